Source: an optimization exercise on an open RTL-to-GDS flow (aim: small area and a short achievable clock period). Production flows keep margins and buffers that such runs may drop. At most, simulation tests tie the RTL to the original design; equivalence was not proved. Order is by start time. A run may have started before the one above it ended, and the first run may already hold edits. Not every run is shown, and edits may drop behaviour that the tests do not exercise. For runs 2 to 15, 28, 29 and 31 to 33, only the layout was checked, not whether the RTL still works. Power figures rest on the tool's default switching activity, not on a simulated workload.

--- config.mk ---
export PLATFORM = sky130hd
export DESIGN_NAME = fir13_filter
export DESIGN_NICKNAME = fir13_filter
export VERILOG_FILES = /design/flow/design.v
export SDC_FILE = /design/flow/constraint.sdc
export NUM_CORES = 4
export LEC_CHECK = 0
export CAP_MARGIN = 20
export CORE_MARGIN = 2
export CORE_UTILIZATION = 40
export SLEW_MARGIN = 20
--- constraint.sdc ---
create_clock -name core_clock -period 7.5 [get_ports {clk}]
set_input_delay 1.5000 -clock core_clock [delete_from_list [all_inputs] [get_ports {clk}]]
set_output_delay 1.5000 -clock core_clock [all_outputs]
set_load 0.01 [all_outputs]
--- design.v ---
`timescale 1ns / 1ps
module fir13_filter(
    input wire clk,
    input wire n_rst,
    input wire signed [7:0] x_in,
    output reg signed [7:0] y_out
);
    wire signed [7:0] h0 = -8'sd24;
    wire signed [7:0] h1 = -8'sd21;
    wire signed [7:0] h2 = 8'sd0;
    wire signed [7:0] h3 = 8'sd37;
    wire signed [7:0] h4 = 8'sd80;
    wire signed [7:0] h5 = 8'sd114;
    wire signed [7:0] h6 = 8'sd127;
    reg signed [7:0] x0, x1, x2, x3, x4, x5, x6, x7, x8, x9, x10, x11, x12;
    always @(posedge clk or negedge n_rst) begin
        if (!n_rst) begin
            x0 <= 0;  x1 <= 0;  x2 <= 0;  x3 <= 0;  x4 <= 0;
            x5 <= 0;  x6 <= 0;  x7 <= 0;  x8 <= 0;  x9 <= 0;
            x10 <= 0; x11 <= 0; x12 <= 0;
        end else begin
            x12 <= x11; x11 <= x10; x10 <= x9; x9 <= x8;
            x8  <= x7;  x7  <= x6;  x6  <= x5; x5 <= x4;
            x4  <= x3;  x3  <= x2;  x2  <= x1; x1 <= x0;
            x0  <= x_in;
        end
    end
    wire signed [8:0] sum0 = x0 + x12;
    wire signed [8:0] sum1 = x1 + x11;
    wire signed [8:0] sum2 = x2 + x10;
    wire signed [8:0] sum3 = x3 + x9;
    wire signed [8:0] sum4 = x4 + x8;
    wire signed [8:0] sum5 = x5 + x7;
    wire signed [16:0] p0 = h0 * sum0;
    wire signed [16:0] p1 = h1 * sum1;
    wire signed [16:0] p2 = h2 * sum2;
    wire signed [16:0] p3 = h3 * sum3;
    wire signed [16:0] p4 = h4 * sum4;
    wire signed [16:0] p5 = h5 * sum5;
    wire signed [16:0] p6 = h6 * x6;
    wire signed [17:0] s1_0 = p0 + p1;
    wire signed [17:0] s1_1 = p2 + p3;
    wire signed [17:0] s1_2 = p4 + p5;
    reg signed [18:0] s2_0, s2_1;
        always @(posedge clk or negedge n_rst) begin
        if (!n_rst) begin
            s2_0 <= 0;
            s2_1 <= 0;
        end else begin
            s2_0 <= s1_0 + s1_1;
            s2_1 <= s1_2 + p6;
        end
    end
    reg signed [19:0] acc ;
    always @(posedge clk or negedge n_rst) begin
        if (!n_rst) begin
            acc <= 0;
        end else begin
            acc <= s2_0 + s2_1;
        end
    end
    wire sign = acc[19];
    wire signed [2:0] acc_top3 = $signed(acc[18:16]);
    wire signed [6:0] acc_mid7 = $signed(acc[15:9]);
    wire signed [7:0] clip_val = $signed({sign, acc_mid7});
    wire signed [7:0] clip;
    assign clip = (sign == 1'b0 && acc_top3 != 3'sb000) ? 8'sd127 :
                (sign == 1'b1 && acc_top3 != 3'sb111) ? -8'sd128 :
                $signed(clip_val);
    always @(posedge clk or negedge n_rst) begin
        if (!n_rst)
            y_out <= 8'd0;
        else
            y_out <= clip;
    end
endmodule
--- run.sh ---
#!/bin/bash
# synth_recipe.tcl (not shown) runs the flow's synth.tcl, then flattens the netlist and writes it again
# the make line also repeats each setting of config.mk as NAME=value (left out here)
make -C /OpenROAD-flow-scripts/flow DESIGN_CONFIG=/design/flow/config.mk WORK_HOME=/design/flow/orfs CLKGATE_MAP_FILE= SYNTH_SCRIPT=/design/flow/synth_recipe.tcl finish
==> results of run 1 <==
[layout by cell type (no fill, tap or decap), types with 7 or more instances in the layout]
cell and instances:
inv_1 292, ha_1 263, dfrtp_1 158, fa_1 123, xnor2_1 65, nor2_1 59
a21oi_1 57, nand2_1 31, xor2_1 29, a21o_1 26, o21ai_0 25, clkbuf_16 17
clkdlybuf4s50_1 16, nor2b_1 12, o21bai_1 11, nor3_1 11, o21a_1 11, nand3_1 10
a21oi_2 8, nand2b_1 7
[area by class of cell]
class	instances	area share
multi-input combinational	824	0.576
sequential	158	0.261
inverter	293	0.0726
tap	448	0.0370
clock buffer	19	0.0299
timing repair buffer	21	0.0135
clock inverter	13	0.00967
[worst min-delay path by stage]
stage	endpoint	cells past startpoint	slack, ps	startpoint
after floorplan	x11[0]$_DFF_PN0_	0	330	x10[0]$_DFF_PN0_
after global placement	x11[5]$_DFF_PN0_	0	330	x10[5]$_DFF_PN0_
after detailed placement	x11[4]$_DFF_PN0_	0	330	x10[4]$_DFF_PN0_
after CTS	x11[4]$_DFF_PN0_	0	350	x10[4]$_DFF_PN0_
after global routing	x3[2]$_DFF_PN0_	0	350	x2[2]$_DFF_PN0_
final	x11[5]$_DFF_PN0_	0	340	x10[5]$_DFF_PN0_
[per-layer routing]
metal,GRT usage,wire (um),vias to the layer above,share of wire
met1,0.207,12600,3902,0.52
met2,0.231,10600,78,0.44
met3,0.0237,547,28,0.023
met4,0.0418,495,0,0.020
met5,0,0,-,0
li1,-,-,4154,-
[through the flow]
stage               cell area, um2  utilization  hold slack, ps  worst slack, ps  TNS (ps)
CTS                          15000        0.447             350             1.48         0
detailed placement           14400        0.429             335             22.4         0
global route                 15100        0.451             352            -64.4     -96.0
floorplan                    13700            -             331              508         0
global placement             14400        0.429             332              174         0
finish                       15100        0.451             344              309         0
[worst reg2reg max path: cells and delay by family, from the launching register on]
| kind | cells | cell delay [ps] |
|---|---|---|
| mux | 1 | 190 |
| fa+ha+maj | 11 | 4110 |
| buf+inv | 3 | 170 |
| simple gates | 2 | 190 |
| flops | 1 | 380 |
| xor+xnor | 3 | 590 |
| compound gates | 10 | 1450 |
[sequential cells by signal, indices dropped and copies added (netlist names)]
name	flops
x7	8
x12	8
x11	8
x6	8
s2_1	18
x2	8
x0	8
x1	8
x5	8
x9	8
acc	11
x4	8
x10	8
y_out	8
s2_0	17
x8	8
x3	8
[what timing repair did]
action	in CTS	in global routing
buffers inserted	0	1
setup endpoints to repair	0	9
gates resized for setup	0	26
[kinds of logic after synthesis]
logic type	share of synthesized area
muxes	0.00192
AOI/OAI and AO/OA	0.0868
and+or+nand+nor	0.0498
adders and majority gates	0.427
DFF	0.289
buffers and inverters	0.0815
xor gates and xnor gates	0.0634
==> metrics.cfg, run 1 <==
[outcome]
status = complete, no violations

[final_layout]
diodes = 0
multiInputGateArea_mm2 = 0.00873
area_growth_pct = 10.8
n_fill_cell = 3069
finalNonFillerCells = 1776
regArea_mm2 = 0.00395
nets = 1717
drive_gt1_frac = 0.0557

[global_routing]
grt_usage = 0.146
grt_pass1_wl_um = 41200
grt_pass1_vias = 8503
antenna_found_initial = 0
grt_max_degree = 86
overflow = 0

[worst_setup_path]
crit_fanout = 5
critPathCaptureType = flip-flop
required_ps = 7850
slowest_stage = fa_1
crit_start = x0[0]$_DFF_PN0_
critPathTopFamily = adder cells
r2r-start = x0[0]$_DFF_PN0_
path_depth = 30
rrSetupSlack_ps = 310
crit_top_cell = fa_1
max_stage_delay_ps = 520
crit_path_start_kind = flip-flop
reg2reg_depth = 30
r2r-end = s2_0[16]$_DFF_PN0_
crit_buf_inv = 3
crit_end = s2_0[16]$_DFF_PN0_
critPathArrivalTime_ps = 7540
worstSetupPathType = flip-flop to flip-flop

[sta]
fmax_ghz = 0.139
period_minus_slack_ps = 7190
rsz0062_at_grt = true
setup_violations = 0
maxSlewViolCount = 0
slew_headroom = 0.512
worst_pin_slew_ps = 732
fin_worst_skew_ps = 9.89
period_share = 0.959
hold_viol = 0

[yosys]
synth_cell_types = 55
synth_top_cell_area_share = 0.289
synth_ff_type = dfrtp_1
netlist_instances = 1279
synth_top_area_cell = dfrtp_1
yosysSeqAreaShare = 0.289
synth_edf_count = 0
avgSynthCellArea_um2 = 10.7
netlist_area_mm2 = 0.0137
synth.area.top_cells = dfrtp_1 29%, ha_1 24%, fa_1 18%
ys_ff_latch = 158
async_flop_share = 1.00
synth_common_cells = 293 x inv_1, 267 x ha_1, 158 x dfrtp_1
synth.most_common_cell = inv_1
syn-num-nets = 1681
yosysWarnings = 1

[clock_network]
cts_buffers = 17
cts-root-buf = clkbuf_16
postCtsHoldBufs = 0
clock_latency_ps = 430
clkTransAtPathRegs_ps = 70
tritoncts = done
htree_levels = 4
cts_buffer_depth = 2
cts_sinks = 158

[die]
start_util = 0.407
die-area_mm2 = 0.0357
fp.dieW_um = 189
pin_count = 18
chipHeight_um = 189
num_rows = 67
design.core.area_mm2 = 0.0336

[drt]
first_pass_iters = 4
drt_iter0_drc = 388
wl_per_cell_um = 13.6
drcViolationCount = 0
postRouteAntennaNets = 0
viasPerCell = 4.60
routed_wl_um = 24200
num_vias = 8162

[place]
port_buffers = 17
dp_hpwl_um = 20500
place_inst = 1743
gp_congestion = 0.821

[worst_hold_path]
hp-class = flip-flop to flip-flop

[job]
max-cap-violations = 0

Power of run 1 is left out: the tool's default activity adds up to more than one toggle a clock period on the data nets, which glitch-free logic cannot reach.
==> run 2, diff against run 1 <==
==> design.v (replaced) <==
`timescale 1ns / 1ps
module fir13_filter(
    input wire clk,
    input wire n_rst,
    input wire signed [7:0] x_in,
    output reg signed [7:0] y_out
);
    reg signed [7:0] xr0, xr1, xr2, xr3, xr4, xr5, xr6, xr7, xr8, xr9, xr10, xr11, xr12, xr13;
    always @(posedge clk or negedge n_rst) begin
        if (!n_rst) begin
            xr0 <= 0; xr1 <= 0; xr2 <= 0; xr3 <= 0; xr4 <= 0; xr5 <= 0; xr6 <= 0;
            xr7 <= 0; xr8 <= 0; xr9 <= 0; xr10 <= 0; xr11 <= 0; xr12 <= 0; xr13 <= 0;
        end else begin
            xr0 <= x_in; xr1 <= xr0; xr2 <= xr1; xr3 <= xr2; xr4 <= xr3; xr5 <= xr4; xr6 <= xr5;
            xr7 <= xr6; xr8 <= xr7; xr9 <= xr8; xr10 <= xr9; xr11 <= xr10; xr12 <= xr11; xr13 <= xr12;
        end
    end
    wire signed [8:0] s0 = xr1 + xr13;
    wire signed [8:0] s1 = xr2 + xr12;
    wire signed [8:0] s3 = xr4 + xr10;
    wire signed [8:0] s4 = xr5 + xr9;
    wire signed [8:0] s5 = xr6 + xr8;
    wire signed [7:0] x6 = xr7;
    wire signed [9:0] d = s3 - s1;
    wire t1 = ~x6[0] ^ 1'b1 ^ d[0];
    wire t2 = (~x6[0] & 1'b1) | (~x6[0] & d[0]) | (1'b1 & d[0]);
    wire t3 = ~x6[1] ^ s5[0] ^ d[1];
    wire t4 = (~x6[1] & s5[0]) | (~x6[1] & d[1]) | (s5[0] & d[1]);
    wire t5 = ~x6[2] ^ s5[1] ^ d[0];
    wire t6 = (~x6[2] & s5[1]) | (~x6[2] & d[0]) | (s5[1] & d[0]);
    wire t7 = d[2] ^ t4 ^ t5;
    wire t8 = (d[2] & t4) | (d[2] & t5) | (t4 & t5);
    wire t9 = ~x6[3] ^ 1'b1 ^ ~s0[0];
    wire t10 = (~x6[3] & 1'b1) | (~x6[3] & ~s0[0]) | (1'b1 & ~s0[0]);
    wire t11 = s5[2] ^ d[1] ^ d[3];
    wire t12 = (s5[2] & d[1]) | (s5[2] & d[3]) | (d[1] & d[3]);
    wire t13 = t9 ^ t6 ^ t11;
    wire t14 = (t9 & t6) | (t9 & t11) | (t6 & t11);
    wire t15 = ~x6[4] ^ 1'b1 ^ ~s0[0];
    wire t16 = (~x6[4] & 1'b1) | (~x6[4] & ~s0[0]) | (1'b1 & ~s0[0]);
    wire t17 = ~s0[1] ^ ~s1[0] ^ s4[0];
    wire t18 = (~s0[1] & ~s1[0]) | (~s0[1] & s4[0]) | (~s1[0] & s4[0]);
    wire t19 = ~s5[0] ^ s5[3] ^ t10;
    wire t20 = (~s5[0] & s5[3]) | (~s5[0] & t10) | (s5[3] & t10);
    wire t21 = d[2] ^ d[4] ^ t15;
    wire t22 = (d[2] & d[4]) | (d[2] & t15) | (d[4] & t15);
    wire t23 = t17 ^ t12 ^ t19;
    wire t24 = (t17 & t12) | (t17 & t19) | (t12 & t19);
    wire t25 = t21 ^ t14 ^ t23;
    wire t26 = (t21 & t14) | (t21 & t23) | (t14 & t23);
    wire t27 = ~x6[5] ^ 1'b1 ^ ~s0[1];
    wire t28 = (~x6[5] & 1'b1) | (~x6[5] & ~s0[1]) | (1'b1 & ~s0[1]);
    wire t29 = ~s0[2] ^ s3[0] ^ ~s1[1];
    wire t30 = (~s0[2] & s3[0]) | (~s0[2] & ~s1[1]) | (s3[0] & ~s1[1]);
    wire t31 = s4[1] ^ ~s5[1] ^ s5[4];
    wire t32 = (s4[1] & ~s5[1]) | (s4[1] & s5[4]) | (~s5[1] & s5[4]);
    wire t33 = t16 ^ t18 ^ d[3];
    wire t34 = (t16 & t18) | (t16 & d[3]) | (t18 & d[3]);
    wire t35 = d[5] ^ t27 ^ t29;
    wire t36 = (d[5] & t27) | (d[5] & t29) | (t27 & t29);
    wire t37 = t31 ^ t20 ^ t22;
    wire t38 = (t31 & t20) | (t31 & t22) | (t20 & t22);
    wire t39 = t33 ^ t35 ^ t24;
    wire t40 = (t33 & t35) | (t33 & t24) | (t35 & t24);
    wire t41 = t37 ^ t26 ^ t39;
    wire t42 = (t37 & t26) | (t37 & t39) | (t26 & t39);
    wire t43 = ~x6[6] ^ ~s0[2] ^ ~s0[3];
    wire t44 = (~x6[6] & ~s0[2]) | (~x6[6] & ~s0[3]) | (~s0[2] & ~s0[3]);
    wire t45 = s3[1] ^ ~s1[2] ^ s4[0];
    wire t46 = (s3[1] & ~s1[2]) | (s3[1] & s4[0]) | (~s1[2] & s4[0]);
    wire t47 = s4[2] ^ ~s5[2] ^ s5[5];
    wire t48 = (s4[2] & ~s5[2]) | (s4[2] & s5[5]) | (~s5[2] & s5[5]);
    wire t49 = t28 ^ t30 ^ t32;
    wire t50 = (t28 & t30) | (t28 & t32) | (t30 & t32);
    wire t51 = d[4] ^ d[6] ^ t43;
    wire t52 = (d[4] & d[6]) | (d[4] & t43) | (d[6] & t43);
    wire t53 = t45 ^ t47 ^ t34;
    wire t54 = (t45 & t47) | (t45 & t34) | (t47 & t34);
    wire t55 = t36 ^ t49 ^ t51;
    wire t56 = (t36 & t49) | (t36 & t51) | (t49 & t51);
    wire t57 = t38 ^ t53 ^ t55;
    wire t58 = (t38 & t53) | (t38 & t55) | (t53 & t55);
    wire t59 = t40 ^ t57 ^ t42;
    wire t60 = (t40 & t57) | (t40 & t42) | (t57 & t42);
    wire t61 = x6[0] ^ x6[7] ^ 1'b1;
    wire t62 = (x6[0] & x6[7]) | (x6[0] & 1'b1) | (x6[7] & 1'b1);
    wire t63 = t61 ^ ~s0[3] ^ ~s0[4];
    wire t64 = (t61 & ~s0[3]) | (t61 & ~s0[4]) | (~s0[3] & ~s0[4]);
    wire t65 = s3[2] ^ ~s1[3] ^ s4[1];
    wire t66 = (s3[2] & ~s1[3]) | (s3[2] & s4[1]) | (~s1[3] & s4[1]);
    wire t67 = s4[3] ^ s5[0] ^ ~s5[3];
    wire t68 = (s4[3] & s5[0]) | (s4[3] & ~s5[3]) | (s5[0] & ~s5[3]);
    wire t69 = s5[6] ^ t44 ^ t46;
    wire t70 = (s5[6] & t44) | (s5[6] & t46) | (t44 & t46);
    wire t71 = t48 ^ d[5] ^ d[7];
    wire t72 = (t48 & d[5]) | (t48 & d[7]) | (d[5] & d[7]);
    wire t73 = t63 ^ t65 ^ t67;
    wire t74 = (t63 & t65) | (t63 & t67) | (t65 & t67);
    wire t75 = t50 ^ t52 ^ t69;
    wire t76 = (t50 & t52) | (t50 & t69) | (t52 & t69);
    wire t77 = t71 ^ t73 ^ t54;
    wire t78 = (t71 & t73) | (t71 & t54) | (t73 & t54);
    wire t79 = t56 ^ t75 ^ t77;
    wire t80 = (t56 & t75) | (t56 & t77) | (t75 & t77);
    wire t81 = t58 ^ t79 ^ t60;
    wire t82 = (t58 & t79) | (t58 & t60) | (t79 & t60);
    wire t83 = x6[1] ^ 1'b1 ^ t62;
    wire t84 = (x6[1] & 1'b1) | (x6[1] & t62) | (1'b1 & t62);
    wire t85 = ~s0[4] ^ ~s0[5] ^ s3[3];
    wire t86 = (~s0[4] & ~s0[5]) | (~s0[4] & s3[3]) | (~s0[5] & s3[3]);
    wire t87 = ~s1[4] ^ s4[2] ^ s4[4];
    wire t88 = (~s1[4] & s4[2]) | (~s1[4] & s4[4]) | (s4[2] & s4[4]);
    wire t89 = s5[1] ^ ~s5[4] ^ s5[7];
    wire t90 = (s5[1] & ~s5[4]) | (s5[1] & s5[7]) | (~s5[4] & s5[7]);
    wire t91 = t83 ^ t64 ^ t66;
    wire t92 = (t83 & t64) | (t83 & t66) | (t64 & t66);
    wire t93 = t68 ^ d[6] ^ d[8];
    wire t94 = (t68 & d[6]) | (t68 & d[8]) | (d[6] & d[8]);
    wire t95 = t85 ^ t87 ^ t89;
    wire t96 = (t85 & t87) | (t85 & t89) | (t87 & t89);
    wire t97 = t70 ^ t72 ^ t74;
    wire t98 = (t70 & t72) | (t70 & t74) | (t72 & t74);
    wire t99 = t91 ^ t93 ^ t95;
    wire t100 = (t91 & t93) | (t91 & t95) | (t93 & t95);
    wire t101 = t76 ^ t97 ^ t99;
    wire t102 = (t76 & t97) | (t76 & t99) | (t97 & t99);
    wire t103 = t78 ^ t101 ^ t80;
    wire t104 = (t78 & t101) | (t78 & t80) | (t101 & t80);
    wire t105 = x6[2] ^ 1'b1 ^ ~s0[5];
    wire t106 = (x6[2] & 1'b1) | (x6[2] & ~s0[5]) | (1'b1 & ~s0[5]);
    wire t107 = ~s0[6] ^ s3[4] ^ ~s1[5];
    wire t108 = (~s0[6] & s3[4]) | (~s0[6] & ~s1[5]) | (s3[4] & ~s1[5]);
    wire t109 = s4[3] ^ s4[5] ^ s5[2];
    wire t110 = (s4[3] & s4[5]) | (s4[3] & s5[2]) | (s4[5] & s5[2]);
    wire t111 = ~s5[5] ^ ~s5[8] ^ t84;
    wire t112 = (~s5[5] & ~s5[8]) | (~s5[5] & t84) | (~s5[8] & t84);
    wire t113 = t86 ^ t88 ^ t90;
    wire t114 = (t86 & t88) | (t86 & t90) | (t88 & t90);
    wire t115 = d[7] ^ ~d[9] ^ t105;
    wire t116 = (d[7] & ~d[9]) | (d[7] & t105) | (~d[9] & t105);
    wire t117 = t107 ^ t109 ^ t111;
    wire t118 = (t107 & t109) | (t107 & t111) | (t109 & t111);
    wire t119 = t92 ^ t94 ^ t96;
    wire t120 = (t92 & t94) | (t92 & t96) | (t94 & t96);
    wire t121 = t113 ^ t115 ^ t117;
    wire t122 = (t113 & t115) | (t113 & t117) | (t115 & t117);
    wire t123 = t98 ^ t100 ^ t119;
    wire t124 = (t98 & t100) | (t98 & t119) | (t100 & t119);
    wire t125 = t121 ^ t102 ^ t123;
    wire t126 = (t121 & t102) | (t121 & t123) | (t102 & t123);
    wire t127 = x6[3] ^ ~s0[6] ^ ~s0[7];
    wire t128 = (x6[3] & ~s0[6]) | (x6[3] & ~s0[7]) | (~s0[6] & ~s0[7]);
    wire t129 = s3[5] ^ ~s1[6] ^ s4[4];
    wire t130 = (s3[5] & ~s1[6]) | (s3[5] & s4[4]) | (~s1[6] & s4[4]);
    wire t131 = s4[6] ^ s5[3] ^ ~s5[6];
    wire t132 = (s4[6] & s5[3]) | (s4[6] & ~s5[6]) | (s5[3] & ~s5[6]);
    wire t133 = t106 ^ t108 ^ t110;
    wire t134 = (t106 & t108) | (t106 & t110) | (t108 & t110);
    wire t135 = d[8] ^ t112 ^ t127;
    wire t136 = (d[8] & t112) | (d[8] & t127) | (t112 & t127);
    wire t137 = t129 ^ t131 ^ t114;
    wire t138 = (t129 & t131) | (t129 & t114) | (t131 & t114);
    wire t139 = t116 ^ t133 ^ t118;
    wire t140 = (t116 & t133) | (t116 & t118) | (t133 & t118);
    wire t141 = t135 ^ t120 ^ t137;
    wire t142 = (t135 & t120) | (t135 & t137) | (t120 & t137);
    wire t143 = t122 ^ t139 ^ t124;
    wire t144 = (t122 & t139) | (t122 & t124) | (t139 & t124);
    wire t145 = t141 ^ t126 ^ t143;
    wire t146 = (t141 & t126) | (t141 & t143) | (t126 & t143);
    wire t147 = x6[4] ^ 1'b1 ^ ~s0[7];
    wire t148 = (x6[4] & 1'b1) | (x6[4] & ~s0[7]) | (1'b1 & ~s0[7]);
    wire t149 = s0[8] ^ s3[6] ^ ~s1[7];
    wire t150 = (s0[8] & s3[6]) | (s0[8] & ~s1[7]) | (s3[6] & ~s1[7]);
    wire t151 = s4[5] ^ s4[7] ^ s5[4];
    wire t152 = (s4[5] & s4[7]) | (s4[5] & s5[4]) | (s4[7] & s5[4]);
    wire t153 = ~s5[7] ^ t128 ^ t130;
    wire t154 = (~s5[7] & t128) | (~s5[7] & t130) | (t128 & t130);
    wire t155 = t132 ^ ~d[9] ^ t147;
    wire t156 = (t132 & ~d[9]) | (t132 & t147) | (~d[9] & t147);
    wire t157 = t149 ^ t151 ^ t134;
    wire t158 = (t149 & t151) | (t149 & t134) | (t151 & t134);
    wire t159 = t136 ^ t153 ^ t155;
    wire t160 = (t136 & t153) | (t136 & t155) | (t153 & t155);
    wire t161 = t138 ^ t157 ^ t140;
    wire t162 = (t138 & t157) | (t138 & t140) | (t157 & t140);
    wire t163 = t159 ^ t142 ^ t161;
    wire t164 = (t159 & t142) | (t159 & t161) | (t142 & t161);
    wire t165 = t144 ^ t163 ^ t146;
    wire t166 = (t144 & t163) | (t144 & t146) | (t163 & t146);
    wire t167 = x6[5] ^ s0[8] ^ s3[7];
    wire t168 = (x6[5] & s0[8]) | (x6[5] & s3[7]) | (s0[8] & s3[7]);
    wire t169 = s1[8] ^ s4[6] ^ ~s4[8];
    wire t170 = (s1[8] & s4[6]) | (s1[8] & ~s4[8]) | (s4[6] & ~s4[8]);
    wire t171 = s5[5] ^ s5[8] ^ t148;
    wire t172 = (s5[5] & s5[8]) | (s5[5] & t148) | (s5[8] & t148);
    wire t173 = t150 ^ t152 ^ t167;
    wire t174 = (t150 & t152) | (t150 & t167) | (t152 & t167);
    wire t175 = t169 ^ t154 ^ t156;
    wire t176 = (t169 & t154) | (t169 & t156) | (t154 & t156);
    wire t177 = t171 ^ t173 ^ t158;
    wire t178 = (t171 & t173) | (t171 & t158) | (t173 & t158);
    wire t179 = t160 ^ t175 ^ t177;
    wire t180 = (t160 & t175) | (t160 & t177) | (t175 & t177);
    wire t181 = t162 ^ t179 ^ t164;
    wire t182 = (t162 & t179) | (t162 & t164) | (t179 & t164);
    wire t183 = x6[6] ^ ~s3[8] ^ s4[7];
    wire t184 = (x6[6] & ~s3[8]) | (x6[6] & s4[7]) | (~s3[8] & s4[7]);
    wire t185 = s5[6] ^ t168 ^ t170;
    wire t186 = (s5[6] & t168) | (s5[6] & t170) | (t168 & t170);
    wire t187 = t183 ^ t172 ^ t174;
    wire t188 = (t183 & t172) | (t183 & t174) | (t172 & t174);
    wire t189 = t185 ^ t176 ^ t187;
    wire t190 = (t185 & t176) | (t185 & t187) | (t176 & t187);
    wire t191 = t178 ^ t189 ^ t180;
    wire t192 = (t178 & t189) | (t178 & t180) | (t189 & t180);
    wire t193 = ~x6[7] ^ ~s4[8] ^ s5[7];
    wire t194 = (~x6[7] & ~s4[8]) | (~x6[7] & s5[7]) | (~s4[8] & s5[7]);
    wire t195 = t184 ^ t193 ^ t186;
    wire t196 = (t184 & t193) | (t184 & t186) | (t193 & t186);
    wire t197 = t188 ^ t195 ^ t190;
    wire t198 = (t188 & t195) | (t188 & t190) | (t195 & t190);
    wire t199 = 1'b1 ^ ~s5[8] ^ t194;
    wire t200 = (1'b1 & ~s5[8]) | (1'b1 & t194) | (~s5[8] & t194);
    wire t201 = t199 ^ t196 ^ t198;
    wire t202 = (t199 & t196) | (t199 & t198) | (t196 & t198);
    wire [8:0] lo_a = {t82, t81, t59, t41, t25, t8, t7, t2, t1};
    wire [8:0] lo_b = {t103, 1'b0, 1'b0, 1'b0, 1'b0, t13, 1'b0, t3, 1'b0};
    wire [9:0] lo_sum = {1'b0, lo_a} + {1'b0, lo_b};
    wire lo_c = lo_sum[9];
    wire [8:0] hi_0 = {1'b1, t200, t201, t192, t182, t166, t165, t145, t104};
    wire [8:0] hi_1 = {1'b0, t202, 1'b0, t197, t191, t181, 1'b0, 1'b0, t125};
    reg [8:0] z0;
    reg [8:0] z1;
    reg zc;
    always @(posedge clk or negedge n_rst) begin
        if (!n_rst) begin
            z0 <= 0;
            z1 <= 0;
            zc <= 0;
        end else begin
            z0 <= hi_0;
            z1 <= hi_1;
            zc <= lo_c;
        end
    end
    wire [8:0] acc_hi = z0 + z1 + {8'd0, zc};
    wire sgn = acc_hi[8];
    wire ovf = acc_hi[8] ^ acc_hi[7];
    wire [7:0] clip = ovf ? {sgn, {7{~sgn}}} : acc_hi[7:0];
    always @(posedge clk or negedge n_rst) begin
        if (!n_rst)
            y_out <= 8'd0;
        else
            y_out <= clip;
    end
endmodule
==> metrics.cfg, run 2 <==
[global_routing]
grtUsageMet1 = 0.206
grt_max_degree = 73
busiest_layer = met2
antenna_found_initial = 0
overflow = 0
grtUsageMet3 = 0.0306
use_met2 = 0.255
grt_pass1_wl_um = 25000
grt_pass1_vias = 4871
grt_usage = 0.154

[clock_network]
cts-root-buf = clkbuf_16
postCtsHoldBufs = 0
cts_buffers = 17
htree_levels = 4
cts_resized = 0
clkTransAtPathRegs_ps = 60
postCtsSetupBuffers = 0
cts_buffer_depth = 2
tritoncts = done
clock_latency_ps = 420
cts_sinks = 135

[drt]
routed_wl_um = 15100
postRouteAntennaNets = 0
drcViolationCount = 0
num_vias = 4465
first_pass_iters = 4
wl_per_cell_um = 15.7
drt_iter0_drc = 154
viasPerCell = 4.63

[yosys]
synth_ff_type = dfrtp_1
synth_top_area_cell = dfrtp_1
avgSynthCellArea_um2 = 12.6
netlist_instances = 645
synth.most_common_cell = inv_1
yosysSeqAreaShare = 0.416
ys_ff_latch = 135
synth.area.top_cells = dfrtp_1 42%, fa_1 22%, ha_1 10%
yosysWarnings = 1
synth_cell_types = 47
synth_edf_count = 0
synth_common_cells = 138 x inv_1, 135 x dfrtp_1, 89 x fa_1
netlist_area_mm2 = 0.00812
async_flop_share = 1.00
syn-num-nets = 811
synth_top_cell_area_share = 0.416

[die]
start_util = 0.404
die-area_mm2 = 0.0215
chipHeight_um = 146
num_rows = 52
fp.dieW_um = 146
pin_count = 18
design.core.area_mm2 = 0.0201

[sta]
hold_viol = 0
slew_headroom = 0.477
fmax_ghz = 0.171
fin_worst_skew_ps = 9.67
period_minus_slack_ps = 5860
setup_violations = 0
period_share = 0.781
tns_ps = 0
maxSlewViolCount = 0
worst_pin_slew_ps = 784
rsz0062_at_grt = false

[final_layout]
drive_gt1_frac = 0.0691
final_cell_mix = 138 x inv_1, 135 x dfrtp_1, 89 x fa_1, 67 x ha_1, 34 x xnor2_1
largest_reg_flops = 9
layout_commonest_cell = inv_1
registers.top_by_ff_count = z0
nets = 848
diodes = 0
area_growth_pct = 13.6

[worst_setup_path]
worstSetupPathType = flip-flop to flip-flop
crit_path_start_kind = flip-flop
crit_fanout = 4
rrSetupSlack_ps = 1640
critPathArrivalTime_ps = 6150
required_ps = 7790
critPathCaptureType = flip-flop

[place]
dp_hpwl_um = 12200
gp_congestion = 0.896
port_buffers = 17

[worst_hold_path]
hp-class = flip-flop to flip-flop

[outcome]
status = complete, no violations

[job]
max-cap-violations = 0

## run 2: changes by cell type after synthesis, moves of 16 or more
cell / change
ha_1: -200
inv_1: -155
nor2_1: -50
fa_1: -36
a21oi_1: -35
xnor2_1: -33
dfrtp_1: -23
nand2_1: -18
a21o_1: -17
o21ai_0: -16
## run 2: routing by layer
layer  routed length, um  part of all wire
met5                   0                 0
met4                 233             0.015
met3                 389             0.026
met2                7470              0.49
met1                7030              0.46
## run 2: final cells by class
type	count	area [um2]
clock buffer	21	470
clock inverter	11	114
fill	1800	10900
inverter	138	518
multi-input combinational	372	4220
sequential	135	3380
tap	270	338
timing repair buffer	18	179
## run 2: final timing paths
check / startpoint / endpoint / cells past startpoint
max in group asynchronous: n_rst / xr8[4]$_DFF_PN0_ / 2
max reg2reg: xr2[0]$_DFF_PN0_ / z0[2]$_DFF_PN0_ / 20
min: xr11[1]$_DFF_PN0_ / xr12[1]$_DFF_PN0_ / 0
min in group asynchronous: n_rst / xr6[0]$_DFF_PN0_ / 1
min reg2reg: xr11[1]$_DFF_PN0_ / xr12[1]$_DFF_PN0_ / 0
max: xr2[0]$_DFF_PN0_ / z0[2]$_DFF_PN0_ / 20
## run 2: logic make-up (layout without fill, tap and decap cells)
family                   count (synthesis)  in the layout  share of synthesized area
AO/OA/AOI/OAI                           95             95                     0.0851
XOR/XNOR                                59             59                     0.0653
adder cells (fa/ha/maj)                168            168                      0.338
buffers and inverters                  138            188                     0.0638
flip-flops                             135            135                      0.416
multiplexers                             2              2                    0.00262
other                                    1              1                   0.000462
AND/OR/NAND/NOR                         47             47                     0.0290
## run 2: metrics by stage
stage	instances	instance area (um2)	hold WS [ps]	utilization	setup slack (ps)
2_1_floorplan	645	8120	331	-	2120
3_3_place_gp	933	8640	332	0.430	1730
3_5_place_dp	933	8640	335	0.430	1660
4_1_cts	965	9220	349	0.459	1620
5_1_grt	965	9220	354	0.459	1340
6_report	965	9220	348	0.459	1640
## run 2: critical path: stages (launching register included)
cell,delay [ps]
dfrtp_1,380
ha_1,230
inv_1,70
fa_1,230
nor2b_1,60
o21ai_0,230
nand2_1,100
xnor2_1,390
ha_1,290
inv_1,70
o21ba_2,260
o21ai_1,330
xor2_1,320
ha_1,300
xor2_1,180
fa_1,520
inv_1,50
fa_1,400
fa_1,430
fa_1,430
fa_1,440
Power of run 2 is not shown: the default activity estimate is doubtful for this run.
==> run 3, diff against run 2 <==
--- a/config.mk
+++ b/config.mk
@@ -5,7 +5,9 @@
 export SDC_FILE = /design/flow/constraint.sdc
 export NUM_CORES = 4
 export LEC_CHECK = 0
+export ABC_CLOCK_PERIOD_IN_PS = 2500
 export CAP_MARGIN = 20
 export CORE_MARGIN = 2
 export CORE_UTILIZATION = 40
+export SETUP_SLACK_MARGIN = 4.8
 export SLEW_MARGIN = 20
==> metrics.cfg, run 3 <==
[place]
port_buffers = 17
gp_congestion = 0.860
dp_hpwl_um = 12500

[die]
fp.dieW_um = 146
chipHeight_um = 146
die-area_mm2 = 0.0215
design.core.area_mm2 = 0.0201
pin_count = 18
start_util = 0.404
num_rows = 52

[yosys]
yosysSeqAreaShare = 0.416
yosysWarnings = 1
synth_top_cell_area_share = 0.416
netlist_instances = 645
synth.most_common_cell = inv_1
synth.area.top_cells = dfrtp_1 42%, fa_1 22%, ha_1 10%
synth_cell_types = 47
synth_ff_type = dfrtp_1
synth_top_area_cell = dfrtp_1
synth_edf_count = 0
async_flop_share = 1.00
netlist_area_mm2 = 0.00812
avgSynthCellArea_um2 = 12.6
ys_ff_latch = 135
synth_common_cells = 138 x inv_1, 135 x dfrtp_1, 89 x fa_1
syn-num-nets = 811

[final_layout]
n_fill_cell = 1698
final_cell_mix = 135 x dfrtp_1, 122 x inv_1, 62 x fa_1, 58 x ha_1, 44 x buf_4
area_growth_pct = 23.8
largest_reg_flops = 9
layout_commonest_cell = dfrtp_1
registers.top_by_ff_count = z0
diodes = 0
drive_gt1_frac = 0.267
nets = 892

[clock_network]
clock_latency_ps = 430
cts_buffer_depth = 2
cts-root-buf = clkbuf_16
cts_sinks = 135
postCtsHoldBufs = 0
tritoncts = done
htree_levels = 4
clkTransAtPathRegs_ps = 60
cts_buffers = 17

[worst_setup_path]
required_ps = 7860
max_stage_delay_ps = 520
worstSetupPathType = flip-flop to flip-flop
crit_fanout = 3
cp_cell_sequence = ha_4, a211o_4, a211oi_4, o21bai_1, a21oi_1, xor2_1, ha_1, a21o_2, a21oi_2, o21a_1, o311ai_4, o31ai_4, fa_1, fa_2, fa_2, fa_2, fa_2
slowest_stage = fa_2
crit_buf_inv = 0
crit_path_start_kind = flip-flop
critPathCaptureType = flip-flop
critPathTopFamily = adder cells
critPathArrivalTime_ps = 5600
crit_top_cell = fa_2

[job]
max-cap-violations = 0

[global_routing]
grt_max_degree = 85
grt_pass1_vias = 5330
overflow = 0
antenna_found_initial = 0
grt_usage = 0.166
grt_pass1_wl_um = 27000

[drt]
postRouteAntennaNets = 0
first_pass_iters = 4
drt_iter0_drc = 187
wl_per_cell_um = 16.3
routed_wl_um = 16400
num_vias = 4735
viasPerCell = 4.69
drcViolationCount = 0

[sta]
maxSlewViolCount = 0
worst_pin_slew_ps = 737
period_minus_slack_ps = 5240
fmax_ghz = 0.191
hold_viol = 0
tns_ps = 0
rsz0062_at_grt = true
fin_worst_skew_ps = 9.87
period_share = 0.699
setup_violations = 0
slew_headroom = 0.509

[worst_hold_path]
hp-class = flip-flop to flip-flop

[outcome]
status = complete, no violations

==> run 3: cell counts after synthesis <==
Identical to the previous run, type by type.
==> run 3: logic make-up after synthesis <==
family                   after synthesis  share of synthesized area
AND/OR/NAND/NOR                       47                     0.0290
buffers and inverters                138                     0.0638
XOR/XNOR                              59                     0.0653
AO/OA/AOI/OAI                         95                     0.0851
flip-flops                           135                      0.416
other                                  1                   0.000462
adder cells (fa/ha/maj)              168                      0.338
multiplexers                           2                    0.00262
==> run 3: area by class of cell <==
class / instances / area [um2] / share of cell area
Multi-Input combinational cell: 372 / 4720 / 0.470
Timing Repair Buffer: 62 / 503 / 0.0501
Clock buffer: 19 / 453 / 0.0451
Sequential cell: 135 / 3380 / 0.336
Clock inverter: 13 / 135 / 0.0134
Tap cell: 270 / 338 / 0.0336
Inverter: 138 / 518 / 0.0516
==> run 3: path summary, 6_finish.rpt <==
check                      slack [ps]           endpoint  cells past startpoint              start
min                               340   xr4[7]$_DFF_PN0_                      0   xr3[7]$_DFF_PN0_
max reg2reg                      2260    z0[2]$_DFF_PN0_                     17  xr12[1]$_DFF_PN0_
min in group asynchronous        1020   xr6[0]$_DFF_PN0_                      1              n_rst
max in group asynchronous        5390  xr13[7]$_DFF_PN0_                      2              n_rst
min reg2reg                       340   xr4[7]$_DFF_PN0_                      0   xr3[7]$_DFF_PN0_
max                              2260    z0[2]$_DFF_PN0_                     17  xr12[1]$_DFF_PN0_
==> run 3: metrics by stage <==
step	utilization	hold slack, ps	worst slack, ps	cell area [um2]	cells
4_1_cts	0.489	346	2200	9820	1000
2_1_floorplan	-	331	2370	8250	645
3_3_place_gp	0.436	332	1920	8770	933
5_1_grt	0.500	355	2050	10000	1009
3_5_place_dp	0.436	335	1890	8770	933
6_report	0.500	342	2260	10000	1009
==> run 3: per-layer routing <==
layer	wire [um]	share of wire	up-vias	global-route usage
met2	8220	0.50	79	0.285
met3	544	0.033	24	0.0400
li1	-	-	2199	-
met5	0	0	-	0
met4	307	0.019	0	0.0466
met1	7340	0.45	2433	0.210
==> run 3: timing repair <==
item,in CTS,in global routing
pin swaps,47,21
gates resized for setup,53,28
buffers inserted,35,9
setup endpoints to repair,22,22
Power of run 3 is not shown: the default activity estimate is doubtful for this run.
==> run 4, diff against run 3 <==
==> design.v (replaced) <==
`timescale 1ns / 1ps
module fir13_filter(
    input wire clk,
    input wire n_rst,
    input wire signed [7:0] x_in,
    output reg signed [7:0] y_out
);
    reg signed [7:0] xr0, xr1, xr2, xr3, xr4, xr5, xr6, xr7, xr8, xr9, xr10, xr11, xr12;
    always @(posedge clk or negedge n_rst) begin
        if (!n_rst) begin
            xr0 <= 0; xr1 <= 0; xr2 <= 0; xr3 <= 0; xr4 <= 0; xr5 <= 0; xr6 <= 0;
            xr7 <= 0; xr8 <= 0; xr9 <= 0; xr10 <= 0; xr11 <= 0; xr12 <= 0;
        end else begin
            xr0 <= x_in; xr1 <= xr0; xr2 <= xr1; xr3 <= xr2; xr4 <= xr3; xr5 <= xr4; xr6 <= xr5;
            xr7 <= xr6; xr8 <= xr7; xr9 <= xr8; xr10 <= xr9; xr11 <= xr10; xr12 <= xr11;
        end
    end
    reg signed [8:0] s0, s1, s3, s4, s5;
    always @(posedge clk or negedge n_rst) begin
        if (!n_rst) begin
            s0 <= 0; s1 <= 0; s3 <= 0; s4 <= 0; s5 <= 0;
        end else begin
            s0 <= xr0 + xr12;
            s1 <= xr1 + xr11;
            s3 <= xr3 + xr9;
            s4 <= xr4 + xr8;
            s5 <= xr5 + xr7;
        end
    end
    wire signed [7:0] x6 = xr7;    
    wire t1 = ~s1[0] ^ s3[0] ^ ~x6[0];
    wire t2 = (~s1[0] & s3[0]) | (~s1[0] & ~x6[0]) | (s3[0] & ~x6[0]);
    wire t3 = ~s1[1] ^ s3[1] ^ s5[0];
    wire t4 = (~s1[1] & s3[1]) | (~s1[1] & s5[0]) | (s3[1] & s5[0]);
    wire t5 = ~x6[1] ^ 1'b1 ^ t2;
    wire t6 = (~x6[1] & 1'b1) | (~x6[1] & t2) | (1'b1 & t2);
    wire t7 = ~s1[0] ^ ~s1[2] ^ s3[0];
    wire t8 = (~s1[0] & ~s1[2]) | (~s1[0] & s3[0]) | (~s1[2] & s3[0]);
    wire t9 = s3[2] ^ s5[1] ^ ~x6[2];
    wire t10 = (s3[2] & s5[1]) | (s3[2] & ~x6[2]) | (s5[1] & ~x6[2]);
    wire t11 = 1'b1 ^ t4 ^ t7;
    wire t12 = (1'b1 & t4) | (1'b1 & t7) | (t4 & t7);
    wire t13 = t9 ^ t6 ^ t11;
    wire t14 = (t9 & t6) | (t9 & t11) | (t6 & t11);
    wire t15 = ~s0[0] ^ ~s1[1] ^ ~s1[3];
    wire t16 = (~s0[0] & ~s1[1]) | (~s0[0] & ~s1[3]) | (~s1[1] & ~s1[3]);
    wire t17 = s3[1] ^ s3[3] ^ s5[2];
    wire t18 = (s3[1] & s3[3]) | (s3[1] & s5[2]) | (s3[3] & s5[2]);
    wire t19 = ~x6[3] ^ 1'b1 ^ t8;
    wire t20 = (~x6[3] & 1'b1) | (~x6[3] & t8) | (1'b1 & t8);
    wire t21 = t10 ^ t15 ^ t17;
    wire t22 = (t10 & t15) | (t10 & t17) | (t15 & t17);
    wire t23 = t12 ^ t19 ^ t21;
    wire t24 = (t12 & t19) | (t12 & t21) | (t19 & t21);
    wire t25 = ~s0[0] ^ ~s0[1] ^ ~s1[0];
    wire t26 = (~s0[0] & ~s0[1]) | (~s0[0] & ~s1[0]) | (~s0[1] & ~s1[0]);
    wire t27 = ~s1[2] ^ ~s1[4] ^ s3[2];
    wire t28 = (~s1[2] & ~s1[4]) | (~s1[2] & s3[2]) | (~s1[4] & s3[2]);
    wire t29 = s3[4] ^ s4[0] ^ ~s5[0];
    wire t30 = (s3[4] & s4[0]) | (s3[4] & ~s5[0]) | (s4[0] & ~s5[0]);
    wire t31 = s5[3] ^ ~x6[4] ^ 1'b1;
    wire t32 = (s5[3] & ~x6[4]) | (s5[3] & 1'b1) | (~x6[4] & 1'b1);
    wire t33 = t16 ^ t18 ^ t25;
    wire t34 = (t16 & t18) | (t16 & t25) | (t18 & t25);
    wire t35 = t27 ^ t29 ^ t31;
    wire t36 = (t27 & t29) | (t27 & t31) | (t29 & t31);
    wire t37 = t20 ^ t22 ^ t33;
    wire t38 = (t20 & t22) | (t20 & t33) | (t22 & t33);
    wire t39 = t35 ^ t24 ^ t37;
    wire t40 = (t35 & t24) | (t35 & t37) | (t24 & t37);
    wire t41 = ~s0[1] ^ ~s0[2] ^ ~s1[1];
    wire t42 = (~s0[1] & ~s0[2]) | (~s0[1] & ~s1[1]) | (~s0[2] & ~s1[1]);
    wire t43 = ~s1[3] ^ ~s1[5] ^ s3[0];
    wire t44 = (~s1[3] & ~s1[5]) | (~s1[3] & s3[0]) | (~s1[5] & s3[0]);
    wire t45 = s3[3] ^ s3[5] ^ s4[1];
    wire t46 = (s3[3] & s3[5]) | (s3[3] & s4[1]) | (s3[5] & s4[1]);
    wire t47 = ~s5[1] ^ s5[4] ^ ~x6[5];
    wire t48 = (~s5[1] & s5[4]) | (~s5[1] & ~x6[5]) | (s5[4] & ~x6[5]);
    wire t49 = 1'b1 ^ t26 ^ t28;
    wire t50 = (1'b1 & t26) | (1'b1 & t28) | (t26 & t28);
    wire t51 = t30 ^ t32 ^ t41;
    wire t52 = (t30 & t32) | (t30 & t41) | (t32 & t41);
    wire t53 = t43 ^ t45 ^ t47;
    wire t54 = (t43 & t45) | (t43 & t47) | (t45 & t47);
    wire t55 = t34 ^ t36 ^ t49;
    wire t56 = (t34 & t36) | (t34 & t49) | (t36 & t49);
    wire t57 = t51 ^ t53 ^ t38;
    wire t58 = (t51 & t53) | (t51 & t38) | (t53 & t38);
    wire t59 = t55 ^ t40 ^ t57;
    wire t60 = (t55 & t40) | (t55 & t57) | (t40 & t57);
    wire t61 = ~s0[2] ^ ~s0[3] ^ ~s1[2];
    wire t62 = (~s0[2] & ~s0[3]) | (~s0[2] & ~s1[2]) | (~s0[3] & ~s1[2]);
    wire t63 = ~s1[4] ^ ~s1[6] ^ s3[1];
    wire t64 = (~s1[4] & ~s1[6]) | (~s1[4] & s3[1]) | (~s1[6] & s3[1]);
    wire t65 = s3[4] ^ s3[6] ^ s4[0];
    wire t66 = (s3[4] & s3[6]) | (s3[4] & s4[0]) | (s3[6] & s4[0]);
    wire t67 = s4[2] ^ ~s5[2] ^ s5[5];
    wire t68 = (s4[2] & ~s5[2]) | (s4[2] & s5[5]) | (~s5[2] & s5[5]);
    wire t69 = ~x6[6] ^ t42 ^ t44;
    wire t70 = (~x6[6] & t42) | (~x6[6] & t44) | (t42 & t44);
    wire t71 = t46 ^ t48 ^ t61;
    wire t72 = (t46 & t48) | (t46 & t61) | (t48 & t61);
    wire t73 = t63 ^ t65 ^ t67;
    wire t74 = (t63 & t65) | (t63 & t67) | (t65 & t67);
    wire t75 = t50 ^ t52 ^ t54;
    wire t76 = (t50 & t52) | (t50 & t54) | (t52 & t54);
    wire t77 = t69 ^ t71 ^ t73;
    wire t78 = (t69 & t71) | (t69 & t73) | (t71 & t73);
    wire t79 = t56 ^ t75 ^ t77;
    wire t80 = (t56 & t75) | (t56 & t77) | (t75 & t77);
    wire t81 = t58 ^ t79 ^ t60;
    wire t82 = (t58 & t79) | (t58 & t60) | (t79 & t60);
    wire t83 = ~s0[3] ^ ~s0[4] ^ ~s1[3];
    wire t84 = (~s0[3] & ~s0[4]) | (~s0[3] & ~s1[3]) | (~s0[4] & ~s1[3]);
    wire t85 = ~s1[5] ^ ~s1[7] ^ s3[2];
    wire t86 = (~s1[5] & ~s1[7]) | (~s1[5] & s3[2]) | (~s1[7] & s3[2]);
    wire t87 = s3[5] ^ s3[7] ^ s4[1];
    wire t88 = (s3[5] & s3[7]) | (s3[5] & s4[1]) | (s3[7] & s4[1]);
    wire t89 = s4[3] ^ s5[0] ^ ~s5[3];
    wire t90 = (s4[3] & s5[0]) | (s4[3] & ~s5[3]) | (s5[0] & ~s5[3]);
    wire t91 = s5[6] ^ x6[0] ^ x6[7];
    wire t92 = (s5[6] & x6[0]) | (s5[6] & x6[7]) | (x6[0] & x6[7]);
    wire t93 = 1'b1 ^ t62 ^ t64;
    wire t94 = (1'b1 & t62) | (1'b1 & t64) | (t62 & t64);
    wire t95 = t66 ^ t68 ^ t83;
    wire t96 = (t66 & t68) | (t66 & t83) | (t68 & t83);
    wire t97 = t85 ^ t87 ^ t89;
    wire t98 = (t85 & t87) | (t85 & t89) | (t87 & t89);
    wire t99 = t91 ^ t70 ^ t72;
    wire t100 = (t91 & t70) | (t91 & t72) | (t70 & t72);
    wire t101 = t74 ^ t93 ^ t95;
    wire t102 = (t74 & t93) | (t74 & t95) | (t93 & t95);
    wire t103 = t97 ^ t76 ^ t78;
    wire t104 = (t97 & t76) | (t97 & t78) | (t76 & t78);
    wire t105 = t99 ^ t101 ^ t80;
    wire t106 = (t99 & t101) | (t99 & t80) | (t101 & t80);
    wire t107 = t103 ^ t105 ^ t82;
    wire t108 = (t103 & t105) | (t103 & t82) | (t105 & t82);
    wire t109 = ~s0[4] ^ ~s0[5] ^ ~s1[4];
    wire t110 = (~s0[4] & ~s0[5]) | (~s0[4] & ~s1[4]) | (~s0[5] & ~s1[4]);
    wire t111 = ~s1[6] ^ s1[8] ^ s3[3];
    wire t112 = (~s1[6] & s1[8]) | (~s1[6] & s3[3]) | (s1[8] & s3[3]);
    wire t113 = s3[6] ^ ~s3[8] ^ s4[2];
    wire t114 = (s3[6] & ~s3[8]) | (s3[6] & s4[2]) | (~s3[8] & s4[2]);
    wire t115 = s4[4] ^ s5[1] ^ ~s5[4];
    wire t116 = (s4[4] & s5[1]) | (s4[4] & ~s5[4]) | (s5[1] & ~s5[4]);
    wire t117 = s5[7] ^ x6[1] ^ 1'b1;
    wire t118 = (s5[7] & x6[1]) | (s5[7] & 1'b1) | (x6[1] & 1'b1);
    wire t119 = t84 ^ t86 ^ t88;
    wire t120 = (t84 & t86) | (t84 & t88) | (t86 & t88);
    wire t121 = t90 ^ t92 ^ t109;
    wire t122 = (t90 & t92) | (t90 & t109) | (t92 & t109);
    wire t123 = t111 ^ t113 ^ t115;
    wire t124 = (t111 & t113) | (t111 & t115) | (t113 & t115);
    wire t125 = t117 ^ t94 ^ t96;
    wire t126 = (t117 & t94) | (t117 & t96) | (t94 & t96);
    wire t127 = t98 ^ t119 ^ t121;
    wire t128 = (t98 & t119) | (t98 & t121) | (t119 & t121);
    wire t129 = t123 ^ t100 ^ t102;
    wire t130 = (t123 & t100) | (t123 & t102) | (t100 & t102);
    wire t131 = t125 ^ t127 ^ t104;
    wire t132 = (t125 & t127) | (t125 & t104) | (t127 & t104);
    wire t133 = t129 ^ t106 ^ t131;
    wire t134 = (t129 & t106) | (t129 & t131) | (t106 & t131);
    wire t135 = ~s0[5] ^ ~s0[6] ^ ~s1[5];
    wire t136 = (~s0[5] & ~s0[6]) | (~s0[5] & ~s1[5]) | (~s0[6] & ~s1[5]);
    wire t137 = ~s1[7] ^ s3[4] ^ s3[7];
    wire t138 = (~s1[7] & s3[4]) | (~s1[7] & s3[7]) | (s3[4] & s3[7]);
    wire t139 = s4[3] ^ s4[5] ^ s5[2];
    wire t140 = (s4[3] & s4[5]) | (s4[3] & s5[2]) | (s4[5] & s5[2]);
    wire t141 = ~s5[5] ^ ~s5[8] ^ x6[2];
    wire t142 = (~s5[5] & ~s5[8]) | (~s5[5] & x6[2]) | (~s5[8] & x6[2]);
    wire t143 = 1'b1 ^ t110 ^ t112;
    wire t144 = (1'b1 & t110) | (1'b1 & t112) | (t110 & t112);
    wire t145 = t114 ^ t116 ^ t118;
    wire t146 = (t114 & t116) | (t114 & t118) | (t116 & t118);
    wire t147 = t135 ^ t137 ^ t139;
    wire t148 = (t135 & t137) | (t135 & t139) | (t137 & t139);
    wire t149 = t141 ^ t120 ^ t122;
    wire t150 = (t141 & t120) | (t141 & t122) | (t120 & t122);
    wire t151 = t124 ^ t143 ^ t145;
    wire t152 = (t124 & t143) | (t124 & t145) | (t143 & t145);
    wire t153 = t147 ^ t126 ^ t128;
    wire t154 = (t147 & t126) | (t147 & t128) | (t126 & t128);
    wire t155 = t149 ^ t151 ^ t130;
    wire t156 = (t149 & t151) | (t149 & t130) | (t151 & t130);
    wire t157 = t153 ^ t132 ^ t155;
    wire t158 = (t153 & t132) | (t153 & t155) | (t132 & t155);
    wire t159 = ~s0[6] ^ ~s0[7] ^ ~s1[6];
    wire t160 = (~s0[6] & ~s0[7]) | (~s0[6] & ~s1[6]) | (~s0[7] & ~s1[6]);
    wire t161 = s1[8] ^ s3[5] ^ ~s3[8];
    wire t162 = (s1[8] & s3[5]) | (s1[8] & ~s3[8]) | (s3[5] & ~s3[8]);
    wire t163 = s4[4] ^ s4[6] ^ s5[3];
    wire t164 = (s4[4] & s4[6]) | (s4[4] & s5[3]) | (s4[6] & s5[3]);
    wire t165 = ~s5[6] ^ x6[3] ^ t136;
    wire t166 = (~s5[6] & x6[3]) | (~s5[6] & t136) | (x6[3] & t136);
    wire t167 = t138 ^ t140 ^ t142;
    wire t168 = (t138 & t140) | (t138 & t142) | (t140 & t142);
    wire t169 = t159 ^ t161 ^ t163;
    wire t170 = (t159 & t161) | (t159 & t163) | (t161 & t163);
    wire t171 = t144 ^ t146 ^ t148;
    wire t172 = (t144 & t146) | (t144 & t148) | (t146 & t148);
    wire t173 = t165 ^ t167 ^ t169;
    wire t174 = (t165 & t167) | (t165 & t169) | (t167 & t169);
    wire t175 = t150 ^ t152 ^ t171;
    wire t176 = (t150 & t152) | (t150 & t171) | (t152 & t171);
    wire t177 = t173 ^ t154 ^ t175;
    wire t178 = (t173 & t154) | (t173 & t175) | (t154 & t175);
    wire t179 = t156 ^ t177 ^ t158;
    wire t180 = (t156 & t177) | (t156 & t158) | (t177 & t158);
    wire t181 = ~s0[7] ^ s0[8] ^ ~s1[7];
    wire t182 = (~s0[7] & s0[8]) | (~s0[7] & ~s1[7]) | (s0[8] & ~s1[7]);
    wire t183 = s3[6] ^ s4[5] ^ s4[7];
    wire t184 = (s3[6] & s4[5]) | (s3[6] & s4[7]) | (s4[5] & s4[7]);
    wire t185 = s5[4] ^ ~s5[7] ^ x6[4];
    wire t186 = (s5[4] & ~s5[7]) | (s5[4] & x6[4]) | (~s5[7] & x6[4]);
    wire t187 = 1'b1 ^ t160 ^ t162;
    wire t188 = (1'b1 & t160) | (1'b1 & t162) | (t160 & t162);
    wire t189 = t164 ^ t181 ^ t183;
    wire t190 = (t164 & t181) | (t164 & t183) | (t181 & t183);
    wire t191 = t185 ^ t166 ^ t168;
    wire t192 = (t185 & t166) | (t185 & t168) | (t166 & t168);
    wire t193 = t170 ^ t187 ^ t189;
    wire t194 = (t170 & t187) | (t170 & t189) | (t187 & t189);
    wire t195 = t172 ^ t191 ^ t174;
    wire t196 = (t172 & t191) | (t172 & t174) | (t191 & t174);
    wire t197 = t193 ^ t176 ^ t195;
    wire t198 = (t193 & t176) | (t193 & t195) | (t176 & t195);
    wire t199 = t178 ^ t197 ^ t180;
    wire t200 = (t178 & t197) | (t178 & t180) | (t197 & t180);
    wire t201 = s0[8] ^ s1[8] ^ s3[7];
    wire t202 = (s0[8] & s1[8]) | (s0[8] & s3[7]) | (s1[8] & s3[7]);
    wire t203 = s4[6] ^ ~s4[8] ^ s5[5];
    wire t204 = (s4[6] & ~s4[8]) | (s4[6] & s5[5]) | (~s4[8] & s5[5]);
    wire t205 = s5[8] ^ x6[5] ^ t182;
    wire t206 = (s5[8] & x6[5]) | (s5[8] & t182) | (x6[5] & t182);
    wire t207 = t184 ^ t186 ^ t201;
    wire t208 = (t184 & t186) | (t184 & t201) | (t186 & t201);
    wire t209 = t203 ^ t188 ^ t190;
    wire t210 = (t203 & t188) | (t203 & t190) | (t188 & t190);
    wire t211 = t205 ^ t207 ^ t192;
    wire t212 = (t205 & t207) | (t205 & t192) | (t207 & t192);
    wire t213 = t194 ^ t209 ^ t211;
    wire t214 = (t194 & t209) | (t194 & t211) | (t209 & t211);
    wire t215 = t196 ^ t213 ^ t198;
    wire t216 = (t196 & t213) | (t196 & t198) | (t213 & t198);
    wire t217 = ~s3[8] ^ s4[7] ^ s5[6];
    wire t218 = (~s3[8] & s4[7]) | (~s3[8] & s5[6]) | (s4[7] & s5[6]);
    wire t219 = x6[6] ^ t202 ^ t204;
    wire t220 = (x6[6] & t202) | (x6[6] & t204) | (t202 & t204);
    wire t221 = t217 ^ t206 ^ t208;
    wire t222 = (t217 & t206) | (t217 & t208) | (t206 & t208);
    wire t223 = t219 ^ t210 ^ t221;
    wire t224 = (t219 & t210) | (t219 & t221) | (t210 & t221);
    wire t225 = t212 ^ t223 ^ t214;
    wire t226 = (t212 & t223) | (t212 & t214) | (t223 & t214);
    wire t227 = ~s4[8] ^ s5[7] ^ ~x6[7];
    wire t228 = (~s4[8] & s5[7]) | (~s4[8] & ~x6[7]) | (s5[7] & ~x6[7]);
    wire t229 = t218 ^ t227 ^ t220;
    wire t230 = (t218 & t227) | (t218 & t220) | (t227 & t220);
    wire t231 = t222 ^ t229 ^ t224;
    wire t232 = (t222 & t229) | (t222 & t224) | (t229 & t224);
    wire t233 = ~s5[8] ^ 1'b1 ^ t228;
    wire t234 = (~s5[8] & 1'b1) | (~s5[8] & t228) | (1'b1 & t228);
    wire t235 = t233 ^ t230 ^ t232;
    wire t236 = (t233 & t230) | (t233 & t232) | (t230 & t232);
    wire [8:0] lo_a = {t108, t107, t81, t59, t39, t14, t13, t3, t1};
    wire [8:0] lo_b = {t133, 1'b0, 1'b0, 1'b0, 1'b0, t23, 1'b0, t5, 1'b0};
    wire [9:0] lo_sum = {1'b0, lo_a} + {1'b0, lo_b};
    wire lo_c = lo_sum[9];
    wire [8:0] hi_0 = {1'b1, t234, t235, t226, t216, t200, t199, t179, t134};
    wire [8:0] hi_1 = {1'b0, t236, 1'b0, t231, t225, t215, 1'b0, 1'b0, t157};
    reg [8:0] z0;
    reg [8:0] z1;
    reg zc;
    always @(posedge clk or negedge n_rst) begin
        if (!n_rst) begin
            z0 <= 0;
            z1 <= 0;
            zc <= 0;
        end else begin
            z0 <= hi_0;
            z1 <= hi_1;
            zc <= lo_c;
        end
    end
    wire [8:0] acc_hi = z0 + z1 + {8'd0, zc};
    wire sgn = acc_hi[8];
    wire ovf = acc_hi[8] ^ acc_hi[7];
    wire [7:0] clip = ovf ? {sgn, {7{~sgn}}} : acc_hi[7:0];
    always @(posedge clk or negedge n_rst) begin
        if (!n_rst)
            y_out <= 8'd0;
        else
            y_out <= clip;
    end
endmodule
--- a/config.mk
+++ b/config.mk
@@ -9,5 +9,5 @@
 export CAP_MARGIN = 20
 export CORE_MARGIN = 2
 export CORE_UTILIZATION = 40
-export SETUP_SLACK_MARGIN = 4.8
+export SETUP_SLACK_MARGIN = 5.0
 export SLEW_MARGIN = 20
==> metrics.cfg, run 4 <==
[worst_setup_path]
path_depth = 15
crit_path_start_kind = flip-flop
crit_fanout = 2
rrSetupSlack_ps = 3490
required_ps = 7820
crit_end = zc$_DFF_PN0_
reg2reg_depth = 15
critPathArrivalTime_ps = 4330
cp_cell_sequence = inv_1, fa_1, inv_1, fa_1, inv_1, fa_1, fa_2, fa_2, fa_2, inv_2, fa_2, inv_1, ha_1, nand2_1, o41ai_2
worstSetupPathType = flip-flop to flip-flop
crit_buf_inv = 5
r2r-start = s1[0]$_DFF_PN0_
slowest_stage = fa_1
max_stage_delay_ps = 530
crit_start = s1[0]$_DFF_PN0_
critPathCaptureType = flip-flop
critPathTopFamily = adder cells
r2r-end = zc$_DFF_PN0_

[global_routing]
antenna_found_initial = 0
overflow = 0
grt_pass1_vias = 5140
grt_usage = 0.147
grt_pass1_wl_um = 26400
grt_max_degree = 89

[sta]
fmax_ghz = 0.250
setup_violations = 0
setup_ws_ps = 3490
maxSlewViolCount = 0
rsz0062_at_grt = true
tns_ps = 0
period_share = 0.534
worst_pin_slew_ps = 780
slew_headroom = 0.480
hold_viol = 0
period_minus_slack_ps = 4010
fin_worst_skew_ps = 12.5

[final_layout]
drive_gt1_frac = 0.153
diodes = 0
layout_commonest_cell = inv_1
final_cell_mix = 183 x inv_1, 162 x dfrtp_1, 82 x fa_1, 57 x ha_1, 31 x fa_2
n_fill_cell = 2042
area_growth_pct = 13.9
nets = 927

[clock_network]
tritoncts = done
htree_levels = 4
cts_buffers = 17
cts_sinks = 172
clock_latency_ps = 430
cts_buffer_depth = 2
cts-root-buf = clkbuf_16
clkTransAtPathRegs_ps = 70
postCtsHoldBufs = 0

[yosys]
synth_top_area_cell = dfrtp_1
muxShareOfSynthArea = 0
synth_top_family_by_area = adder cells
synth_top_cell_area_share = 0.476
synthAdderAreaFrac = 0.330
netlist_instances = 701
async_flop_share = 1.00
synth_compound_area_frac = 0.0494
synth.most_common_cell = inv_1
synth.area.top_cells = dfrtp_1 48%, fa_1 25%, inv_1 8.2%
synthXorXnorAreaFrac = 0.0328
yosysWarnings = 1
ys_ff_latch = 172
synth_common_cells = 198 x inv_1, 172 x dfrtp_1, 113 x fa_1
synth_ff_type = dfrtp_1
avgSynthCellArea_um2 = 12.9
synth_edf_count = 0
netlist_area_mm2 = 0.00904
yosys.area_share.simple = 0.0292
syn-num-nets = 881
synth_cell_types = 32
yosysSeqAreaShare = 0.476

[drt]
num_vias = 4599
first_pass_iters = 6
postRouteAntennaNets = 0
routed_wl_um = 15800
viasPerCell = 4.40
wl_per_cell_um = 15.1
drcViolationCount = 0
drt_iter0_drc = 150

[worst_hold_path]
hp-class = flip-flop to flip-flop

[die]
die-area_mm2 = 0.0238
fp.dieW_um = 154
num_rows = 55
chipHeight_um = 154
start_util = 0.403
pin_count = 18
design.core.area_mm2 = 0.0224

[outcome]
status = complete, no violations

[job]
max-cap-violations = 0

[place]
port_buffers = 17
dp_hpwl_um = 12300
place_ws_ps = 3370
gp_congestion = 0.868

[run 4: through the flow]
step,utilization,hold WS [ps],cells,instance area [um2]
floorplan,-,331,701,9120
global placement,0.430,331,1004,9650
CTS,0.458,342,1043,10300
finish,0.459,343,1045,10300
global route,0.459,355,1045,10300
detailed placement,0.430,335,1004,9650
[run 4: worst min path at each step]
stage | startpoint | cells past startpoint | slack, ps | endpoint
after global placement | xr10[6]$_DFF_PN0_ | 0 | 330 | xr11[6]$_DFF_PN0_
after global routing | xr2[3]$_DFF_PN0_ | 0 | 360 | xr3[3]$_DFF_PN0_
after floorplan | xr10[0]$_DFF_PN0_ | 0 | 330 | xr11[0]$_DFF_PN0_
after detailed placement | xr6[3]$_DFF_PN0_ | 0 | 330 | xr7[3]$_DFF_PN0_
after CTS | xr6[7]$_DFF_PN0_ | 0 | 340 | xr7[7]$_DFF_PN0_
final | xr6[7]$_DFF_PN0_ | 0 | 340 | xr7[7]$_DFF_PN0_
[run 4: area by class of cell]
class	count	area, um2	area share
clock buffer	18	429	0.0417
clock inverter	14	153	0.0148
inverter	198	743	0.0721
multi-input combinational	331	4080	0.396
sequential	172	4320	0.419
tap	285	357	0.0346
timing repair buffer	27	223	0.0216
[run 4: routing by layer]
layer | GRT usage | share of wire
met2 | 0.240 | 0.48
met1 | 0.202 | 0.48
met4 | 0.0445 | 0.015
met3 | 0.0277 | 0.019
met5 | 0 | 0
[run 4: cells by family after synthesis]
kind of cell	after synthesis
AND/OR/NAND/NOR	60
other	1
flip-flops	172
AO/OA/AOI/OAI	66
adder cells (fa/ha/maj)	171
buffers and inverters	198
XOR/XNOR	33
[run 4: repair_timing]
item	CTS	global route
endpoints found under the setup margin	109	21
pin swaps	1	2
setup buffers	7	2
gates resized for setup	47	6
Power of run 4 is not shown: the default activity estimate is doubtful for this run.
==> run 5, diff against run 4 <==
--- a/design.v
+++ b/design.v
@@ -206,85 +206,77 @@
     wire t176 = (t150 & t152) | (t150 & t171) | (t152 & t171);
     wire t177 = t173 ^ t154 ^ t175;
     wire t178 = (t173 & t154) | (t173 & t175) | (t154 & t175);
-    wire t179 = t156 ^ t177 ^ t158;
-    wire t180 = (t156 & t177) | (t156 & t158) | (t177 & t158);
-    wire t181 = ~s0[7] ^ s0[8] ^ ~s1[7];
-    wire t182 = (~s0[7] & s0[8]) | (~s0[7] & ~s1[7]) | (s0[8] & ~s1[7]);
-    wire t183 = s3[6] ^ s4[5] ^ s4[7];
-    wire t184 = (s3[6] & s4[5]) | (s3[6] & s4[7]) | (s4[5] & s4[7]);
-    wire t185 = s5[4] ^ ~s5[7] ^ x6[4];
-    wire t186 = (s5[4] & ~s5[7]) | (s5[4] & x6[4]) | (~s5[7] & x6[4]);
-    wire t187 = 1'b1 ^ t160 ^ t162;
-    wire t188 = (1'b1 & t160) | (1'b1 & t162) | (t160 & t162);
-    wire t189 = t164 ^ t181 ^ t183;
-    wire t190 = (t164 & t181) | (t164 & t183) | (t181 & t183);
-    wire t191 = t185 ^ t166 ^ t168;
-    wire t192 = (t185 & t166) | (t185 & t168) | (t166 & t168);
-    wire t193 = t170 ^ t187 ^ t189;
-    wire t194 = (t170 & t187) | (t170 & t189) | (t187 & t189);
-    wire t195 = t172 ^ t191 ^ t174;
-    wire t196 = (t172 & t191) | (t172 & t174) | (t191 & t174);
-    wire t197 = t193 ^ t176 ^ t195;
-    wire t198 = (t193 & t176) | (t193 & t195) | (t176 & t195);
-    wire t199 = t178 ^ t197 ^ t180;
-    wire t200 = (t178 & t197) | (t178 & t180) | (t197 & t180);
-    wire t201 = s0[8] ^ s1[8] ^ s3[7];
-    wire t202 = (s0[8] & s1[8]) | (s0[8] & s3[7]) | (s1[8] & s3[7]);
-    wire t203 = s4[6] ^ ~s4[8] ^ s5[5];
-    wire t204 = (s4[6] & ~s4[8]) | (s4[6] & s5[5]) | (~s4[8] & s5[5]);
-    wire t205 = s5[8] ^ x6[5] ^ t182;
-    wire t206 = (s5[8] & x6[5]) | (s5[8] & t182) | (x6[5] & t182);
-    wire t207 = t184 ^ t186 ^ t201;
-    wire t208 = (t184 & t186) | (t184 & t201) | (t186 & t201);
-    wire t209 = t203 ^ t188 ^ t190;
-    wire t210 = (t203 & t188) | (t203 & t190) | (t188 & t190);
-    wire t211 = t205 ^ t207 ^ t192;
-    wire t212 = (t205 & t207) | (t205 & t192) | (t207 & t192);
-    wire t213 = t194 ^ t209 ^ t211;
-    wire t214 = (t194 & t209) | (t194 & t211) | (t209 & t211);
-    wire t215 = t196 ^ t213 ^ t198;
-    wire t216 = (t196 & t213) | (t196 & t198) | (t213 & t198);
-    wire t217 = ~s3[8] ^ s4[7] ^ s5[6];
-    wire t218 = (~s3[8] & s4[7]) | (~s3[8] & s5[6]) | (s4[7] & s5[6]);
-    wire t219 = x6[6] ^ t202 ^ t204;
-    wire t220 = (x6[6] & t202) | (x6[6] & t204) | (t202 & t204);
-    wire t221 = t217 ^ t206 ^ t208;
-    wire t222 = (t217 & t206) | (t217 & t208) | (t206 & t208);
-    wire t223 = t219 ^ t210 ^ t221;
-    wire t224 = (t219 & t210) | (t219 & t221) | (t210 & t221);
-    wire t225 = t212 ^ t223 ^ t214;
-    wire t226 = (t212 & t223) | (t212 & t214) | (t223 & t214);
-    wire t227 = ~s4[8] ^ s5[7] ^ ~x6[7];
-    wire t228 = (~s4[8] & s5[7]) | (~s4[8] & ~x6[7]) | (s5[7] & ~x6[7]);
-    wire t229 = t218 ^ t227 ^ t220;
-    wire t230 = (t218 & t227) | (t218 & t220) | (t227 & t220);
-    wire t231 = t222 ^ t229 ^ t224;
-    wire t232 = (t222 & t229) | (t222 & t224) | (t229 & t224);
-    wire t233 = ~s5[8] ^ 1'b1 ^ t228;
-    wire t234 = (~s5[8] & 1'b1) | (~s5[8] & t228) | (1'b1 & t228);
-    wire t235 = t233 ^ t230 ^ t232;
-    wire t236 = (t233 & t230) | (t233 & t232) | (t230 & t232);
+    wire t179 = ~s0[7] ^ s0[8] ^ ~s1[7];
+    wire t180 = (~s0[7] & s0[8]) | (~s0[7] & ~s1[7]) | (s0[8] & ~s1[7]);
+    wire t181 = s3[6] ^ s4[5] ^ s4[7];
+    wire t182 = (s3[6] & s4[5]) | (s3[6] & s4[7]) | (s4[5] & s4[7]);
+    wire t183 = s5[4] ^ ~s5[7] ^ x6[4];
+    wire t184 = (s5[4] & ~s5[7]) | (s5[4] & x6[4]) | (~s5[7] & x6[4]);
+    wire t185 = 1'b1 ^ t160 ^ t162;
+    wire t186 = (1'b1 & t160) | (1'b1 & t162) | (t160 & t162);
+    wire t187 = t164 ^ t179 ^ t181;
+    wire t188 = (t164 & t179) | (t164 & t181) | (t179 & t181);
+    wire t189 = t183 ^ t166 ^ t168;
+    wire t190 = (t183 & t166) | (t183 & t168) | (t166 & t168);
+    wire t191 = t170 ^ t185 ^ t187;
+    wire t192 = (t170 & t185) | (t170 & t187) | (t185 & t187);
+    wire t193 = t172 ^ t189 ^ t174;
+    wire t194 = (t172 & t189) | (t172 & t174) | (t189 & t174);
+    wire t195 = t191 ^ t176 ^ t193;
+    wire t196 = (t191 & t176) | (t191 & t193) | (t176 & t193);
+    wire t197 = s0[8] ^ s1[8] ^ s3[7];
+    wire t198 = (s0[8] & s1[8]) | (s0[8] & s3[7]) | (s1[8] & s3[7]);
+    wire t199 = s4[6] ^ ~s4[8] ^ s5[5];
+    wire t200 = (s4[6] & ~s4[8]) | (s4[6] & s5[5]) | (~s4[8] & s5[5]);
+    wire t201 = s5[8] ^ x6[5] ^ t180;
+    wire t202 = (s5[8] & x6[5]) | (s5[8] & t180) | (x6[5] & t180);
+    wire t203 = t182 ^ t184 ^ t197;
+    wire t204 = (t182 & t184) | (t182 & t197) | (t184 & t197);
+    wire t205 = t199 ^ t186 ^ t188;
+    wire t206 = (t199 & t186) | (t199 & t188) | (t186 & t188);
+    wire t207 = t201 ^ t203 ^ t190;
+    wire t208 = (t201 & t203) | (t201 & t190) | (t203 & t190);
+    wire t209 = t192 ^ t205 ^ t207;
+    wire t210 = (t192 & t205) | (t192 & t207) | (t205 & t207);
+    wire t211 = ~s3[8] ^ s4[7] ^ s5[6];
+    wire t212 = (~s3[8] & s4[7]) | (~s3[8] & s5[6]) | (s4[7] & s5[6]);
+    wire t213 = x6[6] ^ t198 ^ t200;
+    wire t214 = (x6[6] & t198) | (x6[6] & t200) | (t198 & t200);
+    wire t215 = t211 ^ t202 ^ t204;
+    wire t216 = (t211 & t202) | (t211 & t204) | (t202 & t204);
+    wire t217 = t213 ^ t206 ^ t215;
+    wire t218 = (t213 & t206) | (t213 & t215) | (t206 & t215);
+    wire t219 = ~s4[8] ^ s5[7] ^ ~x6[7];
+    wire t220 = (~s4[8] & s5[7]) | (~s4[8] & ~x6[7]) | (s5[7] & ~x6[7]);
+    wire t221 = t212 ^ t219 ^ t214;
+    wire t222 = (t212 & t219) | (t212 & t214) | (t219 & t214);
+    wire t223 = ~s5[8] ^ 1'b1 ^ t220;
+    wire t224 = (~s5[8] & 1'b1) | (~s5[8] & t220) | (1'b1 & t220);
     wire [8:0] lo_a = {t108, t107, t81, t59, t39, t14, t13, t3, t1};
     wire [8:0] lo_b = {t133, 1'b0, 1'b0, 1'b0, 1'b0, t23, 1'b0, t5, 1'b0};
     wire [9:0] lo_sum = {1'b0, lo_a} + {1'b0, lo_b};
     wire lo_c = lo_sum[9];
-    wire [8:0] hi_0 = {1'b1, t234, t235, t226, t216, t200, t199, t179, t134};
-    wire [8:0] hi_1 = {1'b0, t236, 1'b0, t231, t225, t215, 1'b0, 1'b0, t157};
+    wire [8:0] hi_0 = {1'b1, t224, t222, t216, t208, t194, t178, t156, t134};
+    wire [8:0] hi_1 = {1'b0, 1'b0, t223, t218, t210, t196, t195, t158, t157};
+    wire [8:0] hi_2 = {1'b0, 1'b0, 1'b0, t221, t217, t209, 1'b0, t177, 1'b0};
     reg [8:0] z0;
     reg [8:0] z1;
+    reg [8:0] z2;
     reg zc;
     always @(posedge clk or negedge n_rst) begin
         if (!n_rst) begin
             z0 <= 0;
             z1 <= 0;
+            z2 <= 0;
             zc <= 0;
         end else begin
             z0 <= hi_0;
             z1 <= hi_1;
+            z2 <= hi_2;
             zc <= lo_c;
         end
     end
-    wire [8:0] acc_hi = z0 + z1 + {8'd0, zc};
+    wire [8:0] acc_hi = z0 + z1 + z2 + {8'd0, zc};
     wire sgn = acc_hi[8];
     wire ovf = acc_hi[8] ^ acc_hi[7];
     wire [7:0] clip = ovf ? {sgn, {7{~sgn}}} : acc_hi[7:0];
==> metrics.cfg, run 5 <==
[clock_network]
cts_buffer_depth = 2
cts-root-buf = clkbuf_16
tritoncts = done
clock_latency_ps = 440
clkTransAtPathRegs_ps = 80
postCtsHoldBufs = 0
cts_buffers = 17
cts_sinks = 178
htree_levels = 4

[die]
num_rows = 55
fp.dieW_um = 156
pin_count = 18
design.core.area_mm2 = 0.0226
die-area_mm2 = 0.0243
chipHeight_um = 156
start_util = 0.407

[final_layout]
multiInputGateArea_mm2 = 0.00424
area_growth_pct = 15.3
final_cell_mix = 168 x dfrtp_1, 160 x inv_1, 81 x fa_1, 58 x ha_1, 31 x fa_2
diodes = 0
drive_gt1_frac = 0.175
layout_commonest_cell = dfrtp_1
nets = 943
final_util = 0.469
regArea_mm2 = 0.00447
n_fill_cell = 1991
finalNonFillerCells = 1058

[yosys]
synth_cell_types = 36
netlist_area_mm2 = 0.00922
synth_ff_type = dfrtp_1
synth_common_cells = 179 x inv_1, 178 x dfrtp_1, 112 x fa_1
netlist_instances = 707
synth.most_common_cell = inv_1
avgSynthCellArea_um2 = 13.0
yosysSeqAreaShare = 0.483
yosysWarnings = 1
async_flop_share = 1.00
synth_top_area_cell = dfrtp_1
syn-num-nets = 890
ys_ff_latch = 178
synth_top_cell_area_share = 0.483
synth_edf_count = 0
synth.area.top_cells = dfrtp_1 48%, fa_1 24%, ha_1 8.3%

[sta]
tns_ps = 0
period_share = 0.517
worst_pin_slew_ps = 860
slew_headroom = 0.427
fmax_ghz = 0.258
setup_ws_ps = 3620
hold_viol = 0
fin_worst_skew_ps = 13.0
maxSlewViolCount = 0
setup_violations = 0
rsz0062_at_grt = true
period_minus_slack_ps = 3880

[drt]
num_vias = 4757
first_pass_iters = 4
drt_iter0_drc = 224
routed_wl_um = 16200
viasPerCell = 4.50
wl_per_cell_um = 15.4
drcViolationCount = 0
postRouteAntennaNets = 0

[global_routing]
grt_max_degree = 110
grt_pass1_wl_um = 27300
grt_usage = 0.151
antenna_found_initial = 0
grt_pass1_vias = 5286
overflow = 0

[worst_setup_path]
critPathCaptureType = flip-flop
rrSetupSlack_ps = 3620
worstSetupPathType = flip-flop to flip-flop
slowest_stage = fa_1
crit_fanout = 2
crit_path_start_kind = flip-flop
critPathArrivalTime_ps = 4250
cp_cell_sequence = fa_1, fa_1, inv_1, fa_1, fa_2, fa_2, fa_2, inv_2, fa_2, nor2_1, o2111ai_1, nand2b_1
max_stage_delay_ps = 490
required_ps = 7870
crit_top_cell = fa_2

[place]
place_inst = 1010
gp_congestion = 0.879
port_buffers = 17
dp_hpwl_um = 12700
place_ws_ps = 3560

[worst_hold_path]
hp-class = flip-flop to flip-flop

[job]
max-cap-violations = 0

[outcome]
status = complete, no violations

## run 5: changes by cell type after synthesis, sizes merged, moves of 2 or more
cell    before  now
nand2b       5    8
a211oi       0    3
a21o         9    7
a21oi       10   15
a31oi        7    3
inv        198  179
ha          57   61
nor2b        5    7
nor3         3    8
o22ai        0    2
dfrtp      172  178
xnor2       25   22
## run 5: through the flow
step	cell area, um2	hold WS (ps)
global route	10600	343
global placement	9830	331
CTS	10500	343
detailed placement	9830	335
floorplan	9300	331
finish	10600	343
## run 5: worst paths after layout
check / endpoint / cells past startpoint / startpoint
worst max-delay path: zc$_DFF_PN0_ / 12 / s0[0]$_DFF_PN0_
worst min-delay path: xr11[6]$_DFF_PN0_ / 0 / xr10[6]$_DFF_PN0_
worst max register to register: zc$_DFF_PN0_ / 12 / s0[0]$_DFF_PN0_
worst min register to register: xr11[6]$_DFF_PN0_ / 0 / xr10[6]$_DFF_PN0_
max in group asynchronous: s0[4]$_DFF_PN0_ / 2 / n_rst
min in group asynchronous: zc$_DFF_PN0_ / 1 / n_rst
## run 5: repair_timing
| item | in CTS | in global routing |
|---|---|---|
| setup endpoints to repair | 96 | 89 |
| pin swaps | 11 | 4 |
| buffers inserted | 9 | 7 |
| gates resized for setup | 58 | 19 |
## run 5: logic make-up (layout without fill, tap and decap cells)
logic type / count (synthesis) / in the layout / synth area share
AOI/OAI and AO/OA: 71 / 71 / 0.0478
xor gates and xnor gates: 30 / 30 / 0.0293
adders and majority gates: 174 / 174 / 0.327
buffers and inverters: 179 / 245 / 0.0729
DFF: 178 / 178 / 0.483
muxes: 1 / 1 / 0.00109
other: 1 / 1 / 0.000407
and+or+nand+nor: 73 / 73 / 0.0380
## run 5: metal layers
metal | track usage | part of all wire | up-vias
met3 | 0.0292 | 0.023 | 17
met4 | 0.0437 | 0.012 | 0
met2 | 0.243 | 0.49 | 55
met5 | 0 | 0 | -
li1 | - | - | 2252
met1 | 0.211 | 0.48 | 2433
## run 5: worst max-delay path, delay by kind of cell (launching register included)
family	cells	cell delay, ps
buffers and inverters	2	130
DFF	1	420
and+or+nand+nor	2	190
AOI/OAI and AO/OA	1	130
adders and majority gates	7	2940
## run 5: final cells by class
type / instances / share of cell area
clock buffer: 17 / 0.0400
multi-input combinational: 350 / 0.399
sequential: 178 / 0.420
clock inverter: 15 / 0.0173
tap: 285 / 0.0336
timing repair buffer: 34 / 0.0261
inverter: 179 / 0.0632
Power of run 5 is not shown: the default activity estimate is doubtful for this run.
==> run 6, diff against run 5 <==
==> design.v (replaced) <==
`timescale 1ns / 1ps
module fir13_filter(
    input wire clk,
    input wire n_rst,
    input wire signed [7:0] x_in,
    output reg signed [7:0] y_out
);
    reg signed [7:0] xr0, xr1, xr2, xr3, xr4, xr5, xr6, xr7, xr8, xr9, xr10, xr11, xr12, xr13;
    always @(posedge clk or negedge n_rst) begin
        if (!n_rst) begin
            xr0 <= 0; xr1 <= 0; xr2 <= 0; xr3 <= 0; xr4 <= 0; xr5 <= 0; xr6 <= 0;
            xr7 <= 0; xr8 <= 0; xr9 <= 0; xr10 <= 0; xr11 <= 0; xr12 <= 0; xr13 <= 0;
        end else begin
            xr0 <= x_in; xr1 <= xr0; xr2 <= xr1; xr3 <= xr2; xr4 <= xr3; xr5 <= xr4; xr6 <= xr5;
            xr7 <= xr6; xr8 <= xr7; xr9 <= xr8; xr10 <= xr9; xr11 <= xr10; xr12 <= xr11; xr13 <= xr12;
        end
    end
    wire signed [8:0] s0 = xr1 + xr13;
    wire signed [8:0] s1 = xr2 + xr12;
    wire signed [8:0] s3 = xr4 + xr10;
    wire signed [8:0] s4 = xr5 + xr9;
    wire signed [8:0] s5 = xr6 + xr8;
    wire signed [7:0] x6 = xr7;
    wire t1 = ~x6[0] ^ ~s1[0] ^ s3[0];
    wire t2 = (~x6[0] & ~s1[0]) | (~x6[0] & s3[0]) | (~s1[0] & s3[0]);
    wire t3 = ~x6[1] ^ 1'b1 ^ ~s1[1];
    wire t4 = (~x6[1] & 1'b1) | (~x6[1] & ~s1[1]) | (1'b1 & ~s1[1]);
    wire t5 = s3[1] ^ s5[0] ^ t2;
    wire t6 = (s3[1] & s5[0]) | (s3[1] & t2) | (s5[0] & t2);
    wire t7 = ~x6[2] ^ 1'b1 ^ ~s1[0];
    wire t8 = (~x6[2] & 1'b1) | (~x6[2] & ~s1[0]) | (1'b1 & ~s1[0]);
    wire t9 = ~s1[2] ^ s3[0] ^ s3[2];
    wire t10 = (~s1[2] & s3[0]) | (~s1[2] & s3[2]) | (s3[0] & s3[2]);
    wire t11 = s5[1] ^ t4 ^ t7;
    wire t12 = (s5[1] & t4) | (s5[1] & t7) | (t4 & t7);
    wire t13 = t9 ^ t6 ^ t11;
    wire t14 = (t9 & t6) | (t9 & t11) | (t6 & t11);
    wire t15 = ~x6[3] ^ 1'b1 ^ ~s0[0];
    wire t16 = (~x6[3] & 1'b1) | (~x6[3] & ~s0[0]) | (1'b1 & ~s0[0]);
    wire t17 = ~s1[1] ^ ~s1[3] ^ s3[1];
    wire t18 = (~s1[1] & ~s1[3]) | (~s1[1] & s3[1]) | (~s1[3] & s3[1]);
    wire t19 = s3[3] ^ s5[2] ^ t8;
    wire t20 = (s3[3] & s5[2]) | (s3[3] & t8) | (s5[2] & t8);
    wire t21 = t10 ^ t15 ^ t17;
    wire t22 = (t10 & t15) | (t10 & t17) | (t15 & t17);
    wire t23 = t12 ^ t19 ^ t21;
    wire t24 = (t12 & t19) | (t12 & t21) | (t19 & t21);
    wire t25 = ~x6[4] ^ 1'b1 ^ ~s0[0];
    wire t26 = (~x6[4] & 1'b1) | (~x6[4] & ~s0[0]) | (1'b1 & ~s0[0]);
    wire t27 = ~s0[1] ^ ~s1[0] ^ ~s1[2];
    wire t28 = (~s0[1] & ~s1[0]) | (~s0[1] & ~s1[2]) | (~s1[0] & ~s1[2]);
    wire t29 = ~s1[4] ^ s3[2] ^ s3[4];
    wire t30 = (~s1[4] & s3[2]) | (~s1[4] & s3[4]) | (s3[2] & s3[4]);
    wire t31 = s4[0] ^ ~s5[0] ^ s5[3];
    wire t32 = (s4[0] & ~s5[0]) | (s4[0] & s5[3]) | (~s5[0] & s5[3]);
    wire t33 = t16 ^ t18 ^ t25;
    wire t34 = (t16 & t18) | (t16 & t25) | (t18 & t25);
    wire t35 = t27 ^ t29 ^ t31;
    wire t36 = (t27 & t29) | (t27 & t31) | (t29 & t31);
    wire t37 = t20 ^ t22 ^ t33;
    wire t38 = (t20 & t22) | (t20 & t33) | (t22 & t33);
    wire t39 = t35 ^ t24 ^ t37;
    wire t40 = (t35 & t24) | (t35 & t37) | (t24 & t37);
    wire t41 = ~x6[5] ^ 1'b1 ^ ~s0[1];
    wire t42 = (~x6[5] & 1'b1) | (~x6[5] & ~s0[1]) | (1'b1 & ~s0[1]);
    wire t43 = ~s0[2] ^ ~s1[1] ^ ~s1[3];
    wire t44 = (~s0[2] & ~s1[1]) | (~s0[2] & ~s1[3]) | (~s1[1] & ~s1[3]);
    wire t45 = ~s1[5] ^ s3[0] ^ s3[3];
    wire t46 = (~s1[5] & s3[0]) | (~s1[5] & s3[3]) | (s3[0] & s3[3]);
    wire t47 = s3[5] ^ s4[1] ^ ~s5[1];
    wire t48 = (s3[5] & s4[1]) | (s3[5] & ~s5[1]) | (s4[1] & ~s5[1]);
    wire t49 = s5[4] ^ t26 ^ t28;
    wire t50 = (s5[4] & t26) | (s5[4] & t28) | (t26 & t28);
    wire t51 = t30 ^ t32 ^ t41;
    wire t52 = (t30 & t32) | (t30 & t41) | (t32 & t41);
    wire t53 = t43 ^ t45 ^ t47;
    wire t54 = (t43 & t45) | (t43 & t47) | (t45 & t47);
    wire t55 = t34 ^ t36 ^ t49;
    wire t56 = (t34 & t36) | (t34 & t49) | (t36 & t49);
    wire t57 = t51 ^ t53 ^ t38;
    wire t58 = (t51 & t53) | (t51 & t38) | (t53 & t38);
    wire t59 = t55 ^ t40 ^ t57;
    wire t60 = (t55 & t40) | (t55 & t57) | (t40 & t57);
    wire t61 = ~x6[6] ^ ~s0[2] ^ ~s0[3];
    wire t62 = (~x6[6] & ~s0[2]) | (~x6[6] & ~s0[3]) | (~s0[2] & ~s0[3]);
    wire t63 = ~s1[2] ^ ~s1[4] ^ ~s1[6];
    wire t64 = (~s1[2] & ~s1[4]) | (~s1[2] & ~s1[6]) | (~s1[4] & ~s1[6]);
    wire t65 = s3[1] ^ s3[4] ^ s3[6];
    wire t66 = (s3[1] & s3[4]) | (s3[1] & s3[6]) | (s3[4] & s3[6]);
    wire t67 = s4[0] ^ s4[2] ^ ~s5[2];
    wire t68 = (s4[0] & s4[2]) | (s4[0] & ~s5[2]) | (s4[2] & ~s5[2]);
    wire t69 = s5[5] ^ t42 ^ t44;
    wire t70 = (s5[5] & t42) | (s5[5] & t44) | (t42 & t44);
    wire t71 = t46 ^ t48 ^ t61;
    wire t72 = (t46 & t48) | (t46 & t61) | (t48 & t61);
    wire t73 = t63 ^ t65 ^ t67;
    wire t74 = (t63 & t65) | (t63 & t67) | (t65 & t67);
    wire t75 = t50 ^ t52 ^ t54;
    wire t76 = (t50 & t52) | (t50 & t54) | (t52 & t54);
    wire t77 = t69 ^ t71 ^ t73;
    wire t78 = (t69 & t71) | (t69 & t73) | (t71 & t73);
    wire t79 = t56 ^ t75 ^ t77;
    wire t80 = (t56 & t75) | (t56 & t77) | (t75 & t77);
    wire t81 = t58 ^ t79 ^ t60;
    wire t82 = (t58 & t79) | (t58 & t60) | (t79 & t60);
    wire t83 = x6[0] ^ x6[7] ^ 1'b1;
    wire t84 = (x6[0] & x6[7]) | (x6[0] & 1'b1) | (x6[7] & 1'b1);
    wire t85 = t83 ^ ~s0[3] ^ ~s0[4];
    wire t86 = (t83 & ~s0[3]) | (t83 & ~s0[4]) | (~s0[3] & ~s0[4]);
    wire t87 = ~s1[3] ^ ~s1[5] ^ ~s1[7];
    wire t88 = (~s1[3] & ~s1[5]) | (~s1[3] & ~s1[7]) | (~s1[5] & ~s1[7]);
    wire t89 = s3[2] ^ s3[5] ^ s3[7];
    wire t90 = (s3[2] & s3[5]) | (s3[2] & s3[7]) | (s3[5] & s3[7]);
    wire t91 = s4[1] ^ s4[3] ^ s5[0];
    wire t92 = (s4[1] & s4[3]) | (s4[1] & s5[0]) | (s4[3] & s5[0]);
    wire t93 = ~s5[3] ^ s5[6] ^ t62;
    wire t94 = (~s5[3] & s5[6]) | (~s5[3] & t62) | (s5[6] & t62);
    wire t95 = t64 ^ t66 ^ t68;
    wire t96 = (t64 & t66) | (t64 & t68) | (t66 & t68);
    wire t97 = t85 ^ t87 ^ t89;
    wire t98 = (t85 & t87) | (t85 & t89) | (t87 & t89);
    wire t99 = t91 ^ t70 ^ t72;
    wire t100 = (t91 & t70) | (t91 & t72) | (t70 & t72);
    wire t101 = t74 ^ t93 ^ t95;
    wire t102 = (t74 & t93) | (t74 & t95) | (t93 & t95);
    wire t103 = t97 ^ t76 ^ t78;
    wire t104 = (t97 & t76) | (t97 & t78) | (t76 & t78);
    wire t105 = t99 ^ t101 ^ t80;
    wire t106 = (t99 & t101) | (t99 & t80) | (t101 & t80);
    wire t107 = t103 ^ t105 ^ t82;
    wire t108 = (t103 & t105) | (t103 & t82) | (t105 & t82);
    wire t109 = x6[1] ^ 1'b1 ^ t84;
    wire t110 = (x6[1] & 1'b1) | (x6[1] & t84) | (1'b1 & t84);
    wire t111 = ~s0[4] ^ ~s0[5] ^ ~s1[4];
    wire t112 = (~s0[4] & ~s0[5]) | (~s0[4] & ~s1[4]) | (~s0[5] & ~s1[4]);
    wire t113 = ~s1[6] ^ s1[8] ^ s3[3];
    wire t114 = (~s1[6] & s1[8]) | (~s1[6] & s3[3]) | (s1[8] & s3[3]);
    wire t115 = s3[6] ^ ~s3[8] ^ s4[2];
    wire t116 = (s3[6] & ~s3[8]) | (s3[6] & s4[2]) | (~s3[8] & s4[2]);
    wire t117 = s4[4] ^ s5[1] ^ ~s5[4];
    wire t118 = (s4[4] & s5[1]) | (s4[4] & ~s5[4]) | (s5[1] & ~s5[4]);
    wire t119 = s5[7] ^ t109 ^ t86;
    wire t120 = (s5[7] & t109) | (s5[7] & t86) | (t109 & t86);
    wire t121 = t88 ^ t90 ^ t92;
    wire t122 = (t88 & t90) | (t88 & t92) | (t90 & t92);
    wire t123 = t111 ^ t113 ^ t115;
    wire t124 = (t111 & t113) | (t111 & t115) | (t113 & t115);
    wire t125 = t117 ^ t94 ^ t96;
    wire t126 = (t117 & t94) | (t117 & t96) | (t94 & t96);
    wire t127 = t98 ^ t119 ^ t121;
    wire t128 = (t98 & t119) | (t98 & t121) | (t119 & t121);
    wire t129 = t123 ^ t100 ^ t102;
    wire t130 = (t123 & t100) | (t123 & t102) | (t100 & t102);
    wire t131 = t125 ^ t127 ^ t104;
    wire t132 = (t125 & t127) | (t125 & t104) | (t127 & t104);
    wire t133 = t129 ^ t106 ^ t131;
    wire t134 = (t129 & t106) | (t129 & t131) | (t106 & t131);
    wire t135 = x6[2] ^ 1'b1 ^ ~s0[5];
    wire t136 = (x6[2] & 1'b1) | (x6[2] & ~s0[5]) | (1'b1 & ~s0[5]);
    wire t137 = ~s0[6] ^ ~s1[5] ^ ~s1[7];
    wire t138 = (~s0[6] & ~s1[5]) | (~s0[6] & ~s1[7]) | (~s1[5] & ~s1[7]);
    wire t139 = s3[4] ^ s3[7] ^ s4[3];
    wire t140 = (s3[4] & s3[7]) | (s3[4] & s4[3]) | (s3[7] & s4[3]);
    wire t141 = s4[5] ^ s5[2] ^ ~s5[5];
    wire t142 = (s4[5] & s5[2]) | (s4[5] & ~s5[5]) | (s5[2] & ~s5[5]);
    wire t143 = ~s5[8] ^ t110 ^ t112;
    wire t144 = (~s5[8] & t110) | (~s5[8] & t112) | (t110 & t112);
    wire t145 = t114 ^ t116 ^ t118;
    wire t146 = (t114 & t116) | (t114 & t118) | (t116 & t118);
    wire t147 = t135 ^ t137 ^ t139;
    wire t148 = (t135 & t137) | (t135 & t139) | (t137 & t139);
    wire t149 = t141 ^ t120 ^ t122;
    wire t150 = (t141 & t120) | (t141 & t122) | (t120 & t122);
    wire t151 = t124 ^ t143 ^ t145;
    wire t152 = (t124 & t143) | (t124 & t145) | (t143 & t145);
    wire t153 = t147 ^ t126 ^ t128;
    wire t154 = (t147 & t126) | (t147 & t128) | (t126 & t128);
    wire t155 = t149 ^ t151 ^ t130;
    wire t156 = (t149 & t151) | (t149 & t130) | (t151 & t130);
    wire t157 = t153 ^ t132 ^ t155;
    wire t158 = (t153 & t132) | (t153 & t155) | (t132 & t155);
    wire t159 = x6[3] ^ ~s0[6] ^ ~s0[7];
    wire t160 = (x6[3] & ~s0[6]) | (x6[3] & ~s0[7]) | (~s0[6] & ~s0[7]);
    wire t161 = ~s1[6] ^ s1[8] ^ s3[5];
    wire t162 = (~s1[6] & s1[8]) | (~s1[6] & s3[5]) | (s1[8] & s3[5]);
    wire t163 = ~s3[8] ^ s4[4] ^ s4[6];
    wire t164 = (~s3[8] & s4[4]) | (~s3[8] & s4[6]) | (s4[4] & s4[6]);
    wire t165 = s5[3] ^ ~s5[6] ^ t136;
    wire t166 = (s5[3] & ~s5[6]) | (s5[3] & t136) | (~s5[6] & t136);
    wire t167 = t138 ^ t140 ^ t142;
    wire t168 = (t138 & t140) | (t138 & t142) | (t140 & t142);
    wire t169 = t159 ^ t161 ^ t163;
    wire t170 = (t159 & t161) | (t159 & t163) | (t161 & t163);
    wire t171 = t144 ^ t146 ^ t148;
    wire t172 = (t144 & t146) | (t144 & t148) | (t146 & t148);
    wire t173 = t165 ^ t167 ^ t169;
    wire t174 = (t165 & t167) | (t165 & t169) | (t167 & t169);
    wire t175 = t150 ^ t152 ^ t171;
    wire t176 = (t150 & t152) | (t150 & t171) | (t152 & t171);
    wire t177 = t173 ^ t154 ^ t175;
    wire t178 = (t173 & t154) | (t173 & t175) | (t154 & t175);
    wire t179 = t156 ^ t177 ^ t158;
    wire t180 = (t156 & t177) | (t156 & t158) | (t177 & t158);
    wire t181 = x6[4] ^ 1'b1 ^ ~s0[7];
    wire t182 = (x6[4] & 1'b1) | (x6[4] & ~s0[7]) | (1'b1 & ~s0[7]);
    wire t183 = s0[8] ^ ~s1[7] ^ s3[6];
    wire t184 = (s0[8] & ~s1[7]) | (s0[8] & s3[6]) | (~s1[7] & s3[6]);
    wire t185 = s4[5] ^ s4[7] ^ s5[4];
    wire t186 = (s4[5] & s4[7]) | (s4[5] & s5[4]) | (s4[7] & s5[4]);
    wire t187 = ~s5[7] ^ t160 ^ t162;
    wire t188 = (~s5[7] & t160) | (~s5[7] & t162) | (t160 & t162);
    wire t189 = t164 ^ t181 ^ t183;
    wire t190 = (t164 & t181) | (t164 & t183) | (t181 & t183);
    wire t191 = t185 ^ t166 ^ t168;
    wire t192 = (t185 & t166) | (t185 & t168) | (t166 & t168);
    wire t193 = t170 ^ t187 ^ t189;
    wire t194 = (t170 & t187) | (t170 & t189) | (t187 & t189);
    wire t195 = t172 ^ t191 ^ t174;
    wire t196 = (t172 & t191) | (t172 & t174) | (t191 & t174);
    wire t197 = t193 ^ t176 ^ t195;
    wire t198 = (t193 & t176) | (t193 & t195) | (t176 & t195);
    wire t199 = t178 ^ t197 ^ t180;
    wire t200 = (t178 & t197) | (t178 & t180) | (t197 & t180);
    wire t201 = x6[5] ^ s0[8] ^ s1[8];
    wire t202 = (x6[5] & s0[8]) | (x6[5] & s1[8]) | (s0[8] & s1[8]);
    wire t203 = s3[7] ^ s4[6] ^ ~s4[8];
    wire t204 = (s3[7] & s4[6]) | (s3[7] & ~s4[8]) | (s4[6] & ~s4[8]);
    wire t205 = s5[5] ^ s5[8] ^ t182;
    wire t206 = (s5[5] & s5[8]) | (s5[5] & t182) | (s5[8] & t182);
    wire t207 = t184 ^ t186 ^ t201;
    wire t208 = (t184 & t186) | (t184 & t201) | (t186 & t201);
    wire t209 = t203 ^ t188 ^ t190;
    wire t210 = (t203 & t188) | (t203 & t190) | (t188 & t190);
    wire t211 = t205 ^ t207 ^ t192;
    wire t212 = (t205 & t207) | (t205 & t192) | (t207 & t192);
    wire t213 = t194 ^ t209 ^ t211;
    wire t214 = (t194 & t209) | (t194 & t211) | (t209 & t211);
    wire t215 = t196 ^ t213 ^ t198;
    wire t216 = (t196 & t213) | (t196 & t198) | (t213 & t198);
    wire t217 = x6[6] ^ ~s3[8] ^ s4[7];
    wire t218 = (x6[6] & ~s3[8]) | (x6[6] & s4[7]) | (~s3[8] & s4[7]);
    wire t219 = s5[6] ^ t202 ^ t204;
    wire t220 = (s5[6] & t202) | (s5[6] & t204) | (t202 & t204);
    wire t221 = t217 ^ t206 ^ t208;
    wire t222 = (t217 & t206) | (t217 & t208) | (t206 & t208);
    wire t223 = t219 ^ t210 ^ t221;
    wire t224 = (t219 & t210) | (t219 & t221) | (t210 & t221);
    wire t225 = t212 ^ t223 ^ t214;
    wire t226 = (t212 & t223) | (t212 & t214) | (t223 & t214);
    wire t227 = ~x6[7] ^ ~s4[8] ^ s5[7];
    wire t228 = (~x6[7] & ~s4[8]) | (~x6[7] & s5[7]) | (~s4[8] & s5[7]);
    wire t229 = t218 ^ t227 ^ t220;
    wire t230 = (t218 & t227) | (t218 & t220) | (t227 & t220);
    wire t231 = t222 ^ t229 ^ t224;
    wire t232 = (t222 & t229) | (t222 & t224) | (t229 & t224);
    wire t233 = 1'b1 ^ ~s5[8] ^ t228;
    wire t234 = (1'b1 & ~s5[8]) | (1'b1 & t228) | (~s5[8] & t228);
    wire t235 = t233 ^ t230 ^ t232;
    wire t236 = (t233 & t230) | (t233 & t232) | (t230 & t232);
    wire [8:0] lo_a = {t108, t107, t81, t59, t39, t14, t13, t3, t1};
    wire [8:0] lo_b = {t133, 1'b0, 1'b0, 1'b0, 1'b0, t23, 1'b0, t5, 1'b0};
    wire [9:0] lo_sum = {1'b0, lo_a} + {1'b0, lo_b};
    wire lo_c = lo_sum[9];
    wire [8:0] hi_0 = {1'b1, t234, t235, t226, t216, t200, t199, t179, t134};
    wire [8:0] hi_1 = {1'b0, t236, 1'b0, t231, t225, t215, 1'b0, 1'b0, t157};
    reg [8:0] z0;
    reg [8:0] z1;
    reg zc;
    always @(posedge clk or negedge n_rst) begin
        if (!n_rst) begin
            z0 <= 0;
            z1 <= 0;
            zc <= 0;
        end else begin
            z0 <= hi_0;
            z1 <= hi_1;
            zc <= lo_c;
        end
    end
    wire [8:0] acc_hi = z0 + z1 + {8'd0, zc};
    wire sgn = acc_hi[8];
    wire ovf = acc_hi[8] ^ acc_hi[7];
    wire [7:0] clip = ovf ? {sgn, {7{~sgn}}} : acc_hi[7:0];
    always @(posedge clk or negedge n_rst) begin
        if (!n_rst)
            y_out <= 8'd0;
        else
            y_out <= clip;
    end
endmodule
==> metrics.cfg, run 6 <==
[outcome]
status = complete, no violations

[final_layout]
n_fill_cell = 1732
final_util = 0.509
nets = 921
finalNonFillerCells = 1027
area_growth_pct = 24.4
final_cell_mix = 135 x dfrtp_1, 121 x inv_1, 68 x fa_1, 58 x ha_1, 34 x buf_4
largest_reg_flops = 9
registers.top_by_ff_count = z0
multiInputGateArea_mm2 = 0.00497
diodes = 0
regArea_mm2 = 0.00338
layout_commonest_cell = dfrtp_1
drive_gt1_frac = 0.281

[sta]
hold_viol = 0
rsz0062_at_grt = true
fmax_ghz = 0.195
worst_pin_slew_ps = 715
period_share = 0.685
fin_worst_skew_ps = 20.3
slew_headroom = 0.520
tns_ps = 0
maxSlewViolCount = 0
period_minus_slack_ps = 5130
setup_violations = 0

[yosys]
synth_top_area_cell = dfrtp_1
netlist_instances = 669
ys_ff_latch = 135
async_flop_share = 1.00
avgSynthCellArea_um2 = 12.4
yosysSeqAreaShare = 0.406
syn-num-nets = 846
synth.most_common_cell = inv_1
synth.area.top_cells = dfrtp_1 41%, fa_1 24%, ha_1 9.9%
synth_ff_type = dfrtp_1
netlist_area_mm2 = 0.00831
synth_edf_count = 0
synth_cell_types = 59
yosysWarnings = 1
synth_common_cells = 146 x inv_1, 135 x dfrtp_1, 101 x fa_1
synth_top_cell_area_share = 0.406

[drt]
drt_iter0_drc = 260
wl_per_cell_um = 17.6
num_vias = 4867
first_pass_iters = 4
viasPerCell = 4.74
drcViolationCount = 0
routed_wl_um = 18000
postRouteAntennaNets = 0

[worst_setup_path]
slowest_stage = fa_1
r2r-start = xr4[0]$_DFF_PN0_
critPathTopFamily = adder cells
crit_start = xr4[0]$_DFF_PN0_
critPathArrivalTime_ps = 5430
required_ps = 7800
rrSetupSlack_ps = 2370
worstSetupPathType = flip-flop to flip-flop
crit_fanout = 2
crit_path_start_kind = flip-flop
max_stage_delay_ps = 490
crit_top_cell = fa_2
critPathCaptureType = flip-flop
crit_buf_inv = 2
cp_cell_sequence = ha_2, fa_2, a21o_1, a21oi_4, o21bai_1, a21oi_2, nand2b_4, a31oi_4, fa_2, fa_2, fa_2, fa_1, inv_1, fa_1, fa_2, inv_2, fa_1

[clock_network]
cts-root-buf = clkbuf_16
clkTransAtPathRegs_ps = 60
htree_levels = 4
clock_latency_ps = 430
cts_buffer_depth = 2
tritoncts = done
cts_sinks = 135
cts_buffers = 17

[die]
num_rows = 52
start_util = 0.409
design.core.area_mm2 = 0.0203
fp.dieW_um = 148
chipHeight_um = 148
pin_count = 18
die-area_mm2 = 0.0219

[global_routing]
antenna_found_initial = 0
grt_max_degree = 79
grt_pass1_vias = 5461
grt_usage = 0.180
grt_pass1_wl_um = 29500
overflow = 0

[job]
max-cap-violations = 0

[place]
place_inst = 954
port_buffers = 17
dp_hpwl_um = 13900
gp_congestion = 0.854

[worst_hold_path]
hp-class = flip-flop to flip-flop
min_from = xr11[6]$_DFF_PN0_

-- run 6: cell types whose count changed after synthesis, sizes merged, moves of 4 or more --
cell,before,now
o21a,1,7
or2,0,4
fa,112,101
a21o,7,11
a21oi,15,28
o21ai,25,14
xor2,8,20
dfrtp,178,135
xnor2,22,31
ha,61,66
inv,179,147
nand2,20,9
-- run 6: cells by family after synthesis --
family                   Yosys count  share of synthesized area
adder cells (fa/ha/maj)          168                      0.344
buffers and inverters            150                     0.0688
flip-flops                       135                      0.406
AO/OA/AOI/OAI                     91                     0.0762
AND/OR/NAND/NOR                   71                     0.0432
XOR/XNOR                          52                     0.0598
other                              1                   0.000451
multiplexers                       1                    0.00135
-- run 6: worst reg2reg max path, cell delays in order (launching register included) --
cell      delay, ps
dfrtp_1         390
ha_2            200
fa_2            350
a21o_1          200
a21oi_4         160
o21bai_1        110
a21oi_2         260
nand2b_4        190
a31oi_4         110
fa_2            470
fa_2            360
fa_2            400
fa_1            480
inv_1            50
fa_1            490
fa_2            350
inv_2            60
fa_1            390
-- run 6: layout make-up --
cell class | count | share of cell area
Clock buffer | 19 | 0.0419
Tap cell | 270 | 0.0327
Inverter | 147 | 0.0536
Clock inverter | 13 | 0.0166
Sequential cell | 135 | 0.327
Multi-Input combinational cell | 384 | 0.481
Timing Repair Buffer | 59 | 0.0478
-- run 6: path summary, 6_finish.rpt --
check	cells after the start	end
hold / removal	0	xr12[6]$_DFF_PN0_
min in group asynchronous	1	xr0[3]$_DFF_PN0_
setup / recovery	17	z0[2]$_DFF_PN0_
hold reg to reg	0	xr12[6]$_DFF_PN0_
setup reg to reg	17	z0[2]$_DFF_PN0_
max in group asynchronous	2	y_out[0]$_DFF_PN0_
-- run 6: timing repair --
action                     CTS  global route
pin swaps                   42            38
setup buffers               25            16
hold buffers                 0             0
resized for setup           85            53
setup endpoints to repair   22            99
-- run 6: per-stage QoR --
step                instance area, um2  worst slack (ps)  hold WS, ps
detailed placement                8960              2150          335
CTS                              10000              2320          346
global placement                  8960              2150          332
floorplan                         8460              2540          331
finish                           10300              2370          343
global route                     10300              2240          350
-- run 6: routing by layer --
metal,vias up,track usage,routed length [um]
li1,2241,-,-
met5,-,0,0
met3,24,0.0347,598
met4,0,0.0600,422
met1,2523,0.241,8190
met2,79,0.298,8840
Power of run 6 is not shown: the default activity estimate is doubtful for this run.
==> run 7, diff against run 6 <==
==> design.v (replaced) <==
`timescale 1ns / 1ps
module fir13_filter(
    input wire clk,
    input wire n_rst,
    input wire signed [7:0] x_in,
    output reg signed [7:0] y_out
);
    reg signed [7:0] xr0, xr1, xr2, xr3, xr4, xr5, xr6, xr7, xr8, xr9, xr10, xr11, xr12;
    always @(posedge clk or negedge n_rst) begin
        if (!n_rst) begin
            xr0 <= 0; xr1 <= 0; xr2 <= 0; xr3 <= 0; xr4 <= 0; xr5 <= 0; xr6 <= 0;
            xr7 <= 0; xr8 <= 0; xr9 <= 0; xr10 <= 0; xr11 <= 0; xr12 <= 0;
        end else begin
            xr0 <= x_in; xr1 <= xr0; xr2 <= xr1; xr3 <= xr2; xr4 <= xr3; xr5 <= xr4; xr6 <= xr5;
            xr7 <= xr6; xr8 <= xr7; xr9 <= xr8; xr10 <= xr9; xr11 <= xr10; xr12 <= xr11;
        end
    end
    reg signed [8:0] s0, s1, s3, s4, s5;
    always @(posedge clk or negedge n_rst) begin
        if (!n_rst) begin
            s0 <= 0; s1 <= 0; s3 <= 0; s4 <= 0; s5 <= 0;
        end else begin
            s0 <= xr0 + xr12;
            s1 <= xr1 + xr11;
            s3 <= xr3 + xr9;
            s4 <= xr4 + xr8;
            s5 <= xr5 + xr7;
        end
    end
    wire signed [7:0] x6 = xr7;    
    wire t1 = ~s0[3] ^ ~s0[4] ^ ~s1[3];
    wire t2 = (~s0[3] & ~s0[4]) | (~s0[3] & ~s1[3]) | (~s0[4] & ~s1[3]);
    wire t3 = ~s1[5] ^ ~s1[7];
    wire t4 = ~s1[5] & ~s1[7];
    wire t5 = ~s0[4] ^ ~s0[5] ^ ~s1[4];
    wire t6 = (~s0[4] & ~s0[5]) | (~s0[4] & ~s1[4]) | (~s0[5] & ~s1[4]);
    wire t7 = ~s1[6] ^ s1[8] ^ s3[3];
    wire t8 = (~s1[6] & s1[8]) | (~s1[6] & s3[3]) | (s1[8] & s3[3]);
    wire t9 = ~s0[5] ^ ~s0[6] ^ ~s1[5];
    wire t10 = (~s0[5] & ~s0[6]) | (~s0[5] & ~s1[5]) | (~s0[6] & ~s1[5]);
    wire t11 = ~s0[0] ^ ~s0[1] ^ ~s1[0];
    wire t12 = (~s0[0] & ~s0[1]) | (~s0[0] & ~s1[0]) | (~s0[1] & ~s1[0]);
    wire t13 = ~s1[2] ^ ~s1[4];
    wire t14 = ~s1[2] & ~s1[4];
    wire t15 = ~s0[1] ^ ~s0[2] ^ ~s1[1];
    wire t16 = (~s0[1] & ~s0[2]) | (~s0[1] & ~s1[1]) | (~s0[2] & ~s1[1]);
    wire t17 = ~s1[3] ^ ~s1[5] ^ s3[0];
    wire t18 = (~s1[3] & ~s1[5]) | (~s1[3] & s3[0]) | (~s1[5] & s3[0]);
    wire t19 = s3[3] ^ s3[5] ^ s4[1];
    wire t20 = (s3[3] & s3[5]) | (s3[3] & s4[1]) | (s3[5] & s4[1]);
    wire t21 = ~s0[2] ^ ~s0[3] ^ ~s1[2];
    wire t22 = (~s0[2] & ~s0[3]) | (~s0[2] & ~s1[2]) | (~s0[3] & ~s1[2]);
    wire t23 = ~s1[4] ^ ~s1[6] ^ s3[1];
    wire t24 = (~s1[4] & ~s1[6]) | (~s1[4] & s3[1]) | (~s1[6] & s3[1]);
    wire t25 = s3[4] ^ s3[6] ^ s4[0];
    wire t26 = (s3[4] & s3[6]) | (s3[4] & s4[0]) | (s3[6] & s4[0]);
    wire t27 = s4[2] ^ ~s5[2];
    wire t28 = s4[2] & ~s5[2];
    wire t29 = s3[2] ^ s3[5] ^ s3[7];
    wire t30 = (s3[2] & s3[5]) | (s3[2] & s3[7]) | (s3[5] & s3[7]);
    wire t31 = s4[1] ^ s4[3] ^ s5[0];
    wire t32 = (s4[1] & s4[3]) | (s4[1] & s5[0]) | (s4[3] & s5[0]);
    wire t33 = ~s5[3] ^ s5[6] ^ x6[0];
    wire t34 = (~s5[3] & s5[6]) | (~s5[3] & x6[0]) | (s5[6] & x6[0]);
    wire t35 = x6[7] ^ 1'b1 ^ t3;
    wire t36 = (x6[7] & 1'b1) | (x6[7] & t3) | (1'b1 & t3);
    wire t37 = s3[6] ^ ~s3[8] ^ s4[2];
    wire t38 = (s3[6] & ~s3[8]) | (s3[6] & s4[2]) | (~s3[8] & s4[2]);
    wire t39 = s4[4] ^ s5[1] ^ ~s5[4];
    wire t40 = (s4[4] & s5[1]) | (s4[4] & ~s5[4]) | (s5[1] & ~s5[4]);
    wire t41 = s5[7] ^ x6[1] ^ 1'b1;
    wire t42 = (s5[7] & x6[1]) | (s5[7] & 1'b1) | (x6[1] & 1'b1);
    wire t43 = t4 ^ t2 ^ t5;
    wire t44 = (t4 & t2) | (t4 & t5) | (t2 & t5);
    wire t45 = ~s1[7] ^ s3[4] ^ s3[7];
    wire t46 = (~s1[7] & s3[4]) | (~s1[7] & s3[7]) | (s3[4] & s3[7]);
    wire t47 = s4[3] ^ s4[5] ^ s5[2];
    wire t48 = (s4[3] & s4[5]) | (s4[3] & s5[2]) | (s4[5] & s5[2]);
    wire t49 = ~s5[5] ^ ~s5[8] ^ x6[2];
    wire t50 = (~s5[5] & ~s5[8]) | (~s5[5] & x6[2]) | (~s5[8] & x6[2]);
    wire t51 = 1'b1 ^ t6 ^ t8;
    wire t52 = (1'b1 & t6) | (1'b1 & t8) | (t6 & t8);
    wire t53 = ~s0[6] ^ ~s0[7] ^ ~s1[6];
    wire t54 = (~s0[6] & ~s0[7]) | (~s0[6] & ~s1[6]) | (~s0[7] & ~s1[6]);
    wire t55 = s1[8] ^ s3[5] ^ ~s3[8];
    wire t56 = (s1[8] & s3[5]) | (s1[8] & ~s3[8]) | (s3[5] & ~s3[8]);
    wire t57 = s4[4] ^ s4[6] ^ s5[3];
    wire t58 = (s4[4] & s4[6]) | (s4[4] & s5[3]) | (s4[6] & s5[3]);
    wire t59 = ~s5[6] ^ x6[3];
    wire t60 = ~s5[6] & x6[3];
    wire t61 = ~s0[7] ^ s0[8] ^ ~s1[7];
    wire t62 = (~s0[7] & s0[8]) | (~s0[7] & ~s1[7]) | (s0[8] & ~s1[7]);
    wire t63 = s3[6] ^ s4[5] ^ s4[7];
    wire t64 = (s3[6] & s4[5]) | (s3[6] & s4[7]) | (s4[5] & s4[7]);
    wire t65 = s5[4] ^ ~s5[7];
    wire t66 = s5[4] & ~s5[7];
    wire t67 = s0[8] ^ s1[8] ^ s3[7];
    wire t68 = (s0[8] & s1[8]) | (s0[8] & s3[7]) | (s1[8] & s3[7]);
    wire t69 = ~s1[0] ^ ~s1[2];
    wire t70 = ~s1[0] & ~s1[2];
    wire t71 = ~s0[0] ^ ~s1[1] ^ ~s1[3];
    wire t72 = (~s0[0] & ~s1[1]) | (~s0[0] & ~s1[3]) | (~s1[1] & ~s1[3]);
    wire t73 = s3[1] ^ s3[3];
    wire t74 = s3[1] & s3[3];
    wire t75 = s3[2] ^ s3[4] ^ s4[0];
    wire t76 = (s3[2] & s3[4]) | (s3[2] & s4[0]) | (s3[4] & s4[0]);
    wire t77 = ~s5[0] ^ s5[3] ^ ~x6[4];
    wire t78 = (~s5[0] & s5[3]) | (~s5[0] & ~x6[4]) | (s5[3] & ~x6[4]);
    wire t79 = 1'b1 ^ t13;
    wire t80 = 1'b1 & t13;
    wire t81 = ~s5[1] ^ s5[4] ^ ~x6[5];
    wire t82 = (~s5[1] & s5[4]) | (~s5[1] & ~x6[5]) | (s5[4] & ~x6[5]);
    wire t83 = 1'b1 ^ t14 ^ t12;
    wire t84 = (1'b1 & t14) | (1'b1 & t12) | (t14 & t12);
    wire t85 = t15 ^ t17 ^ t19;
    wire t86 = (t15 & t17) | (t15 & t19) | (t17 & t19);
    wire t87 = s5[5] ^ ~x6[6] ^ t27;
    wire t88 = (s5[5] & ~x6[6]) | (s5[5] & t27) | (~x6[6] & t27);
    wire t89 = t16 ^ t18 ^ t20;
    wire t90 = (t16 & t18) | (t16 & t20) | (t18 & t20);
    wire t91 = t21 ^ t23 ^ t25;
    wire t92 = (t21 & t23) | (t21 & t25) | (t23 & t25);
    wire t93 = t28 ^ t22 ^ t24;
    wire t94 = (t28 & t22) | (t28 & t24) | (t22 & t24);
    wire t95 = t26 ^ t29 ^ t31;
    wire t96 = (t26 & t29) | (t26 & t31) | (t29 & t31);
    wire t97 = t33 ^ t1 ^ t35;
    wire t98 = (t33 & t1) | (t33 & t35) | (t1 & t35);
    wire t99 = t30 ^ t32 ^ t34;
    wire t100 = (t30 & t32) | (t30 & t34) | (t32 & t34);
    wire t101 = t37 ^ t39 ^ t41;
    wire t102 = (t37 & t39) | (t37 & t41) | (t39 & t41);
    wire t103 = t7 ^ t36 ^ t43;
    wire t104 = (t7 & t36) | (t7 & t43) | (t36 & t43);
    wire t105 = t38 ^ t40 ^ t42;
    wire t106 = (t38 & t40) | (t38 & t42) | (t40 & t42);
    wire t107 = t45 ^ t47 ^ t49;
    wire t108 = (t45 & t47) | (t45 & t49) | (t47 & t49);
    wire t109 = t9 ^ t44 ^ t51;
    wire t110 = (t9 & t44) | (t9 & t51) | (t44 & t51);
    wire t111 = t59 ^ t46 ^ t48;
    wire t112 = (t59 & t46) | (t59 & t48) | (t46 & t48);
    wire t113 = t50 ^ t10 ^ t53;
    wire t114 = (t50 & t10) | (t50 & t53) | (t10 & t53);
    wire t115 = t55 ^ t57 ^ t52;
    wire t116 = (t55 & t57) | (t55 & t52) | (t57 & t52);
    wire t117 = x6[4] ^ 1'b1 ^ t60;
    wire t118 = (x6[4] & 1'b1) | (x6[4] & t60) | (1'b1 & t60);
    wire t119 = t65 ^ t54 ^ t56;
    wire t120 = (t65 & t54) | (t65 & t56) | (t54 & t56);
    wire t121 = t58 ^ t61 ^ t63;
    wire t122 = (t58 & t61) | (t58 & t63) | (t61 & t63);
    wire t123 = s4[6] ^ ~s4[8] ^ s5[5];
    wire t124 = (s4[6] & ~s4[8]) | (s4[6] & s5[5]) | (~s4[8] & s5[5]);
    wire t125 = s5[8] ^ x6[5] ^ t66;
    wire t126 = (s5[8] & x6[5]) | (s5[8] & t66) | (x6[5] & t66);
    wire t127 = t62 ^ t64 ^ t67;
    wire t128 = (t62 & t64) | (t62 & t67) | (t64 & t67);
    wire t129 = ~s3[8] ^ s4[7] ^ s5[6];
    wire t130 = (~s3[8] & s4[7]) | (~s3[8] & s5[6]) | (s4[7] & s5[6]);
    wire t131 = ~s1[1] ^ s3[1];
    wire t132 = ~s1[1] & s3[1];
    wire t133 = s3[0] ^ s3[2] ^ s5[1];
    wire t134 = (s3[0] & s3[2]) | (s3[0] & s5[1]) | (s3[2] & s5[1]);
    wire t135 = ~x6[2] ^ 1'b1;
    wire t136 = ~x6[2] & 1'b1;
    wire t137 = s5[2] ^ ~x6[3] ^ 1'b1;
    wire t138 = (s5[2] & ~x6[3]) | (s5[2] & 1'b1) | (~x6[3] & 1'b1);
    wire t139 = t70 ^ t73 ^ t71;
    wire t140 = (t70 & t73) | (t70 & t71) | (t73 & t71);
    wire t141 = t74 ^ t72 ^ t75;
    wire t142 = (t74 & t72) | (t74 & t75) | (t72 & t75);
    wire t143 = t77 ^ t11 ^ t79;
    wire t144 = (t77 & t11) | (t77 & t79) | (t11 & t79);
    wire t145 = t76 ^ t78 ^ t81;
    wire t146 = (t76 & t78) | (t76 & t81) | (t78 & t81);
    wire t147 = t80 ^ t83 ^ t85;
    wire t148 = (t80 & t83) | (t80 & t85) | (t83 & t85);
    wire t149 = t82 ^ t84 ^ t87;
    wire t150 = (t82 & t84) | (t82 & t87) | (t84 & t87);
    wire t151 = t86 ^ t89 ^ t91;
    wire t152 = (t86 & t89) | (t86 & t91) | (t89 & t91);
    wire t153 = t88 ^ t90 ^ t92;
    wire t154 = (t88 & t90) | (t88 & t92) | (t90 & t92);
    wire t155 = t93 ^ t95 ^ t97;
    wire t156 = (t93 & t95) | (t93 & t97) | (t95 & t97);
    wire t157 = t94 ^ t96 ^ t99;
    wire t158 = (t94 & t96) | (t94 & t99) | (t96 & t99);
    wire t159 = t101 ^ t98 ^ t103;
    wire t160 = (t101 & t98) | (t101 & t103) | (t98 & t103);
    wire t161 = t100 ^ t102 ^ t105;
    wire t162 = (t100 & t102) | (t100 & t105) | (t102 & t105);
    wire t163 = t107 ^ t104 ^ t109;
    wire t164 = (t107 & t104) | (t107 & t109) | (t104 & t109);
    wire t165 = t106 ^ t108 ^ t111;
    wire t166 = (t106 & t108) | (t106 & t111) | (t108 & t111);
    wire t167 = t113 ^ t110 ^ t115;
    wire t168 = (t113 & t110) | (t113 & t115) | (t110 & t115);
    wire t169 = t117 ^ t112 ^ t114;
    wire t170 = (t117 & t112) | (t117 & t114) | (t112 & t114);
    wire t171 = t119 ^ t121 ^ t116;
    wire t172 = (t119 & t121) | (t119 & t116) | (t121 & t116);
    wire t173 = t123 ^ t118 ^ t125;
    wire t174 = (t123 & t118) | (t123 & t125) | (t118 & t125);
    wire t175 = t120 ^ t122 ^ t127;
    wire t176 = (t120 & t122) | (t120 & t127) | (t122 & t127);
    wire t177 = x6[6] ^ t124 ^ t68;
    wire t178 = (x6[6] & t124) | (x6[6] & t68) | (t124 & t68);
    wire t179 = t129 ^ t126 ^ t128;
    wire t180 = (t129 & t126) | (t129 & t128) | (t126 & t128);
    wire t181 = ~s4[8] ^ s5[7] ^ ~x6[7];
    wire t182 = (~s4[8] & s5[7]) | (~s4[8] & ~x6[7]) | (s5[7] & ~x6[7]);
    wire t183 = s5[0] ^ ~x6[1];
    wire t184 = s5[0] & ~x6[1];
    wire t185 = t132 ^ t135 ^ t69;
    wire t186 = (t132 & t135) | (t132 & t69) | (t135 & t69);
    wire t187 = t136 ^ t134 ^ t137;
    wire t188 = (t136 & t134) | (t136 & t137) | (t134 & t137);
    wire t189 = t138 ^ t140 ^ t141;
    wire t190 = (t138 & t140) | (t138 & t141) | (t140 & t141);
    wire t191 = t142 ^ t145 ^ t144;
    wire t192 = (t142 & t145) | (t142 & t144) | (t145 & t144);
    wire t193 = t146 ^ t149 ^ t148;
    wire t194 = (t146 & t149) | (t146 & t148) | (t149 & t148);
    wire t195 = t150 ^ t152 ^ t153;
    wire t196 = (t150 & t152) | (t150 & t153) | (t152 & t153);
    wire t197 = t154 ^ t157 ^ t156;
    wire t198 = (t154 & t157) | (t154 & t156) | (t157 & t156);
    wire t199 = t158 ^ t161 ^ t163;
    wire t200 = (t158 & t161) | (t158 & t163) | (t161 & t163);
    wire t201 = t162 ^ t165 ^ t167;
    wire t202 = (t162 & t165) | (t162 & t167) | (t165 & t167);
    wire t203 = t166 ^ t169 ^ t171;
    wire t204 = (t166 & t169) | (t166 & t171) | (t169 & t171);
    wire t205 = t173 ^ t170 ^ t175;
    wire t206 = (t173 & t170) | (t173 & t175) | (t170 & t175);
    wire t207 = t177 ^ t174 ^ t176;
    wire t208 = (t177 & t174) | (t177 & t176) | (t174 & t176);
    wire t209 = t130 ^ t181 ^ t178;
    wire t210 = (t130 & t181) | (t130 & t178) | (t181 & t178);
    wire t211 = ~s5[8] ^ 1'b1;
    wire t212 = ~s5[8] & 1'b1;
    wire t213 = ~s1[0] ^ s3[0];
    wire t214 = ~s1[0] & s3[0];
    wire t215 = 1'b1 ^ t183 ^ t131;
    wire t216 = (1'b1 & t183) | (1'b1 & t131) | (t183 & t131);
    wire t217 = t184 ^ t133 ^ t185;
    wire t218 = (t184 & t133) | (t184 & t185) | (t133 & t185);
    wire t219 = t186 ^ t187 ^ t139;
    wire t220 = (t186 & t187) | (t186 & t139) | (t187 & t139);
    wire t221 = t188 ^ t143 ^ t189;
    wire t222 = (t188 & t143) | (t188 & t189) | (t143 & t189);
    wire t223 = t190 ^ t147 ^ t191;
    wire t224 = (t190 & t147) | (t190 & t191) | (t147 & t191);
    wire t225 = t192 ^ t151 ^ t193;
    wire t226 = (t192 & t151) | (t192 & t193) | (t151 & t193);
    wire t227 = t194 ^ t155 ^ t195;
    wire t228 = (t194 & t155) | (t194 & t195) | (t155 & t195);
    wire t229 = t196 ^ t159 ^ t197;
    wire t230 = (t196 & t159) | (t196 & t197) | (t159 & t197);
    wire t231 = t160 ^ t198;
    wire t232 = t160 & t198;
    wire t233 = t164 ^ t200;
    wire t234 = t164 & t200;
    wire t235 = t168 ^ t202;
    wire t236 = t168 & t202;
    wire t237 = t172 ^ t205;
    wire t238 = t172 & t205;
    wire t239 = t179 ^ t207;
    wire t240 = t179 & t207;
    wire t241 = t209 ^ t180;
    wire t242 = t209 & t180;
    wire t243 = t211 ^ t182;
    wire t244 = t211 & t182;
    wire [8:0] lo_a = {t228, t226, t224, t222, t220, t218, t216, t214, t213};
    wire [8:0] lo_b = {t229, t227, t225, t223, t221, t219, t217, t215, ~x6[0]};
    wire [9:0] lo_sum = {1'b0, lo_a} + {1'b0, lo_b};
    wire lo_c = lo_sum[9];
    wire [8:0] hi_0 = {1'b1, t244, t242, t240, t238, t236, t234, t232, t230};
    wire [8:0] hi_1 = {1'b0, t212, t243, t241, t239, t237, t235, t233, t231};
    wire [8:0] hi_2 = {1'b0, 1'b0, t210, t208, t206, t204, t203, t201, t199};
    reg [8:0] z0;
    reg [8:0] z1;
    reg [8:0] z2;
    reg zc;
    always @(posedge clk or negedge n_rst) begin
        if (!n_rst) begin
            z0 <= 0;
            z1 <= 0;
            z2 <= 0;
            zc <= 0;
        end else begin
            z0 <= hi_0;
            z1 <= hi_1;
            z2 <= hi_2;
            zc <= lo_c;
        end
    end
    wire [8:0] acc_hi = z0 + z1 + z2 + {8'd0, zc};
    wire sgn = acc_hi[8];
    wire ovf = acc_hi[8] ^ acc_hi[7];
    wire [7:0] clip = ovf ? {sgn, {7{~sgn}}} : acc_hi[7:0];
    always @(posedge clk or negedge n_rst) begin
        if (!n_rst)
            y_out <= 8'd0;
        else
            y_out <= clip;
    end
endmodule
==> metrics.cfg, run 7 <==
[die]
fp.dieW_um = 158
num_rows = 56
pin_count = 18
die-area_mm2 = 0.0250
chipHeight_um = 158
start_util = 0.406
design.core.area_mm2 = 0.0234

[outcome]
status = complete, no violations

[sta]
setup_violations = 0
worst_pin_slew_ps = 504
hold_viol = 0
fin_worst_skew_ps = 21.8
fmax_ghz = 0.273
period_minus_slack_ps = 3660
period_share = 0.488
slew_headroom = 0.664
rsz0062_at_grt = true
maxSlewViolCount = 0
tns_ps = 0

[final_layout]
layout_commonest_cell = dfrtp_1
area_growth_pct = 14.7
n_fill_cell = 2099
final_cell_mix = 176 x dfrtp_1, 161 x inv_1, 93 x fa_1, 73 x ha_1, 27 x nor2_1
diodes = 0
nets = 968
drive_gt1_frac = 0.143

[yosys]
synth_common_cells = 182 x dfrtp_1, 173 x inv_1, 108 x fa_1
async_flop_share = 1.00
synth_top_area_cell = dfrtp_1
yosysSeqAreaShare = 0.479
netlist_instances = 719
avgSynthCellArea_um2 = 13.2
synth_cell_types = 32
yosysWarnings = 1
ys_ff_latch = 182
netlist_area_mm2 = 0.00951
synth.area.top_cells = dfrtp_1 48%, fa_1 23%, ha_1 11%
synth_edf_count = 0
synth_ff_type = dfrtp_1
synth_top_cell_area_share = 0.479
syn-num-nets = 918
synth.most_common_cell = dfrtp_1

[global_routing]
grt_usage = 0.149
grt_pass1_wl_um = 27700
antenna_found_initial = 0
grt_pass1_vias = 5426
overflow = 0
grt_max_degree = 126

[worst_setup_path]
crit_start = s0[4]$_DFF_PN0_
worstSetupPathType = flip-flop to flip-flop
path_depth = 13
crit_path_start_kind = flip-flop
crit_end = zc$_DFF_PN0_
critPathTopFamily = adder cells
max_stage_delay_ps = 540
crit_fanout = 2
crit_buf_inv = 5
cp_cell_sequence = fa_1, inv_1, fa_1, inv_1, fa_1, inv_1, fa_1, inv_1, fa_1, inv_2, ha_4, a21oi_2, o21ai_1
reg2reg_depth = 13
r2r-start = s0[4]$_DFF_PN0_
required_ps = 7810
rrSetupSlack_ps = 3840
slowest_stage = fa_1
critPathArrivalTime_ps = 3970
crit_top_cell = fa_1
r2r-end = zc$_DFF_PN0_
critPathCaptureType = flip-flop

[job]
max-cap-violations = 0

[drt]
drcViolationCount = 0
wl_per_cell_um = 14.8
num_vias = 4877
postRouteAntennaNets = 0
viasPerCell = 4.43
routed_wl_um = 16300
first_pass_iters = 5
drt_iter0_drc = 139

[clock_network]
postCtsHoldBufs = 0
clkTransAtPathRegs_ps = 70
cts_buffer_depth = 2
cts_buffers = 17
htree_levels = 4
cts_sinks = 182
cts-root-buf = clkbuf_16
tritoncts = done
clock_latency_ps = 440

[place]
gp_congestion = 0.892
dp_hpwl_um = 12900
port_buffers = 17

[worst_hold_path]
hp-class = flip-flop to flip-flop
hold_depth = 0

## run 7: changes by cell type after synthesis, sizes merged, moves of 12 or more
cell   change
a21oi     -13
o21ai     +12
dfrtp     +47
xor2      -15
ha        +15
inv       +26
## run 7: worst reg2reg max path: stages (launching register included)
cell and delay (ps):
dfrtp_2 450, fa_1 540, inv_1 50, fa_1 470
inv_1 50, fa_1 480, inv_1 50, fa_1 470
inv_1 50, fa_1 490, inv_2 50, ha_4 210
a21oi_2 110, o21ai_1 70
## run 7: worst min-delay path by stage
stage / start / endpoint / slack [ps]
after floorplan: xr10[0]$_DFF_PN0_ / xr11[0]$_DFF_PN0_ / 330
after global placement: xr6[7]$_DFF_PN0_ / xr7[7]$_DFF_PN0_ / 330
after detailed placement: xr2[2]$_DFF_PN0_ / xr3[2]$_DFF_PN0_ / 330
after CTS: xr6[4]$_DFF_PN0_ / xr7[4]$_DFF_PN0_ / 350
after global routing: xr6[0]$_DFF_PN0_ / xr7[0]$_DFF_PN0_ / 360
final: xr6[4]$_DFF_PN0_ / xr7[4]$_DFF_PN0_ / 350
## run 7: kinds of logic (layout without fill, tap and decap cells)
kind of cell | count (synthesis) | count (layout) | synth area share
adders and majority gates | 196 | 196 | 0.342
DFF | 182 | 182 | 0.479
buffers and inverters | 173 | 235 | 0.0683
AOI/OAI and AO/OA | 71 | 71 | 0.0484
and+or+nand+nor | 63 | 63 | 0.0287
xor gates and xnor gates | 33 | 33 | 0.0332
other | 1 | 1 | 0.000394
## run 7: area by class of cell
type / count / area, um2 / area share
clock buffers: 18 / 439 / 0.0403
flip-flops and latches: 182 / 4560 / 0.418
multi-input cells: 364 / 4420 / 0.406
clock inverters: 13 / 165 / 0.0151
well taps: 319 / 399 / 0.0366
inverters: 173 / 649 / 0.0596
repair buffers: 31 / 267 / 0.0244
## run 7: what timing repair did
item                       CTS  global route
pin swaps                   18             2
buffers inserted            10             2
gates resized for setup     55             5
setup endpoints to repair   91            25
## run 7: per-layer routing
metal,up-vias,track usage,wire length (um)
met5,-,0,0
met4,0,0.0446,257
met3,14,0.0266,339
met2,50,0.255,8210
met1,2515,0.195,7480
li1,2298,-,-
## run 7: stage by stage
stage                     cells  setup slack, ps  utilization  instance area [um2]  hold WS (ps)
final                      1100             3840        0.466                10900           349
after global placement     1056             3820        0.433                10100           332
after CTS                  1097             3850        0.464                10800           350
after floorplan             719             3930            -                 9560           331
after global routing       1100             3720        0.466                10900           357
after detailed placement   1056             3740        0.433                10100           335
Power of run 7 is not shown: the default activity estimate is doubtful for this run.
==> run 8, diff against run 7 <==
--- a/design.v
+++ b/design.v
@@ -258,45 +258,41 @@
     wire t228 = (t194 & t155) | (t194 & t195) | (t155 & t195);
     wire t229 = t196 ^ t159 ^ t197;
     wire t230 = (t196 & t159) | (t196 & t197) | (t159 & t197);
-    wire t231 = t160 ^ t198;
-    wire t232 = t160 & t198;
-    wire t233 = t164 ^ t200;
-    wire t234 = t164 & t200;
-    wire t235 = t168 ^ t202;
-    wire t236 = t168 & t202;
-    wire t237 = t172 ^ t205;
-    wire t238 = t172 & t205;
-    wire t239 = t179 ^ t207;
-    wire t240 = t179 & t207;
-    wire t241 = t209 ^ t180;
-    wire t242 = t209 & t180;
-    wire t243 = t211 ^ t182;
-    wire t244 = t211 & t182;
+    wire t231 = t160 ^ t198 ^ t199;
+    wire t232 = (t160 & t198) | (t160 & t199) | (t198 & t199);
+    wire t233 = t164 ^ t200 ^ t201;
+    wire t234 = (t164 & t200) | (t164 & t201) | (t200 & t201);
+    wire t235 = t168 ^ t202 ^ t203;
+    wire t236 = (t168 & t202) | (t168 & t203) | (t202 & t203);
+    wire t237 = t172 ^ t205 ^ t204;
+    wire t238 = (t172 & t205) | (t172 & t204) | (t205 & t204);
+    wire t239 = t179 ^ t207 ^ t206;
+    wire t240 = (t179 & t207) | (t179 & t206) | (t207 & t206);
+    wire t241 = t209 ^ t180 ^ t208;
+    wire t242 = (t209 & t180) | (t209 & t208) | (t180 & t208);
+    wire t243 = t211 ^ t182 ^ t210;
+    wire t244 = (t211 & t182) | (t211 & t210) | (t182 & t210);
     wire [8:0] lo_a = {t228, t226, t224, t222, t220, t218, t216, t214, t213};
     wire [8:0] lo_b = {t229, t227, t225, t223, t221, t219, t217, t215, ~x6[0]};
     wire [9:0] lo_sum = {1'b0, lo_a} + {1'b0, lo_b};
     wire lo_c = lo_sum[9];
     wire [8:0] hi_0 = {1'b1, t244, t242, t240, t238, t236, t234, t232, t230};
     wire [8:0] hi_1 = {1'b0, t212, t243, t241, t239, t237, t235, t233, t231};
-    wire [8:0] hi_2 = {1'b0, 1'b0, t210, t208, t206, t204, t203, t201, t199};
     reg [8:0] z0;
     reg [8:0] z1;
-    reg [8:0] z2;
     reg zc;
     always @(posedge clk or negedge n_rst) begin
         if (!n_rst) begin
             z0 <= 0;
             z1 <= 0;
-            z2 <= 0;
             zc <= 0;
         end else begin
             z0 <= hi_0;
             z1 <= hi_1;
-            z2 <= hi_2;
             zc <= lo_c;
         end
     end
-    wire [8:0] acc_hi = z0 + z1 + z2 + {8'd0, zc};
+    wire [8:0] acc_hi = z0 + z1 + {8'd0, zc};
     wire sgn = acc_hi[8];
     wire ovf = acc_hi[8] ^ acc_hi[7];
     wire [7:0] clip = ovf ? {sgn, {7{~sgn}}} : acc_hi[7:0];
==> metrics.cfg, run 8 <==
[yosys]
muxShareOfSynthArea = 0.00108
async_flop_share = 1.00
yosys.area_share.simple = 0.0351
synth_top_area_cell = dfrtp_1
synth_cell_types = 35
yosysSeqAreaShare = 0.472
synth_ff_type = dfrtp_1
synth_common_cells = 186 x inv_1, 175 x dfrtp_1, 109 x fa_1
synthAdderAreaFrac = 0.334
synth.most_common_cell = inv_1
avgSynthCellArea_um2 = 12.8
yosysWarnings = 1
synth_top_family_by_area = adder cells
synth_top_cell_area_share = 0.472
ys_ff_latch = 175
netlist_area_mm2 = 0.00928
syn-num-nets = 916
synth_compound_area_frac = 0.0525
netlist_instances = 725
synth_edf_count = 0
synthXorXnorAreaFrac = 0.0293
synth.area.top_cells = dfrtp_1 47%, fa_1 24%, ha_1 9.7%

[clock_network]
cts_buffers = 17
clkTransAtPathRegs_ps = 70
cts-root-buf = clkbuf_16
cts_buffer_depth = 2
clock_latency_ps = 430
tritoncts = done
htree_levels = 4
cts_sinks = 175

[sta]
rsz0062_at_grt = true
period_share = 0.481
worst_pin_slew_ps = 651
fin_worst_skew_ps = 11.7
fmax_ghz = 0.277
setup_violations = 0
hold_viol = 0
period_minus_slack_ps = 3610
maxSlewViolCount = 0
slew_headroom = 0.566
tns_ps = 0

[outcome]
status = complete, no violations

[place]
dp_hpwl_um = 13000
gp_congestion = 0.850
port_buffers = 17

[drt]
wl_per_cell_um = 15.3
num_vias = 4870
viasPerCell = 4.52
first_pass_iters = 4
drcViolationCount = 0
postRouteAntennaNets = 0
drt_iter0_drc = 193
routed_wl_um = 16500

[worst_setup_path]
r2r-start = s0[5]$_DFF_PN0_
worstSetupPathType = flip-flop to flip-flop
crit_fanout = 2
crit_path_start_kind = flip-flop
critPathCaptureType = flip-flop
required_ps = 7810
critPathArrivalTime_ps = 3920
crit_start = s0[5]$_DFF_PN0_

[die]
fp.dieW_um = 156
die-area_mm2 = 0.0244
chipHeight_um = 156
pin_count = 18
start_util = 0.409
num_rows = 55
design.core.area_mm2 = 0.0227

[global_routing]
grt_max_degree = 69
antenna_found_initial = 0
grt_pass1_wl_um = 27300
overflow = 0
grt_usage = 0.151
grt_pass1_vias = 5338

[final_layout]
drive_gt1_frac = 0.160
n_fill_cell = 2017
multiInputGateArea_mm2 = 0.00434
regArea_mm2 = 0.00438
area_growth_pct = 15.2
diodes = 0
layout_commonest_cell = dfrtp_1
nets = 971
final_cell_mix = 173 x dfrtp_1, 161 x inv_1, 84 x fa_1, 69 x ha_1

[worst_hold_path]
min_from = xr10[2]$_DFF_PN0_
hp-class = flip-flop to flip-flop

[job]
max-cap-violations = 0

## run 8: cell count changes after synthesis, sizes merged, moves of 2 or more
cell / change
xnor2: -3
nor2: -4
nor3: +3
nand2: +4
maj3: -5
nor2b: +2
dfrtp: -7
a21o: -2
a21oi: +7
ha: -9
inv: +13
## run 8: cells by family (layout without fill, tap and decap cells)
logic type                 Yosys count  count (layout)
AOI/OAI and AO/OA                   77              77
adders and majority gates          183             183
xor gates and xnor gates            31              31
muxes                                1               1
DFF                                175             175
and+or+nand+nor                     71              71
other                                1               1
buffers and inverters              186             253
## run 8: cell type report
cell class                      instances  area share
Clock buffer                           18      0.0411
Clock inverter                         13      0.0164
Inverter                              186      0.0653
Tap cell                              285      0.0334
Sequential cell                       175       0.410
Timing Repair Buffer                   36      0.0277
Multi-Input combinational cell        364       0.406
## run 8: through the flow
step / hold slack [ps] / worst slack (ps) / cells / util / instance area (um2)
finish: 349 / 3890 / 1077 / 0.471 / 10700
global route: 347 / 3730 / 1077 / 0.471 / 10700
global placement: 332 / 3840 / 1029 / 0.434 / 9860
CTS: 350 / 3880 / 1071 / 0.466 / 10600
floorplan: 331 / 3930 / 725 / - / 9320
detailed placement: 335 / 3780 / 1029 / 0.434 / 9860
## run 8: path summary, 6_finish.rpt
path | depth (start not counted) | endpoint | slack, ps
max in group asynchronous | 2 | s3[6]$_DFF_PN0_ | 5270
max reg2reg | 11 | zc$_DFF_PN0_ | 3890
min reg2reg | 0 | xr11[2]$_DFF_PN0_ | 350
min | 0 | xr11[2]$_DFF_PN0_ | 350
min in group asynchronous | 1 | z1[0]$_DFF_PN0_ | 1080
max | 11 | zc$_DFF_PN0_ | 3890
## run 8: timing repair
| action | CTS | global route |
|---|---|---|
| resized for setup | 60 | 21 |
| hold buffers | 0 | 0 |
| endpoints found under the hold margin | 0 | 0 |
| cloned | 0 | 0 |
| setup endpoints to repair | 30 | 22 |
| buffers inserted | 11 | 6 |
| pin swaps | 24 | 15 |
## run 8: layer usage
layer | vias to the layer above | track usage | routed length [um]
met5 | - | 0 | 0
met4 | 0 | 0.0533 | 273
met3 | 21 | 0.0269 | 275
met2 | 38 | 0.248 | 7970
met1 | 2493 | 0.202 | 7950
li1 | 2318 | - | -
## run 8: worst max-delay path, stage by stage, from the launching register on
cell	delay (ps)
dfrtp_1	400
fa_1	560
inv_2	40
fa_2	520
inv_2	40
fa_2	520
fa_1	420
fa_2	530
inv_1	60
ha_4	210
a21oi_1	130
o21ai_1	70
Power of run 8 is not shown: the default activity estimate is doubtful for this run.
## Run 9: large edit since run 8, in outline
design.v: 305 -> 316 lines; modules unchanged: 0
  fir13_filter: edited, 304 -> 315 lines, shown in part
==> module fir13_filter, changes in run 9, first 43 of 557 lines <==
@@ -14,281 +14,292 @@
             xr7 <= xr6; xr8 <= xr7; xr9 <= xr8; xr10 <= xr9; xr11 <= xr10; xr12 <= xr11;
         end
     end
-    reg signed [8:0] s0, s1, s3, s4, s5;
+    reg signed [8:0] pa3, pa4, pa5, pb0, pb1;
     always @(posedge clk or negedge n_rst) begin
         if (!n_rst) begin
-            s0 <= 0; s1 <= 0; s3 <= 0; s4 <= 0; s5 <= 0;
+            pa3 <= 0; pa4 <= 0; pa5 <= 0; pb0 <= 0; pb1 <= 0;
         end else begin
-            s0 <= xr0 + xr12;
-            s1 <= xr1 + xr11;
-            s3 <= xr3 + xr9;
-            s4 <= xr4 + xr8;
-            s5 <= xr5 + xr7;
+            pa3 <= xr2 + xr8;    
+            pa4 <= xr3 + xr7;    
+            pa5 <= xr4 + xr6;    
+            pb0 <= xr0 + xr12;
+            pb1 <= xr1 + xr11;
         end
     end
     wire signed [7:0] x6 = xr7;    
-    wire t1 = ~s0[3] ^ ~s0[4] ^ ~s1[3];
-    wire t2 = (~s0[3] & ~s0[4]) | (~s0[3] & ~s1[3]) | (~s0[4] & ~s1[3]);
-    wire t3 = ~s1[5] ^ ~s1[7];
-    wire t4 = ~s1[5] & ~s1[7];
-    wire t5 = ~s0[4] ^ ~s0[5] ^ ~s1[4];
-    wire t6 = (~s0[4] & ~s0[5]) | (~s0[4] & ~s1[4]) | (~s0[5] & ~s1[4]);
-    wire t7 = ~s1[6] ^ s1[8] ^ s3[3];
-    wire t8 = (~s1[6] & s1[8]) | (~s1[6] & s3[3]) | (s1[8] & s3[3]);
-    wire t9 = ~s0[5] ^ ~s0[6] ^ ~s1[5];
-    wire t10 = (~s0[5] & ~s0[6]) | (~s0[5] & ~s1[5]) | (~s0[6] & ~s1[5]);
-    wire t11 = ~s0[0] ^ ~s0[1] ^ ~s1[0];
-    wire t12 = (~s0[0] & ~s0[1]) | (~s0[0] & ~s1[0]) | (~s0[1] & ~s1[0]);
-    wire t13 = ~s1[2] ^ ~s1[4];
-    wire t14 = ~s1[2] & ~s1[4];
-    wire t15 = ~s0[1] ^ ~s0[2] ^ ~s1[1];
-    wire t16 = (~s0[1] & ~s0[2]) | (~s0[1] & ~s1[1]) | (~s0[2] & ~s1[1]);
-    wire t17 = ~s1[3] ^ ~s1[5] ^ s3[0];
-    wire t18 = (~s1[3] & ~s1[5]) | (~s1[3] & s3[0]) | (~s1[5] & s3[0]);
-    wire t19 = s3[3] ^ s3[5] ^ s4[1];
==> metrics.cfg, run 9 <==
[yosys]
synth_top_family_by_area = adder cells
synth_edf_count = 0
yosysWarnings = 1
synthXorXnorAreaFrac = 0.0276
ys_ff_latch = 206
netlist_area_mm2 = 0.0102
synth_ff_type = dfrtp_1
netlist_instances = 769
synth_cell_types = 37
synthAdderAreaFrac = 0.311
synth_common_cells = 199 x inv_1, 194 x dfrtp_1, 108 x fa_1
avgSynthCellArea_um2 = 13.2
synth_compound_area_frac = 0.0477
synth.most_common_cell = inv_1
yosys.area_share.simple = 0.0310
synth_top_cell_area_share = 0.477
syn-num-nets = 965
synth.area.top_cells = dfrtp_1 48%, fa_1 21%, ha_1 9.6%
synth_top_area_cell = dfrtp_1
muxShareOfSynthArea = 0.000984
yosysSeqAreaShare = 0.508
async_flop_share = 1.00

[final_layout]
area_growth_pct = 15.3
finalNonFillerCells = 1177
nets = 1028
n_fill_cell = 2204
drive_gt1_frac = 0.161
layout_commonest_cell = inv_1
final_cell_mix = 183 x inv_1, 182 x dfrtp_1, 94 x fa_1, 77 x ha_1, 27 x xnor2_1
diodes = 0
largest_reg_flops = 31
registers.top_by_ff_count = qa
multiInputGateArea_mm2 = 0.00433
regArea_mm2 = 0.00518

[pwr]
p_per_area_mw_per_mm2 = 430
p_leak_uw = 0.00571
ir_worst_vdd_v = 0.000238
finalPower_uw = 5050

[global_routing]
grt_pass1_vias = 5892
grt_pass1_wl_um = 29800
antenna_found_initial = 0
overflow = 0
grt_usage = 0.146
grt_max_degree = 95

[worst_hold_path]
hp-class = flip-flop to flip-flop

[clock_network]
cts_buffer_depth = 3
cts_buffers = 22
cts-root-buf = clkbuf_16
tritoncts = done
cts_sinks = 206
postCtsHoldBufs = 0
htree_levels = 1
clock_latency_ps = 510
clkTransAtPathRegs_ps = 60

[drt]
routed_wl_um = 17700
wl_per_cell_um = 15.0
dr.max_layer_used = met4
drcViolationCount = 0
wl_met3_um = 609
wl_met1_um = 8180
postRouteAntennaNets = 0
first_pass_iters = 6
viasPerCell = 4.44
drt_iter0_drc = 287
num_vias = 5231
wl_met2_um = 8390

[die]
design.core.area_mm2 = 0.0250
start_util = 0.406
fp.dieW_um = 163
pin_count = 18
die-area_mm2 = 0.0267
num_rows = 58
chipHeight_um = 163

[place]
place_inst = 1118
port_buffers = 17
gp_congestion = 0.825
dp_hpwl_um = 13600

[worst_setup_path]
crit_fanout = 2
max_stage_delay_ps = 550
cp_cell_sequence = inv_2, fa_1, inv_2, fa_2, fa_1, fa_1, inv_2, ha_4, a21oi_2, a21oi_1, a211o_1
slowest_stage = fa_1
required_ps = 7890
crit_path_start_kind = flip-flop
critPathArrivalTime_ps = 3510
critPathCaptureType = flip-flop
worstSetupPathType = flip-flop to flip-flop

[sta]
fin_worst_skew_ps = 19.6
worst_hold_slack_ps = 343
period_share = 0.416
tns_ps = 0
setup_violations = 0
maxSlewViolCount = 0
period_minus_slack_ps = 3120
hold_viol = 0
worst_pin_slew_ps = 743
rsz0062_at_grt = true
slew_headroom = 0.505
fmax_ghz = 0.321

[job]
max-cap-violations = 0

[outcome]
status = complete, no violations

[run 9: changes by cell type in the layout (fill, tap and decap cells not counted), sizes merged, moves of 3 or more]
cell	before	now
xnor2	25	28
dfstp	0	12
clkbuf	18	31
inv	190	200
o21ai	27	24
ha	72	78
clkinv	8	4
dfrtp	175	194
buf	28	31
[run 9: cells by family after synthesis]
logic type               after synthesis
flip-flops                           206
buffers and inverters                199
adder cells (fa/ha/maj)              188
AO/OA/AOI/OAI                         73
AND/OR/NAND/NOR                       69
XOR/XNOR                              32
other                                  1
multiplexers                           1
[run 9: final cells by class]
cell class,instances,area share
tap,330,0.0352
clock inverter,8,0.00917
timing repair buffer,39,0.0261
sequential,206,0.442
clock buffer,31,0.0549
inverter,199,0.0637
multi-input combinational,364,0.369
[run 9: repair_timing]
| action | CTS | global route |
|---|---|---|
| setup endpoints to repair | 22 | 23 |
| resized for setup | 56 | 23 |
| pin swaps | 14 | 12 |
| buffers inserted | 10 | 10 |
[run 9: final timing paths]
kind,from,end,slack [ps],cells after the start
min in group asynchronous,n_rst,qa[4]$_DFF_PN0_,990,1
setup reg to reg,pb1[1]$_DFF_PN0_,zc$_DFF_PN0_,4380,11
max in group asynchronous,n_rst,pb0[2]$_DFF_PN0_,5320,2
setup / recovery,pb1[1]$_DFF_PN0_,zc$_DFF_PN0_,4380,11
hold reg to reg,xr5[6]$_DFF_PN0_,xr6[6]$_DFF_PN0_,340,0
hold / removal,xr5[6]$_DFF_PN0_,xr6[6]$_DFF_PN0_,340,0
[run 9: critical path: cells and delay by family, from the launching register on]
family                   cells  cell delay [ps]
adder cells (fa/ha/maj)      5             2110
AO/OA/AOI/OAI                3              410
flip-flops                   1              350
buffers and inverters        3              140
[run 9: power breakdown]
part | total [uW] | switching [uW] | internal, uW
logic | 2420 | 1310 | 1110
clock network | 1100 | 432 | 670
registers | 1530 | 117 | 1410
[run 9: per-stage QoR]
step / area (um2) / setup WS (ps) / utilization
after detailed placement: 10800 / 4250 / 0.430
final: 11700 / 4380 / 0.468
after CTS: 11600 / 4350 / 0.463
after global routing: 11700 / 4270 / 0.468
after global placement: 10800 / 4320 / 0.430
after floorplan: 10200 / 4400 / -
[run 9: routing by layer]
| metal | GRT usage | up-vias |
|---|---|---|
| met5 | 0 | - |
| met3 | 0.0251 | 30 |
| met4 | 0.0435 | 0 |
| met1 | 0.198 | 2674 |
| li1 | - | 2455 |
| met2 | 0.241 | 72 |
==> run 10, diff against run 9 <==
==> design.v (replaced) <==
`timescale 1ns / 1ps
module fir13_filter(
    input wire clk,
    input wire n_rst,
    input wire signed [7:0] x_in,
    output reg signed [7:0] y_out
);
    reg signed [7:0] xr0, xr1, xr2, xr3, xr4, xr5, xr6, xr7, xr8, xr9, xr10, xr11, xr12;
    always @(posedge clk or negedge n_rst) begin
        if (!n_rst) begin
            xr0 <= 0; xr1 <= 0; xr2 <= 0; xr3 <= 0; xr4 <= 0; xr5 <= 0; xr6 <= 0;
            xr7 <= 0; xr8 <= 0; xr9 <= 0; xr10 <= 0; xr11 <= 0; xr12 <= 0;
        end else begin
            xr0 <= x_in; xr1 <= xr0; xr2 <= xr1; xr3 <= xr2; xr4 <= xr3; xr5 <= xr4; xr6 <= xr5;
            xr7 <= xr6; xr8 <= xr7; xr9 <= xr8; xr10 <= xr9; xr11 <= xr10; xr12 <= xr11;
        end
    end
    reg [8:0] pa3, pa4, pa5, pb0, pb1;
    always @(posedge clk or negedge n_rst) begin
        if (!n_rst) begin
            pa3 <= 9'h000;
            pa4 <= 9'h000;
            pa5 <= 9'h000;
            pb0 <= 9'h1ff;
            pb1 <= 9'h1ff;
        end else begin
            pa3 <= $signed(xr2) + $signed(xr8);    
            pa4 <= $signed(xr3) + $signed(xr7);    
            pa5 <= $signed(xr4) + $signed(xr6);    
            pb0 <= ~($signed(xr0) + $signed(xr12));
            pb1 <= ~($signed(xr1) + $signed(xr11));
        end
    end
    wire [7:0] x6 = xr7;    
    wire t1 = pa3[0] ^ pa3[3];
    wire t2 = pa3[0] & pa3[3];
    wire t3 = pa3[1] ^ pa3[4] ^ pa3[6];
    wire t4 = (pa3[1] & pa3[4]) | (pa3[1] & pa3[6]) | (pa3[4] & pa3[6]);
    wire t5 = pa3[2] ^ pa3[5] ^ pa3[7];
    wire t6 = (pa3[2] & pa3[5]) | (pa3[2] & pa3[7]) | (pa3[5] & pa3[7]);
    wire t7 = pa4[1] ^ pa4[3] ^ pa5[0];
    wire t8 = (pa4[1] & pa4[3]) | (pa4[1] & pa5[0]) | (pa4[3] & pa5[0]);
    wire t9 = pa3[3] ^ pa3[6] ^ pa4[2];
    wire t10 = (pa3[3] & pa3[6]) | (pa3[3] & pa4[2]) | (pa3[6] & pa4[2]);
    wire t11 = pa4[4] ^ pa5[1] ^ pa5[7];
    wire t12 = (pa4[4] & pa5[1]) | (pa4[4] & pa5[7]) | (pa5[1] & pa5[7]);
    wire t13 = pa3[8] ^ pa5[4];
    wire t14 = pa3[8] | pa5[4];
    wire t15 = pa3[4] ^ pa3[7] ^ pa4[3];
    wire t16 = (pa3[4] & pa3[7]) | (pa3[4] & pa4[3]) | (pa3[7] & pa4[3]);
    wire t17 = pa4[5] ^ pa5[2] ^ 1'b1;
    wire t18 = (pa4[5] & pa5[2]) | (pa4[5] & 1'b1) | (pa5[2] & 1'b1);
    wire t19 = pa5[5] ^ pa5[8];
    wire t20 = pa5[5] | pa5[8];
    wire t21 = pa3[5] ^ pa4[4] ^ pa4[6];
    wire t22 = (pa3[5] & pa4[4]) | (pa3[5] & pa4[6]) | (pa4[4] & pa4[6]);
    wire t23 = pa3[8] ^ pa5[3];
    wire t24 = ~pa3[8] & pa5[3];
    wire t25 = pa3[6] ^ pa4[5] ^ pa4[7];
    wire t26 = (pa3[6] & pa4[5]) | (pa3[6] & pa4[7]) | (pa4[5] & pa4[7]);
    wire t27 = pa3[2] ^ pa3[4] ^ pa4[0];
    wire t28 = (pa3[2] & pa3[4]) | (pa3[2] & pa4[0]) | (pa3[4] & pa4[0]);
    wire t29 = pa3[5] ^ pa4[1] ^ pa5[4];
    wire t30 = (pa3[5] & pa4[1]) | (pa3[5] & pa5[4]) | (pa4[1] & pa5[4]);
    wire t31 = pa5[1] ^ 1'b0;
    wire t32 = pa5[1] | 1'b0;
    wire t33 = pa4[0] ^ pa4[2] ^ pa5[5];
    wire t34 = (pa4[0] & pa4[2]) | (pa4[0] & pa5[5]) | (pa4[2] & pa5[5]);
    wire t35 = ~pa5[2] ^ t2 ^ t3;
    wire t36 = (~pa5[2] & t2) | (~pa5[2] & t3) | (t2 & t3);
    wire t37 = pa5[3] ^ ~pa5[6] ^ 1'b0;
    wire t38 = (pa5[3] & ~pa5[6]) | (pa5[3] & 1'b0) | (~pa5[6] & 1'b0);
    wire t39 = t4 ^ t5 ^ t7;
    wire t40 = (t4 & t5) | (t4 & t7) | (t5 & t7);
    wire t41 = 1'b1 ^ t13 ^ t6;
    wire t42 = (1'b1 & t13) | (1'b1 & t6) | (t13 & t6);
    wire t43 = t8 ^ t9 ^ t11;
    wire t44 = (t8 & t9) | (t8 & t11) | (t9 & t11);
    wire t45 = t19 ^ t10 ^ t12;
    wire t46 = (t19 & t10) | (t19 & t12) | (t10 & t12);
    wire t47 = ~t14 ^ t15 ^ t17;
    wire t48 = (~t14 & t15) | (~t14 & t17) | (t15 & t17);
    wire t49 = pa5[6] ^ t20 ^ t23;
    wire t50 = (pa5[6] & t20) | (pa5[6] & t23) | (t20 & t23);
    wire t51 = t16 ^ t18 ^ t21;
    wire t52 = (t16 & t18) | (t16 & t21) | (t18 & t21);
    wire t53 = ~pa5[4] ^ pa5[7] ^ 1'b0;
    wire t54 = (~pa5[4] & pa5[7]) | (~pa5[4] & 1'b0) | (pa5[7] & 1'b0);
    wire t55 = t24 ^ t22 ^ t25;
    wire t56 = (t24 & t22) | (t24 & t25) | (t22 & t25);
    wire t57 = pa3[7] ^ pa4[6] ^ pa5[5];
    wire t58 = (pa3[7] & pa4[6]) | (pa3[7] & pa5[5]) | (pa4[6] & pa5[5]);
    wire t59 = ~pa4[8] ^ pa5[8] ^ t26;
    wire t60 = (~pa4[8] & pa5[8]) | (~pa4[8] & t26) | (pa5[8] & t26);
    wire t61 = pa3[8] ^ pa4[7];
    wire t62 = ~pa3[8] & pa4[7];
    wire t63 = pa3[0] ^ pa3[2];
    wire t64 = pa3[0] & pa3[2];
    wire t65 = pa3[1] ^ pa3[3] ^ pa5[2];
    wire t66 = (pa3[1] & pa3[3]) | (pa3[1] & pa5[2]) | (pa3[3] & pa5[2]);
    wire t67 = pa5[0] ^ ~pa5[3] ^ 1'b0;
    wire t68 = (pa5[0] & ~pa5[3]) | (pa5[0] & 1'b0) | (~pa5[3] & 1'b0);
    wire t69 = t31 ^ t1 ^ t28;
    wire t70 = (t31 & t1) | (t31 & t28) | (t1 & t28);
    wire t71 = ~t32 ^ t30 ^ t33;
    wire t72 = (~t32 & t30) | (~t32 & t33) | (t30 & t33);
    wire t73 = t34 ^ ~t37 ^ t36;
    wire t74 = (t34 & ~t37) | (t34 & t36) | (~t37 & t36);
    wire t75 = ~t38 ^ t40 ^ t41;
    wire t76 = (~t38 & t40) | (~t38 & t41) | (t40 & t41);
    wire t77 = t42 ^ t44 ^ t45;
    wire t78 = (t42 & t44) | (t42 & t45) | (t44 & t45);
    wire t79 = t46 ^ ~t49 ^ t48;
    wire t80 = (t46 & ~t49) | (t46 & t48) | (~t49 & t48);
    wire t81 = t53 ^ t50 ^ ~t52;
    wire t82 = (t53 & t50) | (t53 & ~t52) | (t50 & ~t52);
    wire t83 = t57 ^ t56 ^ t59;
    wire t84 = (t57 & t56) | (t57 & t59) | (t56 & t59);
    wire t85 = pa5[6] ^ ~t61 ^ t58;
    wire t86 = (pa5[6] & ~t61) | (pa5[6] & t58) | (~t61 & t58);
    wire t87 = pa4[8] ^ pa5[7];
    wire t88 = ~pa4[8] & pa5[7];
    wire t89 = pa3[1] ^ pa5[0];
    wire t90 = pa3[1] & pa5[0];
    wire t91 = pa5[1] ^ 1'b1 ^ t63;
    wire t92 = (pa5[1] & 1'b1) | (pa5[1] & t63) | (1'b1 & t63);
    wire t93 = 1'b1 ^ t64 ^ t65;
    wire t94 = (1'b1 & t64) | (1'b1 & t65) | (t64 & t65);
    wire t95 = t66 ^ t27 ^ ~t67;
    wire t96 = (t66 & t27) | (t66 & ~t67) | (t27 & ~t67);
    wire t97 = ~t68 ^ t29 ^ t69;
    wire t98 = (~t68 & t29) | (~t68 & t69) | (t29 & t69);
    wire t99 = t70 ^ t71 ^ t35;
    wire t100 = (t70 & t71) | (t70 & t35) | (t71 & t35);
    wire t101 = t72 ^ t39 ^ t73;
    wire t102 = (t72 & t39) | (t72 & t73) | (t39 & t73);
    wire t103 = t43 ^ t74 ^ t75;
    wire t104 = (t43 & t74) | (t43 & t75) | (t74 & t75);
    wire t105 = t47 ^ t76 ^ t77;
    wire t106 = (t47 & t76) | (t47 & t77) | (t76 & t77);
    wire t107 = t51 ^ t78 ^ t79;
    wire t108 = (t51 & t78) | (t51 & t79) | (t78 & t79);
    wire t109 = t55 ^ t80 ^ ~t81;
    wire t110 = (t55 & t80) | (t55 & ~t81) | (t80 & ~t81);
    wire t111 = t54 ^ t82 ^ ~t83;
    wire t112 = (t54 & t82) | (t54 & ~t83) | (t82 & ~t83);
    wire t113 = t60 ^ t85 ^ t84;
    wire t114 = (t60 & t85) | (t60 & t84) | (t85 & t84);
    wire t115 = t62 ^ ~t87 ^ t86;
    wire t116 = (t62 & ~t87) | (t62 & t86) | (~t87 & t86);
    wire t117 = pa5[8] ^ 1'b0 ^ ~t88;
    wire t118 = (pa5[8] & 1'b0) | (pa5[8] & ~t88) | (1'b0 & ~t88);
    reg [30:0] qa;
    always @(posedge clk or negedge n_rst) begin
        if (!n_rst)
            qa <= 31'b0101010110000100001001000101000;    
        else
            qa <= {t118, t117, t116, t115, t114, t113, t112, t111, t110, t109, t108, t107, t106, t105, t104, t103, t102, t101, t100, t99, t98, t97, t96, t95, t94, t93, t92, t91, t90, t89, pa3[0]};
    end
    wire t119 = pb0[0] ^ pb0[1] ^ pb1[0];
    wire t120 = (pb0[0] & pb0[1]) | (pb0[0] & pb1[0]) | (pb0[1] & pb1[0]);
    wire t121 = pb0[1] ^ pb0[2] ^ pb1[1];
    wire t122 = (pb0[1] & pb0[2]) | (pb0[1] & pb1[1]) | (pb0[2] & pb1[1]);
    wire t123 = pb1[3] ^ pb1[5];
    wire t124 = pb1[3] & pb1[5];
    wire t125 = pb0[2] ^ pb0[3] ^ pb1[2];
    wire t126 = (pb0[2] & pb0[3]) | (pb0[2] & pb1[2]) | (pb0[3] & pb1[2]);
    wire t127 = pb1[4] ^ pb1[6] ^ qa[10];
    wire t128 = (pb1[4] & pb1[6]) | (pb1[4] & qa[10]) | (pb1[6] & qa[10]);
    wire t129 = pb0[3] ^ pb0[4] ^ pb1[3];
    wire t130 = (pb0[3] & pb0[4]) | (pb0[3] & pb1[3]) | (pb0[4] & pb1[3]);
    wire t131 = pb1[5] ^ pb1[7] ^ x6[0];
    wire t132 = (pb1[5] & pb1[7]) | (pb1[5] & x6[0]) | (pb1[7] & x6[0]);
    wire t133 = x6[7] ^ qa[12];
    wire t134 = x6[7] & qa[12];
    wire t135 = pb0[4] ^ pb0[5] ^ pb1[4];
    wire t136 = (pb0[4] & pb0[5]) | (pb0[4] & pb1[4]) | (pb0[5] & pb1[4]);
    wire t137 = pb1[6] ^ x6[1] ^ qa[14];
    wire t138 = (pb1[6] & x6[1]) | (pb1[6] & qa[14]) | (x6[1] & qa[14]);
    wire t139 = pb1[8] ^ qa[15];
    wire t140 = ~pb1[8] & qa[15];
    wire t141 = pb0[5] ^ pb0[6] ^ pb1[5];
    wire t142 = (pb0[5] & pb0[6]) | (pb0[5] & pb1[5]) | (pb0[6] & pb1[5]);
    wire t143 = pb1[7] ^ x6[2] ^ qa[16];
    wire t144 = (pb1[7] & x6[2]) | (pb1[7] & qa[16]) | (x6[2] & qa[16]);
    wire t145 = pb0[6] ^ pb0[7] ^ pb1[6];
    wire t146 = (pb0[6] & pb0[7]) | (pb0[6] & pb1[6]) | (pb0[7] & pb1[6]);
    wire t147 = pb1[8] ^ x6[3];
    wire t148 = ~pb1[8] & x6[3];
    wire t149 = pb0[7] ^ pb1[7] ^ x6[4];
    wire t150 = (pb0[7] & pb1[7]) | (pb0[7] & x6[4]) | (pb1[7] & x6[4]);
    wire t151 = pb1[0] ^ pb1[2];
    wire t152 = pb1[0] & pb1[2];
    wire t153 = pb0[0] ^ pb1[1] ^ pb1[3];
    wire t154 = (pb0[0] & pb1[1]) | (pb0[0] & pb1[3]) | (pb1[1] & pb1[3]);
    wire t155 = x6[3] ^ qa[4];
    wire t156 = ~x6[3] & qa[4];
    wire t157 = pb1[2] ^ pb1[4] ^ qa[6];
    wire t158 = (pb1[2] & pb1[4]) | (pb1[2] & qa[6]) | (pb1[4] & qa[6]);
    wire t159 = ~x6[4] ^ qa[7] ^ t119;
    wire t160 = (~x6[4] & qa[7]) | (~x6[4] & t119) | (qa[7] & t119);
    wire t161 = ~x6[5] ^ qa[8] ^ qa[9];
    wire t162 = (~x6[5] & qa[8]) | (~x6[5] & qa[9]) | (qa[8] & qa[9]);
    wire t163 = t123 ^ t120 ^ t121;
    wire t164 = (t123 & t120) | (t123 & t121) | (t120 & t121);
    wire t165 = ~x6[6] ^ qa[11] ^ t124;
    wire t166 = (~x6[6] & qa[11]) | (~x6[6] & t124) | (qa[11] & t124);
    wire t167 = t122 ^ t125 ^ t127;
    wire t168 = (t122 & t125) | (t122 & t127) | (t125 & t127);
    wire t169 = qa[13] ^ t133 ^ t126;
    wire t170 = (qa[13] & t133) | (qa[13] & t126) | (t133 & t126);
    wire t171 = t128 ^ t129 ^ t131;
    wire t172 = (t128 & t129) | (t128 & t131) | (t129 & t131);
    wire t173 = t134 ^ t130 ^ t132;
    wire t174 = (t134 & t130) | (t134 & t132) | (t130 & t132);
    wire t175 = ~t139 ^ t135 ^ t137;
    wire t176 = (~t139 & t135) | (~t139 & t137) | (t135 & t137);
    wire t177 = qa[17] ^ t140 ^ t136;
    wire t178 = (qa[17] & t140) | (qa[17] & t136) | (t140 & t136);
    wire t179 = t138 ^ t141 ^ t143;
    wire t180 = (t138 & t141) | (t138 & t143) | (t141 & t143);
    wire t181 = qa[18] ^ qa[19] ^ ~t147;
    wire t182 = (qa[18] & qa[19]) | (qa[18] & ~t147) | (qa[19] & ~t147);
    wire t183 = t142 ^ t144 ^ t145;
    wire t184 = (t142 & t144) | (t142 & t145) | (t144 & t145);
    wire t185 = ~pb0[8] ^ qa[20] ^ qa[21];
    wire t186 = (~pb0[8] & qa[20]) | (~pb0[8] & qa[21]) | (qa[20] & qa[21]);
    wire t187 = t148 ^ t146 ^ t149;
    wire t188 = (t148 & t146) | (t148 & t149) | (t146 & t149);
    wire t189 = pb0[8] ^ pb1[8] ^ qa[23];
    wire t190 = (pb0[8] & pb1[8]) | (pb0[8] & qa[23]) | (pb1[8] & qa[23]);
    wire t191 = x6[5] ^ qa[22] ^ t150;
    wire t192 = (x6[5] & qa[22]) | (x6[5] & t150) | (qa[22] & t150);
    wire t193 = x6[6] ^ qa[24];
    wire t194 = x6[6] & ~qa[24];
    wire t195 = pb1[1] ^ x6[1];
    wire t196 = pb1[1] & ~x6[1];
    wire t197 = ~x6[2] ^ qa[2] ^ qa[3];
    wire t198 = (~x6[2] & qa[2]) | (~x6[2] & qa[3]) | (qa[2] & qa[3]);
    wire t199 = qa[5] ^ t152 ^ ~t155;
    wire t200 = (qa[5] & t152) | (qa[5] & ~t155) | (t152 & ~t155);
    wire t201 = t156 ^ t154 ^ t157;
    wire t202 = (t156 & t154) | (t156 & t157) | (t154 & t157);
    wire t203 = t158 ^ t161 ^ t160;
    wire t204 = (t158 & t161) | (t158 & t160) | (t161 & t160);
    wire t205 = t162 ^ t165 ^ t164;
    wire t206 = (t162 & t165) | (t162 & t164) | (t165 & t164);
    wire t207 = t166 ^ t168 ^ t169;
    wire t208 = (t166 & t168) | (t166 & t169) | (t168 & t169);
    wire t209 = t170 ^ t172 ^ t173;
    wire t210 = (t170 & t172) | (t170 & t173) | (t172 & t173);
    wire t211 = t174 ^ t176 ^ t177;
    wire t212 = (t174 & t176) | (t174 & t177) | (t176 & t177);
    wire t213 = t178 ^ t181 ^ t180;
    wire t214 = (t178 & t181) | (t178 & t180) | (t181 & t180);
    wire t215 = t185 ^ t182 ^ t184;
    wire t216 = (t185 & t182) | (t185 & t184) | (t182 & t184);
    wire t217 = t186 ^ t188 ^ t191;
    wire t218 = (t186 & t188) | (t186 & t191) | (t188 & t191);
    wire t219 = ~qa[25] ^ t193 ^ t190;
    wire t220 = (~qa[25] & t193) | (~qa[25] & t190) | (t193 & t190);
    wire t221 = ~x6[7] ^ qa[26] ^ qa[27];
    wire t222 = (~x6[7] & qa[26]) | (~x6[7] & qa[27]) | (qa[26] & qa[27]);
    wire t223 = pb1[0] ^ x6[0];
    wire t224 = pb1[0] & ~x6[0];
    wire t225 = 1'b0 ^ ~qa[1] ^ t195;
    wire t226 = (1'b0 & ~qa[1]) | (1'b0 & t195) | (~qa[1] & t195);
    wire t227 = t196 ^ t151 ^ t197;
    wire t228 = (t196 & t151) | (t196 & t197) | (t151 & t197);
    wire t229 = t198 ^ t153 ^ t199;
    wire t230 = (t198 & t153) | (t198 & t199) | (t153 & t199);
    wire t231 = t200 ^ t201 ^ t159;
    wire t232 = (t200 & t201) | (t200 & t159) | (t201 & t159);
    wire t233 = t202 ^ t163 ^ t203;
    wire t234 = (t202 & t163) | (t202 & t203) | (t163 & t203);
    wire t235 = t167 ^ t204 ^ t205;
    wire t236 = (t167 & t204) | (t167 & t205) | (t204 & t205);
    wire t237 = t171 ^ t206 ^ t207;
    wire t238 = (t171 & t206) | (t171 & t207) | (t206 & t207);
    wire t239 = t175 ^ t208 ^ t209;
    wire t240 = (t175 & t208) | (t175 & t209) | (t208 & t209);
    wire t241 = t179 ^ t210 ^ t211;
    wire t242 = (t179 & t210) | (t179 & t211) | (t210 & t211);
    wire t243 = t183 ^ t212 ^ t213;
    wire t244 = (t183 & t212) | (t183 & t213) | (t212 & t213);
    wire t245 = t187 ^ t214 ^ t215;
    wire t246 = (t187 & t214) | (t187 & t215) | (t214 & t215);
    wire t247 = ~t189 ^ t216 ^ t217;
    wire t248 = (~t189 & t216) | (~t189 & t217) | (t216 & t217);
    wire t249 = t192 ^ ~t219 ^ t218;
    wire t250 = (t192 & ~t219) | (t192 & t218) | (~t219 & t218);
    wire t251 = t194 ^ t221 ^ ~t220;
    wire t252 = (t194 & t221) | (t194 & ~t220) | (t221 & ~t220);
    wire t253 = qa[28] ^ ~qa[29] ^ t222;
    wire t254 = (qa[28] & ~qa[29]) | (qa[28] & t222) | (~qa[29] & t222);
    wire [8:0] lo_a = {t238, t236, t234, t232, t230, t228, ~t226, t224, ~t223};
    wire [8:0] lo_b = {t239, t237, t235, t233, t231, t229, t227, ~t225, qa[0]};
    wire [9:0] lo_sum = {1'b0, lo_a} + {1'b0, lo_b};
    reg [8:0] z0, z1;
    reg zc;
    always @(posedge clk or negedge n_rst) begin
        if (!n_rst) begin
            z0 <= 0; z1 <= 0; zc <= 0;
        end else begin
            z0 <= {1'b1, t254, t252, t250, t248, t246, t244, t242, t240};
            z1 <= {1'b0, ~qa[30], t253, t251, t249, t247, t245, t243, t241};
            zc <= lo_sum[9];
        end
    end
    wire [8:0] acc_hi = z0 + z1 + {8'd0, zc};
    wire sgn = acc_hi[8];
    wire ovf = acc_hi[8] ^ acc_hi[7];
    wire [7:0] clip = ovf ? {sgn, {7{~sgn}}} : acc_hi[7:0];
    always @(posedge clk or negedge n_rst) begin
        if (!n_rst)
            y_out <= 8'd0;
        else
            y_out <= clip;
    end
endmodule
==> metrics.cfg, run 10 <==
[final_layout]
n_fill_cell = 2306
registers.top_by_ff_count = qa
diodes = 0
layout_commonest_cell = inv_1
largest_reg_flops = 31
final_cell_mix = 176 x inv_1, 169 x dfrtp_1, 84 x fa_1, 78 x ha_1, 28 x dfstp_2
drive_gt1_frac = 0.203
area_growth_pct = 16.2
nets = 1033

[clock_network]
htree_levels = 1
clock_latency_ps = 530
cts_buffer_depth = 3
cts_buffers = 23
cts_sinks = 206
tritoncts = done
postCtsHoldBufs = 0
cts-root-buf = clkbuf_16
clkTransAtPathRegs_ps = 60

[yosys]
ys_ff_latch = 206
synth_edf_count = 0
avgSynthCellArea_um2 = 13.2
syn-num-nets = 971
async_flop_share = 1.00
synth.most_common_cell = inv_1
synth_common_cells = 202 x inv_1, 178 x dfrtp_1, 107 x fa_1
synth.area.top_cells = dfrtp_1 44%, fa_1 21%, ha_1 9.9%
yosysWarnings = 1
synth_cell_types = 39
yosysSeqAreaShare = 0.508
synth_top_area_cell = dfrtp_1
netlist_area_mm2 = 0.0102
netlist_instances = 773
synth_ff_type = dfrtp_1
synth_top_cell_area_share = 0.436

[place]
gp_congestion = 0.793
port_buffers = 17
dp_hpwl_um = 13300

[drt]
first_pass_iters = 4
postRouteAntennaNets = 0
viasPerCell = 4.41
drcViolationCount = 0
routed_wl_um = 17800
wl_per_cell_um = 15.1
drt_iter0_drc = 218
num_vias = 5210

[global_routing]
antenna_found_initial = 0
grt_pass1_wl_um = 29400
overflow = 0
grt_max_degree = 122
grt_pass1_vias = 5773
grt_usage = 0.143

[die]
design.core.area_mm2 = 0.0251
num_rows = 58
start_util = 0.407
chipHeight_um = 164
die-area_mm2 = 0.0269
fp.dieW_um = 164
pin_count = 18

[worst_setup_path]
worstSetupPathType = flip-flop to flip-flop
crit_fanout = 2
required_ps = 7890
critPathCaptureType = flip-flop
critPathArrivalTime_ps = 3610
crit_path_start_kind = flip-flop

[sta]
hold_viol = 0
tns_ps = 0
slew_headroom = 0.475
rsz0062_at_grt = true
maxSlewViolCount = 0
setup_violations = 0
worst_hold_slack_ps = 345
period_minus_slack_ps = 3220
worst_pin_slew_ps = 783
fmax_ghz = 0.311
fin_worst_skew_ps = 19.8
period_share = 0.429

[worst_hold_path]
hp-class = flip-flop to flip-flop

[job]
max-cap-violations = 0

[outcome]
status = complete, no violations

-- run 10: area by class of cell --
cell class / instances / area [um2] / share of cell area
clock inverters: 13 / 166 / 0.0140
clock buffers: 28 / 604 / 0.0509
multi-input cells: 365 / 4420 / 0.372
repair buffers: 37 / 307 / 0.0258
flip-flops and latches: 206 / 5200 / 0.438
well taps: 330 / 413 / 0.0348
inverters: 202 / 761 / 0.0641
-- run 10: through the flow --
step	cell area [um2]	cells	setup slack, ps	util
floorplan	10200	773	4320	-
global placement	10800	1121	4100	0.431
detailed placement	10800	1121	4070	0.431
CTS	11700	1172	4260	0.467
global route	11900	1181	4150	0.473
finish	11900	1181	4280	0.473
-- run 10: worst max-delay path, cell delays in order (launching register included) --
cell	delay, ps
dfstp_2	540
inv_2	60
fa_1	530
inv_1	60
fa_2	380
fa_1	500
fa_1	410
ha_1	280
nand2_1	70
a21oi_1	40
a211o_1	230
-- run 10: kinds of logic (layout without fill, tap and decap cells) --
logic type	Yosys count	after routing	synth area share
other cells	1	1	0.000367
simple gates	64	64	0.0293
compound gates	76	76	0.0486
xor+xnor	33	33	0.0283
fa+ha+maj	190	190	0.311
flops	206	206	0.508
buf+inv	202	280	0.0742
mux	1	1	0.000979
-- run 10: timing repair --
item / 4_1_cts / 5_1_grt
pin swaps: 19 / 27
resized for setup: 63 / 43
endpoints found under the setup margin: 118 / 31
gates cloned: 0 / 0
setup buffers: 10 / 9
-- run 10: metal layers --
metal / up-vias / routed length (um) / GRT usage
met3: 31 / 489 / 0.0215
met2: 55 / 8460 / 0.238
li1: 2471 / - / -
met4: 0 / 376 / 0.0355
met1: 2653 / 8520 / 0.200
met5: - / 0 / 0
-- run 10: worst paths after layout --
path / startpoint / to / slack, ps / cells past startpoint
min reg2reg: xr9[6]$_DFF_PN0_ / xr10[6]$_DFF_PN0_ / 340 / 0
max reg2reg: pb1[4]$_DFF_PN1_ / zc$_DFF_PN0_ / 4280 / 10
min: xr9[6]$_DFF_PN0_ / xr10[6]$_DFF_PN0_ / 340 / 0
min in group asynchronous: n_rst / xr10[7]$_DFF_PN0_ / 960 / 1
max in group asynchronous: n_rst / xr7[4]$_DFF_PN0_ / 5300 / 2
max: pb1[4]$_DFF_PN1_ / zc$_DFF_PN0_ / 4280 / 10
Power of run 10 is not shown: the default activity estimate is doubtful for this run.
==> run 11, diff against run 10 <==
--- a/design.v
+++ b/design.v
@@ -293,24 +293,24 @@
     wire t252 = (t194 & t221) | (t194 & ~t220) | (t221 & ~t220);
     wire t253 = qa[28] ^ ~qa[29] ^ t222;
     wire t254 = (qa[28] & ~qa[29]) | (qa[28] & t222) | (~qa[29] & t222);
-    wire [8:0] lo_a = {t238, t236, t234, t232, t230, t228, ~t226, t224, ~t223};
-    wire [8:0] lo_b = {t239, t237, t235, t233, t231, t229, t227, ~t225, qa[0]};
-    wire [9:0] lo_sum = {1'b0, lo_a} + {1'b0, lo_b};
-    reg [8:0] z0, z1;
+    wire [5:0] lo_a = {t232, t230, t228, ~t226, t224, ~t223};
+    wire [5:0] lo_b = {t233, t231, t229, t227, ~t225, qa[0]};
+    wire [6:0] lo_sum = {1'b0, lo_a} + {1'b0, lo_b};
+    reg [11:0] z0, z1;
     reg zc;
     always @(posedge clk or negedge n_rst) begin
         if (!n_rst) begin
             z0 <= 0; z1 <= 0; zc <= 0;
         end else begin
-            z0 <= {1'b1, t254, t252, t250, t248, t246, t244, t242, t240};
-            z1 <= {1'b0, ~qa[30], t253, t251, t249, t247, t245, t243, t241};
-            zc <= lo_sum[9];
+            z0 <= {1'b1, t254, t252, t250, t248, t246, t244, t242, t240, t238, t236, t234};
+            z1 <= {1'b0, ~qa[30], t253, t251, t249, t247, t245, t243, t241, t239, t237, t235};
+            zc <= lo_sum[6];
         end
     end
-    wire [8:0] acc_hi = z0 + z1 + {8'd0, zc};
-    wire sgn = acc_hi[8];
-    wire ovf = acc_hi[8] ^ acc_hi[7];
-    wire [7:0] clip = ovf ? {sgn, {7{~sgn}}} : acc_hi[7:0];
+    wire [11:0] acc_hi = z0 + z1 + {11'd0, zc};
+    wire sgn = acc_hi[11];
+    wire ovf = acc_hi[11] ^ acc_hi[10];
+    wire [7:0] clip = ovf ? {sgn, {7{~sgn}}} : acc_hi[10:3];
     always @(posedge clk or negedge n_rst) begin
         if (!n_rst)
             y_out <= 8'd0;
==> metrics.cfg, run 11 <==
[outcome]
status = complete, no violations

[die]
start_util = 0.405
fp.dieW_um = 166
die-area_mm2 = 0.0275
num_rows = 59
pin_count = 18
chipHeight_um = 166
design.core.area_mm2 = 0.0258

[yosys]
synth_top_area_cell = dfrtp_1
synth_common_cells = 217 x inv_1, 184 x dfrtp_1, 105 x fa_1
yosysSeqAreaShare = 0.510
synth_top_family_by_area = adder cells
synth_top_cell_area_share = 0.440
synthAdderAreaFrac = 0.299
yosysWarnings = 1
yosys.area_share.simple = 0.0346
synth.area.top_cells = dfrtp_1 44%, fa_1 20%, ha_1 9.8%
synth_ff_type = dfrtp_1
syn-num-nets = 993
muxShareOfSynthArea = 0.00287
netlist_instances = 796
avgSynthCellArea_um2 = 13.1
synthXorXnorAreaFrac = 0.0276
ys_ff_latch = 212
synth_compound_area_frac = 0.0472
synth_cell_types = 39
synth.most_common_cell = inv_1
async_flop_share = 1.00
synth_edf_count = 0
netlist_area_mm2 = 0.0105

[sta]
fin_worst_skew_ps = 18.0
slew_headroom = 0.364
maxSlewViolCount = 0
setup_violations = 0
fmax_ghz = 0.341
rsz0062_at_grt = true
period_minus_slack_ps = 2930
worst_pin_slew_ps = 954
tns_ps = 0
hold_viol = 0
period_share = 0.391

[worst_setup_path]
required_ps = 7900
crit_fanout = 2
crit_path_start_kind = flip-flop
worstSetupPathType = flip-flop to flip-flop
critPathArrivalTime_ps = 3330
critPathCaptureType = flip-flop

[place]
port_buffers = 17
place_area_mm2 = 0.0111
gp_congestion = 0.815
dp_hpwl_um = 13500

[final_layout]
area_growth_pct = 16.7
multiInputGateArea_mm2 = 0.00441
layout_commonest_cell = inv_1
diodes = 0
design_area_mm2 = 0.0122
nets = 1056
largest_reg_flops = 31
registers.top_by_ff_count = qa
largestRegisters = qa: 31 flops, z0: 12 flops, z1: 11 flops
regArea_mm2 = 0.00534
final_cell_mix = 186 x inv_1, 182 x dfrtp_1, 80 x ha_1, 75 x fa_1, 31 x inv_2
n_fill_cell = 2320
drive_gt1_frac = 0.201

[clock_network]
cts-root-buf = clkbuf_16
clock_latency_ps = 520
htree_levels = 1
cts_buffer_depth = 3
cts_buffers = 23
tritoncts = done
clkTransAtPathRegs_ps = 60
cts_sinks = 212
postCtsHoldBufs = 0

[global_routing]
grt_usage = 0.139
grt_pass1_wl_um = 30400
overflow = 0
antenna_found_initial = 0
grt_max_degree = 122
grt_pass1_vias = 6053

[drt]
drt_iter0_drc = 177
first_pass_iters = 4
viasPerCell = 4.36
postRouteAntennaNets = 0
num_vias = 5279
routed_wl_um = 17600
drcViolationCount = 0
wl_per_cell_um = 14.5

[pwr]
ir_worst_vdd_v = 0.000193
p_leak_uw = 0.00591
p_per_area_mw_per_mm2 = 415

[worst_hold_path]
hp-class = flip-flop to flip-flop

[job]
max-cap-violations = 0

-- run 11: what timing repair did --
action	CTS	global route
pin swaps	17	19
gates resized for setup	62	35
endpoints found under the setup margin	28	44
setup buffers	14	5
-- run 11: per-stage QoR --
step | setup slack (ps) | util | power, uW | std cells | hold slack (ps)
2_1_floorplan | 4620 | - | 3170 | 796 | 331
3_3_place_gp | 4560 | 0.429 | 3630 | 1150 | 332
3_5_place_dp | 4520 | 0.429 | 3720 | 1150 | 335
4_1_cts | 4570 | 0.469 | 5090 | 1206 | 348
5_1_grt | 4470 | 0.473 | 5610 | 1211 | 355
6_report | 4570 | 0.473 | 5060 | 1211 | 347
-- run 11: report_power, final --
group,leakage (uW),switching [uW],internal (uW)
clock,0.000437,470,852
sequential,0.00244,116,1470
combinational,0.00304,1190,970
-- run 11: per-layer routing --
metal,up-vias,GRT usage,share of wire
met1,2650,0.188,0.45
met4,0,0.0378,0.025
met5,-,0,0
met2,64,0.233,0.49
li1,2530,-,-
met3,35,0.0234,0.031
-- run 11: worst max-delay path: stages, from the launching register on --
cell      delay, ps
dfstp_2         520
inv_2            50
fa_1            510
fa_2            360
fa_1            460
fa_1            490
inv_1            40
ha_1            260
o21ai_1          70
nand2b_1         60
-- run 11: final cells by class --
cell class,instances,share of cell area
sequential,212,0.438
multi-input combinational,367,0.361
inverter,217,0.0667
clock buffer,28,0.0520
tap,335,0.0343
timing repair buffer,38,0.0258
clock inverter,14,0.0227
-- run 11: cells by family after synthesis --
kind of cell               after synthesis
buffers and inverters                  217
muxes                                    2
and+or+nand+nor                         71
other                                    1
adders and majority gates              187
DFF                                    212
AOI/OAI and AO/OA                       73
xor gates and xnor gates                33
-- run 11: final timing paths --
| check | slack [ps] | startpoint | end | cells past startpoint |
|---|---|---|---|---|
| hold reg to reg | 350 | xr5[5]$_DFF_PN0_ | xr6[5]$_DFF_PN0_ | 0 |
| setup / recovery | 4570 | pb0[0]$_DFF_PN1_ | zc$_DFF_PN0_ | 9 |
| setup reg to reg | 4570 | pb0[0]$_DFF_PN1_ | zc$_DFF_PN0_ | 9 |
| max in group asynchronous | 5310 | n_rst | xr7[4]$_DFF_PN0_ | 2 |
| min in group asynchronous | 1000 | n_rst | zc$_DFF_PN0_ | 1 |
| hold / removal | 350 | xr5[5]$_DFF_PN0_ | xr6[5]$_DFF_PN0_ | 0 |
==> run 12, diff against run 11 <==
==> design.v (replaced) <==
`timescale 1ns / 1ps
module fir13_filter(
    input wire clk,
    input wire n_rst,
    input wire signed [7:0] x_in,
    output reg signed [7:0] y_out
);
    reg signed [7:0] xr0, xr1, xr2, xr3, xr4, xr5, xr6, xr7, xr8, xr9, xr10, xr11, xr12;
    always @(posedge clk or negedge n_rst) begin
        if (!n_rst) begin
            xr0 <= 0; xr1 <= 0; xr2 <= 0; xr3 <= 0; xr4 <= 0; xr5 <= 0; xr6 <= 0;
            xr7 <= 0; xr8 <= 0; xr9 <= 0; xr10 <= 0; xr11 <= 0; xr12 <= 0;
        end else begin
            xr0 <= x_in; xr1 <= xr0; xr2 <= xr1; xr3 <= xr2; xr4 <= xr3; xr5 <= xr4; xr6 <= xr5;
            xr7 <= xr6; xr8 <= xr7; xr9 <= xr8; xr10 <= xr9; xr11 <= xr10; xr12 <= xr11;
        end
    end
    reg [8:0] pa3, pa4, pa5, pb0, pb1;
    always @(posedge clk or negedge n_rst) begin
        if (!n_rst) begin
            pa3 <= 9'h000;
            pa4 <= 9'h000;
            pa5 <= 9'h000;
            pb0 <= 9'h1ff;
            pb1 <= 9'h1ff;
        end else begin
            pa3 <= $signed(xr2) + $signed(xr8);    
            pa4 <= $signed(xr3) + $signed(xr7);    
            pa5 <= $signed(xr4) + $signed(xr6);    
            pb0 <= ~($signed(xr0) + $signed(xr12));
            pb1 <= ~($signed(xr1) + $signed(xr11));
        end
    end
    wire [7:0] x6 = xr7;    
    wire t1, t2;
    fir13_ha u_t1 (.a(pa3[0]), .b(pa3[3]), .s(t1), .co(t2));
    wire t3, t4;
    fir13_fa u_t3 (.a(pa3[1]), .b(pa3[4]), .c(pa3[6]), .s(t3), .co(t4));
    wire t5, t6;
    fir13_fa u_t5 (.a(pa3[2]), .b(pa3[5]), .c(pa3[7]), .s(t5), .co(t6));
    wire t7, t8;
    fir13_fa u_t7 (.a(pa4[1]), .b(pa4[3]), .c(pa5[0]), .s(t7), .co(t8));
    wire t9, t10;
    fir13_fa u_t9 (.a(pa3[3]), .b(pa3[6]), .c(pa4[2]), .s(t9), .co(t10));
    wire t11, t12;
    fir13_fa u_t11 (.a(pa4[4]), .b(pa5[1]), .c(pa5[7]), .s(t11), .co(t12));
    wire t13 = pa3[8] ^ pa5[4];
    wire t14 = pa3[8] | pa5[4];
    wire t15, t16;
    fir13_fa u_t15 (.a(pa3[4]), .b(pa3[7]), .c(pa4[3]), .s(t15), .co(t16));
    wire t17 = pa4[5] ^ pa5[2] ^ 1'b1;
    wire t18 = (pa4[5] & pa5[2]) | (pa4[5] & 1'b1) | (pa5[2] & 1'b1);
    wire t19 = pa5[5] ^ pa5[8];
    wire t20 = pa5[5] | pa5[8];
    wire t21, t22;
    fir13_fa u_t21 (.a(pa3[5]), .b(pa4[4]), .c(pa4[6]), .s(t21), .co(t22));
    wire t23 = pa3[8] ^ pa5[3];
    wire t24 = ~pa3[8] & pa5[3];
    wire t25, t26;
    fir13_fa u_t25 (.a(pa3[6]), .b(pa4[5]), .c(pa4[7]), .s(t25), .co(t26));
    wire t27, t28;
    fir13_fa u_t27 (.a(pa3[2]), .b(pa3[4]), .c(pa4[0]), .s(t27), .co(t28));
    wire t29, t30;
    fir13_fa u_t29 (.a(pa3[5]), .b(pa4[1]), .c(pa5[4]), .s(t29), .co(t30));
    wire t31 = pa5[1] ^ 1'b0;
    wire t32 = pa5[1] | 1'b0;
    wire t33, t34;
    fir13_fa u_t33 (.a(pa4[0]), .b(pa4[2]), .c(pa5[5]), .s(t33), .co(t34));
    wire t35, t36;
    fir13_fa u_t35 (.a(~pa5[2]), .b(t2), .c(t3), .s(t35), .co(t36));
    wire t37 = pa5[3] ^ ~pa5[6] ^ 1'b0;
    wire t38 = (pa5[3] & ~pa5[6]) | (pa5[3] & 1'b0) | (~pa5[6] & 1'b0);
    wire t39, t40;
    fir13_fa u_t39 (.a(t4), .b(t5), .c(t7), .s(t39), .co(t40));
    wire t41 = 1'b1 ^ t13 ^ t6;
    wire t42 = (1'b1 & t13) | (1'b1 & t6) | (t13 & t6);
    wire t43, t44;
    fir13_fa u_t43 (.a(t8), .b(t9), .c(t11), .s(t43), .co(t44));
    wire t45, t46;
    fir13_fa u_t45 (.a(t19), .b(t10), .c(t12), .s(t45), .co(t46));
    wire t47, t48;
    fir13_fa u_t47 (.a(~t14), .b(t15), .c(t17), .s(t47), .co(t48));
    wire t49, t50;
    fir13_fa u_t49 (.a(pa5[6]), .b(t20), .c(t23), .s(t49), .co(t50));
    wire t51, t52;
    fir13_fa u_t51 (.a(t16), .b(t18), .c(t21), .s(t51), .co(t52));
    wire t53 = ~pa5[4] ^ pa5[7] ^ 1'b0;
    wire t54 = (~pa5[4] & pa5[7]) | (~pa5[4] & 1'b0) | (pa5[7] & 1'b0);
    wire t55, t56;
    fir13_fa u_t55 (.a(t24), .b(t22), .c(t25), .s(t55), .co(t56));
    wire t57, t58;
    fir13_fa u_t57 (.a(pa3[7]), .b(pa4[6]), .c(pa5[5]), .s(t57), .co(t58));
    wire t59, t60;
    fir13_fa u_t59 (.a(~pa4[8]), .b(pa5[8]), .c(t26), .s(t59), .co(t60));
    wire t61 = pa3[8] ^ pa4[7];
    wire t62 = ~pa3[8] & pa4[7];
    wire t63, t64;
    fir13_ha u_t63 (.a(pa3[0]), .b(pa3[2]), .s(t63), .co(t64));
    wire t65, t66;
    fir13_fa u_t65 (.a(pa3[1]), .b(pa3[3]), .c(pa5[2]), .s(t65), .co(t66));
    wire t67 = pa5[0] ^ ~pa5[3] ^ 1'b0;
    wire t68 = (pa5[0] & ~pa5[3]) | (pa5[0] & 1'b0) | (~pa5[3] & 1'b0);
    wire t69, t70;
    fir13_fa u_t69 (.a(t31), .b(t1), .c(t28), .s(t69), .co(t70));
    wire t71, t72;
    fir13_fa u_t71 (.a(~t32), .b(t30), .c(t33), .s(t71), .co(t72));
    wire t73, t74;
    fir13_fa u_t73 (.a(t34), .b(~t37), .c(t36), .s(t73), .co(t74));
    wire t75, t76;
    fir13_fa u_t75 (.a(~t38), .b(t40), .c(t41), .s(t75), .co(t76));
    wire t77, t78;
    fir13_fa u_t77 (.a(t42), .b(t44), .c(t45), .s(t77), .co(t78));
    wire t79, t80;
    fir13_fa u_t79 (.a(t46), .b(~t49), .c(t48), .s(t79), .co(t80));
    wire t81, t82;
    fir13_fa u_t81 (.a(t53), .b(t50), .c(~t52), .s(t81), .co(t82));
    wire t83, t84;
    fir13_fa u_t83 (.a(t57), .b(t56), .c(t59), .s(t83), .co(t84));
    wire t85, t86;
    fir13_fa u_t85 (.a(pa5[6]), .b(~t61), .c(t58), .s(t85), .co(t86));
    wire t87 = pa4[8] ^ pa5[7];
    wire t88 = ~pa4[8] & pa5[7];
    wire t89, t90;
    fir13_ha u_t89 (.a(pa3[1]), .b(pa5[0]), .s(t89), .co(t90));
    wire t91 = pa5[1] ^ 1'b1 ^ t63;
    wire t92 = (pa5[1] & 1'b1) | (pa5[1] & t63) | (1'b1 & t63);
    wire t93 = 1'b1 ^ t64 ^ t65;
    wire t94 = (1'b1 & t64) | (1'b1 & t65) | (t64 & t65);
    wire t95, t96;
    fir13_fa u_t95 (.a(t66), .b(t27), .c(~t67), .s(t95), .co(t96));
    wire t97, t98;
    fir13_fa u_t97 (.a(~t68), .b(t29), .c(t69), .s(t97), .co(t98));
    wire t99, t100;
    fir13_fa u_t99 (.a(t70), .b(t71), .c(t35), .s(t99), .co(t100));
    wire t101, t102;
    fir13_fa u_t101 (.a(t72), .b(t39), .c(t73), .s(t101), .co(t102));
    wire t103, t104;
    fir13_fa u_t103 (.a(t43), .b(t74), .c(t75), .s(t103), .co(t104));
    wire t105, t106;
    fir13_fa u_t105 (.a(t47), .b(t76), .c(t77), .s(t105), .co(t106));
    wire t107, t108;
    fir13_fa u_t107 (.a(t51), .b(t78), .c(t79), .s(t107), .co(t108));
    wire t109, t110;
    fir13_fa u_t109 (.a(t55), .b(t80), .c(~t81), .s(t109), .co(t110));
    wire t111, t112;
    fir13_fa u_t111 (.a(t54), .b(t82), .c(~t83), .s(t111), .co(t112));
    wire t113, t114;
    fir13_fa u_t113 (.a(t60), .b(t85), .c(t84), .s(t113), .co(t114));
    wire t115, t116;
    fir13_fa u_t115 (.a(t62), .b(~t87), .c(t86), .s(t115), .co(t116));
    wire t117 = pa5[8] ^ 1'b0 ^ ~t88;
    wire t118 = (pa5[8] & 1'b0) | (pa5[8] & ~t88) | (1'b0 & ~t88);
    reg [30:0] qa;
    always @(posedge clk or negedge n_rst) begin
        if (!n_rst)
            qa <= 31'b0101010110000100001001000101000;    
        else
            qa <= {t118, t117, t116, t115, t114, t113, t112, t111, t110, t109, t108, t107, t106, t105, t104, t103, t102, t101, t100, t99, t98, t97, t96, t95, t94, t93, t92, t91, t90, t89, pa3[0]};
    end
    wire t119, t120;
    fir13_fa u_t119 (.a(pb0[0]), .b(pb0[1]), .c(pb1[0]), .s(t119), .co(t120));
    wire t121, t122;
    fir13_fa u_t121 (.a(pb0[1]), .b(pb0[2]), .c(pb1[1]), .s(t121), .co(t122));
    wire t123, t124;
    fir13_ha u_t123 (.a(pb1[3]), .b(pb1[5]), .s(t123), .co(t124));
    wire t125, t126;
    fir13_fa u_t125 (.a(pb0[2]), .b(pb0[3]), .c(pb1[2]), .s(t125), .co(t126));
    wire t127, t128;
    fir13_fa u_t127 (.a(pb1[4]), .b(pb1[6]), .c(qa[10]), .s(t127), .co(t128));
    wire t129, t130;
    fir13_fa u_t129 (.a(pb0[3]), .b(pb0[4]), .c(pb1[3]), .s(t129), .co(t130));
    wire t131, t132;
    fir13_fa u_t131 (.a(pb1[5]), .b(pb1[7]), .c(x6[0]), .s(t131), .co(t132));
    wire t133, t134;
    fir13_ha u_t133 (.a(x6[7]), .b(qa[12]), .s(t133), .co(t134));
    wire t135, t136;
    fir13_fa u_t135 (.a(pb0[4]), .b(pb0[5]), .c(pb1[4]), .s(t135), .co(t136));
    wire t137, t138;
    fir13_fa u_t137 (.a(pb1[6]), .b(x6[1]), .c(qa[14]), .s(t137), .co(t138));
    wire t139 = pb1[8] ^ qa[15];
    wire t140 = ~pb1[8] & qa[15];
    wire t141, t142;
    fir13_fa u_t141 (.a(pb0[5]), .b(pb0[6]), .c(pb1[5]), .s(t141), .co(t142));
    wire t143, t144;
    fir13_fa u_t143 (.a(pb1[7]), .b(x6[2]), .c(qa[16]), .s(t143), .co(t144));
    wire t145, t146;
    fir13_fa u_t145 (.a(pb0[6]), .b(pb0[7]), .c(pb1[6]), .s(t145), .co(t146));
    wire t147 = pb1[8] ^ x6[3];
    wire t148 = ~pb1[8] & x6[3];
    wire t149, t150;
    fir13_fa u_t149 (.a(pb0[7]), .b(pb1[7]), .c(x6[4]), .s(t149), .co(t150));
    wire t151, t152;
    fir13_ha u_t151 (.a(pb1[0]), .b(pb1[2]), .s(t151), .co(t152));
    wire t153, t154;
    fir13_fa u_t153 (.a(pb0[0]), .b(pb1[1]), .c(pb1[3]), .s(t153), .co(t154));
    wire t155 = x6[3] ^ qa[4];
    wire t156 = ~x6[3] & qa[4];
    wire t157, t158;
    fir13_fa u_t157 (.a(pb1[2]), .b(pb1[4]), .c(qa[6]), .s(t157), .co(t158));
    wire t159, t160;
    fir13_fa u_t159 (.a(~x6[4]), .b(qa[7]), .c(t119), .s(t159), .co(t160));
    wire t161, t162;
    fir13_fa u_t161 (.a(~x6[5]), .b(qa[8]), .c(qa[9]), .s(t161), .co(t162));
    wire t163, t164;
    fir13_fa u_t163 (.a(t123), .b(t120), .c(t121), .s(t163), .co(t164));
    wire t165, t166;
    fir13_fa u_t165 (.a(~x6[6]), .b(qa[11]), .c(t124), .s(t165), .co(t166));
    wire t167, t168;
    fir13_fa u_t167 (.a(t122), .b(t125), .c(t127), .s(t167), .co(t168));
    wire t169, t170;
    fir13_fa u_t169 (.a(qa[13]), .b(t133), .c(t126), .s(t169), .co(t170));
    wire t171, t172;
    fir13_fa u_t171 (.a(t128), .b(t129), .c(t131), .s(t171), .co(t172));
    wire t173, t174;
    fir13_fa u_t173 (.a(t134), .b(t130), .c(t132), .s(t173), .co(t174));
    wire t175, t176;
    fir13_fa u_t175 (.a(~t139), .b(t135), .c(t137), .s(t175), .co(t176));
    wire t177, t178;
    fir13_fa u_t177 (.a(qa[17]), .b(t140), .c(t136), .s(t177), .co(t178));
    wire t179, t180;
    fir13_fa u_t179 (.a(t138), .b(t141), .c(t143), .s(t179), .co(t180));
    wire t181, t182;
    fir13_fa u_t181 (.a(qa[18]), .b(qa[19]), .c(~t147), .s(t181), .co(t182));
    wire t183, t184;
    fir13_fa u_t183 (.a(t142), .b(t144), .c(t145), .s(t183), .co(t184));
    wire t185, t186;
    fir13_fa u_t185 (.a(~pb0[8]), .b(qa[20]), .c(qa[21]), .s(t185), .co(t186));
    wire t187, t188;
    fir13_fa u_t187 (.a(t148), .b(t146), .c(t149), .s(t187), .co(t188));
    wire t189, t190;
    fir13_fa u_t189 (.a(pb0[8]), .b(pb1[8]), .c(qa[23]), .s(t189), .co(t190));
    wire t191, t192;
    fir13_fa u_t191 (.a(x6[5]), .b(qa[22]), .c(t150), .s(t191), .co(t192));
    wire t193 = x6[6] ^ qa[24];
    wire t194 = x6[6] & ~qa[24];
    wire t195 = pb1[1] ^ x6[1];
    wire t196 = pb1[1] & ~x6[1];
    wire t197, t198;
    fir13_fa u_t197 (.a(~x6[2]), .b(qa[2]), .c(qa[3]), .s(t197), .co(t198));
    wire t199, t200;
    fir13_fa u_t199 (.a(qa[5]), .b(t152), .c(~t155), .s(t199), .co(t200));
    wire t201, t202;
    fir13_fa u_t201 (.a(t156), .b(t154), .c(t157), .s(t201), .co(t202));
    wire t203, t204;
    fir13_fa u_t203 (.a(t158), .b(t161), .c(t160), .s(t203), .co(t204));
    wire t205, t206;
    fir13_fa u_t205 (.a(t162), .b(t165), .c(t164), .s(t205), .co(t206));
    wire t207, t208;
    fir13_fa u_t207 (.a(t166), .b(t168), .c(t169), .s(t207), .co(t208));
    wire t209, t210;
    fir13_fa u_t209 (.a(t170), .b(t172), .c(t173), .s(t209), .co(t210));
    wire t211, t212;
    fir13_fa u_t211 (.a(t174), .b(t176), .c(t177), .s(t211), .co(t212));
    wire t213, t214;
    fir13_fa u_t213 (.a(t178), .b(t181), .c(t180), .s(t213), .co(t214));
    wire t215, t216;
    fir13_fa u_t215 (.a(t185), .b(t182), .c(t184), .s(t215), .co(t216));
    wire t217, t218;
    fir13_fa u_t217 (.a(t186), .b(t188), .c(t191), .s(t217), .co(t218));
    wire t219, t220;
    fir13_fa u_t219 (.a(~qa[25]), .b(t193), .c(t190), .s(t219), .co(t220));
    wire t221, t222;
    fir13_fa u_t221 (.a(~x6[7]), .b(qa[26]), .c(qa[27]), .s(t221), .co(t222));
    wire t223 = pb1[0] ^ x6[0];
    wire t224 = pb1[0] & ~x6[0];
    wire t225 = 1'b0 ^ ~qa[1] ^ t195;
    wire t226 = (1'b0 & ~qa[1]) | (1'b0 & t195) | (~qa[1] & t195);
    wire t227, t228;
    fir13_fa u_t227 (.a(t196), .b(t151), .c(t197), .s(t227), .co(t228));
    wire t229, t230;
    fir13_fa u_t229 (.a(t198), .b(t153), .c(t199), .s(t229), .co(t230));
    wire t231, t232;
    fir13_fa u_t231 (.a(t200), .b(t201), .c(t159), .s(t231), .co(t232));
    wire t233, t234;
    fir13_fa u_t233 (.a(t202), .b(t163), .c(t203), .s(t233), .co(t234));
    wire t235, t236;
    fir13_fa u_t235 (.a(t167), .b(t204), .c(t205), .s(t235), .co(t236));
    wire t237, t238;
    fir13_fa u_t237 (.a(t171), .b(t206), .c(t207), .s(t237), .co(t238));
    wire t239, t240;
    fir13_fa u_t239 (.a(t175), .b(t208), .c(t209), .s(t239), .co(t240));
    wire t241, t242;
    fir13_fa u_t241 (.a(t179), .b(t210), .c(t211), .s(t241), .co(t242));
    wire t243, t244;
    fir13_fa u_t243 (.a(t183), .b(t212), .c(t213), .s(t243), .co(t244));
    wire t245, t246;
    fir13_fa u_t245 (.a(t187), .b(t214), .c(t215), .s(t245), .co(t246));
    wire t247, t248;
    fir13_fa u_t247 (.a(~t189), .b(t216), .c(t217), .s(t247), .co(t248));
    wire t249, t250;
    fir13_fa u_t249 (.a(t192), .b(~t219), .c(t218), .s(t249), .co(t250));
    wire t251, t252;
    fir13_fa u_t251 (.a(t194), .b(t221), .c(~t220), .s(t251), .co(t252));
    wire t253, t254;
    fir13_fa u_t253 (.a(qa[28]), .b(~qa[29]), .c(t222), .s(t253), .co(t254));
    wire [5:0] lo_a = {t232, t230, t228, ~t226, t224, ~t223};
    wire [5:0] lo_b = {t233, t231, t229, t227, ~t225, qa[0]};
    wire [6:0] lo_sum = {1'b0, lo_a} + {1'b0, lo_b};
    reg [11:0] z0, z1;
    reg zc;
    always @(posedge clk or negedge n_rst) begin
        if (!n_rst) begin
            z0 <= 0; z1 <= 0; zc <= 0;
        end else begin
            z0 <= {1'b1, t254, t252, t250, t248, t246, t244, t242, t240, t238, t236, t234};
            z1 <= {1'b0, ~qa[30], t253, t251, t249, t247, t245, t243, t241, t239, t237, t235};
            zc <= lo_sum[6];
        end
    end
    wire [11:0] acc_hi = z0 + z1 + {11'd0, zc};
    wire sgn = acc_hi[11];
    wire ovf = acc_hi[11] ^ acc_hi[10];
    wire [7:0] clip = ovf ? {sgn, {7{~sgn}}} : acc_hi[10:3];
    always @(posedge clk or negedge n_rst) begin
        if (!n_rst)
            y_out <= 8'd0;
        else
            y_out <= clip;
    end
endmodule
module fir13_fa(input wire a, input wire b, input wire c, output wire s, output wire co);
    assign s = a ^ b ^ c;
    assign co = (a & b) | (a & c) | (b & c);
endmodule
module fir13_ha(input wire a, input wire b, output wire s, output wire co);
    assign s = a ^ b;
    assign co = a & b;
endmodule
--- a/config.mk
+++ b/config.mk
@@ -11,3 +11,5 @@
 export CORE_UTILIZATION = 40
 export SETUP_SLACK_MARGIN = 5.0
 export SLEW_MARGIN = 20
+export SYNTH_HIERARCHICAL = 1
+export SYNTH_MINIMUM_KEEP_SIZE = 0
==> metrics.cfg, run 12 <==
[drt]
postRouteAntennaNets = 0
viasPerCell = 4.63
num_vias = 4865
first_pass_iters = 4
routed_wl_um = 17400
drt_iter0_drc = 192
wl_per_cell_um = 16.6
drcViolationCount = 0

[sta]
tns_ps = 0
hold_viol = 0
setup_ws_ps = 4700
period_minus_slack_ps = 2800
fin_worst_skew_ps = 29.4
worst_pin_slew_ps = 837
rsz0062_at_grt = true
fmax_ghz = 0.357
slew_headroom = 0.442
maxSlewViolCount = 0
setup_violations = 0
period_share = 0.374

[clock_network]
clkTransAtPathRegs_ps = 60
tritoncts = done
postCtsHoldBufs = 0
cts_buffers = 24
cts_buffer_depth = 3
cts_sinks = 212
cts-root-buf = clkbuf_16
htree_levels = 1
clock_latency_ps = 530

[final_layout]
nets = 907
largestRegisters = qa: 31 flops, z0: 12 flops, z1: 11 flops
largest_reg_flops = 31
drive_gt1_frac = 0.184
n_fill_cell = 2068
layout_commonest_cell = dfrtp_1
final_cell_mix = 176 x dfrtp_1, 89 x inv_1, 83 x fa_1, 79 x ha_1, 29 x a21oi_1
area_growth_pct = 16.3
diodes = 0
finalNonFillerCells = 1051
registers.top_by_ff_count = qa
design_area_mm2 = 0.0115

[worst_setup_path]
cp_cell_sequence = fa_1, fa_2, fa_1, fa_1, ha_1, o21ai_1, nand2b_1
slowest_stage = dfstp_2
critPathArrivalTime_ps = 3200
max_stage_delay_ps = 540
crit_path_start_kind = flip-flop
critPathCaptureType = flip-flop
crit_top_cell = fa_1
crit_fanout = 2
worstSetupPathType = flip-flop to flip-flop
required_ps = 7890

[outcome]
status = complete, no violations

[global_routing]
grt_max_degree = 107
antenna_found_initial = 0
grt_usage = 0.143
grt_pass1_wl_um = 28800
grt_pass1_vias = 5619
overflow = 0

[yosys]
async_flop_share = 1.00
syn-num-nets = 857
yosysWarnings = 7
netlist_instances = 660
synth_cell_types = 37
synth.most_common_cell = dfrtp_1
synth.area.top_cells = dfrtp_1 46%, fa_1 21%, ha_1 10%
synth_edf_count = 0
synth_top_cell_area_share = 0.464
synth_ff_type = dfrtp_1
synth_top_area_cell = dfrtp_1
avgSynthCellArea_um2 = 15.0
synth_common_cells = 184 x dfrtp_1, 105 x fa_1, 89 x inv_1
yosysSeqAreaShare = 0.538
netlist_area_mm2 = 0.00993
ys_ff_latch = 212

[worst_hold_path]
hp-class = flip-flop to flip-flop

[place]
dp_hpwl_um = 13100
port_buffers = 17
gp_congestion = 0.812
place_ws_ps = 4590
place_area_mm2 = 0.0105
place_inst = 1002

[job]
max-cap-violations = 0

[die]
design.core.area_mm2 = 0.0243
fp.dieW_um = 162
chipHeight_um = 162
start_util = 0.408
pin_count = 18
num_rows = 57
die-area_mm2 = 0.0261

[pwr]
p_per_area_mw_per_mm2 = 438
p_leak_uw = 0.00521
ir_worst_vdd_v = 0.000203

-- run 12: cell count changes in the layout (fill, tap and decap cells not counted), moves of 6 or more --
cell	previous run	this run
o21ai_0	12	20
buf_4	15	6
nor2_1	27	13
a21oi_1	16	29
dfrtp_1	182	176
fa_1	75	83
inv_2	31	0
inv_1	186	89
dfrtp_2	2	8
fa_2	30	22
maj3_2	0	7
-- run 12: critical path, delay by kind of cell (launching register included) --
kind,cells,cell delay [ps]
adder cells (fa/ha/maj),5,2010
flip-flops,1,540
AO/OA/AOI/OAI,1,70
AND/OR/NAND/NOR,1,60
-- run 12: Yosys stat by module (local to each module, per instance) --
module,cells inside,flip-flops and latches,times used
fir13_ha,1,0,6
fir13_fa,1,0,100
fir13_filter,554,212,1
-- run 12: path summary, 6_finish.rpt --
check | endpoint | slack [ps] | depth (start not counted) | startpoint
worst max-delay path | zc$_DFF_PN0_ | 4700 | 7 | pb0[1]$_DFF_PN1_
worst min-delay path | xr6[2]$_DFF_PN0_ | 340 | 0 | xr5[2]$_DFF_PN0_
worst max register to register | zc$_DFF_PN0_ | 4700 | 7 | pb0[1]$_DFF_PN1_
worst min register to register | xr6[2]$_DFF_PN0_ | 340 | 0 | xr5[2]$_DFF_PN0_
max in group asynchronous | pb0[8]$_DFF_PN1_ | 5460 | 2 | n_rst
min in group asynchronous | xr0[0]$_DFF_PN0_ | 1070 | 1 | n_rst
-- run 12: logic make-up (layout without fill, tap and decap cells) --
logic type,count (synthesis),after routing,share of synthesized area
buffers and inverters,90,157,0.0340
adder cells (fa/ha/maj),194,194,0.323
flip-flops,212,212,0.538
AND/OR/NAND/NOR,43,43,0.0202
AO/OA/AOI/OAI,84,84,0.0522
other,1,1,0.000378
XOR/XNOR,36,36,0.0325
-- run 12: layout make-up --
class                           instances  area (um2)  share of cell area
Inverter                               89         334              0.0289
Clock inverter                         13         226              0.0196
Clock buffer                           30         653              0.0566
Timing Repair Buffer                   25         201              0.0174
Sequential cell                       212        5350               0.463
Multi-Input combinational cell        358        4380               0.379
Tap cell                              324         405              0.0351
-- run 12: repair_timing --
action,in CTS,in global routing
resized for setup,46,26
setup endpoints to repair,26,127
pin swaps,9,9
endpoints found under the hold margin,0,0
setup buffers,4,2
-- run 12: metal layers --
layer	vias up	wire length, um	global-route usage
met3	42	450	0.0211
met1	2534	8030	0.191
met5	-	0	0
met2	68	8350	0.239
met4	0	587	0.0528
li1	2221	-	-
-- run 12: report_power, final --
part / internal [uW] / switching (uW)
Sequential: 1480 / 157
Clock: 795 / 463
Combinational: 1060 / 1100
Total: 3330 / 1720
-- run 12: metrics by stage --
stage	hold WS (ps)	utilization	total power (uW)
2_1_floorplan	331	-	3170
3_3_place_gp	332	0.433	3660
3_5_place_dp	336	0.433	3740
4_1_cts	349	0.471	5040
5_1_grt	356	0.475	5530
6_report	343	0.475	5060
==> run 13, diff against run 12 <==
--- a/design.v
+++ b/design.v
@@ -293,24 +293,24 @@
     fir13_fa u_t251 (.a(t194), .b(t221), .c(~t220), .s(t251), .co(t252));
     wire t253, t254;
     fir13_fa u_t253 (.a(qa[28]), .b(~qa[29]), .c(t222), .s(t253), .co(t254));
-    wire [5:0] lo_a = {t232, t230, t228, ~t226, t224, ~t223};
-    wire [5:0] lo_b = {t233, t231, t229, t227, ~t225, qa[0]};
-    wire [6:0] lo_sum = {1'b0, lo_a} + {1'b0, lo_b};
-    reg [11:0] z0, z1;
+    wire [8:0] lo_a = {t238, t236, t234, t232, t230, t228, ~t226, t224, ~t223};
+    wire [8:0] lo_b = {t239, t237, t235, t233, t231, t229, t227, ~t225, qa[0]};
+    wire [9:0] lo_sum = {1'b0, lo_a} + {1'b0, lo_b};
+    reg [8:0] z0, z1;
     reg zc;
     always @(posedge clk or negedge n_rst) begin
         if (!n_rst) begin
             z0 <= 0; z1 <= 0; zc <= 0;
         end else begin
-            z0 <= {1'b1, t254, t252, t250, t248, t246, t244, t242, t240, t238, t236, t234};
-            z1 <= {1'b0, ~qa[30], t253, t251, t249, t247, t245, t243, t241, t239, t237, t235};
-            zc <= lo_sum[6];
+            z0 <= {1'b1, t254, t252, t250, t248, t246, t244, t242, t240};
+            z1 <= {1'b0, ~qa[30], t253, t251, t249, t247, t245, t243, t241};
+            zc <= lo_sum[9];
         end
     end
-    wire [11:0] acc_hi = z0 + z1 + {11'd0, zc};
-    wire sgn = acc_hi[11];
-    wire ovf = acc_hi[11] ^ acc_hi[10];
-    wire [7:0] clip = ovf ? {sgn, {7{~sgn}}} : acc_hi[10:3];
+    wire [8:0] acc_hi = z0 + z1 + {8'd0, zc};
+    wire sgn = acc_hi[8];
+    wire ovf = acc_hi[8] ^ acc_hi[7];
+    wire [7:0] clip = ovf ? {sgn, {7{~sgn}}} : acc_hi[7:0];
     always @(posedge clk or negedge n_rst) begin
         if (!n_rst)
             y_out <= 8'd0;
==> metrics.cfg, run 13 <==
[die]
die-area_mm2 = 0.0258
chipHeight_um = 161
pin_count = 18
start_util = 0.406
design.core.area_mm2 = 0.0242
num_rows = 57
fp.dieW_um = 161

[yosys]
synth_cell_types = 38
netlist_instances = 655
syn-num-nets = 853
ys_ff_latch = 206
avgSynthCellArea_um2 = 15.0
synth.area.top_cells = dfrtp_1 45%, fa_1 22%, ha_1 10%
synth_top_area_cell = dfrtp_1
synth_top_cell_area_share = 0.454
synth_common_cells = 178 x dfrtp_1, 107 x fa_1, 83 x inv_1
yosysSeqAreaShare = 0.529
synth_edf_count = 0
yosysWarnings = 7
async_flop_share = 1.00
synth_ff_type = dfrtp_1
netlist_area_mm2 = 0.00981
synth.most_common_cell = dfrtp_1

[worst_hold_path]
hold_depth = 0
min_from = xr5[6]$_DFF_PN0_
holdPathEnd = xr6[6]$_DFF_PN0_
hp-class = flip-flop to flip-flop

[place]
port_buffers = 17
dp_hpwl_um = 13700
place_ws_ps = 4250
gp_congestion = 0.871

[sta]
slew_headroom = 0.541
fin_worst_skew_ps = 21.7
worst_pin_slew_ps = 688
tns_ps = 0
period_minus_slack_ps = 3080
setup_ws_ps = 4420
rsz0062_at_grt = true
maxSlewViolCount = 0
period_share = 0.411
hold_viol = 0
setup_violations = 0
fmax_ghz = 0.324

[drt]
drt_iter0_drc = 323
wl_per_cell_um = 17.4
first_pass_iters = 4
num_vias = 4908
routed_wl_um = 18300
drcViolationCount = 0
postRouteAntennaNets = 0
viasPerCell = 4.67

[worst_setup_path]
max_stage_delay_ps = 540
slowest_stage = dfstp_2
crit_path_start_kind = flip-flop
r2r-end = zc$_DFF_PN0_
path_depth = 9
reg2reg_depth = 9
cp_cell_sequence = fa_1, fa_2, fa_1, fa_1, ha_4, nand3_1, o21ai_1, a21oi_1, o21ai_1
worstSetupPathType = flip-flop to flip-flop
crit_top_cell = fa_1
critPathArrivalTime_ps = 3520
required_ps = 7940
critPathTopFamily = adder cells
r2r-start = pb1[0]$_DFF_PN1_
crit_buf_inv = 0
crit_fanout = 2
critPathCaptureType = flip-flop
rrSetupSlack_ps = 4420

[clock_network]
htree_levels = 1
cts-root-buf = clkbuf_16
cts_buffer_depth = 3
clock_latency_ps = 510
clkTransAtPathRegs_ps = 60
cts_sinks = 206
tritoncts = done
cts_buffers = 22

[final_layout]
multiInputGateArea_mm2 = 0.00439
regArea_mm2 = 0.00520
area_growth_pct = 15.1
registers.top_by_ff_count = qa
n_fill_cell = 2017
layout_commonest_cell = dfrtp_1
largest_reg_flops = 31
drive_gt1_frac = 0.171
diodes = 0
nets = 908
final_cell_mix = 169 x dfrtp_1, 92 x fa_1, 82 x inv_1, 79 x ha_1, 28 x dfstp_2

[global_routing]
overflow = 0
grtUsageMet1 = 0.199
antenna_found_initial = 0
busiest_layer = met2
use_met2 = 0.264
grt_pass1_wl_um = 30400
grt_usage = 0.152
grtUsageMet3 = 0.0263
grt_pass1_vias = 5649
grt_max_degree = 144

[pwr]
finalPower_uw = 4860
p_leak_uw = 0.00512
ir_worst_vdd_v = 0.000314
p_per_area_mw_per_mm2 = 430

[outcome]
status = complete, no violations

[job]
max-cap-violations = 0

[run 13: logic make-up after synthesis]
group / synth area share
AND/OR/NAND/NOR: 0.0236
multiplexers: 0.00102
other: 0.000382
AO/OA/AOI/OAI: 0.0663
flip-flops: 0.529
XOR/XNOR: 0.0259
adder cells (fa/ha/maj): 0.322
buffers and inverters: 0.0318
[run 13: metal layers]
metal | vias up | routed length [um]
li1 | 2247 | -
met5 | - | 0
met2 | 65 | 9200
met4 | 0 | 352
met1 | 2566 | 8130
met3 | 30 | 633
[run 13: stage by stage]
stage	cells	hold slack (ps)	util	area, um2
after detailed placement	997	335	0.430	10400
after global placement	997	332	0.430	10400
after global routing	1050	359	0.467	11300
after floorplan	655	331	-	9810
after CTS	1043	346	0.462	11200
final	1050	343	0.467	11300
[run 13: worst max-delay path by stage]
stage | slack [ps] | from | endpoint
3_5_place_dp | 4250 | n_rst | xr11[2]$_DFF_PN0_
6_report | 4420 | pb1[0]$_DFF_PN1_ | zc$_DFF_PN0_
4_1_cts | 4410 | pb1[0]$_DFF_PN1_ | zc$_DFF_PN0_
3_3_place_gp | 4290 | n_rst | pa3[1]$_DFF_PN0_
5_1_grt | 4300 | pb1[0]$_DFF_PN1_ | zc$_DFF_PN0_
2_1_floorplan | 4480 | pb1[0]$_DFF_PN1_ | zc$_DFF_PN0_
[run 13: modules after synthesis (local to each module, per instance)]
| module | area [um2] | cells | copies in the design | flip-flops and latches |
|---|---|---|---|---|
| fir13_ha | 12.5 | 1 | 6 | 0 |
| fir13_fa | 20.0 | 1 | 100 | 0 |
| fir13_filter | 7730 | 549 | 1 | 206 |
[run 13: cell type report]
cell class | count | share of cell area
Clock buffer | 29 | 0.0529
Clock inverter | 11 | 0.0112
Inverter | 83 | 0.0276
Multi-Input combinational cell | 366 | 0.389
Sequential cell | 206 | 0.461
Tap cell | 324 | 0.0359
Timing Repair Buffer | 31 | 0.0228
[run 13: power breakdown]
part | internal, uW | switching [uW]
Clock | 635 | 441
Sequential | 1410 | 146
Combinational | 1060 | 1160
Total | 3110 | 1740
[run 13: what timing repair did]
| action | 4_1_cts | 5_1_grt |
|---|---|---|
| hold buffers | 0 | 0 |
| resized for setup | 48 | 18 |
| pin swaps | 5 | 5 |
| buffers inserted | 6 | 7 |
| endpoints found under the setup margin | 87 | 78 |
==> run 14, diff against run 13 <==
--- a/design.v
+++ b/design.v
@@ -16,20 +16,12 @@
         end
     end
     reg [8:0] pa3, pa4, pa5, pb0, pb1;
-    always @(posedge clk or negedge n_rst) begin
-        if (!n_rst) begin
-            pa3 <= 9'h000;
-            pa4 <= 9'h000;
-            pa5 <= 9'h000;
-            pb0 <= 9'h1ff;
-            pb1 <= 9'h1ff;
-        end else begin
+    always @(posedge clk) begin
             pa3 <= $signed(xr2) + $signed(xr8);    
             pa4 <= $signed(xr3) + $signed(xr7);    
             pa5 <= $signed(xr4) + $signed(xr6);    
             pb0 <= ~($signed(xr0) + $signed(xr12));
             pb1 <= ~($signed(xr1) + $signed(xr11));
-        end
     end
     wire [7:0] x6 = xr7;    
     wire t1, t2;
@@ -151,12 +143,8 @@
     wire t117 = pa5[8] ^ 1'b0 ^ ~t88;
     wire t118 = (pa5[8] & 1'b0) | (pa5[8] & ~t88) | (1'b0 & ~t88);
     reg [30:0] qa;
-    always @(posedge clk or negedge n_rst) begin
-        if (!n_rst)
-            qa <= 31'b0101010110000100001001000101000;    
-        else
-            qa <= {t118, t117, t116, t115, t114, t113, t112, t111, t110, t109, t108, t107, t106, t105, t104, t103, t102, t101, t100, t99, t98, t97, t96, t95, t94, t93, t92, t91, t90, t89, pa3[0]};
-    end
+    always @(posedge clk)
+        qa <= {t118, t117, t116, t115, t114, t113, t112, t111, t110, t109, t108, t107, t106, t105, t104, t103, t102, t101, t100, t99, t98, t97, t96, t95, t94, t93, t92, t91, t90, t89, pa3[0]};
     wire t119, t120;
     fir13_fa u_t119 (.a(pb0[0]), .b(pb0[1]), .c(pb1[0]), .s(t119), .co(t120));
     wire t121, t122;
@@ -293,29 +281,32 @@
     fir13_fa u_t251 (.a(t194), .b(t221), .c(~t220), .s(t251), .co(t252));
     wire t253, t254;
     fir13_fa u_t253 (.a(qa[28]), .b(~qa[29]), .c(t222), .s(t253), .co(t254));
-    wire [8:0] lo_a = {t238, t236, t234, t232, t230, t228, ~t226, t224, ~t223};
-    wire [8:0] lo_b = {t239, t237, t235, t233, t231, t229, t227, ~t225, qa[0]};
-    wire [9:0] lo_sum = {1'b0, lo_a} + {1'b0, lo_b};
-    reg [8:0] z0, z1;
+    wire [5:0] lo_a = {t232, t230, t228, ~t226, t224, ~t223};
+    wire [5:0] lo_b = {t233, t231, t229, t227, ~t225, qa[0]};
+    wire [6:0] lo_sum = {1'b0, lo_a} + {1'b0, lo_b};
+    reg [11:0] z0, z1;
     reg zc;
+    always @(posedge clk) begin
+            z0 <= {1'b1, t254, t252, t250, t248, t246, t244, t242, t240, t238, t236, t234};
+            z1 <= {1'b0, ~qa[30], t253, t251, t249, t247, t245, t243, t241, t239, t237, t235};
+            zc <= lo_sum[6];
+    end
+    reg [2:0] vld;
     always @(posedge clk or negedge n_rst) begin
-        if (!n_rst) begin
-            z0 <= 0; z1 <= 0; zc <= 0;
-        end else begin
-            z0 <= {1'b1, t254, t252, t250, t248, t246, t244, t242, t240};
-            z1 <= {1'b0, ~qa[30], t253, t251, t249, t247, t245, t243, t241};
-            zc <= lo_sum[9];
-        end
+        if (!n_rst)
+            vld <= 3'b000;
+        else
+            vld <= {vld[1:0], 1'b1};
     end
-    wire [8:0] acc_hi = z0 + z1 + {8'd0, zc};
-    wire sgn = acc_hi[8];
-    wire ovf = acc_hi[8] ^ acc_hi[7];
-    wire [7:0] clip = ovf ? {sgn, {7{~sgn}}} : acc_hi[7:0];
+    wire [11:0] acc_hi = z0 + z1 + {11'd0, zc};
+    wire sgn = acc_hi[11];
+    wire ovf = acc_hi[11] ^ acc_hi[10];
+    wire [7:0] clip = ovf ? {sgn, {7{~sgn}}} : acc_hi[10:3];
     always @(posedge clk or negedge n_rst) begin
         if (!n_rst)
             y_out <= 8'd0;
         else
-            y_out <= clip;
+            y_out <= vld[2] ? clip : 8'd0;
     end
 endmodule
 module fir13_fa(input wire a, input wire b, input wire c, output wire s, output wire co);
==> metrics.cfg, run 14 <==
[clock_network]
cts_sinks = 214
tritoncts = done
clkTransAtPathRegs_ps = 60
cts_buffers = 24
postCtsHoldBufs = 0
clock_latency_ps = 510
cts-root-buf = clkbuf_16
htree_levels = 1
cts_buffer_depth = 3

[yosys]
synth.area.top_cells = dfrtp_1 30%, fa_1 22%, dfxtp_1 21%
synth_ff_type = dfrtp_1
synth_edf_count = 0
synth_top_cell_area_share = 0.305
synth_common_cells = 115 x dfrtp_1, 105 x fa_1, 99 x dfxtp_1
synth.most_common_cell = dfrtp_1
async_flop_share = 0.537
avgSynthCellArea_um2 = 14.2
synth_top_area_cell = dfrtp_1
yosysWarnings = 7
netlist_instances = 664
ys_ff_latch = 214
yosysSeqAreaShare = 0.515
synth_cell_types = 44
netlist_area_mm2 = 0.00944
syn-num-nets = 861

[place]
place_area_mm2 = 0.0100
dp_hpwl_um = 12900
gp_congestion = 0.812
port_buffers = 17

[sta]
fin_worst_skew_ps = 12.5
maxSlewViolCount = 0
rsz0062_at_grt = true
period_share = 0.357
fmax_ghz = 0.373
tns_ps = 0
slew_headroom = 0.575
worst_hold_slack_ps = 346
period_minus_slack_ps = 2680
hold_viol = 0
setup_violations = 0
worst_pin_slew_ps = 638

[global_routing]
grt_max_degree = 70
grt_pass1_vias = 5311
grt_usage = 0.146
grt_pass1_wl_um = 27700
overflow = 0
antenna_found_initial = 1

[pwr]
p_clk_frac = 0.239
swShare = 0.347
p_per_area_mw_per_mm2 = 430
p_leak_uw = 0.00487
switchingPower_uw = 1610
comb_power_share = 0.417
seq_power_share = 0.344
ir_worst_vdd_v = 0.000172
intPower_uw = 3030

[final_layout]
final_cell_mix = 110 x dfrtp_1, 104 x fa_1, 89 x dfxtp_1, 81 x ha_1, 72 x inv_1
nets = 906
largest_reg_flops = 31
area_growth_pct = 14.5
layout_commonest_cell = dfrtp_1
design_area_mm2 = 0.0108
drive_gt1_frac = 0.110
diodes = 0
final_util = 0.463
largestRegisters = qa: 31 flops, z0: 11 flops, z1: 11 flops
registers.top_by_ff_count = qa

[worst_hold_path]
hold_depth = 0
hp-class = flip-flop to flip-flop
holdPathEnd = xr11[4]$_DFF_PN0_
min_from = xr10[4]$_DFF_PN0_

[worst_setup_path]
rrSetupSlack_ps = 4820
cp_cell_sequence = fa_1, fa_2, fa_1, fa_1, ha_4, a21oi_2, o21ai_1
critPathArrivalTime_ps = 3070
crit_buf_inv = 0
crit_fanout = 2
r2r-start = pb1[0]$_DFF_P_
crit_path_start_kind = flip-flop
r2r-end = zc$_DFF_P_
required_ps = 7890
slowest_stage = fa_1
critPathTopFamily = adder cells
worstSetupPathType = flip-flop to flip-flop
max_stage_delay_ps = 540
crit_top_cell = fa_1
reg2reg_depth = 7
critPathCaptureType = flip-flop

[drt]
postRouteAntennaNets = 0
first_pass_iters = 4
viasPerCell = 4.53
drcViolationCount = 0
routed_wl_um = 16700
drt_iter0_drc = 207
wl_per_cell_um = 16.0
num_vias = 4742

[job]
max-cap-violations = 0

[die]
num_rows = 56
pin_count = 18
start_util = 0.405
chipHeight_um = 158
die-area_mm2 = 0.0248
design.core.area_mm2 = 0.0233
fp.dieW_um = 158

[outcome]
status = complete, no violations

run 14: changes by cell type after synthesis, sizes merged, moves of 6 or more:
cell	before	now
dfxtp	0	99
o21ai	20	27
dfstp	28	0
nor4	6	0
dfrtp	178	115
nand2	5	22
a211oi	7	1
inv	83	72
run 14: kinds of logic (layout without fill, tap and decap cells):
group                    Yosys count  in the layout  share of synthesized area
flip-flops                       214            214                      0.515
adder cells (fa/ha/maj)          187            187                      0.331
AO/OA/AOI/OAI                     88             88                     0.0601
buffers and inverters             73            136                     0.0290
AND/OR/NAND/NOR                   69             69                     0.0346
XOR/XNOR                          32             32                     0.0297
other                              1              1                   0.000397
run 14: power by group through the flow:
stage / Combinational [uW] / Sequential [uW] / Clock, uW
final: 1940 / 1600 / 1110
after floorplan: 1430 / 1580 / 0
after global placement: 1850 / 1620 / 0
after CTS: 1930 / 1600 / 1140
after global routing: 2330 / 1620 / 1190
after detailed placement: 1930 / 1620 / 0
run 14: how the worst max path moves through the flow:
stage	startpoint	endpoint	slack (ps)	depth (start not counted)
floorplan	pb1[0]$_DFF_P_	zc$_DFF_P_	4860	7
global placement	n_rst	xr7[6]$_DFF_PN0_	4640	2
detailed placement	n_rst	xr5[6]$_DFF_PN0_	4560	2
CTS	pb1[0]$_DFF_P_	zc$_DFF_P_	4740	7
global route	pb1[0]$_DFF_P_	zc$_DFF_P_	4730	7
finish	pb1[0]$_DFF_P_	zc$_DFF_P_	4820	7
run 14: routing by layer:
layer  share of wire  GRT usage  up-vias
li1                -          -     2263
met1            0.45      0.190     2381
met2            0.49      0.252       70
met3           0.036     0.0298       28
met4           0.022     0.0368        0
met5               0          0        -
run 14: repair_timing:
item / in CTS / in global routing
buffers inserted: 1 / 1
pin swaps: 0 / 0
gates cloned: 0 / 0
resized for setup: 35 / 17
endpoints found under the setup margin: 11 / 87
run 14: per-module statistics from Yosys, one instance, submodules excluded:
module	flops+latches	area, um2	cells
fir13_filter	214	7360	558
fir13_fa	0	20.0	1
fir13_ha	0	12.5	1
run 14: through the flow:
step                      total power (uW)  setup slack (ps)  instances
after CTS                             4670              4740       1045
after floorplan                       3010              4860        664
after global routing                  5150              4730       1046
after detailed placement              3550              4560       1000
final                                 4640              4820       1046
after global placement                3470              4640       1000
run 14: layout make-up:
| class | instances | area (um2) |
|---|---|---|
| Fill cell | 2047 | 12500 |
| Sequential cell | 214 | 4880 |
| Multi-Input combinational cell | 377 | 4320 |
| Clock buffer | 32 | 671 |
| Tap cell | 319 | 399 |
| Inverter | 72 | 270 |
| Timing Repair Buffer | 20 | 160 |
| Clock inverter | 12 | 101 |
==> run 15, diff against run 14 <==
--- a/design.v
+++ b/design.v
@@ -281,15 +281,15 @@
     fir13_fa u_t251 (.a(t194), .b(t221), .c(~t220), .s(t251), .co(t252));
     wire t253, t254;
     fir13_fa u_t253 (.a(qa[28]), .b(~qa[29]), .c(t222), .s(t253), .co(t254));
-    wire [5:0] lo_a = {t232, t230, t228, ~t226, t224, ~t223};
-    wire [5:0] lo_b = {t233, t231, t229, t227, ~t225, qa[0]};
-    wire [6:0] lo_sum = {1'b0, lo_a} + {1'b0, lo_b};
-    reg [11:0] z0, z1;
+    wire [8:0] lo_a = {t238, t236, t234, t232, t230, t228, ~t226, t224, ~t223};
+    wire [8:0] lo_b = {t239, t237, t235, t233, t231, t229, t227, ~t225, qa[0]};
+    wire [9:0] lo_sum = {1'b0, lo_a} + {1'b0, lo_b};
+    reg [8:0] z0, z1;
     reg zc;
     always @(posedge clk) begin
-            z0 <= {1'b1, t254, t252, t250, t248, t246, t244, t242, t240, t238, t236, t234};
-            z1 <= {1'b0, ~qa[30], t253, t251, t249, t247, t245, t243, t241, t239, t237, t235};
-            zc <= lo_sum[6];
+            z0 <= {1'b1, t254, t252, t250, t248, t246, t244, t242, t240};
+            z1 <= {1'b0, ~qa[30], t253, t251, t249, t247, t245, t243, t241};
+            zc <= lo_sum[9];
     end
     reg [2:0] vld;
     always @(posedge clk or negedge n_rst) begin
@@ -298,10 +298,10 @@
         else
             vld <= {vld[1:0], 1'b1};
     end
-    wire [11:0] acc_hi = z0 + z1 + {11'd0, zc};
-    wire sgn = acc_hi[11];
-    wire ovf = acc_hi[11] ^ acc_hi[10];
-    wire [7:0] clip = ovf ? {sgn, {7{~sgn}}} : acc_hi[10:3];
+    wire [8:0] acc_hi = z0 + z1 + {8'd0, zc};
+    wire sgn = acc_hi[8];
+    wire ovf = acc_hi[8] ^ acc_hi[7];
+    wire [7:0] clip = ovf ? {sgn, {7{~sgn}}} : acc_hi[7:0];
     always @(posedge clk or negedge n_rst) begin
         if (!n_rst)
             y_out <= 8'd0;
==> metrics.cfg, run 15 <==
[yosys]
yosysWarnings = 7
synth_top_cell_area_share = 0.305
async_flop_share = 0.553
synth_edf_count = 0
synth.area.top_cells = dfrtp_1 30%, fa_1 23%, dfxtp_1 20%
synth_ff_type = dfrtp_1
synth_cell_types = 43
ys_ff_latch = 208
synth.most_common_cell = dfrtp_1
synth_top_area_cell = dfrtp_1
synth_common_cells = 115 x dfrtp_1, 107 x fa_1, 93 x dfxtp_1
avgSynthCellArea_um2 = 14.1
syn-num-nets = 869
netlist_instances = 671
yosysSeqAreaShare = 0.502
netlist_area_mm2 = 0.00944

[pwr]
swShare = 0.357
seq_power_share = 0.309
switchingPower_uw = 1770
comb_power_share = 0.468
p_per_area_mw_per_mm2 = 459
intPower_uw = 3200
ir_worst_vdd_v = 0.000376
p_leak_uw = 0.00486
p_clk_frac = 0.223

[place]
dp_hpwl_um = 13400
place_inst = 1004
place_area_mm2 = 0.0100
gp_congestion = 0.820
port_buffers = 17
place_ws_ps = 4500

[global_routing]
grt_pass1_wl_um = 28200
grt_max_degree = 85
grt_usage = 0.148
antenna_found_initial = 0
overflow = 0
grt_pass1_vias = 5498

[clock_network]
clock_latency_ps = 500
clkTransAtPathRegs_ps = 60
cts-root-buf = clkbuf_16
htree_levels = 1
cts_buffer_depth = 3
tritoncts = done
cts_buffers = 23
cts_sinks = 208

[worst_setup_path]
slowest_stage = fa_1
crit_fanout = 2
critPathCaptureType = flip-flop
critPathTopFamily = adder cells
max_stage_delay_ps = 530
cp_cell_sequence = fa_1, fa_2, fa_1, fa_1, ha_1, or2_4, a21oi_2, a21oi_1
crit_path_start_kind = flip-flop
critPathArrivalTime_ps = 3310
crit_buf_inv = 0
worstSetupPathType = flip-flop to flip-flop
required_ps = 7890
crit_top_cell = fa_1

[drt]
drt_iter0_drc = 154
num_vias = 4853
first_pass_iters = 4
postRouteAntennaNets = 0
routed_wl_um = 17000
drcViolationCount = 0
wl_per_cell_um = 16.2
viasPerCell = 4.62

[die]
die-area_mm2 = 0.0248
chipHeight_um = 158
num_rows = 56
start_util = 0.404
design.core.area_mm2 = 0.0233
fp.dieW_um = 158
pin_count = 18

[final_layout]
diodes = 0
registers.top_by_ff_count = qa
nets = 913
design_area_mm2 = 0.0108
area_growth_pct = 14.6
final_cell_mix = 111 x dfrtp_1, 101 x fa_1, 81 x ha_1, 81 x dfxtp_1, 75 x inv_1
drive_gt1_frac = 0.114
layout_commonest_cell = dfrtp_1
finalNonFillerCells = 1050
largest_reg_flops = 31

[worst_hold_path]
hp-class = flip-flop to flip-flop

[sta]
period_share = 0.389
slew_headroom = 0.514
period_minus_slack_ps = 2920
setup_violations = 0
worst_pin_slew_ps = 729
fmax_ghz = 0.343
rsz0062_at_grt = true
tns_ps = 0
fin_worst_skew_ps = 5.53
maxSlewViolCount = 0
setup_ws_ps = 4580
hold_viol = 0

[job]
max-cap-violations = 0

[outcome]
status = complete, no violations

[run 15: changes by cell type in the layout (fill, tap and decap cells not counted), moves of 4 or more]
cell | before | now
dfxtp_1 | 89 | 81
fa_2 | 1 | 6
nand2_1 | 21 | 13
clkinv_2 | 7 | 3
nand3_1 | 7 | 2
[run 15: path summary, 6_finish.rpt]
path / start / slack (ps) / depth (start not counted) / end
setup / recovery: pb1[6]$_DFF_P_ / 4580 / 8 / zc$_DFF_P_
hold / removal: xr10[3]$_DFF_PN0_ / 350 / 0 / xr11[3]$_DFF_PN0_
setup reg to reg: pb1[6]$_DFF_P_ / 4580 / 8 / zc$_DFF_P_
hold reg to reg: xr10[3]$_DFF_PN0_ / 350 / 0 / xr11[3]$_DFF_PN0_
max in group asynchronous: n_rst / 5440 / 2 / xr7[5]$_DFF_PN0_
min in group asynchronous: n_rst / 940 / 1 / xr2[0]$_DFF_PN0_
[run 15: cell families after synthesis]
family / count (synthesis) / share of synthesized area
compound gates: 99 / 0.0671
xor+xnor: 32 / 0.0297
fa+ha+maj: 191 / 0.338
buf+inv: 79 / 0.0324
flops: 208 / 0.502
other cells: 1 / 0.000397
simple gates: 61 / 0.0306
[run 15: per-layer routing]
layer | share of wire | wire, um | track usage | vias up
li1 | - | - | - | 2293
met2 | 0.50 | 8480 | 0.265 | 81
met3 | 0.045 | 764 | 0.0263 | 22
met1 | 0.44 | 7530 | 0.190 | 2457
met4 | 0.016 | 272 | 0.0329 | 0
met5 | 0 | 0 | 0 | -
[run 15: per-stage QoR]
| step | total power (uW) | util | hold WS (ps) |
|---|---|---|---|
| detailed placement | 3890 | 0.429 | 335 |
| CTS | 5020 | 0.461 | 348 |
| global placement | 3840 | 0.429 | 332 |
| finish | 4970 | 0.463 | 346 |
| global route | 5470 | 0.463 | 358 |
| floorplan | 3320 | - | 331 |
[run 15: modules after synthesis (local to each module, per instance)]
| module | cells | cell area [um2] | copies in the design | flip-flops and latches |
|---|---|---|---|---|
| fir13_fa | 1 | 20.0 | 100 | 0 |
| fir13_ha | 1 | 12.5 | 6 | 0 |
| fir13_filter | 565 | 7360 | 1 | 208 |
[run 15: what timing repair did]
item                                    4_1_cts  5_1_grt
hold endpoints to repair                      0        0
resized for setup                            44       10
setup buffers                                 2        3
endpoints found under the setup margin       13       18
pin swaps                                     7        3
hold buffers                                  0        0
[run 15: power groups by stage]
stage	combinational (uW)	sequential, uW	clock, uW
2_1_floorplan	1800	1520	0
3_3_place_gp	2280	1560	0
3_5_place_dp	2330	1560	0
4_1_cts	2340	1540	1140
5_1_grt	2720	1560	1180
6_report	2320	1540	1110
[run 15: layout make-up]
class / count / area [um2]
clock buffers: 29 / 648
clock inverters: 12 / 119
fillers: 2025 / 12500
inverters: 75 / 282
multi-input cells: 384 / 4420
flip-flops and latches: 208 / 4760
well taps: 319 / 399
repair buffers: 23 / 183
==> run 16, diff against run 15 <==
--- a/design.v
+++ b/design.v
@@ -281,15 +281,15 @@
     fir13_fa u_t251 (.a(t194), .b(t221), .c(~t220), .s(t251), .co(t252));
     wire t253, t254;
     fir13_fa u_t253 (.a(qa[28]), .b(~qa[29]), .c(t222), .s(t253), .co(t254));
-    wire [8:0] lo_a = {t238, t236, t234, t232, t230, t228, ~t226, t224, ~t223};
-    wire [8:0] lo_b = {t239, t237, t235, t233, t231, t229, t227, ~t225, qa[0]};
-    wire [9:0] lo_sum = {1'b0, lo_a} + {1'b0, lo_b};
-    reg [8:0] z0, z1;
+    wire [4:0] lo_a = {t230, t228, ~t226, t224, ~t223};
+    wire [4:0] lo_b = {t231, t229, t227, ~t225, qa[0]};
+    wire [5:0] lo_sum = {1'b0, lo_a} + {1'b0, lo_b};
+    reg [12:0] z0, z1;
     reg zc;
     always @(posedge clk) begin
-            z0 <= {1'b1, t254, t252, t250, t248, t246, t244, t242, t240};
-            z1 <= {1'b0, ~qa[30], t253, t251, t249, t247, t245, t243, t241};
-            zc <= lo_sum[9];
+            z0 <= {1'b1, t254, t252, t250, t248, t246, t244, t242, t240, t238, t236, t234, t232};
+            z1 <= {1'b0, ~qa[30], t253, t251, t249, t247, t245, t243, t241, t239, t237, t235, t233};
+            zc <= lo_sum[5];
     end
     reg [2:0] vld;
     always @(posedge clk or negedge n_rst) begin
@@ -298,10 +298,10 @@
         else
             vld <= {vld[1:0], 1'b1};
     end
-    wire [8:0] acc_hi = z0 + z1 + {8'd0, zc};
-    wire sgn = acc_hi[8];
-    wire ovf = acc_hi[8] ^ acc_hi[7];
-    wire [7:0] clip = ovf ? {sgn, {7{~sgn}}} : acc_hi[7:0];
+    wire [12:0] acc_hi = z0 + z1 + {12'd0, zc};
+    wire sgn = acc_hi[12];
+    wire ovf = acc_hi[12] ^ acc_hi[11];
+    wire [7:0] clip = ovf ? {sgn, {7{~sgn}}} : acc_hi[11:4];
     always @(posedge clk or negedge n_rst) begin
         if (!n_rst)
             y_out <= 8'd0;
==> metrics.cfg, run 16 <==
[outcome]
status = complete, no violations

[clock_network]
cts_sinks = 216
cts-root-buf = clkbuf_16
clkTransAtPathRegs_ps = 60
cts_buffers = 23
tritoncts = done
postCtsHoldBufs = 0
htree_levels = 1
clock_latency_ps = 520
cts_buffer_depth = 3

[global_routing]
grt_max_degree = 72
grt_usage = 0.142
grt_pass1_vias = 5340
grt_pass1_wl_um = 27200
antenna_found_initial = 0
overflow = 0

[final_layout]
drive_gt1_frac = 0.100
final_cell_mix = 111 x dfrtp_1, 105 x fa_1, 97 x dfxtp_1, 82 x ha_1, 70 x inv_1
registers.top_by_ff_count = qa
diodes = 0
layout_commonest_cell = dfrtp_1
largestRegisters = qa: 31 flops, z0: 12 flops, z1: 12 flops
nets = 890
area_growth_pct = 14.1
finalNonFillerCells = 1029
largest_reg_flops = 31

[sta]
rsz0062_at_grt = true
worst_pin_slew_ps = 603
fin_worst_skew_ps = 26.0
maxSlewViolCount = 0
slew_headroom = 0.598
period_minus_slack_ps = 2490
tns_ps = 0
fmax_ghz = 0.401
hold_viol = 0
setup_violations = 0
period_share = 0.333

[worst_setup_path]
cp_cell_sequence = buf_6
critPathArrivalTime_ps = 990
reg2reg_depth = 4
crit_buf_inv = 1
required_ps = 6000
worstSetupPathType = flip-flop to output port
critPathTopFamily = flip-flops
crit_fanout = 1
slowest_stage = dfrtp_1
max_stage_delay_ps = 380
critPathCaptureType = output port
crit_path_start_kind = flip-flop
path_depth = 1

[pwr]
p_clk_frac = 0.246
comb_power_share = 0.398
swShare = 0.340
ir_worst_vdd_v = 0.000254
finalPower_uw = 4520
seq_power_share = 0.356
intPower_uw = 2980
p_per_area_mw_per_mm2 = 419
p_leak_uw = 0.00487
switchingPower_uw = 1540

[die]
chipHeight_um = 158
pin_count = 18
design.core.area_mm2 = 0.0233
fp.dieW_um = 158
die-area_mm2 = 0.0249
start_util = 0.405
num_rows = 56

[yosys]
yosysWarnings = 7
netlist_instances = 648
synth_ff_type = dfrtp_1
netlist_area_mm2 = 0.00945
synth_top_cell_area_share = 0.305
synth_cell_types = 41
ys_ff_latch = 216
synth.most_common_cell = dfrtp_1
synth_top_area_cell = dfrtp_1
yosysSeqAreaShare = 0.519
synth_edf_count = 0
synth.area.top_cells = dfrtp_1 30%, fa_1 22%, dfxtp_1 21%
syn-num-nets = 845
synth_common_cells = 115 x dfrtp_1, 105 x fa_1, 101 x dfxtp_1
async_flop_share = 0.532
avgSynthCellArea_um2 = 14.6

[place]
port_buffers = 17
dp_hpwl_um = 12600
gp_congestion = 0.862
place_inst = 985

[drt]
num_vias = 4634
drt_iter0_drc = 114
viasPerCell = 4.50
wl_per_cell_um = 15.7
drcViolationCount = 0
postRouteAntennaNets = 0
routed_wl_um = 16100
first_pass_iters = 4

[worst_hold_path]
hold_depth = 0
hp-class = flip-flop to flip-flop

[job]
max-cap-violations = 0

## run 16: cell types whose count changed after synthesis, sizes merged, moves of 5 or more
cell / before / now
inv: 75 / 70
dfxtp: 93 / 101
xor2: 13 / 20
nor2: 21 / 15
a21oi: 24 / 19
## run 16: timing repair
action | in CTS | in global routing
endpoints found under the setup margin | 10 | 87
gates resized for setup | 34 | 10
setup buffers | 0 | 2
pin swaps | 0 | 0
## run 16: path summary, 6_finish.rpt
kind,from,to,slack [ps]
max,y_out[7]$_DFF_PN0_,y_out[7],5010
min,xr10[2]$_DFF_PN0_,xr11[2]$_DFF_PN0_,350
max reg2reg,xr7[1]$_DFF_PN0_,z1[4]$_DFF_P_,5060
min reg2reg,xr10[2]$_DFF_PN0_,xr11[2]$_DFF_PN0_,350
max in group asynchronous,n_rst,xr1[3]$_DFF_PN0_,5500
min in group asynchronous,n_rst,xr5[1]$_DFF_PN0_,990
## run 16: routing by layer
metal	GRT usage	routed length, um	vias up
met5	0	0	-
met4	0.0359	368	0
met3	0.0219	527	27
met2	0.244	7810	60
met1	0.190	7450	2345
li1	-	-	2202
## run 16: per-stage QoR
stage / instance area [um2] / util / hold slack, ps / setup WS [ps]
after floorplan: 9450 / - / 331 / 5170
after global placement: 10000 / 0.429 / 332 / 4630
after detailed placement: 10000 / 0.429 / 336 / 4570
after CTS: 10700 / 0.460 / 350 / 4970
after global routing: 10800 / 0.462 / 357 / 4960
final: 10800 / 0.462 / 346 / 5010
## run 16: power by group through the flow
stage / combinational (uW) / sequential [uW] / clock (uW)
6_report: 1800 / 1610 / 1110
3_5_place_dp: 1840 / 1640 / 0
3_3_place_gp: 1790 / 1630 / 0
4_1_cts: 1830 / 1610 / 1150
5_1_grt: 2140 / 1640 / 1200
2_1_floorplan: 1380 / 1600 / 0
## run 16: cell families after synthesis
logic type,count (synthesis),synth area share
flip-flops,216,0.519
adder cells (fa/ha/maj),187,0.331
AO/OA/AOI/OAI,77,0.0544
buffers and inverters,70,0.0278
AND/OR/NAND/NOR,60,0.0325
XOR/XNOR,36,0.0334
other,1,0.000397
multiplexers,1,0.00159
## run 16: cell type report
cell class,instances,area (um2)
well taps,319,399
clock buffers,27,611
flip-flops and latches,216,4910
repair buffers,20,166
clock inverters,15,148
inverters,70,263
fillers,2051,12600
multi-input cells,362,4280
## run 16: modules after synthesis, one instance, submodules excluded
module        cell area, um2  copies in the design  flip-flops and latches
fir13_filter            7370                     1                     216
fir13_ha                12.5                     6                       0
fir13_fa                20.0                   100                       0
==> run 17, diff against run 16 <==
--- a/config.mk
+++ b/config.mk
@@ -9,6 +9,9 @@
 export CAP_MARGIN = 20
 export CORE_MARGIN = 2
 export CORE_UTILIZATION = 40
+export CTS_BUF_LIST = sky130_fd_sc_hd__clkbuf_8
+export CTS_CLUSTER_DIAMETER = 50
+export CTS_CLUSTER_SIZE = 18
 export SETUP_SLACK_MARGIN = 5.0
 export SLEW_MARGIN = 20
 export SYNTH_HIERARCHICAL = 1
==> metrics.cfg, run 17 <==
[outcome]
status = complete, no violations

[final_layout]
largest_reg_flops = 31
final_cell_mix = 110 x dfrtp_1, 105 x fa_1, 96 x dfxtp_1, 82 x ha_1, 72 x inv_1
area_growth_pct = 11.4
drive_gt1_frac = 0.0977
largestRegisters = qa: 31 flops, z0: 12 flops, z1: 12 flops
design_area_mm2 = 0.0105
layout_commonest_cell = dfrtp_1
registers.top_by_ff_count = qa
nets = 888

[sta]
maxSlewViolCount = 0
worst_pin_slew_ps = 609
rsz0062_at_grt = true
slew_headroom = 0.594
hold_viol = 0
fmax_ghz = 0.396
setup_violations = 0
tns_ps = 0
period_share = 0.336
fin_worst_skew_ps = 32.6
period_minus_slack_ps = 2520

[global_routing]
grt_pass1_wl_um = 26800
grt_max_degree = 72
overflow = 0
antenna_found_initial = 1
grt_usage = 0.141
grt_pass1_vias = 5270

[place]
place_area_mm2 = 0.0100
port_buffers = 17
gp_congestion = 0.862
dp_hpwl_um = 12600

[die]
die-area_mm2 = 0.0249
chipHeight_um = 158
fp.dieW_um = 158
pin_count = 18
num_rows = 56
design.core.area_mm2 = 0.0233
start_util = 0.405

[yosys]
synth_top_family_by_area = adder cells
netlist_area_mm2 = 0.00945
synth_ff_type = dfrtp_1
synth_edf_count = 0
synth_top_cell_area_share = 0.305
async_flop_share = 0.532
yosys.area_share.simple = 0.0325
yosysWarnings = 7
synthAdderAreaFrac = 0.331
synth.area.top_cells = dfrtp_1 30%, fa_1 22%, dfxtp_1 21%
synth_compound_area_frac = 0.0544
synthXorXnorAreaFrac = 0.0334
syn-num-nets = 845
synth_cell_types = 41
synth_common_cells = 115 x dfrtp_1, 105 x fa_1, 101 x dfxtp_1
avgSynthCellArea_um2 = 14.6
muxShareOfSynthArea = 0.00159
netlist_instances = 648
synth.most_common_cell = dfrtp_1
ys_ff_latch = 216
synth_top_area_cell = dfrtp_1
yosysSeqAreaShare = 0.519

[drt]
drcViolationCount = 0
first_pass_iters = 4
num_vias = 4599
routed_wl_um = 16000
drt_iter0_drc = 105
postRouteAntennaNets = 0
wl_per_cell_um = 15.6
viasPerCell = 4.48

[pwr]
p_per_area_mw_per_mm2 = 400
p_leak_uw = 0.00475
ir_worst_vdd_v = 0.000181

[worst_setup_path]
crit_buf_inv = 1
slowest_stage = dfrtp_1
crit_fanout = 1
cp_cell_sequence = buf_6
worstSetupPathType = flip-flop to output port
critPathTopFamily = flip-flops
critPathCaptureType = output port
max_stage_delay_ps = 390
path_depth = 1
required_ps = 6000
crit_path_start_kind = flip-flop
critPathArrivalTime_ps = 1020
reg2reg_depth = 4

[worst_hold_path]
hp-class = flip-flop to flip-flop
hold_depth = 0

[clock_network]
cts-root-buf = clkbuf_8
clock_latency_ps = 540
clkTransAtPathRegs_ps = 90
tritoncts = done
cts_buffer_depth = 3
htree_levels = 1
cts_buffers = 21
cts_sinks = 216

[job]
max-cap-violations = 0

run 17: changes by cell type in the layout (fill, tap and decap cells not counted), sizes merged:
cell / before / now
bufinv: 2 / 3
clkbuf: 27 / 21
clkinvlp: 3 / 2
diode: 0 / 1
inv: 71 / 76
clkinv: 9 / 6
run 17: cell type report:
cell class | count | area (um2)
Antenna cell | 1 | 2.50
Clock buffer | 21 | 289
Clock inverter | 17 | 211
Fill cell | 2073 | 12800
Inverter | 70 | 263
Multi-Input combinational cell | 362 | 4280
Sequential cell | 216 | 4910
Tap cell | 319 | 399
Timing Repair Buffer | 20 | 166
run 17: where the power goes:
group	internal [uW]	switching (uW)	total (uW)
clock	390	426	817
sequential	1460	148	1610
combinational	859	932	1790
run 17: final timing paths:
kind,to,start,slack (ps)
worst max-delay path,y_out[7],y_out[7]$_DFF_PN0_,4980
worst min-delay path,xr11[1]$_DFF_PN0_,xr10[1]$_DFF_PN0_,350
worst max register to register,z1[4]$_DFF_P_,xr7[1]$_DFF_PN0_,5060
worst min register to register,xr11[1]$_DFF_PN0_,xr10[1]$_DFF_PN0_,350
max in group asynchronous,xr9[1]$_DFF_PN0_,n_rst,5510
min in group asynchronous,xr7[2]$_DFF_PN0_,n_rst,960
run 17: timing repair:
| item | CTS | global route |
|---|---|---|
| pin swaps | 0 | 0 |
| hold buffers | 0 | 0 |
| gates resized for setup | 35 | 11 |
| endpoints found under the setup margin | 11 | 65 |
| setup buffers | 0 | 2 |
run 17: logic make-up after synthesis:
logic type	count (synthesis)
flip-flops	216
AO/OA/AOI/OAI	77
XOR/XNOR	36
multiplexers	1
AND/OR/NAND/NOR	60
buffers and inverters	70
other	1
adder cells (fa/ha/maj)	187
run 17: stage by stage:
stage | setup slack (ps) | hold WS, ps | cells | util | power [uW]
floorplan | 5170 | 331 | 648 | - | 2980
global placement | 4630 | 332 | 985 | 0.429 | 3420
detailed placement | 4570 | 336 | 985 | 0.429 | 3480
CTS | 4930 | 357 | 1023 | 0.449 | 4280
global route | 4930 | 363 | 1025 | 0.451 | 4660
finish | 4980 | 354 | 1026 | 0.451 | 4220
run 17: per-module statistics from Yosys (local to each module, per instance):
module        copies in the design  flip-flops and latches
fir13_filter                     1                     216
fir13_ha                         6                       0
fir13_fa                       100                       0
run 17: per-layer routing:
metal / track usage / wire (um)
met1: 0.186 / 7400
met2: 0.242 / 7730
met3: 0.0249 / 580
met4: 0.0316 / 290
met5: 0 / 0
==> run 18, diff against run 17 <==
--- a/config.mk
+++ b/config.mk
@@ -9,9 +9,9 @@
 export CAP_MARGIN = 20
 export CORE_MARGIN = 2
 export CORE_UTILIZATION = 40
-export CTS_BUF_LIST = sky130_fd_sc_hd__clkbuf_8
-export CTS_CLUSTER_DIAMETER = 50
-export CTS_CLUSTER_SIZE = 18
+export CTS_BUF_LIST = sky130_fd_sc_hd__clkbuf_16
+export CTS_CLUSTER_DIAMETER = 80
+export CTS_CLUSTER_SIZE = 30
 export SETUP_SLACK_MARGIN = 5.0
 export SLEW_MARGIN = 20
 export SYNTH_HIERARCHICAL = 1
==> metrics.cfg, run 18 <==
[yosys]
synth_cell_types = 41
yosysSeqAreaShare = 0.519
synth_top_cell_area_share = 0.305
syn-num-nets = 845
yosysWarnings = 7
synth_ff_type = dfrtp_1
netlist_area_mm2 = 0.00945
async_flop_share = 0.532
avgSynthCellArea_um2 = 14.6
netlist_instances = 648
synth.area.top_cells = dfrtp_1 30%, fa_1 22%, dfxtp_1 21%
ys_ff_latch = 216
synth_edf_count = 0
synth_top_area_cell = dfrtp_1
synth_common_cells = 115 x dfrtp_1, 105 x fa_1, 101 x dfxtp_1
synth.most_common_cell = dfrtp_1

[drt]
viasPerCell = 4.54
first_pass_iters = 4
num_vias = 4578
postRouteAntennaNets = 0
drcViolationCount = 0
wl_per_cell_um = 15.8
drt_iter0_drc = 147
routed_wl_um = 15900

[worst_setup_path]
crit_buf_inv = 1
max_stage_delay_ps = 370
critPathCaptureType = output port
critPathArrivalTime_ps = 960
crit_fanout = 1
cp_cell_sequence = buf_2
slowest_stage = dfrtp_1
rrSetupSlack_ps = 5060
required_ps = 6000
critPathTopFamily = flip-flops
worstSetupPathType = flip-flop to output port
crit_path_start_kind = flip-flop

[final_layout]
nets = 880
layout_commonest_cell = dfrtp_1
n_fill_cell = 2074
regArea_mm2 = 0.00492
registers.top_by_ff_count = qa
multiInputGateArea_mm2 = 0.00428
drive_gt1_frac = 0.0826
largest_reg_flops = 31
final_cell_mix = 109 x dfrtp_1, 105 x fa_1, 93 x dfxtp_1, 82 x ha_1, 71 x inv_1
design_area_mm2 = 0.0105
diodes = 0
largestRegisters = qa: 31 flops, z0: 12 flops, z1: 12 flops
area_growth_pct = 10.7

[clock_network]
cts_buffer_depth = 3
htree_levels = 1
cts-root-buf = clkbuf_16
cts_buffers = 13
clkTransAtPathRegs_ps = 90
tritoncts = done
cts_sinks = 216
clock_latency_ps = 490

[global_routing]
grt_usage = 0.141
antenna_found_initial = 0
grt_pass1_wl_um = 26800
grt_max_degree = 72
overflow = 0
grt_pass1_vias = 5261

[die]
design.core.area_mm2 = 0.0233
num_rows = 56
chipHeight_um = 158
start_util = 0.405
pin_count = 18
die-area_mm2 = 0.0249
fp.dieW_um = 158

[pwr]
swShare = 0.355
seq_power_share = 0.385
p_leak_uw = 0.00471
intPower_uw = 2690
p_clk_frac = 0.186
switchingPower_uw = 1480
finalPower_uw = 4170
comb_power_share = 0.429
ir_worst_vdd_v = 0.000167
p_per_area_mw_per_mm2 = 399

[place]
port_buffers = 17
place_ws_ps = 4570
place_area_mm2 = 0.0100
gp_congestion = 0.862
dp_hpwl_um = 12600

[sta]
worst_pin_slew_ps = 603
tns_ps = 0
fin_worst_skew_ps = 44.0
fmax_ghz = 0.407
period_share = 0.328
setup_ws_ps = 5040
rsz0062_at_grt = true
worst_hold_slack_ps = 356
period_minus_slack_ps = 2460
maxSlewViolCount = 0
slew_headroom = 0.598
setup_violations = 0
hold_viol = 0

[worst_hold_path]
hp-class = flip-flop to flip-flop

[job]
max-cap-violations = 0

[outcome]
status = complete, no violations

run 18: cell counts after synthesis:
Identical to the previous run, type by type.
run 18: modules after synthesis (local to each module, per instance):
| module | flip-flops and latches | copies in the design | area (um2) |
|---|---|---|---|
| fir13_ha | 0 | 6 | 12.5 |
| fir13_filter | 216 | 1 | 7370 |
| fir13_fa | 0 | 100 | 20.0 |
run 18: cell type report:
| type | instances | area share |
|---|---|---|
| inverter | 70 | 0.0251 |
| sequential | 216 | 0.470 |
| clock inverter | 9 | 0.0114 |
| tap | 319 | 0.0382 |
| clock buffer | 13 | 0.0311 |
| multi-input combinational | 362 | 0.409 |
| timing repair buffer | 20 | 0.0147 |
run 18: routing by layer:
layer / part of all wire / track usage / vias to the layer above
li1: - / - / 2174
met5: 0 / 0 / -
met1: 0.47 / 0.191 / 2334
met2: 0.48 / 0.237 / 51
met4: 0.022 / 0.0381 / 0
met3: 0.029 / 0.0197 / 19
run 18: path summary, 6_finish.rpt:
path | start | to | depth (start not counted)
max | y_out[7]$_DFF_PN0_ | y_out[7] | 1
min | xr10[1]$_DFF_PN0_ | xr11[1]$_DFF_PN0_ | 0
max reg2reg | xr7[1]$_DFF_PN0_ | z1[4]$_DFF_P_ | 4
min reg2reg | xr10[1]$_DFF_PN0_ | xr11[1]$_DFF_PN0_ | 0
max in group asynchronous | n_rst | xr2[3]$_DFF_PN0_ | 2
min in group asynchronous | n_rst | xr5[1]$_DFF_PN0_ | 1
run 18: metrics by stage:
stage,instances,util
detailed placement,985,0.429
CTS,1007,0.447
floorplan,648,-
finish,1009,0.448
global placement,985,0.429
global route,1009,0.448
run 18: kinds of logic after synthesis:
kind of cell	share of synthesized area
flops	0.519
fa+ha+maj	0.331
compound gates	0.0544
buf+inv	0.0278
simple gates	0.0325
xor+xnor	0.0334
other cells	0.000397
mux	0.00159
run 18: what timing repair did:
| action | 4_1_cts | 5_1_grt |
|---|---|---|
| endpoints found under the setup margin | 12 | 84 |
| gates resized for setup | 35 | 13 |
| buffers inserted | 0 | 2 |
| hold buffers | 0 | 0 |
| cloned | 0 | 0 |
run 18: power by group through the flow:
stage | clock, uW | sequential (uW) | combinational (uW)
final | 775 | 1610 | 1790
after global routing | 849 | 1640 | 2130
after CTS | 804 | 1610 | 1830
after detailed placement | 0 | 1640 | 1840
after global placement | 0 | 1630 | 1790
after floorplan | 0 | 1600 | 1380
==> run 19, diff against run 18 <==
--- a/config.mk
+++ b/config.mk
@@ -8,7 +8,7 @@
 export ABC_CLOCK_PERIOD_IN_PS = 2500
 export CAP_MARGIN = 20
 export CORE_MARGIN = 2
-export CORE_UTILIZATION = 40
+export CORE_UTILIZATION = 75
 export CTS_BUF_LIST = sky130_fd_sc_hd__clkbuf_16
 export CTS_CLUSTER_DIAMETER = 80
 export CTS_CLUSTER_SIZE = 30
==> metrics.cfg, run 19 <==
[final_layout]
registers.top_by_ff_count = qa
nets = 878
drive_gt1_frac = 0.0686
final_cell_mix = 111 x dfrtp_1, 105 x fa_1, 94 x dfxtp_1, 82 x ha_1, 74 x inv_1
n_fill_cell = 649
layout_commonest_cell = dfrtp_1
final_util = 0.834
largest_reg_flops = 31
area_growth_pct = 7.44
diodes = 0
largestRegisters = qa: 31 flops, z0: 12 flops, z1: 12 flops

[yosys]
synth.most_common_cell = dfrtp_1
avgSynthCellArea_um2 = 14.6
synth_top_area_cell = dfrtp_1
async_flop_share = 0.532
synth_common_cells = 115 x dfrtp_1, 105 x fa_1, 101 x dfxtp_1
netlist_instances = 648
synth_ff_type = dfrtp_1
netlist_area_mm2 = 0.00945
synth.area.top_cells = dfrtp_1 30%, fa_1 22%, dfxtp_1 21%
synth_cell_types = 41
synth_top_cell_area_share = 0.305
ys_ff_latch = 216
synth_edf_count = 0
yosysWarnings = 7
yosysSeqAreaShare = 0.519
syn-num-nets = 845

[sta]
rsz0062_at_grt = true
worst_pin_slew_ps = 661
setup_violations = 0
slew_headroom = 0.560
maxSlewViolCount = 0
hold_viol = 0
fin_worst_skew_ps = 15.7
period_share = 0.331
tns_ps = 0
fmax_ghz = 0.403
period_minus_slack_ps = 2480

[clock_network]
postCtsHoldBufs = 0
cts_buffers = 11
cts-root-buf = clkbuf_16
htree_levels = 1
cts_buffer_depth = 3
tritoncts = done
cts_sinks = 216
clock_latency_ps = 460
clkTransAtPathRegs_ps = 110

[die]
fp.dieW_um = 116
num_rows = 40
chipHeight_um = 116
pin_count = 18
die-area_mm2 = 0.0135
design.core.area_mm2 = 0.0122
start_util = 0.777

[worst_hold_path]
min_from = xr9[0]$_DFF_PN0_
hp-class = flip-flop to flip-flop
hold_depth = 0
holdPathEnd = xr10[0]$_DFF_PN0_

[job]
max-cap-violations = 0

[drt]
wl_per_cell_um = 20.3
postRouteAntennaNets = 0
drt_iter0_drc = 202
routed_wl_um = 17400
viasPerCell = 5.65
first_pass_iters = 4
num_vias = 4823
drcViolationCount = 0

[global_routing]
grt_pass1_vias = 5535
overflow = 0
grt_usage = 0.284
antenna_found_initial = 0
grt_max_degree = 69
grt_pass1_wl_um = 27900

[pwr]
finalPower_uw = 4140
ir_worst_vdd_v = 0.000270
p_leak_uw = 0.00467
p_per_area_mw_per_mm2 = 408

[worst_setup_path]
worstSetupPathType = flip-flop to flip-flop
crit_top_cell = fa_1
r2r-end = z1[6]$_DFF_P_
crit_path_start_kind = flip-flop
critPathArrivalTime_ps = 2830
r2r-start = xr7[2]$_DFF_PN0_
reg2reg_depth = 4
cp_cell_sequence = fa_1, fa_1, fa_1, fa_1
crit_fanout = 4
critPathCaptureType = flip-flop
required_ps = 7850
slowest_stage = fa_1
rrSetupSlack_ps = 5020
max_stage_delay_ps = 530

[place]
gp_congestion = 0.949
port_buffers = 17
dp_hpwl_um = 13500

[outcome]
status = complete, no violations

-- run 19: power breakdown --
| part | leakage (uW) | total [uW] | internal, uW | switching, uW |
|---|---|---|---|---|
| Clock | 0.000171 | 632 | 278 | 354 |
| Sequential | 0.00220 | 1620 | 1460 | 158 |
| Combinational | 0.00230 | 1890 | 893 | 998 |
-- run 19: critical path: cells and delay by family (launching register included) --
| family | cells | cell delay (ps) |
|---|---|---|
| adders and majority gates | 4 | 1860 |
| DFF | 1 | 510 |
-- run 19: kinds of logic (layout without fill, tap and decap cells) --
group,Yosys count,after routing,share of synthesized area
and+or+nand+nor,60,60,0.0325
AOI/OAI and AO/OA,77,77,0.0544
adders and majority gates,187,187,0.331
DFF,216,216,0.519
xor gates and xnor gates,36,36,0.0334
muxes,1,1,0.00159
other,1,1,0.000397
buffers and inverters,70,107,0.0278
-- run 19: through the flow --
stage               area (um2)  cells  hold WS, ps  setup WS [ps]
floorplan                 9450    648          331           5170
global placement          9830    834          332           4700
detailed placement        9830    834          336           4620
CTS                      10100    851          360           4930
global route             10100    853          364           4990
finish                   10100    853          359           5020
-- run 19: timing repair --
item,in CTS,in global routing
gates resized for setup,34,12
buffers inserted,0,2
setup endpoints to repair,11,81
-- run 19: final cells by class --
| type | instances | area [um2] | share of cell area |
|---|---|---|---|
| Clock buffer | 11 | 275 | 0.0271 |
| Clock inverter | 6 | 43.8 | 0.00432 |
| Inverter | 70 | 263 | 0.0259 |
| Multi-Input combinational cell | 362 | 4280 | 0.422 |
| Sequential cell | 216 | 4910 | 0.484 |
| Tap cell | 168 | 210 | 0.0207 |
| Timing Repair Buffer | 20 | 160 | 0.0158 |
-- run 19: how the worst max path moves through the flow --
stage	startpoint	endpoint
6_report	xr7[2]$_DFF_PN0_	z1[6]$_DFF_P_
4_1_cts	y_out[2]$_DFF_PN0_	y_out[2]
3_5_place_dp	n_rst	xr12[3]$_DFF_PN0_
5_1_grt	y_out[6]$_DFF_PN0_	y_out[6]
2_1_floorplan	xr7[1]$_DFF_PN0_	z1[4]$_DFF_P_
3_3_place_gp	n_rst	xr8[3]$_DFF_PN0_
-- run 19: routing by layer --
layer,vias to the layer above,track usage,wire (um)
met5,-,0,0
met2,100,0.516,9050
met3,47,0.0457,690
met1,2511,0.355,7050
met4,0,0.0849,563
li1,2165,-,-
-- run 19: modules after synthesis, one instance, submodules excluded --
module | cell area (um2) | copies in the design
fir13_fa | 20.0 | 100
fir13_filter | 7370 | 1
fir13_ha | 12.5 | 6
==> run 20, diff against run 19 <==
--- a/config.mk
+++ b/config.mk
@@ -8,11 +8,11 @@
 export ABC_CLOCK_PERIOD_IN_PS = 2500
 export CAP_MARGIN = 20
 export CORE_MARGIN = 2
-export CORE_UTILIZATION = 75
+export CORE_UTILIZATION = 60
 export CTS_BUF_LIST = sky130_fd_sc_hd__clkbuf_16
 export CTS_CLUSTER_DIAMETER = 80
 export CTS_CLUSTER_SIZE = 30
-export SETUP_SLACK_MARGIN = 5.0
+export SETUP_SLACK_MARGIN = 4.8
 export SLEW_MARGIN = 20
 export SYNTH_HIERARCHICAL = 1
 export SYNTH_MINIMUM_KEEP_SIZE = 0
==> metrics.cfg, run 20 <==
[outcome]
status = complete, no violations

[drt]
first_pass_iters = 4
num_vias = 4541
drcViolationCount = 0
viasPerCell = 5.08
routed_wl_um = 15400
drt_iter0_drc = 126
postRouteAntennaNets = 0
wl_per_cell_um = 17.2

[yosys]
netlist_instances = 648
netlist_area_mm2 = 0.00945
synth_edf_count = 0
syn-num-nets = 845
synth_top_cell_area_share = 0.305
synth.most_common_cell = dfrtp_1
synth_top_area_cell = dfrtp_1
synth_common_cells = 115 x dfrtp_1, 105 x fa_1, 101 x dfxtp_1
synth_ff_type = dfrtp_1
yosysWarnings = 7
synth.area.top_cells = dfrtp_1 30%, fa_1 22%, dfxtp_1 21%
ys_ff_latch = 216
avgSynthCellArea_um2 = 14.6
synth_cell_types = 41
yosysSeqAreaShare = 0.519
async_flop_share = 0.532

[final_layout]
drive_gt1_frac = 0.0410
nets = 876
final_cell_mix = 115 x dfrtp_1, 105 x fa_1, 101 x dfxtp_1, 82 x ha_1, 72 x inv_1
layout_commonest_cell = dfrtp_1
area_growth_pct = 8.37
registers.top_by_ff_count = qa
n_fill_cell = 1105
diodes = 0
largestRegisters = qa: 31 flops, z0: 12 flops, z1: 12 flops
design_area_mm2 = 0.0102
finalNonFillerCells = 894
largest_reg_flops = 31

[sta]
fin_worst_skew_ps = 11.3
period_minus_slack_ps = 2600
period_share = 0.347
fmax_ghz = 0.384
tns_ps = 0
setup_violations = 0
maxSlewViolCount = 0
worst_pin_slew_ps = 734
setup_ws_ps = 4900
hold_viol = 0
rsz0062_at_grt = false
slew_headroom = 0.510
worst_hold_slack_ps = 357

[place]
gp_congestion = 0.870
place_ws_ps = 4590
port_buffers = 17
place_inst = 877
dp_hpwl_um = 12500
place_area_mm2 = 0.00988

[global_routing]
grtUsageMet1 = 0.263
grt_pass1_wl_um = 25100
use_met2 = 0.355
antenna_found_initial = 0
overflow = 0
grtUsageMet3 = 0.0277
grt_pass1_vias = 5071
grt_usage = 0.199
grt_max_degree = 89
busiest_layer = met2

[clock_network]
cts_buffer_depth = 3
cts_buffers = 11
htree_levels = 1
tritoncts = done
clock_latency_ps = 450
cts-root-buf = clkbuf_16
postCtsHoldBufs = 0
cts_sinks = 216
clkTransAtPathRegs_ps = 100

[worst_setup_path]
crit_start = y_out[5]$_DFF_PN0_
crit_path_start_kind = flip-flop
critPathArrivalTime_ps = 1100
path_depth = 1
r2r-start = xr7[3]$_DFF_PN0_
crit_end = y_out[5]
crit_fanout = 1
required_ps = 6000
r2r-end = zc$_DFF_P_
slowest_stage = dfrtp_1
crit_buf_inv = 1
reg2reg_depth = 8
critPathTopFamily = flip-flops
worstSetupPathType = flip-flop to output port
max_stage_delay_ps = 370
rrSetupSlack_ps = 4970
critPathCaptureType = output port
cp_cell_sequence = dlygate4sd2_1

[die]
pin_count = 18
die-area_mm2 = 0.0168
chipHeight_um = 129
design.core.area_mm2 = 0.0153
fp.dieW_um = 129
num_rows = 45
start_util = 0.617

[pwr]
ir_worst_vdd_v = 0.000228
seq_power_share = 0.395
swShare = 0.351
switchingPower_uw = 1430
p_leak_uw = 0.00469
p_clk_frac = 0.164
intPower_uw = 2640
comb_power_share = 0.441
p_per_area_mw_per_mm2 = 398

[job]
max-cap-violations = 0

[worst_hold_path]
hp-class = flip-flop to flip-flop

==> run 20: cell count changes in the layout (fill, tap and decap cells not counted), moves of 2 or more <==
cell,delta
buf_2,-7
buf_4,-2
dfrtp_1,+4
dfrtp_2,-4
dfxtp_1,+7
dfxtp_2,-7
dlygate4sd2_1,+8
inv_1,-2
==> run 20: metal layers <==
layer,part of all wire,wire length [um],vias to the layer above
li1,-,-,2164
met3,0.030,464,23
met4,0.022,333,0
met5,0,0,-
met2,0.50,7710,62
met1,0.45,6900,2292
==> run 20: cell type report <==
type,count,area (um2),area share
Clock inverter,5,57.6,0.00562
Clock buffer,12,300,0.0293
Multi-Input combinational cell,362,4280,0.418
Inverter,70,263,0.0257
Sequential cell,216,4900,0.479
Tap cell,211,264,0.0258
Timing Repair Buffer,18,169,0.0165
==> run 20: repair_timing <==
item	CTS	global route
gates resized for setup	8	0
endpoints found under the hold margin	0	0
buffers inserted	0	0
setup endpoints to repair	8	0
==> run 20: worst min-delay path by stage <==
stage                           start                end  slack, ps  cells past startpoint
floorplan            vld[0]$_DFF_PN0_   vld[1]$_DFF_PN0_        330                      0
global placement     xr9[0]$_DFF_PN0_  xr10[0]$_DFF_PN0_        330                      0
detailed placement  xr10[0]$_DFF_PN0_  xr11[0]$_DFF_PN0_        330                      0
CTS                  xr5[6]$_DFF_PN0_   xr6[6]$_DFF_PN0_        360                      0
global route         xr5[6]$_DFF_PN0_   xr6[6]$_DFF_PN0_        370                      0
finish               xr5[6]$_DFF_PN0_   xr6[6]$_DFF_PN0_        360                      0
==> run 20: per-module statistics from Yosys (local to each module, per instance) <==
module | cells inside | copies in the design
fir13_filter | 542 | 1
fir13_ha | 1 | 6
fir13_fa | 1 | 100
==> run 20: through the flow <==
step	power (uW)	util
6_report	4070	0.668
5_1_grt	4490	0.668
4_1_cts	4140	0.668
3_5_place_dp	3470	0.645
3_3_place_gp	3400	0.645
2_1_floorplan	2980	-
==> run 20: cell families (layout without fill, tap and decap cells) <==
group | Yosys count | in the layout | share of synthesized area
other | 1 | 1 | 0.000397
AND/OR/NAND/NOR | 60 | 60 | 0.0325
XOR/XNOR | 36 | 36 | 0.0334
multiplexers | 1 | 1 | 0.00159
flip-flops | 216 | 216 | 0.519
adder cells (fa/ha/maj) | 187 | 187 | 0.331
buffers and inverters | 70 | 105 | 0.0278
AO/OA/AOI/OAI | 77 | 77 | 0.0544
==> run 20: power by group through the flow <==
stage,clock network [uW],logic (uW),registers [uW]
after floorplan,0,1380,1600
after global placement,0,1760,1630
after detailed placement,0,1840,1640
after CTS,694,1830,1610
after global routing,734,2120,1640
final,669,1790,1610
==> run 21, diff against run 20 <==
--- a/config.mk
+++ b/config.mk
@@ -12,7 +12,7 @@
 export CTS_BUF_LIST = sky130_fd_sc_hd__clkbuf_16
 export CTS_CLUSTER_DIAMETER = 80
 export CTS_CLUSTER_SIZE = 30
-export SETUP_SLACK_MARGIN = 4.8
+export SETUP_SLACK_MARGIN = 5.0
 export SLEW_MARGIN = 20
 export SYNTH_HIERARCHICAL = 1
 export SYNTH_MINIMUM_KEEP_SIZE = 0
==> metrics.cfg, run 21 <==
[final_layout]
layout_commonest_cell = dfrtp_1
registers.top_by_ff_count = qa
nets = 879
finalNonFillerCells = 897
final_util = 0.669
area_growth_pct = 8.45
largest_reg_flops = 31
largestRegisters = qa: 31 flops, z0: 12 flops, z1: 12 flops
drive_gt1_frac = 0.0743
final_cell_mix = 110 x dfrtp_1, 105 x fa_1, 94 x dfxtp_1, 82 x ha_1, 72 x inv_1
diodes = 0

[clock_network]
tritoncts = done
htree_levels = 1
cts-root-buf = clkbuf_16
cts_sinks = 216
clkTransAtPathRegs_ps = 100
cts_buffers = 11
clock_latency_ps = 450
postCtsHoldBufs = 0
cts_buffer_depth = 3

[sta]
setup_violations = 0
period_share = 0.328
worst_pin_slew_ps = 729
tns_ps = 0
maxSlewViolCount = 0
fmax_ghz = 0.406
period_minus_slack_ps = 2460
slew_headroom = 0.514
rsz0062_at_grt = true
hold_viol = 0
fin_worst_skew_ps = 11.0
worst_hold_slack_ps = 357

[outcome]
status = complete, no violations

[yosys]
avgSynthCellArea_um2 = 14.6
async_flop_share = 0.532
yosysWarnings = 7
synth_edf_count = 0
synth.most_common_cell = dfrtp_1
synth_top_cell_area_share = 0.305
synth.area.top_cells = dfrtp_1 30%, fa_1 22%, dfxtp_1 21%
synth_ff_type = dfrtp_1
netlist_area_mm2 = 0.00945
syn-num-nets = 845
synth_cell_types = 41
synth_top_area_cell = dfrtp_1
yosysSeqAreaShare = 0.519
ys_ff_latch = 216
synth_common_cells = 115 x dfrtp_1, 105 x fa_1, 101 x dfxtp_1
netlist_instances = 648

[job]
max-cap-violations = 0

[worst_setup_path]
required_ps = 6000
r2r-end = z1[3]$_DFF_P_
r2r-start = xr7[0]$_DFF_PN0_
critPathCaptureType = output port
crit_buf_inv = 1
max_stage_delay_ps = 380
critPathArrivalTime_ps = 960
slowest_stage = dfrtp_1
crit_fanout = 1
path_depth = 1
cp_cell_sequence = buf_2
critPathTopFamily = flip-flops
reg2reg_depth = 4
rrSetupSlack_ps = 5070
crit_path_start_kind = flip-flop
worstSetupPathType = flip-flop to output port

[pwr]
finalPower_uw = 4070
p_leak_uw = 0.00468
p_per_area_mw_per_mm2 = 398
ir_worst_vdd_v = 0.000229

[place]
dp_hpwl_um = 12500
place_inst = 877
port_buffers = 17
gp_congestion = 0.870

[drt]
viasPerCell = 5.09
wl_per_cell_um = 17.2
num_vias = 4570
drcViolationCount = 0
first_pass_iters = 4
routed_wl_um = 15500
drt_iter0_drc = 132
postRouteAntennaNets = 0

[global_routing]
grt_pass1_vias = 5073
antenna_found_initial = 0
grt_usage = 0.199
grt_max_degree = 89
overflow = 0
grt_pass1_wl_um = 25200

[die]
start_util = 0.617
chipHeight_um = 129
num_rows = 45
die-area_mm2 = 0.0168
pin_count = 18
design.core.area_mm2 = 0.0153
fp.dieW_um = 129

[worst_hold_path]
min_from = xr5[6]$_DFF_PN0_
hp-class = flip-flop to flip-flop
hold_depth = 0
holdPathEnd = xr6[6]$_DFF_PN0_

==> run 21: cell counts after synthesis <==
Identical to the previous run, type by type.
==> run 21: power by group <==
group          internal, uW  switching [uW]
sequential             1460             150
clock                   330             338
combinational           855             940
total                  2640            1430
==> run 21: logic make-up (layout without fill, tap and decap cells) <==
group           after synthesis  count (layout)  share of synthesized area
fa+ha+maj                   187             187                      0.331
flops                       216             216                      0.519
buf+inv                      70             108                     0.0278
mux                           1               1                    0.00159
simple gates                 60              60                     0.0325
other cells                   1               1                   0.000397
xor+xnor                     36              36                     0.0334
compound gates               77              77                     0.0544
==> run 21: modules after synthesis (local to each module, per instance) <==
module	cell area [um2]	cells	flip-flops and latches
fir13_fa	20.0	1	0
fir13_filter	7370	542	216
fir13_ha	12.5	1	0
==> run 21: worst max path at each step <==
stage	to	startpoint	slack (ps)
after global placement	xr5[7]$_DFF_PN0_	n_rst	4640
after detailed placement	xr10[7]$_DFF_PN0_	n_rst	4590
final	y_out[2]	y_out[2]$_DFF_PN0_	5040
after CTS	z1[7]$_DFF_P_	xr7[4]$_DFF_PN0_	5020
after global routing	zc$_DFF_P_	pb1[4]$_DFF_P_	4990
after floorplan	z1[4]$_DFF_P_	xr7[1]$_DFF_PN0_	5170
==> run 21: final cells by class <==
class	count	area, um2
fill	1108	5070
sequential	216	4910
clock buffer	12	300
inverter	70	263
multi-input combinational	362	4280
timing repair buffer	21	161
tap	211	264
clock inverter	5	57.6
==> run 21: metal layers <==
metal,vias to the layer above,wire [um],GRT usage
li1,2172,-,-
met1,2309,6840,0.264
met2,66,7770,0.355
met3,23,513,0.0277
met4,0,333,0.0468
met5,-,0,0
==> run 21: repair_timing <==
item | in CTS | in global routing
endpoints found under the hold margin | 0 | 0
buffers inserted | 0 | 3
setup endpoints to repair | 10 | 11
resized for setup | 34 | 11
==> run 21: metrics by stage <==
step	setup WS, ps	cell area [um2]
after floorplan	5170	9450
after global placement	4640	9880
after detailed placement	4590	9880
after CTS	5020	10200
after global routing	4990	10200
final	5040	10200
==> run 22, diff against run 21 <==
--- a/config.mk
+++ b/config.mk
@@ -9,9 +9,9 @@
 export CAP_MARGIN = 20
 export CORE_MARGIN = 2
 export CORE_UTILIZATION = 60
-export CTS_BUF_LIST = sky130_fd_sc_hd__clkbuf_16
-export CTS_CLUSTER_DIAMETER = 80
-export CTS_CLUSTER_SIZE = 30
+export CTS_BUF_LIST = sky130_fd_sc_hd__clkbuf_4 sky130_fd_sc_hd__clkbuf_8
+export CTS_CLUSTER_DIAMETER = 40
+export CTS_CLUSTER_SIZE = 12
 export SETUP_SLACK_MARGIN = 5.0
 export SLEW_MARGIN = 20
 export SYNTH_HIERARCHICAL = 1
==> metrics.cfg, run 22 <==
[final_layout]
design_area_mm2 = 0.0105
largest_reg_flops = 31
largestRegisters = qa: 31 flops, z0: 12 flops, z1: 12 flops
diodes = 0
multiInputGateArea_mm2 = 0.00428
regArea_mm2 = 0.00492
area_growth_pct = 11.6
final_cell_mix = 110 x dfrtp_1, 105 x fa_1, 92 x dfxtp_1, 82 x ha_1, 70 x inv_1
layout_commonest_cell = dfrtp_1
nets = 898
registers.top_by_ff_count = qa
final_util = 0.688
drive_gt1_frac = 0.126
n_fill_cell = 1106

[sta]
fin_worst_skew_ps = 32.5
tns_ps = 0
period_share = 0.339
setup_violations = 0
fmax_ghz = 0.394
slew_headroom = 0.502
maxSlewViolCount = 0
hold_viol = 0
period_minus_slack_ps = 2540
rsz0062_at_grt = true
worst_pin_slew_ps = 748

[worst_setup_path]
crit_buf_inv = 1
critPathTopFamily = flip-flops
crit_path_start_kind = flip-flop
required_ps = 6000
max_stage_delay_ps = 360
critPathArrivalTime_ps = 1040
cp_cell_sequence = buf_2
worstSetupPathType = flip-flop to output port
slowest_stage = dfrtp_1
crit_fanout = 1
critPathCaptureType = output port

[drt]
postRouteAntennaNets = 0
wl_per_cell_um = 17.0
first_pass_iters = 4
drt_iter0_drc = 134
routed_wl_um = 15900
drcViolationCount = 0
num_vias = 4730
viasPerCell = 5.07

[pwr]
p_per_area_mw_per_mm2 = 413
comb_power_share = 0.413
ir_worst_vdd_v = 0.000166
p_leak_uw = 0.00483
switchingPower_uw = 1530
intPower_uw = 2820
p_clk_frac = 0.217
swShare = 0.351
seq_power_share = 0.370

[worst_hold_path]
hp-class = flip-flop to flip-flop

[global_routing]
antenna_found_initial = 0
grt_pass1_wl_um = 25800
grt_pass1_vias = 5235
grt_max_degree = 89
overflow = 0
grt_usage = 0.206

[clock_network]
cts_buffers = 28
clock_latency_ps = 560
htree_levels = 1
tritoncts = done
clkTransAtPathRegs_ps = 80
cts_sinks = 216
cts-root-buf = clkbuf_8
cts_buffer_depth = 3

[place]
port_buffers = 17
place_area_mm2 = 0.00988
dp_hpwl_um = 12500
gp_congestion = 0.870

[yosys]
yosysSeqAreaShare = 0.519
synth.area.top_cells = dfrtp_1 30%, fa_1 22%, dfxtp_1 21%
synth_cell_types = 41
synth.most_common_cell = dfrtp_1
synth_top_area_cell = dfrtp_1
ys_ff_latch = 216
synth_edf_count = 0
netlist_area_mm2 = 0.00945
synth_compound_area_frac = 0.0544
netlist_instances = 648
synth_common_cells = 115 x dfrtp_1, 105 x fa_1, 101 x dfxtp_1
yosys.area_share.simple = 0.0325
async_flop_share = 0.532
synthXorXnorAreaFrac = 0.0334
muxShareOfSynthArea = 0.00159
synth_top_cell_area_share = 0.305
syn-num-nets = 845
synth_top_family_by_area = adder cells
yosysWarnings = 7
synth_ff_type = dfrtp_1
avgSynthCellArea_um2 = 14.6
synthAdderAreaFrac = 0.331

[die]
design.core.area_mm2 = 0.0153
fp.dieW_um = 129
pin_count = 18
start_util = 0.617
chipHeight_um = 129
num_rows = 45
die-area_mm2 = 0.0168

[job]
max-cap-violations = 0

[outcome]
status = complete, no violations

[run 22: cell count changes in the layout (fill, tap and decap cells not counted), sizes merged]
cell	change
bufinv	+2
inv	+1
clkbuf	+22
buf	+2
clkinvlp	+3
clkinv	+6
[run 22: metal layers]
metal,wire length [um],GRT usage,vias up
met2,7890,0.357,94
met1,6910,0.268,2379
met5,0,0,-
met4,472,0.0734,0
met3,629,0.0334,36
li1,-,-,2221
[run 22: kinds of logic after synthesis]
| logic type | count (synthesis) |
|---|---|
| muxes | 1 |
| xor gates and xnor gates | 36 |
| and+or+nand+nor | 60 |
| adders and majority gates | 187 |
| buffers and inverters | 70 |
| DFF | 216 |
| other | 1 |
| AOI/OAI and AO/OA | 77 |
[run 22: path summary, 6_finish.rpt]
path	start	end	slack, ps	cells past startpoint
min in group asynchronous	n_rst	xr5[0]$_DFF_PN0_	860	1
max	y_out[5]$_DFF_PN0_	y_out[5]	4960	1
max reg2reg	xr7[3]$_DFF_PN0_	zc$_DFF_P_	5060	8
min reg2reg	xr10[5]$_DFF_PN0_	xr11[5]$_DFF_PN0_	340	0
min	xr10[5]$_DFF_PN0_	xr11[5]$_DFF_PN0_	340	0
max in group asynchronous	n_rst	xr7[4]$_DFF_PN0_	5560	2
[run 22: Yosys stat by module, one instance, submodules excluded]
module        times used  flops+latches  cells inside
fir13_ha               6              0             1
fir13_fa             100              0             1
fir13_filter           1            216           542
[run 22: final cells by class]
class | instances | share of cell area
flip-flops and latches | 216 | 0.467
multi-input cells | 362 | 0.406
clock buffers | 34 | 0.0414
well taps | 211 | 0.0251
inverters | 70 | 0.0249
clock inverters | 17 | 0.0186
repair buffers | 23 | 0.0167
[run 22: power groups by stage]
stage / Sequential [uW] / Combinational (uW) / Clock [uW]
6_report: 1610 / 1790 / 942
5_1_grt: 1640 / 2120 / 1020
4_1_cts: 1610 / 1830 / 970
3_5_place_dp: 1640 / 1840 / 0
3_3_place_gp: 1630 / 1760 / 0
2_1_floorplan: 1600 / 1380 / 0
[run 22: repair_timing]
action	in CTS	in global routing
setup buffers	0	5
endpoints found under the setup margin	10	19
hold buffers	0	0
gates resized for setup	34	12
[run 22: metrics by stage]
step	power [uW]	setup WS, ps	std cells	hold slack [ps]
2_1_floorplan	2980	5170	648	331
3_3_place_gp	3400	4640	877	332
3_5_place_dp	3470	4590	877	335
4_1_cts	4410	4920	928	343
5_1_grt	4780	4910	933	334
6_report	4350	4960	933	344
==> run 23, diff against run 22 <==
--- a/config.mk
+++ b/config.mk
@@ -9,9 +9,9 @@
 export CAP_MARGIN = 20
 export CORE_MARGIN = 2
 export CORE_UTILIZATION = 60
-export CTS_BUF_LIST = sky130_fd_sc_hd__clkbuf_4 sky130_fd_sc_hd__clkbuf_8
-export CTS_CLUSTER_DIAMETER = 40
-export CTS_CLUSTER_SIZE = 12
+export CTS_BUF_LIST = sky130_fd_sc_hd__clkbuf_16
+export CTS_CLUSTER_DIAMETER = 150
+export CTS_CLUSTER_SIZE = 35
 export SETUP_SLACK_MARGIN = 5.0
 export SLEW_MARGIN = 20
 export SYNTH_HIERARCHICAL = 1
==> metrics.cfg, run 23 <==
[worst_setup_path]
crit_buf_inv = 1
rrSetupSlack_ps = 5070
path_depth = 1
required_ps = 6000
critPathArrivalTime_ps = 980
reg2reg_depth = 4
max_stage_delay_ps = 380
r2r-start = xr7[0]$_DFF_PN0_
slowest_stage = dfrtp_1
worstSetupPathType = flip-flop to output port
crit_path_start_kind = flip-flop
r2r-end = z1[3]$_DFF_P_
crit_fanout = 1
critPathCaptureType = output port
cp_cell_sequence = buf_2
crit_start = y_out[5]$_DFF_PN0_
critPathTopFamily = flip-flops

[worst_hold_path]
hp-class = flip-flop to flip-flop
hold_depth = 0
min_from = xr5[6]$_DFF_PN0_
holdPathEnd = xr6[6]$_DFF_PN0_

[final_layout]
nets = 878
largest_reg_flops = 31
largestRegisters = qa: 31 flops, z0: 12 flops, z1: 12 flops
registers.top_by_ff_count = qa
diodes = 0
layout_commonest_cell = dfrtp_1
area_growth_pct = 8.03
finalNonFillerCells = 896
drive_gt1_frac = 0.0672
final_cell_mix = 110 x dfrtp_1, 105 x fa_1, 96 x dfxtp_1, 82 x ha_1, 74 x inv_1
n_fill_cell = 1122

[drt]
wl_per_cell_um = 17.2
drcViolationCount = 0
routed_wl_um = 15400
first_pass_iters = 4
postRouteAntennaNets = 0
viasPerCell = 5.09
drt_iter0_drc = 132
num_vias = 4557

[global_routing]
grt_pass1_vias = 5059
grt_usage = 0.199
grt_pass1_wl_um = 25100
antenna_found_initial = 0
grt_max_degree = 89
overflow = 0

[clock_network]
cts_buffers = 10
tritoncts = done
clock_latency_ps = 470
cts_sinks = 216
cts_buffer_depth = 3
htree_levels = 1
cts-root-buf = clkbuf_16
clkTransAtPathRegs_ps = 120

[pwr]
p_leak_uw = 0.00467
finalPower_uw = 4020
ir_worst_vdd_v = 0.000190
p_per_area_mw_per_mm2 = 394

[yosys]
ys_ff_latch = 216
synth_ff_type = dfrtp_1
synth_top_cell_area_share = 0.305
syn-num-nets = 845
netlist_area_mm2 = 0.00945
yosysWarnings = 7
netlist_instances = 648
synth_edf_count = 0
async_flop_share = 0.532
avgSynthCellArea_um2 = 14.6
yosysSeqAreaShare = 0.519
synth.area.top_cells = dfrtp_1 30%, fa_1 22%, dfxtp_1 21%
synth_common_cells = 115 x dfrtp_1, 105 x fa_1, 101 x dfxtp_1
synth.most_common_cell = dfrtp_1
synth_top_area_cell = dfrtp_1
synth_cell_types = 41

[die]
pin_count = 18
die-area_mm2 = 0.0168
design.core.area_mm2 = 0.0153
fp.dieW_um = 129
start_util = 0.617
chipHeight_um = 129
num_rows = 45

[sta]
period_share = 0.331
hold_viol = 0
tns_ps = 0
fin_worst_skew_ps = 42.6
rsz0062_at_grt = true
setup_ws_ps = 5020
slew_headroom = 0.508
worst_hold_slack_ps = 360
fmax_ghz = 0.403
maxSlewViolCount = 0
worst_pin_slew_ps = 738
setup_violations = 0
period_minus_slack_ps = 2480

[place]
dp_hpwl_um = 12500
gp_congestion = 0.870
place_ws_ps = 4590
port_buffers = 17
place_inst = 877

[job]
max-cap-violations = 0

[outcome]
status = complete, no violations

run 23: cell count changes in the layout (fill, tap and decap cells not counted), moves of 2 or more:
| cell | previous run | this run |
|---|---|---|
| dfxtp_1 | 92 | 96 |
| clkbuf_8 | 29 | 0 |
| dfxtp_2 | 9 | 5 |
| clkinvlp_4 | 3 | 0 |
| clkbuf_4 | 5 | 0 |
| clkinv_2 | 4 | 0 |
| inv_1 | 70 | 74 |
| clkbuf_16 | 0 | 11 |
| bufinv_16 | 3 | 0 |
| inv_6 | 3 | 0 |
| clkinv_4 | 3 | 0 |
| buf_4 | 6 | 4 |
run 23: worst max-delay path by stage:
stage / end / slack (ps)
5_1_grt: y_out[6] / 4970
6_report: y_out[5] / 5020
4_1_cts: y_out[2] / 5000
3_3_place_gp: xr5[7]$_DFF_PN0_ / 4640
2_1_floorplan: z1[4]$_DFF_P_ / 5170
3_5_place_dp: xr10[7]$_DFF_PN0_ / 4590
run 23: cells by family (layout without fill, tap and decap cells):
group                    count (synthesis)  count (layout)  share of synthesized area
AO/OA/AOI/OAI                           77              77                     0.0544
adder cells (fa/ha/maj)                187             187                      0.331
multiplexers                             1               1                    0.00159
flip-flops                             216             216                      0.519
buffers and inverters                   70             107                     0.0278
other                                    1               1                   0.000397
XOR/XNOR                                36              36                     0.0334
AND/OR/NAND/NOR                         60              60                     0.0325
run 23: metrics by stage:
step,cell area (um2),util
2_1_floorplan,9450,-
3_3_place_gp,9880,0.645
3_5_place_dp,9880,0.645
4_1_cts,10200,0.664
5_1_grt,10200,0.666
6_report,10200,0.666
run 23: report_power, final:
group	total, uW	switching, uW	internal (uW)
logic	1800	940	856
registers	1610	150	1460
clock network	614	339	275
run 23: layout make-up:
type,count,area (um2),share of cell area
clock buffer,11,275,0.0270
sequential,216,4910,0.481
clock inverter,5,45.0,0.00441
timing repair buffer,21,161,0.0158
multi-input combinational,362,4280,0.420
inverter,70,263,0.0258
tap,211,264,0.0259
run 23: what timing repair did:
| action | CTS | global route |
|---|---|---|
| buffers inserted | 0 | 3 |
| hold endpoints to repair | 0 | 0 |
| setup endpoints to repair | 10 | 15 |
| hold buffers | 0 | 0 |
| resized for setup | 34 | 9 |
run 23: modules after synthesis (local to each module, per instance):
module / cell area, um2 / flip-flops and latches / copies in the design / cells
fir13_fa: 20.0 / 0 / 100 / 1
fir13_ha: 12.5 / 0 / 6 / 1
fir13_filter: 7370 / 216 / 1 / 542
run 23: routing by layer:
layer	GRT usage	share of wire	vias to the layer above
li1	-	-	2168
met1	0.266	0.45	2302
met2	0.352	0.50	63
met3	0.0264	0.029	24
met4	0.0468	0.022	0
met5	0	0	-
==> run 24, diff against run 23 <==
==> flow/run.sh (new file) <==
#!/bin/bash
bash standard.sh SETUP_SLACK_MARGIN=5.3 finish > standard.log 2>&1
==> standard.sh (new file) <==
#!/bin/bash
# synth_recipe.tcl (not shown) runs the flow's synth.tcl, then flattens the netlist and writes it again
# the make line also repeats each setting of config.mk as NAME=value (left out here)
make -C /OpenROAD-flow-scripts/flow DESIGN_CONFIG=/design/flow/config.mk WORK_HOME=/design/flow/orfs CLKGATE_MAP_FILE= SYNTH_SCRIPT=/design/flow/synth_recipe.tcl "${@:-finish}"
--- a/config.mk
+++ b/config.mk
@@ -10,8 +10,8 @@
 export CORE_MARGIN = 2
 export CORE_UTILIZATION = 60
 export CTS_BUF_LIST = sky130_fd_sc_hd__clkbuf_16
-export CTS_CLUSTER_DIAMETER = 150
-export CTS_CLUSTER_SIZE = 35
+export CTS_CLUSTER_DIAMETER = 80
+export CTS_CLUSTER_SIZE = 30
 export SETUP_SLACK_MARGIN = 5.0
 export SLEW_MARGIN = 20
 export SYNTH_HIERARCHICAL = 1
removed: run.sh
==> metrics.cfg, run 24 <==
[global_routing]
busiest_layer = met2
grt_pass1_vias = 5232
grt_usage = 0.219
grt_max_degree = 68
overflow = 0
grtUsageMet3 = 0.0244
grt_pass1_wl_um = 27300
use_met2 = 0.392
grtUsageMet1 = 0.296
antenna_found_initial = 0

[drt]
postRouteAntennaNets = 0
drcViolationCount = 0
routed_wl_um = 16800
first_pass_iters = 4
num_vias = 4680
drt_iter0_drc = 149
wl_per_cell_um = 18.4
viasPerCell = 5.11

[clock_network]
cts_buffers = 11
cts_sinks = 216
htree_levels = 1
clock_latency_ps = 460
clkTransAtPathRegs_ps = 110
cts-root-buf = clkbuf_16
postCtsHoldBufs = 0
cts_buffer_depth = 3
tritoncts = done

[worst_setup_path]
crit_path_start_kind = flip-flop
max_stage_delay_ps = 390
rrSetupSlack_ps = 5050
critPathArrivalTime_ps = 960
cp_cell_sequence = buf_6
crit_buf_inv = 1
slowest_stage = dfrtp_1
required_ps = 6000
critPathCaptureType = output port
critPathTopFamily = flip-flops
worstSetupPathType = flip-flop to output port
crit_fanout = 1

[die]
design.core.area_mm2 = 0.0153
die-area_mm2 = 0.0168
pin_count = 18
start_util = 0.617
fp.dieW_um = 129
num_rows = 45
chipHeight_um = 129

[pwr]
p_per_area_mw_per_mm2 = 400
ir_worst_vdd_v = 0.000180
p_leak_uw = 0.00472
finalPower_uw = 4280

[sta]
fin_worst_skew_ps = 13.5
maxSlewViolCount = 0
rsz0062_at_grt = true
slew_headroom = 0.537
period_minus_slack_ps = 2460
worst_pin_slew_ps = 694
tns_ps = 0
fmax_ghz = 0.406
hold_viol = 0
setup_violations = 0
period_share = 0.328
setup_ws_ps = 5040

[job]
max-cap-violations = 0

[place]
gp_congestion = 0.827
dp_hpwl_um = 13000
place_inst = 877
port_buffers = 17
place_ws_ps = 4570

[yosys]
synth_edf_count = 0
async_flop_share = 0.532
ys_ff_latch = 216
synth_top_cell_area_share = 0.305
synth_ff_type = dfrtp_1
synth_top_area_cell = dfrtp_1
netlist_area_mm2 = 0.00945
avgSynthCellArea_um2 = 14.6
yosysWarnings = 7
synth_common_cells = 115 x dfrtp_1, 105 x fa_1, 101 x dfxtp_1
yosysSeqAreaShare = 0.519
synth_cell_types = 41
syn-num-nets = 845
synth.area.top_cells = dfrtp_1 30%, fa_1 22%, dfxtp_1 21%
netlist_instances = 648
synth.most_common_cell = dfrtp_1

[final_layout]
drive_gt1_frac = 0.244
finalNonFillerCells = 915
n_fill_cell = 1076
diodes = 0
largestRegisters = qa: 31 flops, z0: 12 flops, z1: 12 flops
area_growth_pct = 13.4
largest_reg_flops = 31
registers.top_by_ff_count = qa
nets = 897
layout_commonest_cell = dfrtp_1
final_cell_mix = 107 x dfrtp_1, 75 x ha_1, 70 x inv_1, 61 x dfxtp_1, 55 x fa_1

[worst_hold_path]
hp-class = flip-flop to flip-flop

[outcome]
status = complete, no violations

-- run 24: cell counts after synthesis --
Identical to the previous run, type by type.
-- run 24: report_power, final --
part,switching [uW],total (uW),internal [uW]
clock,352,628,277
combinational,1010,2020,1010
sequential,163,1640,1470
-- run 24: timing repair --
action | in CTS | in global routing
gates resized for setup | 96 | 38
endpoints found under the setup margin | 113 | 120
setup buffers | 16 | 5
pin swaps | 17 | 15
-- run 24: per-stage QoR --
stage	area (um2)	hold slack [ps]	utilization
detailed placement	9980	336	0.651
floorplan	9540	331	-
global placement	9980	332	0.651
CTS	10600	359	0.689
global route	10700	355	0.700
finish	10700	357	0.700
-- run 24: path summary, 6_finish.rpt --
| check | from | endpoint | cells after the start |
|---|---|---|---|
| worst max-delay path | y_out[3]$_DFF_PN0_ | y_out[3] | 1 |
| worst min-delay path | xr5[1]$_DFF_PN0_ | xr6[1]$_DFF_PN0_ | 0 |
| worst max register to register | xr7[2]$_DFF_PN0_ | z1[5]$_DFF_P_ | 5 |
| worst min register to register | xr5[1]$_DFF_PN0_ | xr6[1]$_DFF_PN0_ | 0 |
| max in group asynchronous | n_rst | xr7[0]$_DFF_PN0_ | 2 |
| min in group asynchronous | n_rst | y_out[1]$_DFF_PN0_ | 1 |
-- run 24: Yosys stat by module, one instance, submodules excluded --
module / area, um2 / flops+latches / cells
fir13_filter: 7370 / 216 / 542
fir13_ha: 12.5 / 0 / 1
fir13_fa: 20.0 / 0 / 1
-- run 24: cells by family (layout without fill, tap and decap cells) --
family | Yosys count | after routing | synth area share
other | 1 | 1 | 0.000397
AOI/OAI and AO/OA | 77 | 77 | 0.0544
buffers and inverters | 70 | 126 | 0.0278
adders and majority gates | 187 | 187 | 0.331
DFF | 216 | 216 | 0.519
muxes | 1 | 1 | 0.00159
and+or+nand+nor | 60 | 60 | 0.0325
xor gates and xnor gates | 36 | 36 | 0.0334
-- run 24: routing by layer --
layer | wire length, um | share of wire | vias up
met5 | 0 | 0 | -
met3 | 447 | 0.027 | 19
met1 | 7420 | 0.44 | 2386
met4 | 238 | 0.014 | 0
met2 | 8690 | 0.52 | 69
li1 | - | - | 2206
-- run 24: final cells by class --
class	instances	area, um2	area share
timing repair buffer	39	324	0.0302
clock inverter	6	43.8	0.00409
clock buffer	11	275	0.0257
inverter	70	263	0.0245
tap	211	264	0.0246
sequential	216	5010	0.467
multi-input combinational	362	4540	0.424
==> run 25, diff against run 24 <==
==> flow/run.sh (replaced) <==
#!/bin/bash
bash standard.sh SETUP_SLACK_MARGIN=5.6 finish > standard.log 2>&1
==> metrics.cfg, run 25 <==
[outcome]
status = complete, no violations

[final_layout]
n_fill_cell = 989
largestRegisters = qa: 31 flops, z0: 12 flops, z1: 12 flops
final_cell_mix = 106 x dfrtp_1, 68 x ha_1, 67 x fa_2, 65 x inv_1, 60 x dfxtp_1
diodes = 0
finalNonFillerCells = 943
area_growth_pct = 19.2
drive_gt1_frac = 0.362
layout_commonest_cell = dfrtp_1
nets = 925
largest_reg_flops = 31
registers.top_by_ff_count = qa

[yosys]
yosysSeqAreaShare = 0.519
avgSynthCellArea_um2 = 14.6
async_flop_share = 0.532
synth_edf_count = 0
synth_cell_types = 41
synth_ff_type = dfrtp_1
yosysWarnings = 7
synth_top_area_cell = dfrtp_1
synth.most_common_cell = dfrtp_1
netlist_area_mm2 = 0.00945
ys_ff_latch = 216
synth.area.top_cells = dfrtp_1 30%, fa_1 22%, dfxtp_1 21%
synth_top_cell_area_share = 0.305
syn-num-nets = 845
synth_common_cells = 115 x dfrtp_1, 105 x fa_1, 101 x dfxtp_1
netlist_instances = 648

[drt]
first_pass_iters = 4
viasPerCell = 5.15
drt_iter0_drc = 223
routed_wl_um = 17600
postRouteAntennaNets = 0
num_vias = 4857
drcViolationCount = 0
wl_per_cell_um = 18.7

[clock_network]
clock_latency_ps = 470
cts_sinks = 216
tritoncts = done
cts_buffers = 11
clkTransAtPathRegs_ps = 110
cts_buffer_depth = 3
cts-root-buf = clkbuf_16
htree_levels = 1

[pwr]
ir_worst_vdd_v = 0.000239
finalPower_uw = 4510
p_leak_uw = 0.00491
p_per_area_mw_per_mm2 = 400

[sta]
setup_ws_ps = 5040
period_minus_slack_ps = 2460
slew_headroom = 0.666
hold_viol = 0
fmax_ghz = 0.406
fin_worst_skew_ps = 18.1
setup_violations = 0
worst_pin_slew_ps = 502
period_share = 0.328
tns_ps = 0
maxSlewViolCount = 0
rsz0062_at_grt = true

[place]
dp_hpwl_um = 12800
gp_congestion = 0.839
place_ws_ps = 4590
place_inst = 877
port_buffers = 17

[worst_setup_path]
crit_path_start_kind = flip-flop
critPathArrivalTime_ps = 960
max_stage_delay_ps = 380
crit_buf_inv = 1
worstSetupPathType = flip-flop to output port
critPathCaptureType = output port
critPathTopFamily = flip-flops
required_ps = 6000
cp_cell_sequence = buf_2
crit_fanout = 1
slowest_stage = dfrtp_1

[die]
start_util = 0.617
fp.dieW_um = 129
pin_count = 18
die-area_mm2 = 0.0168
design.core.area_mm2 = 0.0153
chipHeight_um = 129
num_rows = 45

[global_routing]
antenna_found_initial = 0
grt_max_degree = 67
grt_pass1_vias = 5531
grt_usage = 0.226
grt_pass1_wl_um = 28200
overflow = 0

[worst_hold_path]
hp-class = flip-flop to flip-flop

[job]
max-cap-violations = 0

==> run 25: cell counts after synthesis <==
Identical to the previous run, type by type.
==> run 25: kinds of logic after synthesis <==
kind of cell    count (synthesis)  synth area share
flops                         216             0.519
fa+ha+maj                     187             0.331
compound gates                 77            0.0544
buf+inv                        70            0.0278
simple gates                   60            0.0325
xor+xnor                       36            0.0334
other cells                     1          0.000397
mux                             1           0.00159
==> run 25: cell type report <==
type | instances | area (um2) | share of cell area
sequential | 216 | 5010 | 0.445
timing repair buffer | 67 | 557 | 0.0495
multi-input combinational | 362 | 4820 | 0.428
tap | 211 | 264 | 0.0234
clock inverter | 6 | 63.8 | 0.00567
inverter | 70 | 263 | 0.0233
clock buffer | 11 | 275 | 0.0244
==> run 25: final timing paths <==
check	slack, ps	from	cells past startpoint	end
hold / removal	360	xr9[5]$_DFF_PN0_	0	xr10[5]$_DFF_PN0_
setup / recovery	5040	y_out[0]$_DFF_PN0_	1	y_out[0]
min in group asynchronous	980	n_rst	1	xr1[0]$_DFF_PN0_
setup reg to reg	5090	pb1[4]$_DFF_P_	5	z1[4]$_DFF_P_
max in group asynchronous	5780	n_rst	2	xr7[1]$_DFF_PN0_
hold reg to reg	360	xr9[5]$_DFF_PN0_	0	xr10[5]$_DFF_PN0_
==> run 25: repair_timing <==
item / CTS / global route
gates resized for setup: 140 / 47
setup endpoints to repair: 130 / 138
hold buffers: 0 / 0
cloned: 0 / 0
buffers inserted: 37 / 12
pin swaps: 51 / 52
==> run 25: routing by layer <==
layer | GRT usage | part of all wire
met2 | 0.397 | 0.51
met5 | 0 | 0
met4 | 0.0683 | 0.022
met1 | 0.300 | 0.43
met3 | 0.0264 | 0.028
==> run 25: metrics by stage <==
stage | util | cell area [um2] | hold slack [ps]
floorplan | - | 9630 | 331
global placement | 0.657 | 10100 | 332
detailed placement | 0.657 | 10100 | 336
CTS | 0.717 | 11000 | 362
global route | 0.735 | 11300 | 369
finish | 0.735 | 11300 | 359
==> run 25: report_power, final <==
part | switching (uW) | total [uW] | internal, uW
Clock | 353 | 663 | 310
Sequential | 164 | 1640 | 1470
Combinational | 1100 | 2210 | 1110
Total | 1610 | 4510 | 2890
==> run 25: Yosys stat by module (local to each module, per instance) <==
module | times used | cell area, um2 | flops+latches | cells
fir13_fa | 100 | 20.0 | 0 | 1
fir13_filter | 1 | 7370 | 216 | 542
fir13_ha | 6 | 12.5 | 0 | 1
==> run 26, diff against run 25 <==
==> run.sh (new file) <==
#!/bin/bash
# synth_recipe.tcl (not shown) runs the flow's synth.tcl, then flattens the netlist and writes it again
# the make line also repeats each setting of config.mk as NAME=value (left out here)
make -C /OpenROAD-flow-scripts/flow DESIGN_CONFIG=/design/flow/config.mk WORK_HOME=/design/flow/orfs CLKGATE_MAP_FILE= SYNTH_SCRIPT=/design/flow/synth_recipe.tcl finish
--- a/config.mk
+++ b/config.mk
@@ -12,6 +12,8 @@
 export CTS_BUF_LIST = sky130_fd_sc_hd__clkbuf_16
 export CTS_CLUSTER_DIAMETER = 80
 export CTS_CLUSTER_SIZE = 30
+export GPL_ROUTABILITY_DRIVEN = 0
+export GPL_TIMING_DRIVEN = 0
 export SETUP_SLACK_MARGIN = 5.0
 export SLEW_MARGIN = 20
 export SYNTH_HIERARCHICAL = 1
removed: flow/run.sh
removed: standard.sh
==> metrics.cfg, run 26 <==
[yosys]
yosys.area_share.simple = 0.0325
synthXorXnorAreaFrac = 0.0334
async_flop_share = 0.532
synth.most_common_cell = dfrtp_1
netlist_instances = 648
synthAdderAreaFrac = 0.331
yosysSeqAreaShare = 0.519
ys_ff_latch = 216
muxShareOfSynthArea = 0.00159
synth_compound_area_frac = 0.0544
synth_top_area_cell = dfrtp_1
yosysWarnings = 7
synth.area.top_cells = dfrtp_1 30%, fa_1 22%, dfxtp_1 21%
avgSynthCellArea_um2 = 14.6
syn-num-nets = 845
synth_ff_type = dfrtp_1
synth_top_cell_area_share = 0.305
synth_cell_types = 41
synth_edf_count = 0
synth_common_cells = 115 x dfrtp_1, 105 x fa_1, 101 x dfxtp_1
synth_top_family_by_area = adder cells
netlist_area_mm2 = 0.00945

[final_layout]
area_growth_pct = 8.35
largest_reg_flops = 31
nets = 880
final_cell_mix = 110 x dfrtp_1, 105 x fa_1, 90 x dfxtp_1, 82 x ha_1, 73 x inv_1
drive_gt1_frac = 0.0801
diodes = 0
registers.top_by_ff_count = qa
layout_commonest_cell = dfrtp_1
largestRegisters = qa: 31 flops, z0: 12 flops, z1: 12 flops

[sta]
tns_ps = 0
period_share = 0.327
slew_headroom = 0.664
hold_viol = 0
setup_violations = 0
period_minus_slack_ps = 2450
worst_pin_slew_ps = 504
fmax_ghz = 0.408
maxSlewViolCount = 0
worst_hold_slack_ps = 350
rsz0062_at_grt = false
fin_worst_skew_ps = 14.7

[global_routing]
antenna_found_initial = 0
grt_pass1_wl_um = 25700
overflow = 0
grt_max_degree = 68
grt_usage = 0.204
grt_pass1_vias = 5203

[worst_setup_path]
crit_path_start_kind = flip-flop
slowest_stage = dfrtp_1
worstSetupPathType = flip-flop to output port
crit_buf_inv = 1
cp_cell_sequence = buf_2
max_stage_delay_ps = 370
crit_fanout = 1
critPathTopFamily = flip-flops
critPathCaptureType = output port
critPathArrivalTime_ps = 950
required_ps = 6000

[clock_network]
cts_buffer_depth = 3
tritoncts = done
htree_levels = 1
clock_latency_ps = 460
postCtsHoldBufs = 0
cts-root-buf = clkbuf_16
cts_sinks = 216
cts_buffers = 11
clkTransAtPathRegs_ps = 110

[die]
num_rows = 45
fp.dieW_um = 129
design.core.area_mm2 = 0.0153
start_util = 0.617
chipHeight_um = 129
die-area_mm2 = 0.0168
pin_count = 18

[place]
port_buffers = 17
dp_hpwl_um = 12600

[pwr]
swShare = 0.356
p_per_area_mw_per_mm2 = 394
finalPower_uw = 4030
intPower_uw = 2590
p_leak_uw = 0.00468
switchingPower_uw = 1430
p_clk_frac = 0.156
comb_power_share = 0.444
seq_power_share = 0.401
ir_worst_vdd_v = 0.000207

[drt]
num_vias = 4566
wl_per_cell_um = 17.4
drt_iter0_drc = 176
routed_wl_um = 15600
drcViolationCount = 0
first_pass_iters = 4
postRouteAntennaNets = 0
viasPerCell = 5.08

[outcome]
status = complete, no violations

[worst_hold_path]
hp-class = flip-flop to flip-flop

[job]
max-cap-violations = 0

==> run 26: cell counts after synthesis <==
Identical to the previous run, type by type.
==> run 26: power by group through the flow <==
stage / logic, uW / registers [uW] / clock network [uW]
finish: 1790 / 1610 / 626
global route: 2130 / 1640 / 687
CTS: 1830 / 1620 / 649
detailed placement: 1840 / 1640 / 0
global placement: 1750 / 1640 / 0
floorplan: 1380 / 1600 / 0
==> run 26: worst paths after layout <==
kind                                     from  cells past startpoint                 to  slack [ps]
min reg2reg                 xr10[4]$_DFF_PN0_                      0  xr11[4]$_DFF_PN0_         350
min in group asynchronous               n_rst                      1  xr11[0]$_DFF_PN0_         990
max                        y_out[5]$_DFF_PN0_                      1           y_out[5]        5050
min                         xr10[4]$_DFF_PN0_                      0  xr11[4]$_DFF_PN0_         350
max in group asynchronous               n_rst                      2   xr7[4]$_DFF_PN0_        5820
max reg2reg                  xr7[4]$_DFF_PN0_                      4      z1[7]$_DFF_P_        5060
==> run 26: layer usage <==
layer,share of wire,track usage
met4,0.015,0.0342
met2,0.51,0.369
met3,0.019,0.0223
met5,0,0
met1,0.46,0.274
==> run 26: layout make-up <==
class,instances,area [um2]
fillers,1129,5080
flip-flops and latches,216,4920
multi-input cells,362,4280
clock buffers,11,275
well taps,211,264
inverters,70,263
repair buffers,22,189
clock inverters,6,40.0
==> run 26: logic make-up after synthesis <==
kind of cell | count (synthesis)
AO/OA/AOI/OAI | 77
XOR/XNOR | 36
adder cells (fa/ha/maj) | 187
buffers and inverters | 70
flip-flops | 216
multiplexers | 1
other | 1
AND/OR/NAND/NOR | 60
==> run 26: what timing repair did <==
action,in CTS,in global routing
endpoints found under the hold margin,0,0
setup endpoints to repair,15,10
gates resized for setup,35,12
setup buffers,0,4
==> run 26: per-module statistics from Yosys (local to each module, per instance) <==
module / cells / flip-flops and latches / area (um2) / copies in the design
fir13_filter: 542 / 216 / 7370 / 1
fir13_ha: 1 / 0 / 12.5 / 6
fir13_fa: 1 / 0 / 20.0 / 100
==> run 26: metrics by stage <==
step	cell area, um2	utilization	instances	worst slack, ps
4_1_cts	10200	0.666	894	4930
3_5_place_dp	9910	0.647	877	4940
2_1_floorplan	9450	-	648	5170
5_1_grt	10200	0.668	898	5000
3_3_place_gp	9880	0.645	876	648
6_report	10200	0.668	898	5050
==> run 27, diff against run 26 <==
--- a/config.mk
+++ b/config.mk
@@ -10,10 +10,8 @@
 export CORE_MARGIN = 2
 export CORE_UTILIZATION = 60
 export CTS_BUF_LIST = sky130_fd_sc_hd__clkbuf_16
-export CTS_CLUSTER_DIAMETER = 80
-export CTS_CLUSTER_SIZE = 30
-export GPL_ROUTABILITY_DRIVEN = 0
-export GPL_TIMING_DRIVEN = 0
+export CTS_CLUSTER_DIAMETER = 100
+export CTS_CLUSTER_SIZE = 32
 export SETUP_SLACK_MARGIN = 5.0
 export SLEW_MARGIN = 20
 export SYNTH_HIERARCHICAL = 1
==> metrics.cfg, run 27 <==
[outcome]
status = complete, no violations

[worst_setup_path]
reg2reg_depth = 4
crit_buf_inv = 1
r2r-end = qa[15]$_DFF_P_
crit_path_start_kind = flip-flop
crit_fanout = 1
critPathCaptureType = output port
required_ps = 6000
slowest_stage = dfrtp_1
critPathTopFamily = flip-flops
cp_cell_sequence = buf_2
critPathArrivalTime_ps = 970
worstSetupPathType = flip-flop to output port
r2r-start = pa3[7]$_DFF_P_
max_stage_delay_ps = 380
rrSetupSlack_ps = 5060

[final_layout]
nets = 878
layout_commonest_cell = dfrtp_1
area_growth_pct = 7.76
multiInputGateArea_mm2 = 0.00428
diodes = 0
regArea_mm2 = 0.00491
n_fill_cell = 1126
final_cell_mix = 110 x dfrtp_1, 105 x fa_1, 96 x dfxtp_1, 82 x ha_1, 72 x inv_1
largestRegisters = qa: 31 flops, z0: 12 flops, z1: 12 flops
drive_gt1_frac = 0.0687
registers.top_by_ff_count = qa
largest_reg_flops = 31

[drt]
wl_met2_um = 7740
dr.max_layer_used = met4
viasPerCell = 5.09
wl_met1_um = 6890
drt_iter0_drc = 130
postRouteAntennaNets = 0
wl_met3_um = 494
routed_wl_um = 15500
wl_per_cell_um = 17.3
first_pass_iters = 4
num_vias = 4560
drcViolationCount = 0

[sta]
period_share = 0.330
setup_violations = 0
rsz0062_at_grt = true
slew_headroom = 0.505
period_minus_slack_ps = 2470
fin_worst_skew_ps = 19.0
hold_viol = 0
maxSlewViolCount = 0
worst_hold_slack_ps = 358
worst_pin_slew_ps = 742
tns_ps = 0
fmax_ghz = 0.405

[pwr]
finalPower_uw = 4010
p_leak_uw = 0.00465
p_per_area_mw_per_mm2 = 394
ir_worst_vdd_v = 0.000201

[yosys]
async_flop_share = 0.532
synth_top_cell_area_share = 0.305
synth_common_cells = 115 x dfrtp_1, 105 x fa_1, 101 x dfxtp_1
ys_ff_latch = 216
netlist_area_mm2 = 0.00945
synth.area.top_cells = dfrtp_1 30%, fa_1 22%, dfxtp_1 21%
synth_ff_type = dfrtp_1
synth_top_area_cell = dfrtp_1
synth.most_common_cell = dfrtp_1
yosysWarnings = 7
syn-num-nets = 845
avgSynthCellArea_um2 = 14.6
yosysSeqAreaShare = 0.519
synth_edf_count = 0
synth_cell_types = 41
netlist_instances = 648

[worst_hold_path]
holdPathEnd = xr6[6]$_DFF_PN0_
hold_depth = 0
min_from = xr5[6]$_DFF_PN0_
hp-class = flip-flop to flip-flop

[die]
chipHeight_um = 129
pin_count = 18
fp.dieW_um = 129
num_rows = 45
die-area_mm2 = 0.0168
start_util = 0.617
design.core.area_mm2 = 0.0153

[clock_network]
cts_sinks = 216
cts-root-buf = clkbuf_16
cts_buffer_depth = 3
clock_latency_ps = 460
clkTransAtPathRegs_ps = 110
tritoncts = done
cts_buffers = 10
htree_levels = 1

[global_routing]
grt_max_degree = 89
grt_pass1_wl_um = 25000
overflow = 0
grt_usage = 0.199
antenna_found_initial = 0
grt_pass1_vias = 5031

[place]
dp_hpwl_um = 12500
gp_congestion = 0.870
port_buffers = 17

[job]
max-cap-violations = 0

run 27: cells by family (layout without fill, tap and decap cells):
group / after synthesis / in the layout / share of synthesized area
compound gates: 77 / 77 / 0.0544
xor+xnor: 36 / 36 / 0.0334
fa+ha+maj: 187 / 187 / 0.331
buf+inv: 70 / 106 / 0.0278
flops: 216 / 216 / 0.519
mux: 1 / 1 / 0.00159
other cells: 1 / 1 / 0.000397
simple gates: 60 / 60 / 0.0325
run 27: where the power goes:
group	switching, uW	internal (uW)
clock	330	268
combinational	943	857
sequential	149	1460
total	1420	2580
run 27: how the worst max path moves through the flow:
stage,from,end,cells after the start
finish,y_out[5]$_DFF_PN0_,y_out[5],1
detailed placement,n_rst,xr10[7]$_DFF_PN0_,2
global placement,n_rst,xr5[7]$_DFF_PN0_,2
floorplan,xr7[1]$_DFF_PN0_,z1[4]$_DFF_P_,4
CTS,y_out[2]$_DFF_PN0_,y_out[2],1
global route,y_out[6]$_DFF_PN0_,y_out[6],1
run 27: metrics by stage:
stage | instances | util | setup slack [ps] | cell area (um2)
floorplan | 648 | - | 5170 | 9450
global placement | 877 | 0.645 | 4640 | 9880
detailed placement | 877 | 0.645 | 4590 | 9880
CTS | 892 | 0.662 | 5010 | 10100
global route | 895 | 0.665 | 4980 | 10200
finish | 895 | 0.665 | 5030 | 10200
run 27: cell type report:
| cell class | count | area share |
|---|---|---|
| clock inverters | 4 | 0.00197 |
| multi-input cells | 362 | 0.421 |
| inverters | 70 | 0.0258 |
| well taps | 211 | 0.0259 |
| flip-flops and latches | 216 | 0.483 |
| clock buffers | 11 | 0.0270 |
| repair buffers | 21 | 0.0159 |
run 27: what timing repair did:
item,in CTS,in global routing
setup endpoints to repair,10,15
hold buffers,0,0
gates resized for setup,34,9
buffers inserted,0,3
gates cloned,0,0
run 27: per-layer routing:
metal  vias up  GRT usage
li1       2168          -
met1      2316      0.263
met2        56      0.351
met3        20     0.0314
met4         0     0.0481
met5         -          0
run 27: modules after synthesis (local to each module, per instance):
module,flops+latches,cells inside,copies in the design
fir13_filter,216,542,1
fir13_fa,0,1,100
fir13_ha,0,1,6
run 27: worst register-to-register path, cell delays in order, from the launching register on:
cell	delay, ps
dfxtp_1	470
fa_1	500
fa_1	440
fa_1	530
fa_1	400
==> run 28, diff against run 27 <==
==> design.v (replaced) <==
`timescale 1ns / 1ps
module fir13_filter(
    input wire clk,
    input wire n_rst,
    input wire signed [7:0] x_in,
    output reg signed [7:0] y_out
);
    reg signed [7:0] xr0, xr1, xr2, xr3, xr4, xr5, xr6, xr7, xr8, xr9, xr10, xr11;
    always @(posedge clk or negedge n_rst) begin
        if (!n_rst) begin
            xr0 <= 0; xr1 <= 0; xr2 <= 0; xr3 <= 0; xr4 <= 0; xr5 <= 0; xr6 <= 0; xr7 <= 0; xr8 <= 0; xr9 <= 0; xr10 <= 0; xr11 <= 0;
        end else begin
            xr0 <= x_in; xr1 <= xr0; xr2 <= xr1; xr3 <= xr2; xr4 <= xr3; xr5 <= xr4; xr6 <= xr5; xr7 <= xr6; xr8 <= xr7; xr9 <= xr8; xr10 <= xr9; xr11 <= xr10;
        end
    end
    reg [8:0] pa0, pa1, pa3, pb4, pb5;
    always @(posedge clk) begin
            pa0 <= ~($signed(x_in) + $signed(xr11));    
            pa1 <= ~($signed(xr0) + $signed(xr10));    
            pa3 <= $signed(xr2) + $signed(xr8);    
            pb4 <= $signed(xr4) + $signed(xr8);
            pb5 <= $signed(xr5) + $signed(xr7);
    end
    wire [7:0] x6 = xr7;    
    wire t1, t2;
    fir13_fa u_t1 (.a(pa0[0]), .b(pa0[1]), .c(pa1[0]), .s(t1), .co(t2));
    wire t3, t4;
    fir13_fa u_t3 (.a(pa0[1]), .b(pa0[2]), .c(pa1[1]), .s(t3), .co(t4));
    wire t5, t6;
    fir13_fa u_t5 (.a(pa1[3]), .b(pa1[5]), .c(pa3[0]), .s(t5), .co(t6));
    wire t7, t8;
    fir13_fa u_t7 (.a(pa0[2]), .b(pa0[3]), .c(pa1[2]), .s(t7), .co(t8));
    wire t9, t10;
    fir13_fa u_t9 (.a(pa1[4]), .b(pa1[6]), .c(pa3[1]), .s(t9), .co(t10));
    wire t11, t12;
    fir13_fa u_t11 (.a(pa0[3]), .b(pa0[4]), .c(pa1[3]), .s(t11), .co(t12));
    wire t13, t14;
    fir13_fa u_t13 (.a(pa1[5]), .b(pa1[7]), .c(pa3[2]), .s(t13), .co(t14));
    wire t15, t16;
    fir13_ha u_t15 (.a(pa3[5]), .b(pa3[7]), .s(t15), .co(t16));
    wire t17, t18;
    fir13_fa u_t17 (.a(pa0[4]), .b(pa0[5]), .c(pa1[4]), .s(t17), .co(t18));
    wire t19, t20;
    fir13_fa u_t19 (.a(pa1[6]), .b(pa3[3]), .c(pa3[6]), .s(t19), .co(t20));
    wire t21 = pa1[8] ^ pa3[8] ^ 1'b0;
    wire t22 = (pa1[8] & pa3[8]) | (pa1[8] & 1'b0) | (pa3[8] & 1'b0);
    wire t23, t24;
    fir13_fa u_t23 (.a(pa0[5]), .b(pa0[6]), .c(pa1[5]), .s(t23), .co(t24));
    wire t25, t26;
    fir13_fa u_t25 (.a(pa1[7]), .b(pa3[4]), .c(pa3[7]), .s(t25), .co(t26));
    wire t27, t28;
    fir13_fa u_t27 (.a(pa0[6]), .b(pa0[7]), .c(pa1[6]), .s(t27), .co(t28));
    wire t29, t30;
    fir13_ha u_t29 (.a(pa1[0]), .b(pa1[2]), .s(t29), .co(t30));
    wire t31, t32;
    fir13_fa u_t31 (.a(pa0[0]), .b(pa1[1]), .c(pa1[3]), .s(t31), .co(t32));
    wire t33, t34;
    fir13_ha u_t33 (.a(pa3[1]), .b(pa3[3]), .s(t33), .co(t34));
    wire t35, t36;
    fir13_fa u_t35 (.a(pa1[2]), .b(pa1[4]), .c(pa3[2]), .s(t35), .co(t36));
    wire t37 = pa3[4] ^ 1'b1 ^ t1;
    wire t38 = (pa3[4] & 1'b1) | (pa3[4] & t1) | (1'b1 & t1);
    wire t39 = pa3[3] ^ pa3[5] ^ 1'b1;
    wire t40 = (pa3[3] & pa3[5]) | (pa3[3] & 1'b1) | (pa3[5] & 1'b1);
    wire t41, t42;
    fir13_fa u_t41 (.a(t2), .b(t3), .c(t5), .s(t41), .co(t42));
    wire t43, t44;
    fir13_fa u_t43 (.a(pa3[4]), .b(pa3[6]), .c(t4), .s(t43), .co(t44));
    wire t45, t46;
    fir13_fa u_t45 (.a(t6), .b(t7), .c(t9), .s(t45), .co(t46));
    wire t47 = 1'b1 ^ t15 ^ t8;
    wire t48 = (1'b1 & t15) | (1'b1 & t8) | (t15 & t8);
    wire t49, t50;
    fir13_fa u_t49 (.a(t10), .b(t11), .c(t13), .s(t49), .co(t50));
    wire t51, t52;
    fir13_fa u_t51 (.a(t16), .b(t12), .c(t14), .s(t51), .co(t52));
    wire t53, t54;
    fir13_fa u_t53 (.a(t17), .b(t19), .c(~t21), .s(t53), .co(t54));
    wire t55 = 1'b1 ^ t18 ^ t20;
    wire t56 = (1'b1 & t18) | (1'b1 & t20) | (t18 & t20);
    wire t57, t58;
    fir13_fa u_t57 (.a(~t22), .b(t23), .c(t25), .s(t57), .co(t58));
    wire t59, t60;
    fir13_fa u_t59 (.a(pa1[8]), .b(~pa3[5]), .c(pa3[8]), .s(t59), .co(t60));
    wire t61, t62;
    fir13_fa u_t61 (.a(t24), .b(t26), .c(t27), .s(t61), .co(t62));
    wire t63, t64;
    fir13_fa u_t63 (.a(pa0[7]), .b(pa1[7]), .c(pa3[6]), .s(t63), .co(t64));
    wire t65 = pa0[8] ^ 1'b0 ^ ~t28;
    wire t66 = (pa0[8] & 1'b0) | (pa0[8] & ~t28) | (1'b0 & ~t28);
    wire t67 = pa0[8] ^ pa1[8];
    wire t68 = pa0[8] | pa1[8];
    wire t69, t70;
    fir13_ha u_t69 (.a(pa3[0]), .b(pa3[2]), .s(t69), .co(t70));
    wire t71 = 1'b1 ^ t30 ^ t33;
    wire t72 = (1'b1 & t30) | (1'b1 & t33) | (t30 & t33);
    wire t73, t74;
    fir13_fa u_t73 (.a(t34), .b(t32), .c(t35), .s(t73), .co(t74));
    wire t75, t76;
    fir13_fa u_t75 (.a(t36), .b(t39), .c(t38), .s(t75), .co(t76));
    wire t77, t78;
    fir13_fa u_t77 (.a(t40), .b(t42), .c(t43), .s(t77), .co(t78));
    wire t79, t80;
    fir13_fa u_t79 (.a(t44), .b(t46), .c(t47), .s(t79), .co(t80));
    wire t81, t82;
    fir13_fa u_t81 (.a(t48), .b(t50), .c(t51), .s(t81), .co(t82));
    wire t83, t84;
    fir13_fa u_t83 (.a(t52), .b(t55), .c(t54), .s(t83), .co(t84));
    wire t85, t86;
    fir13_fa u_t85 (.a(~t59), .b(t56), .c(t58), .s(t85), .co(t86));
    wire t87, t88;
    fir13_fa u_t87 (.a(~t60), .b(t63), .c(t62), .s(t87), .co(t88));
    wire t89, t90;
    fir13_fa u_t89 (.a(pa3[7]), .b(t67), .c(t64), .s(t89), .co(t90));
    wire t91, t92;
    fir13_ha u_t91 (.a(pa1[1]), .b(pa3[1]), .s(t91), .co(t92));
    wire t93 = 1'b1 ^ t69 ^ t29;
    wire t94 = (1'b1 & t69) | (1'b1 & t29) | (t69 & t29);
    wire t95, t96;
    fir13_fa u_t95 (.a(t70), .b(t31), .c(t71), .s(t95), .co(t96));
    wire t97, t98;
    fir13_fa u_t97 (.a(t72), .b(t73), .c(t37), .s(t97), .co(t98));
    wire t99, t100;
    fir13_fa u_t99 (.a(t74), .b(t41), .c(t75), .s(t99), .co(t100));
    wire t101, t102;
    fir13_fa u_t101 (.a(t45), .b(t76), .c(t77), .s(t101), .co(t102));
    wire t103, t104;
    fir13_fa u_t103 (.a(t49), .b(t78), .c(t79), .s(t103), .co(t104));
    wire t105, t106;
    fir13_fa u_t105 (.a(t53), .b(t80), .c(t81), .s(t105), .co(t106));
    wire t107, t108;
    fir13_fa u_t107 (.a(t57), .b(t82), .c(t83), .s(t107), .co(t108));
    wire t109, t110;
    fir13_fa u_t109 (.a(t61), .b(t84), .c(t85), .s(t109), .co(t110));
    wire t111, t112;
    fir13_fa u_t111 (.a(~t65), .b(t86), .c(t87), .s(t111), .co(t112));
    wire t113, t114;
    fir13_fa u_t113 (.a(~t66), .b(t89), .c(t88), .s(t113), .co(t114));
    wire t115, t116;
    fir13_fa u_t115 (.a(pa3[8]), .b(t68), .c(~t90), .s(t115), .co(t116));
    reg [27:0] qa;
    always @(posedge clk)
        qa <= {t116, t115, t114, t113, t112, t111, t110, t109, t108, t107, t106, t105, t104, t103, t102, t101, t100, t99, t98, t97, t96, t95, t94, t93, t92, t91, pa3[0], pa1[0]};
    wire t117, t118;
    fir13_ha u_t117 (.a(pb4[0]), .b(pb4[2]), .s(t117), .co(t118));
    wire t119, t120;
    fir13_fa u_t119 (.a(pb4[1]), .b(pb4[3]), .c(pb5[0]), .s(t119), .co(t120));
    wire t121, t122;
    fir13_fa u_t121 (.a(pb5[6]), .b(x6[0]), .c(x6[7]), .s(t121), .co(t122));
    wire t123, t124;
    fir13_fa u_t123 (.a(pb4[2]), .b(pb4[4]), .c(pb5[1]), .s(t123), .co(t124));
    wire t125, t126;
    fir13_fa u_t125 (.a(pb5[7]), .b(x6[1]), .c(qa[15]), .s(t125), .co(t126));
    wire t127, t128;
    fir13_fa u_t127 (.a(pb4[3]), .b(pb4[5]), .c(pb5[2]), .s(t127), .co(t128));
    wire t129, t130;
    fir13_fa u_t129 (.a(x6[2]), .b(qa[17]), .c(qa[18]), .s(t129), .co(t130));
    wire t131, t132;
    fir13_fa u_t131 (.a(pb4[4]), .b(pb4[6]), .c(pb5[3]), .s(t131), .co(t132));
    wire t133 = pb5[6] ^ x6[3];
    wire t134 = ~pb5[6] & x6[3];
    wire t135, t136;
    fir13_fa u_t135 (.a(pb4[5]), .b(pb4[7]), .c(pb5[4]), .s(t135), .co(t136));
    wire t137 = pb5[7] ^ x6[4];
    wire t138 = ~pb5[7] & x6[4];
    wire t139, t140;
    fir13_fa u_t139 (.a(pb4[6]), .b(pb5[5]), .c(pb5[8]), .s(t139), .co(t140));
    wire t141 = pb4[8] ^ x6[5];
    wire t142 = ~pb4[8] & x6[5];
    wire t143, t144;
    fir13_ha u_t143 (.a(pb4[7]), .b(pb5[6]), .s(t143), .co(t144));
    wire t145, t146;
    fir13_fa u_t145 (.a(pb4[0]), .b(pb5[3]), .c(qa[7]), .s(t145), .co(t146));
    wire t147, t148;
    fir13_fa u_t147 (.a(pb4[1]), .b(pb5[4]), .c(qa[9]), .s(t147), .co(t148));
    wire t149 = pb5[1] ^ x6[5];
    wire t150 = pb5[1] | x6[5];
    wire t151, t152;
    fir13_fa u_t151 (.a(pb5[5]), .b(qa[11]), .c(qa[12]), .s(t151), .co(t152));
    wire t153, t154;
    fir13_fa u_t153 (.a(pb5[2]), .b(x6[6]), .c(~t117), .s(t153), .co(t154));
    wire t155, t156;
    fir13_fa u_t155 (.a(~pb5[3]), .b(qa[13]), .c(qa[14]), .s(t155), .co(t156));
    wire t157, t158;
    fir13_fa u_t157 (.a(t118), .b(t119), .c(t121), .s(t157), .co(t158));
    wire t159, t160;
    fir13_fa u_t159 (.a(qa[16]), .b(t120), .c(t122), .s(t159), .co(t160));
    wire t161, t162;
    fir13_fa u_t161 (.a(~pb5[4]), .b(t123), .c(t125), .s(t161), .co(t162));
    wire t163, t164;
    fir13_fa u_t163 (.a(~pb5[5]), .b(t124), .c(t126), .s(t163), .co(t164));
    wire t165, t166;
    fir13_fa u_t165 (.a(~pb5[8]), .b(t127), .c(t129), .s(t165), .co(t166));
    wire t167, t168;
    fir13_fa u_t167 (.a(qa[19]), .b(qa[20]), .c(~t133), .s(t167), .co(t168));
    wire t169, t170;
    fir13_fa u_t169 (.a(t128), .b(t130), .c(t131), .s(t169), .co(t170));
    wire t171, t172;
    fir13_fa u_t171 (.a(qa[21]), .b(qa[22]), .c(t134), .s(t171), .co(t172));
    wire t173, t174;
    fir13_fa u_t173 (.a(~t137), .b(t132), .c(t135), .s(t173), .co(t174));
    wire t175, t176;
    fir13_fa u_t175 (.a(qa[23]), .b(qa[24]), .c(t138), .s(t175), .co(t176));
    wire t177, t178;
    fir13_fa u_t177 (.a(~t141), .b(t136), .c(t139), .s(t177), .co(t178));
    wire t179, t180;
    fir13_fa u_t179 (.a(x6[6]), .b(qa[25]), .c(~qa[26]), .s(t179), .co(t180));
    wire t181, t182;
    fir13_fa u_t181 (.a(t142), .b(t143), .c(t140), .s(t181), .co(t182));
    wire t183, t184;
    fir13_fa u_t183 (.a(pb4[8]), .b(x6[7]), .c(qa[27]), .s(t183), .co(t184));
    wire t185, t186;
    fir13_ha u_t185 (.a(pb5[7]), .b(t144), .s(t185), .co(t186));
    wire t187 = pb5[0] ^ x6[1];
    wire t188 = pb5[0] & ~x6[1];
    wire t189, t190;
    fir13_fa u_t189 (.a(pb5[1]), .b(qa[3]), .c(qa[4]), .s(t189), .co(t190));
    wire t191, t192;
    fir13_fa u_t191 (.a(pb5[2]), .b(qa[5]), .c(qa[6]), .s(t191), .co(t192));
    wire t193, t194;
    fir13_fa u_t193 (.a(pb5[0]), .b(x6[4]), .c(~qa[8]), .s(t193), .co(t194));
    wire t195, t196;
    fir13_fa u_t195 (.a(qa[10]), .b(t149), .c(t146), .s(t195), .co(t196));
    wire t197, t198;
    fir13_fa u_t197 (.a(~t150), .b(t148), .c(t151), .s(t197), .co(t198));
    wire t199, t200;
    fir13_fa u_t199 (.a(t152), .b(t155), .c(~t154), .s(t199), .co(t200));
    wire t201, t202;
    fir13_fa u_t201 (.a(t156), .b(t158), .c(t159), .s(t201), .co(t202));
    wire t203, t204;
    fir13_fa u_t203 (.a(t160), .b(t162), .c(t163), .s(t203), .co(t204));
    wire t205, t206;
    fir13_fa u_t205 (.a(t164), .b(t167), .c(t166), .s(t205), .co(t206));
    wire t207, t208;
    fir13_fa u_t207 (.a(t171), .b(t168), .c(t170), .s(t207), .co(t208));
    wire t209, t210;
    fir13_fa u_t209 (.a(t172), .b(t175), .c(t174), .s(t209), .co(t210));
    wire t211, t212;
    fir13_fa u_t211 (.a(t179), .b(t176), .c(t178), .s(t211), .co(t212));
    wire t213, t214;
    fir13_fa u_t213 (.a(t180), .b(~t183), .c(t185), .s(t213), .co(t214));
    wire t215 = pb5[8] ^ 1'b0 ^ t184;
    wire t216 = (pb5[8] & 1'b0) | (pb5[8] & t184) | (1'b0 & t184);
    wire t217 = x6[0] ^ qa[0];
    wire t218 = ~x6[0] & qa[0];
    wire t219 = 1'b0 ^ ~qa[2] ^ t187;
    wire t220 = (1'b0 & ~qa[2]) | (1'b0 & t187) | (~qa[2] & t187);
    wire t221, t222;
    fir13_fa u_t221 (.a(~x6[2]), .b(t188), .c(t189), .s(t221), .co(t222));
    wire t223, t224;
    fir13_fa u_t223 (.a(~x6[3]), .b(t190), .c(t191), .s(t223), .co(t224));
    wire t225, t226;
    fir13_fa u_t225 (.a(t192), .b(t145), .c(~t193), .s(t225), .co(t226));
    wire t227, t228;
    fir13_fa u_t227 (.a(~t194), .b(t147), .c(t195), .s(t227), .co(t228));
    wire t229, t230;
    fir13_fa u_t229 (.a(t196), .b(~t153), .c(t197), .s(t229), .co(t230));
    wire t231, t232;
    fir13_fa u_t231 (.a(t198), .b(t157), .c(t199), .s(t231), .co(t232));
    wire t233, t234;
    fir13_fa u_t233 (.a(t161), .b(t200), .c(t201), .s(t233), .co(t234));
    wire t235, t236;
    fir13_fa u_t235 (.a(t165), .b(t202), .c(t203), .s(t235), .co(t236));
    wire t237, t238;
    fir13_fa u_t237 (.a(t169), .b(t204), .c(t205), .s(t237), .co(t238));
    wire t239, t240;
    fir13_fa u_t239 (.a(t173), .b(t206), .c(t207), .s(t239), .co(t240));
    wire t241, t242;
    fir13_fa u_t241 (.a(t177), .b(t208), .c(t209), .s(t241), .co(t242));
    wire t243, t244;
    fir13_fa u_t243 (.a(t181), .b(t210), .c(t211), .s(t243), .co(t244));
    wire t245, t246;
    fir13_fa u_t245 (.a(t182), .b(t213), .c(t212), .s(t245), .co(t246));
    wire t247, t248;
    fir13_fa u_t247 (.a(t186), .b(~t215), .c(t214), .s(t247), .co(t248));
    wire [4:0] lo_a = {t224, t222, ~t220, t218, ~t217};
    wire [4:0] lo_b = {t225, t223, t221, ~t219, qa[1]};
    wire [5:0] lo_sum = {1'b0, lo_a} + {1'b0, lo_b};
    reg [12:0] z0, z1;
    reg zc;
    always @(posedge clk) begin
            z0 <= {1'b1, t248, t246, t244, t242, t240, t238, t236, t234, t232, t230, t228, t226};
            z1 <= {1'b0, ~t216, t247, t245, t243, t241, t239, t237, t235, t233, t231, t229, t227};
            zc <= lo_sum[5];
    end
    reg [2:0] vld;
    always @(posedge clk or negedge n_rst) begin
        if (!n_rst)
            vld <= 3'b000;
        else
            vld <= {vld[1:0], 1'b1};
    end
    wire [12:0] acc_hi = z0 + z1 + {12'd0, zc};
    wire sgn = acc_hi[12];
    wire ovf = acc_hi[12] ^ acc_hi[11];
    wire [7:0] clip = ovf ? {sgn, {7{~sgn}}} : acc_hi[11:4];
    always @(posedge clk or negedge n_rst) begin
        if (!n_rst)
            y_out <= 8'd0;
        else
            y_out <= vld[2] ? clip : 8'd0;
    end
endmodule
module fir13_fa(input wire a, input wire b, input wire c, output wire s, output wire co);
    assign s = a ^ b ^ c;
    assign co = (a & b) | (a & c) | (b & c);
endmodule
module fir13_ha(input wire a, input wire b, output wire s, output wire co);
    assign s = a ^ b;
    assign co = a & b;
endmodule
==> metrics.cfg, run 28 <==
[worst_setup_path]
max_stage_delay_ps = 380
r2r-start = pa1[3]$_DFF_P_
r2r-end = qa[16]$_DFF_P_
reg2reg_depth = 4
path_depth = 1
crit_fanout = 1
crit_start = y_out[3]$_DFF_PN0_
slowest_stage = dfrtp_1
rrSetupSlack_ps = 5070
crit_path_start_kind = flip-flop
crit_buf_inv = 1
worstSetupPathType = flip-flop to output port
critPathCaptureType = output port
cp_cell_sequence = buf_2
critPathTopFamily = flip-flops
required_ps = 6000
critPathArrivalTime_ps = 970
crit_end = y_out[3]

[place]
place_ws_ps = 3990
dp_hpwl_um = 12100
gp_congestion = 0.875
place_area_mm2 = 0.00971
port_buffers = 17

[yosys]
ys_ff_latch = 205
netlist_area_mm2 = 0.00928
synth_top_area_cell = dfrtp_1
syn-num-nets = 857
netlist_instances = 662
synth_common_cells = 107 x dfrtp_1, 104 x fa_1, 98 x dfxtp_1
synth_edf_count = 0
synth.most_common_cell = dfrtp_1
async_flop_share = 0.522
synth_top_cell_area_share = 0.289
yosysWarnings = 7
yosysSeqAreaShare = 0.500
avgSynthCellArea_um2 = 14.0
synth.area.top_cells = dfrtp_1 29%, fa_1 22%, dfxtp_1 21%
synth_ff_type = dfrtp_1
synth_cell_types = 41

[final_layout]
largest_reg_flops = 28
area_growth_pct = 8.36
largestRegisters = qa: 28 flops, z0: 12 flops, z1: 12 flops
n_fill_cell = 1104
layout_commonest_cell = dfrtp_1
nets = 888
design_area_mm2 = 0.0101
final_util = 0.664
drive_gt1_frac = 0.0846
registers.top_by_ff_count = qa
diodes = 0
final_cell_mix = 103 x dfrtp_1, 102 x fa_1, 95 x dfxtp_1, 84 x inv_1, 78 x ha_1

[die]
chipHeight_um = 128
fp.dieW_um = 128
start_util = 0.612
pin_count = 18
design.core.area_mm2 = 0.0151
die-area_mm2 = 0.0165
num_rows = 45

[outcome]
status = complete, no violations

[global_routing]
grt_pass1_vias = 5115
overflow = 0
use_met2 = 0.349
grt_max_degree = 61
grtUsageMet1 = 0.269
grt_pass1_wl_um = 25600
antenna_found_initial = 0
busiest_layer = met2
grt_usage = 0.201
grtUsageMet3 = 0.0304

[sta]
hold_viol = 0
worst_hold_slack_ps = 321
maxSlewViolCount = 0
period_minus_slack_ps = 2470
worst_pin_slew_ps = 728
tns_ps = 0
setup_ws_ps = 5030
setup_violations = 0
fin_worst_skew_ps = 28.7
fmax_ghz = 0.406
rsz0062_at_grt = true
period_share = 0.329
slew_headroom = 0.515

[drt]
viasPerCell = 5.17
num_vias = 4575
first_pass_iters = 4
wl_per_cell_um = 16.9
routed_wl_um = 15000
drcViolationCount = 0
drt_iter0_drc = 138
postRouteAntennaNets = 0

[clock_network]
htree_levels = 1
cts_buffer_depth = 3
cts-root-buf = clkbuf_16
cts_sinks = 205
clkTransAtPathRegs_ps = 120
postCtsHoldBufs = 0
cts_buffers = 10
clock_latency_ps = 470
tritoncts = done

[worst_hold_path]
hp-class = flip-flop to flip-flop

[pwr]
ir_worst_vdd_v = 0.000246
p_per_area_mw_per_mm2 = 399
p_leak_uw = 0.00460

[job]
max-cap-violations = 0

run 28: area by class of cell:
type	count	area, um2	share of cell area
Multi-Input combinational cell	372	4400	0.437
Clock buffer	11	275	0.0274
Clock inverter	5	35.0	0.00349
Sequential cell	205	4650	0.462
Timing Repair Buffer	21	151	0.0151
Tap cell	188	235	0.0234
Inverter	83	312	0.0310
run 28: worst min path at each step:
stage	startpoint	to	depth (start not counted)
after floorplan	vld[0]$_DFF_PN0_	vld[1]$_DFF_PN0_	0
after global placement	vld[1]$_DFF_PN0_	vld[2]$_DFF_PN0_	0
after detailed placement	xr1[1]$_DFF_PN0_	xr2[1]$_DFF_PN0_	0
after CTS	xr1[2]$_DFF_PN0_	xr2[2]$_DFF_PN0_	0
after global routing	xr1[2]$_DFF_PN0_	xr2[2]$_DFF_PN0_	0
final	xr1[2]$_DFF_PN0_	xr2[2]$_DFF_PN0_	0
run 28: Yosys stat by module, one instance, submodules excluded:
module	cell area, um2	times used
fir13_filter	7190	1
fir13_ha	12.5	8
fir13_fa	20.0	99
run 28: metrics by stage:
stage,std cells,power [uW]
global placement,866,3370
detailed placement,866,3470
finish,885,4020
floorplan,662,2920
global route,885,4460
CTS,885,4070
run 28: kinds of logic after synthesis:
group	Yosys count	share of synthesized area
DFF	205	0.500
other	1	0.000404
muxes	2	0.00270
xor gates and xnor gates	34	0.0321
AOI/OAI and AO/OA	80	0.0607
buffers and inverters	85	0.0344
adders and majority gates	185	0.334
and+or+nand+nor	70	0.0359
run 28: power by group:
group	total (uW)	leakage [uW]	internal, uW	switching, uW
clock network	608	0.000167	274	334
logic	1870	0.00236	879	988
registers	1540	0.00208	1380	155
run 28: metal layers:
metal / share of wire / wire length (um) / vias up
li1: - / - / 2199
met1: 0.45 / 6740 / 2302
met2: 0.50 / 7450 / 57
met3: 0.029 / 439 / 17
met4: 0.021 / 313 / 0
met5: 0 / 0 / -
run 28: what timing repair did:
| action | in CTS | in global routing |
|---|---|---|
| cloned | 0 | 0 |
| buffers inserted | 3 | 0 |
| endpoints found under the setup margin | 13 | 15 |
| resized for setup | 49 | 15 |
| pin swaps | 12 | 3 |
| endpoints found under the hold margin | 0 | 0 |
==> run 29, diff against run 28 <==
--- a/config.mk
+++ b/config.mk
@@ -10,8 +10,8 @@
 export CORE_MARGIN = 2
 export CORE_UTILIZATION = 60
 export CTS_BUF_LIST = sky130_fd_sc_hd__clkbuf_16
-export CTS_CLUSTER_DIAMETER = 100
-export CTS_CLUSTER_SIZE = 32
+export CTS_CLUSTER_DIAMETER = 80
+export CTS_CLUSTER_SIZE = 30
 export SETUP_SLACK_MARGIN = 5.0
 export SLEW_MARGIN = 20
 export SYNTH_HIERARCHICAL = 1
==> metrics.cfg, run 29 <==
[outcome]
status = complete, no violations

[yosys]
yosysSeqAreaShare = 0.500
synth.area.top_cells = dfrtp_1 29%, fa_1 22%, dfxtp_1 21%
synth.most_common_cell = dfrtp_1
synth_common_cells = 107 x dfrtp_1, 104 x fa_1, 98 x dfxtp_1
synth_top_cell_area_share = 0.289
netlist_area_mm2 = 0.00928
synth_cell_types = 41
syn-num-nets = 857
yosysWarnings = 7
synth_edf_count = 0
netlist_instances = 662
async_flop_share = 0.522
avgSynthCellArea_um2 = 14.0
synth_top_area_cell = dfrtp_1
synth_ff_type = dfrtp_1
ys_ff_latch = 205

[die]
num_rows = 45
fp.dieW_um = 128
design.core.area_mm2 = 0.0151
start_util = 0.612
die-area_mm2 = 0.0165
chipHeight_um = 128
pin_count = 18

[global_routing]
grt_pass1_wl_um = 25600
antenna_found_initial = 0
overflow = 0
grt_max_degree = 61
grt_usage = 0.202
grt_pass1_vias = 5122

[sta]
tns_ps = 0
fin_worst_skew_ps = 14.5
period_share = 0.331
setup_violations = 0
maxSlewViolCount = 0
rsz0062_at_grt = true
worst_pin_slew_ps = 723
hold_viol = 0
slew_headroom = 0.518
fmax_ghz = 0.403
period_minus_slack_ps = 2480

[final_layout]
final_cell_mix = 104 x dfrtp_1, 102 x fa_1, 92 x dfxtp_1, 83 x inv_1, 78 x ha_1
nets = 889
drive_gt1_frac = 0.0888
layout_commonest_cell = dfrtp_1
diodes = 0
area_growth_pct = 8.75
registers.top_by_ff_count = qa
largestRegisters = qa: 28 flops, z0: 12 flops, z1: 12 flops
largest_reg_flops = 28
finalNonFillerCells = 886

[clock_network]
cts_sinks = 205
cts-root-buf = clkbuf_16
postCtsHoldBufs = 0
cts_buffers = 11
cts_buffer_depth = 3
tritoncts = done
clock_latency_ps = 460
clkTransAtPathRegs_ps = 100
htree_levels = 1

[place]
place_inst = 866
port_buffers = 17
gp_congestion = 0.875
dp_hpwl_um = 12100

[pwr]
p_per_area_mw_per_mm2 = 400
p_leak_uw = 0.00461
ir_worst_vdd_v = 0.000170

[worst_setup_path]
r2r-end = z1[3]$_DFF_P_
crit_path_start_kind = flip-flop
reg2reg_depth = 4
critPathCaptureType = flip-flop
crit_fanout = 4
rrSetupSlack_ps = 5020
worstSetupPathType = flip-flop to flip-flop
critPathArrivalTime_ps = 2820
r2r-start = xr7[7]$_DFF_PN0_
required_ps = 7840

[drt]
routed_wl_um = 15000
wl_per_cell_um = 17.0
viasPerCell = 5.19
num_vias = 4600
drcViolationCount = 0
first_pass_iters = 4
drt_iter0_drc = 175
postRouteAntennaNets = 0

[worst_hold_path]
holdPathEnd = vld[2]$_DFF_PN0_
hp-class = flip-flop to flip-flop
min_from = vld[1]$_DFF_PN0_
hold_depth = 0

[job]
max-cap-violations = 0

run 29: cell counts after synthesis:
No cell type changed its count.
run 29: metrics by stage:
stage               instance area (um2)   util  hold WS, ps  worst slack, ps  total power, uW
floorplan                          9300      -          331             4740             2920
global placement                   9710  0.641          331             4050             3370
detailed placement                 9710  0.641          335             3990             3470
CTS                               10000  0.664          358             5020             4080
global route                      10100  0.666          366             4970             4470
finish                            10100  0.666          354             5020             4030
run 29: layout make-up:
type	instances	area, um2
fillers	1101	5060
flip-flops and latches	205	4650
multi-input cells	372	4400
inverters	83	312
clock buffers	11	275
well taps	188	235
repair buffers	21	159
clock inverters	6	53.8
run 29: power breakdown:
| group | total, uW | switching (uW) | internal, uW | leakage, uW |
|---|---|---|---|---|
| Clock | 630 | 351 | 280 | 0.000168 |
| Sequential | 1540 | 155 | 1390 | 0.00208 |
| Combinational | 1860 | 986 | 877 | 0.00236 |
run 29: worst max path at each step:
| stage | from | end | slack (ps) | depth (start not counted) |
|---|---|---|---|---|
| 3_3_place_gp | x_in[0] | pa0[6]$_DFF_P_ | 4050 | 10 |
| 3_5_place_dp | x_in[0] | pa0[6]$_DFF_P_ | 3990 | 10 |
| 6_report | xr7[7]$_DFF_PN0_ | z1[3]$_DFF_P_ | 5020 | 4 |
| 2_1_floorplan | x_in[0] | pa0[6]$_DFF_P_ | 4740 | 9 |
| 5_1_grt | xr7[7]$_DFF_PN0_ | z1[3]$_DFF_P_ | 4970 | 4 |
| 4_1_cts | x_in[0] | pa0[6]$_DFF_P_ | 5020 | 10 |
run 29: cell families (layout without fill, tap and decap cells):
kind of cell               count (synthesis)  in the layout  synth area share
muxes                                      2              2           0.00270
DFF                                      205            205             0.500
xor gates and xnor gates                  34             34            0.0321
other                                      1              1          0.000404
adders and majority gates                185            185             0.334
AOI/OAI and AO/OA                         80             80            0.0607
buffers and inverters                     85            121            0.0344
and+or+nand+nor                           70             70            0.0359
run 29: critical path, cell delays in order (launching register included):
cell and delay, ps:
dfrtp_1 540, fa_1 500, fa_1 400, fa_1 530
fa_1 410
run 29: what timing repair did:
action | in CTS | in global routing
resized for setup | 48 | 18
pin swaps | 10 | 4
setup endpoints to repair | 13 | 12
setup buffers | 2 | 1
run 29: per-layer routing:
metal / global-route usage / up-vias / routed length [um]
met4: 0.0640 / 0 / 442
li1: - / 2198 / -
met5: 0 / - / 0
met1: 0.271 / 2320 / 6840
met3: 0.0279 / 23 / 405
met2: 0.345 / 59 / 7340
run 29: Yosys stat by module, one instance, submodules excluded:
module        cells inside  area (um2)  times used
fir13_filter           555        7190           1
fir13_ha                 1        12.5           8
fir13_fa                 1        20.0          99
==> run 30, diff against run 29 <==
--- a/design.v
+++ b/design.v
@@ -18,8 +18,8 @@
             pa0 <= ~($signed(x_in) + $signed(xr11));    
             pa1 <= ~($signed(xr0) + $signed(xr10));    
             pa3 <= $signed(xr2) + $signed(xr8);    
-            pb4 <= $signed(xr4) + $signed(xr8);
-            pb5 <= $signed(xr5) + $signed(xr7);
+            pb4 <= $signed(xr4) + $signed(xr8);    
+            pb5 <= $signed(xr5) + $signed(xr7);    
     end
     wire [7:0] x6 = xr7;    
     wire t1, t2;
--- a/config.mk
+++ b/config.mk
@@ -10,8 +10,8 @@
 export CORE_MARGIN = 2
 export CORE_UTILIZATION = 60
 export CTS_BUF_LIST = sky130_fd_sc_hd__clkbuf_16
-export CTS_CLUSTER_DIAMETER = 80
-export CTS_CLUSTER_SIZE = 30
+export CTS_CLUSTER_DIAMETER = 100
+export CTS_CLUSTER_SIZE = 32
 export SETUP_SLACK_MARGIN = 5.0
 export SLEW_MARGIN = 20
 export SYNTH_HIERARCHICAL = 1
==> metrics.cfg, run 30 <==
[worst_setup_path]
max_stage_delay_ps = 380
crit_fanout = 1
required_ps = 6000
worstSetupPathType = flip-flop to output port
cp_cell_sequence = buf_2
critPathTopFamily = flip-flops
slowest_stage = dfrtp_1
crit_path_start_kind = flip-flop
rrSetupSlack_ps = 5070
critPathCaptureType = output port
crit_buf_inv = 1
critPathArrivalTime_ps = 970

[clock_network]
cts_buffers = 10
cts-root-buf = clkbuf_16
postCtsHoldBufs = 0
htree_levels = 1
clkTransAtPathRegs_ps = 120
cts_sinks = 205
clock_latency_ps = 470
tritoncts = done
cts_buffer_depth = 3

[sta]
worst_hold_slack_ps = 321
setup_violations = 0
rsz0062_at_grt = true
maxSlewViolCount = 0
fmax_ghz = 0.406
period_minus_slack_ps = 2470
period_share = 0.329
fin_worst_skew_ps = 28.7
hold_viol = 0
slew_headroom = 0.515
tns_ps = 0
worst_pin_slew_ps = 728

[final_layout]
diodes = 0
layout_commonest_cell = dfrtp_1
drive_gt1_frac = 0.0846
area_growth_pct = 8.36
final_cell_mix = 103 x dfrtp_1, 102 x fa_1, 95 x dfxtp_1, 84 x inv_1, 78 x ha_1
n_fill_cell = 1104
largest_reg_flops = 28
largestRegisters = qa: 28 flops, z0: 12 flops, z1: 12 flops
registers.top_by_ff_count = qa
nets = 888
final_util = 0.664
design_area_mm2 = 0.0101

[drt]
first_pass_iters = 4
num_vias = 4575
postRouteAntennaNets = 0
wl_per_cell_um = 16.9
drcViolationCount = 0
viasPerCell = 5.17
drt_iter0_drc = 138
routed_wl_um = 15000

[yosys]
synth_cell_types = 41
synth.area.top_cells = dfrtp_1 29%, fa_1 22%, dfxtp_1 21%
syn-num-nets = 857
netlist_area_mm2 = 0.00928
ys_ff_latch = 205
avgSynthCellArea_um2 = 14.0
synth_edf_count = 0
synth_compound_area_frac = 0.0607
muxShareOfSynthArea = 0.00270
netlist_instances = 662
synth_top_area_cell = dfrtp_1
synth_ff_type = dfrtp_1
synthAdderAreaFrac = 0.334
synth_top_cell_area_share = 0.289
yosys.area_share.simple = 0.0359
async_flop_share = 0.522
yosysSeqAreaShare = 0.500
synthXorXnorAreaFrac = 0.0321
synth_common_cells = 107 x dfrtp_1, 104 x fa_1, 98 x dfxtp_1
synth_top_family_by_area = adder cells
yosysWarnings = 7
synth.most_common_cell = dfrtp_1

[die]
pin_count = 18
num_rows = 45
start_util = 0.612
fp.dieW_um = 128
design.core.area_mm2 = 0.0151
chipHeight_um = 128
die-area_mm2 = 0.0165

[pwr]
switchingPower_uw = 1480
comb_power_share = 0.465
intPower_uw = 2540
seq_power_share = 0.384
p_per_area_mw_per_mm2 = 399
swShare = 0.368
p_clk_frac = 0.151
p_leak_uw = 0.00460
ir_worst_vdd_v = 0.000246

[outcome]
status = complete, no violations

[job]
max-cap-violations = 0

[place]
port_buffers = 17
place_area_mm2 = 0.00971
dp_hpwl_um = 12100
gp_congestion = 0.875

[global_routing]
overflow = 0
grt_usage = 0.201
antenna_found_initial = 0
grt_pass1_vias = 5115
grt_max_degree = 61
grt_pass1_wl_um = 25600

[worst_hold_path]
hp-class = flip-flop to flip-flop

## run 30: cell counts after synthesis
No cell type changed its count.
## run 30: logic make-up (layout without fill, tap and decap cells)
logic type / count (synthesis) / in the layout
adder cells (fa/ha/maj): 185 / 185
multiplexers: 2 / 2
AND/OR/NAND/NOR: 70 / 70
flip-flops: 205 / 205
XOR/XNOR: 34 / 34
AO/OA/AOI/OAI: 80 / 80
other: 1 / 1
buffers and inverters: 85 / 120
## run 30: through the flow
| step | cells | worst slack [ps] | power, uW |
|---|---|---|---|
| floorplan | 662 | 4740 | 2920 |
| global placement | 866 | 4050 | 3370 |
| detailed placement | 866 | 3990 | 3470 |
| CTS | 885 | 5000 | 4070 |
| global route | 885 | 4970 | 4460 |
| finish | 885 | 5030 | 4020 |
## run 30: per-module statistics from Yosys (local to each module, per instance)
module        flops+latches  times used  area, um2
fir13_fa                  0          99       20.0
fir13_ha                  0           8       12.5
fir13_filter            205           1       7190
## run 30: power groups by stage
| stage | clock, uW | sequential [uW] | combinational [uW] |
|---|---|---|---|
| CTS | 630 | 1540 | 1900 |
| detailed placement | 0 | 1570 | 1900 |
| global route | 677 | 1570 | 2210 |
| global placement | 0 | 1560 | 1810 |
| floorplan | 0 | 1520 | 1400 |
| finish | 608 | 1540 | 1870 |
## run 30: what timing repair did
action                     4_1_cts  5_1_grt
setup buffers                    3        0
setup endpoints to repair       13       15
gates resized for setup         49       15
pin swaps                       12        3
## run 30: area by class of cell
class | count | area (um2) | share of cell area
Clock buffer | 11 | 275 | 0.0274
Sequential cell | 205 | 4650 | 0.462
Tap cell | 188 | 235 | 0.0234
Clock inverter | 5 | 35.0 | 0.00349
Inverter | 83 | 312 | 0.0310
Timing Repair Buffer | 21 | 151 | 0.0151
Multi-Input combinational cell | 372 | 4400 | 0.437
## run 30: worst paths after layout
| path | depth (start not counted) | start | to |
|---|---|---|---|
| worst max-delay path | 1 | y_out[3]$_DFF_PN0_ | y_out[3] |
| worst min-delay path | 0 | xr1[2]$_DFF_PN0_ | xr2[2]$_DFF_PN0_ |
| worst max register to register | 4 | pa1[3]$_DFF_P_ | qa[16]$_DFF_P_ |
| worst min register to register | 0 | xr1[2]$_DFF_PN0_ | xr2[2]$_DFF_PN0_ |
| max in group asynchronous | 2 | n_rst | xr7[7]$_DFF_PN0_ |
| min in group asynchronous | 1 | n_rst | xr6[1]$_DFF_PN0_ |
## run 30: layer usage
layer	vias to the layer above	part of all wire	GRT usage
met5	-	0	0
met4	0	0.021	0.0498
met3	17	0.029	0.0304
met2	57	0.50	0.349
met1	2302	0.45	0.269
li1	2199	-	-
==> run 31, diff against run 30 <==
==> design.v (replaced) <==
`timescale 1ns / 1ps
module fir13_filter(
    input wire clk,
    input wire n_rst,
    input wire signed [7:0] x_in,
    output reg signed [7:0] y_out
);
    reg signed [7:0] xr0, xr1, xr2, xr3, xr4, xr5, xr6, xr7, xr8, xr9, xr10, xr11;
    always @(posedge clk or negedge n_rst) begin
        if (!n_rst) begin
            xr0 <= 0; xr1 <= 0; xr2 <= 0; xr3 <= 0; xr4 <= 0; xr5 <= 0; xr6 <= 0; xr7 <= 0; xr8 <= 0; xr9 <= 0; xr10 <= 0; xr11 <= 0;
        end else begin
            xr0 <= x_in; xr1 <= xr0; xr2 <= xr1; xr3 <= xr2; xr4 <= xr3; xr5 <= xr4; xr6 <= xr5; xr7 <= xr6; xr8 <= xr7; xr9 <= xr8; xr10 <= xr9; xr11 <= xr10;
        end
    end
    reg [8:0] pa0, pa1, pa3, pb4, pb5;
    always @(posedge clk) begin
            pa0 <= $signed(x_in) + $signed(xr11);    
            pa1 <= ~($signed(xr0) + $signed(xr10));    
            pa3 <= $signed(xr2) + $signed(xr8);    
            pb4 <= $signed(xr4) + $signed(xr8);    
            pb5 <= $signed(xr5) + $signed(xr7);    
    end
    wire [7:0] x6 = xr7;    
    wire t1, t2;
    fir13_fa u_t1 (.a(pa0[2]), .b(pa1[1]), .c(pa1[3]), .s(t1), .co(t2));
    wire t3, t4;
    fir13_fa u_t3 (.a(pa0[3]), .b(pa1[2]), .c(pa1[4]), .s(t3), .co(t4));
    wire t5, t6;
    fir13_fa u_t5 (.a(pa1[6]), .b(pa3[1]), .c(pa3[4]), .s(t5), .co(t6));
    wire t7, t8;
    fir13_fa u_t7 (.a(pa0[4]), .b(pa1[3]), .c(pa1[5]), .s(t7), .co(t8));
    wire t9, t10;
    fir13_fa u_t9 (.a(pa1[7]), .b(pa3[2]), .c(pa3[5]), .s(t9), .co(t10));
    wire t11 = pa0[2] ^ pa3[7];
    wire t12 = ~pa0[2] & pa3[7];
    wire t13, t14;
    fir13_fa u_t13 (.a(pa0[5]), .b(pa1[4]), .c(pa1[6]), .s(t13), .co(t14));
    wire t15, t16;
    fir13_fa u_t15 (.a(pa0[3]), .b(pa1[8]), .c(pa3[8]), .s(t15), .co(t16));
    wire t17 = pa3[3] ^ pa3[6] ^ 1'b1;
    wire t18 = (pa3[3] & pa3[6]) | (pa3[3] & 1'b1) | (pa3[6] & 1'b1);
    wire t19, t20;
    fir13_fa u_t19 (.a(pa0[6]), .b(pa1[5]), .c(pa1[7]), .s(t19), .co(t20));
    wire t21 = pa3[4] ^ pa3[7] ^ 1'b1;
    wire t22 = (pa3[4] & pa3[7]) | (pa3[4] & 1'b1) | (pa3[7] & 1'b1);
    wire t23, t24;
    fir13_fa u_t23 (.a(pa0[7]), .b(pa1[6]), .c(pa3[5]), .s(t23), .co(t24));
    wire t25, t26;
    fir13_ha u_t25 (.a(pa1[0]), .b(pa1[2]), .s(t25), .co(t26));
    wire t27, t28;
    fir13_fa u_t27 (.a(pa0[0]), .b(pa1[1]), .c(pa1[3]), .s(t27), .co(t28));
    wire t29, t30;
    fir13_fa u_t29 (.a(pa0[1]), .b(pa1[0]), .c(pa1[2]), .s(t29), .co(t30));
    wire t31, t32;
    fir13_ha u_t31 (.a(pa1[4]), .b(pa3[2]), .s(t31), .co(t32));
    wire t33, t34;
    fir13_fa u_t33 (.a(pa1[5]), .b(pa3[0]), .c(pa3[3]), .s(t33), .co(t34));
    wire t35, t36;
    fir13_fa u_t35 (.a(~pa0[0]), .b(pa3[5]), .c(t1), .s(t35), .co(t36));
    wire t37 = pa0[1] ^ ~pa3[6] ^ 1'b0;
    wire t38 = (pa0[1] & ~pa3[6]) | (pa0[1] & 1'b0) | (~pa3[6] & 1'b0);
    wire t39, t40;
    fir13_fa u_t39 (.a(t2), .b(t3), .c(t5), .s(t39), .co(t40));
    wire t41 = 1'b1 ^ t4 ^ t6;
    wire t42 = (1'b1 & t4) | (1'b1 & t6) | (t4 & t6);
    wire t43, t44;
    fir13_fa u_t43 (.a(~t11), .b(t7), .c(t9), .s(t43), .co(t44));
    wire t45, t46;
    fir13_fa u_t45 (.a(t12), .b(t8), .c(t10), .s(t45), .co(t46));
    wire t47, t48;
    fir13_fa u_t47 (.a(t13), .b(~t15), .c(t17), .s(t47), .co(t48));
    wire t49, t50;
    fir13_fa u_t49 (.a(~pa0[4]), .b(t14), .c(t18), .s(t49), .co(t50));
    wire t51, t52;
    fir13_fa u_t51 (.a(~t16), .b(t19), .c(t21), .s(t51), .co(t52));
    wire t53, t54;
    fir13_fa u_t53 (.a(pa0[5]), .b(pa1[8]), .c(pa3[8]), .s(t53), .co(t54));
    wire t55, t56;
    fir13_fa u_t55 (.a(t20), .b(t22), .c(t23), .s(t55), .co(t56));
    wire t57 = pa0[6] ^ pa0[8] ^ 1'b0;
    wire t58 = (pa0[6] & pa0[8]) | (pa0[6] & 1'b0) | (pa0[8] & 1'b0);
    wire t59, t60;
    fir13_fa u_t59 (.a(pa1[7]), .b(pa3[6]), .c(t24), .s(t59), .co(t60));
    wire t61 = pa0[7] ^ pa1[8] ^ 1'b0;
    wire t62 = (pa0[7] & pa1[8]) | (pa0[7] & 1'b0) | (pa1[8] & 1'b0);
    wire t63, t64;
    fir13_ha u_t63 (.a(pa3[0]), .b(pa3[2]), .s(t63), .co(t64));
    wire t65, t66;
    fir13_fa u_t65 (.a(pa3[1]), .b(pa3[3]), .c(t26), .s(t65), .co(t66));
    wire t67, t68;
    fir13_fa u_t67 (.a(pa3[4]), .b(t31), .c(t28), .s(t67), .co(t68));
    wire t69, t70;
    fir13_fa u_t69 (.a(t32), .b(t30), .c(t33), .s(t69), .co(t70));
    wire t71, t72;
    fir13_fa u_t71 (.a(t34), .b(~t37), .c(t36), .s(t71), .co(t72));
    wire t73, t74;
    fir13_fa u_t73 (.a(~t38), .b(t40), .c(t41), .s(t73), .co(t74));
    wire t75, t76;
    fir13_fa u_t75 (.a(t42), .b(t44), .c(t45), .s(t75), .co(t76));
    wire t77, t78;
    fir13_fa u_t77 (.a(t46), .b(t49), .c(t48), .s(t77), .co(t78));
    wire t79, t80;
    fir13_fa u_t79 (.a(~t53), .b(t50), .c(t52), .s(t79), .co(t80));
    wire t81, t82;
    fir13_fa u_t81 (.a(~t54), .b(t56), .c(t59), .s(t81), .co(t82));
    wire t83, t84;
    fir13_fa u_t83 (.a(~pa3[7]), .b(t58), .c(t61), .s(t83), .co(t84));
    wire t85 = ~pa0[8] ^ pa3[8] ^ 1'b0;
    wire t86 = (~pa0[8] & pa3[8]) | (~pa0[8] & 1'b0) | (pa3[8] & 1'b0);
    wire t87, t88;
    fir13_ha u_t87 (.a(pa1[1]), .b(pa3[1]), .s(t87), .co(t88));
    wire t89 = 1'b1 ^ t63 ^ t25;
    wire t90 = (1'b1 & t63) | (1'b1 & t25) | (t63 & t25);
    wire t91, t92;
    fir13_fa u_t91 (.a(t64), .b(t27), .c(t65), .s(t91), .co(t92));
    wire t93, t94;
    fir13_fa u_t93 (.a(t29), .b(t66), .c(t67), .s(t93), .co(t94));
    wire t95, t96;
    fir13_fa u_t95 (.a(t68), .b(t69), .c(t35), .s(t95), .co(t96));
    wire t97, t98;
    fir13_fa u_t97 (.a(t70), .b(t39), .c(t71), .s(t97), .co(t98));
    wire t99, t100;
    fir13_fa u_t99 (.a(t43), .b(t72), .c(t73), .s(t99), .co(t100));
    wire t101, t102;
    fir13_fa u_t101 (.a(t47), .b(t74), .c(t75), .s(t101), .co(t102));
    wire t103, t104;
    fir13_fa u_t103 (.a(t51), .b(t76), .c(t77), .s(t103), .co(t104));
    wire t105, t106;
    fir13_fa u_t105 (.a(t55), .b(t78), .c(t79), .s(t105), .co(t106));
    wire t107, t108;
    fir13_fa u_t107 (.a(~t57), .b(t80), .c(t81), .s(t107), .co(t108));
    wire t109, t110;
    fir13_fa u_t109 (.a(t60), .b(~t83), .c(t82), .s(t109), .co(t110));
    wire t111, t112;
    fir13_fa u_t111 (.a(t62), .b(t85), .c(t84), .s(t111), .co(t112));
    wire t113 = 1'b0 ^ t86;
    wire t114 = 1'b0 | t86;
    reg [29:0] qa;
    always @(posedge clk)
        qa <= {t114, t113, t112, t111, t110, t109, t108, t107, t106, t105, t104, t103, t102, t101, t100, t99, t98, t97, t96, t95, t94, t93, t92, t91, t90, t89, t88, t87, pa3[0], pa1[0]};
    wire t115, t116;
    fir13_ha u_t115 (.a(pb4[0]), .b(pb4[2]), .s(t115), .co(t116));
    wire t117, t118;
    fir13_fa u_t117 (.a(pb4[1]), .b(pb4[3]), .c(pb5[0]), .s(t117), .co(t118));
    wire t119, t120;
    fir13_fa u_t119 (.a(pb5[6]), .b(x6[0]), .c(x6[7]), .s(t119), .co(t120));
    wire t121, t122;
    fir13_fa u_t121 (.a(pb4[2]), .b(pb4[4]), .c(pb5[1]), .s(t121), .co(t122));
    wire t123, t124;
    fir13_fa u_t123 (.a(pb5[7]), .b(x6[1]), .c(qa[15]), .s(t123), .co(t124));
    wire t125, t126;
    fir13_fa u_t125 (.a(pb4[3]), .b(pb4[5]), .c(pb5[2]), .s(t125), .co(t126));
    wire t127, t128;
    fir13_fa u_t127 (.a(x6[2]), .b(qa[17]), .c(qa[18]), .s(t127), .co(t128));
    wire t129, t130;
    fir13_fa u_t129 (.a(pb4[4]), .b(pb4[6]), .c(pb5[3]), .s(t129), .co(t130));
    wire t131 = pb5[6] ^ x6[3];
    wire t132 = ~pb5[6] & x6[3];
    wire t133, t134;
    fir13_fa u_t133 (.a(pb4[5]), .b(pb4[7]), .c(pb5[4]), .s(t133), .co(t134));
    wire t135 = pb5[7] ^ x6[4];
    wire t136 = ~pb5[7] & x6[4];
    wire t137, t138;
    fir13_fa u_t137 (.a(pb4[6]), .b(pb5[5]), .c(pb5[8]), .s(t137), .co(t138));
    wire t139 = pb4[8] ^ x6[5];
    wire t140 = ~pb4[8] & x6[5];
    wire t141, t142;
    fir13_ha u_t141 (.a(pb4[7]), .b(pb5[6]), .s(t141), .co(t142));
    wire t143, t144;
    fir13_fa u_t143 (.a(pb4[0]), .b(pb5[3]), .c(qa[7]), .s(t143), .co(t144));
    wire t145, t146;
    fir13_fa u_t145 (.a(pb4[1]), .b(pb5[4]), .c(qa[9]), .s(t145), .co(t146));
    wire t147 = pb5[1] ^ x6[5];
    wire t148 = pb5[1] | x6[5];
    wire t149, t150;
    fir13_fa u_t149 (.a(pb5[5]), .b(qa[11]), .c(qa[12]), .s(t149), .co(t150));
    wire t151, t152;
    fir13_fa u_t151 (.a(pb5[2]), .b(x6[6]), .c(~t115), .s(t151), .co(t152));
    wire t153, t154;
    fir13_fa u_t153 (.a(~pb5[3]), .b(qa[13]), .c(qa[14]), .s(t153), .co(t154));
    wire t155, t156;
    fir13_fa u_t155 (.a(t116), .b(t117), .c(t119), .s(t155), .co(t156));
    wire t157, t158;
    fir13_fa u_t157 (.a(qa[16]), .b(t118), .c(t120), .s(t157), .co(t158));
    wire t159, t160;
    fir13_fa u_t159 (.a(~pb5[4]), .b(t121), .c(t123), .s(t159), .co(t160));
    wire t161, t162;
    fir13_fa u_t161 (.a(~pb5[5]), .b(t122), .c(t124), .s(t161), .co(t162));
    wire t163, t164;
    fir13_fa u_t163 (.a(~pb5[8]), .b(t125), .c(t127), .s(t163), .co(t164));
    wire t165, t166;
    fir13_fa u_t165 (.a(qa[19]), .b(qa[20]), .c(~t131), .s(t165), .co(t166));
    wire t167, t168;
    fir13_fa u_t167 (.a(t126), .b(t128), .c(t129), .s(t167), .co(t168));
    wire t169, t170;
    fir13_fa u_t169 (.a(qa[21]), .b(qa[22]), .c(t132), .s(t169), .co(t170));
    wire t171, t172;
    fir13_fa u_t171 (.a(~t135), .b(t130), .c(t133), .s(t171), .co(t172));
    wire t173, t174;
    fir13_fa u_t173 (.a(qa[23]), .b(qa[24]), .c(t136), .s(t173), .co(t174));
    wire t175, t176;
    fir13_fa u_t175 (.a(~t139), .b(t134), .c(t137), .s(t175), .co(t176));
    wire t177, t178;
    fir13_fa u_t177 (.a(x6[6]), .b(qa[25]), .c(~qa[26]), .s(t177), .co(t178));
    wire t179, t180;
    fir13_fa u_t179 (.a(t140), .b(t141), .c(t138), .s(t179), .co(t180));
    wire t181, t182;
    fir13_fa u_t181 (.a(pb4[8]), .b(x6[7]), .c(qa[27]), .s(t181), .co(t182));
    wire t183, t184;
    fir13_fa u_t183 (.a(pb5[7]), .b(qa[28]), .c(t142), .s(t183), .co(t184));
    wire t185 = pb5[0] ^ x6[1];
    wire t186 = pb5[0] & ~x6[1];
    wire t187, t188;
    fir13_fa u_t187 (.a(pb5[1]), .b(qa[3]), .c(qa[4]), .s(t187), .co(t188));
    wire t189, t190;
    fir13_fa u_t189 (.a(pb5[2]), .b(qa[5]), .c(qa[6]), .s(t189), .co(t190));
    wire t191, t192;
    fir13_fa u_t191 (.a(pb5[0]), .b(x6[4]), .c(~qa[8]), .s(t191), .co(t192));
    wire t193, t194;
    fir13_fa u_t193 (.a(qa[10]), .b(t147), .c(t144), .s(t193), .co(t194));
    wire t195, t196;
    fir13_fa u_t195 (.a(~t148), .b(t146), .c(t149), .s(t195), .co(t196));
    wire t197, t198;
    fir13_fa u_t197 (.a(t150), .b(t153), .c(~t152), .s(t197), .co(t198));
    wire t199, t200;
    fir13_fa u_t199 (.a(t154), .b(t156), .c(t157), .s(t199), .co(t200));
    wire t201, t202;
    fir13_fa u_t201 (.a(t158), .b(t160), .c(t161), .s(t201), .co(t202));
    wire t203, t204;
    fir13_fa u_t203 (.a(t162), .b(t165), .c(t164), .s(t203), .co(t204));
    wire t205, t206;
    fir13_fa u_t205 (.a(t169), .b(t166), .c(t168), .s(t205), .co(t206));
    wire t207, t208;
    fir13_fa u_t207 (.a(t170), .b(t173), .c(t172), .s(t207), .co(t208));
    wire t209, t210;
    fir13_fa u_t209 (.a(t177), .b(t174), .c(t176), .s(t209), .co(t210));
    wire t211, t212;
    fir13_fa u_t211 (.a(t178), .b(~t181), .c(t183), .s(t211), .co(t212));
    wire t213, t214;
    fir13_fa u_t213 (.a(pb5[8]), .b(qa[29]), .c(t182), .s(t213), .co(t214));
    wire t215 = x6[0] ^ qa[0];
    wire t216 = ~x6[0] & qa[0];
    wire t217 = 1'b0 ^ ~qa[2] ^ t185;
    wire t218 = (1'b0 & ~qa[2]) | (1'b0 & t185) | (~qa[2] & t185);
    wire t219, t220;
    fir13_fa u_t219 (.a(~x6[2]), .b(t186), .c(t187), .s(t219), .co(t220));
    wire t221, t222;
    fir13_fa u_t221 (.a(~x6[3]), .b(t188), .c(t189), .s(t221), .co(t222));
    wire t223, t224;
    fir13_fa u_t223 (.a(t190), .b(t143), .c(~t191), .s(t223), .co(t224));
    wire t225, t226;
    fir13_fa u_t225 (.a(~t192), .b(t145), .c(t193), .s(t225), .co(t226));
    wire t227, t228;
    fir13_fa u_t227 (.a(t194), .b(~t151), .c(t195), .s(t227), .co(t228));
    wire t229, t230;
    fir13_fa u_t229 (.a(t196), .b(t155), .c(t197), .s(t229), .co(t230));
    wire t231, t232;
    fir13_fa u_t231 (.a(t159), .b(t198), .c(t199), .s(t231), .co(t232));
    wire t233, t234;
    fir13_fa u_t233 (.a(t163), .b(t200), .c(t201), .s(t233), .co(t234));
    wire t235, t236;
    fir13_fa u_t235 (.a(t167), .b(t202), .c(t203), .s(t235), .co(t236));
    wire t237, t238;
    fir13_fa u_t237 (.a(t171), .b(t204), .c(t205), .s(t237), .co(t238));
    wire t239, t240;
    fir13_fa u_t239 (.a(t175), .b(t206), .c(t207), .s(t239), .co(t240));
    wire t241, t242;
    fir13_fa u_t241 (.a(t179), .b(t208), .c(t209), .s(t241), .co(t242));
    wire t243, t244;
    fir13_fa u_t243 (.a(t180), .b(t211), .c(t210), .s(t243), .co(t244));
    wire t245, t246;
    fir13_fa u_t245 (.a(t184), .b(~t213), .c(t212), .s(t245), .co(t246));
    wire [4:0] lo_a = {t222, t220, ~t218, t216, ~t215};
    wire [4:0] lo_b = {t223, t221, t219, ~t217, qa[1]};
    wire [5:0] lo_sum = {1'b0, lo_a} + {1'b0, lo_b};
    reg [12:0] z0, z1;
    reg zc;
    always @(posedge clk) begin
            z0 <= {1'b1, t246, t244, t242, t240, t238, t236, t234, t232, t230, t228, t226, t224};
            z1 <= {1'b0, ~t214, t245, t243, t241, t239, t237, t235, t233, t231, t229, t227, t225};
            zc <= lo_sum[5];
    end
    reg [2:0] vld;
    always @(posedge clk or negedge n_rst) begin
        if (!n_rst)
            vld <= 3'b000;
        else
            vld <= {vld[1:0], 1'b1};
    end
    wire [12:0] acc_hi = z0 + z1 + {12'd0, zc};
    wire sgn = acc_hi[12];
    wire ovf = acc_hi[12] ^ acc_hi[11];
    wire [7:0] clip = ovf ? {sgn, {7{~sgn}}} : acc_hi[11:4];
    always @(posedge clk or negedge n_rst) begin
        if (!n_rst)
            y_out <= 8'd0;
        else
            y_out <= vld[2] ? clip : 8'd0;
    end
endmodule
module fir13_fa(input wire a, input wire b, input wire c, output wire s, output wire co);
    assign s = a ^ b ^ c;
    assign co = (a & b) | (a & c) | (b & c);
endmodule
module fir13_ha(input wire a, input wire b, output wire s, output wire co);
    assign s = a ^ b;
    assign co = a & b;
endmodule
==> metrics.cfg, run 31 <==
[outcome]
status = complete, no violations

[global_routing]
grtUsageMet1 = 0.271
grt_pass1_vias = 5146
grt_usage = 0.206
grt_pass1_wl_um = 25800
busiest_layer = met2
antenna_found_initial = 0
use_met2 = 0.369
grt_max_degree = 60
grtUsageMet3 = 0.0250
overflow = 0

[drt]
wl_per_cell_um = 17.8
viasPerCell = 5.22
drcViolationCount = 0
drt_iter0_drc = 172
postRouteAntennaNets = 0
routed_wl_um = 15500
num_vias = 4539
first_pass_iters = 4

[sta]
tns_ps = 0
slew_headroom = 0.508
maxSlewViolCount = 0
fmax_ghz = 0.378
fin_worst_skew_ps = 19.2
rsz0062_at_grt = true
worst_pin_slew_ps = 739
period_share = 0.353
period_minus_slack_ps = 2650
setup_violations = 0
hold_viol = 0

[place]
port_buffers = 17
gp_congestion = 0.889
dp_hpwl_um = 12400

[yosys]
synth_top_cell_area_share = 0.291
yosysWarnings = 7
netlist_instances = 639
synth_ff_type = dfrtp_1
synth_edf_count = 0
yosysSeqAreaShare = 0.506
async_flop_share = 0.519
synth.most_common_cell = dfrtp_1
syn-num-nets = 832
synth_cell_types = 40
synth.area.top_cells = dfrtp_1 29%, fa_1 23%, dfxtp_1 22%
synth_common_cells = 107 x dfrtp_1, 105 x fa_1, 99 x dfxtp_1
netlist_area_mm2 = 0.00920
avgSynthCellArea_um2 = 14.4
synth_top_area_cell = dfrtp_1
ys_ff_latch = 206

[die]
die-area_mm2 = 0.0163
pin_count = 18
design.core.area_mm2 = 0.0151
chipHeight_um = 128
num_rows = 45
fp.dieW_um = 128
start_util = 0.610

[job]
max-cap-violations = 0

[clock_network]
cts-root-buf = clkbuf_16
cts_buffers = 10
htree_levels = 1
clock_latency_ps = 470
cts_sinks = 206
clkTransAtPathRegs_ps = 110
tritoncts = done
cts_buffer_depth = 3
postCtsHoldBufs = 0

[final_layout]
final_cell_mix = 104 x fa_1, 103 x dfrtp_1, 95 x dfxtp_1, 72 x inv_1, 71 x ha_1
largestRegisters = qa: 29 flops, z0: 12 flops, z1: 12 flops
nets = 870
registers.top_by_ff_count = qa
n_fill_cell = 1061
layout_commonest_cell = fa_1
diodes = 0
area_growth_pct = 9.52
drive_gt1_frac = 0.101
largest_reg_flops = 29

[worst_setup_path]
critPathArrivalTime_ps = 3060
max_stage_delay_ps = 360
r2r-start = pa0[3]$_DFF_P_
required_ps = 7910
crit_buf_inv = 1
crit_fanout = 2
crit_top_cell = a21oi_2
critPathCaptureType = flip-flop
crit_path_start_kind = input port
cp_cell_sequence = buf_6, ha_4, fa_2, a21o_1, a21oi_2, o21bai_1, a21oi_2, nor2b_1, nor3_1, mux2_4
crit_start = x_in[0]
slowest_stage = fa_2
critPathTopFamily = compound AO/OA/AOI/OAI gates
worstSetupPathType = input port to flip-flop

[pwr]
p_per_area_mw_per_mm2 = 397
seq_power_share = 0.387
swShare = 0.363
switchingPower_uw = 1450
intPower_uw = 2550
finalPower_uw = 4000
comb_power_share = 0.461
p_leak_uw = 0.00461
p_clk_frac = 0.152
ir_worst_vdd_v = 0.000276

[worst_hold_path]
min_from = xr9[0]$_DFF_PN0_
hp-class = flip-flop to flip-flop

-- run 31: worst paths after layout --
kind                                endpoint  slack [ps]  cells after the start
setup / recovery              pa0[8]$_DFF_P_        4850                     10
hold / removal             xr10[0]$_DFF_PN0_         350                      0
setup reg to reg              qa[18]$_DFF_P_        5070                      5
hold reg to reg            xr10[0]$_DFF_PN0_         350                      0
max in group asynchronous   xr7[7]$_DFF_PN0_        5200                      2
min in group asynchronous   xr7[0]$_DFF_PN0_        1030                      1
-- run 31: stage by stage --
stage	setup WS [ps]	cell area, um2	instances	hold WS (ps)	utilization
finish	4850	10100	869	347	0.668
global route	4770	10100	869	353	0.668
CTS	4750	9990	865	350	0.662
detailed placement	3950	9650	845	335	0.639
global placement	3990	9650	845	332	0.639
floorplan	4620	9240	639	331	-
-- run 31: area by class of cell --
type	count	area (um2)	share of cell area
Multi-Input combinational cell	364	4410	0.438
Timing Repair Buffer	26	191	0.0190
Tap cell	188	235	0.0233
Sequential cell	206	4670	0.463
Clock buffer	11	275	0.0273
Inverter	69	259	0.0257
Clock inverter	5	36.3	0.00360
-- run 31: power groups by stage --
stage	Clock (uW)	Combinational (uW)	Sequential, uW
after floorplan	0	1370	1530
after global placement	0	1770	1570
after detailed placement	0	1870	1580
after CTS	632	1870	1550
after global routing	668	2170	1580
final	608	1840	1550
-- run 31: per-module statistics from Yosys, one instance, submodules excluded --
module        times used  cells inside  area [um2]  flip-flops and latches
fir13_filter           1           533        7120                     206
fir13_fa             100             1        20.0                       0
fir13_ha               6             1        12.5                       0
-- run 31: kinds of logic (layout without fill, tap and decap cells) --
family,Yosys count,after routing,synth area share
buf+inv,69,111,0.0282
flops,206,206,0.506
fa+ha+maj,183,183,0.335
other cells,1,1,0.000408
mux,3,3,0.00367
compound gates,79,79,0.0545
xor+xnor,37,37,0.0352
simple gates,61,61,0.0370
-- run 31: timing repair --
item                       4_1_cts  5_1_grt
setup buffers                    4        4
setup endpoints to repair       14       17
cloned                           0        0
resized for setup               49       16
pin swaps                        9       10
-- run 31: routing by layer --
metal  part of all wire  wire (um)  vias to the layer above
met5                  0          0                        -
met1               0.45       6900                     2319
met2               0.51       7830                       51
met3              0.026        399                       23
met4              0.022        339                        0
li1                   -          -                     2146
==> run 32, diff against run 31 <==
--- a/design.v
+++ b/design.v
@@ -271,15 +271,15 @@
     fir13_fa u_t243 (.a(t180), .b(t211), .c(t210), .s(t243), .co(t244));
     wire t245, t246;
     fir13_fa u_t245 (.a(t184), .b(~t213), .c(t212), .s(t245), .co(t246));
-    wire [4:0] lo_a = {t222, t220, ~t218, t216, ~t215};
-    wire [4:0] lo_b = {t223, t221, t219, ~t217, qa[1]};
-    wire [5:0] lo_sum = {1'b0, lo_a} + {1'b0, lo_b};
-    reg [12:0] z0, z1;
+    wire [5:0] lo_a = {t224, t222, t220, ~t218, t216, ~t215};
+    wire [5:0] lo_b = {t225, t223, t221, t219, ~t217, qa[1]};
+    wire [6:0] lo_sum = {1'b0, lo_a} + {1'b0, lo_b};
+    reg [11:0] z0, z1;
     reg zc;
     always @(posedge clk) begin
-            z0 <= {1'b1, t246, t244, t242, t240, t238, t236, t234, t232, t230, t228, t226, t224};
-            z1 <= {1'b0, ~t214, t245, t243, t241, t239, t237, t235, t233, t231, t229, t227, t225};
-            zc <= lo_sum[5];
+            z0 <= {1'b1, t246, t244, t242, t240, t238, t236, t234, t232, t230, t228, t226};
+            z1 <= {1'b0, ~t214, t245, t243, t241, t239, t237, t235, t233, t231, t229, t227};
+            zc <= lo_sum[6];
     end
     reg [2:0] vld;
     always @(posedge clk or negedge n_rst) begin
@@ -288,10 +288,10 @@
         else
             vld <= {vld[1:0], 1'b1};
     end
-    wire [12:0] acc_hi = z0 + z1 + {12'd0, zc};
-    wire sgn = acc_hi[12];
-    wire ovf = acc_hi[12] ^ acc_hi[11];
-    wire [7:0] clip = ovf ? {sgn, {7{~sgn}}} : acc_hi[11:4];
+    wire [11:0] acc_hi = z0 + z1 + {11'd0, zc};
+    wire sgn = acc_hi[11];
+    wire ovf = acc_hi[11] ^ acc_hi[10];
+    wire [7:0] clip = ovf ? {sgn, {7{~sgn}}} : acc_hi[10:3];
     always @(posedge clk or negedge n_rst) begin
         if (!n_rst)
             y_out <= 8'd0;
==> metrics.cfg, run 32 <==
[outcome]
status = complete, no violations

[global_routing]
grt_usage = 0.209
antenna_found_initial = 0
grt_max_degree = 74
grt_pass1_vias = 5130
grt_pass1_wl_um = 26000
overflow = 0

[pwr]
ir_worst_vdd_v = 0.000253
p_clk_frac = 0.161
p_per_area_mw_per_mm2 = 404
comb_power_share = 0.460
switchingPower_uw = 1500
intPower_uw = 2550
seq_power_share = 0.379
p_leak_uw = 0.00456
swShare = 0.370

[drt]
routed_wl_um = 15500
wl_per_cell_um = 17.8
drcViolationCount = 0
drt_iter0_drc = 153
num_vias = 4550
postRouteAntennaNets = 0
viasPerCell = 5.24
first_pass_iters = 4

[die]
pin_count = 18
die-area_mm2 = 0.0162
fp.dieW_um = 127
chipHeight_um = 127
num_rows = 45
start_util = 0.608
design.core.area_mm2 = 0.0150

[yosys]
ys_ff_latch = 204
avgSynthCellArea_um2 = 14.4
synth.area.top_cells = dfrtp_1 29%, fa_1 23%, dfxtp_1 21%
synth_ff_type = dfrtp_1
yosysWarnings = 7
synth_top_cell_area_share = 0.293
yosysSeqAreaShare = 0.505
syn-num-nets = 830
synth.most_common_cell = dfrtp_1
async_flop_share = 0.525
synth_common_cells = 107 x dfrtp_1, 105 x fa_1, 97 x dfxtp_1
synth_top_area_cell = dfrtp_1
synth_edf_count = 0
netlist_instances = 637
synth_cell_types = 37
netlist_area_mm2 = 0.00914

[worst_setup_path]
reg2reg_depth = 4
slowest_stage = ha_4
crit_buf_inv = 1
cp_cell_sequence = buf_2, ha_4, a21o_1, a21oi_2, nor2b_1, o21a_1, o41ai_2, xnor2_1
r2r-start = xr7[0]$_DFF_PN0_
required_ps = 7850
rrSetupSlack_ps = 5070
critPathArrivalTime_ps = 2840
worstSetupPathType = input port to flip-flop
r2r-end = z1[2]$_DFF_P_
critPathCaptureType = flip-flop
critPathTopFamily = compound AO/OA/AOI/OAI gates
crit_fanout = 3
crit_path_start_kind = input port
max_stage_delay_ps = 240

[clock_network]
tritoncts = done
cts_buffer_depth = 3
htree_levels = 1
cts_buffers = 11
postCtsHoldBufs = 0
clock_latency_ps = 470
cts-root-buf = clkbuf_16
clkTransAtPathRegs_ps = 110
cts_sinks = 204

[sta]
hold_viol = 0
fin_worst_skew_ps = 31.6
tns_ps = 0
setup_violations = 0
period_minus_slack_ps = 2490
rsz0062_at_grt = true
fmax_ghz = 0.402
slew_headroom = 0.548
worst_pin_slew_ps = 678
period_share = 0.332
maxSlewViolCount = 0
worst_hold_slack_ps = 339

[job]
max-cap-violations = 0

[final_layout]
drive_gt1_frac = 0.0866
registers.top_by_ff_count = qa
largestRegisters = qa: 29 flops, z0: 11 flops, z1: 11 flops
final_cell_mix = 103 x fa_1, 103 x dfrtp_1, 94 x dfxtp_1, 76 x inv_1, 74 x ha_1
area_growth_pct = 9.53
n_fill_cell = 1096
nets = 870
largest_reg_flops = 29
diodes = 0
final_util = 0.666

[place]
port_buffers = 17
dp_hpwl_um = 12600
gp_congestion = 0.836

[worst_hold_path]
hp-class = flip-flop to flip-flop
holdPathEnd = xr10[1]$_DFF_PN0_
min_from = xr9[1]$_DFF_PN0_
hold_depth = 0

## run 32: cell type report
| type | count | area (um2) | share of cell area |
|---|---|---|---|
| clock buffer | 11 | 275 | 0.0275 |
| clock inverter | 6 | 73.8 | 0.00737 |
| inverter | 75 | 282 | 0.0281 |
| multi-input combinational | 358 | 4320 | 0.431 |
| sequential | 204 | 4630 | 0.462 |
| tap | 188 | 235 | 0.0235 |
| timing repair buffer | 27 | 200 | 0.0200 |
## run 32: worst reg2reg max path: cells and delay by family, from the launching register on
| family | cells | cell delay, ps |
|---|---|---|
| fa+ha+maj | 4 | 1830 |
| flops | 1 | 470 |
## run 32: Yosys stat by module, one instance, submodules excluded
module | times used | cells inside | area (um2) | flops+latches
fir13_ha | 6 | 1 | 12.5 | 0
fir13_fa | 100 | 1 | 20.0 | 0
fir13_filter | 1 | 531 | 7060 | 204
## run 32: power by group through the flow
stage | clock [uW] | sequential (uW) | combinational [uW]
2_1_floorplan | 0 | 1510 | 1380
3_3_place_gp | 0 | 1560 | 1810
3_5_place_dp | 0 | 1560 | 1900
4_1_cts | 674 | 1540 | 1890
5_1_grt | 711 | 1560 | 2190
6_report | 652 | 1530 | 1860
## run 32: logic make-up after synthesis
logic type               share of synthesized area
flip-flops                                   0.505
adder cells (fa/ha/maj)                      0.337
AO/OA/AOI/OAI                               0.0610
buffers and inverters                       0.0308
AND/OR/NAND/NOR                             0.0312
XOR/XNOR                                    0.0345
other                                     0.000410
## run 32: per-layer routing
layer | GRT usage | routed length, um | share of wire | up-vias
met3 | 0.0201 | 304 | 0.020 | 22
met4 | 0.0446 | 333 | 0.021 | 0
met1 | 0.280 | 6930 | 0.45 | 2336
met2 | 0.377 | 7940 | 0.51 | 51
met5 | 0 | 0 | 0 | -
li1 | - | - | - | 2141
## run 32: how the worst max path moves through the flow
stage                     endpoint  slack [ps]     from  cells after the start
floorplan           pa0[8]$_DFF_P_        4710  x_in[0]                      8
detailed placement  pa0[8]$_DFF_P_        4060  x_in[0]                      9
global route        pa0[8]$_DFF_P_        4920  x_in[0]                      9
finish              pa0[7]$_DFF_P_        5010  x_in[1]                      8
global placement    pa0[8]$_DFF_P_        4110  x_in[0]                      9
CTS                 pa0[7]$_DFF_P_        4940  x_in[1]                      8
## run 32: what timing repair did
action | in CTS | in global routing
setup endpoints to repair | 15 | 65
hold endpoints to repair | 0 | 0
buffers inserted | 6 | 3
gates resized for setup | 47 | 8
pin swaps | 11 | 8
## run 32: metrics by stage
step	setup WS (ps)	area, um2	power (uW)	std cells
3_5_place_dp	4060	9600	3460	843
3_3_place_gp	4110	9600	3360	843
5_1_grt	4920	10000	4460	869
2_1_floorplan	4710	9190	2900	637
6_report	5010	10000	4040	869
4_1_cts	4940	9970	4100	866
==> run 33, diff against run 32 <==
==> design.v (replaced) <==
`timescale 1ns / 1ps
module fir13_filter(
    input wire clk,
    input wire n_rst,
    input wire signed [7:0] x_in,
    output reg signed [7:0] y_out
);
    reg signed [7:0] xr0, xr1, xr2, xr3, xr4, xr5, xr6, xr7, xr8, xr9, xr10, xr11;
    always @(posedge clk or negedge n_rst) begin
        if (!n_rst) begin
            xr0 <= 0; xr1 <= 0; xr2 <= 0; xr3 <= 0; xr4 <= 0; xr5 <= 0; xr6 <= 0; xr7 <= 0; xr8 <= 0; xr9 <= 0; xr10 <= 0; xr11 <= 0;
        end else begin
            xr0 <= x_in; xr1 <= xr0; xr2 <= xr1; xr3 <= xr2; xr4 <= xr3; xr5 <= xr4; xr6 <= xr5; xr7 <= xr6; xr8 <= xr7; xr9 <= xr8; xr10 <= xr9; xr11 <= xr10;
        end
    end
    reg [8:0] pa0, pa1, pa3, pb4, pb5;
    always @(posedge clk) begin
            pa0 <= ~($signed(x_in) + $signed(xr11));    
            pa1 <= ~($signed(xr0) + $signed(xr10));    
            pa3 <= $signed(xr2) + $signed(xr8);    
            pb4 <= $signed(xr4) + $signed(xr8);    
            pb5 <= $signed(xr5) + $signed(xr7);    
    end
    wire [7:0] x6 = xr7;    
    wire t1, t2;
    fir13_fa u_t1 (.a(pa0[0]), .b(pa0[1]), .c(pa1[0]), .s(t1), .co(t2));
    wire t3, t4;
    fir13_fa u_t3 (.a(pa0[1]), .b(pa0[2]), .c(pa1[1]), .s(t3), .co(t4));
    wire t5, t6;
    fir13_fa u_t5 (.a(pa1[3]), .b(pa1[5]), .c(pa3[0]), .s(t5), .co(t6));
    wire t7, t8;
    fir13_fa u_t7 (.a(pa0[2]), .b(pa0[3]), .c(pa1[2]), .s(t7), .co(t8));
    wire t9, t10;
    fir13_fa u_t9 (.a(pa1[4]), .b(pa1[6]), .c(pa3[1]), .s(t9), .co(t10));
    wire t11, t12;
    fir13_fa u_t11 (.a(pa0[3]), .b(pa0[4]), .c(pa1[3]), .s(t11), .co(t12));
    wire t13, t14;
    fir13_fa u_t13 (.a(pa1[5]), .b(pa1[7]), .c(pa3[2]), .s(t13), .co(t14));
    wire t15, t16;
    fir13_ha u_t15 (.a(pa3[5]), .b(pa3[7]), .s(t15), .co(t16));
    wire t17, t18;
    fir13_fa u_t17 (.a(pa0[4]), .b(pa0[5]), .c(pa1[4]), .s(t17), .co(t18));
    wire t19, t20;
    fir13_fa u_t19 (.a(pa1[6]), .b(pa3[3]), .c(pa3[6]), .s(t19), .co(t20));
    wire t21 = pa1[8] ^ pa3[8] ^ 1'b0;
    wire t22 = (pa1[8] & pa3[8]) | (pa1[8] & 1'b0) | (pa3[8] & 1'b0);
    wire t23, t24;
    fir13_fa u_t23 (.a(pa0[5]), .b(pa0[6]), .c(pa1[5]), .s(t23), .co(t24));
    wire t25, t26;
    fir13_fa u_t25 (.a(pa1[7]), .b(pa3[4]), .c(pa3[7]), .s(t25), .co(t26));
    wire t27, t28;
    fir13_fa u_t27 (.a(pa0[6]), .b(pa0[7]), .c(pa1[6]), .s(t27), .co(t28));
    wire t29, t30;
    fir13_ha u_t29 (.a(pa1[0]), .b(pa1[2]), .s(t29), .co(t30));
    wire t31, t32;
    fir13_fa u_t31 (.a(pa0[0]), .b(pa1[1]), .c(pa1[3]), .s(t31), .co(t32));
    wire t33, t34;
    fir13_ha u_t33 (.a(pa3[1]), .b(pa3[3]), .s(t33), .co(t34));
    wire t35, t36;
    fir13_fa u_t35 (.a(pa1[2]), .b(pa1[4]), .c(pa3[2]), .s(t35), .co(t36));
    wire t37 = pa3[4] ^ 1'b1 ^ t1;
    wire t38 = (pa3[4] & 1'b1) | (pa3[4] & t1) | (1'b1 & t1);
    wire t39 = pa3[3] ^ pa3[5] ^ 1'b1;
    wire t40 = (pa3[3] & pa3[5]) | (pa3[3] & 1'b1) | (pa3[5] & 1'b1);
    wire t41, t42;
    fir13_fa u_t41 (.a(t2), .b(t3), .c(t5), .s(t41), .co(t42));
    wire t43, t44;
    fir13_fa u_t43 (.a(pa3[4]), .b(pa3[6]), .c(t4), .s(t43), .co(t44));
    wire t45, t46;
    fir13_fa u_t45 (.a(t6), .b(t7), .c(t9), .s(t45), .co(t46));
    wire t47 = 1'b1 ^ t15 ^ t8;
    wire t48 = (1'b1 & t15) | (1'b1 & t8) | (t15 & t8);
    wire t49, t50;
    fir13_fa u_t49 (.a(t10), .b(t11), .c(t13), .s(t49), .co(t50));
    wire t51, t52;
    fir13_fa u_t51 (.a(t16), .b(t12), .c(t14), .s(t51), .co(t52));
    wire t53, t54;
    fir13_fa u_t53 (.a(t17), .b(t19), .c(~t21), .s(t53), .co(t54));
    wire t55 = 1'b1 ^ t18 ^ t20;
    wire t56 = (1'b1 & t18) | (1'b1 & t20) | (t18 & t20);
    wire t57, t58;
    fir13_fa u_t57 (.a(~t22), .b(t23), .c(t25), .s(t57), .co(t58));
    wire t59, t60;
    fir13_fa u_t59 (.a(pa1[8]), .b(~pa3[5]), .c(pa3[8]), .s(t59), .co(t60));
    wire t61, t62;
    fir13_fa u_t61 (.a(t24), .b(t26), .c(t27), .s(t61), .co(t62));
    wire t63, t64;
    fir13_fa u_t63 (.a(pa0[7]), .b(pa1[7]), .c(pa3[6]), .s(t63), .co(t64));
    wire t65 = pa0[8] ^ 1'b0 ^ ~t28;
    wire t66 = (pa0[8] & 1'b0) | (pa0[8] & ~t28) | (1'b0 & ~t28);
    wire t67 = pa0[8] ^ pa1[8];
    wire t68 = pa0[8] | pa1[8];
    wire t69, t70;
    fir13_ha u_t69 (.a(pa3[0]), .b(pa3[2]), .s(t69), .co(t70));
    wire t71 = 1'b1 ^ t30 ^ t33;
    wire t72 = (1'b1 & t30) | (1'b1 & t33) | (t30 & t33);
    wire t73, t74;
    fir13_fa u_t73 (.a(t34), .b(t32), .c(t35), .s(t73), .co(t74));
    wire t75, t76;
    fir13_fa u_t75 (.a(t36), .b(t39), .c(t38), .s(t75), .co(t76));
    wire t77, t78;
    fir13_fa u_t77 (.a(t40), .b(t42), .c(t43), .s(t77), .co(t78));
    wire t79, t80;
    fir13_fa u_t79 (.a(t44), .b(t46), .c(t47), .s(t79), .co(t80));
    wire t81, t82;
    fir13_fa u_t81 (.a(t48), .b(t50), .c(t51), .s(t81), .co(t82));
    wire t83, t84;
    fir13_fa u_t83 (.a(t52), .b(t55), .c(t54), .s(t83), .co(t84));
    wire t85, t86;
    fir13_fa u_t85 (.a(~t59), .b(t56), .c(t58), .s(t85), .co(t86));
    wire t87, t88;
    fir13_fa u_t87 (.a(~t60), .b(t63), .c(t62), .s(t87), .co(t88));
    wire t89, t90;
    fir13_fa u_t89 (.a(pa3[7]), .b(t67), .c(t64), .s(t89), .co(t90));
    wire t91, t92;
    fir13_ha u_t91 (.a(pa1[1]), .b(pa3[1]), .s(t91), .co(t92));
    wire t93 = 1'b1 ^ t69 ^ t29;
    wire t94 = (1'b1 & t69) | (1'b1 & t29) | (t69 & t29);
    wire t95, t96;
    fir13_fa u_t95 (.a(t70), .b(t31), .c(t71), .s(t95), .co(t96));
    wire t97, t98;
    fir13_fa u_t97 (.a(t72), .b(t73), .c(t37), .s(t97), .co(t98));
    wire t99, t100;
    fir13_fa u_t99 (.a(t74), .b(t41), .c(t75), .s(t99), .co(t100));
    wire t101, t102;
    fir13_fa u_t101 (.a(t45), .b(t76), .c(t77), .s(t101), .co(t102));
    wire t103, t104;
    fir13_fa u_t103 (.a(t49), .b(t78), .c(t79), .s(t103), .co(t104));
    wire t105, t106;
    fir13_fa u_t105 (.a(t53), .b(t80), .c(t81), .s(t105), .co(t106));
    wire t107, t108;
    fir13_fa u_t107 (.a(t57), .b(t82), .c(t83), .s(t107), .co(t108));
    wire t109, t110;
    fir13_fa u_t109 (.a(t61), .b(t84), .c(t85), .s(t109), .co(t110));
    wire t111, t112;
    fir13_fa u_t111 (.a(~t65), .b(t86), .c(t87), .s(t111), .co(t112));
    wire t113, t114;
    fir13_fa u_t113 (.a(~t66), .b(t89), .c(t88), .s(t113), .co(t114));
    wire t115, t116;
    fir13_fa u_t115 (.a(pa3[8]), .b(t68), .c(~t90), .s(t115), .co(t116));
    reg [27:0] qa;
    always @(posedge clk)
        qa <= {t116, t115, t114, t113, t112, t111, t110, t109, t108, t107, t106, t105, t104, t103, t102, t101, t100, t99, t98, t97, t96, t95, t94, t93, t92, t91, pa3[0], pa1[0]};
    wire t117, t118;
    fir13_ha u_t117 (.a(pb4[0]), .b(pb4[2]), .s(t117), .co(t118));
    wire t119, t120;
    fir13_fa u_t119 (.a(pb4[1]), .b(pb4[3]), .c(pb5[0]), .s(t119), .co(t120));
    wire t121, t122;
    fir13_fa u_t121 (.a(pb5[6]), .b(x6[0]), .c(x6[7]), .s(t121), .co(t122));
    wire t123, t124;
    fir13_fa u_t123 (.a(pb4[2]), .b(pb4[4]), .c(pb5[1]), .s(t123), .co(t124));
    wire t125, t126;
    fir13_fa u_t125 (.a(pb5[7]), .b(x6[1]), .c(qa[15]), .s(t125), .co(t126));
    wire t127, t128;
    fir13_fa u_t127 (.a(pb4[3]), .b(pb4[5]), .c(pb5[2]), .s(t127), .co(t128));
    wire t129, t130;
    fir13_fa u_t129 (.a(x6[2]), .b(qa[17]), .c(qa[18]), .s(t129), .co(t130));
    wire t131, t132;
    fir13_fa u_t131 (.a(pb4[4]), .b(pb4[6]), .c(pb5[3]), .s(t131), .co(t132));
    wire t133 = pb5[6] ^ x6[3];
    wire t134 = ~pb5[6] & x6[3];
    wire t135, t136;
    fir13_fa u_t135 (.a(pb4[5]), .b(pb4[7]), .c(pb5[4]), .s(t135), .co(t136));
    wire t137 = pb5[7] ^ x6[4];
    wire t138 = ~pb5[7] & x6[4];
    wire t139, t140;
    fir13_fa u_t139 (.a(pb4[6]), .b(pb5[5]), .c(pb5[8]), .s(t139), .co(t140));
    wire t141 = pb4[8] ^ x6[5];
    wire t142 = ~pb4[8] & x6[5];
    wire t143, t144;
    fir13_ha u_t143 (.a(pb4[7]), .b(pb5[6]), .s(t143), .co(t144));
    wire t145, t146;
    fir13_fa u_t145 (.a(pb4[0]), .b(pb5[3]), .c(qa[7]), .s(t145), .co(t146));
    wire t147, t148;
    fir13_fa u_t147 (.a(pb4[1]), .b(pb5[4]), .c(qa[9]), .s(t147), .co(t148));
    wire t149 = pb5[1] ^ x6[5];
    wire t150 = pb5[1] | x6[5];
    wire t151, t152;
    fir13_fa u_t151 (.a(pb5[5]), .b(qa[11]), .c(qa[12]), .s(t151), .co(t152));
    wire t153, t154;
    fir13_fa u_t153 (.a(pb5[2]), .b(x6[6]), .c(~t117), .s(t153), .co(t154));
    wire t155, t156;
    fir13_fa u_t155 (.a(~pb5[3]), .b(qa[13]), .c(qa[14]), .s(t155), .co(t156));
    wire t157, t158;
    fir13_fa u_t157 (.a(t118), .b(t119), .c(t121), .s(t157), .co(t158));
    wire t159, t160;
    fir13_fa u_t159 (.a(qa[16]), .b(t120), .c(t122), .s(t159), .co(t160));
    wire t161, t162;
    fir13_fa u_t161 (.a(~pb5[4]), .b(t123), .c(t125), .s(t161), .co(t162));
    wire t163, t164;
    fir13_fa u_t163 (.a(~pb5[5]), .b(t124), .c(t126), .s(t163), .co(t164));
    wire t165, t166;
    fir13_fa u_t165 (.a(~pb5[8]), .b(t127), .c(t129), .s(t165), .co(t166));
    wire t167, t168;
    fir13_fa u_t167 (.a(qa[19]), .b(qa[20]), .c(~t133), .s(t167), .co(t168));
    wire t169, t170;
    fir13_fa u_t169 (.a(t128), .b(t130), .c(t131), .s(t169), .co(t170));
    wire t171, t172;
    fir13_fa u_t171 (.a(qa[21]), .b(qa[22]), .c(t134), .s(t171), .co(t172));
    wire t173, t174;
    fir13_fa u_t173 (.a(~t137), .b(t132), .c(t135), .s(t173), .co(t174));
    wire t175, t176;
    fir13_fa u_t175 (.a(qa[23]), .b(qa[24]), .c(t138), .s(t175), .co(t176));
    wire t177, t178;
    fir13_fa u_t177 (.a(~t141), .b(t136), .c(t139), .s(t177), .co(t178));
    wire t179, t180;
    fir13_fa u_t179 (.a(x6[6]), .b(qa[25]), .c(~qa[26]), .s(t179), .co(t180));
    wire t181, t182;
    fir13_fa u_t181 (.a(t142), .b(t143), .c(t140), .s(t181), .co(t182));
    wire t183, t184;
    fir13_fa u_t183 (.a(pb4[8]), .b(x6[7]), .c(qa[27]), .s(t183), .co(t184));
    wire t185, t186;
    fir13_ha u_t185 (.a(pb5[7]), .b(t144), .s(t185), .co(t186));
    wire t187 = pb5[0] ^ x6[1];
    wire t188 = pb5[0] & ~x6[1];
    wire t189, t190;
    fir13_fa u_t189 (.a(pb5[1]), .b(qa[3]), .c(qa[4]), .s(t189), .co(t190));
    wire t191, t192;
    fir13_fa u_t191 (.a(pb5[2]), .b(qa[5]), .c(qa[6]), .s(t191), .co(t192));
    wire t193, t194;
    fir13_fa u_t193 (.a(pb5[0]), .b(x6[4]), .c(~qa[8]), .s(t193), .co(t194));
    wire t195, t196;
    fir13_fa u_t195 (.a(qa[10]), .b(t149), .c(t146), .s(t195), .co(t196));
    wire t197, t198;
    fir13_fa u_t197 (.a(~t150), .b(t148), .c(t151), .s(t197), .co(t198));
    wire t199, t200;
    fir13_fa u_t199 (.a(t152), .b(t155), .c(~t154), .s(t199), .co(t200));
    wire t201, t202;
    fir13_fa u_t201 (.a(t156), .b(t158), .c(t159), .s(t201), .co(t202));
    wire t203, t204;
    fir13_fa u_t203 (.a(t160), .b(t162), .c(t163), .s(t203), .co(t204));
    wire t205, t206;
    fir13_fa u_t205 (.a(t164), .b(t167), .c(t166), .s(t205), .co(t206));
    wire t207, t208;
    fir13_fa u_t207 (.a(t171), .b(t168), .c(t170), .s(t207), .co(t208));
    wire t209, t210;
    fir13_fa u_t209 (.a(t172), .b(t175), .c(t174), .s(t209), .co(t210));
    wire t211, t212;
    fir13_fa u_t211 (.a(t179), .b(t176), .c(t178), .s(t211), .co(t212));
    wire t213, t214;
    fir13_fa u_t213 (.a(t180), .b(~t183), .c(t185), .s(t213), .co(t214));
    wire t215 = pb5[8] ^ 1'b0 ^ t184;
    wire t216 = (pb5[8] & 1'b0) | (pb5[8] & t184) | (1'b0 & t184);
    wire t217 = x6[0] ^ qa[0];
    wire t218 = ~x6[0] & qa[0];
    wire t219 = 1'b0 ^ ~qa[2] ^ t187;
    wire t220 = (1'b0 & ~qa[2]) | (1'b0 & t187) | (~qa[2] & t187);
    wire t221, t222;
    fir13_fa u_t221 (.a(~x6[2]), .b(t188), .c(t189), .s(t221), .co(t222));
    wire t223, t224;
    fir13_fa u_t223 (.a(~x6[3]), .b(t190), .c(t191), .s(t223), .co(t224));
    wire t225, t226;
    fir13_fa u_t225 (.a(t192), .b(t145), .c(~t193), .s(t225), .co(t226));
    wire t227, t228;
    fir13_fa u_t227 (.a(~t194), .b(t147), .c(t195), .s(t227), .co(t228));
    wire t229, t230;
    fir13_fa u_t229 (.a(t196), .b(~t153), .c(t197), .s(t229), .co(t230));
    wire t231, t232;
    fir13_fa u_t231 (.a(t198), .b(t157), .c(t199), .s(t231), .co(t232));
    wire t233, t234;
    fir13_fa u_t233 (.a(t161), .b(t200), .c(t201), .s(t233), .co(t234));
    wire t235, t236;
    fir13_fa u_t235 (.a(t165), .b(t202), .c(t203), .s(t235), .co(t236));
    wire t237, t238;
    fir13_fa u_t237 (.a(t169), .b(t204), .c(t205), .s(t237), .co(t238));
    wire t239, t240;
    fir13_fa u_t239 (.a(t173), .b(t206), .c(t207), .s(t239), .co(t240));
    wire t241, t242;
    fir13_fa u_t241 (.a(t177), .b(t208), .c(t209), .s(t241), .co(t242));
    wire t243, t244;
    fir13_fa u_t243 (.a(t181), .b(t210), .c(t211), .s(t243), .co(t244));
    wire t245, t246;
    fir13_fa u_t245 (.a(t182), .b(t213), .c(t212), .s(t245), .co(t246));
    wire t247, t248;
    fir13_fa u_t247 (.a(t186), .b(~t215), .c(t214), .s(t247), .co(t248));
    wire [5:0] lo_a = {t226, t224, t222, ~t220, t218, ~t217};
    wire [5:0] lo_b = {t227, t225, t223, t221, ~t219, qa[1]};
    wire [6:0] lo_sum = {1'b0, lo_a} + {1'b0, lo_b};
    reg [11:0] z0, z1;
    reg zc;
    always @(posedge clk) begin
            z0 <= {1'b1, t248, t246, t244, t242, t240, t238, t236, t234, t232, t230, t228};
            z1 <= {1'b0, ~t216, t247, t245, t243, t241, t239, t237, t235, t233, t231, t229};
            zc <= lo_sum[6];
    end
    reg [2:0] vld;
    always @(posedge clk or negedge n_rst) begin
        if (!n_rst)
            vld <= 3'b000;
        else
            vld <= {vld[1:0], 1'b1};
    end
    wire [11:0] acc_hi = z0 + z1 + {11'd0, zc};
    wire sgn = acc_hi[11];
    wire ovf = acc_hi[11] ^ acc_hi[10];
    wire [7:0] clip = ovf ? {sgn, {7{~sgn}}} : acc_hi[10:3];
    always @(posedge clk or negedge n_rst) begin
        if (!n_rst)
            y_out <= 8'd0;
        else
            y_out <= vld[2] ? clip : 8'd0;
    end
endmodule
module fir13_fa(input wire a, input wire b, input wire c, output wire s, output wire co);
    assign s = a ^ b ^ c;
    assign co = (a & b) | (a & c) | (b & c);
endmodule
module fir13_ha(input wire a, input wire b, output wire s, output wire co);
    assign s = a ^ b;
    assign co = a & b;
endmodule
==> metrics.cfg, run 33 <==
[yosys]
synth_top_cell_area_share = 0.291
ys_ff_latch = 203
yosysWarnings = 7
synth_common_cells = 107 x dfrtp_1, 104 x fa_1, 96 x dfxtp_1
async_flop_share = 0.527
avgSynthCellArea_um2 = 14.1
syn-num-nets = 846
netlist_instances = 651
synth.most_common_cell = dfrtp_1
synth.area.top_cells = dfrtp_1 29%, fa_1 23%, dfxtp_1 21%
synth_ff_type = dfrtp_1
synth_cell_types = 42
synth_top_area_cell = dfrtp_1
yosysSeqAreaShare = 0.500
synth_edf_count = 0
netlist_area_mm2 = 0.00920

[worst_setup_path]
crit_path_start_kind = input port
worstSetupPathType = input port to flip-flop
critPathTopFamily = adder cells
slowest_stage = fa_2
critPathArrivalTime_ps = 2840
required_ps = 7870
r2r-end = z1[2]$_DFF_P_
reg2reg_depth = 4
crit_start = x_in[0]
r2r-start = xr7[0]$_DFF_PN0_
path_depth = 10
crit_end = pa0[6]$_DFF_P_
critPathCaptureType = flip-flop
crit_buf_inv = 2
max_stage_delay_ps = 370
crit_fanout = 2
rrSetupSlack_ps = 5050
cp_cell_sequence = buf_8, ha_4, inv_2, fa_2, nor2b_2, o21ai_2, a21oi_2, o21a_1, nor2_1, xor2_1

[sta]
worst_pin_slew_ps = 749
fin_worst_skew_ps = 26.3
period_share = 0.330
setup_violations = 0
fmax_ghz = 0.404
setup_ws_ps = 5030
period_minus_slack_ps = 2470
tns_ps = 0
rsz0062_at_grt = true
hold_viol = 0
maxSlewViolCount = 0
slew_headroom = 0.496

[clock_network]
cts-root-buf = clkbuf_16
cts_buffers = 11
clkTransAtPathRegs_ps = 120
cts_buffer_depth = 3
tritoncts = done
clock_latency_ps = 470
htree_levels = 1
cts_sinks = 203

[final_layout]
nets = 886
final_cell_mix = 103 x fa_1, 103 x dfrtp_1, 87 x dfxtp_1, 83 x inv_1, 77 x ha_1
area_growth_pct = 9.59
diodes = 0
largestRegisters = qa: 28 flops, z0: 11 flops, z1: 11 flops
drive_gt1_frac = 0.102
largest_reg_flops = 28
registers.top_by_ff_count = qa
n_fill_cell = 1091

[global_routing]
grt_pass1_wl_um = 25600
grt_pass1_vias = 5070
grt_usage = 0.206
overflow = 0
grt_max_degree = 64
antenna_found_initial = 0

[die]
fp.dieW_um = 128
chipHeight_um = 128
start_util = 0.610
pin_count = 18
design.core.area_mm2 = 0.0151
num_rows = 45
die-area_mm2 = 0.0163

[job]
max-cap-violations = 0

[worst_hold_path]
min_from = xr9[1]$_DFF_PN0_
hp-class = flip-flop to flip-flop

[drt]
first_pass_iters = 4
viasPerCell = 5.18
postRouteAntennaNets = 0
drt_iter0_drc = 147
routed_wl_um = 15500
drcViolationCount = 0
num_vias = 4572
wl_per_cell_um = 17.5

[place]
place_ws_ps = 3990
port_buffers = 17
dp_hpwl_um = 12500
gp_congestion = 0.849

[outcome]
status = complete, no violations

[pwr]
p_per_area_mw_per_mm2 = 405
ir_worst_vdd_v = 0.000204
p_leak_uw = 0.00464

## run 33: worst min path at each step
stage	end	cells past startpoint	slack (ps)
detailed placement	xr10[1]$_DFF_PN0_	0	330
global placement	vld[2]$_DFF_PN0_	0	330
CTS	xr10[1]$_DFF_PN0_	0	330
finish	xr10[1]$_DFF_PN0_	0	330
floorplan	vld[1]$_DFF_PN0_	0	330
global route	xr10[2]$_DFF_PN0_	0	330
## run 33: area by class of cell
| class | count | area (um2) | area share |
|---|---|---|---|
| well taps | 188 | 235 | 0.0233 |
| clock inverters | 6 | 70.1 | 0.00695 |
| inverters | 84 | 329 | 0.0326 |
| multi-input cells | 364 | 4350 | 0.431 |
| clock buffers | 11 | 275 | 0.0273 |
| flip-flops and latches | 203 | 4620 | 0.458 |
| repair buffers | 27 | 208 | 0.0206 |
## run 33: layer usage
layer | vias up | part of all wire | global-route usage
li1 | 2180 | - | -
met1 | 2315 | 0.45 | 0.271
met2 | 53 | 0.51 | 0.364
met3 | 24 | 0.020 | 0.0259
met4 | 0 | 0.026 | 0.0562
met5 | - | 0 | 0
## run 33: cells by family (layout without fill, tap and decap cells)
kind of cell | Yosys count | in the layout | synth area share
flops | 203 | 203 | 0.500
simple gates | 64 | 64 | 0.0344
other cells | 1 | 1 | 0.000408
xor+xnor | 35 | 35 | 0.0333
fa+ha+maj | 185 | 185 | 0.336
buf+inv | 84 | 128 | 0.0358
compound gates | 79 | 79 | 0.0598
## run 33: worst register-to-register path, stage by stage, from the launching register on
cell and delay, ps:
dfrtp_2 460, fa_1 490, fa_1 400, fa_1 540, fa_1 430
## run 33: power by group
| group | switching, uW | total, uW | internal, uW |
|---|---|---|---|
| registers | 151 | 1520 | 1370 |
| logic | 1010 | 1910 | 906 |
| clock network | 366 | 653 | 287 |
## run 33: repair_timing
item                       4_1_cts  5_1_grt
buffers inserted                 1        8
gates resized for setup         47       17
gates cloned                     0        0
hold buffers                     0        0
setup endpoints to repair       14       19
pin swaps                        8        9
## run 33: Yosys stat by module (local to each module, per instance)
module / cells inside / area (um2) / times used / flip-flops and latches
fir13_ha: 1 / 12.5 / 8 / 0
fir13_fa: 1 / 20.0 / 99 / 0
fir13_filter: 544 / 7120 / 1 / 203
## run 33: stage by stage
step / area (um2) / total power (uW) / hold slack (ps) / instances / utilization
after floorplan: 9260 / 2920 / 331 / 651 / -
after global placement: 9670 / 3390 / 332 / 857 / 0.641
after detailed placement: 9670 / 3490 / 335 / 857 / 0.641
after CTS: 9990 / 4150 / 330 / 875 / 0.662
after global routing: 10100 / 4510 / 331 / 883 / 0.668
final: 10100 / 4090 / 332 / 883 / 0.668
==> run 34, diff against run 33 <==
--- a/design.v
+++ b/design.v
@@ -273,15 +273,15 @@
     fir13_fa u_t245 (.a(t182), .b(t213), .c(t212), .s(t245), .co(t246));
     wire t247, t248;
     fir13_fa u_t247 (.a(t186), .b(~t215), .c(t214), .s(t247), .co(t248));
-    wire [5:0] lo_a = {t226, t224, t222, ~t220, t218, ~t217};
-    wire [5:0] lo_b = {t227, t225, t223, t221, ~t219, qa[1]};
-    wire [6:0] lo_sum = {1'b0, lo_a} + {1'b0, lo_b};
-    reg [11:0] z0, z1;
+    wire [4:0] lo_a = {t224, t222, ~t220, t218, ~t217};
+    wire [4:0] lo_b = {t225, t223, t221, ~t219, qa[1]};
+    wire [5:0] lo_sum = {1'b0, lo_a} + {1'b0, lo_b};
+    reg [12:0] z0, z1;
     reg zc;
     always @(posedge clk) begin
-            z0 <= {1'b1, t248, t246, t244, t242, t240, t238, t236, t234, t232, t230, t228};
-            z1 <= {1'b0, ~t216, t247, t245, t243, t241, t239, t237, t235, t233, t231, t229};
-            zc <= lo_sum[6];
+            z0 <= {1'b1, t248, t246, t244, t242, t240, t238, t236, t234, t232, t230, t228, t226};
+            z1 <= {1'b0, ~t216, t247, t245, t243, t241, t239, t237, t235, t233, t231, t229, t227};
+            zc <= lo_sum[5];
     end
     reg [2:0] vld;
     always @(posedge clk or negedge n_rst) begin
@@ -290,10 +290,10 @@
         else
             vld <= {vld[1:0], 1'b1};
     end
-    wire [11:0] acc_hi = z0 + z1 + {11'd0, zc};
-    wire sgn = acc_hi[11];
-    wire ovf = acc_hi[11] ^ acc_hi[10];
-    wire [7:0] clip = ovf ? {sgn, {7{~sgn}}} : acc_hi[10:3];
+    wire [12:0] acc_hi = z0 + z1 + {12'd0, zc};
+    wire sgn = acc_hi[12];
+    wire ovf = acc_hi[12] ^ acc_hi[11];
+    wire [7:0] clip = ovf ? {sgn, {7{~sgn}}} : acc_hi[11:4];
     always @(posedge clk or negedge n_rst) begin
         if (!n_rst)
             y_out <= 8'd0;
--- a/config.mk
+++ b/config.mk
@@ -8,10 +8,10 @@
 export ABC_CLOCK_PERIOD_IN_PS = 2500
 export CAP_MARGIN = 20
 export CORE_MARGIN = 2
-export CORE_UTILIZATION = 60
+export CORE_UTILIZATION = 70
 export CTS_BUF_LIST = sky130_fd_sc_hd__clkbuf_16
-export CTS_CLUSTER_DIAMETER = 100
-export CTS_CLUSTER_SIZE = 32
+export CTS_CLUSTER_DIAMETER = 80
+export CTS_CLUSTER_SIZE = 30
 export SETUP_SLACK_MARGIN = 5.0
 export SLEW_MARGIN = 20
 export SYNTH_HIERARCHICAL = 1
==> metrics.cfg, run 34 <==
[worst_setup_path]
worstSetupPathType = input port to flip-flop
cp_cell_sequence = clkdlybuf4s50_1, ha_4, o21ai_2, a21oi_2, o21a_1, nor2_1, xor2_1
slowest_stage = clkdlybuf4s50_1
crit_fanout = 3
max_stage_delay_ps = 460
critPathCaptureType = flip-flop
critPathArrivalTime_ps = 2890
crit_buf_inv = 1
crit_path_start_kind = input port
critPathTopFamily = buffers and inverters
required_ps = 7860

[die]
pin_count = 18
fp.dieW_um = 119
chipHeight_um = 119
start_util = 0.709
die-area_mm2 = 0.0142
design.core.area_mm2 = 0.0131
num_rows = 42

[global_routing]
antenna_found_initial = 0
grt_pass1_vias = 5497
overflow = 0
grt_pass1_wl_um = 26500
grt_usage = 0.240
grt_max_degree = 71

[sta]
period_minus_slack_ps = 2530
tns_ps = 0
rsz0062_at_grt = true
setup_violations = 0
fin_worst_skew_ps = 28.1
hold_viol = 0
maxSlewViolCount = 0
fmax_ghz = 0.396
slew_headroom = 0.570
worst_pin_slew_ps = 646
period_share = 0.337

[place]
dp_hpwl_um = 12100
place_inst = 854
port_buffers = 17
gp_congestion = 0.842

[yosys]
synthXorXnorAreaFrac = 0.0321
async_flop_share = 0.522
muxShareOfSynthArea = 0.00270
avgSynthCellArea_um2 = 14.0
synthAdderAreaFrac = 0.334
netlist_area_mm2 = 0.00928
synth_top_family_by_area = adder cells
synth_edf_count = 0
synth.area.top_cells = dfrtp_1 29%, fa_1 22%, dfxtp_1 21%
synth_top_cell_area_share = 0.289
synth.most_common_cell = dfrtp_1
ys_ff_latch = 205
syn-num-nets = 857
synth_compound_area_frac = 0.0607
yosys.area_share.simple = 0.0359
synth_top_area_cell = dfrtp_1
synth_common_cells = 107 x dfrtp_1, 104 x fa_1, 98 x dfxtp_1
synth_ff_type = dfrtp_1
netlist_instances = 662
yosysWarnings = 7
yosysSeqAreaShare = 0.500
synth_cell_types = 41

[pwr]
p_leak_uw = 0.00461
p_per_area_mw_per_mm2 = 401
seq_power_share = 0.381
ir_worst_vdd_v = 0.000233
switchingPower_uw = 1490
finalPower_uw = 4040
p_clk_frac = 0.149
comb_power_share = 0.470
swShare = 0.369
intPower_uw = 2550

[drt]
first_pass_iters = 5
routed_wl_um = 15600
num_vias = 4753
drt_iter0_drc = 163
wl_per_cell_um = 17.7
drcViolationCount = 0
viasPerCell = 5.42
postRouteAntennaNets = 0

[final_layout]
drive_gt1_frac = 0.0970
layout_commonest_cell = dfrtp_1
area_growth_pct = 8.79
final_cell_mix = 103 x dfrtp_1, 102 x fa_1, 90 x dfxtp_1, 84 x inv_1, 77 x ha_1
largestRegisters = qa: 28 flops, z0: 12 flops, z1: 12 flops
largest_reg_flops = 28
nets = 893
finalNonFillerCells = 877
registers.top_by_ff_count = qa
diodes = 0
n_fill_cell = 793

[clock_network]
tritoncts = done
cts_buffers = 11
postCtsHoldBufs = 0
clkTransAtPathRegs_ps = 110
clock_latency_ps = 460
htree_levels = 1
cts-root-buf = clkbuf_16
cts_sinks = 205
cts_buffer_depth = 3

[job]
max-cap-violations = 0

[worst_hold_path]
hp-class = flip-flop to flip-flop

[outcome]
status = complete, no violations

## run 34: cell count changes after synthesis, sizes merged, moves of 2 or more
cell | before | now
a211oi | 0 | 2
a21boi | 0 | 4
a21o | 11 | 9
a21oi | 24 | 26
a31oi | 4 | 2
dfxtp | 96 | 98
nor2 | 28 | 26
nor3 | 5 | 10
o31ai | 7 | 3
xnor2 | 15 | 17
xor2 | 20 | 17
## run 34: cell type report
| class | count | area [um2] | share of cell area |
|---|---|---|---|
| tap | 176 | 220 | 0.0218 |
| clock buffer | 11 | 275 | 0.0273 |
| clock inverter | 5 | 28.8 | 0.00285 |
| sequential | 205 | 4650 | 0.461 |
| timing repair buffer | 25 | 190 | 0.0188 |
| multi-input combinational | 372 | 4410 | 0.437 |
| inverter | 83 | 314 | 0.0311 |
## run 34: worst paths after layout
| check | slack [ps] | startpoint | cells after the start | end |
|---|---|---|---|---|
| min in group asynchronous | 1010 | n_rst | 1 | xr0[2]$_DFF_PN0_ |
| min reg2reg | 360 | xr6[1]$_DFF_PN0_ | 0 | xr7[1]$_DFF_PN0_ |
| min | 360 | xr6[1]$_DFF_PN0_ | 0 | xr7[1]$_DFF_PN0_ |
| max reg2reg | 5070 | pa3[6]$_DFF_P_ | 4 | qa[18]$_DFF_P_ |
| max | 4970 | x_in[3] | 7 | pa0[6]$_DFF_P_ |
| max in group asynchronous | 5500 | n_rst | 2 | xr7[7]$_DFF_PN0_ |
## run 34: power by group through the flow
stage               clock [uW]  sequential [uW]  combinational, uW
global route               656             1570               2220
detailed placement           0             1560               1900
finish                     603             1540               1900
global placement             0             1560               1790
floorplan                    0             1520               1400
CTS                        616             1540               1920
## run 34: worst reg2reg max path: cells and delay by family (launching register included)
kind,cells,cell delay (ps)
adder cells (fa/ha/maj),4,1830
flip-flops,1,490
## run 34: per-stage QoR
step	cell area (um2)	utilization	hold slack [ps]	worst slack, ps
floorplan	9300	-	331	4740
global placement	9690	0.741	332	4050
detailed placement	9690	0.741	335	4030
CTS	10000	0.766	355	4980
global route	10100	0.771	364	4900
finish	10100	0.771	355	4970
## run 34: logic make-up (layout without fill, tap and decap cells)
logic type               after synthesis  count (layout)
AO/OA/AOI/OAI                         80              80
multiplexers                           2               2
XOR/XNOR                              34              34
adder cells (fa/ha/maj)              185             185
other                                  1               1
buffers and inverters                 85             124
AND/OR/NAND/NOR                       70              70
flip-flops                           205             205
## run 34: routing by layer
layer / wire, um / global-route usage / part of all wire
met2: 8180 / 0.437 / 0.53
met3: 393 / 0.0287 / 0.025
met5: 0 / 0 / 0
met1: 6700 / 0.309 / 0.43
met4: 274 / 0.0580 / 0.018
## run 34: modules after synthesis, one instance, submodules excluded
module / copies in the design / cells
fir13_fa: 99 / 1
fir13_filter: 1 / 555
fir13_ha: 8 / 1
## run 34: repair_timing
action                                  CTS  global route
buffers inserted                          2             5
endpoints found under the setup margin   15            64
pin swaps                                11            10
resized for setup                        51            19

-- port drivers added, routing unchanged --
The flow's constraints put no driver on any port. The routed layouts listed below were extracted and timed again, unchanged, in two steps.
Step 1 assumes that a clkbuf_16 drives the clock port and a buf_2 every other input.
Step 2 adds t to the input delays and takes it off the output delays; t is the mean of the earliest and latest rising clock arrival at the registers after step 1. Input paths then give back, and output paths get back, about the clock's delay inside the block.
Slacks: ideal / step 1 / step 2; pairs: ideal / step 1.
| run | shift t [ns] | slack for setup (ns) | worst setup path after step 2 | latest minus earliest clock arrival (ns) | slew at the worst register clock pin (ns) |
|---|---|---|---|---|---|
| run 1 | 0.474 | 0.309 / 0.309 / 0.309 | register to register | 0.010 / 0.011 | 0.07 / 0.07 |
| run 2 | 0.460 | 1.641 / 1.641 / 1.641 | register to register | 0.010 / 0.010 | 0.06 / 0.06 |
| run 3 | 0.462 | 2.257 / 2.257 / 2.257 | register to register | 0.010 / 0.010 | 0.07 / 0.07 |
| run 4 | 0.471 | 3.493 / 3.493 / 3.493 | register to register | 0.014 / 0.014 | 0.07 / 0.07 |
| run 5 | 0.475 | 3.619 / 3.619 / 3.619 | register to register | 0.014 / 0.014 | 0.08 / 0.08 |
| run 6 | 0.462 | 2.366 / 2.366 / 2.366 | register to register | 0.021 / 0.021 | 0.06 / 0.06 |
| run 7 | 0.475 | 3.841 / 3.841 / 3.841 | register to register | 0.022 / 0.022 | 0.08 / 0.08 |
| run 8 | 0.469 | 3.891 / 3.891 / 3.891 | register to register | 0.014 / 0.014 | 0.07 / 0.07 |
| run 9 | 0.547 | 4.383 / 4.383 / 4.383 | register to register | 0.020 / 0.020 | 0.06 / 0.06 |
| run 10 | 0.558 | 4.283 / 4.283 / 4.283 | register to register | 0.021 / 0.021 | 0.06 / 0.06 |
| run 11 | 0.556 | 4.565 / 4.565 / 4.565 | register to register | 0.019 / 0.019 | 0.06 / 0.06 |
| run 12 | 0.561 | 4.696 / 4.696 / 4.696 | register to register | 0.030 / 0.029 | 0.06 / 0.06 |
| run 13 | 0.544 | 4.417 / 4.417 / 4.417 | register to register | 0.022 / 0.022 | 0.06 / 0.06 |
| run 14 | 0.554 | 4.820 / 4.820 / 4.820 | register to register | 0.013 / 0.013 | 0.06 / 0.06 |
| run 15 | 0.542 | 4.582 / 4.582 / 4.582 | register to register | 0.006 / 0.007 | 0.06 / 0.06 |
| run 16 | 0.553 | 5.006 / 4.961 / 4.958 | input, reset recovery | 0.026 / 0.026 | 0.06 / 0.06 |
| run 17 | 0.566 | 4.978 / 4.936 / 4.961 | input, reset recovery | 0.032 / 0.033 | 0.11 / 0.11 |
| run 18 | 0.517 | 5.043 / 4.997 / 4.980 | input, reset recovery | 0.044 / 0.044 | 0.10 / 0.10 |
| run 19 | 0.491 | 5.020 / 4.983 / 4.930 | input, reset recovery | 0.017 / 0.017 | 0.11 / 0.11 |
| run 20 | 0.488 | 4.897 / 4.856 / 4.971 | register to register | 0.012 / 0.013 | 0.10 / 0.10 |
| run 21 | 0.489 | 5.039 / 4.998 / 4.986 | input, reset recovery | 0.013 / 0.012 | 0.10 / 0.10 |
| run 22 | 0.583 | 4.961 / 4.922 / 4.985 | input, reset recovery | 0.032 / 0.032 | 0.08 / 0.08 |
| run 23 | 0.486 | 5.019 / 4.979 / 5.008 | input, reset recovery | 0.043 / 0.043 | 0.12 / 0.12 |
| run 24 | 0.498 | 5.039 / 4.996 / 5.028 | input, reset recovery | 0.015 / 0.015 | 0.11 / 0.11 |
| run 25 | 0.500 | 5.038 / 4.995 / 5.092 | register to register | 0.018 / 0.019 | 0.11 / 0.11 |
| run 26 | 0.491 | 5.047 / 5.007 / 5.060 | register to register | 0.015 / 0.015 | 0.11 / 0.11 |
| run 27 | 0.497 | 5.029 / 4.984 / 4.987 | input, reset recovery | 0.020 / 0.020 | 0.11 / 0.11 |
| run 28 | 0.495 | 5.034 / 4.992 / 4.577 | input to register | 0.028 / 0.029 | 0.12 / 0.12 |
| run 29 | 0.496 | 5.018 / 5.002 / 4.562 | input to register | 0.014 / 0.015 | 0.11 / 0.11 |
| run 30 | 0.495 | 5.034 / 4.992 / 4.577 | input to register | 0.028 / 0.029 | 0.12 / 0.12 |
| run 31 | 0.495 | 4.853 / 4.855 / 4.360 | input to register | 0.020 / 0.019 | 0.11 / 0.11 |
| run 32 | 0.488 | 5.012 / 4.993 / 4.541 | input to register | 0.031 / 0.031 | 0.12 / 0.12 |
| run 33 | 0.497 | 5.026 / 4.993 / 4.520 | input to register | 0.027 / 0.028 | 0.12 / 0.12 |
| run 34 | 0.483 | 4.974 / 4.975 / 4.492 | input to register | 0.029 / 0.028 | 0.11 / 0.11 |
After both steps setup and hold are still met in every run listed. For run 33, which loses most, drivers alone change the setup slack by -0.033 ns; drivers and shift together by -0.506 ns. Setup slack includes reset recovery checks.
